From an optimization exercise on the open Yosys and OpenROAD flow, aimed at small area, a short achievable clock period and few clock cycles per item; shortcuts taken in it are not production practice.
RTL that was checked went through simulation tests only; none was proved equivalent to the original.
Runs are listed by start time; runs that overlapped did not see each other's results, and the first one shown may already differ from the original design.
Not every run is shown, and edits may drop behaviour that the tests do not exercise.
For runs 2, 3, 15 to 19, 24 to 26, 29 and 33, only the layout was checked, not whether the RTL still works.

$ cat config.mk
export PLATFORM = sky130hd
export DESIGN_NAME = led_serial
export DESIGN_NICKNAME = led_serial
export VERILOG_FILES = /design/flow/design.v
export SDC_FILE = /design/flow/constraint.sdc
export NUM_CORES = 4
export LEC_CHECK = 0
export CAP_MARGIN = 20
export CORE_MARGIN = 2
export CORE_UTILIZATION = 40
export PLACE_DENSITY = 0.6
export SLEW_MARGIN = 20
$ cat constraint.sdc
create_clock -name core_clock -period 10.0 [get_ports {clk}]
set_input_delay 2.0000 -clock core_clock [delete_from_list [all_inputs] [get_ports {clk}]]
set_output_delay 2.0000 -clock core_clock [all_outputs]
set_load 0.01 [all_outputs]
$ cat design.v
module led_serial
   (
    clk,
    reset,
    keyi,
    datai,
    dataq,
    start,
    done);
   input          clk;
   input          reset;
   input  [127:0] keyi;
   input  [63:0]  datai;
   output [63:0]  dataq;
   input          start;
   output         done;
   reg  [63:0] state;
   reg  [5:0]  rc;      
   reg  [1:0]  cnt;     
   reg         ksel;    
   reg         busy;
   wire [63:0] k1 = keyi[127:64];
   wire [63:0] k2 = keyi[63:0];
   wire last = (rc == 6'h09);
   function automatic [63:0] addc;
      input [5:0] r;
      begin
         addc = 64'h0;
         addc[63:60] = 4'h8;
         addc[59:56] = {1'b0, r[5:3]};
         addc[47:44] = 4'h9;
         addc[43:40] = {1'b0, r[2:0]};
         addc[31:28] = 4'h2;
         addc[27:24] = {1'b0, r[5:3]};
         addc[15:12] = 4'h3;
         addc[11:8]  = {1'b0, r[2:0]};
      end
   endfunction
   function automatic [3:0] x2;
      input [3:0] d;
      x2 = {d[2], d[1], d[3] ^ d[0], d[3]};
   endfunction
   function automatic [15:0] mcol;
      input [15:0] c;
      reg [3:0] c0, c1, c2, c3, n;
      integer j;
      begin
         c0 = c[15:12]; c1 = c[11:8]; c2 = c[7:4]; c3 = c[3:0];
         for (j = 0; j < 4; j = j + 1) begin
            n = x2(x2(c0)) ^ c1 ^ x2(c2 ^ c3);
            c0 = c1; c1 = c2; c2 = c3; c3 = n;
         end
         mcol = {c0, c1, c2, c3};
      end
   endfunction
   wire [63:0] s;    
   wire [63:0] t;    
   genvar i, r, c;
   generate
      for (i = 0; i < 16; i = i + 1) begin : g_sb
         led_sbox u_sb (.x(state[63-4*i -: 4]), .y(s[63-4*i -: 4]));
      end
      for (r = 0; r < 4; r = r + 1) begin : g_sr_r
         for (c = 0; c < 4; c = c + 1) begin : g_sr_c
            assign t[63-4*(r*4+c) -: 4] = s[63-4*(r*4 + (c+r)%4) -: 4];
         end
      end
   endgenerate
   wire [63:0] mc;
   generate
      for (c = 0; c < 4; c = c + 1) begin : g_mc
         wire [15:0] o = mcol({t[63-4*c -: 4], t[63-4*(4+c) -: 4], t[63-4*(8+c) -: 4], t[63-4*(12+c) -: 4]});
         assign mc[63-4*c -: 4]      = o[15:12];
         assign mc[63-4*(4+c) -: 4]  = o[11:8];
         assign mc[63-4*(8+c) -: 4]  = o[7:4];
         assign mc[63-4*(12+c) -: 4] = o[3:0];
      end
   endgenerate
   wire [5:0] rc_next = {rc[4:0], rc[5] ^ rc[4] ^ 1'b1};
   wire       step_end = (cnt == 2'd3);
   wire [63:0] kmask = step_end ? (ksel ? k2 : k1) : 64'h0;
   wire [63:0] mask  = kmask ^ (last ? 64'h0 : addc(rc));
   always @(posedge clk)
     if (busy) begin
        state <= mc ^ mask;
        rc    <= rc_next;
        cnt   <= cnt + 2'd1;
        if (step_end) ksel <= ~ksel;
     end else if (start) begin
        state <= datai ^ k1 ^ addc(6'h01);
        rc    <= 6'h03;
        cnt   <= 2'd0;
        ksel  <= 1'b1;
     end
   always @(posedge clk, posedge reset)
     if (reset)
       busy <= 1'b0;
     else if (busy)
       busy <= ~last;
     else
       busy <= start;
   assign done  = ~busy;
   assign dataq = state;
endmodule
module led_sbox (x, y);
   input  [3:0] x;
   output [3:0] y;
   localparam [15:0] T0 = 16'h659A, T1 = 16'hA74C, T2 = 16'h3687, T3 = 16'h0ED9;
   assign y = {T3[x], T2[x], T1[x], T0[x]};
endmodule
$ cat run.sh
#!/bin/bash
# synth_recipe.tcl (not shown) runs the flow's synth.tcl, then flattens the netlist and writes it again
# the make line also repeats each setting of config.mk as NAME=value (left out here)
make -C /OpenROAD-flow-scripts/flow DESIGN_CONFIG=/design/flow/config.mk WORK_HOME=/design/flow/orfs CLKGATE_MAP_FILE= SYNTH_SCRIPT=/design/flow/synth_recipe.tcl finish
==> results.txt, run 1 <==
- In this run the biggest area consumer among cell types represents 20.9% of the synthesized area.
- The number of rows in the core area is a little under 60.
- The die covers approximately 27000 µm².
- The longest individual stage delay on the worst path is 0.68 ns.
- The origin of the worst min-delay path is cnt[0].
- The final routed DRC violation total is 0.
- For this run, the top clock speed supported by timing is approximately 0.28 GHz.
- The start of the worst register-to-register path is state[37].
- The die span in x is 166 µm.
- Along the worst hold path, the cell count comes to 1.
- The number of buffers added for setup after CTS is 0.
- The initial core utilization is 40.5%.
- The clock buffer count from CTS is 9.
- Setup repair after global routing left no endpoint under its margin.
- In this run the worst hold path is classified as reg2reg.
- The element type at the critical path end is an output port.
- Buffers placed on the I/O ports in this run total 259.
- After synthesis, the share of flip-flops with an asynchronous set or reset is under 10%.
- The endpoint of the most critical register-to-register path is state[25].
- The run finished with no timing, DRC or antenna violations.
- Hold repair after CTS inserted 0 buffers.
- The sink of the worst hold path is cnt[0].
- The number of warnings issued by yosys is 1.
- Summed over all instances, the cell type with the most area after synthesis is sky130_fd_sc_hd__edfxtp_1.
- At the end of the flow, the number of nets in the layout was 1555.
- The number of resized instances in the post-cts repair step is 0.
- The number of flops mapped to enable cells by yosys is 73.
- The mean instance size in the synthesized netlist is 10.0 µm².
- For met3 alone, demand over resource in global routing was approximately 3.4%.
- The final count of hold timing violations is 0.
- After synthesis, flip-flops and latches occupy 21.2% of the total area.
- The number of nets in the synthesized netlist is roughly 1300.
- The number of max-capacitance violations reported is 0.
- The cell area after placement is 13300 µm².
- The TritonCTS clock tree is yes.
- The number of top-level design ports is 260.
- Once layout is done, the placed cells without fillers occupy around 14000 µm².
- Synthesis produced 1042 cells.
- At the worst endpoint, the required time is 8.00 ns.
- The area of the core is between 20000 and 30000 µm².
- Across every metal layer, demand over resource in global routing totals 21.0%.
- The growth of design area from synthesis to finish is 29.9%.
- The setup slack of the worst register-to-register path is 6.52 ns.
- The count of distinct cell types in the synthesized netlist is 44.
- The post-route clock skew is a little over 0.007 ns.
- The height of the die is ~170 µm.
- The clock latency of the later-clocked register in the worst-skew pair is 0.34 ns.
- In the synthesized netlist, the cells that appear most often are sky130_fd_sc_hd__xnor2_1 (198), sky130_fd_sc_hd__xor2_1 (116), sky130_fd_sc_hd__nand2_1 (107), sky130_fd_sc_hd__ha_1 (86), sky130_fd_sc_hd__edfxtp_1 (73).
- For this block, the initial DRC count from the detailed router was 414.
- Counting flops and latches in the post-synthesis netlist gives 74.
- Sorting the synthesized cells by area gives the leading types as sky130_fd_sc_hd__edfxtp_1 (21%), sky130_fd_sc_hd__xnor2_1 (17%), sky130_fd_sc_hd__ha_1 (10%).
- For this run, the leading register cell type out of synthesis is sky130_fd_sc_hd__edfxtp_1.
- After synthesis the cells add up to 10500 µm².
- The pre-antenna-repair detailed-routing pass consisted of 4 iterations.
- The final worst-path cycle share is between 30% and 40%.
- The maximum buffer depth of the clock tree is 2.
- The cell family contributing the most delay on the critical path is buffers and inverters.
- The worst setup path category is reg2out.
- The number of pins with negative max-slew slack in the final report was 0.
- The met1 layer usage reported by global route is 28.8%.
- STA puts the critical path data arrival time at approximately 1.6 ns.
- The time the final worst path needs with I/O delays and setup is 3.64 ns.
- The placed wire-length estimate is 22800 µm.
- The clock root buffer master is sky130_fd_sc_hd__clkbuf_16.
- The clock transition at the registers of the reported paths is 0.06 ns.
- Measured on the finished design, the core utilization comes to roughly 53%.
- At the end of routability-driven placement, the weighted congestion stood at 0.806.
- The kind of start point of the critical path is a flip-flop.
- The number of levels the H-tree was split into is 3.
- Counting both buffers and inverters, the worst setup path holds a total of 1.
- Setup slack closes at between 6 and 7 ns.
- The sequential cells in the finished layout cover a total of 2220 µm².
- For this block, the routed nets add up to 28800 µm of wire.
- Dividing the detail-routed wire length by the instance count gives 17.8 µm.
- The met2 demand-to-capacity share in global routing is between 30% and 40%.
- OpenSTA, run right after detailed placement, puts the worst setup slack at roughly 6.0 ns.
- The master of the slowest instance on the critical path is sky130_fd_sc_hd__clkdlybuf4s50_1.
- The repair_antennas step left the layout with diodes totalling 0.
- Entering global routing, the biggest net connects 72 pins.
- In this run the worst path has a maximum fanout of 8.
- After routing, the total negative slack on setup checks comes to 0 ns.
- The share of cells above drive strength 1 is 12.1%.
- sky130_fd_sc_hd__xnor2_1 is the most common cell in the netlist.
- The filler cell count in the final layout is 2449.
- The routed layout has 7849 vias.
- Counting cells, the worst reg-to-reg path comes to 8.
- The total overflow left after global routing is 0.
- For this design, the sink count on the clock tree is 74.
- The remaining antenna violation count is 0.
- The most congested layer reported by global routing is met2.
- The first global-routing pass estimated between 40000 and 50000 µm of wire.
- At the pin with the least slew margin, the transition time is 0.827 ns.
- Setup violations remaining at the end of the flow were counted as 0.
- The remaining max-slew budget at the tightest pin is 44.9%.
- After detailed routing, the number of vias per cell comes to just under 5.
- The signal on the critical path passes through clkdlybuf4s50_1.
- Summing all multi-input logic gate instances after layout gives 7810 µm².
- The number of antenna violations at the first check in global routing came to 0.
- The number of global-route vias before repair is 7950.
-- final cells by class --
class                   instances  area share [%]
multi-input cells             861            57.4
well taps                     335            3.08
flip-flops and latches         74            16.3
clock buffers                  11            1.71
clock inverters                 4           0.322
inverters                      62            1.71
repair buffers                266            19.4
-- through the flow --
step,hold slack (ns),cells
6_report,0.569,1613
3_5_place_dp,0.560,1598
3_3_place_gp,0.544,1598
2_1_floorplan,0.529,1042
5_1_grt,0.594,1613
4_1_cts,0.568,1613
-- cell families (layout without fill, tap and decap cells) --
family / after synthesis / in the layout / synth area share [%]
XOR/XNOR: 360 / 360 / 35.2
AO/OA/AOI/OAI: 115 / 115 / 6.23
AND/OR/NAND/NOR: 181 / 181 / 6.84
buffers and inverters: 107 / 343 / 4.26
flip-flops: 74 / 74 / 21.2
multiplexers: 119 / 119 / 16.0
adder cells (fa/ha/maj): 86 / 86 / 10.3
-- cells in the final DEF (no fill, tap or decap), drive strengths merged, types with 2 or more instances in the layout --
master / n
nor2: 59
o21ai: 58
xor2: 122
xor3: 6
ha: 86
mux2: 67
mux2i: 20
o31ai: 3
clkinv: 6
nor2b: 4
a21oi: 39
nand2: 107
clkbuf: 11
xnor3: 19
nor3: 2
xnor2: 213
inv: 59
and2: 5
mux4: 32
clkdlybuf4s50: 259
a211oi: 12
edfxtp: 73
buf: 7
-- sequential cells by signal (all words and copies together), names as in the netlist --
signal / count
busy: 1
rc: 6
ksel: 1
cnt: 2
state: 64
-- worst reg2reg max path, delay by kind of cell, from the launching register on --
family                     cells  cell delay (ns)
buffers and inverters          1             0.18
DFF                            1             0.46
AOI/OAI and AO/OA              1             0.10
muxes                          1             0.55
adders and majority gates      1             0.35
xor gates and xnor gates       4             1.56
-- layer usage --
layer	routed length (µm)	part of all wire, %
met2	13800	48
met4	294	1.0
met5	0	0
met1	13300	46
met3	1370	4.8
-- worst max-delay path by stage --
stage,startpoint,end,slack [ns],cells past startpoint
2_1_floorplan,keyi[10],state[10],6.56,8
3_3_place_gp,keyi[74],state[10],6.01,9
3_5_place_dp,start,state[54],5.99,3
4_1_cts,start,state[6],6.35,3
5_1_grt,keyi[74],state[10],6.26,9
6_report,state[23],dataq[23],6.36,1
Testbench counts, summed over its fixed seeds: cycles 2,352, items 48.
Power of run 1 is not shown: default switching activity piles up to over one toggle a cycle in this logic, so the estimate is an artifact.
==> inputs of run 2 (changes only) <==
--- a/design.v
+++ b/design.v
@@ -21,19 +21,3 @@
    reg         busy;
-   wire [63:0] k1 = keyi[127:64];
-   wire [63:0] k2 = keyi[63:0];
    wire last = (rc == 6'h09);
-   function automatic [63:0] addc;
-      input [5:0] r;
-      begin
-         addc = 64'h0;
-         addc[63:60] = 4'h8;
-         addc[59:56] = {1'b0, r[5:3]};
-         addc[47:44] = 4'h9;
-         addc[43:40] = {1'b0, r[2:0]};
-         addc[31:28] = 4'h2;
-         addc[27:24] = {1'b0, r[5:3]};
-         addc[15:12] = 4'h3;
-         addc[11:8]  = {1'b0, r[2:0]};
-      end
-   endfunction
    function automatic [3:0] x2;
@@ -55,4 +39,4 @@
    endfunction
-   wire [63:0] s;    
-   wire [63:0] t;    
+   wire [63:0] s;
+   wire [63:0] t;
    genvar i, r, c;
@@ -71,3 +55,4 @@
       for (c = 0; c < 4; c = c + 1) begin : g_mc
-         wire [15:0] o = mcol({t[63-4*c -: 4], t[63-4*(4+c) -: 4], t[63-4*(8+c) -: 4], t[63-4*(12+c) -: 4]});
+         wire [15:0] o = mcol({t[63-4*c -: 4], t[63-4*(4+c) -: 4],
+                               t[63-4*(8+c) -: 4], t[63-4*(12+c) -: 4]});
          assign mc[63-4*c -: 4]      = o[15:12];
@@ -78,17 +63,25 @@
    endgenerate
-   wire [5:0] rc_next = {rc[4:0], rc[5] ^ rc[4] ^ 1'b1};
    wire       step_end = (cnt == 2'd3);
-   wire [63:0] kmask = step_end ? (ksel ? k2 : k1) : 64'h0;
-   wire [63:0] mask  = kmask ^ (last ? 64'h0 : addc(rc));
+   wire       use_k1 = ~busy | (step_end & ~ksel);
+   wire       use_k2 = busy & step_end & ksel;
+   wire [5:0] rca = busy ? rc : 6'h01;
+   wire       addc = ~(busy & last);
+   wire [63:0] cmask = addc ? {4'h8, 1'b0, rca[5:3], 8'h0,
+                                4'h9, 1'b0, rca[2:0], 8'h0,
+                                4'h2, 1'b0, rca[5:3], 8'h0,
+                                4'h3, 1'b0, rca[2:0], 8'h0} : 64'h0;
+   wire [63:0] mask = ({64{use_k1}} & keyi[127:64]) | ({64{use_k2}} & keyi[63:0]);
+   wire [63:0] state_next = (busy ? mc : datai) ^ mask ^ cmask;
    always @(posedge clk)
-     if (busy) begin
-        state <= mc ^ mask;
-        rc    <= rc_next;
-        cnt   <= cnt + 2'd1;
+     if (busy | start)
+       state <= state_next;
+   always @(posedge clk)
+     if (start & ~busy) begin
+        rc   <= 6'h03;
+        cnt  <= 2'd0;
+        ksel <= 1'b1;
+     end else begin
+        rc   <= {rc[4:0], rc[5] ^ rc[4] ^ 1'b1};
+        cnt  <= cnt + 2'd1;
         if (step_end) ksel <= ~ksel;
-     end else if (start) begin
-        state <= datai ^ k1 ^ addc(6'h01);
-        rc    <= 6'h03;
-        cnt   <= 2'd0;
-        ksel  <= 1'b1;
      end
@@ -107,4 +100,13 @@
    output [3:0] y;
-   localparam [15:0] T0 = 16'h659A, T1 = 16'hA74C, T2 = 16'h3687, T3 = 16'h0ED9;
-   assign y = {T3[x], T2[x], T1[x], T0[x]};
+   wire a = x[0] & ~x[2];
+   wire b = x[3] & ~a;
+   wire e = x[0] & x[1];
+   wire f = x[2] | ~x[1];
+   wire g = ~((f & ~x[0]) | x[3]) & ~e;
+   wire h = x[3] ^ x[0];
+   wire k = ~((~(x[3] & x[0]) | f) & (x[3] | x[1]));
+   assign y[0] = h ^ (x[2] & ~x[1]);
+   assign y[1] = ~((h & x[2]) | k);
+   assign y[2] = ((b | ~e) & ~(b & ~x[1])) ^ x[2];
+   assign y[3] = ~((f & b) | g);
 endmodule
==> results.txt, run 2 <==
- The number of flops mapped to enable cells by yosys is 64 (-12%).
- The kind of path behind the tightest hold check is reg2reg.
- The number of levels the H-tree was split into is 3 (unchanged).
- The commonest cells after synthesis are sky130_fd_sc_hd__xnor2_1 (150), sky130_fd_sc_hd__xor2_1 (99), sky130_fd_sc_hd__a22oi_1 (64), sky130_fd_sc_hd__edfxtp_1 (64), sky130_fd_sc_hd__a21oi_1 (58).
- The number of resized instances in the post-cts repair step is 0 (unchanged).
- The total negative slack for setup checks is 0 ns (unchanged).
- The global placer's final weighted congestion came to 0.845 (+4.8%).
- The required time of the worst setup path is 8.00 ns (about the same).
- The number of detailed-routing iterations run before antenna repair is 5 (+1).
- The post-route clock skew is 0.0153 ns (+0.00813 ns).
- The height of the die is 156 µm (-6.1%).
- The worst hold-check slack is 0.429 ns (-0.140 ns).
- The length in cells of the worst reg-to-reg path is 10 (+2).
- The transition at the pin with the smallest max-transition slack was 1.05 ns (+0.225 ns).
- The largest net degree at the start of global routing is 66 (-8.3%).
- The clock buffer count from CTS is 9 (unchanged).
- The longest individual stage delay on the worst path is 0.89 ns (+0.21 ns).
- The overall overflow remaining after global route is 0 (unchanged).
- Setup repair after global routing left no endpoint under its margin.
- The number of nets in the synthesized netlist was 1180 (-11%).
- The number of synthesized register bits is 74 (unchanged).
- The share of flip-flops with an asynchronous set or reset was 1.35% (unchanged).
- The share of cells above drive strength 1 came to 4.92% (-7.1 points).
- By area the synthesized netlist is led by sky130_fd_sc_hd__edfxtp_1 (21%), sky130_fd_sc_hd__xnor2_1 (14%), sky130_fd_sc_hd__xor2_1 (9.4%).
- The kind of start point of the critical path is a flip-flop.
- The leading cell type by number of instances after synthesis is sky130_fd_sc_hd__xnor2_1.
- The count of routing violations after the opening detailed-route iteration is 369 (-11%).
- Among all flip-flop cells after synthesis, the most frequent one is sky130_fd_sc_hd__edfxtp_1.
- The worst hold path terminates at cnt[0].
- The clock latency of the later-clocked register in the worst-skew pair came to 0.36 ns (+0.02 ns).
- The mean instance size in the synthesized netlist is 9.51 µm² (-5.3%).
- The number of top-level design ports was 260 (unchanged).
- The setup slack of the worst register-to-register path came to 6.27 ns (-0.25 ns).
- The placed wire-length estimate was 21700 µm (-4.9%).
- The number of warnings issued by yosys was 1 (unchanged).
- More flip-flops sit in one register than any other, and that register is state.
- In this run the critical register-to-register path is launched from state[15].
- The final count of hold timing violations is 0 (unchanged).
- The number of setup violations in the final report came to 0 (unchanged).
- The top cell type's share of synthesized area is 20.9% (-0.049 points).
- The worst setup path category is reg2out.
- The final non-filler cell total is 1465 (-9.2%).
- The maximum buffer depth of the clock tree is 2 (unchanged).
- The cell area after placement was 11900 µm² (-11%).
- The cell area after synthesis was 9200 µm² (-12%).
- The final worst-path cycle share is 42.3% (+5.9 points).
- The wire length of the first global-routing pass was 41600 µm (-8.2%).
- The initial core utilization is 40.7% (+0.24 points).
- The maximum fanout along the worst path is 58 (+50).
- The share of synthesized area occupied by flip-flops and latches is 23.1% (+1.9 points).
- The largest registers in the layout are state: 64 flops, rc: 6 flops, cnt: 2 flops.
- Walking the worst path, the cells encountered are inv_1, clkdlybuf4s50_1.
- The count of distinct cell types in the synthesized netlist is 78 (+77%).
- In this run the most critical hold path is launched from cnt[0].
- The average routed wire per standard cell is 18.9 µm (+5.9%).
- The number of rows in the core area is 55 (-6.8%).
- The master of the slowest instance on the critical path is sky130_fd_sc_hd__dfrtp_4.
- The final instance area came to 12200 µm² (-10%).
- The instance count along the most critical hold path is 1 (unchanged).
- The post-layout net count was 1387 (-11%).
- The final routed DRC violation total came to 0 (unchanged).
- The clock transition at the registers of the reported paths is 0.07 ns (about the same).
- The number of placed instances with taps included was 1448 (-9.4%).
- The total routed wirelength is 27700 µm (-3.8%).
- The count of buffering cells on the critical path with inverters included was 2 (+1).
- The biggest area contributor in the post-synthesis netlist is sky130_fd_sc_hd__edfxtp_1.
- The number of vias after detailed routing was 7724 (-1.6%).
- In the layout the commonest cells are sky130_fd_sc_hd__clkdlybuf4s50_1 (259), sky130_fd_sc_hd__xnor2_1 (150), sky130_fd_sc_hd__xor2_1 (99), sky130_fd_sc_hd__a22oi_1 (64), sky130_fd_sc_hd__edfxtp_1 (64).
- The number of sinks on the clock net came to 74 (unchanged).
- The number of global-route vias before repair was 7275 (-8.5%).
- The hold-fix buffer count after cts is 0 (unchanged).
- The number of antenna violations at the first check in global routing was 1 (+1).
- The number of max-capacitance violations reported is 0 (unchanged).
- The worst register-to-register path ends at state[10].
- The number of pins with negative max-slew slack in the final report is 0 (unchanged).
- The cell count after synthesis is 967 (-7.2%).
- The area of the core came to 22600 µm² (-13%).
- STA classifies the critical path endpoint as an output port.
- In this run the clock root is driven by a sky130_fd_sc_hd__clkbuf_16.
- The multi-input logic area is 6700 µm² (-14%).
- The die span in x is 156 µm (-6.1%).
- The remaining max-slew budget at the tightest pin came to 29.9% (-15 points).
- The number of buffers added for setup after CTS was 0 (unchanged).
- The cell type group with the largest total delay on the critical path is buffers and inverters.
- The filler cell count in the final layout was 2064 (-16%).
- The sequential standard cell area was 2130 µm² (-3.9%).
- Relative to the synthesized area, the layout overhead comes to 32.7%.
- The remaining antenna violation count was 0 (unchanged).
- The global-route usage over all layers is 22.3% (+1.3 points).
- The time the final worst path needs with I/O delays and setup is 4.23 ns (+0.590 ns).
- TritonCTS built the clock tree.
- The library cell used most frequently in the layout, excluding fill and tap cells, is sky130_fd_sc_hd__clkdlybuf4s50_1.
- The flip-flop count of the largest register, all copies and words added came to 64 (unchanged).
- The number of I/O port buffers is 259 (unchanged).
- The number of vias per cell came to 5.27 (+8.3%).
- The run finished with no timing, DRC or antenna violations.
- The data arrival time at the worst-slack endpoint came to 2.23 ns (+0.59 ns).
- The total die area was 24200 µm² (-12%).
- The fmax is 0.237 GHz (-14%).
run 2: changes by cell type after synthesis, moves of 24 or more:
cell,change
sky130_fd_sc_hd__nand2_1,-64
sky130_fd_sc_hd__ha_1,-68
sky130_fd_sc_hd__nor2b_1,+24
sky130_fd_sc_hd__a22oi_1,+64
sky130_fd_sc_hd__mux4_2,-31
sky130_fd_sc_hd__mux2_2,-63
sky130_fd_sc_hd__o21ai_1,-31
sky130_fd_sc_hd__xnor2_1,-48
sky130_fd_sc_hd__inv_1,-40
run 2: cells by family after synthesis:
kind of cell               after synthesis  synth area share [%]
AOI/OAI and AO/OA                      238                  17.4
xor gates and xnor gates               297                  35.1
adders and majority gates               18                  2.45
buffers and inverters                   84                  4.05
DFF                                     74                  23.1
muxes                                   42                  4.76
and+or+nand+nor                        214                  13.1
run 2: worst register-to-register path: cells and delay by family (launching register included):
kind	cells	cell delay, ns
XOR/XNOR	6	1.81
buffers and inverters	1	0.08
flip-flops	1	0.56
adder cells (fa/ha/maj)	1	0.44
AO/OA/AOI/OAI	2	0.58
run 2: layout make-up:
type / count / area share, %
antenna: 1 / 0.0205
inverter: 18 / 0.553
multi-input combinational: 809 / 54.9
clock buffer: 12 / 2.46
timing repair buffer: 262 / 21.4
sequential: 74 / 17.5
tap: 285 / 2.92
clock inverter: 4 / 0.266
run 2: how the worst max path moves through the flow:
stage,start,slack (ns),cells after the start,end
finish,busy,5.77,2,done
global route,busy,5.64,2,done
CTS,busy,5.74,2,done
detailed placement,busy,6.15,2,done
global placement,busy,6.14,2,done
floorplan,state[11],6.75,10,state[5]
run 2: per-stage QoR:
step | setup WS (ns) | utilization (%)
floorplan | 6.75 | -
global placement | 6.14 | 52.6
detailed placement | 6.15 | 52.6
CTS | 5.74 | 54.1
global route | 5.64 | 54.1
finish | 5.77 | 54.1
run 2: layer usage:
metal  part of all wire (%)  up-vias  track usage [%]
li1                       -     3904                -
met1                     46     3587             30.4
met2                     47      212             37.2
met3                    5.4       21             3.94
met4                    1.3        0             4.94
met5                      0        -                0
Power of run 2 is left out for the same reason.
==> inputs of run 3 (changes only) <==
--- a/design.v
+++ b/design.v
@@ -22,19 +22,2 @@
    wire last = (rc == 6'h09);
-   function automatic [3:0] x2;
-      input [3:0] d;
-      x2 = {d[2], d[1], d[3] ^ d[0], d[3]};
-   endfunction
-   function automatic [15:0] mcol;
-      input [15:0] c;
-      reg [3:0] c0, c1, c2, c3, n;
-      integer j;
-      begin
-         c0 = c[15:12]; c1 = c[11:8]; c2 = c[7:4]; c3 = c[3:0];
-         for (j = 0; j < 4; j = j + 1) begin
-            n = x2(x2(c0)) ^ c1 ^ x2(c2 ^ c3);
-            c0 = c1; c1 = c2; c2 = c3; c3 = n;
-         end
-         mcol = {c0, c1, c2, c3};
-      end
-   endfunction
    wire [63:0] s;
@@ -55,4 +38,5 @@
       for (c = 0; c < 4; c = c + 1) begin : g_mc
-         wire [15:0] o = mcol({t[63-4*c -: 4], t[63-4*(4+c) -: 4],
-                               t[63-4*(8+c) -: 4], t[63-4*(12+c) -: 4]});
+         wire [15:0] o;
+         led_mcol u_mc (.i({t[63-4*c -: 4], t[63-4*(4+c) -: 4],
+                            t[63-4*(8+c) -: 4], t[63-4*(12+c) -: 4]}), .o(o));
          assign mc[63-4*c -: 4]      = o[15:12];
@@ -112 +96,78 @@
 endmodule
+module led_mcol (i, o);
+   input  [15:0] i;
+   output [15:0] o;
+   wire x0 = i[15] ^ i[7];
+   wire x1 = i[10] ^ i[5];
+   wire x2 = i[4] ^ i[3];
+   wire x3 = i[9] ^ x0;
+   wire x4 = i[6] ^ i[2];
+   wire x5 = i[11] ^ i[0];
+   wire x6 = i[14] ^ i[8];
+   wire x7 = i[12] ^ i[1];
+   wire x8 = x1 ^ x7;
+   wire x9 = i[13] ^ x4;
+   wire x10 = i[6] ^ x5;
+   wire x11 = i[1] ^ x2;
+   wire x12 = i[7] ^ x6;
+   wire x13 = i[12] ^ i[4];
+   wire x14 = i[14] ^ i[0];
+   wire x15 = x3 ^ x8;
+   wire x16 = i[5] ^ x11;
+   wire x17 = x3 ^ x6;
+   wire x18 = i[11] ^ x9;
+   wire x19 = i[13] ^ i[9];
+   wire x20 = i[9] ^ i[10];
+   wire x21 = i[13] ^ i[6];
+   wire x22 = i[12] ^ i[2];
+   wire x23 = i[8] ^ i[3];
+   wire x24 = i[15] ^ i[8];
+   wire x25 = x4 ^ x14;
+   wire x26 = x1 ^ x23;
+   wire x27 = x2 ^ x5;
+   wire x28 = x4 ^ x13;
+   wire x29 = i[13] ^ x5;
+   wire x30 = x13 ^ x20;
+   wire x31 = x2 ^ x14;
+   wire x32 = x22 ^ x24;
+   wire x33 = i[10] ^ x2;
+   wire x34 = i[0] ^ x1;
+   wire x35 = i[4] ^ x1;
+   wire x36 = x10 ^ x30;
+   wire x37 = x3 ^ x31;
+   wire x38 = x0 ^ x10;
+   wire x39 = i[3] ^ x12;
+   wire x40 = i[5] ^ x28;
+   wire x41 = x12 ^ x34;
+   wire x42 = x27 ^ x32;
+   wire x43 = i[15] ^ x8;
+   wire x44 = x21 ^ x26;
+   wire x45 = x10 ^ x11;
+   wire x46 = x25 ^ x35;
+   wire x47 = x16 ^ x19;
+   wire x48 = x9 ^ x41;
+   wire x49 = x18 ^ x33;
+   wire x50 = x17 ^ x40;
+   wire x51 = x16 ^ x38;
+   wire x52 = i[2] ^ x15;
+   wire x53 = x15 ^ x29;
+   wire x54 = x12 ^ x36;
+   wire x55 = x3 ^ x44;
+   wire x56 = x17 ^ x45;
+   assign o[12] = x39;
+   assign o[13] = x37;
+   assign o[14] = x43;
+   assign o[15] = x18;
+   assign o[8] = x49;
+   assign o[9] = x48;
+   assign o[10] = x56;
+   assign o[11] = x52;
+   assign o[4] = x53;
+   assign o[5] = x50;
+   assign o[6] = x55;
+   assign o[7] = x54;
+   assign o[0] = x51;
+   assign o[1] = x42;
+   assign o[2] = x47;
+   assign o[3] = x46;
+endmodule
==> results.txt, run 3 <==
- The register with the most flip-flops in the final layout is state.
- In the layout the commonest cells are sky130_fd_sc_hd__clkdlybuf4s50_1 (259), sky130_fd_sc_hd__xnor2_1 (201), sky130_fd_sc_hd__xor2_1 (106), sky130_fd_sc_hd__a22oi_1 (65), sky130_fd_sc_hd__edfxtp_1 (64).
- The number of sinks on the clock net came to 74 (unchanged).
- The average routed wire per standard cell is 18.5 µm (-1.9%).
- The total die area is 23300 µm² (-3.8%).
- The filler cell count in the final layout is 2062 (-0.097%).
- The number of buffers added for setup after CTS came to 0 (unchanged).
- The element type at the critical path end is an output port.
- The final count of hold timing violations is 0 (unchanged).
- The top flip-flop cell by instance count after synthesis is sky130_fd_sc_hd__edfxtp_1.
- The flip-flop count of the largest register, all copies and words added was 64 (unchanged).
- The clock transition at the registers of the reported paths is 0.06 ns (about the same).
- The number of setup violations in the final report is 0 (unchanged).
- The number of resized instances in the post-cts repair step came to 0 (unchanged).
- In the post-synthesis netlist, the cell with the most instances is sky130_fd_sc_hd__xnor2_1.
- The met1 layer usage reported by global route is 30.8% (+0.46 points).
- The number of antenna violations at the first check in global routing is 1 (unchanged).
- The length in cells of the worst reg-to-reg path was 8 (-2).
- The library cell with the largest summed area after synthesis is sky130_fd_sc_hd__edfxtp_1.
- The initial core utilization came to 40.6% (-0.13 points).
- The endpoint identified for the worst register-to-register timing path is state[47].
- Ranked by total cell area, the synthesized netlist is headed by sky130_fd_sc_hd__edfxtp_1 (22%), sky130_fd_sc_hd__xnor2_1 (20%), sky130_fd_sc_hd__xor2_1 (11%).
- The number of global-route vias before repair is 7216 (-0.81%).
- The post-layout net count is 1375 (-0.87%).
- The number of flops mapped to enable cells by yosys is 64 (unchanged).
- In this run the worst setup path terminates at done.
- The mean instance size in the synthesized netlist was 9.40 µm² (-1.2%).
- The number of max-capacitance violations reported was 0 (unchanged).
- The setup slack of the worst register-to-register path was 6.81 ns (+0.54 ns).
- The number of I/O port buffers is 259 (unchanged).
- The final non-filler cell total is 1447 (-1.2%).
- The routing usage on met3 came to 3.67% (-0.28 points).
- The final worst-path cycle share is 40.0% (-2.3 points).
- The wire length of the first global-routing pass is 41000 µm (-1.3%).
- The largest net degree at the start of global routing came to 68 (+3.0%).
- The height of the die is 153 µm (-1.9%).
- The number of antenna cells inserted is 0 (-1).
- The share of flip-flops with an asynchronous set or reset is 1.35% (unchanged).
- The start of the worst register-to-register path is state[0].
- The critical path starts at busy.
- The final routed DRC violation total came to 0 (unchanged).
- The number of pins with negative max-slew slack in the final report is 0 (unchanged).
- The flow ran to the end and the layout has no timing, DRC or antenna violations.
- The transition at the pin with the smallest max-transition slack came to 0.974 ns (-0.0773 ns).
- The most common library cell in the layout ignoring fill and taps is sky130_fd_sc_hd__clkdlybuf4s50_1.
- The clock buffer count from CTS was 9 (unchanged).
- The number of vias after detailed routing is 7535 (-2.4%).
- The maximum fanout along the worst path is 34 (-41%).
- Setup repair after global routing left no endpoint under its margin.
- The clock latency of the later-clocked register in the worst-skew pair is 0.35 ns (about the same).
- The placed wire-length estimate is 20900 µm (-3.7%).
- The number of detailed-routing iterations run before antenna repair is 5 (unchanged).
- The kind of start point of the critical path is a flip-flop.
- The number of nets in the synthesized netlist is 1153 (-2.3%).
- The number of warnings issued by yosys was 1 (unchanged).
- The remaining antenna violation count is 0 (unchanged).
- The remaining max-slew budget at the tightest pin is 35.0% (+5.2 points).
- The number of rows in the core area is 54 (-1.8%).
- The most congested layer reported by global routing is met2.
- The maximum buffer depth of the clock tree is 2 (unchanged).
- The count of distinct cell types in the synthesized netlist is 61 (-22%).
- The number of placed instances with taps included came to 1431 (-1.2%).
- The largest registers in the layout are state: 64 flops, rc: 6 flops, cnt: 2 flops.
- The global-route usage over all layers is 22.4% (+0.052 points).
- Compared with the post-synthesis result, the final layout area differs by 34.9%.
- The number of vias per cell was 5.21 (-1.2%).
- TritonCTS built the clock tree.
- The count of routing violations after the opening detailed-route iteration is 420 (+14%).
- The number of levels the H-tree was split into came to 3 (unchanged).
- The share of cells above drive strength 1 is 4.71% (-0.21 points).
- The tree is rooted in a sky130_fd_sc_hd__clkbuf_16.
- The overall overflow remaining after global route came to 0 (unchanged).
- The share of synthesized area occupied by flip-flops and latches is 24.1% (+0.95 points).
- By count the netlist is led by sky130_fd_sc_hd__xnor2_1 (201), sky130_fd_sc_hd__xor2_1 (106), sky130_fd_sc_hd__a22oi_1 (65), sky130_fd_sc_hd__edfxtp_1 (64), sky130_fd_sc_hd__mux2i_1 (45).
- The cell area after synthesis is 8830 µm² (-3.9%).
- The top cell type's share of synthesized area is 21.8% (+0.86 points).
- The total routed wirelength is 26800 µm (-3.1%).
- The number of synthesized register bits was 74 (unchanged).
- The global placer's final weighted congestion is 0.869 (+2.9%).
- The area of the core was 21800 µm² (-3.6%).
- The time the final worst path needs with I/O delays and setup is 4.00 ns (-0.228 ns).
- The data arrival time at the worst-slack endpoint is 2.00 ns (-0.23 ns).
- The fmax is 0.250 GHz (+5.7%).
- The number of top-level design ports came to 260 (unchanged).
- The kind of path behind the tightest hold check is reg2reg.
- The hold-fix buffer count after cts was 0 (unchanged).
- The worst setup path category is reg2out.
- The die span in x is 153 µm (-1.9%).
- The post-route clock skew was 0.0142 ns (-0.00107 ns).
- The met2 demand-to-capacity share in global routing is 37.3% (+0.074 points).
- The total negative slack for setup checks is 0 ns (unchanged).
- The cell count after synthesis is 940 (-2.8%).
- The required time of the worst setup path was 8.00 ns (about the same).
==> run 3: area by class of cell <==
class,instances,area (µm²),area share (%)
multi-input cells,803,6460,54.2
repair buffers,262,2620,21.9
flip-flops and latches,74,2130,17.9
well taps,280,350,2.94
clock buffers,10,250,2.10
clock inverters,6,67.6,0.567
inverters,12,45.0,0.378
==> run 3: worst min path at each step <==
| stage | from | end | depth (start not counted) |
|---|---|---|---|
| 2_1_floorplan | cnt[0] | cnt[0] | 1 |
| 3_3_place_gp | cnt[0] | cnt[0] | 1 |
| 3_5_place_dp | cnt[0] | cnt[0] | 1 |
| 4_1_cts | cnt[0] | cnt[0] | 1 |
| 5_1_grt | cnt[0] | cnt[0] | 1 |
| 6_report | cnt[0] | cnt[0] | 1 |
==> run 3: routing by layer <==
layer	wire length, µm	share of wire [%]
met5	13	0.049
met4	265	0.99
met3	1340	5.0
met2	12600	47
met1	12600	47
==> run 3: kinds of logic after synthesis <==
logic type / after synthesis / synth area share [%]
adders and majority gates: 18 / 2.55
DFF: 74 / 24.1
AOI/OAI and AO/OA: 223 / 17.2
muxes: 52 / 5.99
xor gates and xnor gates: 332 / 36.0
and+or+nand+nor: 178 / 11.3
buffers and inverters: 63 / 2.87
==> run 3: critical path, stage by stage (launching register included) <==
cell                              delay (ns)
sky130_fd_sc_hd__dfrtp_4                0.69
sky130_fd_sc_hd__clkinv_1               0.38
sky130_fd_sc_hd__clkdlybuf4s50_1        0.58
==> run 3: stage by stage <==
step                setup slack (ns)  area, µm²  util, %  hold slack, ns
CTS                             5.97      11900     54.8           0.445
global placement                6.24      11600     53.3           0.430
detailed placement              6.23      11600     53.3           0.433
global route                    5.90      11900     54.8           0.447
finish                          6.00      11900     54.8           0.451
floorplan                       6.77       8830        -           0.395
Power of run 3 is left out for the same reason.
==> inputs of run 4 (changes only) <==
--- a/design.v
+++ b/design.v
@@ -21,2 +21,3 @@
    reg         busy;
+   reg         done_r;  
    wire last = (rc == 6'h09);
@@ -71,10 +72,12 @@
      end
+   wire busy_next = busy ? ~last : start;
    always @(posedge clk, posedge reset)
-     if (reset)
-       busy <= 1'b0;
-     else if (busy)
-       busy <= ~last;
-     else
-       busy <= start;
-   assign done  = ~busy;
+     if (reset) begin
+        busy   <= 1'b0;
+        done_r <= 1'b1;
+     end else begin
+        busy   <= busy_next;
+        done_r <= ~busy_next;
+     end
+   assign done  = done_r;
    assign dataq = state;
==> results.txt, run 4 <==
- The remaining antenna violation count is 0 (unchanged).
- The startpoint identified for the worst register-to-register timing path is state[24].
- The height of the die is 153 µm (+0.28%).
- The number of vias per cell is 5.21 (about the same).
- The flip-flop count of the largest register, all copies and words added came to 64 (unchanged).
- The data arrival time at the worst-slack endpoint is 1.65 ns (-0.35 ns).
- The number of warnings issued by yosys came to 1 (unchanged).
- The count of routing violations after the opening detailed-route iteration is 419 (-0.24%).
- The time the final worst path needs with I/O delays and setup came to 3.65 ns (-0.345 ns).
- The clock buffer count from CTS is 9 (unchanged).
- In this run the most critical hold path is launched from cnt[0].
- The longest individual stage delay on the worst path was 0.67 ns (-0.02 ns).
- The number of flops mapped to enable cells by yosys came to 64 (unchanged).
- The fmax is 0.274 GHz (+9.4%).
- The largest net degree at the start of global routing is 66 (-2.9%).
- The required time of the worst setup path is 8.00 ns (about the same).
- The master of the slowest instance on the critical path is sky130_fd_sc_hd__clkdlybuf4s50_1.
- The kind of start point of the critical path is a flip-flop.
- The cell count after synthesis came to 940 (unchanged).
- The clock root buffer master is sky130_fd_sc_hd__clkbuf_16.
- The number of levels the H-tree was split into came to 3 (unchanged).
- The worst setup path category is reg2out.
- The share of flip-flops with an asynchronous set or reset is 2.67% (+1.3 points).
- The most used flip-flop cell after synthesis is sky130_fd_sc_hd__edfxtp_1.
- The final count of hold timing violations is 0 (unchanged).
- Grouping stages by cell kind, the critical path spends the most delay in buffers and inverters.
- The area of the core is 21800 µm² (+0.31%).
- The initial core utilization is 40.7% (+0.11 points).
- The number of nets in the synthesized netlist is 1153 (unchanged).
- The global placer's final weighted congestion is 0.892 (+2.7%).
- The number of antenna violations at the first check in global routing is 1 (unchanged).
- The number of placed instances with taps included came to 1426 (-0.35%).
- The number of setup violations in the final report is 0 (unchanged).
- The most common library cell in the layout ignoring fill and taps is sky130_fd_sc_hd__clkdlybuf4s50_1.
- The growth of design area from synthesis to finish is 34.0%.
- The total negative slack for setup checks is 0 ns (unchanged).
- The global-route usage over all layers came to 22.7% (+0.30 points).
- The total die area is 23400 µm² (+0.56%).
- The post-route clock skew is 0.00602 ns (-0.00821 ns).
- The length in cells of the worst reg-to-reg path was 8 (unchanged).
- The number of synthesized register bits is 75 (+1.4%).
- The clock transition at the registers of the reported paths is 0.07 ns (about the same).
- STA classifies the critical path endpoint as an output port.
- The cell area after placement came to 11600 µm² (about the same).
- The cell area after synthesis was 8890 µm² (+0.58%).
- The library cells used most frequently in the layout, excluding fill and tap cells, are sky130_fd_sc_hd__clkdlybuf4s50_1 (259), sky130_fd_sc_hd__xnor2_1 (218), sky130_fd_sc_hd__xor2_1 (98), sky130_fd_sc_hd__a22oi_1 (66), sky130_fd_sc_hd__edfxtp_1 (64).
- The number of global-route vias before repair is 7193 (-0.32%).
- The share of cells above drive strength 1 is 4.39% (-0.32 points).
- The total routed wirelength is 27000 µm (+0.69%).
- The top cell type's share of synthesized area is 21.6% (-0.13 points).
- The number of vias after detailed routing was 7515 (-0.27%).
- The final instance area is 11900 µm² (about the same).
- The number of sinks on the clock net is 75 (+1.4%).
- The post-layout net count was 1370 (-0.36%).
- The number of max-capacitance violations reported was 0 (unchanged).
- The number of top-level design ports came to 260 (unchanged).
- The remaining max-slew budget at the tightest pin came to 30.3% (-4.8 points).
- The final non-filler cell total is 1442 (-0.35%).
- In the synthesized netlist, the cells that appear most often are sky130_fd_sc_hd__xnor2_1 (218), sky130_fd_sc_hd__xor2_1 (98), sky130_fd_sc_hd__a22oi_1 (66), sky130_fd_sc_hd__edfxtp_1 (64), sky130_fd_sc_hd__mux2i_1 (46).
- The transition at the pin with the smallest max-transition slack came to 1.05 ns (+0.0717 ns).
- Setup repair after global routing left no endpoint under its margin.
- The number of I/O port buffers is 259 (unchanged).
- The setup slack of the worst register-to-register path is 6.68 ns (-0.13 ns).
- The instance count along the most critical hold path came to 1 (unchanged).
- The endpoint of the most critical register-to-register path is state[16].
- The average routed wire per standard cell is 18.7 µm (+1.0%).
- The count of buffering cells on the critical path with inverters included is 1 (-1).
- The tightest min-delay check is of the reg2reg type.
- The placed wire-length estimate is 20900 µm (+0.18%).
- The number of detailed-routing iterations run before antenna repair is 5 (unchanged).
- The worst hold path terminates at cnt[0].
- The count of distinct cell types in the synthesized netlist is 67 (+9.8%).
- The hold-fix buffer count after cts came to 0 (unchanged).
- The wire length of the first global-routing pass is 41700 µm (+1.6%).
- The number of resized instances in the post-cts repair step is 0 (unchanged).
- The number of pins with negative max-slew slack in the final report came to 0 (unchanged).
- After synthesis, the cell types taking the most area are sky130_fd_sc_hd__edfxtp_1 (22%), sky130_fd_sc_hd__xnor2_1 (21%), sky130_fd_sc_hd__xor2_1 (9.7%).
- The overall overflow remaining after global route is 0 (unchanged).
- The library cell with the largest summed area after synthesis is sky130_fd_sc_hd__edfxtp_1.
- The clock latency of the later-clocked register in the worst-skew pair was 0.35 ns (about the same).
- The number of buffers added for setup after CTS is 0 (unchanged).
- The final worst-path cycle share came to 36.5% (-3.4 points).
- The mean instance size in the synthesized netlist is 9.45 µm² (+0.58%).
- The TritonCTS clock tree is yes.
- The number of antenna cells inserted is 0 (unchanged).
- The run finished with no timing, DRC or antenna violations.
- The maximum fanout along the worst path is 12 (-65%).
- The share of synthesized area occupied by flip-flops and latches came to 24.2% (+0.16 points).
- The number of rows in the core area is 54 (unchanged).
- The final routed DRC violation total is 0 (unchanged).
- The signal on the critical path passes through clkdlybuf4s50_1.
- Among all cell types in the netlist, the one instantiated most often is sky130_fd_sc_hd__xnor2_1.
- The maximum buffer depth of the clock tree was 2 (unchanged).
- In the final layout, the registers with the most flip-flops are state: 64 flops, rc: 6 flops, cnt: 2 flops.
- The die span in x came to 153 µm (+0.28%).
- The register with the most flip-flops is state.
## run 4: changes by cell type after synthesis, sizes merged, moves of 4 or more
cell	change
nor3b	-5
inv	+9
nand2	-5
o211ai	-8
clkbuf	+4
xnor2	+10
a21oi	-6
xor2	-11
## run 4: through the flow
stage	utilization [%]	hold slack [ns]	setup WS (ns)
2_1_floorplan	-	0.398	6.77
3_3_place_gp	53.1	0.416	6.27
3_5_place_dp	53.1	0.417	6.24
4_1_cts	54.6	0.428	6.35
5_1_grt	54.6	0.447	6.28
6_report	54.6	0.425	6.35
## run 4: kinds of logic after synthesis
logic type	after synthesis	synth area share (%)
mux	57	7.00
xor+xnor	332	35.0
simple gates	170	11.0
fa+ha+maj	18	2.53
compound gates	212	16.3
buf+inv	76	3.87
flops	75	24.2
## run 4: final cells by class
| cell class | count | area (µm²) |
|---|---|---|
| Timing Repair Buffer | 262 | 2620 |
| Clock inverter | 5 | 43.8 |
| Sequential cell | 75 | 2160 |
| Inverter | 20 | 75.1 |
| Multi-Input combinational cell | 789 | 6390 |
| Fill cell | 2102 | 9910 |
| Tap cell | 280 | 350 |
| Clock buffer | 11 | 275 |
## run 4: worst max path at each step
stage,start,cells past startpoint,slack [ns],endpoint
after detailed placement,start,2,6.24,state[48]
final,state[25],1,6.35,dataq[25]
after global routing,state[25],1,6.28,dataq[25]
after CTS,state[25],1,6.35,dataq[25]
after floorplan,start,1,6.77,state[0]
after global placement,start,2,6.27,state[48]
## run 4: layer usage
metal | global-route usage (%) | up-vias | share of wire (%)
met5 | 0 | - | 0
met1 | 31.3 | 3510 | 47
met3 | 4.08 | 24 | 5.3
li1 | - | 3779 | -
met4 | 5.56 | 0 | 1.6
met2 | 36.9 | 202 | 46
Testbench counts for the RTL of run 4, summed over its fixed seeds: cycles 2,352, items 48.
Power of run 4 is left out for the same reason.
==> inputs of run 5 (changes only) <==
==> flow/run.sh (new file) <==
#!/bin/bash
# Layout flow: the standard flow, with the ports buffered by the smallest
# buffer instead of the one buffer_ports picks by default.
set -euo pipefail
bash standard.sh synth > synth.log 2>&1
bash standard.sh "BUFFER_PORTS_ARGS=-buffer_cell sky130_fd_sc_hd__buf_1" finish > layout.log 2>&1
==> standard.sh (new file) <==
#!/bin/bash
# synth_recipe.tcl (not shown) runs the flow's synth.tcl, then flattens the netlist and writes it again
# the make line also repeats each setting of config.mk as NAME=value (left out here)
make -C /OpenROAD-flow-scripts/flow DESIGN_CONFIG=/design/flow/config.mk WORK_HOME=/design/flow/orfs CLKGATE_MAP_FILE= SYNTH_SCRIPT=/design/flow/synth_recipe.tcl "${@:-finish}"
removed: run.sh
==> results.txt, run 5 <==
- The number of buffers added for setup after CTS is 0 (unchanged).
- Leaving out fill and tap cells, the most frequent cells in the layout are sky130_fd_sc_hd__buf_1 (259), sky130_fd_sc_hd__xnor2_1 (218), sky130_fd_sc_hd__xor2_1 (98), sky130_fd_sc_hd__a22oi_1 (66), sky130_fd_sc_hd__edfxtp_1 (64).
- The cell count after synthesis came to 940 (unchanged).
- The number of synthesized register bits is 75 (unchanged).
- The fmax is 0.312 GHz (+14%).
- The biggest area contributor in the post-synthesis netlist is sky130_fd_sc_hd__edfxtp_1.
- By instance count, the leading cell after synthesis is sky130_fd_sc_hd__xnor2_1.
- The number of global-route vias before repair is 7092 (-1.4%).
- The TritonCTS clock tree is yes.
- The final count of hold timing violations is 0 (unchanged).
- The number of levels the H-tree was split into came to 3 (unchanged).
- The commonest cells after synthesis are sky130_fd_sc_hd__xnor2_1 (218), sky130_fd_sc_hd__xor2_1 (98), sky130_fd_sc_hd__a22oi_1 (66), sky130_fd_sc_hd__edfxtp_1 (64), sky130_fd_sc_hd__mux2i_1 (46).
- The data arrival time at the worst-slack endpoint was 1.21 ns (-0.44 ns).
- The register with the most flip-flops is state.
- The number of flops mapped to enable cells by yosys is 64 (unchanged).
- The flip-flop count of the largest register, all copies and words added is 64 (unchanged).
- The number of I/O port buffers is 259 (unchanged).
- The total routed wirelength is 25200 µm (-6.6%).
- The top flip-flop cell by instance count after synthesis is sky130_fd_sc_hd__edfxtp_1.
- The clock latency of the later-clocked register in the worst-skew pair is 0.35 ns (about the same).
- The count of buffering cells on the critical path with inverters included is 1 (unchanged).
- The post-layout net count came to 1370 (unchanged).
- The number of antenna violations at the first check in global routing came to 1 (unchanged).
- Yosys attributes the largest share of cell area to sky130_fd_sc_hd__edfxtp_1 (22%), sky130_fd_sc_hd__xnor2_1 (21%), sky130_fd_sc_hd__xor2_1 (9.7%).
- The kind of path behind the tightest hold check is reg2reg.
- The total die area is 23400 µm² (unchanged).
- The share of flip-flops with an asynchronous set or reset came to 2.67% (unchanged).
- From synthesis to final layout, the design area changed by 15.6%.
- The global placer's final weighted congestion was 0.907 (+1.6%).
- The maximum buffer depth of the clock tree is 2 (unchanged).
- The wire length of the first global-routing pass was 38800 µm (-6.8%).
- The count of distinct cell types in the synthesized netlist came to 67 (unchanged).
- The number of detailed-routing iterations run before antenna repair was 5 (unchanged).
- The largest net degree at the start of global routing is 67 (+1.5%).
- The total negative slack for setup checks was 0 ns (unchanged).
- The number of sinks on the clock net is 75 (unchanged).
- The maximum fanout along the worst path is 12 (unchanged).
- The number of vias per cell is 5.20 (-0.27%).
- The number of vias after detailed routing was 7500 (-0.20%).
- The number of top-level design ports came to 260 (unchanged).
- The time the final worst path needs with I/O delays and setup is 3.21 ns (-0.444 ns).
- The height of the die is 153 µm (unchanged).
- The critical path goes through buf_1.
- The number of resized instances in the post-cts repair step came to 0 (unchanged).
- The placed wire-length estimate came to 19800 µm (-5.6%).
- The final worst-path cycle share came to 32.1% (-4.4 points).
- The average routed wire per standard cell is 17.5 µm (-6.7%).
- The share of cells above drive strength 1 is 4.39% (unchanged).
- The global-route usage over all layers came to 21.1% (-1.5 points).
- The run finished with no timing, DRC or antenna violations.
- The clock root buffer master is sky130_fd_sc_hd__clkbuf_16.
- The number of pins with negative max-slew slack in the final report is 0 (unchanged).
- The cell area after synthesis is 8890 µm² (unchanged).
- The hold-fix buffer count after cts came to 0 (unchanged).
- The post-route clock skew was 0.00728 ns (+0.00127 ns).
- The cell type group with the largest total delay on the critical path is flip-flops.
- The die span in x was 153 µm (unchanged).
- The required time of the worst setup path came to 8.00 ns (about the same).
- The number of max-capacitance violations reported came to 0 (unchanged).
- The initial core utilization is 40.7% (unchanged).
- The worst setup path is launched from a flip-flop.
- The worst setup path category is reg2out.
- The element type at the critical path end is an output port.
- The master of the slowest instance on the critical path is sky130_fd_sc_hd__edfxtp_1.
- Setup repair after global routing left no endpoint under its margin.
- The overall overflow remaining after global route came to 0 (unchanged).
- The number of warnings issued by yosys came to 1 (unchanged).
- The mean instance size in the synthesized netlist is 9.45 µm² (unchanged).
- The remaining max-slew budget at the tightest pin is 33.0% (+2.7 points).
- The final routed DRC violation total came to 0 (unchanged).
- The number of setup violations in the final report was 0 (unchanged).
- Leaving out fill and tap cells, the most frequent cell in the layout is sky130_fd_sc_hd__buf_1.
- The area of the core came to 21800 µm² (unchanged).
- The count of routing violations after the opening detailed-route iteration was 567 (+35%).
- The transition at the pin with the smallest max-transition slack is 1.01 ns (-0.0405 ns).
- The share of synthesized area occupied by flip-flops and latches is 24.2% (unchanged).
- The number of nets in the synthesized netlist is 1153 (unchanged).
- The clock buffer count from CTS is 9 (unchanged).
- The number of rows in the core area was 54 (unchanged).
- The clock transition at the registers of the reported paths is 0.07 ns (about the same).
- The remaining antenna violation count came to 0 (unchanged).
- The longest individual stage delay on the worst path was 0.62 ns (-0.05 ns).
- The top cell type's share of synthesized area is 21.6% (unchanged).
- The largest registers in the layout are state: 64 flops, rc: 6 flops, cnt: 2 flops.
run 5: logic make-up (layout without fill, tap and decap cells):
kind of cell | after synthesis | after routing | share of synthesized area [%]
simple gates | 170 | 170 | 11.0
buf+inv | 76 | 298 | 3.87
mux | 57 | 57 | 7.00
other cells | 0 | 1 | 0
fa+ha+maj | 18 | 18 | 2.53
compound gates | 212 | 212 | 16.3
flops | 75 | 75 | 24.2
xor+xnor | 332 | 332 | 35.0
run 5: final timing paths:
kind / startpoint / slack (ns) / to / depth (start not counted)
max: state[25] / 6.79 / dataq[25] / 1
min: cnt[0] / 0.43 / cnt[0] / 1
max reg2reg: state[4] / 6.83 / state[16] / 8
min reg2reg: cnt[0] / 0.43 / cnt[0] / 1
max in group asynchronous: reset / 8.35 / done_r / 2
min in group asynchronous: reset / 1.46 / busy / 2
run 5: area by class of cell:
type                            instances  area, µm²
Clock buffer                           10        250
Timing Repair Buffer                  262        995
Clock inverter                          6       43.8
Inverter                               20       75.1
Sequential cell                        75       2160
Multi-Input combinational cell        789       6390
Antenna cell                            1       2.50
Fill cell                            2185      11600
Tap cell                              280        350
run 5: worst register-to-register path, delay by kind of cell (launching register included):
family	cells	cell delay, ns
AOI/OAI and AO/OA	2	0.56
xor gates and xnor gates	5	1.47
adders and majority gates	1	0.37
DFF	1	0.50
run 5: per-stage QoR:
step / hold slack, ns / cells / setup slack [ns] / cell area [µm²] / utilization [%]
after floorplan: 0.398 / 940 / 6.77 / 8890 / -
after global placement: 0.411 / 1426 / 6.67 / 9970 / 45.7
after detailed placement: 0.414 / 1426 / 6.66 / 9970 / 45.7
after CTS: 0.430 / 1442 / 6.79 / 10300 / 47.0
after global routing: 0.453 / 1442 / 6.65 / 10300 / 47.0
final: 0.429 / 1443 / 6.79 / 10300 / 47.1
run 5: layer usage:
metal / up-vias / global-route usage [%] / routed length (µm)
li1: 3775 / - / -
met1: 3492 / 28.5 / 11600
met2: 202 / 33.9 / 11500
met3: 31 / 4.59 / 1440
met4: 0 / 6.57 / 619
met5: - / 0 / 0
Power of run 5 is left out for the same reason.
==> inputs of run 6 (changes only) <==
==> flow/run.sh (replaced) <==
#!/bin/bash
# Layout flow: the standard flow, with two changes.
#  1. Synthesis maps the logic with the ABC script flow/abc.script in place of
#     ORFS's abc_speed.script (same Yosys script, registers untouched).
#  2. The ports are buffered by the smallest buffer, sky130_fd_sc_hd__buf_1,
#     instead of the one buffer_ports picks by default.
set -euo pipefail
here=$(pwd)
rm -rf "$here/scripts_abc"
cp -r "$FLOW_HOME/scripts" "$here/scripts_abc"
cp "$here/flow/abc.script" "$here/scripts_abc/abc_speed.script"
bash standard.sh "SCRIPTS_DIR=$here/scripts_abc" synth > synth.log 2>&1
bash standard.sh "BUFFER_PORTS_ARGS=-buffer_cell sky130_fd_sc_hd__buf_1" finish > layout.log 2>&1
==> flow/abc.script (new file) <==
&get -n
&st
&syn2
&dch
&nf
&put
==> results.txt, run 6 <==
- The mean instance size in the synthesized netlist came to 9.35 µm² (-1.0%).
- The post-layout net count is 1349 (-1.5%).
- The global placer's final weighted congestion is 0.885 (-2.4%).
- The final non-filler cell total was 1406 (-2.6%).
- The number of resized instances in the post-cts repair step is 0 (unchanged).
- The final worst slack is 6.86 ns (+0.0670 ns).
- The number of pins with negative max-slew slack in the final report was 0 (unchanged).
- The maximum fanout along the worst path is 7 (-5).
- The number of max-capacitance violations reported is 0 (unchanged).
- The placed wire-length estimate came to 17800 µm (-9.9%).
- The share of cells above drive strength 1 came to 2.10% (-2.3 points).
- The area of the core is 19700 µm² (-9.9%).
- The hold-fix buffer count after cts is 0 (unchanged).
- The final routed DRC violation total is 0 (unchanged).
- The pre-CTS setup slack was 6.67 ns (+0.00934 ns).
- The number of placed instances with taps included is 1390 (-2.5%).
- The total routed wirelength is 23000 µm (-8.8%).
- The number of top-level design ports is 260 (unchanged).
- The wire length of the first global-routing pass is 35700 µm (-8.1%).
- Sorting the synthesized cells by area gives the leading types as sky130_fd_sc_hd__xnor2_1 (26%), sky130_fd_sc_hd__edfxtp_1 (24%), sky130_fd_sc_hd__xor2_1 (8.6%).
- The longest individual stage delay on the worst path came to 0.77 ns (+0.15 ns).
- The number of vias after detailed routing is 7178 (-4.3%).
- The number of rows in the core area came to 51 (-5.6%).
- The post-route clock skew came to 0.00511 ns (-0.00217 ns).
- The number of antenna cells inserted is 0 (-1).
- The kind of start point of the critical path is a flip-flop.
- The run finished with no timing, DRC or antenna violations.
- The commonest cells after synthesis are sky130_fd_sc_hd__xnor2_1 (244), sky130_fd_sc_hd__xor2_1 (79), sky130_fd_sc_hd__a21oi_1 (72), sky130_fd_sc_hd__nor2_1 (69).
- The number of nets in the synthesized netlist was 1076 (-6.7%).
- The maximum buffer depth of the clock tree is 2 (unchanged).
- The total negative slack for setup checks is 0 ns (unchanged).
- The worst setup path is captured at a flip-flop.
- The global-route usage over all layers is 21.0% (-0.11 points).
- The kind of path behind the tightest hold check is reg2reg.
- The overall overflow remaining after global route is 0 (unchanged).
- The data arrival time at the worst-slack endpoint was 3.29 ns (+2.08 ns).
- The cell count after synthesis is 863 (-8.2%).
- Yosys instantiated no cell more often than sky130_fd_sc_hd__xnor2_1.
- The largest registers in the layout are state: 64 flops, rc: 6 flops, cnt: 2 flops.
- The number of warnings issued by yosys came to 1 (unchanged).
- The flip-flop count of the largest register, all copies and words added is 64 (unchanged).
- The remaining max-slew budget at the tightest pin was 34.4% (+1.4 points).
- The cell area after synthesis came to 8070 µm² (-9.2%).
- The die span in x was 146 µm (-4.6%).
- The number of buffers added for setup after CTS was 0 (unchanged).
- The share of flip-flops with an asynchronous set or reset is 2.67% (unchanged).
- The count of distinct cell types in the synthesized netlist was 38 (-43%).
- The master of the slowest instance on the critical path is sky130_fd_sc_hd__a211oi_1.
- Setup repair after global routing left no endpoint under its margin.
- TritonCTS built the clock tree.
- The final count of hold timing violations is 0 (unchanged).
- The time the final worst path needs with I/O delays and setup is 3.14 ns (-0.0670 ns).
- The library cells used most frequently in the layout, excluding fill and tap cells, are sky130_fd_sc_hd__buf_1 (259), sky130_fd_sc_hd__xnor2_1 (244), sky130_fd_sc_hd__xor2_1 (79), sky130_fd_sc_hd__a21oi_1 (72), sky130_fd_sc_hd__nor2_1 (69).
- The number of flops mapped to enable cells by yosys came to 64 (unchanged).
- The largest net degree at the start of global routing came to 71 (+6.0%).
- The number of I/O port buffers is 259 (unchanged).
- The height of the die is 146 µm (-4.6%).
- The top flip-flop cell by instance count after synthesis is sky130_fd_sc_hd__edfxtp_1.
- The final worst-path cycle share is 31.4% (-0.67 points).
- The clock latency of the later-clocked register in the worst-skew pair is 0.35 ns (about the same).
- The count of routing violations after the opening detailed-route iteration is 368 (-35%).
- The initial core utilization came to 41.1% (+0.36 points).
- The clock transition at the registers of the reported paths is 0.07 ns (about the same).
- The transition at the pin with the smallest max-transition slack is 0.985 ns (-0.0209 ns).
- Clock tree synthesis selected as its root buffer the cell sky130_fd_sc_hd__clkbuf_16.
- The top cell type's share of synthesized area is 26.5% (+4.8 points).
- The clock buffer count from CTS was 9 (unchanged).
- The share of synthesized area occupied by flip-flops and latches was 26.7% (+2.4 points).
- The register with the most flip-flops in the final layout is state.
- The number of vias per cell is 5.11 (-1.8%).
- The average routed wire per standard cell came to 16.3 µm (-6.4%).
- The remaining antenna violation count is 0 (unchanged).
- The required time of the worst setup path came to 10.15 ns (+2.15 ns).
- The fmax was 0.318 GHz (+2.1%).
- The number of sinks on the clock net is 75 (unchanged).
- The worst setup path category is reg2reg.
- The most common library cell in the layout ignoring fill and taps is sky130_fd_sc_hd__buf_1.
- The core occupancy in the finished layout is 49.4% (+2.3 points).
- Walking the worst path, the cells encountered are ha_1, a211oi_1, xnor2_1, xnor3_1, xnor2_1, mux2i_1, xnor2_1.
- The number of detailed-routing iterations run before antenna repair came to 5 (unchanged).
- The synthesized design spends more area on one cell type than any other, namely sky130_fd_sc_hd__xnor2_1.
- The total die area came to 21300 µm² (-8.9%).
- The number of setup violations in the final report is 0 (unchanged).
- The most common cell type on the critical path is sky130_fd_sc_hd__xnor2_1.
- The number of antenna violations at the first check in global routing is 0 (-1).
- The number of global-route vias before repair is 6713 (-5.3%).
- The number of levels the H-tree was split into is 3 (unchanged).
- The number of synthesized register bits is 75 (unchanged).
- From synthesis to final layout, the design area changed by 20.2%.
[run 6: cell type report]
type,instances,area [µm²]
well taps,265,332
multi-input cells,778,5890
inverters,10,37.5
clock inverters,7,66.3
repair buffers,262,995
fillers,1980,9950
flip-flops and latches,75,2160
clock buffers,9,225
[run 6: worst paths after layout]
kind / cells after the start / start / slack, ns / endpoint
setup / recovery: 7 / state[16] / 6.86 / state[26]
hold / removal: 1 / cnt[0] / 0.43 / cnt[0]
setup reg to reg: 7 / state[16] / 6.86 / state[26]
hold reg to reg: 1 / cnt[0] / 0.43 / cnt[0]
max in group asynchronous: 2 / reset / 8.36 / done_r
min in group asynchronous: 2 / reset / 1.45 / busy
[run 6: per-stage QoR]
stage | hold WS, ns | cell area [µm²]
2_1_floorplan | 0.398 | 8070
3_3_place_gp | 0.419 | 9410
3_5_place_dp | 0.424 | 9410
4_1_cts | 0.436 | 9700
5_1_grt | 0.439 | 9700
6_report | 0.431 | 9700
[run 6: worst max-delay path: cells and delay by family, from the launching register on]
family | cells | cell delay [ns]
AOI/OAI and AO/OA | 1 | 0.77
xor gates and xnor gates | 4 | 1.18
adders and majority gates | 1 | 0.36
DFF | 1 | 0.50
muxes | 1 | 0.12
[run 6: cells by family after synthesis]
kind of cell | after synthesis | synth area share (%)
XOR/XNOR | 337 | 38.9
AND/OR/NAND/NOR | 188 | 12.2
adder cells (fa/ha/maj) | 18 | 2.79
multiplexers | 10 | 1.24
AO/OA/AOI/OAI | 225 | 17.7
flip-flops | 75 | 26.7
buffers and inverters | 10 | 0.465
[run 6: layer usage]
| metal | GRT usage (%) | share of wire (%) |
|---|---|---|
| met3 | 3.22 | 5.0 |
| met2 | 34.8 | 46 |
| met4 | 5.10 | 1.4 |
| met5 | 0 | 0 |
| met1 | 28.9 | 47 |
Power of run 6 is left out for the same reason.
==> inputs of run 7 (changes only) <==
==> flow/abc.script (replaced) <==
strash
&get -n
&fraig -x
&put
scorr
dc2
dretime
strash
&get -n
&dch -f
&nf
&put
==> results.txt, run 7 <==
- The flow ran to the end and the layout has no timing, DRC or antenna violations.
- The worst setup path category is reg2reg.
- The number of pins with negative max-slew slack in the final report came to 0 (unchanged).
- The number of antenna violations at the first check in global routing is 0 (unchanged).
- The element type at the critical path end is a flip-flop.
- STA classifies the critical path startpoint as a flip-flop.
- The multi-input logic area is 5540 µm² (-5.9%).
- The final routed DRC violation total is 0 (unchanged).
- The post-route clock skew came to 0.00847 ns (+0.00336 ns).
- The largest registers in the layout are state: 64 flops, rc: 6 flops, cnt: 2 flops.
- The number of setup violations in the final report was 0 (unchanged).
- Setup repair after global routing left no endpoint under its margin.
- The required time of the worst setup path is 10.10 ns (-0.05 ns).
- The placed wire-length estimate is 17900 µm (+0.33%).
- Leaving out fill and tap cells, the most frequent cells in the layout are sky130_fd_sc_hd__buf_1 (259), sky130_fd_sc_hd__xnor2_1 (246), sky130_fd_sc_hd__a22oi_1 (75), sky130_fd_sc_hd__xor2_1 (69), sky130_fd_sc_hd__nor2_1 (65).
- The clock buffer count from CTS is 9 (unchanged).
- The clock transition at the registers of the reported paths is 0.07 ns (about the same).
- The height of the die is 143 µm (-1.9%).
- The global-route usage over all layers was 21.9% (+0.91 points).
- The total die area was 20500 µm² (-3.8%).
- The library cell with the largest summed area after synthesis is sky130_fd_sc_hd__xnor2_1.
- The number of resized instances in the post-cts repair step is 0 (unchanged).
- The growth of design area from synthesis to finish is 21.1%.
- The maximum fanout along the worst path was 5 (-2).
- The hold-fix buffer count after cts was 0 (unchanged).
- The count of distinct cell types in the synthesized netlist is 34 (-11%).
- The number of rows in the core area is 50 (-2.0%).
- The cell area after placement was 9110 µm² (-3.2%).
- The number of warnings issued by yosys is 1 (unchanged).
- The number of vias after detailed routing is 6788 (-5.4%).
- The cell count after synthesis is 825 (-4.4%).
- Counting instances in the post-synthesis netlist gives the leading cell types as sky130_fd_sc_hd__xnor2_1 (246), sky130_fd_sc_hd__a22oi_1 (75), sky130_fd_sc_hd__xor2_1 (69), sky130_fd_sc_hd__nor2_1 (65), sky130_fd_sc_hd__edfxtp_1 (64).
- The number of flops mapped to enable cells by yosys is 64 (unchanged).
- The number of I/O port buffers came to 259 (unchanged).
- The number of top-level design ports is 260 (unchanged).
- After synthesis, the cell types taking the most area are sky130_fd_sc_hd__xnor2_1 (28%), sky130_fd_sc_hd__edfxtp_1 (25%), sky130_fd_sc_hd__xor2_1 (7.8%).
- The number of levels the H-tree was split into was 3 (unchanged).
- The most common library cell in the layout ignoring fill and taps is sky130_fd_sc_hd__buf_1.
- The post-layout net count is 1311 (-2.8%).
- The number of sinks on the clock net is 75 (unchanged).
- sky130_fd_sc_hd__xnor2_1 is the most common cell in the netlist.
- The share of flip-flops with an asynchronous set or reset came to 2.67% (unchanged).
- The top cell type's share of synthesized area was 27.8% (+1.3 points).
- The final worst-path cycle share is 33.2% (+1.8 points).
- The number of global-route vias before repair is 6220 (-7.3%).
- The top flip-flop cell by instance count after synthesis is sky130_fd_sc_hd__edfxtp_1.
- The largest net degree at the start of global routing is 73 (+2.8%).
- Ranked by flip-flop count, first place goes to state.
- The die span in x is 143 µm (-1.9%).
- The global placer's final weighted congestion is 0.892 (+0.76%).
- The mean instance size in the synthesized netlist is 9.40 µm² (+0.49%).
- The remaining max-slew budget at the tightest pin is 32.9% (-1.4 points).
- The share of synthesized area occupied by flip-flops and latches was 27.8% (+1.1 points).
- The clock latency of the later-clocked register in the worst-skew pair was 0.35 ns (about the same).
- The fmax is 0.301 GHz (-5.3%).
- The number of synthesized register bits is 75 (unchanged).
- The number of detailed-routing iterations run before antenna repair was 5 (unchanged).
- The clock root buffer master is sky130_fd_sc_hd__clkbuf_16.
- The number of max-capacitance violations reported was 0 (unchanged).
- The sequential standard cell area came to 2160 µm² (unchanged).
- The number of nets in the synthesized netlist was 1038 (-3.5%).
- The final instance area is 9390 µm² (-3.2%).
- The total routed wirelength came to 22700 µm (-1.0%).
- The flip-flop count of the largest register, all copies and words added is 64 (unchanged).
- The number of buffers added for setup after CTS is 0 (unchanged).
- In this run the worst hold path is classified as reg2reg.
- The time the final worst path needs with I/O delays and setup is 3.32 ns (+0.175 ns).
- The maximum buffer depth of the clock tree came to 2 (unchanged).
- The area of the core came to 18900 µm² (-3.9%).
- The number of antenna cells inserted is 0 (unchanged).
- The initial core utilization came to 41.0% (about the same).
- The remaining antenna violation count is 0 (unchanged).
- The transition at the pin with the smallest max-transition slack came to 1.01 ns (+0.0212 ns).
- The wire length of the first global-routing pass came to 34100 µm (-4.5%).
- The overall overflow remaining after global route is 0 (unchanged).
- The share of cells above drive strength 1 was 2.27% (+0.16 points).
- The final count of hold timing violations was 0 (unchanged).
- The filler cell count in the final layout is 1886 (-4.7%).
- The count of routing violations after the opening detailed-route iteration is 359 (-2.4%).
- The data arrival time at the worst-slack endpoint is 3.42 ns (+0.13 ns).
- The cell area after synthesis was 7750 µm² (-3.9%).
- The average routed wire per standard cell is 16.7 µm (+2.1%).
- The TritonCTS clock tree is yes.
- The total negative slack for setup checks came to 0 ns (unchanged).
- The number of vias per cell is 4.98 (-2.4%).
run 7: changes by cell type after synthesis, moves of 9 or more:
cell                       change
sky130_fd_sc_hd__o211ai_1     -21
sky130_fd_sc_hd__o22ai_1      +18
sky130_fd_sc_hd__clkinv_1     +15
sky130_fd_sc_hd__nand3b_1     -12
sky130_fd_sc_hd__a21oi_1      -11
sky130_fd_sc_hd__a22oi_1      +11
sky130_fd_sc_hd__or4b_1       -11
sky130_fd_sc_hd__xor2_1       -10
sky130_fd_sc_hd__mux2i_1       +9
run 7: area by class of cell:
type                       count  area share (%)
multi-input combinational    725            59.0
sequential                    75            23.0
timing repair buffer         262            10.6
tap                          260            3.47
clock buffer                   9            2.40
inverter                      25            1.00
clock inverter                 7           0.573
run 7: final timing paths:
path,startpoint,end,slack [ns],cells past startpoint
setup / recovery,state[36],state[41],6.68,8
hold / removal,cnt[0],cnt[0],0.43,1
hold reg to reg,cnt[0],cnt[0],0.43,1
max in group asynchronous,reset,done_r,8.36,2
min in group asynchronous,reset,busy,1.45,2
setup reg to reg,state[36],state[41],6.68,8
run 7: cells by family (layout without fill, tap and decap cells):
family / count (synthesis) / after routing / share of synthesized area (%)
mux: 19 / 19 / 2.45
flops: 75 / 75 / 27.8
fa+ha+maj: 18 / 18 / 2.90
simple gates: 147 / 147 / 8.84
compound gates: 211 / 211 / 16.8
xor+xnor: 330 / 330 / 40.0
buf+inv: 25 / 303 / 1.21
run 7: through the flow:
stage	hold slack (ns)	std cells	util, %	setup slack [ns]
final	0.430	1363	49.7	6.68
after CTS	0.435	1363	49.7	6.71
after global routing	0.437	1363	49.7	6.50
after global placement	0.424	1347	48.2	6.59
after floorplan	0.395	825	-	3.44
after detailed placement	0.425	1347	48.2	6.55
run 7: layer usage:
layer	wire (µm)	track usage (%)	up-vias	part of all wire (%)
met3	1220	3.76	24	5.4
met2	10400	34.7	204	46
li1	-	-	3480	-
met5	0	0	-	0
met4	414	6.91	0	1.8
met1	10700	30.6	3080	47
run 7: critical path: stages, from the launching register on:
cell	delay [ns]
sky130_fd_sc_hd__edfxtp_1	0.49
sky130_fd_sc_hd__ha_1	0.37
sky130_fd_sc_hd__xnor2_1	0.40
sky130_fd_sc_hd__xor3_1	0.46
sky130_fd_sc_hd__xor2_1	0.49
sky130_fd_sc_hd__xnor3_1	0.43
sky130_fd_sc_hd__xor2_1	0.15
sky130_fd_sc_hd__a21oi_1	0.18
sky130_fd_sc_hd__xnor2_1	0.10
Power of run 7 is left out for the same reason.
==> inputs of run 8 (changes only) <==
--- a/flow/run.sh
+++ b/flow/run.sh
@@ -12,2 +12,2 @@
 bash standard.sh "SCRIPTS_DIR=$here/scripts_abc" synth > synth.log 2>&1
-bash standard.sh "BUFFER_PORTS_ARGS=-buffer_cell sky130_fd_sc_hd__buf_1" finish > layout.log 2>&1
+bash standard.sh "BUFFER_PORTS_ARGS=-buffer_cell sky130_fd_sc_hd__buf_1" SETUP_SLACK_MARGIN=7.2 finish > layout.log 2>&1
==> flow/abc.script (replaced) <==
&get -n
&st
&deepsyn -T 60
&dch
&nf
&put
==> results.txt, run 8 <==
- The run finished with no timing, DRC or antenna violations.
- The final worst-path cycle share was 30.2% (-2.9 points).
- The critical path in this run is classified as reg2out.
- The number of warnings issued by yosys is 1 (unchanged).
- The number of rows in the core area was 50 (unchanged).
- The placed wire-length estimate is 17900 µm (+0.17%).
- The pre-CTS setup slack was 6.43 ns (-0.120 ns).
- The initial core utilization is 41.0% (-0.046 points).
- The maximum fanout along the worst path is 5 (unchanged).
- The number of top-level design ports is 260 (unchanged).
- The total routed wirelength came to 28100 µm (+24%).
- The transition at the pin with the smallest max-transition slack is 0.911 ns (-0.0951 ns).
- The number of vias per cell was 5.25 (+5.5%).
- The maximum buffer depth of the clock tree is 2 (unchanged).
- The height of the die is 143 µm (-0.38%).
- The slowest stage of the critical path is the sky130_fd_sc_hd__edfxtp_1 cell.
- By instance count, the leading cell after synthesis is sky130_fd_sc_hd__xnor2_1.
- The number of antenna violations at the first check in global routing is 0 (unchanged).
- The global-route usage over all layers was 24.3% (+2.4 points).
- In this run the clock root is driven by a sky130_fd_sc_hd__clkbuf_16.
- The top cell type's share of synthesized area is 27.4% (-0.35 points).
- The cell count after synthesis is 824 (-0.12%).
- The number of global-route vias before repair is 7185 (+16%).
- The overall overflow remaining after global route was 0 (unchanged).
- STA classifies the critical path startpoint as a flip-flop.
- The clock buffer count from CTS is 9 (unchanged).
- The clock latency of the later-clocked register in the worst-skew pair is 0.35 ns (about the same).
- The number of nets in the synthesized netlist was 1037 (-0.096%).
- The number of detailed-routing iterations run before antenna repair is 5 (unchanged).
- Setup repair after global routing could not meet its margin everywhere.
- The cell type group with the largest total delay on the critical path is flip-flops.
- The number of pins with negative max-slew slack in the final report is 0 (unchanged).
- The fmax was 0.331 GHz (+9.7%).
- The required time of the worst setup path came to 8.00 ns (-2.10 ns).
- The global placer's final weighted congestion is 0.926 (+3.8%).
- The die span in x is 143 µm (-0.38%).
- The hold-fix buffer count after cts is 0 (unchanged).
- By count the netlist is led by sky130_fd_sc_hd__xnor2_1 (241), sky130_fd_sc_hd__xor2_1 (83), sky130_fd_sc_hd__a21oi_1 (75), sky130_fd_sc_hd__a22oi_1 (75), sky130_fd_sc_hd__nor2_1 (70).
- The final count of hold timing violations is 0 (unchanged).
- The total negative slack for setup checks was 0 ns (unchanged).
- The remaining max-slew budget at the tightest pin was 38.6% (+5.7 points).
- The final non-filler cell total was 1511 (+11%).
- The number of levels the H-tree was split into is 3 (unchanged).
- The largest net degree at the start of global routing was 69 (-5.5%).
- The post-layout net count is 1485 (+13%).
- The number of synthesized register bits was 75 (unchanged).
- The number of flops mapped to enable cells by yosys was 64 (unchanged).
- The share of flip-flops with an asynchronous set or reset is 2.67% (unchanged).
- The post-route clock skew was 0.0129 ns (+0.00446 ns).
- The remaining antenna violation count is 0 (unchanged).
- The biggest area contributor in the post-synthesis netlist is sky130_fd_sc_hd__xnor2_1.
- The mean instance size in the synthesized netlist came to 9.34 µm² (-0.65%).
- The wire length of the first global-routing pass was 37800 µm (+11%).
- The number of I/O port buffers is 259 (unchanged).
- The top flip-flop cell by instance count after synthesis is sky130_fd_sc_hd__edfxtp_1.
- The path class of the tightest hold or removal check is reg2reg.
- The number of sinks on the clock net is 75 (unchanged).
- The number of placed instances with taps included came to 1320 (-2.0%).
- The total die area is 20400 µm² (-0.75%).
- The final instance area came to 12000 µm² (+28%).
- The number of antenna cells inserted was 0 (unchanged).
- The count of routing violations after the opening detailed-route iteration came to 387 (+7.8%).
- Leaving out fill and tap cells, the most frequent cell in the layout is sky130_fd_sc_hd__buf_1.
- The cell area after synthesis is 7690 µm² (-0.77%).
- The time the final worst path needs with I/O delays and setup is 3.02 ns (-0.294 ns).
- The final worst slack is 6.98 ns (+0.294 ns).
- The flip-flop count of the largest register, all copies and words added is 64 (unchanged).
- The area of the core came to 18800 µm² (-0.66%).
- The count of buffering cells on the critical path with inverters included is 1 (+1).
- In the post-synthesis netlist, the biggest area contributors are sky130_fd_sc_hd__xnor2_1 (27%), sky130_fd_sc_hd__edfxtp_1 (25%), sky130_fd_sc_hd__xor2_1 (9.4%).
- STA classifies the critical path endpoint as an output port.
- The number of setup violations in the final report is 0 (unchanged).
- TritonCTS built the clock tree.
- The share of synthesized area occupied by flip-flops and latches came to 28.0% (+0.22 points).
- The longest individual stage delay on the worst path is 0.50 ns (about the same).
- The count of distinct cell types in the synthesized netlist is 29 (-15%).
- The top cell types in the final layout, fill and taps aside, are sky130_fd_sc_hd__buf_1 (202), sky130_fd_sc_hd__xnor2_1 (186), sky130_fd_sc_hd__buf_4 (171), sky130_fd_sc_hd__a22oi_1 (70), sky130_fd_sc_hd__nor2_1 (69).
- The growth of design area from synthesis to finish is 56.6%.
- The cell area after placement was 9020 µm² (-1.0%).
- The final routed DRC violation total came to 0 (unchanged).
- The average routed wire per standard cell is 18.6 µm (+12%).
- The number of max-capacitance violations reported came to 0 (unchanged).
- The data arrival time at the worst-slack endpoint is 1.02 ns (-2.40 ns).
- The number of vias after detailed routing was 7940 (+17%).
- In the final layout, the registers with the most flip-flops are state: 64 flops, rc: 6 flops, cnt: 2 flops.
- The critical path goes through buf_1.
- The share of cells above drive strength 1 is 34.0% (+32 points).
- The register with the most flip-flops is state.
- The clock transition at the registers of the reported paths is 0.07 ns (about the same).
[run 8: timing repair]
item                                    CTS  global route
endpoints found under the setup margin  195           117
setup buffers                            89            85
pin swaps                                18            59
gates resized for setup                  96           214
gates cloned                              1             0
[run 8: stage by stage]
| stage | util [%] | hold WS [ns] |
|---|---|---|
| 6_report | 64.2 | 0.432 |
| 5_1_grt | 64.2 | 0.456 |
| 4_1_cts | 55.7 | 0.434 |
| 3_5_place_dp | 48.0 | 0.423 |
| 3_3_place_gp | 48.0 | 0.419 |
| 2_1_floorplan | - | 0.407 |
[run 8: per-layer routing]
metal	vias to the layer above	part of all wire [%]	GRT usage (%)
li1	3795	-	-
met4	0	2.4	6.83
met1	3831	42	31.3
met2	270	50	42.7
met5	-	0	0
met3	44	5.1	3.19
[run 8: cell families after synthesis]
kind of cell,Yosys count,synth area share [%]
compound gates,210,16.5
mux,17,2.24
xor+xnor,335,40.1
flops,75,28.0
buf+inv,16,0.781
simple gates,153,9.40
fa+ha+maj,18,2.93
[run 8: cell type report]
class | count | area (µm²)
fillers | 1586 | 6720
clock inverters | 7 | 61.3
multi-input cells | 734 | 6750
clock buffers | 9 | 225
flip-flops and latches | 75 | 2160
well taps | 234 | 293
inverters | 16 | 61.3
repair buffers | 436 | 2500
[run 8: worst paths after layout]
| path | start | to | cells after the start | slack [ns] |
|---|---|---|---|---|
| max | state[16] | dataq[16] | 1 | 6.98 |
| min reg2reg | cnt[0] | cnt[0] | 1 | 0.43 |
| min in group asynchronous | reset | busy | 2 | 1.45 |
| min | cnt[0] | cnt[0] | 1 | 0.43 |
| max reg2reg | state[53] | state[39] | 13 | 7.09 |
| max in group asynchronous | reset | done_r | 2 | 8.36 |
Power of run 8 is left out for the same reason.
==> inputs of run 9 (changes only) <==
--- a/flow/run.sh
+++ b/flow/run.sh
@@ -12,2 +12,2 @@
 bash standard.sh "SCRIPTS_DIR=$here/scripts_abc" synth > synth.log 2>&1
-bash standard.sh "BUFFER_PORTS_ARGS=-buffer_cell sky130_fd_sc_hd__buf_1" SETUP_SLACK_MARGIN=7.2 finish > layout.log 2>&1
+bash standard.sh "BUFFER_PORTS_ARGS=-buffer_cell sky130_fd_sc_hd__buf_1" SETUP_SLACK_MARGIN=7.0 finish > layout.log 2>&1
==> results.txt, run 9 <==
- The flow ran to the end and the layout has no timing, DRC or antenna violations.
- The number of flops mapped to enable cells by yosys is 64 (unchanged).
- The final count of hold timing violations came to 0 (unchanged).
- The worst setup path is launched from a flip-flop.
- The path class of the tightest hold or removal check is reg2reg.
- The longest individual stage delay on the worst path is 0.50 ns (about the same).
- The required time of the worst setup path is 8.00 ns (about the same).
- The largest total area in the synthesized netlist belongs to sky130_fd_sc_hd__xnor2_1.
- The master of the slowest instance on the critical path is sky130_fd_sc_hd__edfxtp_1.
- The multi-input logic area came to 5950 µm² (-12%).
- The sequential standard cell area is 2160 µm² (unchanged).
- The number of pins with negative max-slew slack in the final report was 0 (unchanged).
- The clock root buffer master is sky130_fd_sc_hd__clkbuf_16.
- The final worst-path cycle share is 30.2% (-0.091 points).
- Setup repair after global routing could not meet its margin everywhere.
- The average routed wire per standard cell is 17.3 µm (-6.9%).
- The element type at the critical path end is an output port.
- The growth of design area from synthesis to finish is 36.9%.
- The number of levels the H-tree was split into came to 3 (unchanged).
- The leading cell type by number of instances after synthesis is sky130_fd_sc_hd__xnor2_1.
- The number of antenna violations at the first check in global routing is 2 (+2).
- state holds more flip-flops than any other register.
- The cell area after placement was 9020 µm² (unchanged).
- The worst setup path is of the reg2out kind.
- The number of vias after detailed routing is 7321 (-7.8%).
- The total negative slack for setup checks is 0 ns (unchanged).
- The cell type group with the largest total delay on the critical path is flip-flops.
- The count of distinct cell types in the synthesized netlist was 29 (unchanged).
- The count of buffering cells on the critical path with inverters included is 1 (unchanged).
- The number of synthesized register bits is 75 (unchanged).
- The area of the core is 18800 µm² (unchanged).
- The flip-flop count of the largest register, all copies and words added is 64 (unchanged).
- The hold-fix buffer count after cts is 0 (unchanged).
- The global placer's final weighted congestion was 0.926 (unchanged).
- The number of top-level design ports is 260 (unchanged).
- The number of max-capacitance violations reported was 0 (unchanged).
- The top flip-flop cell by instance count after synthesis is sky130_fd_sc_hd__edfxtp_1.
- The maximum fanout along the worst path is 5 (unchanged).
- In the layout the commonest cells are sky130_fd_sc_hd__buf_1 (238), sky130_fd_sc_hd__xnor2_1 (209), sky130_fd_sc_hd__buf_4 (93), sky130_fd_sc_hd__a22oi_1 (75), sky130_fd_sc_hd__a21oi_1 (74).
- The share of flip-flops with an asynchronous set or reset is 2.67% (unchanged).
- The number of global-route vias before repair is 6792 (-5.5%).
- The number of vias per cell is 5.11 (-2.7%).
- The remaining antenna violation count is 0 (unchanged).
- The number of setup violations in the final report is 0 (unchanged).
- The clock latency of the later-clocked register in the worst-skew pair came to 0.35 ns (about the same).
- The post-route clock skew is 0.00993 ns (-0.00300 ns).
- The wire length of the first global-routing pass is 36000 µm (-4.7%).
- The data arrival time at the worst-slack endpoint is 1.02 ns (about the same).
- The filler cell count in the final layout is 1799 (+13%).
- The placed wire-length estimate is 17900 µm (unchanged).
- The fmax was 0.332 GHz (+0.30%).
- The final instance area is 10500 µm² (-13%).
- The number of sinks on the clock net is 75 (unchanged).
- The die span in x was 143 µm (unchanged).
- The critical path goes through buf_6.
- The number of detailed-routing iterations run before antenna repair came to 5 (unchanged).
- The total die area was 20400 µm² (unchanged).
- The time the final worst path needs with I/O delays and setup is 3.02 ns (-0.00913 ns).
- The remaining max-slew budget at the tightest pin was 36.5% (-2.1 points).
- The share of cells above drive strength 1 was 17.1% (-17 points).
- TritonCTS built the clock tree.
- The clock buffer count from CTS is 9 (unchanged).
- The cell count after synthesis is 824 (unchanged).
- The number of rows in the core area came to 50 (unchanged).
- The count of routing violations after the opening detailed-route iteration is 333 (-14%).
- By area the synthesized netlist is led by sky130_fd_sc_hd__xnor2_1 (27%), sky130_fd_sc_hd__edfxtp_1 (25%), sky130_fd_sc_hd__xor2_1 (9.4%).
- The most common library cell in the layout ignoring fill and taps is sky130_fd_sc_hd__buf_1.
- The maximum buffer depth of the clock tree is 2 (unchanged).
- The clock transition at the registers of the reported paths was 0.07 ns (about the same).
- The top cell type's share of synthesized area came to 27.4% (unchanged).
- The cell area after synthesis is 7690 µm² (unchanged).
- The largest net degree at the start of global routing is 68 (-1.4%).
- The share of synthesized area occupied by flip-flops and latches is 28.0% (unchanged).
- The largest registers in the layout are state: 64 flops, rc: 6 flops, cnt: 2 flops.
- The height of the die came to 143 µm (unchanged).
- The number of nets in the synthesized netlist is 1037 (unchanged).
- The mean instance size in the synthesized netlist was 9.34 µm² (unchanged).
- The initial core utilization is 41.0% (unchanged).
- The final routed DRC violation total is 0 (unchanged).
- The global-route usage over all layers is 23.0% (-1.3 points).
- The transition at the pin with the smallest max-transition slack came to 0.942 ns (+0.0315 ns).
- The commonest cells after synthesis are sky130_fd_sc_hd__xnor2_1 (241), sky130_fd_sc_hd__xor2_1 (83), sky130_fd_sc_hd__a21oi_1 (75), sky130_fd_sc_hd__a22oi_1 (75), sky130_fd_sc_hd__nor2_1 (70).
- The number of warnings issued by yosys is 1 (unchanged).
- The overall overflow remaining after global route is 0 (unchanged).
- The number of I/O port buffers is 259 (unchanged).
- The post-layout net count was 1404 (-5.5%).
- The total routed wirelength was 24800 µm (-12%).
[run 9: cell types whose count changed in the layout (fill, tap and decap cells not counted), moves of 13 or more]
cell                       previous run  this run
sky130_fd_sc_hd__buf_1              202       238
sky130_fd_sc_hd__buf_4              171        93
sky130_fd_sc_hd__clkbuf_2            46        11
sky130_fd_sc_hd__nor2b_1             21        38
sky130_fd_sc_hd__nor2b_2             16         2
sky130_fd_sc_hd__o21ai_0             18        31
sky130_fd_sc_hd__o21ai_2             19         2
sky130_fd_sc_hd__xnor2_1            186       209
sky130_fd_sc_hd__xnor2_2             44        31
sky130_fd_sc_hd__xor2_1              53        70
[run 9: path summary, 6_finish.rpt]
| path | start | end | slack (ns) | cells after the start |
|---|---|---|---|---|
| setup / recovery | state[23] | dataq[23] | 6.98 | 1 |
| hold / removal | cnt[0] | cnt[0] | 0.43 | 1 |
| setup reg to reg | state[20] | state[14] | 7.02 | 8 |
| hold reg to reg | cnt[0] | cnt[0] | 0.43 | 1 |
| max in group asynchronous | reset | done_r | 8.36 | 2 |
| min in group asynchronous | reset | busy | 1.46 | 2 |
[run 9: cells by family (layout without fill, tap and decap cells)]
family	count (synthesis)	count (layout)	share of synthesized area, %
muxes	17	17	2.24
AOI/OAI and AO/OA	210	210	16.5
buffers and inverters	16	387	0.781
DFF	75	75	28.0
other	0	2	0
and+or+nand+nor	153	154	9.40
xor gates and xnor gates	335	335	40.1
adders and majority gates	18	18	2.93
[run 9: metal layers]
| metal | vias up | GRT usage (%) | share of wire [%] | wire, µm |
|---|---|---|---|---|
| met4 | 0 | 6.57 | 1.8 | 459 |
| met3 | 27 | 3.19 | 5.3 | 1300 |
| met2 | 216 | 38.8 | 49 | 12100 |
| met5 | - | 0 | 0 | 0 |
| met1 | 3442 | 30.9 | 44 | 11000 |
| li1 | 3636 | - | - | - |
[run 9: layout make-up]
type / count / area share, %
clock buffers: 9 / 2.14
clock inverters: 7 / 0.582
multi-input cells: 734 / 56.5
well taps: 234 / 2.78
inverters: 16 / 0.582
repair buffers: 355 / 16.9
diodes: 2 / 0.0475
flip-flops and latches: 75 / 20.5
[run 9: what timing repair did]
item | in CTS | in global routing
endpoints found under the setup margin | 93 | 154
cloned | 0 | 1
buffers inserted | 39 | 54
endpoints found under the hold margin | 0 | 0
resized for setup | 39 | 77
pin swaps | 2 | 11
[run 9: stage by stage]
step / utilization (%) / instances / hold WS, ns / worst slack [ns]
after floorplan: - / 824 / 0.407 / 5.08
after global placement: 48.0 / 1320 / 0.419 / 6.48
after detailed placement: 48.0 / 1320 / 0.423 / 6.43
after CTS: 52.1 / 1375 / 0.434 / 6.97
after global routing: 56.1 / 1431 / 0.456 / 6.89
final: 56.1 / 1432 / 0.432 / 6.98
Power of run 9 is left out for the same reason.
==> inputs of run 10 (changes only) <==
--- a/flow/run.sh
+++ b/flow/run.sh
@@ -12,2 +12,2 @@
 bash standard.sh "SCRIPTS_DIR=$here/scripts_abc" synth > synth.log 2>&1
-bash standard.sh "BUFFER_PORTS_ARGS=-buffer_cell sky130_fd_sc_hd__buf_1" SETUP_SLACK_MARGIN=7.0 finish > layout.log 2>&1
+bash standard.sh "BUFFER_PORTS_ARGS=-buffer_cell sky130_fd_sc_hd__buf_1" SETUP_SLACK_MARGIN=7.0 TNS_END_PERCENT=0 finish > layout.log 2>&1
==> results.txt, run 10 <==
- The top cell type's share of synthesized area is 27.4% (unchanged).
- The number of vias after detailed routing is 6870 (-6.2%).
- The maximum buffer depth of the clock tree is 2 (unchanged).
- The wire length of the first global-routing pass was 33200 µm (-7.7%).
- The startpoint identified for the worst register-to-register timing path is state[43].
- The share of cells above drive strength 1 is 8.19% (-8.9 points).
- The global placer's final weighted congestion is 0.907 (-2.1%).
- The remaining antenna violation count is 0 (unchanged).
- The clock buffer count from CTS is 9 (unchanged).
- The cell type group with the largest total delay on the critical path is flip-flops.
- The maximum fanout along the worst path is 5 (unchanged).
- The global-route usage over all layers is 21.2% (-1.8 points).
- The number of sinks on the clock net came to 75 (unchanged).
- The count of buffering cells on the critical path with inverters included was 1 (unchanged).
- The final routed DRC violation total is 0 (unchanged).
- The number of setup violations in the final report is 0 (unchanged).
- The signal on the critical path passes through buf_1.
- The instance count along the most critical hold path is 1 (unchanged).
- The transition at the pin with the smallest max-transition slack is 0.968 ns (+0.0252 ns).
- The startpoint identified for the worst hold timing path is cnt[0].
- The placed wire-length estimate came to 17500 µm (-2.3%).
- The total routed wirelength is 22600 µm (-8.9%).
- The most common library cell in the layout ignoring fill and taps is sky130_fd_sc_hd__buf_1.
- The number of antenna cells inserted is 0 (-2).
- The share of synthesized area occupied by flip-flops and latches is 28.0% (unchanged).
- The number of vias per cell was 5.06 (-0.97%).
- The final count of hold timing violations was 0 (unchanged).
- The number of I/O port buffers is 259 (unchanged).
- The total die area is 20400 µm² (unchanged).
- The number of nets in the synthesized netlist is 1037 (unchanged).
- The TritonCTS clock tree is yes.
- The number of warnings issued by yosys was 1 (unchanged).
- The mean instance size in the synthesized netlist came to 9.34 µm² (unchanged).
- Among all flip-flop cells after synthesis, the most frequent one is sky130_fd_sc_hd__edfxtp_1.
- The sink of the worst hold path is cnt[0].
- In the final layout, the registers with the most flip-flops are state: 64 flops, rc: 6 flops, cnt: 2 flops.
- The tree is rooted in a sky130_fd_sc_hd__clkbuf_16.
- The number of synthesized register bits is 75 (unchanged).
- The remaining max-slew budget at the tightest pin was 35.5% (-1.0 points).
- The final worst-path cycle share is 30.7% (+0.54 points).
- The endpoint identified for the worst register-to-register timing path is state[45].
- The length in cells of the worst reg-to-reg path came to 8 (unchanged).
- The library cell with the largest summed area after synthesis is sky130_fd_sc_hd__xnor2_1.
- The element type at the critical path end is an output port.
- By instance count, the leading cell after synthesis is sky130_fd_sc_hd__xnor2_1.
- The clock transition at the registers of the reported paths is 0.06 ns (about the same).
- Tracing the worst setup path back leads to its startpoint at state[34].
- The overall overflow remaining after global route is 0 (unchanged).
- Ranked by flip-flop count, first place goes to state.
- The flow ran to the end and the layout has no timing, DRC or antenna violations.
- The worst setup path category is reg2out.
- The number of top-level design ports is 260 (unchanged).
- The required time of the worst setup path is 8.00 ns (about the same).
- The growth of design area from synthesis to finish is 27.4%.
- The die span in x is 143 µm (unchanged).
- The fmax is 0.326 GHz (-1.8%).
- The total negative slack for setup checks is 0 ns (unchanged).
- The number of pins with negative max-slew slack in the final report was 0 (unchanged).
- Sorting the synthesized cells by how often they occur yields sky130_fd_sc_hd__xnor2_1 (241), sky130_fd_sc_hd__xor2_1 (83), sky130_fd_sc_hd__a21oi_1 (75), sky130_fd_sc_hd__a22oi_1 (75), sky130_fd_sc_hd__nor2_1 (70).
- The number of levels the H-tree was split into came to 3 (unchanged).
- The cell count after synthesis is 824 (unchanged).
- The data arrival time at the worst-slack endpoint is 1.07 ns (+0.05 ns).
- The share of flip-flops with an asynchronous set or reset is 2.67% (unchanged).
- The clock latency of the later-clocked register in the worst-skew pair was 0.34 ns (about the same).
- The post-route clock skew was 0.00749 ns (-0.00244 ns).
- The number of detailed-routing iterations run before antenna repair is 5 (unchanged).
- The height of the die is 143 µm (unchanged).
- Setup repair after global routing could not meet its margin everywhere.
- The post-layout net count is 1331 (-5.2%).
- The longest individual stage delay on the worst path is 0.52 ns (+0.02 ns).
- The kind of start point of the critical path is a flip-flop.
- The count of distinct cell types in the synthesized netlist is 29 (unchanged).
- In the post-synthesis netlist, the biggest area contributors are sky130_fd_sc_hd__xnor2_1 (27%), sky130_fd_sc_hd__edfxtp_1 (25%), sky130_fd_sc_hd__xor2_1 (9.4%).
- The setup slack of the worst register-to-register path was 7.02 ns (about the same).
- The count of routing violations after the opening detailed-route iteration was 310 (-6.9%).
- The number of max-capacitance violations reported is 0 (unchanged).
- The area of the core is 18800 µm² (unchanged).
- The largest individual stage delay along the critical path comes from the cell sky130_fd_sc_hd__edfxtp_1.
- The number of antenna violations at the first check in global routing was 0 (-2).
- The number of rows in the core area is 50 (unchanged).
- In the layout the commonest cells are sky130_fd_sc_hd__buf_1 (255), sky130_fd_sc_hd__xnor2_1 (220), sky130_fd_sc_hd__a22oi_1 (75), sky130_fd_sc_hd__a21oi_1 (75), sky130_fd_sc_hd__xor2_1 (74).
- The largest net degree at the start of global routing is 104 (+53%).
- The flip-flop count of the largest register, all copies and words added is 64 (unchanged).
- The kind of path behind the tightest hold check is reg2reg.
- The initial core utilization was 41.0% (unchanged).
- The depth of the critical timing path with buffers and inverters included was 1 (unchanged).
- The number of flops mapped to enable cells by yosys was 64 (unchanged).
- The number of global-route vias before repair is 6213 (-8.5%).
- The cell area after synthesis was 7690 µm² (unchanged).
- The average routed wire per standard cell is 16.7 µm (-3.9%).
- The time the final worst path needs with I/O delays and setup was 3.07 ns (+0.0537 ns).
run 10: cell types whose count changed in the layout (fill, tap and decap cells not counted), moves of 7 or more:
cell                       previous run  this run
sky130_fd_sc_hd__buf_4               93        23
sky130_fd_sc_hd__xnor2_2             31        21
sky130_fd_sc_hd__buf_6                7         0
sky130_fd_sc_hd__xnor2_1            209       220
sky130_fd_sc_hd__o21ai_0             31        39
sky130_fd_sc_hd__clkbuf_2            11         4
sky130_fd_sc_hd__buf_1              238       255
run 10: through the flow:
step           area [µm²]  hold WS [ns]  instances  utilization, %  worst slack [ns]
2_1_floorplan        7710         0.407        824               -              5.01
3_3_place_gp         9020         0.419       1321            48.1              6.68
3_5_place_dp         9020         0.418       1321            48.1              6.65
4_1_cts              9410         0.429       1337            50.1              6.87
5_1_grt              9810         0.440       1357            52.2              6.88
6_report             9810         0.426       1357            52.2              6.93
run 10: logic make-up after synthesis:
kind of cell	share of synthesized area, %
muxes	2.24
xor gates and xnor gates	40.1
DFF	28.0
adders and majority gates	2.93
buffers and inverters	0.781
AOI/OAI and AO/OA	16.5
and+or+nand+nor	9.40
run 10: final cells by class:
type	count	area, µm²
repair buffers	283	1160
well taps	234	293
fillers	1803	8960
flip-flops and latches	75	2160
multi-input cells	733	5790
clock buffers	11	275
inverters	16	61.3
clock inverters	5	62.6
run 10: per-layer routing:
| layer | vias to the layer above | wire [µm] | share of wire, % | GRT usage, % |
|---|---|---|---|---|
| met2 | 211 | 10800 | 48 | 36.2 |
| met4 | 0 | 259 | 1.1 | 4.85 |
| met1 | 3151 | 10300 | 46 | 28.4 |
| met3 | 18 | 1290 | 5.7 | 3.12 |
| li1 | 3490 | - | - | - |
| met5 | - | 0 | 0 | 0 |
run 10: worst max-delay path by stage:
stage,end,slack (ns)
2_1_floorplan,state[40],5.01
3_3_place_gp,done_r,6.68
3_5_place_dp,done_r,6.65
4_1_cts,state[24],6.87
5_1_grt,state[47],6.88
6_report,dataq[34],6.93
run 10: what timing repair did:
item / CTS / global route
resized for setup: 7 / 46
pin swaps: 0 / 2
hold buffers: 0 / 0
buffers inserted: 0 / 20
endpoints found under the setup margin: 81 / 172
Power of run 10 is left out for the same reason.
==> inputs of run 11 (changes only) <==
--- a/flow/run.sh
+++ b/flow/run.sh
@@ -12,2 +12,2 @@
 bash standard.sh "SCRIPTS_DIR=$here/scripts_abc" synth > synth.log 2>&1
-bash standard.sh "BUFFER_PORTS_ARGS=-buffer_cell sky130_fd_sc_hd__buf_1" SETUP_SLACK_MARGIN=7.0 TNS_END_PERCENT=0 finish > layout.log 2>&1
+bash standard.sh "BUFFER_PORTS_ARGS=-buffer_cell sky130_fd_sc_hd__buf_1" SETUP_SLACK_MARGIN=6.8 TNS_END_PERCENT=0 finish > layout.log 2>&1
==> results.txt, run 11 <==
- The met1 layer usage reported by global route was 28.4% (-0.069 points).
- The number of top-level design ports was 260 (unchanged).
- The post-route clock skew was 0.00613 ns (-0.00136 ns).
- The number of levels the H-tree was split into is 3 (unchanged).
- The number of synthesized register bits came to 75 (unchanged).
- The placed wire-length estimate was 17500 µm (unchanged).
- The overall overflow remaining after global route is 0 (unchanged).
- The count of buffering cells on the critical path with inverters included is 0 (-1).
- The flip-flop count of the largest register, all copies and words added is 64 (unchanged).
- The cell area after placement is 9020 µm² (unchanged).
- The remaining max-slew budget at the tightest pin is 34.9% (-0.55 points).
- The post-layout net count is 1311 (-1.5%).
- The final worst-path cycle share was 31.8% (+1.1 points).
- The number of vias per cell came to 5.07 (+0.11%).
- The path with the worst hold slack has its endpoint at cnt[0].
- In the final layout, the registers with the most flip-flops are state: 64 flops, rc: 6 flops, cnt: 2 flops.
- The transition at the pin with the smallest max-transition slack came to 0.976 ns (+0.00826 ns).
- The number of setup violations in the final report is 0 (unchanged).
- The core occupancy in the finished layout is 50.2% (-2.0 points).
- For this run, the leading register cell type out of synthesis is sky130_fd_sc_hd__edfxtp_1.
- The clock latency of the later-clocked register in the worst-skew pair is 0.34 ns (about the same).
- The share of cells above drive strength 1 is 3.35% (-4.8 points).
- The total negative slack for setup checks came to 0 ns (unchanged).
- The kind of start point of the critical path is a flip-flop.
- The top cell type's share of synthesized area is 27.4% (unchanged).
- The number of sinks on the clock net was 75 (unchanged).
- The fmax is 0.315 GHz (-3.4%).
- The master of the slowest instance on the critical path is sky130_fd_sc_hd__xnor3_1.
- The global placer's final weighted congestion was 0.907 (unchanged).
- The setup slack of the worst register-to-register path was 6.82 ns (-0.20 ns).
- The start of the worst register-to-register path is state[22].
- Setup repair after global routing could not meet its margin everywhere.
- The worst setup path category is reg2reg.
- The remaining antenna violation count is 0 (unchanged).
- The number of vias after detailed routing was 6776 (-1.4%).
- The die span in x is 143 µm (unchanged).
- The time the final worst path needs with I/O delays and setup is 3.18 ns (+0.108 ns).
- The number of pins with negative max-slew slack in the final report was 0 (unchanged).
- The length in cells of the worst reg-to-reg path was 8 (unchanged).
- The final count of hold timing violations is 0 (unchanged).
- The met2 demand-to-capacity share in global routing came to 36.1% (-0.10 points).
- The area of the core came to 18800 µm² (unchanged).
- The number of antenna cells inserted is 0 (unchanged).
- The TritonCTS clock tree is yes.
- The flow ran to the end and the layout has no timing, DRC or antenna violations.
- The number of nets in the synthesized netlist is 1037 (unchanged).
- The initial core utilization is 41.0% (unchanged).
- The worst register-to-register path ends at state[45].
- Summed over all instances, the cell type with the most area after synthesis is sky130_fd_sc_hd__xnor2_1.
- The total die area is 20400 µm² (unchanged).
- The number of I/O port buffers is 259 (unchanged).
- The min-delay analysis places its worst path in the category reg2reg.
- The global-route usage over all layers is 21.2% (-0.051 points).
- The total routed wirelength is 22200 µm (-1.9%).
- The number of rows in the core area is 50 (unchanged).
- The maximum buffer depth of the clock tree is 2 (unchanged).
- The number of flops mapped to enable cells by yosys was 64 (unchanged).
- The number of detailed-routing iterations run before antenna repair came to 4 (-1).
- The number of warnings issued by yosys is 1 (unchanged).
- The data arrival time at the worst-slack endpoint is 3.26 ns (+2.19 ns).
- The average routed wire per standard cell is 16.6 µm (-0.47%).
- The count of distinct cell types in the synthesized netlist is 29 (unchanged).
- The mean instance size in the synthesized netlist is 9.34 µm² (unchanged).
- The number of max-capacitance violations reported is 0 (unchanged).
- The number of buffers added for setup after CTS is 0 (unchanged).
- The most common library cell in the layout ignoring fill and taps is sky130_fd_sc_hd__buf_1.
- The most common cell type on the critical path is sky130_fd_sc_hd__xnor2_1.
- The clock root buffer master is sky130_fd_sc_hd__clkbuf_16.
- The element type at the critical path end is a flip-flop.
- The final routed DRC violation total is 0 (unchanged).
- Walking the worst path, the cells encountered are o21ai_0, mux2i_1, xnor2_1, xnor2_1, xor2_1, xnor3_1, a21oi_1, xnor2_1.
- The filler cell count in the final layout is 1834 (+1.7%).
- The final instance area is 9420 µm² (-3.9%).
- The wire length of the first global-routing pass is 33100 µm (-0.29%).
- The worst hold-check slack is 0.426 ns (+0.000134 ns).
- The share of flip-flops with an asynchronous set or reset is 2.67% (unchanged).
- The leading cell type by number of instances after synthesis is sky130_fd_sc_hd__xnor2_1.
- Ranked by total cell area, the synthesized netlist is headed by sky130_fd_sc_hd__xnor2_1 (27%), sky130_fd_sc_hd__edfxtp_1 (25%), sky130_fd_sc_hd__xor2_1 (9.4%).
- The count of routing violations after the opening detailed-route iteration is 354 (+14%).
- The required time of the worst setup path was 10.09 ns (+2.09 ns).
- The cell count after synthesis is 824 (unchanged).
- Broken down by cell family, the worst path's largest delay share belongs to XOR/XNOR gates.
- The cell area after synthesis is 7690 µm² (unchanged).
- The height of the die is 143 µm (unchanged).
- The instance count along the most critical hold path is 1 (unchanged).
- The routing usage on met3 came to 3.12% (unchanged).
- The number of global-route vias before repair is 6196 (-0.27%).
- More flip-flops sit in one register than any other, and that register is state.
- The number of antenna violations at the first check in global routing is 0 (unchanged).
- The clock buffer count from CTS came to 9 (unchanged).
- The multi-input logic area is 5570 µm² (-3.9%).
- The share of synthesized area occupied by flip-flops and latches is 28.0% (unchanged).
- The largest net degree at the start of global routing is 104 (unchanged).
- The top cell types in the final layout, fill and taps aside, are sky130_fd_sc_hd__buf_1 (259), sky130_fd_sc_hd__xnor2_1 (238), sky130_fd_sc_hd__xor2_1 (81), sky130_fd_sc_hd__a22oi_1 (75), sky130_fd_sc_hd__a21oi_1 (75).
- In the synthesized netlist, the cells that appear most often are sky130_fd_sc_hd__xnor2_1 (241), sky130_fd_sc_hd__xor2_1 (83), sky130_fd_sc_hd__a21oi_1 (75), sky130_fd_sc_hd__a22oi_1 (75), sky130_fd_sc_hd__nor2_1 (70).
- The maximum fanout along the worst path is 6 (+1).
- The clock transition at the registers of the reported paths was 0.07 ns (about the same).
- The most congested layer reported by global routing is met2.
- The sequential standard cell area is 2160 µm² (unchanged).
- The longest individual stage delay on the worst path was 0.50 ns (-0.02 ns).
- The origin of the worst min-delay path is cnt[0].
- From synthesis to final layout, the design area changed by 22.5%.
-- run 11: cell counts after synthesis --
No cell type changed its count.
-- run 11: routing by layer --
layer	wire length [µm]	vias up
li1	-	3458
met1	10300	3098
met2	10400	204
met3	1190	16
met4	242	0
met5	0	-
-- run 11: metrics by stage --
stage               setup slack (ns)  instances
floorplan                       5.01        824
global placement                6.68       1321
detailed placement              6.65       1321
CTS                             6.80       1337
global route                    6.63       1337
finish                          6.82       1337
-- run 11: cell type report --
class                   count  share of cell area (%)
repair buffers            263                    10.7
flip-flops and latches     75                    22.9
clock buffers              11                    2.92
multi-input cells         733                    59.1
clock inverters             5                   0.664
inverters                  16                   0.651
well taps                 234                    3.11
-- run 11: worst max-delay path by stage --
stage / startpoint / cells after the start / endpoint
2_1_floorplan: cnt[1] / 6 / state[40]
3_3_place_gp: start / 4 / done_r
3_5_place_dp: start / 4 / done_r
4_1_cts: state[35] / 7 / state[21]
5_1_grt: state[54] / 9 / state[21]
6_report: state[22] / 8 / state[45]
-- run 11: timing repair --
item	CTS	global route
endpoints found under the hold margin	0	0
hold buffers	0	0
endpoints found under the setup margin	10	20
gates resized for setup	3	6
-- run 11: cells by family after synthesis --
family | count (synthesis) | synth area share, %
compound gates | 210 | 16.5
xor+xnor | 335 | 40.1
fa+ha+maj | 18 | 2.93
buf+inv | 16 | 0.781
flops | 75 | 28.0
mux | 17 | 2.24
simple gates | 153 | 9.40
Power of run 11 is left out for the same reason.
==> inputs of run 12 (changes only) <==
--- a/flow/run.sh
+++ b/flow/run.sh
@@ -12,2 +12,2 @@
 bash standard.sh "SCRIPTS_DIR=$here/scripts_abc" synth > synth.log 2>&1
-bash standard.sh "BUFFER_PORTS_ARGS=-buffer_cell sky130_fd_sc_hd__buf_1" SETUP_SLACK_MARGIN=6.8 TNS_END_PERCENT=0 finish > layout.log 2>&1
+bash standard.sh "BUFFER_PORTS_ARGS=-buffer_cell sky130_fd_sc_hd__buf_1" finish > layout.log 2>&1
==> results.txt, run 12 <==
- The run finished with no timing, DRC or antenna violations.
- Summed over all instances, the cell type with the most area after synthesis is sky130_fd_sc_hd__xnor2_1.
- The share of cells above drive strength 1 is 2.27% (-1.1 points).
- The data arrival time at the worst-slack endpoint is 3.29 ns (+0.03 ns).
- The remaining max-slew budget at the tightest pin was 34.0% (-0.96 points).
- The sequential standard cell area is 2160 µm² (-0.12%).
- The wire length of the first global-routing pass is 32500 µm (-1.8%).
- The worst hold path belongs to the class reg2reg.
- The longest individual stage delay on the worst path is 0.63 ns (+0.13 ns).
- The flip-flop count of the largest register, all copies and words added came to 64 (unchanged).
- The filler cell count in the final layout is 1897 (+3.4%).
- In this run the critical register-to-register path is launched from state[35].
- Setup repair after global routing left no endpoint under its margin.
- The cell count after synthesis is 824 (unchanged).
- The origin of the worst min-delay path is cnt[0].
- The top cell type's share of synthesized area is 27.4% (unchanged).
- The number of nets in the synthesized netlist is 1037 (unchanged).
- The number of buffers added for setup after CTS is 0 (unchanged).
- STA classifies the critical path endpoint as a flip-flop.
- The setup path with the least slack is of type reg2reg.
- The number of top-level design ports is 260 (unchanged).
- The clock transition at the registers of the reported paths is 0.07 ns (about the same).
- The total negative slack for setup checks is 0 ns (unchanged).
- The master of the slowest instance on the critical path is sky130_fd_sc_hd__a221oi_1.
- The number of vias after detailed routing came to 6725 (-0.75%).
- The depth of the critical timing path with buffers and inverters included is 7 (-1).
- The fmax is 0.313 GHz (-0.50%).
- The global-route usage over all layers is 20.9% (-0.30 points).
- The post-route clock skew is 0.0124 ns (+0.00622 ns).
- The number of global-route vias before repair is 6151 (-0.73%).
- The register with the most flip-flops in the final layout is state.
- The number of warnings issued by yosys is 1 (unchanged).
- The number of antenna violations at the first check in global routing is 0 (unchanged).
- The mean instance size in the synthesized netlist is 9.34 µm² (unchanged).
- The cell type group with the largest total delay on the critical path is XOR/XNOR gates.
- The placed wire-length estimate came to 17500 µm (+0.24%).
- The initial core utilization is 41.0% (unchanged).
- The multi-input logic area is 5500 µm² (-1.2%).
- The number of sinks on the clock net is 75 (unchanged).
- The largest net degree at the start of global routing is 69 (-34%).
- The overall overflow remaining after global route came to 0 (unchanged).
- The cell area after synthesis is 7690 µm² (unchanged).
- The instance count along the most critical hold path is 1 (unchanged).
- The clock root buffer master is sky130_fd_sc_hd__clkbuf_16.
- The area of the core is 18800 µm² (unchanged).
- Among all cell types in the netlist, the one instantiated most often is sky130_fd_sc_hd__xnor2_1.
- The number of max-capacitance violations reported came to 0 (unchanged).
- The endpoint of the most critical register-to-register path is state[21].
- The setup slack of the worst register-to-register path is 6.81 ns (-0.02 ns).
- The top flip-flop cell by instance count after synthesis is sky130_fd_sc_hd__edfxtp_1.
- The most common library cell in the layout ignoring fill and taps is sky130_fd_sc_hd__buf_1.
- The count of distinct cell types in the synthesized netlist is 29 (unchanged).
- The share of flip-flops with an asynchronous set or reset is 2.67% (unchanged).
- The final worst-path cycle share is 31.9% (+0.16 points).
- The number of I/O port buffers is 259 (unchanged).
- The length in cells of the worst reg-to-reg path was 7 (-1).
- The number of detailed-routing iterations run before antenna repair is 5 (+1).
- The post-layout net count is 1311 (unchanged).
- The global placer's final weighted congestion is 0.881 (-2.9%).
- The kind of start point of the critical path is a flip-flop.
- Sorting the synthesized cells by how often they occur yields sky130_fd_sc_hd__xnor2_1 (241), sky130_fd_sc_hd__xor2_1 (83), sky130_fd_sc_hd__a21oi_1 (75), sky130_fd_sc_hd__a22oi_1 (75), sky130_fd_sc_hd__nor2_1 (70).
- The critical path goes through ha_1, a221oi_1, xor2_1, xor2_1, xnor3_1, a21oi_1, xnor2_1.
- Yosys attributes the largest share of cell area to sky130_fd_sc_hd__xnor2_1 (27%), sky130_fd_sc_hd__edfxtp_1 (25%), sky130_fd_sc_hd__xor2_1 (9.4%).
- The growth of design area from synthesis to finish is 21.4%.
- The number of rows in the core area is 50 (unchanged).
- The transition at the pin with the smallest max-transition slack is 0.990 ns (+0.0144 ns).
- The required time of the worst setup path was 10.10 ns (about the same).
- The final routed DRC violation total is 0 (unchanged).
- The die span in x is 143 µm (unchanged).
- The number of levels the H-tree was split into is 3 (unchanged).
- The TritonCTS clock tree is yes.
- The final count of hold timing violations is 0 (unchanged).
- The average routed wire per standard cell was 16.4 µm (-1.3%).
- The total routed wirelength was 21900 µm (-1.3%).
- The number of flops mapped to enable cells by yosys is 64 (unchanged).
- The clock buffer count from CTS is 9 (unchanged).
- The number of antenna cells inserted is 0 (unchanged).
- The share of synthesized area occupied by flip-flops and latches is 28.0% (unchanged).
- The number of synthesized register bits came to 75 (unchanged).
- The most common cell type on the critical path is sky130_fd_sc_hd__xor2_1.
- The number of setup violations in the final report is 0 (unchanged).
- The total die area is 20400 µm² (unchanged).
- The count of routing violations after the opening detailed-route iteration is 236 (-33%).
- The count of buffering cells on the critical path with inverters included is 0 (unchanged).
- The number of resized instances in the post-cts repair step is 0 (-3).
- The number of vias per cell was 5.03 (-0.75%).
- The sink of the worst hold path is cnt[0].
- The maximum fanout along the worst path was 6 (unchanged).
- The remaining antenna violation count is 0 (unchanged).
- The largest registers in the layout are state: 64 flops, rc: 6 flops, cnt: 2 flops.
- The height of the die is 143 µm (unchanged).
- The hold-fix buffer count after cts is 0 (unchanged).
- The final worst slack is 6.81 ns (-0.0158 ns).
- The number of pins with negative max-slew slack in the final report is 0 (unchanged).
- The maximum buffer depth of the clock tree is 2 (unchanged).
- In the layout the commonest cells are sky130_fd_sc_hd__buf_1 (259), sky130_fd_sc_hd__xnor2_1 (241), sky130_fd_sc_hd__xor2_1 (83), sky130_fd_sc_hd__a22oi_1 (75), sky130_fd_sc_hd__a21oi_1 (75).
- The clock latency of the later-clocked register in the worst-skew pair was 0.34 ns (about the same).
- The time the final worst path needs with I/O delays and setup came to 3.19 ns (+0.0158 ns).
- The pre-CTS setup slack is 6.62 ns (-0.0287 ns).
==> run 12: kinds of logic (layout without fill, tap and decap cells) <==
group	Yosys count	after routing	share of synthesized area [%]
buf+inv	16	295	0.781
simple gates	153	153	9.40
mux	17	17	2.24
flops	75	75	28.0
compound gates	210	210	16.5
xor+xnor	335	335	40.1
fa+ha+maj	18	18	2.93
==> run 12: routing by layer <==
metal,vias up,wire length [µm],part of all wire [%],GRT usage (%)
met5,-,0,0,0
met4,0,206,0.94,3.96
met3,11,1170,5.3,2.98
met2,203,10300,47,34.8
met1,3056,10200,47,29.0
li1,3455,-,-,-
==> run 12: final cells by class <==
type	instances	area share, %
Inverter	16	0.643
Multi-Input combinational cell	733	58.8
Timing Repair Buffer	263	10.7
Clock buffer	13	3.36
Sequential cell	75	23.1
Tap cell	234	3.13
Clock inverter	3	0.241
==> run 12: worst register-to-register path, stage by stage (launching register included) <==
cell	delay, ns
sky130_fd_sc_hd__edfxtp_1	0.49
sky130_fd_sc_hd__ha_1	0.35
sky130_fd_sc_hd__a221oi_1	0.63
sky130_fd_sc_hd__xor2_1	0.49
sky130_fd_sc_hd__xor2_1	0.27
sky130_fd_sc_hd__xnor3_1	0.46
sky130_fd_sc_hd__a21oi_1	0.19
sky130_fd_sc_hd__xnor2_1	0.08
==> run 12: how the worst max path moves through the flow <==
stage              start   endpoint  slack, ns
3_5_place_dp       start     done_r       6.62
2_1_floorplan       busy  state[40]       3.25
4_1_cts        state[54]  state[21]       6.80
5_1_grt        state[54]  state[21]       6.59
3_3_place_gp       start     done_r       6.67
6_report       state[35]  state[21]       6.81
==> run 12: metrics by stage <==
step / instances / utilization, % / cell area, µm² / hold WS (ns)
2_1_floorplan: 824 / - / 7690 / 0.398
3_3_place_gp: 1321 / 48.0 / 9010 / 0.416
3_5_place_dp: 1321 / 48.0 / 9010 / 0.422
4_1_cts: 1337 / 49.8 / 9350 / 0.431
5_1_grt: 1337 / 49.8 / 9350 / 0.459
6_report: 1337 / 49.8 / 9350 / 0.442
Power of run 12 is left out for the same reason.
==> inputs of run 13 (changes only) <==
--- a/config.mk
+++ b/config.mk
@@ -10,2 +10,4 @@
 export CORE_UTILIZATION = 40
+export CTS_CLUSTER_DIAMETER = 500
+export CTS_CLUSTER_SIZE = 100
 export PLACE_DENSITY = 0.6
==> results.txt, run 13 <==
- The flow ran to the end and the layout has no timing, DRC or antenna violations.
- The top layer reached by signal wires is met4.
- The clock root buffer master is sky130_fd_sc_hd__clkbuf_16.
- The clock latency of the later-clocked register in the worst-skew pair was 0.34 ns (about the same).
- The number of warnings issued by yosys was 1 (unchanged).
- The number of top-level design ports came to 260 (unchanged).
- The maximum buffer depth of the clock tree was 2 (unchanged).
- The required time of the worst setup path is 10.10 ns (about the same).
- The number of resized instances in the post-cts repair step is 0 (unchanged).
- The number of pins with negative max-slew slack in the final report is 0 (unchanged).
- The hold-fix buffer count after cts is 0 (unchanged).
- The share of flip-flops with an asynchronous set or reset came to 2.67% (unchanged).
- The number of antenna violations at the first check in global routing is 0 (unchanged).
- The share of cells above drive strength 1 was 2.27% (unchanged).
- After synthesis, the most frequently instantiated cells are sky130_fd_sc_hd__xnor2_1 (241), sky130_fd_sc_hd__xor2_1 (83), sky130_fd_sc_hd__a21oi_1 (75), sky130_fd_sc_hd__a22oi_1 (75), sky130_fd_sc_hd__nor2_1 (70).
- The most used flip-flop cell after synthesis is sky130_fd_sc_hd__edfxtp_1.
- The count of routing violations after the opening detailed-route iteration is 236 (unchanged).
- The detailed-routed wire length on met3 is 1170 µm (unchanged).
- The global placer's final weighted congestion was 0.881 (unchanged).
- The number of nets in the synthesized netlist came to 1037 (unchanged).
- The final count of hold timing violations is 0 (unchanged).
- The final routed DRC violation total is 0 (unchanged).
- Setup repair after global routing left no endpoint under its margin.
- The worst setup path category is reg2reg.
- The leading cell type by number of instances after synthesis is sky130_fd_sc_hd__xnor2_1.
- The global-route usage over all layers is 20.9% (unchanged).
- The number of I/O port buffers is 259 (unchanged).
- The register with the most flip-flops is state.
- The count of distinct cell types in the synthesized netlist was 29 (unchanged).
- The flip-flop count of the largest register, all copies and words added came to 64 (unchanged).
- The library cells used most frequently in the layout, excluding fill and tap cells, are sky130_fd_sc_hd__buf_1 (259), sky130_fd_sc_hd__xnor2_1 (241), sky130_fd_sc_hd__xor2_1 (83), sky130_fd_sc_hd__a22oi_1 (75), sky130_fd_sc_hd__a21oi_1 (75).
- The number of flops mapped to enable cells by yosys is 64 (unchanged).
- The kind of path behind the tightest hold check is reg2reg.
- The share of synthesized area occupied by flip-flops and latches was 28.0% (unchanged).
- The most common library cell in the layout ignoring fill and taps is sky130_fd_sc_hd__buf_1.
- The worst setup path is launched from a flip-flop.
- The area of the core is 18800 µm² (unchanged).
- The number of setup violations in the final report is 0 (unchanged).
- The total routed wirelength is 21900 µm (unchanged).
- The remaining max-slew budget at the tightest pin is 34.0% (unchanged).
- TritonCTS built the clock tree.
- The clock transition at the registers of the reported paths is 0.07 ns (about the same).
- Ranked by total cell area, the synthesized netlist is headed by sky130_fd_sc_hd__xnor2_1 (27%), sky130_fd_sc_hd__edfxtp_1 (25%), sky130_fd_sc_hd__xor2_1 (9.4%).
- The maximum fanout along the worst path is 6 (unchanged).
- The filler cell count in the final layout is 1897 (unchanged).
- The number of buffers added for setup after CTS was 0 (unchanged).
- The number of synthesized register bits is 75 (unchanged).
- The placed wire-length estimate is 17500 µm (unchanged).
- The growth of design area from synthesis to finish is 21.4% (unchanged).
- The top cell type's share of synthesized area was 27.4% (unchanged).
- The clock buffer count from CTS is 9 (unchanged).
- The post-route clock skew is 0.0124 ns (unchanged).
- The total negative slack for setup checks came to 0 ns (unchanged).
- The transition at the pin with the smallest max-transition slack is 0.990 ns (unchanged).
- The largest net degree at the start of global routing is 69 (unchanged).
- The fmax is 0.313 GHz (unchanged).
- The worst setup path is captured at a flip-flop.
- The final worst-path cycle share is 31.9% (unchanged).
- The number of sinks on the clock net is 75 (unchanged).
- The number of vias after detailed routing came to 6725 (unchanged).
- The overall overflow remaining after global route is 0 (unchanged).
- The number of rows in the core area is 50 (unchanged).
- The mean instance size in the synthesized netlist is 9.34 µm² (unchanged).
- The number of max-capacitance violations reported is 0 (unchanged).
- The largest registers in the layout are state: 64 flops, rc: 6 flops, cnt: 2 flops.
- The total die area is 20400 µm² (unchanged).
- The die span in x was 143 µm (unchanged).
- The library cell with the largest summed area after synthesis is sky130_fd_sc_hd__xnor2_1.
- The height of the die was 143 µm (unchanged).
- The average routed wire per standard cell is 16.4 µm (unchanged).
- The total met2 wirelength after detailed routing is 10300 µm (unchanged).
- The data arrival time at the worst-slack endpoint is 3.29 ns (about the same).
- The number of levels the H-tree was split into is 3 (unchanged).
- The number of vias per cell was 5.03 (unchanged).
- The post-layout net count is 1311 (unchanged).
- The time the final worst path needs with I/O delays and setup is 3.19 ns (unchanged).
- The initial core utilization is 41.0% (unchanged).
- The cell area after synthesis is 7690 µm² (unchanged).
- The number of detailed-routing iterations run before antenna repair came to 5 (unchanged).
- The routed metal-1 wire length came to 10200 µm (unchanged).
- The number of antenna cells inserted is 0 (unchanged).
- The cell count after synthesis is 824 (unchanged).
- The number of global-route vias before repair is 6151 (unchanged).
- The remaining antenna violation count is 0 (unchanged).
- The wire length of the first global-routing pass came to 32500 µm (unchanged).
==> run 13: cell counts in the layout (fill, tap and decap cells not counted) <==
No cell type changed its count.
==> run 13: path summary, 6_finish.rpt <==
check,start,endpoint,slack (ns),cells after the start
max reg2reg,state[35],state[21],6.81,7
min reg2reg,cnt[0],cnt[0],0.44,1
max,state[35],state[21],6.81,7
min in group asynchronous,reset,busy,1.47,2
min,cnt[0],cnt[0],0.44,1
max in group asynchronous,reset,done_r,8.34,2
==> run 13: logic make-up after synthesis <==
| group | count (synthesis) | share of synthesized area, % |
|---|---|---|
| fa+ha+maj | 18 | 2.93 |
| compound gates | 210 | 16.5 |
| mux | 17 | 2.24 |
| xor+xnor | 335 | 40.1 |
| simple gates | 153 | 9.40 |
| buf+inv | 16 | 0.781 |
| flops | 75 | 28.0 |
==> run 13: worst max-delay path: stages, from the launching register on <==
cell and delay (ns):
sky130_fd_sc_hd__edfxtp_1 0.49, sky130_fd_sc_hd__ha_1 0.35, sky130_fd_sc_hd__a221oi_1 0.63, sky130_fd_sc_hd__xor2_1 0.49, sky130_fd_sc_hd__xor2_1 0.27, sky130_fd_sc_hd__xnor3_1 0.46, sky130_fd_sc_hd__a21oi_1 0.19, sky130_fd_sc_hd__xnor2_1 0.08
==> run 13: cell type report <==
class	count	area [µm²]	area share, %
multi-input combinational	733	5500	58.8
sequential	75	2160	23.1
timing repair buffer	263	1000	10.7
clock buffer	13	314	3.36
tap	234	293	3.13
inverter	16	60.1	0.643
clock inverter	3	22.5	0.241
==> run 13: layer usage <==
layer	vias up	track usage (%)
li1	3455	-
met1	3056	29.0
met2	203	34.8
met3	11	2.98
met4	0	3.96
met5	-	0
==> run 13: per-stage QoR <==
stage                     setup WS (ns)  cell area [µm²]  hold WS, ns  std cells  utilization (%)
final                              6.81             9350        0.442       1337             49.8
after global routing               6.59             9350        0.459       1337             49.8
after CTS                          6.80             9350        0.431       1337             49.8
after detailed placement           6.62             9010        0.422       1321             48.0
after global placement             6.67             9010        0.416       1321             48.0
after floorplan                    3.25             7690        0.398        824                -
Power of run 13 is left out for the same reason.
==> inputs of run 14 (changes only) <==
--- a/config.mk
+++ b/config.mk
@@ -10,4 +10,3 @@
 export CORE_UTILIZATION = 40
-export CTS_CLUSTER_DIAMETER = 500
-export CTS_CLUSTER_SIZE = 100
+export CTS_BUF_LIST = sky130_fd_sc_hd__clkbuf_8
 export PLACE_DENSITY = 0.6
==> results.txt, run 14 <==
- The global-route usage over all layers was 20.9% (about the same).
- The overall overflow remaining after global route is 0 (unchanged).
- The number of max-capacitance violations reported is 0 (unchanged).
- The cell count after synthesis is 824 (unchanged).
- The number of synthesized register bits was 75 (unchanged).
- The fmax is 0.312 GHz (-0.47%).
- The clock buffer count from CTS came to 9 (unchanged).
- The post-synthesis compound-gate area fraction was 16.5% (unchanged).
- The average routed wire per standard cell came to 16.4 µm (unchanged).
- The number of nets in the synthesized netlist is 1037 (unchanged).
- The count of routing violations after the opening detailed-route iteration is 232 (-1.7%).
- The hold-fix buffer count after cts is 0 (unchanged).
- The leading cell type by number of instances after synthesis is sky130_fd_sc_hd__xnor2_1.
- The number of global-route vias before repair is 6154 (+0.049%).
- The xor-xnor portion of the synthesized cell area is 40.1% (unchanged).
- The number of flops mapped to enable cells by yosys is 64 (unchanged).
- Among all stages on the critical path, the largest delay is contributed by sky130_fd_sc_hd__a221oi_1.
- The cell sitting at the root of the clock tree is a sky130_fd_sc_hd__clkbuf_8.
- The number of rows in the core area is 50 (unchanged).
- The required time of the worst setup path is 10.12 ns (+0.02 ns).
- The longest individual stage delay on the worst path is 0.63 ns (about the same).
- The remaining antenna violation count came to 0 (unchanged).
- The initial core utilization is 41.0% (unchanged).
- The library cell used most frequently in the layout, excluding fill and tap cells, is sky130_fd_sc_hd__buf_1.
- The post-route clock skew is 0.0136 ns (+0.00125 ns).
- sky130_fd_sc_hd__xnor2_1 takes more of the synthesized area than any other cell.
- Setup repair after global routing left no endpoint under its margin.
- The clock latency of the later-clocked register in the worst-skew pair is 0.37 ns (+0.03 ns).
- The number of antenna cells inserted was 0 (unchanged).
- The clock transition at the registers of the reported paths was 0.09 ns (+0.02 ns).
- The number of warnings issued by yosys is 1 (unchanged).
- TritonCTS built the clock tree.
- The top cell type's share of synthesized area came to 27.4% (unchanged).
- The transition at the pin with the smallest max-transition slack is 1.01 ns (+0.0168 ns).
- The dominant combinational cell family by area after synthesis is XOR/XNOR gates.
- The die span in x is 143 µm (unchanged).
- The number of vias after detailed routing came to 6702 (-0.34%).
- The number of I/O port buffers was 259 (unchanged).
- The number of pins with negative max-slew slack in the final report is 0 (unchanged).
- Counting stages on the worst path, the most repeated cell is sky130_fd_sc_hd__xor2_1.
- The count of distinct cell types in the synthesized netlist is 29 (unchanged).
- The maximum fanout along the worst path came to 6 (unchanged).
- The synthesized-area fraction occupied by and/or/nand/nor cells is 9.40% (unchanged).
- The data arrival time at the worst-slack endpoint is 3.33 ns (+0.04 ns).
- On the critical path the largest part of the delay comes from XOR/XNOR gates.
- The height of the die came to 143 µm (unchanged).
- The share of flip-flops with an asynchronous set or reset is 2.67% (unchanged).
- The number of detailed-routing iterations run before antenna repair came to 4 (-1).
- The area of the core is 18800 µm² (unchanged).
- The top flip-flop cell by instance count after synthesis is sky130_fd_sc_hd__edfxtp_1.
- The total routed wirelength was 21900 µm (unchanged).
- The number of sinks on the clock net is 75 (unchanged).
- By startpoint and endpoint, the worst setup path is classified as reg2reg.
- The flow ran to the end and the layout has no timing, DRC or antenna violations.
- The number of top-level design ports was 260 (unchanged).
- The count of buffering cells on the critical path with inverters included came to 0 (unchanged).
- The total die area is 20400 µm² (unchanged).
- The post-layout net count is 1311 (unchanged).
- In the final layout, the registers with the most flip-flops are state: 64 flops, rc: 6 flops, cnt: 2 flops.
- The share of synthesized area occupied by flip-flops and latches is 28.0% (unchanged).
- The final count of hold timing violations is 0 (unchanged).
- The commonest cells after synthesis are sky130_fd_sc_hd__xnor2_1 (241), sky130_fd_sc_hd__xor2_1 (83), sky130_fd_sc_hd__a21oi_1 (75), sky130_fd_sc_hd__a22oi_1 (75), sky130_fd_sc_hd__nor2_1 (70).
- The number of antenna violations at the first check in global routing is 0 (unchanged).
- The path class of the tightest hold or removal check is reg2reg.
- The share of synthesized cell area in full adder, half adder and majority cells was 2.93% (unchanged).
- In the layout the commonest cells are sky130_fd_sc_hd__buf_1 (259), sky130_fd_sc_hd__xnor2_1 (241), sky130_fd_sc_hd__xor2_1 (83), sky130_fd_sc_hd__a22oi_1 (75), sky130_fd_sc_hd__a21oi_1 (75).
- The largest net degree at the start of global routing was 69 (unchanged).
- The total negative slack for setup checks is 0 ns (unchanged).
- The maximum buffer depth of the clock tree is 2 (unchanged).
- The number of levels the H-tree was split into is 3 (unchanged).
- The placed wire-length estimate is 17500 µm (unchanged).
- The cell area after synthesis is 7690 µm² (unchanged).
- The time the final worst path needs with I/O delays and setup came to 3.21 ns (+0.0152 ns).
- The flip-flop count of the largest register, all copies and words added is 64 (unchanged).
- The worst setup path is captured at a flip-flop.
- The final routed DRC violation total is 0 (unchanged).
- The number of setup violations in the final report is 0 (unchanged).
- The number of vias per cell was 5.01 (-0.34%).
- The wire length of the first global-routing pass is 32500 µm (about the same).
- Traced cell by cell, the critical path runs through ha_1, a221oi_1, xor2_1, xor2_1, xnor3_1, a21oi_1, xnor2_1.
- The growth of design area from synthesis to finish is 20.3%.
- The global placer's final weighted congestion is 0.881 (unchanged).
- The portion of netlist area occupied by mux cells is 2.24% (unchanged).
- The number of resized instances in the post-cts repair step is 0 (unchanged).
- The number of buffers added for setup after CTS is 0 (unchanged).
- The filler cell count in the final layout came to 1900 (+0.16%).
- After synthesis, the cell types taking the most area are sky130_fd_sc_hd__xnor2_1 (27%), sky130_fd_sc_hd__edfxtp_1 (25%), sky130_fd_sc_hd__xor2_1 (9.4%).
- The final worst-path cycle share is 32.1% (+0.15 points).
- state holds more flip-flops than any other register.
- The mean instance size in the synthesized netlist was 9.34 µm² (unchanged).
- The worst setup path is launched from a flip-flop.
- The remaining max-slew budget at the tightest pin came to 32.9% (-1.1 points).
- The share of cells above drive strength 1 came to 2.27% (unchanged).
[run 14: kinds of logic (layout without fill, tap and decap cells)]
kind of cell | count (synthesis) | after routing
AOI/OAI and AO/OA | 210 | 210
xor gates and xnor gates | 335 | 335
adders and majority gates | 18 | 18
buffers and inverters | 16 | 295
DFF | 75 | 75
muxes | 17 | 17
and+or+nand+nor | 153 | 153
[run 14: layout make-up]
type                       instances  area, µm²  share of cell area, %
clock inverter                     6        113                   1.22
timing repair buffer             263       1000                   10.8
clock buffer                      10        138                   1.49
tap                              234        293                   3.16
sequential                        75       2160                   23.3
multi-input combinational        733       5500                   59.4
inverter                          16       60.1                  0.649
[run 14: worst reg2reg max path, cell delays in order (launching register included)]
cell and delay (ns):
sky130_fd_sc_hd__edfxtp_1 0.48, sky130_fd_sc_hd__ha_1 0.36, sky130_fd_sc_hd__a221oi_1 0.63, sky130_fd_sc_hd__xor2_1 0.50, sky130_fd_sc_hd__xor2_1 0.28, sky130_fd_sc_hd__xnor3_1 0.46, sky130_fd_sc_hd__a21oi_1 0.18, sky130_fd_sc_hd__xnor2_1 0.08
[run 14: through the flow]
step	setup WS (ns)	instance area, µm²	hold slack, ns	cells	utilization [%]
2_1_floorplan	3.25	7690	0.398	824	-
3_3_place_gp	6.67	9010	0.416	1321	48.0
3_5_place_dp	6.62	9010	0.422	1321	48.0
4_1_cts	6.81	9260	0.435	1337	49.3
5_1_grt	6.59	9260	0.463	1337	49.3
6_report	6.79	9260	0.449	1337	49.3
[run 14: worst paths after layout]
kind | startpoint | endpoint | slack, ns | depth (start not counted)
max in group asynchronous | reset | done_r | 8.37 | 2
min reg2reg | cnt[0] | cnt[0] | 0.45 | 1
max reg2reg | state[32] | state[21] | 6.79 | 7
min | cnt[0] | cnt[0] | 0.45 | 1
max | state[32] | state[21] | 6.79 | 7
min in group asynchronous | reset | busy | 1.45 | 2
[run 14: per-layer routing]
metal | wire length [µm] | global-route usage [%] | up-vias
met5 | 0 | 0 | -
met3 | 1040 | 2.31 | 17
met2 | 10300 | 35.0 | 184
met1 | 10200 | 28.8 | 3050
met4 | 276 | 5.26 | 0
li1 | - | - | 3451
Power of run 14 is left out for the same reason.
==> inputs of run 15 (changes only) <==
--- a/design.v
+++ b/design.v
@@ -49,15 +49,20 @@
    wire       step_end = (cnt == 2'd3);
-   wire       use_k1 = ~busy | (step_end & ~ksel);
+   wire       load = ~busy & start;
+   wire       use_k1 = load | (busy & step_end & ~ksel);
    wire       use_k2 = busy & step_end & ksel;
-   wire [5:0] rca = busy ? rc : 6'h01;
-   wire       addc = ~(busy & last);
-   wire [63:0] cmask = addc ? {4'h8, 1'b0, rca[5:3], 8'h0,
-                                4'h9, 1'b0, rca[2:0], 8'h0,
-                                4'h2, 1'b0, rca[5:3], 8'h0,
-                                4'h3, 1'b0, rca[2:0], 8'h0} : 64'h0;
+   wire       busy_next = busy ? ~last : start;
+   wire [5:0] rca = (busy ? rc : 6'h01) & {6{busy_next}};
+   wire [3:0] c8 = {busy_next, 3'b000};
+   wire [3:0] c9 = {busy_next, 2'b00, busy_next};
+   wire [3:0] c2 = {2'b00, busy_next, 1'b0};
+   wire [3:0] c3 = {2'b00, busy_next, busy_next};
+   wire [63:0] cmask = {c8, 1'b0, rca[5:3], 8'h0,
+                        c9, 1'b0, rca[2:0], 8'h0,
+                        c2, 1'b0, rca[5:3], 8'h0,
+                        c3, 1'b0, rca[2:0], 8'h0};
    wire [63:0] mask = ({64{use_k1}} & keyi[127:64]) | ({64{use_k2}} & keyi[63:0]);
-   wire [63:0] state_next = (busy ? mc : datai) ^ mask ^ cmask;
+   wire [63:0] base = busy ? mc : (start ? datai : state);
+   wire [63:0] state_next = base ^ mask ^ cmask;
    always @(posedge clk)
-     if (busy | start)
-       state <= state_next;
+     state <= state_next;
    always @(posedge clk)
@@ -72,3 +77,2 @@
      end
-   wire busy_next = busy ? ~last : start;
    always @(posedge clk, posedge reset)
--- a/config.mk
+++ b/config.mk
@@ -10,3 +10,2 @@
 export CORE_UTILIZATION = 40
-export CTS_BUF_LIST = sky130_fd_sc_hd__clkbuf_8
 export PLACE_DENSITY = 0.6
==> results.txt, run 15 <==
- The run finished with no timing, DRC or antenna violations.
- The clock buffer count from CTS is 9 (unchanged).
- The number of resized instances in the post-cts repair step is 0 (unchanged).
- The post-layout net count is 1339 (+2.1%).
- Setup repair after global routing left no endpoint under its margin.
- The number of antenna violations at the first check in global routing is 0 (unchanged).
- TritonCTS built the clock tree.
- The required time of the worst setup path came to 10.23 ns (+0.11 ns).
- The number of antenna cells inserted was 0 (unchanged).
- The global-route usage over all layers is 24.2% (+3.3 points).
- The tree is rooted in a sky130_fd_sc_hd__clkbuf_16.
- The total die area is 19500 µm² (-4.4%).
- The maximum buffer depth of the clock tree is 2 (unchanged).
- In the synthesized netlist the dominant register cell turns out to be sky130_fd_sc_hd__dfxtp_1.
- The number of flops mapped to enable cells by yosys is 0 (-100%).
- The placed wire-length estimate is 18300 µm (+4.3%).
- The number of max-capacitance violations reported was 0 (unchanged).
- The largest registers in the layout are state: 64 flops, rc: 6 flops, cnt: 2 flops.
- The number of vias per cell was 5.40 (+7.8%).
- The number of top-level design ports was 260 (unchanged).
- The number of setup violations in the final report came to 0 (unchanged).
- In the synthesized netlist, the cells that appear most often are sky130_fd_sc_hd__xnor2_1 (201), sky130_fd_sc_hd__xor2_1 (103), sky130_fd_sc_hd__dfxtp_1 (73), sky130_fd_sc_hd__a22oi_1 (70), sky130_fd_sc_hd__a21oi_1 (60).
- The count of routing violations after the opening detailed-route iteration is 505 (+120%).
- Compared with the post-synthesis result, the final layout area differs by 21.8%.
- The total routed wirelength came to 24000 µm (+10%).
- The share of flip-flops with an asynchronous set or reset is 2.67% (unchanged).
- The number of pins with negative max-slew slack in the final report is 0 (unchanged).
- The data arrival time at the worst-slack endpoint was 4.40 ns (+1.07 ns).
- The clock latency of the later-clocked register in the worst-skew pair is 0.34 ns (-0.03 ns).
- The number of sinks on the clock net came to 75 (unchanged).
- The number of I/O port buffers is 259 (unchanged).
- The number of vias after detailed routing is 7349 (+9.7%).
- The leading cell type by number of instances after synthesis is sky130_fd_sc_hd__xnor2_1.
- Of all cell types, the one taking the most synthesized area is sky130_fd_sc_hd__xnor2_1.
- Leaving out fill and tap cells, the most frequent cells in the layout are sky130_fd_sc_hd__buf_1 (259), sky130_fd_sc_hd__xnor2_1 (201), sky130_fd_sc_hd__xor2_1 (103), sky130_fd_sc_hd__dfxtp_1 (73), sky130_fd_sc_hd__a22oi_1 (70).
- The worst setup path is launched from an input pin.
- The number of buffers added for setup after CTS was 0 (unchanged).
- The hold-fix buffer count after cts is 0 (unchanged).
- The share of cells above drive strength 1 was 2.39% (+0.12 points).
- Ranked by total cell area, the synthesized netlist is headed by sky130_fd_sc_hd__xnor2_1 (24%), sky130_fd_sc_hd__dfxtp_1 (20%), sky130_fd_sc_hd__xor2_1 (12%).
- The total negative slack for setup checks is 0 ns (unchanged).
- The most common library cell in the layout ignoring fill and taps is sky130_fd_sc_hd__buf_1.
- The number of levels the H-tree was split into is 3 (unchanged).
- The time the final worst path needs with I/O delays and setup is 4.17 ns (+0.960 ns).
- The number of synthesized register bits is 75 (unchanged).
- The height of the die is 140 µm (-2.2%).
- The kind of path behind the tightest hold check is reg2reg.
- The mean instance size in the synthesized netlist was 8.65 µm² (-7.4%).
- The area of the core is 18000 µm² (-4.3%).
- The number of warnings issued by yosys is 1 (unchanged).
- The maximum fanout along the worst path came to 33 (+27).
- The final routed DRC violation total came to 0 (unchanged).
- The remaining max-slew budget at the tightest pin is 42.5% (+9.6 points).
- The final count of hold timing violations is 0 (unchanged).
- The count of distinct cell types in the synthesized netlist was 53 (+83%).
- The critical path is of the in2reg type.
- The fmax was 0.240 GHz (-23%).
- STA classifies the critical path endpoint as a flip-flop.
- The transition at the pin with the smallest max-transition slack is 0.855 ns (-0.152 ns).
- The global placer's final weighted congestion is 0.896 (+1.8%).
- The top cell type's share of synthesized area is 24.0% (-3.5 points).
- The wire length of the first global-routing pass came to 37500 µm (+15%).
- Counting flops per register, the top entry is state.
- The die span in x came to 140 µm (-2.2%).
- The overall overflow remaining after global route came to 0 (unchanged).
- The final worst-path cycle share came to 41.7% (+9.6 points).
- The number of rows in the core area is 49 (-2.0%).
- The number of detailed-routing iterations run before antenna repair is 6 (+2).
- The post-route clock skew is 0.00678 ns (-0.00683 ns).
- The cell area after synthesis is 7340 µm² (-4.6%).
- The clock transition at the registers of the reported paths is 0.06 ns (-0.03 ns).
- The share of synthesized area occupied by flip-flops and latches came to 20.6% (-7.4 points).
- The remaining antenna violation count is 0 (unchanged).
- The number of global-route vias before repair is 6874 (+12%).
- The flip-flop count of the largest register, all copies and words added is 64 (unchanged).
- The number of nets in the synthesized netlist came to 1062 (+2.4%).
- The largest net degree at the start of global routing is 65 (-5.8%).
- The average routed wire per standard cell was 17.7 µm (+8.1%).
- The cell count after synthesis was 849 (+3.0%).
- The initial core utilization was 40.9% (-0.11 points).
[run 15: through the flow]
step           instance area, µm²  instances  util (%)  setup slack, ns  hold slack (ns)
2_1_floorplan                7340        849         -             4.93            0.399
3_3_place_gp                 8670       1344      48.3             5.58            0.411
3_5_place_dp                 8670       1344      48.3             5.48            0.418
4_1_cts                      8940       1360      49.8             5.86            0.427
5_1_grt                      8940       1360      49.8             5.64            0.447
6_report                     8940       1360      49.8             5.83            0.421
[run 15: routing by layer]
layer / up-vias / global-route usage [%] / part of all wire, %
met5: - / 0 / 0
met4: 0 / 6.80 / 1.7
met3: 25 / 3.17 / 6.0
met2: 255 / 38.5 / 45
met1: 3383 / 34.4 / 47
li1: 3686 / - / -
[run 15: path summary, 6_finish.rpt]
path / from / end / slack (ns) / cells after the start
worst max-delay path: start / state[10] / 5.83 / 9
max in group asynchronous: reset / done_r / 8.34 / 2
min in group asynchronous: reset / busy / 1.47 / 2
worst max register to register: state[36] / state[40] / 6.77 / 9
worst min register to register: cnt[0] / cnt[0] / 0.42 / 1
worst min-delay path: cnt[0] / cnt[0] / 0.42 / 1
[run 15: layout make-up]
| cell class | count | area [µm²] |
|---|---|---|
| clock buffers | 14 | 264 |
| flip-flops and latches | 75 | 1510 |
| inverters | 21 | 78.8 |
| clock inverters | 2 | 10.0 |
| well taps | 229 | 287 |
| repair buffers | 266 | 1020 |
| multi-input cells | 753 | 5760 |
| fillers | 1820 | 9020 |
[run 15: logic make-up (layout without fill, tap and decap cells)]
logic type	count (synthesis)	after routing	synth area share, %
adder cells (fa/ha/maj)	18	18	3.07
multiplexers	7	7	0.954
buffers and inverters	21	303	1.07
AND/OR/NAND/NOR	127	127	8.71
flip-flops	75	75	20.6
AO/OA/AOI/OAI	288	288	26.5
XOR/XNOR	313	313	39.1
[run 15: critical path, cell delays in order]
cell	delay (ns)
sky130_fd_sc_hd__buf_1	0.21
sky130_fd_sc_hd__nand2_2	0.10
sky130_fd_sc_hd__nand2_2	0.53
sky130_fd_sc_hd__buf_4	0.48
sky130_fd_sc_hd__a22oi_1	0.18
sky130_fd_sc_hd__xnor2_1	0.32
sky130_fd_sc_hd__xor2_1	0.20
sky130_fd_sc_hd__xnor2_1	0.09
sky130_fd_sc_hd__a221o_1	0.29
Power of run 15 is left out for the same reason.
==> inputs of run 16 (changes only) <==
--- a/config.mk
+++ b/config.mk
@@ -10,2 +10,3 @@
 export CORE_UTILIZATION = 40
+export CTS_BUF_LIST = sky130_fd_sc_hd__clkbuf_8
 export PLACE_DENSITY = 0.6
==> results.txt, run 16 <==
- The flow ran to the end and the layout has no timing, DRC or antenna violations.
- In this run the most critical hold path is launched from cnt[0].
- The count of routing violations after the opening detailed-route iteration was 488 (-3.4%).
- The fmax was 0.242 GHz (+0.92%).
- The total met2 wirelength after detailed routing came to 11600 µm (+6.4%).
- Setup repair after global routing left no endpoint under its margin.
- The routed metal-1 wire length is 11300 µm (about the same).
- The time the final worst path needs with I/O delays and setup was 4.13 ns (-0.0379 ns).
- The worst setup path is captured at a flip-flop.
- The share of cells above drive strength 1 is 2.54% (+0.15 points).
- The top cell types in the final layout, fill and taps aside, are sky130_fd_sc_hd__buf_1 (259), sky130_fd_sc_hd__xnor2_1 (205), sky130_fd_sc_hd__xor2_1 (91), sky130_fd_sc_hd__a22oi_1 (76), sky130_fd_sc_hd__dfxtp_1 (73).
- The required time of the worst setup path is 10.26 ns (+0.03 ns).
- Of all cell types, the one taking the most synthesized area is sky130_fd_sc_hd__xnor2_1.
- The sink of the worst hold path is cnt[0].
- The cell area after synthesis is 7470 µm² (+1.8%).
- The number of levels the H-tree was split into was 3 (unchanged).
- The wire length of the first global-routing pass came to 38800 µm (+3.5%).
- The number of global-route vias before repair is 7179 (+4.4%).
- The post-route clock skew came to 0.0119 ns (+0.00516 ns).
- The number of flops mapped to enable cells by yosys is 0 (unchanged).
- The count of distinct cell types in the synthesized netlist is 45 (-15%).
- The number of sinks on the clock net is 75 (unchanged).
- More flip-flops sit in one register than any other, and that register is state.
- The global placer's final weighted congestion is 0.902 (+0.66%).
- By instance count, the leading cell after synthesis is sky130_fd_sc_hd__xnor2_1.
- The global-route usage over all layers was 25.0% (+0.84 points).
- The clock buffer count from CTS is 9 (unchanged).
- The number of rows in the core area is 49 (unchanged).
- The height of the die is 141 µm (+0.85%).
- The master of the slowest instance on the critical path is sky130_fd_sc_hd__buf_4.
- The share of synthesized area occupied by flip-flops and latches is 20.2% (-0.36 points).
- The number of antenna cells inserted is 0 (unchanged).
- Traced cell by cell, the critical path runs through buf_1, nand2_2, nand2_2, buf_4, a22oi_1, xnor2_1, xor2_1, o21ai_0, a21oi_1, a21oi_1.
- The largest net degree at the start of global routing was 69 (+6.2%).
- The placed wire-length estimate is 19200 µm (+5.1%).
- The top layer reached by signal wires is met4.
- The number of vias per cell was 5.46 (+1.0%).
- The top cell type's share of synthesized area is 24.0% (+0.055 points).
- The post-layout net count is 1349 (+0.75%).
- By count the netlist is led by sky130_fd_sc_hd__xnor2_1 (205), sky130_fd_sc_hd__xor2_1 (91), sky130_fd_sc_hd__a22oi_1 (76), sky130_fd_sc_hd__dfxtp_1 (73), sky130_fd_sc_hd__a21oi_1 (60).
- The number of buffers added for setup after CTS is 0 (unchanged).
- The final worst-path cycle share was 41.3% (-0.38 points).
- The number of synthesized register bits was 75 (unchanged).
- The clock transition at the registers of the reported paths is 0.09 ns (+0.03 ns).
- The clock latency of the later-clocked register in the worst-skew pair was 0.37 ns (+0.03 ns).
- The total die area is 19800 µm² (+1.7%).
- The total negative slack for setup checks was 0 ns (unchanged).
- The critical path is of the in2reg type.
- The number of resized instances in the post-cts repair step is 0 (unchanged).
- Ranked by total cell area, the synthesized netlist is headed by sky130_fd_sc_hd__xnor2_1 (24%), sky130_fd_sc_hd__dfxtp_1 (20%), sky130_fd_sc_hd__xor2_1 (11%).
- The worst setup path is launched from an input pin.
- The maximum fanout along the worst path is 37 (+12%).
- The library cell used most frequently in the layout, excluding fill and tap cells, is sky130_fd_sc_hd__buf_1.
- The cell type group with the largest total delay on the critical path is buffers and inverters.
- The largest registers in the layout are state: 64 flops, rc: 6 flops, cnt: 2 flops.
- The number of detailed-routing iterations run before antenna repair came to 5 (-1).
- The longest individual stage delay on the worst path is 0.51 ns (-0.02 ns).
- The remaining max-slew budget at the tightest pin is 31.7% (-11 points).
- The average routed wire per standard cell is 18.3 µm (+3.5%).
- The area of the core is 18100 µm² (+1.0%).
- The share of flip-flops with an asynchronous set or reset is 2.67% (unchanged).
- The number of antenna violations at the first check in global routing is 0 (unchanged).
- The number of warnings issued by yosys is 1 (unchanged).
- The worst register-to-register path begins at state[63].
- The remaining antenna violation count is 0 (unchanged).
- The data arrival time at the worst-slack endpoint is 4.39 ns (about the same).
- The total routed wirelength was 25100 µm (+4.3%).
- The clock root buffer master is sky130_fd_sc_hd__clkbuf_8.
- The final routed DRC violation total came to 0 (unchanged).
- The number of vias after detailed routing is 7478 (+1.8%).
- The count of buffering cells on the critical path with inverters included is 2 (unchanged).
- The path class of the tightest hold or removal check is reg2reg.
- The instance count along the most critical hold path was 1 (unchanged).
- Tracing the worst setup path back leads to its startpoint at start.
- The die span in x is 141 µm (+0.85%).
- The endpoint of the most critical register-to-register path is state[29].
- The top flip-flop cell by instance count after synthesis is sky130_fd_sc_hd__dfxtp_1.
- The flip-flop count of the largest register, all copies and words added is 64 (unchanged).
- The number of nets in the synthesized netlist came to 1074 (+1.1%).
- The initial core utilization came to 41.2% (+0.30 points).
- The number of top-level design ports is 260 (unchanged).
- The number of max-capacitance violations reported came to 0 (unchanged).
- The hold-fix buffer count after cts is 0 (unchanged).
- The final count of hold timing violations was 0 (unchanged).
- TritonCTS built the clock tree.
- The number of I/O port buffers is 259 (unchanged).
- The transition at the pin with the smallest max-transition slack is 1.02 ns (+0.169 ns).
- The maximum buffer depth of the clock tree is 2 (unchanged).
- The setup slack of the worst register-to-register path is 6.58 ns (-0.19 ns).
- The length in cells of the worst reg-to-reg path is 9 (unchanged).
- The number of pins with negative max-slew slack in the final report is 0 (unchanged).
- The mean instance size in the synthesized netlist is 8.68 µm² (+0.34%).
- Relative to the synthesized area, the layout overhead comes to 20.6%.
- The detailed-routed wire length on met3 is 1800 µm (+25%).
- The cell count after synthesis is 861 (+1.4%).
- The number of setup violations in the final report was 0 (unchanged).
- The overall overflow remaining after global route is 0 (unchanged).
## run 16: kinds of logic (layout without fill, tap and decap cells)
group	after synthesis	count (layout)	share of synthesized area [%]
xor+xnor	310	310	39.0
compound gates	273	273	24.5
simple gates	156	156	10.8
flops	75	75	20.2
fa+ha+maj	18	18	3.01
buf+inv	17	297	0.854
mux	12	12	1.61
## run 16: cell type report
type | count | area (µm²)
clock buffers | 10 | 138
clock inverters | 6 | 86.3
fillers | 1887 | 9140
inverters | 17 | 63.8
multi-input cells | 769 | 5910
flip-flops and latches | 75 | 1510
well taps | 229 | 287
repair buffers | 264 | 1010
## run 16: stage by stage
step | cell area (µm²) | utilization, % | setup slack, ns | hold WS (ns) | std cells
floorplan | 7470 | - | 4.97 | 0.399 | 861
global placement | 8790 | 48.4 | 5.53 | 0.414 | 1354
detailed placement | 8790 | 48.4 | 5.44 | 0.414 | 1354
CTS | 9010 | 49.7 | 5.85 | 0.431 | 1370
global route | 9010 | 49.7 | 5.58 | 0.459 | 1370
finish | 9010 | 49.7 | 5.87 | 0.433 | 1370
## run 16: routing by layer
metal,vias up,track usage [%]
li1,3713,-
met1,3439,34.0
met2,298,41.6
met3,28,3.60
met4,0,6.89
met5,-,0
## run 16: worst max path at each step
stage           endpoint  slack (ns)  cells past startpoint
6_report       state[47]        5.87                     10
5_1_grt        state[47]        5.58                     10
4_1_cts        state[47]        5.85                     10
3_5_place_dp   state[47]        5.44                     10
3_3_place_gp   state[47]        5.53                     10
2_1_floorplan  state[47]        4.97                      8
Power of run 16 is left out for the same reason.
==> inputs of run 17 (changes only) <==
--- a/flow/run.sh
+++ b/flow/run.sh
@@ -12,2 +12,2 @@
 bash standard.sh "SCRIPTS_DIR=$here/scripts_abc" synth > synth.log 2>&1
-bash standard.sh "BUFFER_PORTS_ARGS=-buffer_cell sky130_fd_sc_hd__buf_1" finish > layout.log 2>&1
+bash standard.sh "BUFFER_PORTS_ARGS=-buffer_cell sky130_fd_sc_hd__buf_1" SETUP_SLACK_MARGIN=6.6 TNS_END_PERCENT=0 finish > layout.log 2>&1
--- a/config.mk
+++ b/config.mk
@@ -10,3 +10,2 @@
 export CORE_UTILIZATION = 40
-export CTS_BUF_LIST = sky130_fd_sc_hd__clkbuf_8
 export PLACE_DENSITY = 0.6
==> results.txt, run 17 <==
- The routing usage on met3 is 5.47% (+1.9 points).
- In this run the critical register-to-register path is launched from state[7].
- TritonCTS built the clock tree.
- The number of levels the H-tree was split into is 3 (unchanged).
- The start point of the critical path is start.
- The number of synthesized register bits is 75 (unchanged).
- The worst hold-check slack is 0.420 ns (-0.0122 ns).
- The number of top-level design ports is 260 (unchanged).
- The number of I/O port buffers is 259 (unchanged).
- The largest net degree at the start of global routing is 50 (-28%).
- The time the final worst path needs with I/O delays and setup is 3.39 ns (-0.740 ns).
- The number of pins with negative max-slew slack in the final report is 0 (unchanged).
- The final routed DRC violation total is 0 (unchanged).
- The overall overflow remaining after global route was 0 (unchanged).
- The depth of the critical timing path with buffers and inverters included is 11 (+1).
- The post-layout net count is 1341 (-0.59%).
- The number of sinks on the clock net was 75 (unchanged).
- The signal on the critical path passes through buf_4, nor2_4, buf_12, a21oi_4, buf_12, a22oi_2, xnor2_1, xnor3_1, xor2_1, a22oi_1, xor2_1.
- The most congested layer reported by global routing is met2.
- The number of rows in the core area was 50 (+2.0%).
- The average routed wire per standard cell came to 19.8 µm (+8.0%).
- The wire length of the first global-routing pass is 41000 µm (+5.6%).
- The critical path capture point is state[24].
- The clock transition at the registers of the reported paths came to 0.07 ns (-0.02 ns).
- The number of nets in the synthesized netlist is 1049 (-2.3%).
- The total negative slack for setup checks was 0 ns (unchanged).
- The share of flip-flops with an asynchronous set or reset came to 2.67% (unchanged).
- The run finished with no timing, DRC or antenna violations.
- The clock buffer count from CTS is 9 (unchanged).
- In the synthesized netlist, the cells that appear most often are sky130_fd_sc_hd__xnor2_1 (158), sky130_fd_sc_hd__xor2_1 (99), sky130_fd_sc_hd__dfxtp_1 (73), sky130_fd_sc_hd__a22oi_1 (69), sky130_fd_sc_hd__a21oi_1 (50).
- Broken down by cell family, the worst path's largest delay share belongs to XOR/XNOR gates.
- By area the synthesized netlist is led by sky130_fd_sc_hd__dfxtp_1 (19%), sky130_fd_sc_hd__xnor2_1 (18%), sky130_fd_sc_hd__xor2_1 (11%).
- In the synthesized netlist the dominant register cell turns out to be sky130_fd_sc_hd__dfxtp_1.
- The clock latency of the later-clocked register in the worst-skew pair is 0.36 ns (about the same).
- The hold-fix buffer count after cts is 0 (unchanged).
- The register with the most flip-flops is state.
- The sequential standard cell area is 1510 µm² (unchanged).
- The flip-flop count of the largest register, all copies and words added was 64 (unchanged).
- The remaining antenna violation count came to 0 (unchanged).
- The initial core utilization is 41.2% (about the same).
- The share of cells above drive strength 1 is 4.24% (+1.7 points).
- The mean instance size in the synthesized netlist came to 9.27 µm² (+6.8%).
- The number of antenna cells inserted is 0 (unchanged).
- The cell area after placement is 9130 µm² (+3.9%).
- The met2 demand-to-capacity share in global routing was 43.6% (+2.0 points).
- The longest individual stage delay on the worst path was 0.24 ns (-0.27 ns).
- The data arrival time at the worst-slack endpoint came to 3.67 ns (-0.72 ns).
- The growth of design area from synthesis to finish is 25.1%.
- The number of max-capacitance violations reported is 0 (unchanged).
- In this run the critical register-to-register path is captured at state[34].
- The length in cells of the worst reg-to-reg path is 8 (-1).
- The maximum buffer depth of the clock tree is 2 (unchanged).
- The required time of the worst setup path is 10.28 ns (+0.02 ns).
- The number of vias per cell is 5.51 (+0.94%).
- The count of routing violations after the opening detailed-route iteration is 653 (+34%).
- The number of flops mapped to enable cells by yosys is 0 (unchanged).
- The number of antenna violations at the first check in global routing is 0 (unchanged).
- The transition at the pin with the smallest max-transition slack was 0.826 ns (-0.198 ns).
- The share of synthesized area occupied by flip-flops and latches is 19.5% (-0.72 points).
- The maximum fanout along the worst path came to 12 (-68%).
- On the critical path, the stage with the largest delay is an instance of sky130_fd_sc_hd__xnor3_1.
- The global placer's final weighted congestion is 0.946 (+4.8%).
- The leading cell type by number of instances after synthesis is sky130_fd_sc_hd__xnor2_1.
- STA classifies the critical path endpoint as a flip-flop.
- The post-route clock skew is 0.00979 ns (-0.00214 ns).
- The top cell type's share of synthesized area is 18.9% (-5.2 points).
- The kind of path behind the tightest hold check is reg2reg.
- The library cells used most frequently in the layout, excluding fill and tap cells, are sky130_fd_sc_hd__buf_1 (258), sky130_fd_sc_hd__xnor2_1 (158), sky130_fd_sc_hd__xor2_1 (99), sky130_fd_sc_hd__dfxtp_1 (73), sky130_fd_sc_hd__a22oi_1 (68).
- The number of detailed-routing iterations run before antenna repair came to 6 (+1).
- The number of global-route vias before repair came to 7131 (-0.67%).
- The height of the die is 143 µm (+1.8%).
- The remaining max-slew budget at the tightest pin came to 44.3% (+13 points).
- Setup repair after global routing could not meet its margin everywhere.
- In the final layout, the registers with the most flip-flops are state: 64 flops, rc: 6 flops, cnt: 2 flops.
- The number of setup violations in the final report is 0 (unchanged).
- The final count of hold timing violations is 0 (unchanged).
- The met1 layer usage reported by global route was 35.1% (+1.1 points).
- The count of buffering cells on the critical path with inverters included is 3 (+1).
- The library cell used most frequently in the layout, excluding fill and tap cells, is sky130_fd_sc_hd__buf_1.
- The core occupancy in the finished layout is 51.5% (+1.8 points).
- The kind of start point of the critical path is an input pin.
- The global-route usage over all layers was 26.7% (+1.6 points).
- The final instance area came to 9700 µm² (+7.6%).
- By startpoint and endpoint, the worst setup path is classified as in2reg.
- The area of the core is 18800 µm² (+3.8%).
- The count of distinct cell types in the synthesized netlist is 51 (+13%).
- The fmax is 0.295 GHz (+22%).
- The total routed wirelength is 27500 µm (+9.9%).
- The filler cell count in the final layout was 1879 (-0.42%).
- The setup slack of the worst register-to-register path was 6.72 ns (+0.14 ns).
- The placed wire-length estimate is 19300 µm (+0.30%).
- The total die area was 20500 µm² (+3.6%).
- Of all cell types, the one taking the most synthesized area is sky130_fd_sc_hd__dfxtp_1.
- The number of warnings issued by yosys is 1 (unchanged).
- The clock root buffer master is sky130_fd_sc_hd__clkbuf_16.
- The multi-input logic area is 6240 µm² (+5.6%).
- The die span in x is 143 µm (+1.8%).
- The number of vias after detailed routing was 7675 (+2.6%).
- The cell count after synthesis is 836 (-2.9%).
- The cell area after synthesis was 7750 µm² (+3.7%).
- The final worst-path cycle share was 33.9% (-7.4 points).
run 17: cell count changes in the layout (fill, tap and decap cells not counted), sizes merged, moves of 9 or more:
cell | before | now
nor2b | 33 | 24
xnor3 | 10 | 33
o22ai | 39 | 25
xnor2 | 205 | 158
buf | 264 | 277
a21oi | 60 | 51
a222oi | 18 | 28
run 17: worst min-delay path by stage:
stage | from | to | cells after the start
2_1_floorplan | cnt[0] | cnt[0] | 1
3_3_place_gp | cnt[0] | cnt[0] | 1
3_5_place_dp | cnt[0] | cnt[0] | 1
4_1_cts | cnt[0] | cnt[0] | 1
5_1_grt | cnt[0] | cnt[0] | 1
6_report | cnt[0] | cnt[0] | 1
run 17: area by class of cell:
class / count / share of cell area [%]
Clock buffer: 10 / 2.36
Timing Repair Buffer: 279 / 12.6
Tap cell: 260 / 3.36
Sequential cell: 75 / 15.6
Multi-Input combinational cell: 743 / 64.4
Inverter: 20 / 0.774
Clock inverter: 6 / 0.929
run 17: cells by family (layout without fill, tap and decap cells):
logic type | Yosys count | count (layout) | share of synthesized area [%]
XOR/XNOR | 296 | 296 | 40.5
AO/OA/AOI/OAI | 274 | 275 | 25.1
AND/OR/NAND/NOR | 149 | 150 | 10.5
flip-flops | 75 | 75 | 19.5
buffers and inverters | 20 | 315 | 0.969
adder cells (fa/ha/maj) | 18 | 18 | 2.91
multiplexers | 4 | 4 | 0.517
run 17: what timing repair did:
item,CTS,global route
gates cloned,4,0
resized for setup,13,4
pin swaps,2,1
buffers inserted,8,4
endpoints found under the setup margin,64,20
run 17: routing by layer:
metal | vias up | part of all wire (%)
met3 | 41 | 7.6
met5 | - | 0
met2 | 297 | 47
met4 | 0 | 2.5
met1 | 3588 | 43
li1 | 3749 | -
run 17: worst register-to-register path: cells and delay by family (launching register included):
kind | cells | cell delay, ns
flip-flops | 1 | 0.51
AO/OA/AOI/OAI | 1 | 0.34
XOR/XNOR | 6 | 2.02
adder cells (fa/ha/maj) | 1 | 0.34
run 17: per-stage QoR:
step / instances / setup WS, ns
after floorplan: 836 / 5.77
final: 1393 / 6.61
after global placement: 1361 / 5.01
after global routing: 1393 / 6.53
after detailed placement: 1361 / 4.96
after CTS: 1389 / 6.56
Power of run 17 is left out for the same reason.
==> inputs of run 18 (changes only) <==
--- a/flow/run.sh
+++ b/flow/run.sh
@@ -12,2 +12,2 @@
 bash standard.sh "SCRIPTS_DIR=$here/scripts_abc" synth > synth.log 2>&1
-bash standard.sh "BUFFER_PORTS_ARGS=-buffer_cell sky130_fd_sc_hd__buf_1" SETUP_SLACK_MARGIN=6.6 TNS_END_PERCENT=0 finish > layout.log 2>&1
+bash standard.sh "BUFFER_PORTS_ARGS=-buffer_cell sky130_fd_sc_hd__buf_1" SETUP_SLACK_MARGIN=6.9 TNS_END_PERCENT=0 finish > layout.log 2>&1
==> results.txt, run 18 <==
- The share of cells above drive strength 1 is 4.42% (+0.18 points).
- The filler cell count in the final layout was 1876 (-0.16%).
- The number of detailed-routing iterations run before antenna repair came to 7 (+1).
- Relative to the synthesized area, the layout overhead comes to 25.5%.
- The kind of start point of the critical path is an input pin.
- The area of the core is 18800 µm² (unchanged).
- The final routed DRC violation total is 0 (unchanged).
- The met1 layer usage reported by global route was 34.4% (-0.72 points).
- The global placer's final weighted congestion was 0.946 (unchanged).
- Setup repair after global routing could not meet its margin everywhere.
- The hold-fix buffer count after cts is 0 (unchanged).
- The clock transition at the registers of the reported paths is 0.07 ns (about the same).
- The die span in x is 143 µm (unchanged).
- The clock buffer count from CTS came to 9 (unchanged).
- The largest net degree at the start of global routing was 50 (unchanged).
- By area the synthesized netlist is led by sky130_fd_sc_hd__dfxtp_1 (19%), sky130_fd_sc_hd__xnor2_1 (18%), sky130_fd_sc_hd__xor2_1 (11%).
- The number of global-route vias before repair came to 7175 (+0.62%).
- The maximum buffer depth of the clock tree is 2 (unchanged).
- The total die area is 20500 µm² (unchanged).
- The overall overflow remaining after global route is 0 (unchanged).
- The number of synthesized register bits is 75 (unchanged).
- The share of synthesized area occupied by flip-flops and latches came to 19.5% (unchanged).
- The cell area after synthesis is 7750 µm² (unchanged).
- The number of I/O port buffers is 259 (unchanged).
- The number of vias after detailed routing is 7666 (-0.12%).
- The final worst-path cycle share is 32.8% (-1.1 points).
- The remaining antenna violation count came to 0 (unchanged).
- The number of antenna cells inserted is 0 (unchanged).
- The count of routing violations after the opening detailed-route iteration is 555 (-15%).
- More flip-flops sit in one register than any other, and that register is state.
- Leaving out fill and tap cells, the most frequent cells in the layout are sky130_fd_sc_hd__buf_1 (258), sky130_fd_sc_hd__xnor2_1 (155), sky130_fd_sc_hd__xor2_1 (99), sky130_fd_sc_hd__dfxtp_1 (73), sky130_fd_sc_hd__a22oi_1 (68).
- The start of the worst register-to-register path is state[33].
- The cell count after synthesis is 836 (unchanged).
- The initial core utilization was 41.2% (unchanged).
- The setup slack of the worst register-to-register path was 6.81 ns (+0.09 ns).
- The number of nets in the synthesized netlist is 1049 (unchanged).
- The number of antenna violations at the first check in global routing is 0 (unchanged).
- The post-layout net count is 1340 (-0.075%).
- The path class of the tightest hold or removal check is reg2reg.
- The number of pins with negative max-slew slack in the final report came to 0 (unchanged).
- The mean instance size in the synthesized netlist was 9.27 µm² (unchanged).
- STA classifies the critical path endpoint as a flip-flop.
- The largest registers in the layout are state: 64 flops, rc: 6 flops, cnt: 2 flops.
- The library cell with the largest summed area after synthesis is sky130_fd_sc_hd__dfxtp_1.
- The wire length of the first global-routing pass is 41000 µm (about the same).
- The most congested layer reported by global routing is met2.
- The total routed wirelength is 27600 µm (+0.19%).
- The number of setup violations in the final report is 0 (unchanged).
- The placed wire-length estimate is 19300 µm (unchanged).
- The critical path ends at state[24].
- The required time of the worst setup path is 10.28 ns (about the same).
- The transition at the pin with the smallest max-transition slack is 0.919 ns (+0.0928 ns).
- The top cell type's share of synthesized area was 18.9% (unchanged).
- The longest individual stage delay on the worst path is 0.24 ns (about the same).
- The average routed wire per standard cell is 19.8 µm (+0.26%).
- The slowest stage of the critical path belongs to the cell sky130_fd_sc_hd__xnor3_1.
- The share of flip-flops with an asynchronous set or reset is 2.67% (unchanged).
- The run finished with no timing, DRC or antenna violations.
- The time the final worst path needs with I/O delays and setup is 3.28 ns (-0.109 ns).
- The length in cells of the worst reg-to-reg path is 8 (unchanged).
- The number of warnings issued by yosys is 1 (unchanged).
- The number of levels the H-tree was split into was 3 (unchanged).
- The number of flops mapped to enable cells by yosys was 0 (unchanged).
- The total negative slack for setup checks is 0 ns (unchanged).
- The maximum fanout along the worst path is 7 (-5).
- The fmax is 0.305 GHz (+3.3%).
- The clock latency of the later-clocked register in the worst-skew pair was 0.36 ns (about the same).
- The number of vias per cell is 5.51 (about the same).
- The data arrival time at the worst-slack endpoint is 3.56 ns (-0.11 ns).
- The tree is rooted in a sky130_fd_sc_hd__clkbuf_16.
- The routing usage on met3 is 6.04% (+0.57 points).
- The global-route usage over all layers is 26.6% (about the same).
- The multi-input logic area was 6270 µm² (+0.36%).
- The worst register-to-register path ends at state[38].
- The post-route clock skew came to 0.0110 ns (+0.00118 ns).
- Yosys instantiated no cell more often than sky130_fd_sc_hd__xnor2_1.
- The remaining max-slew budget at the tightest pin is 38.1% (-6.2 points).
- For this run, the leading register cell type out of synthesis is sky130_fd_sc_hd__dfxtp_1.
- The number of max-capacitance violations reported is 0 (unchanged).
- The number of sinks on the clock net is 75 (unchanged).
- TritonCTS built the clock tree.
- The count of distinct cell types in the synthesized netlist is 51 (unchanged).
- The worst setup path category is in2reg.
- The flip-flop count of the largest register, all copies and words added was 64 (unchanged).
- After synthesis, the most frequently instantiated cells are sky130_fd_sc_hd__xnor2_1 (158), sky130_fd_sc_hd__xor2_1 (99), sky130_fd_sc_hd__dfxtp_1 (73), sky130_fd_sc_hd__a22oi_1 (69), sky130_fd_sc_hd__a21oi_1 (50).
- The start point of the critical path is start.
- Counting stages on the worst path, the most repeated cell is sky130_fd_sc_hd__buf_12.
- The most common library cell in the layout ignoring fill and taps is sky130_fd_sc_hd__buf_1.
- The sequential standard cell area is 1510 µm² (unchanged).
- The height of the die came to 143 µm (unchanged).
- The number of top-level design ports was 260 (unchanged).
- Walking the worst path, the cells encountered are buf_12, nor2_4, buf_12, a21oi_4, buf_12, a22oi_2, xnor2_1, xnor3_1, xor2_1, a22oi_1, xor2_1.
- The final count of hold timing violations is 0 (unchanged).
- The number of rows in the core area is 50 (unchanged).
- The met2 demand-to-capacity share in global routing came to 43.9% (+0.28 points).
-- run 18: cell counts after synthesis --
No cell type changed its count.
-- run 18: cell families (layout without fill, tap and decap cells) --
| kind of cell | after synthesis | count (layout) | share of synthesized area, % |
|---|---|---|---|
| buffers and inverters | 20 | 314 | 0.969 |
| multiplexers | 4 | 4 | 0.517 |
| XOR/XNOR | 296 | 296 | 40.5 |
| AO/OA/AOI/OAI | 274 | 275 | 25.1 |
| flip-flops | 75 | 75 | 19.5 |
| adder cells (fa/ha/maj) | 18 | 18 | 2.91 |
| AND/OR/NAND/NOR | 149 | 150 | 10.5 |
-- run 18: worst min-delay path by stage --
stage	slack, ns	from	endpoint	cells after the start
6_report	0.42	cnt[0]	cnt[0]	1
4_1_cts	0.42	cnt[0]	cnt[0]	1
5_1_grt	0.45	cnt[0]	cnt[0]	1
2_1_floorplan	0.40	cnt[0]	cnt[0]	1
3_3_place_gp	0.41	cnt[0]	cnt[0]	1
3_5_place_dp	0.41	cnt[0]	cnt[0]	1
-- run 18: timing repair --
action / 4_1_cts / 5_1_grt
hold endpoints to repair: 0 / 0
gates cloned: 4 / 0
gates resized for setup: 19 / 5
endpoints found under the setup margin: 77 / 60
setup buffers: 11 / 0
pin swaps: 5 / 3
-- run 18: worst max-delay path: cells and delay by family --
family / cells / cell delay, ns
AO/OA/AOI/OAI: 3 / 0.36
XOR/XNOR: 4 / 0.69
AND/OR/NAND/NOR: 1 / 0.11
buffers and inverters: 3 / 0.40
-- run 18: through the flow --
step                setup WS, ns  cells  util [%]  hold slack [ns]  instance area, µm²
floorplan                   5.77    836         -            0.399                7780
global placement            5.01   1361      48.5            0.411                9130
detailed placement          4.96   1361      48.5            0.410                9130
CTS                         6.69   1392      51.5            0.421                9690
global route                6.64   1392      51.7            0.453                9730
finish                      6.72   1392      51.7            0.420                9730
-- run 18: final cells by class --
| class | instances | area share (%) |
|---|---|---|
| inverter | 20 | 0.772 |
| multi-input combinational | 743 | 64.4 |
| sequential | 75 | 15.6 |
| clock inverter | 6 | 0.926 |
| tap | 260 | 3.34 |
| clock buffer | 10 | 2.35 |
| timing repair buffer | 278 | 12.6 |
-- run 18: layer usage --
metal / vias to the layer above / part of all wire (%)
met4: 0 / 2.7
met3: 48 / 7.4
met2: 284 / 47
met5: - / 0
met1: 3588 / 43
li1: 3746 / -
Power of run 18 is left out for the same reason.
==> inputs of run 19 (changes only) <==
--- a/flow/run.sh
+++ b/flow/run.sh
@@ -12,2 +12,2 @@
 bash standard.sh "SCRIPTS_DIR=$here/scripts_abc" synth > synth.log 2>&1
-bash standard.sh "BUFFER_PORTS_ARGS=-buffer_cell sky130_fd_sc_hd__buf_1" SETUP_SLACK_MARGIN=6.9 TNS_END_PERCENT=0 finish > layout.log 2>&1
+bash standard.sh "BUFFER_PORTS_ARGS=-buffer_cell sky130_fd_sc_hd__buf_1" finish > layout.log 2>&1
--- a/config.mk
+++ b/config.mk
@@ -12 +12,2 @@
 export SLEW_MARGIN = 20
+export SYNTH_HIERARCHICAL = 1
==> results.txt, run 19 <==
- The run finished with no timing, DRC or antenna violations.
- The post-route clock skew is 0.00900 ns (-0.00198 ns).
- The count of distinct cell types in the synthesized netlist is 35 (-31%).
- The number of detailed-routing iterations run before antenna repair is 4 (-3).
- The instance count along the most critical hold path is 1 (unchanged).
- The data arrival time at the worst-slack endpoint is 4.01 ns (+0.45 ns).
- The area of the core came to 19500 µm² (+3.7%).
- The register with the most flip-flops is state.
- The library cell used most frequently in the layout, excluding fill and tap cells, is sky130_fd_sc_hd__buf_1.
- The sequential standard cell area is 1510 µm² (unchanged).
- The count of routing violations after the opening detailed-route iteration is 361 (-35%).
- The number of top-level design ports came to 260 (unchanged).
- The worst hold-check slack is 0.422 ns (+0.00229 ns).
- The filler cell count in the final layout is 1976 (+5.3%).
- The number of synthesized register bits is 75 (unchanged).
- The number of warnings issued by yosys is 7 (+6).
- The global placer's final weighted congestion is 0.912 (-3.6%).
- The maximum fanout along the worst path came to 35 (+28).
- The post-layout net count came to 1296 (-3.3%).
- The pre-CTS setup slack is 5.80 ns (+0.839 ns).
- The min-delay analysis places its worst path in the category reg2reg.
- The total negative slack for setup checks is 0 ns (unchanged).
- Setup repair after global routing left no endpoint under its margin.
- The number of rows in the core area is 51 (+2.0%).
- The number of setup violations in the final report came to 0 (unchanged).
- The flip-flop count of the largest register, all copies and words added is 64 (unchanged).
- The final worst slack is 6.22 ns (-0.501 ns).
- The top cell type's share of synthesized area is 18.3% (-0.56 points).
- The longest individual stage delay on the worst path is 0.59 ns (+0.35 ns).
- By count the netlist is led by sky130_fd_sc_hd__xnor2_1 (148), sky130_fd_sc_hd__xor2_1 (121), sky130_fd_sc_hd__a21oi_1 (75), sky130_fd_sc_hd__dfxtp_1 (73), sky130_fd_sc_hd__a22oi_1 (66).
- The number of resized instances in the post-cts repair step is 0 (-19).
- The placed wire-length estimate came to 18800 µm (-2.3%).
- The total die area came to 21100 µm² (+2.9%).
- The clock transition at the registers of the reported paths was 0.06 ns (about the same).
- The required time of the worst setup path is 10.23 ns (-0.05 ns).
- The number of levels the H-tree was split into is 3 (unchanged).
- The number of flops mapped to enable cells by yosys is 0 (unchanged).
- The clock root buffer master is sky130_fd_sc_hd__clkbuf_16.
- The total routed wirelength came to 24900 µm (-9.6%).
- The number of global-route vias before repair came to 6876 (-4.2%).
- The cell count after synthesis is 865 (+3.5%).
- The height of the die is 145 µm (+1.5%).
- The time the final worst path needs with I/O delays and setup was 3.78 ns (+0.501 ns).
- The number of max-capacitance violations reported was 0 (unchanged).
- The final worst-path cycle share was 37.8% (+5.0 points).
- The final count of hold timing violations came to 0 (unchanged).
- The worst setup path category is in2reg.
- The share of flip-flops with an asynchronous set or reset is 2.67% (unchanged).
- The depth of the critical timing path with buffers and inverters included is 7 (-4).
- The element type at the critical path end is a flip-flop.
- STA classifies the critical path startpoint as an input pin.
- The number of antenna cells inserted is 0 (unchanged).
- The number of vias per cell is 5.32 (-3.3%).
- The growth of design area from synthesis to finish is 15.4%.
- The mean instance size in the synthesized netlist is 9.23 µm² (-0.42%).
- The TritonCTS clock tree is yes.
- The number of nets in the synthesized netlist was 1078 (+2.8%).
- In the layout the commonest cells are sky130_fd_sc_hd__buf_1 (259), sky130_fd_sc_hd__xnor2_1 (148), sky130_fd_sc_hd__xor2_1 (121), sky130_fd_sc_hd__a21oi_1 (75), sky130_fd_sc_hd__dfxtp_1 (73).
- The remaining antenna violation count is 0 (unchanged).
- The maximum buffer depth of the clock tree is 2 (unchanged).
- The global-route usage over all layers was 23.2% (-3.4 points).
- The share of synthesized area occupied by flip-flops and latches is 18.9% (-0.57 points).
- The top flip-flop cell by instance count after synthesis is sky130_fd_sc_hd__dfxtp_1.
- The length in cells of the worst reg-to-reg path is 8 (unchanged).
- The overall overflow remaining after global route was 0 (unchanged).
- The critical path goes through buf_1, nor2b_4, a21oi_1, nor2_4, buf_4, a22oi_1, xor2_1.
- The average routed wire per standard cell is 18.4 µm (-7.0%).
- The fmax is 0.264 GHz (-13%).
- The core occupancy in the finished layout came to 47.2% (-4.4 points).
- The die span in x is 145 µm (+1.5%).
- On the critical path, the stage with the largest delay is an instance of sky130_fd_sc_hd__nor2_4.
- The cell area after synthesis is 7990 µm² (+3.0%).
- The number of sinks on the clock net is 75 (unchanged).
- The share of cells above drive strength 1 was 2.85% (-1.6 points).
- The remaining max-slew budget at the tightest pin is 21.3% (-17 points).
- The number of pins with negative max-slew slack in the final report is 0 (unchanged).
- The hold-fix buffer count after cts is 0 (unchanged).
- The final routed DRC violation total is 0 (unchanged).
- The cell type group with the largest total delay on the critical path is simple AND/OR/NAND/NOR gates.
- The leading cell type by number of instances after synthesis is sky130_fd_sc_hd__xnor2_1.
- The count of buffering cells on the critical path with inverters included is 2 (-1).
- Yosys attributes the largest share of cell area to sky130_fd_sc_hd__dfxtp_1 (18%), sky130_fd_sc_hd__xnor2_1 (16%), sky130_fd_sc_hd__xor2_1 (13%).
- The transition at the pin with the smallest max-transition slack is 1.18 ns (+0.261 ns).
- sky130_fd_sc_hd__dfxtp_1 takes more of the synthesized area than any other cell.
- The number of I/O port buffers was 259 (unchanged).
- The largest net degree at the start of global routing is 52 (+4.0%).
- The multi-input logic area was 5990 µm² (-4.4%).
- The number of antenna violations at the first check in global routing is 0 (unchanged).
- The largest registers in the layout are state: 64 flops, rc: 6 flops, cnt: 2 flops.
- The initial core utilization is 40.9% (-0.26 points).
- The number of vias after detailed routing is 7202 (-6.1%).
- The clock latency of the later-clocked register in the worst-skew pair is 0.35 ns (about the same).
- The wire length of the first global-routing pass is 38500 µm (-6.0%).
- The number of buffers added for setup after CTS is 0 (-11).
- The clock buffer count from CTS is 9 (unchanged).
run 19: path summary, 6_finish.rpt:
check | end | from | slack [ns]
worst max-delay path | state[54] | start | 6.22
worst min-delay path | cnt[0] | cnt[0] | 0.42
worst max register to register | state[47] | state[23] | 6.57
worst min register to register | cnt[0] | cnt[0] | 0.42
max in group asynchronous | done_r | reset | 8.36
min in group asynchronous | busy | reset | 1.45
run 19: Yosys stat by module (local to each module, per instance):
module      cells  flops+latches  copies in the design
led_mcol       69              0                     4
led_sbox       13              0                    16
led_serial    381             75                     1
run 19: kinds of logic (layout without fill, tap and decap cells):
family | after synthesis | in the layout | synth area share, %
AO/OA/AOI/OAI | 282 | 282 | 24.5
buffers and inverters | 70 | 293 | 6.30
flip-flops | 75 | 75 | 18.9
adder cells (fa/ha/maj) | 18 | 18 | 2.82
multiplexers | 13 | 13 | 1.66
XOR/XNOR | 301 | 301 | 38.7
AND/OR/NAND/NOR | 106 | 106 | 7.15
run 19: per-layer routing:
metal / vias up / GRT usage (%) / part of all wire [%]
li1: 3561 / - / -
met1: 3353 / 31.5 / 45
met2: 263 / 38.3 / 46
met3: 25 / 3.99 / 6.5
met4: 0 / 5.78 / 1.7
met5: - / 0 / 0
run 19: cell type report:
class                           instances  share of cell area, %
Clock buffer                           14                   2.86
Clock inverter                          2                  0.380
Inverter                                6                  0.244
Multi-Input combinational cell        720                   65.0
Sequential cell                        75                   16.4
Tap cell                              265                   3.60
Timing Repair Buffer                  271                   11.5
run 19: metrics by stage:
stage	cells	cell area [µm²]
2_1_floorplan	865	7990
3_3_place_gp	1335	8910
3_5_place_dp	1335	8910
4_1_cts	1351	9210
5_1_grt	1353	9220
6_report	1353	9220
Power of run 19 is left out for the same reason.
==> inputs of run 20 (changes only) <==
--- a/design.v
+++ b/design.v
@@ -49,20 +49,15 @@
    wire       step_end = (cnt == 2'd3);
-   wire       load = ~busy & start;
-   wire       use_k1 = load | (busy & step_end & ~ksel);
+   wire       use_k1 = ~busy | (step_end & ~ksel);
    wire       use_k2 = busy & step_end & ksel;
-   wire       busy_next = busy ? ~last : start;
-   wire [5:0] rca = (busy ? rc : 6'h01) & {6{busy_next}};
-   wire [3:0] c8 = {busy_next, 3'b000};
-   wire [3:0] c9 = {busy_next, 2'b00, busy_next};
-   wire [3:0] c2 = {2'b00, busy_next, 1'b0};
-   wire [3:0] c3 = {2'b00, busy_next, busy_next};
-   wire [63:0] cmask = {c8, 1'b0, rca[5:3], 8'h0,
-                        c9, 1'b0, rca[2:0], 8'h0,
-                        c2, 1'b0, rca[5:3], 8'h0,
-                        c3, 1'b0, rca[2:0], 8'h0};
+   wire [5:0] rca = busy ? rc : 6'h01;
+   wire       addc = ~(busy & last);
+   wire [63:0] cmask = addc ? {4'h8, 1'b0, rca[5:3], 8'h0,
+                                4'h9, 1'b0, rca[2:0], 8'h0,
+                                4'h2, 1'b0, rca[5:3], 8'h0,
+                                4'h3, 1'b0, rca[2:0], 8'h0} : 64'h0;
    wire [63:0] mask = ({64{use_k1}} & keyi[127:64]) | ({64{use_k2}} & keyi[63:0]);
-   wire [63:0] base = busy ? mc : (start ? datai : state);
-   wire [63:0] state_next = base ^ mask ^ cmask;
+   wire [63:0] state_next = (busy ? mc : datai) ^ mask ^ cmask;
    always @(posedge clk)
-     state <= state_next;
+     if (busy | start)
+       state <= state_next;
    always @(posedge clk)
@@ -77,2 +72,3 @@
      end
+   wire busy_next = busy ? ~last : start;
    always @(posedge clk, posedge reset)
==> flow/abc.script (replaced) <==
&get -n
&st
&deepsyn -T 60
&dch
&nf -p -R 50
&put
--- a/config.mk
+++ b/config.mk
@@ -10,4 +10,4 @@
 export CORE_UTILIZATION = 40
+export CTS_BUF_LIST = sky130_fd_sc_hd__clkbuf_8
 export PLACE_DENSITY = 0.6
 export SLEW_MARGIN = 20
-export SYNTH_HIERARCHICAL = 1
==> results.txt, run 20 <==
- The number of max-capacitance violations reported is 0 (unchanged).
- The final count of hold timing violations was 0 (unchanged).
- The mean instance size in the synthesized netlist is 8.95 µm² (-3.0%).
- The share of cells above drive strength 1 came to 1.79% (-1.1 points).
- The time the final worst path needs with I/O delays and setup is 3.29 ns (-0.488 ns).
- The largest total area in the synthesized netlist belongs to sky130_fd_sc_hd__xnor2_1.
- The number of antenna violations at the first check in global routing is 0 (unchanged).
- sky130_fd_sc_hd__xnor2_1 is the most common cell in the netlist.
- The count of distinct cell types in the synthesized netlist was 27 (-23%).
- Among all flip-flop cells after synthesis, the most frequent one is sky130_fd_sc_hd__edfxtp_1.
- The number of I/O port buffers is 259 (unchanged).
- The post-layout net count is 1327 (+2.4%).
- The number of sinks on the clock net came to 75 (unchanged).
- The worst hold-check slack is 0.431 ns (+0.00871 ns).
- The initial core utilization is 40.5% (-0.42 points).
- The number of vias after detailed routing was 6685 (-7.2%).
- The clock latency of the later-clocked register in the worst-skew pair is 0.38 ns (+0.03 ns).
- The height of the die is 141 µm (-2.9%).
- The largest registers in the layout are state: 64 flops, rc: 6 flops, cnt: 2 flops.
- The overall overflow remaining after global route is 0 (unchanged).
- The placed wire-length estimate is 16600 µm (-12%).
- The area of the core is 18600 µm² (-4.8%).
- The share of flip-flops with an asynchronous set or reset is 2.67% (unchanged).
- The largest net degree at the start of global routing is 106 (+100%).
- The start point of the critical path is state[28].
- The number of setup violations in the final report is 0 (unchanged).
- The remaining max-slew budget at the tightest pin is 29.5% (+8.2 points).
- Leaving out fill and tap cells, the most frequent cell in the layout is sky130_fd_sc_hd__buf_1.
- The cell count after synthesis is 840 (-2.9%).
- The data arrival time at the worst-slack endpoint is 3.47 ns (-0.54 ns).
- The worst setup path is captured at a flip-flop.
- The cell area after synthesis is 7520 µm² (-5.8%).
- The transition at the pin with the smallest max-transition slack is 1.06 ns (-0.123 ns).
- The clock root buffer master is sky130_fd_sc_hd__clkbuf_8.
- The register with the most flip-flops is state.
- The top cell type's share of synthesized area is 29.5% (+11 points).
- The start of the worst register-to-register path is state[28].
- The number of buffers added for setup after CTS came to 0 (unchanged).
- The kind of start point of the critical path is a flip-flop.
- The flip-flop count of the largest register, all copies and words added is 64 (unchanged).
- The hold-fix buffer count after cts was 0 (unchanged).
- The number of vias per cell is 4.94 (-7.2%).
- The wire length of the first global-routing pass is 32700 µm (-15%).
- The number of synthesized register bits was 75 (unchanged).
- The count of routing violations after the opening detailed-route iteration is 262 (-27%).
- The average routed wire per standard cell is 15.8 µm (-14%).
- The number of warnings issued by yosys is 1 (-6).
- The total die area came to 19900 µm² (-5.7%).
- The kind of path behind the tightest hold check is reg2reg.
- The number of rows in the core area is 50 (-2.0%).
- The total negative slack for setup checks is 0 ns (unchanged).
- The final routed DRC violation total came to 0 (unchanged).
- The number of detailed-routing iterations run before antenna repair was 4 (unchanged).
- The clock buffer count from CTS is 9 (unchanged).
- The remaining antenna violation count is 0 (unchanged).
- The sequential standard cell area came to 2160 µm² (+42%).
- The number of nets in the synthesized netlist is 1053 (-2.3%).
- Compared with the post-synthesis result, the final layout area differs by 19.5%.
- The number of levels the H-tree was split into is 3 (unchanged).
- The number of antenna cells inserted is 0 (unchanged).
- Leaving out fill and tap cells, the most frequent cells in the layout are sky130_fd_sc_hd__buf_1 (259), sky130_fd_sc_hd__xnor2_1 (253), sky130_fd_sc_hd__xor2_1 (86), sky130_fd_sc_hd__a21oi_1 (81).
- The number of global-route vias before repair was 6180 (-10%).
- The multi-input logic area came to 5280 µm² (-12%).
- Ranked by instance count, the synthesized netlist is headed by sky130_fd_sc_hd__xnor2_1 (253), sky130_fd_sc_hd__xor2_1 (86), sky130_fd_sc_hd__a21oi_1 (81), sky130_fd_sc_hd__o21ai_0 (79), sky130_fd_sc_hd__a22oi_1 (78).
- By area the synthesized netlist is led by sky130_fd_sc_hd__xnor2_1 (29%), sky130_fd_sc_hd__edfxtp_1 (26%), sky130_fd_sc_hd__xor2_1 (10%).
- The total routed wirelength came to 21300 µm (-14%).
- The global placer's final weighted congestion is 0.886 (-2.8%).
- The filler cell count in the final layout is 1899 (-3.9%).
- The share of synthesized area occupied by flip-flops and latches is 28.6% (+9.7 points).
- The final worst-path cycle share is 32.9% (-4.9 points).
- The maximum buffer depth of the clock tree is 2 (unchanged).
- The clock transition at the registers of the reported paths is 0.08 ns (+0.02 ns).
- The flow ran to the end and the layout has no timing, DRC or antenna violations.
- The number of top-level design ports is 260 (unchanged).
- By startpoint and endpoint, the worst setup path is classified as reg2reg.
- Setup repair after global routing left no endpoint under its margin.
- The post-route clock skew is 0.0149 ns (+0.00587 ns).
- The TritonCTS clock tree is yes.
- The number of flops mapped to enable cells by yosys is 64 (+64).
- The origin of the worst min-delay path is cnt[0].
- The required time of the worst setup path is 10.18 ns (-0.05 ns).
- The fmax was 0.304 GHz (+15%).
- The number of resized instances in the post-cts repair step was 0 (unchanged).
- The number of pins with negative max-slew slack in the final report came to 0 (unchanged).
- The die span in x is 141 µm (-2.9%).
- The global-route usage over all layers is 21.1% (-2.1 points).
- The maximum fanout along the worst path is 6 (-83%).
==> run 20: cell types whose count changed in the layout (fill, tap and decap cells not counted), moves of 17 or more <==
cell / delta
sky130_fd_sc_hd__xor2_1: -35
sky130_fd_sc_hd__o22ai_1: -17
sky130_fd_sc_hd__xnor2_1: +105
sky130_fd_sc_hd__dfxtp_1: -64
sky130_fd_sc_hd__nor2_1: +42
sky130_fd_sc_hd__nand2b_1: -18
sky130_fd_sc_hd__o21ai_0: +69
sky130_fd_sc_hd__clkinv_1: +24
sky130_fd_sc_hd__a211oi_1: -18
sky130_fd_sc_hd__edfxtp_1: +64
sky130_fd_sc_hd__a22o_1: -30
sky130_fd_sc_hd__a221oi_1: -22
sky130_fd_sc_hd__xnor3_1: -24
==> run 20: worst paths after layout <==
check	to	slack [ns]	depth (start not counted)
worst max-delay path	state[20]	6.71	9
worst min-delay path	cnt[0]	0.43	1
worst max register to register	state[20]	6.71	9
worst min register to register	cnt[0]	0.43	1
max in group asynchronous	done_r	8.39	2
min in group asynchronous	busy	1.43	2
==> run 20: cells by family (layout without fill, tap and decap cells) <==
kind of cell | after synthesis | count (layout) | synth area share, %
buffers and inverters | 28 | 307 | 1.40
adder cells (fa/ha/maj) | 18 | 18 | 3.00
XOR/XNOR | 339 | 339 | 39.5
multiplexers | 1 | 1 | 0.133
flip-flops | 75 | 75 | 28.6
AND/OR/NAND/NOR | 137 | 137 | 8.47
AO/OA/AOI/OAI | 242 | 242 | 18.9
==> run 20: stage by stage <==
stage	util, %	instances	setup slack [ns]	cell area (µm²)
CTS	48.4	1353	6.65	8990
detailed placement	47.5	1337	6.70	8830
global route	48.4	1353	6.45	8990
finish	48.4	1353	6.71	8990
floorplan	-	840	3.31	7520
global placement	47.5	1337	6.66	8830
==> run 20: worst max-delay path, cell delays in order, from the launching register on <==
cell                       delay [ns]
sky130_fd_sc_hd__edfxtp_1        0.52
sky130_fd_sc_hd__ha_1            0.37
sky130_fd_sc_hd__a22oi_1         0.16
sky130_fd_sc_hd__o21ai_0         0.32
sky130_fd_sc_hd__xnor2_1         0.57
sky130_fd_sc_hd__xnor2_1         0.23
sky130_fd_sc_hd__xnor2_1         0.33
sky130_fd_sc_hd__xnor2_1         0.16
sky130_fd_sc_hd__a21oi_1         0.09
sky130_fd_sc_hd__xnor2_1         0.32
==> run 20: layout make-up <==
type                            count  area share, %
Tap cell                          234           3.26
Inverter                           28           1.17
Sequential cell                    75           24.0
Timing Repair Buffer              263           11.2
Clock inverter                      7          0.320
Multi-Input combinational cell    737           58.7
Clock buffer                        9           1.38
==> run 20: routing by layer <==
| layer | track usage [%] | wire length [µm] |
|---|---|---|
| met1 | 29.1 | 10200 |
| met2 | 35.1 | 9770 |
| met3 | 2.92 | 1080 |
| met4 | 5.37 | 229 |
| met5 | 0 | 0 |
Testbench counts for the RTL of run 20, summed over its fixed seeds: cycles 2,352, items 48.
Power of run 20 is left out for the same reason.
==> inputs of run 21 (changes only) <==
==> flow/abc.script (replaced) <==
&get -n
&st
&deepsyn -T 60
&dch
&nf -R 35
&put
==> results.txt, run 21 <==
- Traced cell by cell, the critical path runs through ha_1, a22oi_1, o21ai_0, xnor2_1, xnor2_1, xnor2_1, xor2_1, a21oi_1, xnor2_1.
- The share of cells above drive strength 1 is 1.88% (+0.096 points).
- The mean instance size in the synthesized netlist is 8.99 µm² (+0.48%).
- The time the final worst path needs with I/O delays and setup is 3.23 ns (-0.0596 ns).
- The number of max-capacitance violations reported was 0 (unchanged).
- The area of the core is 18600 µm² (unchanged).
- The cell sitting at the root of the clock tree is a sky130_fd_sc_hd__clkbuf_8.
- The number of sinks on the clock net is 75 (unchanged).
- The number of top-level design ports is 260 (unchanged).
- STA classifies the critical path endpoint as a flip-flop.
- The number of rows in the core area is 50 (unchanged).
- The cell area after synthesis came to 7520 µm² (unchanged).
- The final worst slack is 6.77 ns (+0.0596 ns).
- The required time of the worst setup path was 10.12 ns (-0.06 ns).
- The number of resized instances in the post-cts repair step is 0 (unchanged).
- TritonCTS built the clock tree.
- The clock latency of the later-clocked register in the worst-skew pair is 0.38 ns (about the same).
- The number of global-route vias before repair was 6253 (+1.2%).
- The top cell type's share of synthesized area was 29.5% (unchanged).
- The total die area is 19900 µm² (unchanged).
- The number of detailed-routing iterations run before antenna repair is 5 (+1).
- The number of synthesized register bits is 75 (unchanged).
- Among the stages of the critical path, the cell type that occurs most often is sky130_fd_sc_hd__xnor2_1.
- The number of setup violations in the final report was 0 (unchanged).
- The final count of hold timing violations came to 0 (unchanged).
- The remaining antenna violation count is 0 (unchanged).
- The clock buffer count from CTS is 9 (unchanged).
- The height of the die came to 141 µm (unchanged).
- The top layer reached by signal wires is met4.
- The detailed-routed wire length on met3 is 1170 µm (+7.7%).
- The largest registers in the layout are state: 64 flops, rc: 6 flops, cnt: 2 flops.
- The sequential standard cell area was 2160 µm² (unchanged).
- The number of buffers added for setup after CTS came to 0 (unchanged).
- The cell type group with the largest total delay on the critical path is XOR/XNOR gates.
- The overall overflow remaining after global route is 0 (unchanged).
- The hold-fix buffer count after cts was 0 (unchanged).
- The count of routing violations after the opening detailed-route iteration is 321 (+23%).
- The clock transition at the registers of the reported paths is 0.08 ns (about the same).
- The fmax is 0.309 GHz (+1.8%).
- The largest net degree at the start of global routing is 80 (-25%).
- The placed wire-length estimate came to 17200 µm (+3.4%).
- The kind of path behind the tightest hold check is reg2reg.
- The maximum fanout along the worst path is 6 (unchanged).
- The post-route clock skew is 0.0128 ns (-0.00203 ns).
- The count of buffering cells on the critical path with inverters included is 0 (unchanged).
- The wire length of the first global-routing pass is 32700 µm (about the same).
- The longest individual stage delay on the worst path is 0.57 ns (about the same).
- The post-layout net count is 1323 (-0.30%).
- The final worst-path cycle share is 32.3% (-0.60 points).
- The initial core utilization is 40.5% (unchanged).
- The data arrival time at the worst-slack endpoint is 3.36 ns (-0.11 ns).
- The number of antenna cells inserted is 0 (unchanged).
- The number of levels the H-tree was split into is 3 (unchanged).
- The maximum buffer depth of the clock tree was 2 (unchanged).
- From synthesis to final layout, the design area changed by 19.9%.
- The global placer's final weighted congestion came to 0.907 (+2.3%).
- The register with the most flip-flops is state.
- The number of I/O port buffers was 259 (unchanged).
- The kind of start point of the critical path is a flip-flop.
- The flow ran to the end and the layout has no timing, DRC or antenna violations.
- The master of the slowest instance on the critical path is sky130_fd_sc_hd__xnor2_1.
- After synthesis, the most frequently instantiated cells are sky130_fd_sc_hd__xnor2_1 (253), sky130_fd_sc_hd__xor2_1 (86), sky130_fd_sc_hd__a21oi_1 (78), sky130_fd_sc_hd__a22oi_1 (78), sky130_fd_sc_hd__nor2_1 (76).
- The setup path with the least slack is of type reg2reg.
- The multi-input logic area is 5280 µm² (unchanged).
- The remaining max-slew budget at the tightest pin is 34.6% (+5.1 points).
- The average routed wire per standard cell was 16.1 µm (+2.1%).
- The number of vias after detailed routing was 6770 (+1.3%).
- The cell count after synthesis is 836 (-0.48%).
- The transition at the pin with the smallest max-transition slack was 0.980 ns (-0.0771 ns).
- The number of warnings issued by yosys is 1 (unchanged).
- The library cell with the largest summed area after synthesis is sky130_fd_sc_hd__xnor2_1.
- The number of antenna violations at the first check in global routing was 0 (unchanged).
- Leaving out fill and tap cells, the most frequent cells in the layout are sky130_fd_sc_hd__buf_1 (259), sky130_fd_sc_hd__xnor2_1 (253), sky130_fd_sc_hd__xor2_1 (86), sky130_fd_sc_hd__a22oi_1 (78), sky130_fd_sc_hd__a21oi_1 (78).
- The flip-flop count of the largest register, all copies and words added came to 64 (unchanged).
- The number of flops mapped to enable cells by yosys came to 64 (unchanged).
- Ranked by total cell area, the synthesized netlist is headed by sky130_fd_sc_hd__xnor2_1 (29%), sky130_fd_sc_hd__edfxtp_1 (26%), sky130_fd_sc_hd__xor2_1 (10%).
- Setup repair after global routing left no endpoint under its margin.
- The final routed DRC violation total is 0 (unchanged).
- Leaving out fill and tap cells, the most frequent cell in the layout is sky130_fd_sc_hd__buf_1.
- The total met2 wirelength after detailed routing is 10300 µm (+5.9%).
- The top flip-flop cell by instance count after synthesis is sky130_fd_sc_hd__edfxtp_1.
- The share of synthesized area occupied by flip-flops and latches is 28.6% (unchanged).
- The pre-CTS setup slack was 6.67 ns (-0.0308 ns).
- Among all cell types in the netlist, the one instantiated most often is sky130_fd_sc_hd__xnor2_1.
- The count of distinct cell types in the synthesized netlist is 27 (unchanged).
- The number of pins with negative max-slew slack in the final report is 0 (unchanged).
- The die span in x is 141 µm (unchanged).
- The filler cell count in the final layout was 1882 (-0.90%).
- The global-route usage over all layers is 21.3% (+0.18 points).
- The number of nets in the synthesized netlist is 1049 (-0.38%).
- The total negative slack for setup checks is 0 ns (unchanged).
- The number of vias per cell is 5.02 (+1.6%).
- The routed metal-1 wire length was 9980 µm (-2.5%).
- The total routed wirelength is 21700 µm (+1.8%).
- The share of flip-flops with an asynchronous set or reset was 2.67% (unchanged).
-- run 21: cell type report --
cell class                      count  share of cell area [%]
Clock inverter                      7                   0.666
Sequential cell                    75                    23.9
Timing Repair Buffer              263                    11.1
Multi-Input combinational cell    733                    58.5
Inverter                           28                    1.17
Clock buffer                        9                    1.37
Tap cell                          234                    3.25
-- run 21: cell families (layout without fill, tap and decap cells) --
logic type      Yosys count  in the layout  share of synthesized area, %
buf+inv                  28            307                          1.40
simple gates            134            134                          8.15
fa+ha+maj                18             18                          3.00
compound gates          237            237                          18.7
flops                    75             75                          28.6
xor+xnor                339            339                          39.5
mux                       5              5                         0.666
-- run 21: routing by layer --
layer	vias up	GRT usage [%]
met5	-	0
met1	3085	28.3
met3	14	4.25
met4	0	4.63
li1	3482	-
met2	189	36.1
-- run 21: path summary, 6_finish.rpt --
check                           cells past startpoint  slack [ns]         to  startpoint
worst max-delay path                                9        6.77  state[39]   state[28]
worst max register to register                      9        6.77  state[39]   state[28]
min in group asynchronous                           2        1.43       busy       reset
worst min register to register                      1        0.44     cnt[0]      cnt[0]
max in group asynchronous                           2        8.38     done_r       reset
worst min-delay path                                1        0.44     cnt[0]      cnt[0]
-- run 21: per-stage QoR --
stage | cells | utilization [%] | instance area (µm²) | hold slack [ns]
2_1_floorplan | 836 | - | 7520 | 0.398
3_3_place_gp | 1333 | 47.5 | 8830 | 0.419
3_5_place_dp | 1333 | 47.5 | 8830 | 0.423
4_1_cts | 1349 | 48.5 | 9020 | 0.434
5_1_grt | 1349 | 48.5 | 9020 | 0.482
6_report | 1349 | 48.5 | 9020 | 0.442
-- run 21: worst register-to-register path: stages, from the launching register on --
cell and delay (ns):
sky130_fd_sc_hd__edfxtp_1 0.48, sky130_fd_sc_hd__ha_1 0.37, sky130_fd_sc_hd__a22oi_1 0.17, sky130_fd_sc_hd__o21ai_0 0.28, sky130_fd_sc_hd__xnor2_1 0.57, sky130_fd_sc_hd__xnor2_1 0.22
sky130_fd_sc_hd__xnor2_1 0.31, sky130_fd_sc_hd__xor2_1 0.30, sky130_fd_sc_hd__a21oi_1 0.13, sky130_fd_sc_hd__xnor2_1 0.16
Power of run 21 is left out for the same reason.
==> inputs of run 22 (changes only) <==
==> flow/abc.script (replaced) <==
&get -n
&st
&deepsyn -T 60
&dch
&nf -R 20
&put
--- a/config.mk
+++ b/config.mk
@@ -9,5 +9,5 @@
 export CORE_MARGIN = 2
-export CORE_UTILIZATION = 40
+export CORE_UTILIZATION = 60
 export CTS_BUF_LIST = sky130_fd_sc_hd__clkbuf_8
-export PLACE_DENSITY = 0.6
+export PLACE_DENSITY = 0.8
 export SLEW_MARGIN = 20
==> results.txt, run 22 <==
- The number of antenna cells inserted is 0 (unchanged).
- The startpoint identified for the worst register-to-register timing path is state[13].
- The cell count after synthesis is 830 (-0.72%).
- The master of the slowest instance on the critical path is sky130_fd_sc_hd__o21ai_0.
- The count of distinct cell types in the synthesized netlist was 29 (+7.4%).
- The share of cells above drive strength 1 is 2.16% (+0.28 points).
- The average routed wire per standard cell was 15.6 µm (-2.9%).
- The number of vias per cell was 5.40 (+7.6%).
- The initial core utilization is 62.0% (+22 points).
- The length in cells of the worst reg-to-reg path came to 9 (unchanged).
- The count of buffering cells on the critical path with inverters included was 0 (unchanged).
- The overall overflow remaining after global route is 0 (unchanged).
- The total routed wirelength is 19900 µm (-8.1%).
- By area the synthesized netlist is led by sky130_fd_sc_hd__xnor2_1 (29%), sky130_fd_sc_hd__edfxtp_1 (25%), sky130_fd_sc_hd__xor2_1 (9.9%).
- The mean instance size in the synthesized netlist is 9.08 µm² (+0.97%).
- The top cell type's share of synthesized area is 29.4% (-0.073 points).
- The filler cell count in the final layout is 1016 (-46%).
- The post-layout net count is 1317 (-0.45%).
- The cell area after synthesis is 7540 µm² (+0.25%).
- The kind of path behind the tightest hold check is reg2reg.
- The library cell used most frequently in the layout, excluding fill and tap cells, is sky130_fd_sc_hd__buf_1.
- The area of the core came to 12200 µm² (-35%).
- The number of antenna violations at the first check in global routing is 0 (unchanged).
- The worst setup path is captured at a flip-flop.
- The number of synthesized register bits is 75 (unchanged).
- The final non-filler cell total is 1277 (-5.3%).
- The setup slack of the worst register-to-register path is 6.82 ns (+0.06 ns).
- The share of flip-flops with an asynchronous set or reset is 2.67% (unchanged).
- The number of vias after detailed routing is 6898 (+1.9%).
- The clock buffer count from CTS was 9 (unchanged).
- The transition at the pin with the smallest max-transition slack is 0.923 ns (-0.0572 ns).
- The total negative slack for setup checks came to 0 ns (unchanged).
- The number of pins with negative max-slew slack in the final report came to 0 (unchanged).
- The maximum fanout along the worst path is 6 (unchanged).
- The growth of design area from synthesis to finish is 19.2%.
- The number of detailed-routing iterations run before antenna repair is 5 (unchanged).
- The count of routing violations after the opening detailed-route iteration came to 459 (+43%).
- The setup path with the least slack is of type reg2reg.
- The core occupancy in the finished layout was 73.9% (+25 points).
- The number of warnings issued by yosys was 1 (unchanged).
- The clock transition at the registers of the reported paths is 0.08 ns (about the same).
- The number of global-route vias before repair is 6194 (-0.94%).
- The number of sinks on the clock net is 75 (unchanged).
- The number of top-level design ports is 260 (unchanged).
- The global placer's final weighted congestion was 0.917 (+1.1%).
- The final routed DRC violation total came to 0 (unchanged).
- The flip-flop count of the largest register, all copies and words added came to 64 (unchanged).
- The most common cell in the synthesized netlist is sky130_fd_sc_hd__xnor2_1.
- The critical path goes through nor2b_1, o21ai_0, xor2_1, xor2_1, o21ai_0, a21oi_1, a211oi_1, a21oi_1, xnor2_1.
- The number of resized instances in the post-cts repair step was 0 (unchanged).
- The number of setup violations in the final report is 0 (unchanged).
- The height of the die is 116 µm (-18%).
- The clock root buffer master is sky130_fd_sc_hd__clkbuf_8.
- The global-route usage over all layers is 29.1% (+7.8 points).
- The largest net degree at the start of global routing is 81 (+1.3%).
- The clock latency of the later-clocked register in the worst-skew pair is 0.36 ns (-0.02 ns).
- The number of buffers added for setup after CTS is 0 (unchanged).
- The data arrival time at the worst-slack endpoint is 3.29 ns (-0.07 ns).
- Following the worst setup path forward leads to its endpoint at state[10].
- The remaining antenna violation count was 0 (unchanged).
- The kind of start point of the critical path is a flip-flop.
- The final worst-path cycle share was 31.8% (-0.55 points).
- The wire length of the first global-routing pass is 30300 µm (-7.3%).
- The die span in x is 116 µm (-18%).
- The share of synthesized area occupied by flip-flops and latches is 28.6% (-0.071 points).
- The flow ran to the end and the layout has no timing, DRC or antenna violations.
- The number of nets in the synthesized netlist is 1043 (-0.57%).
- The largest registers in the layout are state: 64 flops, rc: 6 flops, cnt: 2 flops.
- The number of rows in the core area is 40 (-20%).
- Broken down by cell family, the worst path's largest delay share belongs to compound AO/OA/AOI/OAI gates.
- Counting instances in the post-synthesis netlist gives the leading cell types as sky130_fd_sc_hd__xnor2_1 (253), sky130_fd_sc_hd__xor2_1 (85), sky130_fd_sc_hd__a22oi_1 (77), sky130_fd_sc_hd__nor2_1 (72), sky130_fd_sc_hd__a21oi_1 (71).
- The final instance area is 8980 µm² (-0.37%).
- The hold-fix buffer count after cts is 0 (unchanged).
- The biggest area contributor in the post-synthesis netlist is sky130_fd_sc_hd__xnor2_1.
- The maximum buffer depth of the clock tree is 2 (unchanged).
- The cell area after placement is 8770 µm² (-0.72%).
- In the layout the commonest cells are sky130_fd_sc_hd__buf_1 (259), sky130_fd_sc_hd__xnor2_1 (253), sky130_fd_sc_hd__xor2_1 (85), sky130_fd_sc_hd__a22oi_1 (77), sky130_fd_sc_hd__nor2_1 (72).
- The time the final worst path needs with I/O delays and setup is 3.18 ns (-0.0552 ns).
- The number of placed instances with taps included is 1261 (-5.4%).
- The total die area is 13500 µm² (-32%).
- The longest individual stage delay on the worst path is 0.60 ns (+0.03 ns).
- The depth of the critical timing path with buffers and inverters included is 9 (unchanged).
- The required time of the worst setup path is 10.11 ns (about the same).
- The number of I/O port buffers is 259 (unchanged).
- The final count of hold timing violations is 0 (unchanged).
- The post-route clock skew is 0.00511 ns (-0.00773 ns).
- The number of flops mapped to enable cells by yosys is 64 (unchanged).
- Setup repair after global routing left no endpoint under its margin.
- The number of levels the H-tree was split into was 3 (unchanged).
- The top flip-flop cell by instance count after synthesis is sky130_fd_sc_hd__edfxtp_1.
- The critical path starts at state[13].
- The number of max-capacitance violations reported was 0 (unchanged).
- TritonCTS built the clock tree.
- The placed wire-length estimate is 15600 µm (-9.0%).
- The remaining max-slew budget at the tightest pin is 38.5% (+3.8 points).
- The endpoint of the most critical register-to-register path is state[10].
- The register with the most flip-flops is state.
- The fmax is 0.315 GHz (+1.7%).
==> run 22: changes by cell type after synthesis, moves of 4 or more <==
cell / before / now
sky130_fd_sc_hd__o21ai_0: 72 / 60
sky130_fd_sc_hd__mux2i_1: 5 / 13
sky130_fd_sc_hd__a21oi_1: 78 / 71
sky130_fd_sc_hd__nand2_1: 10 / 17
sky130_fd_sc_hd__nand3_1: 7 / 2
sky130_fd_sc_hd__o22ai_1: 4 / 9
sky130_fd_sc_hd__nor2_1: 76 / 72
sky130_fd_sc_hd__nor2b_1: 29 / 33
==> run 22: area by class of cell <==
class,count,area (µm²),share of cell area [%]
Tap cell,168,210,2.34
Inverter,26,97.6,1.09
Timing Repair Buffer,263,1000,11.2
Clock inverter,4,48.8,0.543
Multi-Input combinational cell,729,5300,59.0
Clock buffer,12,165,1.84
Sequential cell,75,2160,24.0
==> run 22: worst min path at each step <==
stage                 from     end  slack, ns  depth (start not counted)
floorplan           cnt[0]  cnt[0]       0.40                          1
global placement    cnt[0]  cnt[0]       0.41                          1
detailed placement  cnt[0]  cnt[0]       0.42                          1
CTS                 cnt[0]  cnt[0]       0.44                          1
global route        cnt[0]  cnt[0]       0.45                          1
finish              cnt[0]  cnt[0]       0.44                          1
==> run 22: cells by family after synthesis <==
kind of cell | count (synthesis) | share of synthesized area, %
simple gates | 138 | 8.46
fa+ha+maj | 18 | 2.99
flops | 75 | 28.6
mux | 13 | 1.73
buf+inv | 26 | 1.29
xor+xnor | 338 | 39.3
compound gates | 222 | 17.7
==> run 22: stage by stage <==
stage / hold slack [ns] / worst slack, ns
after detailed placement: 0.420 / 6.72
after CTS: 0.438 / 6.83
after global placement: 0.412 / 6.75
final: 0.439 / 6.82
after global routing: 0.450 / 6.62
after floorplan: 0.398 / 3.26
==> run 22: worst reg2reg max path, cell delays in order, from the launching register on <==
cell	delay, ns
sky130_fd_sc_hd__edfxtp_1	0.51
sky130_fd_sc_hd__nor2b_1	0.22
sky130_fd_sc_hd__o21ai_0	0.60
sky130_fd_sc_hd__xor2_1	0.51
sky130_fd_sc_hd__xor2_1	0.32
sky130_fd_sc_hd__o21ai_0	0.15
sky130_fd_sc_hd__a21oi_1	0.25
sky130_fd_sc_hd__a211oi_1	0.08
sky130_fd_sc_hd__a21oi_1	0.21
sky130_fd_sc_hd__xnor2_1	0.08
==> run 22: metal layers <==
metal	global-route usage (%)	vias to the layer above	wire length [µm]
li1	-	3451	-
met1	37.3	3144	8560
met2	50.5	272	9580
met3	5.29	31	1400
met4	8.65	0	407
met5	0	-	0
Power of run 22 is left out for the same reason.
==> inputs of run 23 (changes only) <==
--- a/config.mk
+++ b/config.mk
@@ -9,5 +9,5 @@
 export CORE_MARGIN = 2
-export CORE_UTILIZATION = 60
+export CORE_UTILIZATION = 40
 export CTS_BUF_LIST = sky130_fd_sc_hd__clkbuf_8
-export PLACE_DENSITY = 0.8
+export PLACE_DENSITY = 0.6
 export SLEW_MARGIN = 20
==> results.txt, run 23 <==
- The mean instance size in the synthesized netlist is 9.08 µm² (unchanged).
- The final instance area is 9050 µm² (+0.71%).
- The final worst-path cycle share is 31.8% (about the same).
- The sequential standard cell area was 2160 µm² (unchanged).
- The maximum buffer depth of the clock tree came to 2 (unchanged).
- For this run, the leading register cell type out of synthesis is sky130_fd_sc_hd__edfxtp_1.
- The met2 demand-to-capacity share in global routing is 35.5% (-15 points).
- The total negative slack for setup checks was 0 ns (unchanged).
- The number of detailed-routing iterations run before antenna repair was 4 (-1).
- The final routed DRC violation total was 0 (unchanged).
- The worst register-to-register path begins at state[31].
- Ranked by flip-flop count, first place goes to state.
- The number of pins with negative max-slew slack in the final report came to 0 (unchanged).
- The number of levels the H-tree was split into was 3 (unchanged).
- The fmax is 0.315 GHz (about the same).
- The most congested layer reported by global routing is met2.
- Setup repair after global routing left no endpoint under its margin.
- The number of top-level design ports was 260 (unchanged).
- The share of cells above drive strength 1 is 2.07% (-0.090 points).
- The overall overflow remaining after global route was 0 (unchanged).
- By count the netlist is led by sky130_fd_sc_hd__xnor2_1 (253), sky130_fd_sc_hd__xor2_1 (85), sky130_fd_sc_hd__a22oi_1 (77), sky130_fd_sc_hd__nor2_1 (72), sky130_fd_sc_hd__a21oi_1 (71).
- The cell area after placement is 8850 µm² (+0.94%).
- The cell area after synthesis is 7540 µm² (unchanged).
- The clock buffer count from CTS is 9 (unchanged).
- The total die area is 20000 µm² (+48%).
- The time the final worst path needs with I/O delays and setup is 3.18 ns (-0.00121 ns).
- The post-route clock skew is 0.0117 ns (+0.00663 ns).
- The share of synthesized cell area in full adder, half adder and majority cells is 2.99% (unchanged).
- The global-route usage over all layers was 21.0% (-8.1 points).
- In the post-synthesis netlist, the cell with the most instances is sky130_fd_sc_hd__xnor2_1.
- The growth of design area from synthesis to finish is 20.0%.
- The kind of start point of the critical path is a flip-flop.
- The core occupancy in the finished layout came to 48.7% (-25 points).
- The required time of the worst setup path is 10.12 ns (about the same).
- The count of routing violations after the opening detailed-route iteration is 343 (-25%).
- The number of rows in the core area is 50 (+25%).
- After synthesis, the largest family of logic cells by area is XOR/XNOR gates.
- The clock root buffer master is sky130_fd_sc_hd__clkbuf_8.
- The remaining antenna violation count is 0 (unchanged).
- The number of buffers added for setup after CTS is 0 (unchanged).
- The transition at the pin with the smallest max-transition slack is 0.993 ns (+0.0695 ns).
- The clock latency of the later-clocked register in the worst-skew pair is 0.36 ns (about the same).
- The placed wire-length estimate is 17000 µm (+8.8%).
- The top cell type's share of synthesized area is 29.4% (unchanged).
- In the layout the commonest cells are sky130_fd_sc_hd__buf_1 (259), sky130_fd_sc_hd__xnor2_1 (253), sky130_fd_sc_hd__xor2_1 (85), sky130_fd_sc_hd__a22oi_1 (77), sky130_fd_sc_hd__nor2_1 (72).
- The library cell with the largest summed area after synthesis is sky130_fd_sc_hd__xnor2_1.
- The number of sinks on the clock net is 75 (unchanged).
- The number of flops mapped to enable cells by yosys is 64 (unchanged).
- The origin of the worst min-delay path is cnt[0].
- The number of vias per cell is 5.00 (-7.4%).
- TritonCTS built the clock tree.
- The remaining max-slew budget at the tightest pin came to 33.8% (-4.6 points).
- The number of warnings issued by yosys is 1 (unchanged).
- The number of max-capacitance violations reported came to 0 (unchanged).
- The start point of the critical path is state[31].
- By startpoint and endpoint, the worst setup path is classified as reg2reg.
- The filler cell count in the final layout is 1908 (+88%).
- The largest registers in the layout are state: 64 flops, rc: 6 flops, cnt: 2 flops.
- The multi-input logic area came to 5300 µm² (unchanged).
- The wire length of the first global-routing pass was 32700 µm (+8.0%).
- The number of antenna cells inserted is 0 (unchanged).
- The height of the die is 141 µm (+22%).
- The routing usage on met3 is 2.80% (-2.5 points).
- The data arrival time at the worst-slack endpoint is 3.29 ns (about the same).
- The synthesized-area fraction occupied by and/or/nand/nor cells is 8.46% (unchanged).
- The worst hold path belongs to the class reg2reg.
- The number of antenna violations at the first check in global routing is 0 (unchanged).
- The post-layout net count is 1317 (unchanged).
- The count of distinct cell types in the synthesized netlist was 29 (unchanged).
- The post-synthesis compound-gate area fraction was 17.7% (unchanged).
- The portion of netlist area occupied by mux cells is 1.73% (unchanged).
- Yosys attributes the largest share of cell area to sky130_fd_sc_hd__xnor2_1 (29%), sky130_fd_sc_hd__edfxtp_1 (25%), sky130_fd_sc_hd__xor2_1 (9.9%).
- The number of resized instances in the post-cts repair step is 0 (unchanged).
- The average routed wire per standard cell is 15.9 µm (+2.1%).
- The number of global-route vias before repair is 6252 (+0.94%).
- The number of I/O port buffers was 259 (unchanged).
- The number of setup violations in the final report is 0 (unchanged).
- The total routed wirelength came to 21400 µm (+7.4%).
- The clock transition at the registers of the reported paths is 0.09 ns (about the same).
- The share of synthesized area occupied by flip-flops and latches was 28.6% (unchanged).
- The number of synthesized register bits is 75 (unchanged).
- The initial core utilization came to 40.6% (-21 points).
- The cell count after synthesis is 830 (unchanged).
- The largest net degree at the start of global routing came to 82 (+1.2%).
- The hold-fix buffer count after cts is 0 (unchanged).
- The area of the core was 18600 µm² (+53%).
- The number of vias after detailed routing is 6720 (-2.6%).
- The xor-xnor portion of the synthesized cell area came to 39.3% (unchanged).
- The die span in x is 141 µm (+22%).
- The flow ran to the end and the layout has no timing, DRC or antenna violations.
- The final count of hold timing violations is 0 (unchanged).
- The worst hold-check slack came to 0.431 ns (-0.00749 ns).
- The maximum fanout along the worst path is 5 (-1).
- The met1 layer usage reported by global route was 28.6% (-8.7 points).
- The number of nets in the synthesized netlist was 1043 (unchanged).
- The flip-flop count of the largest register, all copies and words added is 64 (unchanged).
- The element type at the critical path end is a flip-flop.
- The share of flip-flops with an asynchronous set or reset is 2.67% (unchanged).
- The most common library cell in the layout ignoring fill and taps is sky130_fd_sc_hd__buf_1.
- The global placer's final weighted congestion is 0.919 (+0.26%).
-- run 23: logic make-up after synthesis --
logic type,Yosys count
adders and majority gates,18
AOI/OAI and AO/OA,222
muxes,13
and+or+nand+nor,138
xor gates and xnor gates,338
DFF,75
buffers and inverters,26
-- run 23: worst paths after layout --
check / endpoint / cells after the start / slack, ns
hold / removal: cnt[0] / 1 / 0.43
max in group asynchronous: done_r / 2 / 8.38
setup / recovery: state[20] / 9 / 6.82
min in group asynchronous: busy / 2 / 1.44
hold reg to reg: cnt[0] / 1 / 0.43
setup reg to reg: state[20] / 9 / 6.82
-- run 23: layout make-up --
class / count / share of cell area, %
Inverter: 26 / 1.08
Sequential cell: 75 / 23.8
Timing Repair Buffer: 263 / 11.1
Clock buffer: 10 / 1.52
Tap cell: 234 / 3.24
Clock inverter: 6 / 0.636
Multi-Input combinational cell: 729 / 58.6
-- run 23: worst max-delay path: stages (launching register included) --
cell	delay, ns
sky130_fd_sc_hd__edfxtp_1	0.47
sky130_fd_sc_hd__ha_1	0.34
sky130_fd_sc_hd__a22oi_1	0.16
sky130_fd_sc_hd__o21ai_0	0.35
sky130_fd_sc_hd__xnor2_1	0.61
sky130_fd_sc_hd__xnor2_1	0.21
sky130_fd_sc_hd__xnor2_1	0.33
sky130_fd_sc_hd__xnor2_1	0.18
sky130_fd_sc_hd__a21oi_1	0.11
sky130_fd_sc_hd__xnor2_1	0.16
-- run 23: routing by layer --
layer / part of all wire, % / up-vias
li1: - / 3455
met1: 47 / 3064
met2: 47 / 185
met3: 4.9 / 16
met4: 1.3 / 0
met5: 0 / -
-- run 23: through the flow --
stage	setup slack, ns	cells
after detailed placement	6.67	1327
final	6.82	1343
after global routing	6.61	1343
after floorplan	3.26	830
after CTS	6.84	1343
after global placement	6.68	1327
Power of run 23 is left out for the same reason.
==> inputs of run 24 (changes only) <==
--- a/design.v
+++ b/design.v
@@ -23,41 +23,23 @@
    wire last = (rc == 6'h09);
-   wire [63:0] s;
-   wire [63:0] t;
-   genvar i, r, c;
-   generate
-      for (i = 0; i < 16; i = i + 1) begin : g_sb
-         led_sbox u_sb (.x(state[63-4*i -: 4]), .y(s[63-4*i -: 4]));
-      end
-      for (r = 0; r < 4; r = r + 1) begin : g_sr_r
-         for (c = 0; c < 4; c = c + 1) begin : g_sr_c
-            assign t[63-4*(r*4+c) -: 4] = s[63-4*(r*4 + (c+r)%4) -: 4];
-         end
-      end
-   endgenerate
    wire [63:0] mc;
-   generate
-      for (c = 0; c < 4; c = c + 1) begin : g_mc
-         wire [15:0] o;
-         led_mcol u_mc (.i({t[63-4*c -: 4], t[63-4*(4+c) -: 4],
-                            t[63-4*(8+c) -: 4], t[63-4*(12+c) -: 4]}), .o(o));
-         assign mc[63-4*c -: 4]      = o[15:12];
-         assign mc[63-4*(4+c) -: 4]  = o[11:8];
-         assign mc[63-4*(8+c) -: 4]  = o[7:4];
-         assign mc[63-4*(12+c) -: 4] = o[3:0];
-      end
-   endgenerate
+   led_round u_round (.s(state), .o(mc));
    wire       step_end = (cnt == 2'd3);
-   wire       use_k1 = ~busy | (step_end & ~ksel);
+   wire       load = ~busy & start;
+   wire       use_k1 = load | (busy & step_end & ~ksel);
    wire       use_k2 = busy & step_end & ksel;
-   wire [5:0] rca = busy ? rc : 6'h01;
-   wire       addc = ~(busy & last);
-   wire [63:0] cmask = addc ? {4'h8, 1'b0, rca[5:3], 8'h0,
-                                4'h9, 1'b0, rca[2:0], 8'h0,
-                                4'h2, 1'b0, rca[5:3], 8'h0,
-                                4'h3, 1'b0, rca[2:0], 8'h0} : 64'h0;
+   wire       busy_next = busy ? ~last : start;
+   wire [5:0] rca = (busy ? rc : 6'h01) & {6{busy_next}};
+   wire [3:0] c8 = {busy_next, 3'b000};
+   wire [3:0] c9 = {busy_next, 2'b00, busy_next};
+   wire [3:0] c2 = {2'b00, busy_next, 1'b0};
+   wire [3:0] c3 = {2'b00, busy_next, busy_next};
+   wire [63:0] cmask = {c8, 1'b0, rca[5:3], 8'h0,
+                        c9, 1'b0, rca[2:0], 8'h0,
+                        c2, 1'b0, rca[5:3], 8'h0,
+                        c3, 1'b0, rca[2:0], 8'h0};
    wire [63:0] mask = ({64{use_k1}} & keyi[127:64]) | ({64{use_k2}} & keyi[63:0]);
-   wire [63:0] state_next = (busy ? mc : datai) ^ mask ^ cmask;
+   wire [63:0] base = busy ? mc : (start ? datai : state);
+   wire [63:0] state_next = base ^ mask ^ cmask;
    always @(posedge clk)
-     if (busy | start)
-       state <= state_next;
+     state <= state_next;
    always @(posedge clk)
@@ -72,3 +54,2 @@
      end
-   wire busy_next = busy ? ~last : start;
    always @(posedge clk, posedge reset)
@@ -83,2 +64,28 @@
    assign dataq = state;
+endmodule
+module led_round (s, o);
+   input  [63:0] s;
+   output [63:0] o;
+   wire [63:0] sb;
+   wire [63:0] sr;
+   genvar i, r, c;
+   generate
+      for (i = 0; i < 16; i = i + 1) begin : g_sb
+         led_sbox u_sb (.x(s[63-4*i -: 4]), .y(sb[63-4*i -: 4]));
+      end
+      for (r = 0; r < 4; r = r + 1) begin : g_sr_r
+         for (c = 0; c < 4; c = c + 1) begin : g_sr_c
+            assign sr[63-4*(r*4+c) -: 4] = sb[63-4*(r*4 + (c+r)%4) -: 4];
+         end
+      end
+      for (c = 0; c < 4; c = c + 1) begin : g_mc
+         wire [15:0] m;
+         led_mcol u_mc (.i({sr[63-4*c -: 4], sr[63-4*(4+c) -: 4],
+                            sr[63-4*(8+c) -: 4], sr[63-4*(12+c) -: 4]}), .o(m));
+         assign o[63-4*c -: 4]      = m[15:12];
+         assign o[63-4*(4+c) -: 4]  = m[11:8];
+         assign o[63-4*(8+c) -: 4]  = m[7:4];
+         assign o[63-4*(12+c) -: 4] = m[3:0];
+      end
+   endgenerate
 endmodule
--- a/config.mk
+++ b/config.mk
@@ -13 +13,3 @@
 export SLEW_MARGIN = 20
+export SYNTH_HIERARCHICAL = 1
+export SYNTH_MINIMUM_KEEP_SIZE = 500
==> results.txt, run 24 <==
- The run finished with no timing, DRC or antenna violations.
- The cell count after synthesis was 893 (+7.6%).
- The number of synthesized register bits was 75 (unchanged).
- The largest total area in the synthesized netlist belongs to sky130_fd_sc_hd__dfxtp_1.
- The number of setup violations in the final report was 0 (unchanged).
- The overall overflow remaining after global route came to 0 (unchanged).
- The number of vias after detailed routing is 7045 (+4.8%).
- The worst setup path category is in2reg.
- The number of top-level design ports was 260 (unchanged).
- The hold-fix buffer count after cts is 0 (unchanged).
- The placed wire-length estimate is 18100 µm (+6.6%).
- The post-route clock skew is 0.0130 ns (+0.00125 ns).
- The top cell type's share of synthesized area is 19.2% (-10 points).
- The wire length of the first global-routing pass was 34700 µm (+6.1%).
- The global placer's final weighted congestion is 0.896 (-2.5%).
- By count the netlist is led by sky130_fd_sc_hd__xnor2_1 (158), sky130_fd_sc_hd__xor2_1 (153), sky130_fd_sc_hd__a22oi_1 (76), sky130_fd_sc_hd__dfxtp_1 (73), sky130_fd_sc_hd__o21ai_0 (70).
- The number of pins with negative max-slew slack in the final report is 0 (unchanged).
- TritonCTS built the clock tree.
- The clock buffer count from CTS was 9 (unchanged).
- The number of global-route vias before repair is 6504 (+4.0%).
- The mean instance size in the synthesized netlist is 8.55 µm² (-5.9%).
- The number of max-capacitance violations reported is 0 (unchanged).
- The instance count along the most critical hold path was 1 (unchanged).
- The origin of the worst min-delay path is cnt[0].
- The post-layout net count is 1321 (+0.30%).
- The number of sinks on the clock net is 75 (unchanged).
- The filler cell count in the final layout is 1910 (+0.10%).
- The average routed wire per standard cell came to 17.3 µm (+8.7%).
- The clock transition at the registers of the reported paths is 0.09 ns (about the same).
- The element type at the critical path end is a flip-flop.
- The worst hold path belongs to the class reg2reg.
- The number of antenna violations at the first check in global routing came to 0 (unchanged).
- The share of synthesized area occupied by flip-flops and latches is 19.8% (-8.7 points).
- The share of flip-flops with an asynchronous set or reset came to 2.67% (unchanged).
- The number of buffers added for setup after CTS is 0 (unchanged).
- The count of routing violations after the opening detailed-route iteration is 327 (-4.7%).
- The count of distinct cell types in the synthesized netlist is 29 (unchanged).
- The number of I/O port buffers is 259 (unchanged).
- The number of warnings issued by yosys was 7 (+6).
- The top flip-flop cell by instance count after synthesis is sky130_fd_sc_hd__dfxtp_1.
- The height of the die was 142 µm (+0.59%).
- The maximum fanout along the worst path is 42 (+37).
- The endpoint of the most critical register-to-register path is state[41].
- The area of the core is 18700 µm² (+0.67%).
- The total die area came to 20200 µm² (+1.2%).
- The number of resized instances in the post-cts repair step is 0 (unchanged).
- The register with the most flip-flops in the final layout is state.
- The time the final worst path needs with I/O delays and setup was 4.27 ns (+1.09 ns).
- The data arrival time at the worst-slack endpoint is 4.54 ns (+1.25 ns).
- The leading cell type by number of instances after synthesis is sky130_fd_sc_hd__xnor2_1.
- The sink of the worst hold path is cnt[0].
- Setup repair after global routing left no endpoint under its margin.
- The library cell used most frequently in the layout, excluding fill and tap cells, is sky130_fd_sc_hd__buf_1.
- Yosys attributes the largest share of cell area to sky130_fd_sc_hd__dfxtp_1 (19%), sky130_fd_sc_hd__xnor2_1 (18%), sky130_fd_sc_hd__xor2_1 (18%).
- The largest net degree at the start of global routing was 66 (-20%).
- The met2 demand-to-capacity share in global routing is 37.1% (+1.6 points).
- The share of cells above drive strength 1 is 2.79% (+0.71 points).
- The total negative slack for setup checks came to 0 ns (unchanged).
- The total routed wirelength is 23400 µm (+9.1%).
- The length in cells of the worst reg-to-reg path came to 12 (+3).
- The global-route usage over all layers came to 22.3% (+1.3 points).
- The routing usage on met3 is 3.16% (+0.36 points).
- The clock latency of the later-clocked register in the worst-skew pair was 0.38 ns (+0.02 ns).
- The library cells used most frequently in the layout, excluding fill and tap cells, are sky130_fd_sc_hd__buf_1 (259), sky130_fd_sc_hd__xnor2_1 (158), sky130_fd_sc_hd__xor2_1 (153), sky130_fd_sc_hd__a22oi_1 (76), sky130_fd_sc_hd__dfxtp_1 (73).
- The met1 layer usage reported by global route came to 30.2% (+1.6 points).
- The fmax was 0.234 GHz (-26%).
- The final routed DRC violation total came to 0 (unchanged).
- In the final layout, the registers with the most flip-flops are state: 64 flops, rc: 6 flops, cnt: 2 flops.
- The number of vias per cell is 5.23 (+4.4%).
- The cell area after synthesis is 7630 µm² (+1.2%).
- The maximum buffer depth of the clock tree is 2 (unchanged).
- The flip-flop count of the largest register, all copies and words added is 64 (unchanged).
- The number of nets in the synthesized netlist came to 1106 (+6.0%).
- The transition at the pin with the smallest max-transition slack came to 0.929 ns (-0.0640 ns).
- The remaining antenna violation count is 0 (unchanged).
- The number of rows in the core area came to 50 (unchanged).
- The initial core utilization is 40.8% (+0.22 points).
- The number of flops mapped to enable cells by yosys came to 0 (-100%).
- The remaining max-slew budget at the tightest pin was 37.4% (+3.6 points).
- met2 is the most crowded layer.
- The worst register-to-register path begins at state[56].
- The clock root buffer master is sky130_fd_sc_hd__clkbuf_8.
- The growth of design area from synthesis to finish is 14.3%.
- The final count of hold timing violations came to 0 (unchanged).
- The required time of the worst setup path is 10.27 ns (+0.15 ns).
- STA classifies the critical path startpoint as an input pin.
- The setup slack of the worst register-to-register path was 6.73 ns (-0.09 ns).
- The number of levels the H-tree was split into came to 3 (unchanged).
- The final worst-path cycle share is 42.7% (+11 points).
- The die span in x is 142 µm (+0.59%).
- The number of detailed-routing iterations run before antenna repair is 7 (+3).
-- run 24: critical path, stage by stage --
cell and delay [ns]:
sky130_fd_sc_hd__buf_1 0.21, sky130_fd_sc_hd__nor2b_4 0.18, sky130_fd_sc_hd__buf_4 0.47, sky130_fd_sc_hd__a21oi_1 0.16
sky130_fd_sc_hd__nor2_4 0.64, sky130_fd_sc_hd__buf_4 0.49, sky130_fd_sc_hd__a22oi_1 0.17, sky130_fd_sc_hd__xor2_1 0.19
-- run 24: per-layer routing --
metal / part of all wire, % / wire length [µm] / vias to the layer above
met5: 0 / 0 / -
met4: 1.3 / 299 / 0
met3: 5.4 / 1260 / 19
met2: 46 / 10800 / 229
met1: 47 / 11000 / 3246
li1: - / - / 3551
-- run 24: per-module statistics from Yosys, one instance, submodules excluded --
| module | area (µm²) | copies in the design | flip-flops and latches | cells |
|---|---|---|---|---|
| led_round | 3880 | 1 | 0 | 511 |
| led_serial | 3750 | 1 | 75 | 382 |
-- run 24: stage by stage --
step           std cells  area, µm²  util (%)  hold WS (ns)  setup slack (ns)
2_1_floorplan        893       7630         -         0.399              3.85
3_3_place_gp        1331       8510      45.5         0.410              5.41
3_5_place_dp        1331       8510      45.5         0.413              5.31
4_1_cts             1347       8720      46.6         0.425              5.72
5_1_grt             1347       8720      46.6         0.459              5.49
6_report            1348       8720      46.6         0.422              5.73
-- run 24: worst max path at each step --
stage	start	cells past startpoint	end	slack, ns
after detailed placement	start	8	state[12]	5.31
after global routing	start	8	state[29]	5.49
after floorplan	start	5	state[10]	3.85
final	start	8	state[12]	5.73
after CTS	start	8	state[29]	5.72
after global placement	start	8	state[41]	5.41
-- run 24: cell type report --
type / count / area [µm²] / area share [%]
tap: 234 / 293 / 3.36
antenna: 1 / 2.50 / 0.0287
multi-input combinational: 724 / 5550 / 63.6
clock buffer: 11 / 151 / 1.74
clock inverter: 5 / 60.1 / 0.689
timing repair buffer: 268 / 1040 / 11.9
sequential: 75 / 1510 / 17.4
inverter: 30 / 113 / 1.29
-- run 24: kinds of logic (layout without fill, tap and decap cells) --
group                    Yosys count  count (layout)  share of synthesized area (%)
buffers and inverters             94             314                           7.77
flip-flops                        75              75                           19.8
AO/OA/AOI/OAI                    276             276                           24.1
multiplexers                      21              21                           2.79
XOR/XNOR                         312             312                           36.0
AND/OR/NAND/NOR                   97              97                           6.61
adder cells (fa/ha/maj)           18              18                           2.95
other                              0               1                              0
Power of run 24 is left out for the same reason.
==> inputs of run 25 (changes only) <==
--- a/design.v
+++ b/design.v
@@ -26,20 +26,15 @@
    wire       step_end = (cnt == 2'd3);
-   wire       load = ~busy & start;
-   wire       use_k1 = load | (busy & step_end & ~ksel);
+   wire       use_k1 = ~busy | (step_end & ~ksel);
    wire       use_k2 = busy & step_end & ksel;
-   wire       busy_next = busy ? ~last : start;
-   wire [5:0] rca = (busy ? rc : 6'h01) & {6{busy_next}};
-   wire [3:0] c8 = {busy_next, 3'b000};
-   wire [3:0] c9 = {busy_next, 2'b00, busy_next};
-   wire [3:0] c2 = {2'b00, busy_next, 1'b0};
-   wire [3:0] c3 = {2'b00, busy_next, busy_next};
-   wire [63:0] cmask = {c8, 1'b0, rca[5:3], 8'h0,
-                        c9, 1'b0, rca[2:0], 8'h0,
-                        c2, 1'b0, rca[5:3], 8'h0,
-                        c3, 1'b0, rca[2:0], 8'h0};
+   wire [5:0] rca = busy ? rc : 6'h01;
+   wire       addc = ~(busy & last);
+   wire [63:0] cmask = addc ? {4'h8, 1'b0, rca[5:3], 8'h0,
+                                4'h9, 1'b0, rca[2:0], 8'h0,
+                                4'h2, 1'b0, rca[5:3], 8'h0,
+                                4'h3, 1'b0, rca[2:0], 8'h0} : 64'h0;
    wire [63:0] mask = ({64{use_k1}} & keyi[127:64]) | ({64{use_k2}} & keyi[63:0]);
-   wire [63:0] base = busy ? mc : (start ? datai : state);
-   wire [63:0] state_next = base ^ mask ^ cmask;
+   wire [63:0] state_next = (busy ? mc : datai) ^ mask ^ cmask;
    always @(posedge clk)
-     state <= state_next;
+     if (busy | start)
+       state <= state_next;
    always @(posedge clk)
@@ -54,2 +49,3 @@
      end
+   wire busy_next = busy ? ~last : start;
    always @(posedge clk, posedge reset)
==> results.txt, run 25 <==
- The overall overflow remaining after global route is 0 (unchanged).
- The element type at the critical path end is a flip-flop.
- The final worst slack is 6.76 ns (+1.03 ns).
- The kind of start point of the critical path is a flip-flop.
- The pre-CTS setup slack is 6.66 ns (+1.36 ns).
- In the synthesized netlist the dominant register cell turns out to be sky130_fd_sc_hd__edfxtp_1.
- The clock transition at the registers of the reported paths is 0.09 ns (about the same).
- The origin of the worst min-delay path is cnt[0].
- The average routed wire per standard cell is 16.6 µm (-4.2%).
- The number of detailed-routing iterations run before antenna repair is 4 (-3).
- The growth of design area from synthesis to finish is 13.6%.
- The length in cells of the worst reg-to-reg path is 10 (-2).
- The global-route usage over all layers is 20.1% (-2.2 points).
- The number of vias after detailed routing is 6435 (-8.7%).
- The setup path with the least slack is of type reg2reg.
- The maximum fanout along the worst path is 6 (-86%).
- The share of flip-flops with an asynchronous set or reset is 2.67% (unchanged).
- The endpoint of the most critical register-to-register path is state[24].
- The setup slack of the worst register-to-register path is 6.76 ns (+0.03 ns).
- The maximum buffer depth of the clock tree is 2 (unchanged).
- The global placer's final weighted congestion is 0.849 (-5.3%).
- The worst hold-check slack is 0.432 ns (+0.00967 ns).
- The final worst-path cycle share was 32.4% (-10 points).
- The number of levels the H-tree was split into was 3 (unchanged).
- Counting stages on the worst path, the most repeated cell is sky130_fd_sc_hd__xnor2_1.
- More flip-flops sit in one register than any other, and that register is state.
- The count of routing violations after the opening detailed-route iteration is 238 (-27%).
- The time the final worst path needs with I/O delays and setup is 3.24 ns (-1.03 ns).
- The number of sinks on the clock net was 75 (unchanged).
- The total die area is 21200 µm² (+5.1%).
- The data arrival time at the worst-slack endpoint is 3.36 ns (-1.18 ns).
- The share of cells above drive strength 1 came to 2.20% (-0.58 points).
- The flip-flop count of the largest register, all copies and words added is 64 (unchanged).
- The number of synthesized register bits is 75 (unchanged).
- The number of buffers added for setup after CTS is 0 (unchanged).
- The cell area after synthesis is 8030 µm² (+5.2%).
- The count of distinct cell types in the synthesized netlist was 26 (-10%).
- The number of top-level design ports is 260 (unchanged).
- Among all stages on the critical path, the largest delay is contributed by sky130_fd_sc_hd__xnor2_1.
- The number of antenna violations at the first check in global routing is 0 (unchanged).
- The critical path capture point is state[24].
- The number of flops mapped to enable cells by yosys is 64 (+64).
- The final non-filler cell total is 1309 (-2.9%).
- The die span in x was 146 µm (+2.5%).
- The fmax is 0.309 GHz (+32%).
- The largest net degree at the start of global routing is 66 (unchanged).
- The number of max-capacitance violations reported is 0 (unchanged).
- The longest individual stage delay on the worst path is 0.56 ns (-0.08 ns).
- In this run the clock root is driven by a sky130_fd_sc_hd__clkbuf_8.
- The number of rows in the core area is 51 (+2.0%).
- The leading cell type by number of instances after synthesis is sky130_fd_sc_hd__xnor2_1.
- The remaining antenna violation count is 0 (unchanged).
- The number of I/O port buffers is 259 (unchanged).
- The number of vias per cell is 4.92 (-5.9%).
- The multi-input logic area was 5300 µm² (-4.4%).
- Traced cell by cell, the critical path runs through ha_1, a22oi_1, o21ai_0, xnor2_1, xnor2_1, xor2_1, xnor2_1, mux2i_1, xor2_1, xnor2_1.
- Yosys attributes the largest share of cell area to sky130_fd_sc_hd__edfxtp_1 (24%), sky130_fd_sc_hd__xnor2_1 (21%), sky130_fd_sc_hd__xor2_1 (16%).
- The start point of the critical path is state[16].
- The kind of path behind the tightest hold check is reg2reg.
- The number of pins with negative max-slew slack in the final report was 0 (unchanged).
- TritonCTS built the clock tree.
- The height of the die is 146 µm (+2.5%).
- The sequential standard cell area is 2160 µm² (+42%).
- The number of warnings issued by yosys is 7 (unchanged).
- Setup repair after global routing left no endpoint under its margin.
- The hold-fix buffer count after cts is 0 (unchanged).
- The startpoint identified for the worst register-to-register timing path is state[16].
- The number of nets in the synthesized netlist is 1043 (-5.7%).
- The required time of the worst setup path is 10.12 ns (-0.15 ns).
- The number of resized instances in the post-cts repair step is 0 (unchanged).
- The number of placed instances with taps included is 1293 (-2.9%).
- The post-route clock skew is 0.0124 ns (-0.000632 ns).
- The library cells used most frequently in the layout, excluding fill and tap cells, are sky130_fd_sc_hd__buf_1 (259), sky130_fd_sc_hd__xnor2_1 (189), sky130_fd_sc_hd__xor2_1 (148), sky130_fd_sc_hd__a22oi_1 (74), sky130_fd_sc_hd__mux2i_1 (66).
- The filler cell count in the final layout is 1956 (+2.4%).
- The number of global-route vias before repair is 6203 (-4.6%).
- The clock buffer count from CTS is 9 (unchanged).
- The post-layout net count is 1252 (-5.2%).
- The placed wire-length estimate was 17000 µm (-6.1%).
- The total routed wirelength was 21700 µm (-7.0%).
- The largest registers in the layout are state: 64 flops, rc: 6 flops, cnt: 2 flops.
- The transition at the pin with the smallest max-transition slack is 0.991 ns (+0.0619 ns).
- The most common library cell in the layout ignoring fill and taps is sky130_fd_sc_hd__buf_1.
- The top cell type's share of synthesized area is 23.9% (+4.8 points).
- The remaining max-slew budget at the tightest pin is 34.0% (-3.5 points).
- The final count of hold timing violations is 0 (unchanged).
- The wire length of the first global-routing pass is 33500 µm (-3.7%).
- The cell count after synthesis is 830 (-7.1%).
- The library cell with the largest summed area after synthesis is sky130_fd_sc_hd__edfxtp_1.
- The share of synthesized area occupied by flip-flops and latches was 26.8% (+7.0 points).
- The clock latency of the later-clocked register in the worst-skew pair is 0.37 ns (about the same).
- The total negative slack for setup checks is 0 ns (unchanged).
- The number of antenna cells inserted is 0 (-1).
- The number of setup violations in the final report is 0 (unchanged).
- The run finished with no timing, DRC or antenna violations.
- The initial core utilization is 41.0% (+0.19 points).
- The final routed DRC violation total is 0 (unchanged).
- Counting instances in the post-synthesis netlist gives the leading cell types as sky130_fd_sc_hd__xnor2_1 (189), sky130_fd_sc_hd__xor2_1 (148), sky130_fd_sc_hd__a22oi_1 (74), sky130_fd_sc_hd__mux2i_1 (66).
- The area of the core came to 19600 µm² (+4.7%).
- The mean instance size in the synthesized netlist was 9.67 µm² (+13%).
## run 25: logic make-up after synthesis
logic type               count (synthesis)  share of synthesized area [%]
AO/OA/AOI/OAI                          162                           12.9
XOR/XNOR                               338                           37.0
adder cells (fa/ha/maj)                 18                           2.81
buffers and inverters                   94                           7.39
flip-flops                              75                           26.8
multiplexers                            66                           8.23
AND/OR/NAND/NOR                         77                           4.78
## run 25: critical path: cells and delay by family, from the launching register on
family / cells / cell delay (ns)
adders and majority gates: 1 / 0.36
DFF: 1 / 0.47
AOI/OAI and AO/OA: 2 / 0.48
muxes: 1 / 0.11
xor gates and xnor gates: 6 / 1.56
## run 25: how the worst min path moves through the flow
stage,to,slack (ns),cells past startpoint
final,cnt[0],0.43,1
after global routing,cnt[0],0.44,1
after detailed placement,cnt[0],0.42,1
after CTS,cnt[0],0.43,1
after global placement,cnt[0],0.41,1
after floorplan,cnt[0],0.40,1
## run 25: per-stage QoR
step,utilization [%],cell area (µm²)
after floorplan,-,8030
after global placement,45.4,8900
after detailed placement,45.4,8900
after CTS,46.5,9120
after global routing,46.5,9120
final,46.5,9120
## run 25: per-layer routing
metal / up-vias / track usage [%] / wire, µm
met5: - / 0 / 0
met4: 0 / 2.50 / 102
met3: 6 / 4.20 / 1270
met2: 203 / 34.0 / 10300
met1: 2973 / 27.2 / 10100
li1: 3253 / - / -
## run 25: layout make-up
class | instances | share of cell area [%]
tap | 265 | 3.64
timing repair buffer | 262 | 10.9
multi-input combinational | 661 | 58.2
clock buffer | 10 | 1.51
clock inverter | 6 | 0.878
sequential | 75 | 23.7
inverter | 30 | 1.24
## run 25: per-module statistics from Yosys, one instance, submodules excluded
module | times used | cells | cell area [µm²]
led_round | 1 | 511 | 3880
led_serial | 1 | 319 | 4150
Power of run 25 is left out for the same reason.
==> inputs of run 26 (changes only) <==
--- a/design.v
+++ b/design.v
@@ -26,15 +26,20 @@
    wire       step_end = (cnt == 2'd3);
-   wire       use_k1 = ~busy | (step_end & ~ksel);
+   wire       load = ~busy & start;
+   wire       use_k1 = load | (busy & step_end & ~ksel);
    wire       use_k2 = busy & step_end & ksel;
-   wire [5:0] rca = busy ? rc : 6'h01;
-   wire       addc = ~(busy & last);
-   wire [63:0] cmask = addc ? {4'h8, 1'b0, rca[5:3], 8'h0,
-                                4'h9, 1'b0, rca[2:0], 8'h0,
-                                4'h2, 1'b0, rca[5:3], 8'h0,
-                                4'h3, 1'b0, rca[2:0], 8'h0} : 64'h0;
+   wire       busy_next = busy ? ~last : start;
+   wire [5:0] rca = (busy ? rc : 6'h01) & {6{busy_next}};
+   wire [3:0] c8 = {busy_next, 3'b000};
+   wire [3:0] c9 = {busy_next, 2'b00, busy_next};
+   wire [3:0] c2 = {2'b00, busy_next, 1'b0};
+   wire [3:0] c3 = {2'b00, busy_next, busy_next};
+   wire [63:0] cmask = {c8, 1'b0, rca[5:3], 8'h0,
+                        c9, 1'b0, rca[2:0], 8'h0,
+                        c2, 1'b0, rca[5:3], 8'h0,
+                        c3, 1'b0, rca[2:0], 8'h0};
    wire [63:0] mask = ({64{use_k1}} & keyi[127:64]) | ({64{use_k2}} & keyi[63:0]);
-   wire [63:0] state_next = (busy ? mc : datai) ^ mask ^ cmask;
+   wire [63:0] base = busy ? mc : (start ? datai : state);
+   wire [63:0] state_next = base ^ mask ^ cmask;
    always @(posedge clk)
-     if (busy | start)
-       state <= state_next;
+     state <= state_next;
    always @(posedge clk)
@@ -49,3 +54,2 @@
      end
-   wire busy_next = busy ? ~last : start;
    always @(posedge clk, posedge reset)
--- a/flow/run.sh
+++ b/flow/run.sh
@@ -12,2 +12,3 @@
 bash standard.sh "SCRIPTS_DIR=$here/scripts_abc" synth > synth.log 2>&1
+bash standard.sh SETUP_SLACK_MARGIN=6.8 floorplan > floorplan.log 2>&1
 bash standard.sh "BUFFER_PORTS_ARGS=-buffer_cell sky130_fd_sc_hd__buf_1" finish > layout.log 2>&1
==> results.txt, run 26 <==
- The final count of hold timing violations is 0 (unchanged).
- The number of vias per cell is 5.23 (+6.4%).
- The register with the most flip-flops is state.
- The global placer's final weighted congestion is 0.858 (+1.2%).
- The depth of the critical timing path with buffers and inverters included is 7 (-3).
- The required time of the worst setup path was 10.27 ns (+0.15 ns).
- In the layout the commonest cells are sky130_fd_sc_hd__buf_1 (259), sky130_fd_sc_hd__xnor2_1 (158), sky130_fd_sc_hd__xor2_1 (153), sky130_fd_sc_hd__a22oi_1 (76), sky130_fd_sc_hd__dfxtp_1 (73).
- The largest registers in the layout are state: 64 flops, rc: 6 flops, cnt: 2 flops.
- The transition at the pin with the smallest max-transition slack came to 0.953 ns (-0.0374 ns).
- The length in cells of the worst reg-to-reg path came to 10 (unchanged).
- The growth of design area from synthesis to finish is 14.2%.
- The post-route clock skew is 0.0138 ns (+0.00144 ns).
- By area the synthesized netlist is led by sky130_fd_sc_hd__dfxtp_1 (19%), sky130_fd_sc_hd__xnor2_1 (18%), sky130_fd_sc_hd__xor2_1 (18%).
- The critical path in this run is classified as in2reg.
- The number of sinks on the clock net is 75 (unchanged).
- The final worst-path cycle share is 37.5% (+5.1 points).
- The most critical setup path has its endpoint at state[17].
- The number of nets in the synthesized netlist is 1106 (+6.0%).
- The fmax came to 0.267 GHz (-14%).
- The total negative slack for setup checks is 0 ns (unchanged).
- The global-route usage over all layers is 22.9% (+2.8 points).
- Counting instances in the post-synthesis netlist gives the leading cell types as sky130_fd_sc_hd__xnor2_1 (158), sky130_fd_sc_hd__xor2_1 (153), sky130_fd_sc_hd__a22oi_1 (76), sky130_fd_sc_hd__dfxtp_1 (73), sky130_fd_sc_hd__o21ai_0 (70).
- The largest net degree at the start of global routing was 46 (-30%).
- The time the final worst path needs with I/O delays and setup was 3.75 ns (+0.510 ns).
- The hold-fix buffer count after cts is 0 (unchanged).
- In this run the critical register-to-register path is launched from state[16].
- The mean instance size in the synthesized netlist came to 8.55 µm² (-12%).
- The cell count after synthesis came to 893 (+7.6%).
- The die span in x is 142 µm (-2.4%).
- The cell area after placement came to 8510 µm² (-4.4%).
- The number of buffers added for setup after CTS is 0 (unchanged).
- Setup repair after global routing left no endpoint under its margin.
- The clock transition at the registers of the reported paths is 0.09 ns (about the same).
- The number of levels the H-tree was split into came to 3 (unchanged).
- The total die area is 20200 µm² (-4.8%).
- The number of I/O port buffers came to 259 (unchanged).
- The library cell used most frequently in the layout, excluding fill and tap cells, is sky130_fd_sc_hd__buf_1.
- The worst setup path is launched from an input pin.
- The share of synthesized area occupied by flip-flops and latches was 19.8% (-7.0 points).
- The remaining antenna violation count is 0 (unchanged).
- The share of flip-flops with an asynchronous set or reset is 2.67% (unchanged).
- The clock buffer count from CTS is 9 (unchanged).
- The top cell type's share of synthesized area was 19.2% (-4.8 points).
- The final instance area came to 8710 µm² (-4.4%).
- The placed wire-length estimate is 17900 µm (+5.2%).
- The number of flops mapped to enable cells by yosys is 0 (-100%).
- The number of vias after detailed routing is 7044 (+9.5%).
- The cell area after synthesis came to 7630 µm² (-5.0%).
- The flip-flop count of the largest register, all copies and words added is 64 (unchanged).
- The data arrival time at the worst-slack endpoint is 4.02 ns (+0.66 ns).
- The slowest stage of the critical path is the sky130_fd_sc_hd__buf_4 cell.
- The number of max-capacitance violations reported is 0 (unchanged).
- The share of cells above drive strength 1 is 2.88% (+0.67 points).
- The remaining max-slew budget at the tightest pin is 35.8% (+1.8 points).
- The count of buffering cells on the critical path with inverters included came to 3 (+3).
- The final routed DRC violation total is 0 (unchanged).
- The wire length of the first global-routing pass is 36000 µm (+7.7%).
- In this run the worst setup path begins at start.
- The setup slack of the worst register-to-register path came to 6.66 ns (-0.10 ns).
- The total routed wirelength is 23300 µm (+7.3%).
- The cell type group with the largest total delay on the critical path is buffers and inverters.
- The count of distinct cell types in the synthesized netlist is 29 (+12%).
- In this run the worst hold path is classified as reg2reg.
- The flow ran to the end and the layout has no timing, DRC or antenna violations.
- The TritonCTS clock tree is yes.
- The number of top-level design ports is 260 (unchanged).
- The library cell with the largest summed area after synthesis is sky130_fd_sc_hd__dfxtp_1.
- The number of rows in the core area is 50 (-2.0%).
- The filler cell count in the final layout is 1901 (-2.8%).
- The number of global-route vias before repair is 6740 (+8.7%).
- The height of the die is 142 µm (-2.4%).
- The number of detailed-routing iterations run before antenna repair is 6 (+2).
- The top flip-flop cell by instance count after synthesis is sky130_fd_sc_hd__dfxtp_1.
- The maximum fanout along the worst path is 45 (+39).
- The number of warnings issued by yosys is 7 (unchanged).
- Traced cell by cell, the critical path runs through buf_1, nor2_4, buf_4, nor2_4, buf_4, a22oi_1, xor2_1.
- The number of resized instances in the post-cts repair step is 0 (unchanged).
- The maximum buffer depth of the clock tree came to 2 (unchanged).
- The average routed wire per standard cell is 17.3 µm (+4.3%).
- The element type at the critical path end is a flip-flop.
- The initial core utilization is 40.8% (-0.19 points).
- The number of synthesized register bits came to 75 (unchanged).
- The number of antenna cells inserted came to 0 (unchanged).
- The endpoint of the most critical register-to-register path is state[43].
- The clock latency of the later-clocked register in the worst-skew pair is 0.39 ns (+0.02 ns).
- The longest individual stage delay on the worst path is 0.54 ns (-0.02 ns).
- The clock root buffer master is sky130_fd_sc_hd__clkbuf_8.
- The overall overflow remaining after global route came to 0 (unchanged).
- The count of routing violations after the opening detailed-route iteration is 348 (+46%).
- The area of the core was 18700 µm² (-4.5%).
- The number of pins with negative max-slew slack in the final report is 0 (unchanged).
- The leading cell type by number of instances after synthesis is sky130_fd_sc_hd__xnor2_1.
- The number of setup violations in the final report is 0 (unchanged).
- The post-layout net count is 1321 (+5.5%).
- The number of antenna violations at the first check in global routing is 0 (unchanged).
-- run 26: cell count changes after synthesis, moves of 5 or more --
cell and delta:
sky130_fd_sc_hd__a21oi_1 +39, sky130_fd_sc_hd__a221oi_1 +6, sky130_fd_sc_hd__a22o_1 +30, sky130_fd_sc_hd__dfxtp_1 +64
sky130_fd_sc_hd__edfxtp_1 -64, sky130_fd_sc_hd__mux2i_1 -47, sky130_fd_sc_hd__nand2_1 +5, sky130_fd_sc_hd__nand2b_1 +18
sky130_fd_sc_hd__o21ai_0 +11, sky130_fd_sc_hd__o221ai_1 +22, sky130_fd_sc_hd__xnor2_1 -31, sky130_fd_sc_hd__xor2_1 +5
-- run 26: worst register-to-register path: stages (launching register included) --
cell and delay [ns]:
sky130_fd_sc_hd__dfxtp_1 0.46, sky130_fd_sc_hd__ha_1 0.30, sky130_fd_sc_hd__a22oi_1 0.19, sky130_fd_sc_hd__o21ai_0 0.37, sky130_fd_sc_hd__xnor2_1 0.67, sky130_fd_sc_hd__xnor2_1 0.25, sky130_fd_sc_hd__xor2_1 0.30, sky130_fd_sc_hd__xor2_1 0.29
sky130_fd_sc_hd__a22o_1 0.21, sky130_fd_sc_hd__a21oi_1 0.05, sky130_fd_sc_hd__xor2_1 0.16
-- run 26: cells by family (layout without fill, tap and decap cells) --
kind of cell / count (synthesis) / in the layout / synth area share [%]
simple gates: 97 / 97 / 6.61
compound gates: 276 / 276 / 24.1
fa+ha+maj: 18 / 18 / 2.95
flops: 75 / 75 / 19.8
buf+inv: 94 / 314 / 7.77
xor+xnor: 312 / 312 / 36.0
mux: 21 / 21 / 2.79
-- run 26: layout make-up --
type	count	area (µm²)	area share [%]
clock buffer	9	124	1.42
clock inverter	7	78.8	0.905
inverter	30	113	1.29
multi-input combinational	724	5550	63.7
sequential	75	1510	17.4
tap	234	293	3.36
timing repair buffer	268	1040	11.9
-- run 26: metrics by stage --
| stage | instances | hold WS (ns) | worst slack (ns) | utilization, % |
|---|---|---|---|---|
| after CTS | 1347 | 0.432 | 6.28 | 46.6 |
| after floorplan | 893 | 0.399 | 6.09 | - |
| after global routing | 1347 | 0.457 | 6.08 | 46.6 |
| after global placement | 1331 | 0.411 | 5.87 | 45.5 |
| after detailed placement | 1331 | 0.412 | 5.85 | 45.5 |
| final | 1347 | 0.431 | 6.25 | 46.6 |
-- run 26: how the worst min path moves through the flow --
stage | from | cells after the start | endpoint
after CTS | cnt[0] | 1 | cnt[0]
after floorplan | cnt[0] | 1 | cnt[0]
after global placement | cnt[0] | 1 | cnt[0]
after detailed placement | cnt[0] | 1 | cnt[0]
after global routing | cnt[0] | 1 | cnt[0]
final | cnt[0] | 1 | cnt[0]
-- run 26: modules after synthesis, one instance, submodules excluded --
module	flip-flops and latches	area (µm²)	times used	cells inside
led_serial	75	3750	1	382
led_round	0	3880	1	511
-- run 26: layer usage --
layer	part of all wire, %	up-vias	GRT usage, %
met4	0.95	0	3.84
met3	4.7	15	4.14
met1	47	3282	30.5
li1	-	3554	-
met2	47	193	39.1
met5	0	-	0
Power of run 26 is left out for the same reason.
==> inputs of run 27 (changes only) <==
==> design.v: back to that of run 4 <==
--- a/flow/run.sh
+++ b/flow/run.sh
@@ -12,3 +12,2 @@
 bash standard.sh "SCRIPTS_DIR=$here/scripts_abc" synth > synth.log 2>&1
-bash standard.sh SETUP_SLACK_MARGIN=6.8 floorplan > floorplan.log 2>&1
 bash standard.sh "BUFFER_PORTS_ARGS=-buffer_cell sky130_fd_sc_hd__buf_1" finish > layout.log 2>&1
==> flow/abc.script (replaced) <==
&get -n
&st
&deepsyn -T 60
&dch
&nf -R 10
&put
--- a/config.mk
+++ b/config.mk
@@ -13,3 +13 @@
 export SLEW_MARGIN = 20
-export SYNTH_HIERARCHICAL = 1
-export SYNTH_MINIMUM_KEEP_SIZE = 500
==> results.txt, run 27 <==
- The run finished with no timing, DRC or antenna violations.
- The number of flops mapped to enable cells by yosys is 64 (+64).
- The overall overflow remaining after global route is 0 (unchanged).
- The largest net degree at the start of global routing is 69 (+50%).
- The average routed wire per standard cell is 16.4 µm (-5.5%).
- The die span in x was 143 µm (+0.41%).
- The share of flip-flops with an asynchronous set or reset was 2.67% (unchanged).
- The instance count along the most critical hold path came to 1 (unchanged).
- The number of vias after detailed routing is 6702 (-4.9%).
- The number of nets in the synthesized netlist came to 1037 (-6.2%).
- The clock latency of the later-clocked register in the worst-skew pair was 0.37 ns (-0.02 ns).
- The wire length of the first global-routing pass is 32500 µm (-9.7%).
- The filler cell count in the final layout is 1900 (-0.053%).
- The total routed wirelength is 21900 µm (-6.2%).
- The number of synthesized register bits came to 75 (unchanged).
- The worst setup path category is reg2reg.
- The number of sinks on the clock net is 75 (unchanged).
- The length in cells of the worst reg-to-reg path is 7 (-3).
- The top cell type's share of synthesized area was 27.4% (+8.3 points).
- The tightest min-delay check is of the reg2reg type.
- The area of the core was 18800 µm² (+0.33%).
- The remaining antenna violation count is 0 (unchanged).
- The largest registers in the layout are state: 64 flops, rc: 6 flops, cnt: 2 flops.
- The worst setup path is launched from a flip-flop.
- The setup slack of the worst register-to-register path is 6.79 ns (+0.13 ns).
- The pre-CTS setup slack was 6.62 ns (+0.768 ns).
- The cell sitting at the root of the clock tree is a sky130_fd_sc_hd__clkbuf_8.
- The hold-fix buffer count after cts is 0 (unchanged).
- The number of resized instances in the post-cts repair step was 0 (unchanged).
- The number of warnings issued by yosys is 1 (-6).
- The cell area after synthesis is 7690 µm² (+0.84%).
- The number of antenna violations at the first check in global routing came to 0 (unchanged).
- The share of synthesized area occupied by flip-flops and latches came to 28.0% (+8.2 points).
- The global-route usage over all layers is 20.9% (-2.0 points).
- The TritonCTS clock tree is yes.
- The multi-input logic area is 5500 µm² (-1.0%).
- The global placer's final weighted congestion is 0.881 (+2.6%).
- The final routed DRC violation total is 0 (unchanged).
- The number of global-route vias before repair is 6154 (-8.7%).
- The clock transition at the registers of the reported paths is 0.09 ns (about the same).
- In the layout the commonest cells are sky130_fd_sc_hd__buf_1 (259), sky130_fd_sc_hd__xnor2_1 (241), sky130_fd_sc_hd__xor2_1 (83), sky130_fd_sc_hd__a22oi_1 (75), sky130_fd_sc_hd__a21oi_1 (75).
- The number of setup violations in the final report is 0 (unchanged).
- The total negative slack for setup checks is 0 ns (unchanged).
- The number of top-level design ports was 260 (unchanged).
- The final count of hold timing violations is 0 (unchanged).
- The initial core utilization came to 41.0% (+0.20 points).
- The data arrival time at the worst-slack endpoint is 3.33 ns (-0.69 ns).
- The register with the most flip-flops is state.
- sky130_fd_sc_hd__xnor2_1 takes more of the synthesized area than any other cell.
- The count of routing violations after the opening detailed-route iteration came to 232 (-33%).
- The sequential standard cell area came to 2160 µm² (+42%).
- The number of pins with negative max-slew slack in the final report is 0 (unchanged).
- The number of rows in the core area is 50 (unchanged).
- The maximum buffer depth of the clock tree is 2 (unchanged).
- The flip-flop count of the largest register, all copies and words added was 64 (unchanged).
- The worst setup path is captured at a flip-flop.
- The remaining max-slew budget at the tightest pin is 32.9% (-2.9 points).
- The number of vias per cell came to 5.01 (-4.1%).
- The origin of the worst min-delay path is cnt[0].
- The clock buffer count from CTS is 9 (unchanged).
- The total die area was 20400 µm² (+0.82%).
- The height of the die is 143 µm (+0.41%).
- The required time of the worst setup path came to 10.12 ns (-0.15 ns).
- The endpoint of the most critical register-to-register path is state[21].
- After synthesis, the cell types taking the most area are sky130_fd_sc_hd__xnor2_1 (27%), sky130_fd_sc_hd__edfxtp_1 (25%), sky130_fd_sc_hd__xor2_1 (9.4%).
- The count of distinct cell types in the synthesized netlist came to 29 (unchanged).
- The final worst-path cycle share is 32.1% (-5.4 points).
- The share of cells above drive strength 1 is 2.27% (-0.61 points).
- The number of detailed-routing iterations run before antenna repair was 4 (-2).
- The final worst slack is 6.79 ns (+0.538 ns).
- The number of antenna cells inserted is 0 (unchanged).
- The number of max-capacitance violations reported was 0 (unchanged).
- The transition at the pin with the smallest max-transition slack is 1.01 ns (+0.0539 ns).
- The number of buffers added for setup after CTS came to 0 (unchanged).
- The start of the worst register-to-register path is state[32].
- Leaving out fill and tap cells, the most frequent cell in the layout is sky130_fd_sc_hd__buf_1.
- The mean instance size in the synthesized netlist is 9.34 µm² (+9.3%).
- The sink of the worst hold path is cnt[0].
- sky130_fd_sc_hd__xnor2_1 is the most common cell in the netlist.
- The post-route clock skew is 0.0136 ns (-0.000203 ns).
- The cell count after synthesis was 824 (-7.7%).
- The maximum fanout along the worst path was 6 (-87%).
- The placed wire-length estimate is 17500 µm (-2.2%).
- Setup repair after global routing left no endpoint under its margin.
- The number of I/O port buffers was 259 (unchanged).
- The number of levels the H-tree was split into is 3 (unchanged).
- The post-layout net count is 1311 (-0.76%).
- After synthesis, the most frequently instantiated cells are sky130_fd_sc_hd__xnor2_1 (241), sky130_fd_sc_hd__xor2_1 (83), sky130_fd_sc_hd__a21oi_1 (75), sky130_fd_sc_hd__a22oi_1 (75), sky130_fd_sc_hd__nor2_1 (70).
- The growth of design area from synthesis to finish is 20.3%.
- The fmax is 0.312 GHz (+17%).
- The time the final worst path needs with I/O delays and setup came to 3.21 ns (-0.538 ns).
- The most used flip-flop cell after synthesis is sky130_fd_sc_hd__edfxtp_1.
run 27: final cells by class:
class / instances / area share, %
well taps: 234 / 3.16
clock buffers: 10 / 1.49
inverters: 16 / 0.649
multi-input cells: 733 / 59.4
repair buffers: 263 / 10.8
clock inverters: 6 / 1.22
flip-flops and latches: 75 / 23.3
run 27: worst max-delay path by stage:
stage / startpoint / end / slack, ns / cells past startpoint
detailed placement: start / done_r / 6.62 / 4
global placement: start / done_r / 6.67 / 4
finish: state[32] / state[21] / 6.79 / 7
floorplan: busy / state[40] / 3.25 / 4
CTS: state[54] / state[21] / 6.81 / 9
global route: state[54] / state[21] / 6.59 / 9
run 27: logic make-up after synthesis:
family	share of synthesized area (%)
XOR/XNOR	40.1
multiplexers	2.24
buffers and inverters	0.781
flip-flops	28.0
AND/OR/NAND/NOR	9.40
adder cells (fa/ha/maj)	2.93
AO/OA/AOI/OAI	16.5
run 27: layer usage:
layer / vias up / part of all wire, % / GRT usage (%)
met5: - / 0 / 0
met4: 0 / 1.3 / 5.26
met3: 17 / 4.7 / 2.31
met2: 184 / 47 / 35.0
met1: 3050 / 47 / 28.8
li1: 3451 / - / -
run 27: worst max-delay path, stage by stage, from the launching register on:
cell and delay [ns]:
sky130_fd_sc_hd__edfxtp_1 0.48, sky130_fd_sc_hd__ha_1 0.36, sky130_fd_sc_hd__a221oi_1 0.63, sky130_fd_sc_hd__xor2_1 0.50, sky130_fd_sc_hd__xor2_1 0.27, sky130_fd_sc_hd__xnor3_1 0.46, sky130_fd_sc_hd__a21oi_1 0.18, sky130_fd_sc_hd__xnor2_1 0.08
run 27: through the flow:
step,hold WS [ns],area (µm²),std cells,utilization [%]
finish,0.449,9260,1337,49.3
global route,0.463,9260,1337,49.3
CTS,0.435,9260,1337,49.3
detailed placement,0.422,9010,1321,48.0
global placement,0.416,9010,1321,48.0
floorplan,0.398,7690,824,-
Testbench counts for the RTL of run 27, summed over its fixed seeds: cycles 2,352, items 48.
Power of run 27 is left out for the same reason.
==> inputs of run 28 (changes only) <==
==> flow/abc.script (replaced) <==
&get -n
&st
&deepsyn -T 60
&dch
&nf -R 25
&put
==> results.txt, run 28 <==
- The flow ran to the end and the layout has no timing, DRC or antenna violations.
- The final worst-path cycle share came to 33.9% (+1.8 points).
- The TritonCTS clock tree is yes.
- The post-route clock skew is 0.0114 ns (-0.00224 ns).
- The top cell type's share of synthesized area came to 29.5% (+2.0 points).
- The number of vias per cell was 5.04 (+0.64%).
- In this run the critical register-to-register path is launched from busy.
- The share of synthesized area occupied by flip-flops and latches was 28.6% (+0.65 points).
- The maximum fanout along the worst path is 78 (+72).
- The final routed DRC violation total is 0 (unchanged).
- The number of buffers added for setup after CTS is 0 (unchanged).
- The number of warnings issued by yosys is 1 (unchanged).
- The library cells used most frequently in the layout, excluding fill and tap cells, are sky130_fd_sc_hd__buf_1 (259), sky130_fd_sc_hd__xnor2_1 (253), sky130_fd_sc_hd__xor2_1 (86), sky130_fd_sc_hd__a22oi_1 (78), sky130_fd_sc_hd__nor2_1 (76).
- The number of global-route vias before repair is 6384 (+3.7%).
- The cell area after synthesis is 7520 µm² (-2.3%).
- The growth of design area from synthesis to finish is 20.0%.
- The average routed wire per standard cell is 16.7 µm (+2.2%).
- The hold-fix buffer count after cts is 0 (unchanged).
- The count of distinct cell types in the synthesized netlist is 27 (-6.9%).
- The remaining max-slew budget at the tightest pin is 32.4% (-0.45 points).
- The number of pins with negative max-slew slack in the final report is 0 (unchanged).
- The start point of the critical path is busy.
- The global-route usage over all layers is 22.0% (+1.1 points).
- The endpoint of the most critical register-to-register path is state[58].
- In the final layout, the registers with the most flip-flops are state: 64 flops, rc: 6 flops, cnt: 2 flops.
- The number of I/O port buffers is 259 (unchanged).
- STA classifies the critical path endpoint as a flip-flop.
- The total routed wirelength came to 22500 µm (+2.8%).
- The required time of the worst setup path is 10.12 ns (about the same).
- The most critical setup path has its endpoint at state[58].
- The number of top-level design ports came to 260 (unchanged).
- The wire length of the first global-routing pass was 33900 µm (+4.1%).
- The kind of start point of the critical path is a flip-flop.
- The maximum buffer depth of the clock tree came to 2 (unchanged).
- The number of max-capacitance violations reported was 0 (unchanged).
- The number of antenna cells inserted is 0 (unchanged).
- The number of rows in the core area came to 50 (unchanged).
- The overall overflow remaining after global route is 0 (unchanged).
- The number of resized instances in the post-cts repair step is 0 (unchanged).
- The total die area came to 19900 µm² (-2.2%).
- The clock buffer count from CTS is 9 (unchanged).
- The initial core utilization is 40.5% (-0.53 points).
- The data arrival time at the worst-slack endpoint is 3.51 ns (+0.18 ns).
- The post-layout net count came to 1319 (+0.61%).
- The number of setup violations in the final report is 0 (unchanged).
- The mean instance size in the synthesized netlist is 9.04 µm² (-3.2%).
- The clock root buffer master is sky130_fd_sc_hd__clkbuf_8.
- The setup slack of the worst register-to-register path was 6.61 ns (-0.18 ns).
- The area of the core is 18600 µm² (-1.0%).
- The number of antenna violations at the first check in global routing was 0 (unchanged).
- The number of levels the H-tree was split into is 3 (unchanged).
- The clock latency of the later-clocked register in the worst-skew pair is 0.38 ns (about the same).
- The library cell with the largest summed area after synthesis is sky130_fd_sc_hd__xnor2_1.
- The register with the most flip-flops is state.
- The remaining antenna violation count came to 0 (unchanged).
- The commonest cells after synthesis are sky130_fd_sc_hd__xnor2_1 (253), sky130_fd_sc_hd__xor2_1 (86), sky130_fd_sc_hd__a22oi_1 (78), sky130_fd_sc_hd__nor2_1 (76), sky130_fd_sc_hd__a21oi_1 (74).
- The global placer's final weighted congestion came to 0.899 (+2.1%).
- The total negative slack for setup checks is 0 ns (unchanged).
- The die span in x was 141 µm (-1.1%).
- The cell count after synthesis is 832 (+0.97%).
- The worst setup path category is reg2reg.
- The time the final worst path needs with I/O delays and setup is 3.39 ns (+0.182 ns).
- Ranked by total cell area, the synthesized netlist is headed by sky130_fd_sc_hd__xnor2_1 (29%), sky130_fd_sc_hd__edfxtp_1 (26%), sky130_fd_sc_hd__xor2_1 (10%).
- The fmax is 0.295 GHz (-5.4%).
- The number of synthesized register bits is 75 (unchanged).
- The number of sinks on the clock net came to 75 (unchanged).
- The transition at the pin with the smallest max-transition slack is 1.01 ns (+0.00676 ns).
- The share of flip-flops with an asynchronous set or reset is 2.67% (unchanged).
- The clock transition at the registers of the reported paths is 0.10 ns (about the same).
- The placed wire-length estimate was 17300 µm (-1.3%).
- The share of cells above drive strength 1 was 2.25% (-0.016 points).
- The flip-flop count of the largest register, all copies and words added is 64 (unchanged).
- The top flip-flop cell by instance count after synthesis is sky130_fd_sc_hd__edfxtp_1.
- The count of routing violations after the opening detailed-route iteration was 324 (+40%).
- The kind of path behind the tightest hold check is reg2reg.
- Setup repair after global routing left no endpoint under its margin.
- The number of nets in the synthesized netlist was 1045 (+0.77%).
- The number of detailed-routing iterations run before antenna repair is 5 (+1).
- The number of vias after detailed routing is 6785 (+1.2%).
- The length in cells of the worst reg-to-reg path is 6 (-1).
- The height of the die is 141 µm (-1.1%).
- The leading cell type by number of instances after synthesis is sky130_fd_sc_hd__xnor2_1.
- The largest net degree at the start of global routing is 79 (+14%).
- The number of flops mapped to enable cells by yosys is 64 (unchanged).
- The final count of hold timing violations is 0 (unchanged).
- Leaving out fill and tap cells, the most frequent cell in the layout is sky130_fd_sc_hd__buf_1.
## run 28: changes by cell type in the layout (fill, tap and decap cells not counted), sizes merged, moves of 7 or more
cell,delta
o21ai,+18
xnor2,+12
nor2b,-11
clkinv,+9
nand2,-8
xnor3,-8
inv,+7
nand2b,-7
## run 28: worst min path at each step
stage	start	end	cells after the start
floorplan	cnt[0]	cnt[0]	1
global placement	cnt[0]	cnt[0]	1
detailed placement	cnt[0]	cnt[0]	1
CTS	cnt[0]	cnt[0]	1
global route	cnt[0]	cnt[0]	1
finish	cnt[0]	cnt[0]	1
## run 28: final cells by class
type	count	area, µm²
Clock inverter	7	63.8
Fill cell	1846	9560
Timing Repair Buffer	263	1000
Sequential cell	75	2160
Tap cell	234	293
Clock buffer	9	124
Inverter	28	105
Multi-Input combinational cell	729	5280
## run 28: through the flow
| step | instance area, µm² | worst slack [ns] | hold WS (ns) | std cells | utilization [%] |
|---|---|---|---|---|---|
| after floorplan | 7520 | 3.24 | 0.398 | 832 | - |
| after global placement | 8830 | 6.65 | 0.415 | 1329 | 47.5 |
| after detailed placement | 8830 | 6.65 | 0.422 | 1329 | 47.5 |
| after CTS | 9020 | 6.67 | 0.438 | 1345 | 48.6 |
| after global routing | 9020 | 6.35 | 0.461 | 1345 | 48.6 |
| final | 9020 | 6.61 | 0.434 | 1345 | 48.6 |
## run 28: routing by layer
metal | GRT usage (%) | vias up | wire [µm]
met5 | 0 | - | 0
met4 | 6.89 | 0 | 400
met3 | 3.16 | 20 | 1300
met2 | 35.5 | 228 | 10300
met1 | 30.4 | 3071 | 10500
li1 | - | 3466 | -
## run 28: cell families (layout without fill, tap and decap cells)
logic type	count (synthesis)	after routing	synth area share, %
DFF	75	75	28.6
buffers and inverters	28	307	1.40
AOI/OAI and AO/OA	229	229	18.2
and+or+nand+nor	134	134	8.09
adders and majority gates	18	18	3.00
xor gates and xnor gates	339	339	39.5
muxes	9	9	1.20
## run 28: critical path: stages, from the launching register on
cell	delay, ns
sky130_fd_sc_hd__dfrtp_4	0.84
sky130_fd_sc_hd__buf_4	0.72
sky130_fd_sc_hd__and3_2	0.28
sky130_fd_sc_hd__buf_4	0.62
sky130_fd_sc_hd__a22oi_1	0.21
sky130_fd_sc_hd__xnor2_1	0.26
sky130_fd_sc_hd__xnor2_1	0.10
Power of run 28 is left out for the same reason.
==> inputs of run 29 (changes only) <==
--- a/design.v
+++ b/design.v
@@ -23,41 +23,23 @@
    wire last = (rc == 6'h09);
-   wire [63:0] s;
-   wire [63:0] t;
-   genvar i, r, c;
-   generate
-      for (i = 0; i < 16; i = i + 1) begin : g_sb
-         led_sbox u_sb (.x(state[63-4*i -: 4]), .y(s[63-4*i -: 4]));
-      end
-      for (r = 0; r < 4; r = r + 1) begin : g_sr_r
-         for (c = 0; c < 4; c = c + 1) begin : g_sr_c
-            assign t[63-4*(r*4+c) -: 4] = s[63-4*(r*4 + (c+r)%4) -: 4];
-         end
-      end
-   endgenerate
    wire [63:0] mc;
-   generate
-      for (c = 0; c < 4; c = c + 1) begin : g_mc
-         wire [15:0] o;
-         led_mcol u_mc (.i({t[63-4*c -: 4], t[63-4*(4+c) -: 4],
-                            t[63-4*(8+c) -: 4], t[63-4*(12+c) -: 4]}), .o(o));
-         assign mc[63-4*c -: 4]      = o[15:12];
-         assign mc[63-4*(4+c) -: 4]  = o[11:8];
-         assign mc[63-4*(8+c) -: 4]  = o[7:4];
-         assign mc[63-4*(12+c) -: 4] = o[3:0];
-      end
-   endgenerate
+   led_round u_round (.s(state), .o(mc));
    wire       step_end = (cnt == 2'd3);
-   wire       use_k1 = ~busy | (step_end & ~ksel);
+   wire       use_k1 = busy ? (step_end & ~ksel) : start;
    wire       use_k2 = busy & step_end & ksel;
-   wire [5:0] rca = busy ? rc : 6'h01;
-   wire       addc = ~(busy & last);
-   wire [63:0] cmask = addc ? {4'h8, 1'b0, rca[5:3], 8'h0,
-                                4'h9, 1'b0, rca[2:0], 8'h0,
-                                4'h2, 1'b0, rca[5:3], 8'h0,
-                                4'h3, 1'b0, rca[2:0], 8'h0} : 64'h0;
-   wire [63:0] mask = ({64{use_k1}} & keyi[127:64]) | ({64{use_k2}} & keyi[63:0]);
-   wire [63:0] state_next = (busy ? mc : datai) ^ mask ^ cmask;
+   wire       busy_next = busy ? ~last : start;
+   wire [5:0] rca = (busy ? rc : 6'h01) & {6{busy_next}};
+   wire [3:0] c8 = {busy_next, 3'b000};
+   wire [3:0] c9 = {busy_next, 2'b00, busy_next};
+   wire [3:0] c2 = {2'b00, busy_next, 1'b0};
+   wire [3:0] c3 = {2'b00, busy_next, busy_next};
+   wire [63:0] cmask = {c8, 1'b0, rca[5:3], 8'h0,
+                        c9, 1'b0, rca[2:0], 8'h0,
+                        c2, 1'b0, rca[5:3], 8'h0,
+                        c3, 1'b0, rca[2:0], 8'h0};
+   wire [63:0] state_next;
+   led_mix u_mix (.mc(mc), .d(datai), .q(state), .k1(keyi[127:64]), .k2(keyi[63:0]),
+                  .c(cmask), .busy(busy), .start(start), .u1(use_k1), .u2(use_k2),
+                  .o(state_next));
    always @(posedge clk)
-     if (busy | start)
-       state <= state_next;
+     state <= state_next;
    always @(posedge clk)
@@ -72,3 +54,2 @@
      end
-   wire busy_next = busy ? ~last : start;
    always @(posedge clk, posedge reset)
@@ -83,2 +64,35 @@
    assign dataq = state;
+endmodule
+module led_mix (mc, d, q, k1, k2, c, busy, start, u1, u2, o);
+   input  [63:0] mc, d, q, k1, k2, c;
+   input         busy, start, u1, u2;
+   output [63:0] o;
+   wire [63:0] base = busy ? mc : (start ? d : q);
+   assign o = base ^ (({64{u1}} & k1) | ({64{u2}} & k2)) ^ c;
+endmodule
+module led_round (s, o);
+   input  [63:0] s;
+   output [63:0] o;
+   wire [63:0] sb;
+   wire [63:0] sr;
+   genvar i, r, c;
+   generate
+      for (i = 0; i < 16; i = i + 1) begin : g_sb
+         led_sbox u_sb (.x(s[63-4*i -: 4]), .y(sb[63-4*i -: 4]));
+      end
+      for (r = 0; r < 4; r = r + 1) begin : g_sr_r
+         for (c = 0; c < 4; c = c + 1) begin : g_sr_c
+            assign sr[63-4*(r*4+c) -: 4] = sb[63-4*(r*4 + (c+r)%4) -: 4];
+         end
+      end
+      for (c = 0; c < 4; c = c + 1) begin : g_mc
+         wire [15:0] m;
+         led_mcol u_mc (.i({sr[63-4*c -: 4], sr[63-4*(4+c) -: 4],
+                            sr[63-4*(8+c) -: 4], sr[63-4*(12+c) -: 4]}), .o(m));
+         assign o[63-4*c -: 4]      = m[15:12];
+         assign o[63-4*(4+c) -: 4]  = m[11:8];
+         assign o[63-4*(8+c) -: 4]  = m[7:4];
+         assign o[63-4*(12+c) -: 4] = m[3:0];
+      end
+   endgenerate
 endmodule
==> flow/abc.script (replaced) <==
&get -n
&st
&deepsyn -T 60
&dch
&nf -R 20
&put
--- a/config.mk
+++ b/config.mk
@@ -13 +13,3 @@
 export SLEW_MARGIN = 20
+export SYNTH_HIERARCHICAL = 1
+export SYNTH_MINIMUM_KEEP_SIZE = 500
==> results.txt, run 29 <==
- The number of antenna violations at the first check in global routing is 0 (unchanged).
- The signal on the critical path passes through buf_1, nor2_4, nor2_4, buf_4, a22oi_1, xor2_1.
- The number of vias per cell came to 5.34 (+5.9%).
- Among all stages on the critical path, the largest delay is contributed by sky130_fd_sc_hd__nor2_4.
- Counting instances in the post-synthesis netlist gives the leading cell types as sky130_fd_sc_hd__xnor2_1 (181), sky130_fd_sc_hd__xor2_1 (143), sky130_fd_sc_hd__a22oi_1 (75), sky130_fd_sc_hd__dfxtp_1 (73), sky130_fd_sc_hd__o21ai_0 (69).
- The hold-fix buffer count after cts was 0 (unchanged).
- The final count of hold timing violations came to 0 (unchanged).
- The number of sinks on the clock net is 75 (unchanged).
- The clock latency of the later-clocked register in the worst-skew pair is 0.39 ns (about the same).
- The kind of path behind the tightest hold check is reg2reg.
- The met1 layer usage reported by global route is 31.1% (+0.70 points).
- The post-route clock skew is 0.0166 ns (+0.00528 ns).
- The maximum fanout along the worst path is 37 (-53%).
- The data arrival time at the worst-slack endpoint is 4.16 ns (+0.65 ns).
- The cell count after synthesis is 870 (+4.6%).
- The number of synthesized register bits came to 75 (unchanged).
- The final worst-path cycle share came to 38.5% (+4.6 points).
- The portion of netlist area occupied by mux cells is 1.90% (+0.71 points).
- The TritonCTS clock tree is yes.
- The most common library cell in the layout ignoring fill and taps is sky130_fd_sc_hd__buf_1.
- The routing usage on met3 is 2.96% (-0.20 points).
- The remaining antenna violation count was 0 (unchanged).
- In the post-synthesis netlist, the cell with the most instances is sky130_fd_sc_hd__xnor2_1.
- The cell area after synthesis is 7490 µm² (-0.35%).
- The fmax is 0.260 GHz (-12%).
- The most used flip-flop cell after synthesis is sky130_fd_sc_hd__dfxtp_1.
- The global placer's final weighted congestion was 0.914 (+1.6%).
- The die span in x is 141 µm (-0.17%).
- The endpoint identified for the worst register-to-register timing path is state[28].
- The maximum buffer depth of the clock tree came to 2 (unchanged).
- The number of flops mapped to enable cells by yosys is 0 (-100%).
- The dominant combinational cell family by area after synthesis is XOR/XNOR gates.
- The share of cells above drive strength 1 is 2.48% (+0.23 points).
- The clock buffer count from CTS is 9 (unchanged).
- Yosys attributes the largest share of cell area to sky130_fd_sc_hd__xnor2_1 (21%), sky130_fd_sc_hd__dfxtp_1 (20%), sky130_fd_sc_hd__xor2_1 (17%).
- The global routing stage identified its most utilized layer as met2.
- The largest registers in the layout are state: 64 flops, rc: 6 flops, cnt: 2 flops.
- The required time of the worst setup path is 10.31 ns (+0.19 ns).
- The number of buffers added for setup after CTS was 0 (unchanged).
- The biggest area contributor in the post-synthesis netlist is sky130_fd_sc_hd__xnor2_1.
- The worst register-to-register path begins at state[40].
- The number of antenna cells inserted is 0 (unchanged).
- The synthesized-area fraction occupied by and/or/nand/nor cells came to 5.49% (-2.6 points).
- The worst hold-check slack is 0.428 ns (-0.00587 ns).
- The transition at the pin with the smallest max-transition slack is 1.07 ns (+0.0604 ns).
- The post-layout net count is 1295 (-1.8%).
- The number of max-capacitance violations reported is 0 (unchanged).
- CTS placed an instance of sky130_fd_sc_hd__clkbuf_8 at the clock tree root.
- The share of flip-flops with an asynchronous set or reset is 2.67% (unchanged).
- The critical path in this run is classified as in2reg.
- The number of top-level design ports is 260 (unchanged).
- The total routed wirelength is 23400 µm (+4.1%).
- The top cell type's share of synthesized area is 21.2% (-8.3 points).
- The area growth from synthesis to layout is 14.1%.
- Setup repair after global routing left no endpoint under its margin.
- The number of setup violations in the final report is 0 (unchanged).
- The number of pins with negative max-slew slack in the final report is 0 (unchanged).
- The height of the die is 141 µm (-0.17%).
- The overall overflow remaining after global route is 0 (unchanged).
- The number of levels the H-tree was split into came to 3 (unchanged).
- The share of synthesized cell area in full adder, half adder and majority cells is 3.01% (+0.011 points).
- The number of nets in the synthesized netlist is 1083 (+3.6%).
- The number of rows in the core area came to 50 (unchanged).
- The flow ran to the end and the layout has no timing, DRC or antenna violations.
- The count of distinct cell types in the synthesized netlist is 28 (+3.7%).
- The mean instance size in the synthesized netlist is 8.61 µm² (-4.7%).
- The wire length of the first global-routing pass was 35700 µm (+5.5%).
- The number of detailed-routing iterations run before antenna repair came to 7 (+2).
- The setup slack of the worst register-to-register path is 6.60 ns (about the same).
- The longest individual stage delay on the worst path is 0.85 ns (about the same).
- The average routed wire per standard cell is 17.7 µm (+6.0%).
- The count of routing violations after the opening detailed-route iteration was 510 (+57%).
- The length in cells of the worst reg-to-reg path is 10 (+4).
- The total negative slack for setup checks was 0 ns (unchanged).
- The startpoint identified for the worst hold timing path is cnt[0].
- The met2 demand-to-capacity share in global routing came to 38.6% (+3.2 points).
- The total die area is 19800 µm² (-0.34%).
- The global-route usage over all layers is 23.2% (+1.2 points).
- The placed wire-length estimate is 18200 µm (+5.1%).
- The share of synthesized area occupied by flip-flops and latches was 20.2% (-8.4 points).
- The final routed DRC violation total is 0 (unchanged).
- The number of I/O port buffers came to 259 (unchanged).
- The remaining max-slew budget at the tightest pin is 28.2% (-4.2 points).
- The number of global-route vias before repair is 6591 (+3.2%).
- The instance count along the most critical hold path is 1 (unchanged).
- The initial core utilization is 40.5% (about the same).
- The number of warnings issued by yosys came to 7 (+6).
- The number of resized instances in the post-cts repair step is 0 (unchanged).
- The kind of start point of the critical path is an input pin.
- The largest net degree at the start of global routing is 49 (-38%).
- The post-synthesis compound-gate area fraction is 22.8% (+4.6 points).
- In the layout the commonest cells are sky130_fd_sc_hd__buf_1 (259), sky130_fd_sc_hd__xnor2_1 (181), sky130_fd_sc_hd__xor2_1 (143), sky130_fd_sc_hd__a22oi_1 (75), sky130_fd_sc_hd__dfxtp_1 (73).
- The clock transition at the registers of the reported paths is 0.09 ns (about the same).
- The number of vias after detailed routing is 7055 (+4.0%).
- The register with the most flip-flops in the final layout is state.
- The number of placed instances with taps included is 1305 (-1.8%).
- The final non-filler cell total is 1321 (-1.8%).
- The flip-flop count of the largest register, all copies and words added was 64 (unchanged).
- Among the stages of the critical path, the cell type that occurs most often is sky130_fd_sc_hd__nor2_4.
- STA classifies the critical path endpoint as a flip-flop.
- The time the final worst path needs with I/O delays and setup is 3.85 ns (+0.462 ns).
- The xor-xnor portion of the synthesized cell area was 38.2% (-1.3 points).
- The area of the core was 18500 µm² (-0.34%).
- The sink of the worst hold path is cnt[0].
-- run 29: cell count changes in the layout (fill, tap and decap cells not counted), sizes merged, moves of 35 or more --
cell	delta
xor2	+57
xnor2	-72
edfxtp	-64
nor2	-47
a21oi	-48
a222oi	+35
dfxtp	+64
-- run 29: logic make-up (layout without fill, tap and decap cells) --
logic type	after synthesis	count (layout)
multiplexers	14	14
buffers and inverters	104	321
AO/OA/AOI/OAI	250	250
AND/OR/NAND/NOR	84	84
flip-flops	75	75
XOR/XNOR	325	325
adder cells (fa/ha/maj)	18	18
-- run 29: through the flow --
stage / cell area [µm²] / util [%] / setup WS (ns)
finish: 8550 / 46.2 / 6.15
global route: 8550 / 46.2 / 5.96
CTS: 8550 / 46.2 / 6.18
detailed placement: 8350 / 45.1 / 5.78
global placement: 8350 / 45.1 / 5.87
floorplan: 7490 / - / 3.76
-- run 29: critical path, delay by kind of cell --
kind	cells	cell delay, ns
and+or+nand+nor	2	1.22
xor gates and xnor gates	1	0.17
buffers and inverters	2	0.52
AOI/OAI and AO/OA	1	0.24
-- run 29: layout make-up --
class	instances	area (µm²)
Fill cell	1876	9960
Timing Repair Buffer	265	1020
Clock inverter	5	53.8
Clock buffer	11	151
Sequential cell	75	1510
Inverter	40	150
Tap cell	234	293
Multi-Input combinational cell	691	5370
-- run 29: how the worst max path moves through the flow --
stage                     startpoint         to  slack [ns]
after floorplan                start  state[12]        3.76
after global placement         start   state[2]        5.87
after detailed placement       start  state[24]        5.78
after CTS                      start  state[11]        6.18
after global routing           start  state[11]        5.96
final                          start  state[11]        6.15
-- run 29: modules after synthesis, one instance, submodules excluded --
module,cell area (µm²),flip-flops and latches,cells,times used
led_round,3880,0,511,1
led_serial,3610,75,359,1
-- run 29: metal layers --
metal	vias to the layer above	part of all wire [%]	routed length, µm
met1	3262	45	10500
li1	3493	-	-
met5	-	0	0
met4	0	1.8	414
met3	25	6.6	1530
met2	275	47	10900
Power of run 29 is left out for the same reason.
==> inputs of run 30 (changes only) <==
==> design.v: back to that of run 4 <==
==> flow/abc.script (replaced) <==
&get -n
&st
&deepsyn -T 60
&dch
&nf -R 20
&put
buffer -c
topo
stime -c
upsize -c
dnsize -c
--- a/config.mk
+++ b/config.mk
@@ -13,3 +13 @@
 export SLEW_MARGIN = 20
-export SYNTH_HIERARCHICAL = 1
-export SYNTH_MINIMUM_KEEP_SIZE = 500
==> results.txt, run 30 <==
- Setup repair after global routing left no endpoint under its margin.
- The maximum fanout along the worst path came to 85 (+130%).
- The number of antenna violations at the first check in global routing is 0 (unchanged).
- The element type at the critical path end is a flip-flop.
- The transition at the pin with the smallest max-transition slack is 1.03 ns (-0.0438 ns).
- The cell count after synthesis is 859 (-1.3%).
- The flow ran to the end and the layout has no timing, DRC or antenna violations.
- The number of detailed-routing iterations run before antenna repair came to 5 (-2).
- Tracing the worst setup path back leads to its startpoint at busy.
- The final worst-path cycle share came to 33.7% (-4.8 points).
- The clock latency of the later-clocked register in the worst-skew pair is 0.37 ns (-0.02 ns).
- The number of vias per cell is 5.00 (-6.4%).
- The share of synthesized area occupied by flip-flops and latches was 27.6% (+7.4 points).
- The number of flops mapped to enable cells by yosys was 64 (+64).
- The data arrival time at the worst-slack endpoint was 3.50 ns (-0.66 ns).
- The number of pins with negative max-slew slack in the final report was 0 (unchanged).
- The global routing stage identified its most utilized layer as met2.
- The endpoint of the most critical register-to-register path is state[56].
- By startpoint and endpoint, the worst setup path is classified as reg2reg.
- The clock root buffer master is sky130_fd_sc_hd__clkbuf_8.
- The fmax was 0.296 GHz (+14%).
- The average routed wire per standard cell was 17.1 µm (-3.7%).
- The number of resized instances in the post-cts repair step is 0 (unchanged).
- The post-route clock skew is 0.00524 ns (-0.0114 ns).
- The number of top-level design ports is 260 (unchanged).
- The top cell type's share of synthesized area is 27.5% (+6.3 points).
- The time the final worst path needs with I/O delays and setup is 3.37 ns (-0.476 ns).
- The tightest min-delay check is of the reg2reg type.
- The maximum buffer depth of the clock tree came to 2 (unchanged).
- The remaining max-slew budget at the tightest pin is 31.3% (+3.1 points).
- The count of distinct cell types in the synthesized netlist is 38 (+36%).
- The cell area after synthesis is 7810 µm² (+4.2%).
- The number of global-route vias before repair is 6519 (-1.1%).
- TritonCTS built the clock tree.
- The global-route usage over all layers is 22.4% (-0.76 points).
- From synthesis to final layout, the design area changed by 18.7%.
- The kind of start point of the critical path is a flip-flop.
- The number of nets in the synthesized netlist is 1072 (-1.0%).
- The setup slack of the worst register-to-register path is 6.63 ns (+0.03 ns).
- The clock buffer count from CTS came to 9 (unchanged).
- The share of cells above drive strength 1 came to 4.15% (+1.7 points).
- The number of levels the H-tree was split into was 3 (unchanged).
- The area of the core was 19300 µm² (+4.4%).
- The length in cells of the worst reg-to-reg path is 6 (-4).
- The most common library cell in the layout ignoring fill and taps is sky130_fd_sc_hd__buf_1.
- The total negative slack for setup checks came to 0 ns (unchanged).
- The height of the die is 144 µm (+2.0%).
- The filler cell count in the final layout is 1954 (+4.2%).
- The longest individual stage delay on the worst path was 0.78 ns (-0.07 ns).
- The register with the most flip-flops is state.
- The flip-flop count of the largest register, all copies and words added was 64 (unchanged).
- The commonest cells after synthesis are sky130_fd_sc_hd__xnor2_1 (245), sky130_fd_sc_hd__a22oi_1 (77), sky130_fd_sc_hd__xor2_1 (76), sky130_fd_sc_hd__nor2_1 (72), sky130_fd_sc_hd__a21oi_1 (70).
- The number of setup violations in the final report is 0 (unchanged).
- The met1 layer usage reported by global route is 30.4% (-0.72 points).
- The master of the slowest instance on the critical path is sky130_fd_sc_hd__dfrtp_4.
- The number of synthesized register bits is 75 (unchanged).
- The share of flip-flops with an asynchronous set or reset came to 2.67% (unchanged).
- The wire length of the first global-routing pass is 35300 µm (-1.1%).
- The placed wire-length estimate is 18400 µm (+1.3%).
- The number of warnings issued by yosys is 1 (-6).
- The number of rows in the core area is 51 (+2.0%).
- The met2 demand-to-capacity share in global routing is 36.3% (-2.3 points).
- The final routed DRC violation total came to 0 (unchanged).
- The hold-fix buffer count after cts is 0 (unchanged).
- The overall overflow remaining after global route is 0 (unchanged).
- The core occupancy in the finished layout is 48.0% (+1.8 points).
- The clock transition at the registers of the reported paths is 0.09 ns (about the same).
- The largest registers in the layout are state: 64 flops, rc: 6 flops, cnt: 2 flops.
- Sorting the synthesized cells by area gives the leading types as sky130_fd_sc_hd__xnor2_1 (27%), sky130_fd_sc_hd__edfxtp_1 (25%), sky130_fd_sc_hd__xor2_1 (8.5%).
- The top flip-flop cell by instance count after synthesis is sky130_fd_sc_hd__edfxtp_1.
- In the layout the commonest cells are sky130_fd_sc_hd__buf_1 (259), sky130_fd_sc_hd__xnor2_1 (245), sky130_fd_sc_hd__a22oi_1 (77), sky130_fd_sc_hd__xor2_1 (76), sky130_fd_sc_hd__nor2_1 (72).
- The number of I/O port buffers came to 259 (unchanged).
- The number of sinks on the clock net is 75 (unchanged).
- The number of max-capacitance violations reported is 0 (unchanged).
- The leading cell type by number of instances after synthesis is sky130_fd_sc_hd__xnor2_1.
- The die span in x is 144 µm (+2.0%).
- The final count of hold timing violations was 0 (unchanged).
- The total routed wirelength was 23400 µm (+0.13%).
- The remaining antenna violation count is 0 (unchanged).
- The library cell with the largest summed area after synthesis is sky130_fd_sc_hd__xnor2_1.
- The largest net degree at the start of global routing is 86 (+76%).
- The routing usage on met3 is 3.53% (+0.58 points).
- The required time of the worst setup path came to 10.13 ns (-0.18 ns).
- The count of routing violations after the opening detailed-route iteration is 506 (-0.78%).
- The post-layout net count was 1316 (+1.6%).
- The number of vias after detailed routing was 6866 (-2.7%).
- In this run the worst setup path terminates at state[56].
- The total die area is 20700 µm² (+4.1%).
- The initial core utilization came to 40.4% (-0.073 points).
- The number of buffers added for setup after CTS is 0 (unchanged).
- The global placer's final weighted congestion is 0.893 (-2.3%).
- The mean instance size in the synthesized netlist is 9.09 µm² (+5.6%).
- Walking the worst path, the cells encountered are buf_4, and3_2, buf_4, a22oi_1, xnor2_1, xnor2_1.
- The startpoint identified for the worst register-to-register timing path is busy.
- The number of antenna cells inserted is 0 (unchanged).
## run 30: stage by stage
stage | instances | cell area [µm²] | setup slack (ns) | hold WS (ns)
3_3_place_gp | 1357 | 9050 | 6.66 | 0.417
5_1_grt | 1373 | 9270 | 6.37 | 0.450
4_1_cts | 1373 | 9270 | 6.58 | 0.428
6_report | 1373 | 9270 | 6.63 | 0.436
3_5_place_dp | 1357 | 9050 | 6.60 | 0.412
2_1_floorplan | 859 | 7810 | 6.77 | 0.398
## run 30: cell families after synthesis
kind of cell             share of synthesized area, %
AO/OA/AOI/OAI                                    17.5
AND/OR/NAND/NOR                                  8.23
multiplexers                                     1.67
flip-flops                                       27.6
XOR/XNOR                                         39.5
buffers and inverters                            2.64
adder cells (fa/ha/maj)                          2.88
## run 30: layout make-up
class                           count  area (µm²)  area share (%)
Clock buffer                       10         138            1.48
Clock inverter                      6        88.8           0.958
Inverter                           26        97.6            1.05
Multi-Input combinational cell    729        5470            58.9
Sequential cell                    75        2160            23.3
Tap cell                          265         332            3.58
Timing Repair Buffer              262         995            10.7
## run 30: worst min-delay path by stage
stage | slack (ns) | depth (start not counted) | start | endpoint
after floorplan | 0.40 | 1 | cnt[0] | cnt[0]
after global placement | 0.42 | 1 | cnt[0] | cnt[0]
after detailed placement | 0.41 | 1 | cnt[0] | cnt[0]
after CTS | 0.43 | 1 | cnt[0] | cnt[0]
after global routing | 0.45 | 1 | cnt[0] | cnt[0]
final | 0.44 | 1 | cnt[0] | cnt[0]
## run 30: critical path: cells and delay by family, from the launching register on
family	cells	cell delay [ns]
buffers and inverters	2	1.29
DFF	1	0.78
xor gates and xnor gates	2	0.31
AOI/OAI and AO/OA	1	0.20
and+or+nand+nor	1	0.51
## run 30: layer usage
| layer | up-vias | routed length, µm | part of all wire (%) |
|---|---|---|---|
| li1 | 3447 | - | - |
| met1 | 3182 | 10600 | 45 |
| met2 | 205 | 11000 | 47 |
| met3 | 32 | 1280 | 5.4 |
| met4 | 0 | 572 | 2.4 |
| met5 | - | 0 | 0 |
Testbench counts for the RTL of run 30, summed over its fixed seeds: cycles 2,352, items 48.
Power of run 30 is left out for the same reason.
==> inputs of run 31 (changes only) <==
--- a/flow/run.sh
+++ b/flow/run.sh
@@ -12,2 +12,2 @@
 bash standard.sh "SCRIPTS_DIR=$here/scripts_abc" synth > synth.log 2>&1
-bash standard.sh "BUFFER_PORTS_ARGS=-buffer_cell sky130_fd_sc_hd__buf_1" finish > layout.log 2>&1
+bash standard.sh "BUFFER_PORTS_ARGS=-buffer_cell sky130_fd_sc_hd__buf_1" SETUP_SLACK_MARGIN=7.1 TNS_END_PERCENT=0 SETUP_MOVE_SEQUENCE=sizeup,swap finish > layout.log 2>&1
==> flow/abc.script (replaced) <==
&get -n
&st
&deepsyn -T 60
&dch
&nf -R 20
&put
==> results.txt, run 31 <==
- By area the synthesized netlist is led by sky130_fd_sc_hd__xnor2_1 (29%), sky130_fd_sc_hd__edfxtp_1 (25%), sky130_fd_sc_hd__xor2_1 (9.9%).
- The number of setup violations in the final report is 0 (unchanged).
- The instance count along the most critical hold path is 1 (unchanged).
- The global placer's final weighted congestion came to 0.876 (-1.9%).
- The overall overflow remaining after global route came to 0 (unchanged).
- Ranked by instance count, the synthesized netlist is headed by sky130_fd_sc_hd__xnor2_1 (253), sky130_fd_sc_hd__xor2_1 (85), sky130_fd_sc_hd__a22oi_1 (77), sky130_fd_sc_hd__nor2_1 (72), sky130_fd_sc_hd__a21oi_1 (71).
- The largest registers in the layout are state: 64 flops, rc: 6 flops, cnt: 2 flops.
- The number of global-route vias before repair was 6270 (-3.8%).
- The final count of hold timing violations is 0 (unchanged).
- The core occupancy in the finished layout is 50.0% (+2.1 points).
- The number of flops mapped to enable cells by yosys is 64 (unchanged).
- The number of sinks on the clock net is 75 (unchanged).
- The height of the die was 141 µm (-1.7%).
- The fmax is 0.320 GHz (+8.1%).
- The time the final worst path needs with I/O delays and setup is 3.12 ns (-0.253 ns).
- The worst hold-check slack is 0.426 ns (-0.00992 ns).
- The number of warnings issued by yosys was 1 (unchanged).
- The start of the worst register-to-register path is state[4].
- The maximum fanout along the worst path came to 5 (-94%).
- The library cell with the largest summed area after synthesis is sky130_fd_sc_hd__xnor2_1.
- The required time of the worst setup path came to 8.00 ns (-2.13 ns).
- The worst setup path is of the reg2out kind.
- The largest net degree at the start of global routing was 82 (-4.7%).
- Setup repair after global routing could not meet its margin everywhere.
- The number of antenna violations at the first check in global routing is 0 (unchanged).
- The register with the most flip-flops is state.
- The transition at the pin with the smallest max-transition slack is 0.979 ns (-0.0515 ns).
- The placed wire-length estimate was 17500 µm (-5.3%).
- The number of buffers added for setup after CTS is 0 (unchanged).
- The master of the slowest instance on the critical path is sky130_fd_sc_hd__edfxtp_1.
- The area of the core is 18600 µm² (-3.9%).
- The final worst slack is 6.88 ns (+0.253 ns).
- The wire length of the first global-routing pass is 33500 µm (-5.3%).
- The count of buffering cells on the critical path with inverters included is 1 (-1).
- The count of distinct cell types in the synthesized netlist is 29 (-24%).
- The cell type group with the largest total delay on the critical path is flip-flops.
- The number of levels the H-tree was split into is 3 (unchanged).
- The share of flip-flops with an asynchronous set or reset was 2.67% (unchanged).
- The number of synthesized register bits came to 75 (unchanged).
- The final routed DRC violation total is 0 (unchanged).
- The sink of the worst hold path is cnt[0].
- The endpoint identified for the worst register-to-register timing path is state[19].
- The pre-CTS setup slack is 6.67 ns (+0.0768 ns).
- The worst setup path is captured at an output port.
- The post-route clock skew was 0.0140 ns (+0.00880 ns).
- The number of pins with negative max-slew slack in the final report is 0 (unchanged).
- The number of detailed-routing iterations run before antenna repair came to 5 (unchanged).
- The global-route usage over all layers is 21.7% (-0.74 points).
- The number of antenna cells inserted was 0 (unchanged).
- The final worst-path cycle share was 31.2% (-2.5 points).
- The kind of start point of the critical path is a flip-flop.
- The most common library cell in the layout ignoring fill and taps is sky130_fd_sc_hd__buf_1.
- The run finished with no timing, DRC or antenna violations.
- The longest individual stage delay on the worst path is 0.55 ns (-0.23 ns).
- The number of vias per cell is 5.04 (+0.88%).
- The number of nets in the synthesized netlist came to 1043 (-2.7%).
- The average routed wire per standard cell is 16.8 µm (-1.8%).
- The length in cells of the worst reg-to-reg path was 8 (+2).
- The number of top-level design ports came to 260 (unchanged).
- Leaving out fill and tap cells, the most frequent cells in the layout are sky130_fd_sc_hd__buf_1 (257), sky130_fd_sc_hd__xnor2_1 (241), sky130_fd_sc_hd__a22oi_1 (77), sky130_fd_sc_hd__nor2_1 (72), sky130_fd_sc_hd__a21oi_1 (71).
- The filler cell count in the final layout is 1853 (-5.2%).
- The clock buffer count from CTS was 9 (unchanged).
- The initial core utilization is 40.6% (+0.18 points).
- The post-layout net count is 1317 (+0.076%).
- The origin of the worst min-delay path is cnt[0].
- The clock latency of the later-clocked register in the worst-skew pair is 0.38 ns (about the same).
- The number of max-capacitance violations reported is 0 (unchanged).
- The TritonCTS clock tree is yes.
- The data arrival time at the worst-slack endpoint was 1.12 ns (-2.38 ns).
- The clock transition at the registers of the reported paths is 0.08 ns (about the same).
- The number of I/O port buffers is 259 (unchanged).
- The top cell type's share of synthesized area is 29.4% (+1.9 points).
- The total routed wirelength is 22500 µm (-4.0%).
- The leading cell type by number of instances after synthesis is sky130_fd_sc_hd__xnor2_1.
- The total negative slack for setup checks is 0 ns (unchanged).
- The count of routing violations after the opening detailed-route iteration is 319 (-37%).
- The share of synthesized area occupied by flip-flops and latches is 28.6% (+0.99 points).
- The maximum buffer depth of the clock tree is 2 (unchanged).
- The setup slack of the worst register-to-register path is 7.03 ns (+0.40 ns).
- In the synthesized netlist the dominant register cell turns out to be sky130_fd_sc_hd__edfxtp_1.
- The cell count after synthesis is 830 (-3.4%).
- The clock root buffer master is sky130_fd_sc_hd__clkbuf_8.
- The remaining antenna violation count is 0 (unchanged).
- The critical path goes through buf_1.
- The mean instance size in the synthesized netlist is 9.08 µm² (-0.10%).
- The cell area after synthesis is 7540 µm² (-3.5%).
- The number of vias after detailed routing is 6775 (-1.3%).
- The flip-flop count of the largest register, all copies and words added is 64 (unchanged).
- In this run the worst hold path is classified as reg2reg.
- The share of cells above drive strength 1 was 5.14% (+0.99 points).
- The total die area is 20000 µm² (-3.4%).
- The growth of design area from synthesis to finish is 23.4%.
- The die span in x was 141 µm (-1.7%).
- The remaining max-slew budget at the tightest pin is 34.7% (+3.4 points).
- The number of rows in the core area was 50 (-2.0%).
-- run 31: cell count changes after synthesis, sizes merged --
cell / delta
clkbuf: -28
clkinv: +26
inv: -26
and2b: -4
nor2b: +4
buf: -1
-- run 31: cell type report --
cell class / instances / area, µm² / share of cell area [%]
well taps: 234 / 293 / 3.15
inverters: 26 / 98.8 / 1.06
clock inverters: 5 / 46.3 / 0.498
clock buffers: 11 / 151 / 1.63
repair buffers: 263 / 1010 / 10.8
flip-flops and latches: 75 / 2160 / 23.2
multi-input cells: 729 / 5540 / 59.6
-- run 31: metrics by stage --
step | std cells | area (µm²)
after floorplan | 830 | 7560
after global placement | 1327 | 8870
after detailed placement | 1327 | 8870
after CTS | 1343 | 9080
after global routing | 1343 | 9300
final | 1343 | 9300
-- run 31: cell families (layout without fill, tap and decap cells) --
logic type,Yosys count,count (layout),share of synthesized area (%)
DFF,75,75,28.6
buffers and inverters,26,305,1.29
adders and majority gates,18,18,2.99
muxes,13,13,1.73
xor gates and xnor gates,338,338,39.3
AOI/OAI and AO/OA,222,222,17.7
and+or+nand+nor,138,138,8.46
-- run 31: how the worst max path moves through the flow --
| stage | slack [ns] | start | end | cells after the start |
|---|---|---|---|---|
| floorplan | 5.01 | cnt[1] | state[40] | 6 |
| global placement | 6.68 | start | done_r | 4 |
| detailed placement | 6.67 | start | state[61] | 2 |
| CTS | 6.87 | state[33] | dataq[33] | 1 |
| global route | 6.86 | state[22] | state[28] | 10 |
| finish | 6.88 | state[35] | dataq[35] | 1 |
-- run 31: what timing repair did --
action	4_1_cts	5_1_grt
gates resized for setup	2	41
endpoints found under the hold margin	0	0
cloned	0	0
endpoints found under the setup margin	166	182
pin swaps	0	4
hold buffers	0	0
-- run 31: routing by layer --
layer,routed length [µm],up-vias,part of all wire [%],GRT usage (%)
met5,0,-,0,0
met2,10700,190,48,36.8
met4,246,0,1.1,5.21
met3,1130,18,5.0,2.83
met1,10400,3126,46,29.4
li1,-,3441,-,-
Power of run 31 is left out for the same reason.
==> inputs of run 32 (changes only) <==
--- a/flow/run.sh
+++ b/flow/run.sh
@@ -12,2 +12,2 @@
 bash standard.sh "SCRIPTS_DIR=$here/scripts_abc" synth > synth.log 2>&1
-bash standard.sh "BUFFER_PORTS_ARGS=-buffer_cell sky130_fd_sc_hd__buf_1" SETUP_SLACK_MARGIN=7.1 TNS_END_PERCENT=0 SETUP_MOVE_SEQUENCE=sizeup,swap finish > layout.log 2>&1
+bash standard.sh "BUFFER_PORTS_ARGS=-buffer_cell sky130_fd_sc_hd__buf_1" SETUP_SLACK_MARGIN=6.95 TNS_END_PERCENT=0 SETUP_MOVE_SEQUENCE=sizeup,swap finish > layout.log 2>&1
==> results.txt, run 32 <==
- The flow ran to the end and the layout has no timing, DRC or antenna violations.
- The count of buffering cells on the critical path with inverters included is 1 (unchanged).
- The flip-flop count of the largest register, all copies and words added came to 64 (unchanged).
- The kind of cell with the highest combined delay along the critical path is flip-flops.
- The register with the most flip-flops in the final layout is state.
- The final instance area came to 9150 µm² (-1.6%).
- Summed over all instances, the cell type with the most area after synthesis is sky130_fd_sc_hd__xnor2_1.
- The post-route clock skew is 0.0132 ns (-0.000861 ns).
- The number of vias after detailed routing is 6777 (+0.030%).
- The number of levels the H-tree was split into came to 3 (unchanged).
- The data arrival time at the worst-slack endpoint is 1.12 ns (about the same).
- Setup repair after global routing could not meet its margin everywhere.
- The number of top-level design ports is 260 (unchanged).
- The wire length of the first global-routing pass is 33500 µm (unchanged).
- The cell area after placement was 8870 µm² (unchanged).
- The cell area after synthesis came to 7540 µm² (unchanged).
- By instance count, the leading cell after synthesis is sky130_fd_sc_hd__xnor2_1.
- The average routed wire per standard cell is 16.7 µm (-0.47%).
- The post-layout net count is 1317 (unchanged).
- The worst register-to-register path begins at state[46].
- The final routed DRC violation total is 0 (unchanged).
- The share of synthesized area occupied by flip-flops and latches is 28.6% (unchanged).
- The global-route usage over all layers came to 21.7% (unchanged).
- The height of the die is 141 µm (unchanged).
- The number of synthesized register bits is 75 (unchanged).
- The time the final worst path needs with I/O delays and setup is 3.12 ns (-0.00354 ns).
- The origin of the worst min-delay path is cnt[0].
- The mean instance size in the synthesized netlist is 9.08 µm² (unchanged).
- The number of buffers added for setup after CTS is 0 (unchanged).
- The number of I/O port buffers came to 259 (unchanged).
- The final non-filler cell total is 1343 (unchanged).
- The root buffer cell chosen for the clock tree is sky130_fd_sc_hd__clkbuf_8.
- The transition at the pin with the smallest max-transition slack is 0.975 ns (-0.00358 ns).
- The longest individual stage delay on the worst path came to 0.54 ns (about the same).
- The commonest cells after synthesis are sky130_fd_sc_hd__xnor2_1 (253), sky130_fd_sc_hd__xor2_1 (85), sky130_fd_sc_hd__a22oi_1 (77), sky130_fd_sc_hd__nor2_1 (72), sky130_fd_sc_hd__a21oi_1 (71).
- The instance count along the most critical hold path was 1 (unchanged).
- The share of flip-flops with an asynchronous set or reset is 2.67% (unchanged).
- The maximum buffer depth of the clock tree came to 2 (unchanged).
- The remaining max-slew budget at the tightest pin is 35.0% (+0.24 points).
- The kind of start point of the critical path is a flip-flop.
- The top flip-flop cell by instance count after synthesis is sky130_fd_sc_hd__edfxtp_1.
- The largest registers in the layout are state: 64 flops, rc: 6 flops, cnt: 2 flops.
- The count of routing violations after the opening detailed-route iteration is 371 (+16%).
- The total negative slack for setup checks is 0 ns (unchanged).
- The endpoint of the most critical register-to-register path is state[16].
- The most common library cell in the layout ignoring fill and taps is sky130_fd_sc_hd__buf_1.
- The TritonCTS clock tree is yes.
- The number of antenna cells inserted came to 0 (unchanged).
- The fmax is 0.321 GHz (+0.11%).
- The number of nets in the synthesized netlist was 1043 (unchanged).
- The number of rows in the core area is 50 (unchanged).
- Ranked by total cell area, the synthesized netlist is headed by sky130_fd_sc_hd__xnor2_1 (29%), sky130_fd_sc_hd__edfxtp_1 (25%), sky130_fd_sc_hd__xor2_1 (9.9%).
- The setup slack of the worst register-to-register path is 6.96 ns (-0.07 ns).
- STA classifies the critical path endpoint as an output port.
- The top cell type's share of synthesized area is 29.4% (unchanged).
- The sink of the worst hold path is cnt[0].
- The maximum fanout along the worst path was 5 (unchanged).
- The count of distinct cell types in the synthesized netlist is 29 (unchanged).
- The share of cells above drive strength 1 is 3.34% (-1.8 points).
- Traced cell by cell, the critical path runs through buf_1.
- The tightest min-delay check is of the reg2reg type.
- The remaining antenna violation count came to 0 (unchanged).
- The clock buffer count from CTS is 9 (unchanged).
- The total die area came to 20000 µm² (unchanged).
- The final count of hold timing violations is 0 (unchanged).
- The area of the core came to 18600 µm² (unchanged).
- The worst setup path category is reg2out.
- The growth of design area from synthesis to finish is 21.4%.
- The initial core utilization was 40.6% (unchanged).
- The number of placed instances with taps included came to 1327 (unchanged).
- The number of flops mapped to enable cells by yosys is 64 (unchanged).
- The number of vias per cell is 5.05 (about the same).
- The final worst-path cycle share is 31.2% (-0.035 points).
- The number of detailed-routing iterations run before antenna repair is 5 (unchanged).
- The number of pins with negative max-slew slack in the final report is 0 (unchanged).
- The depth of the critical timing path with buffers and inverters included came to 1 (unchanged).
- The clock latency of the later-clocked register in the worst-skew pair is 0.38 ns (about the same).
- The placed wire-length estimate is 17500 µm (unchanged).
- The clock transition at the registers of the reported paths is 0.08 ns (about the same).
- The number of antenna violations at the first check in global routing is 0 (unchanged).
- The required time of the worst setup path is 8.00 ns (about the same).
- The global placer's final weighted congestion is 0.876 (unchanged).
- The number of setup violations in the final report was 0 (unchanged).
- The die span in x is 141 µm (unchanged).
- The length in cells of the worst reg-to-reg path was 9 (+1).
- The number of max-capacitance violations reported is 0 (unchanged).
- The overall overflow remaining after global route came to 0 (unchanged).
- The number of global-route vias before repair is 6270 (unchanged).
- The number of warnings issued by yosys was 1 (unchanged).
- The largest net degree at the start of global routing is 82 (unchanged).
- The number of sinks on the clock net is 75 (unchanged).
- The cell count after synthesis is 830 (unchanged).
- The total routed wirelength came to 22400 µm (-0.47%).
- In the layout the commonest cells are sky130_fd_sc_hd__buf_1 (259), sky130_fd_sc_hd__xnor2_1 (251), sky130_fd_sc_hd__a22oi_1 (77), sky130_fd_sc_hd__xor2_1 (77), sky130_fd_sc_hd__nor2_1 (72).
- The slowest stage of the critical path belongs to the cell sky130_fd_sc_hd__edfxtp_1.
-- run 32: cell types whose count changed in the layout (fill, tap and decap cells not counted), moves of 2 or more --
| cell | change |
|---|---|
| sky130_fd_sc_hd__xnor2_1 | +10 |
| sky130_fd_sc_hd__clkbuf_2 | -2 |
| sky130_fd_sc_hd__o21ai_0 | +7 |
| sky130_fd_sc_hd__xor2_1 | +7 |
| sky130_fd_sc_hd__xor2_2 | -6 |
| sky130_fd_sc_hd__buf_1 | +2 |
| sky130_fd_sc_hd__o21ai_1 | -7 |
| sky130_fd_sc_hd__xnor2_2 | -10 |
-- run 32: worst max path at each step --
stage                    from   endpoint  slack [ns]
finish              state[33]  dataq[33]        6.88
global route        state[28]  state[36]        6.74
detailed placement      start  state[61]        6.67
global placement        start     done_r        6.68
floorplan              cnt[1]  state[40]        5.01
CTS                 state[33]  dataq[33]        6.87
-- run 32: cell type report --
class                      instances  area, µm²
sequential                        75       2160
fill                            1873       9430
timing repair buffer             263       1010
clock buffer                      11        151
clock inverter                     5       46.3
multi-input combinational        729       5400
tap                              234        293
inverter                          26       98.8
-- run 32: metrics by stage --
stage          hold slack [ns]  setup WS, ns  util, %
3_5_place_dp             0.420          6.67     47.7
2_1_floorplan            0.407          5.01        -
3_3_place_gp             0.414          6.68     47.7
5_1_grt                  0.439          6.74     49.3
4_1_cts                  0.431          6.87     48.9
6_report                 0.426          6.88     49.3
-- run 32: routing by layer --
| layer | part of all wire (%) | GRT usage [%] | up-vias |
|---|---|---|---|
| li1 | - | - | 3446 |
| met1 | 46 | 29.4 | 3120 |
| met2 | 48 | 36.8 | 194 |
| met3 | 5.1 | 2.83 | 17 |
| met4 | 1.1 | 5.21 | 0 |
| met5 | 0 | 0 | - |
-- run 32: timing repair --
action	in CTS	in global routing
gates resized for setup	2	13
hold buffers	0	0
pin swaps	0	1
endpoints found under the setup margin	39	154
-- run 32: cell families (layout without fill, tap and decap cells) --
logic type      after synthesis  count (layout)  share of synthesized area (%)
compound gates              222             222                           17.7
xor+xnor                    338             338                           39.3
flops                        75              75                           28.6
fa+ha+maj                    18              18                           2.99
buf+inv                      26             305                           1.29
mux                          13              13                           1.73
simple gates                138             138                           8.46
Power of run 32 is left out for the same reason.
==> inputs of run 33 (changes only) <==
==> design.v: back to that of run 29 <==
--- a/flow/run.sh
+++ b/flow/run.sh
@@ -12,2 +12,2 @@
 bash standard.sh "SCRIPTS_DIR=$here/scripts_abc" synth > synth.log 2>&1
-bash standard.sh "BUFFER_PORTS_ARGS=-buffer_cell sky130_fd_sc_hd__buf_1" SETUP_SLACK_MARGIN=6.95 TNS_END_PERCENT=0 SETUP_MOVE_SEQUENCE=sizeup,swap finish > layout.log 2>&1
+bash standard.sh "BUFFER_PORTS_ARGS=-buffer_cell sky130_fd_sc_hd__buf_1" SETUP_SLACK_MARGIN=6.95 TNS_END_PERCENT=0 SETUP_MOVE_SEQUENCE=sizeup,swap,buffer finish > layout.log 2>&1
--- a/config.mk
+++ b/config.mk
@@ -13 +13,3 @@
 export SLEW_MARGIN = 20
+export SYNTH_HIERARCHICAL = 1
+export SYNTH_MINIMUM_KEEP_SIZE = 500
==> results.txt, run 33 <==
- The flow ran to the end and the layout has no timing, DRC or antenna violations.
- The remaining max-slew budget at the tightest pin is 43.5% (+8.5 points).
- The time the final worst path needs with I/O delays and setup is 3.55 ns (+0.428 ns).
- The die span in x came to 141 µm (-0.29%).
- The element type at the critical path end is a flip-flop.
- The most common library cell in the layout ignoring fill and taps is sky130_fd_sc_hd__buf_1.
- The kind of path behind the tightest hold check is reg2reg.
- The flip-flop count of the largest register, all copies and words added is 64 (unchanged).
- The maximum buffer depth of the clock tree is 2 (unchanged).
- The number of setup violations in the final report is 0 (unchanged).
- The cell area after synthesis is 7490 µm² (-0.60%).
- The core occupancy in the finished layout is 47.1% (-2.1 points).
- The global-route usage over all layers is 23.1% (+1.4 points).
- The final count of hold timing violations is 0 (unchanged).
- By count the netlist is led by sky130_fd_sc_hd__xnor2_1 (181), sky130_fd_sc_hd__xor2_1 (143), sky130_fd_sc_hd__a22oi_1 (75), sky130_fd_sc_hd__dfxtp_1 (73), sky130_fd_sc_hd__o21ai_0 (69).
- The total routed wirelength is 23500 µm (+4.9%).
- The count of distinct cell types in the synthesized netlist is 28 (-3.4%).
- Walking the worst path, the cells encountered are buf_8, nor2b_4, buf_12, a21oi_4, nor2_4, buf_12, a22oi_2, xor2_1.
- The number of max-capacitance violations reported is 0 (unchanged).
- The wire length of the first global-routing pass is 36100 µm (+8.0%).
- The largest registers in the layout are state: 64 flops, rc: 6 flops, cnt: 2 flops.
- The total die area came to 19800 µm² (-0.58%).
- The hold-fix buffer count after cts is 0 (unchanged).
- sky130_fd_sc_hd__xnor2_1 takes more of the synthesized area than any other cell.
- The clock latency of the later-clocked register in the worst-skew pair is 0.38 ns (about the same).
- The register with the most flip-flops in the final layout is state.
- In the layout the commonest cells are sky130_fd_sc_hd__buf_1 (258), sky130_fd_sc_hd__xnor2_1 (181), sky130_fd_sc_hd__xor2_1 (143), sky130_fd_sc_hd__dfxtp_1 (73), sky130_fd_sc_hd__o21ai_0 (69).
- Setup repair after global routing could not meet its margin everywhere.
- The global placer's final weighted congestion is 0.931 (+6.3%).
- The number of top-level design ports is 260 (unchanged).
- The height of the die is 141 µm (-0.29%).
- The leading cell type by number of instances after synthesis is sky130_fd_sc_hd__xnor2_1.
- The filler cell count in the final layout is 1913 (+2.1%).
- The TritonCTS clock tree is yes.
- The number of antenna violations at the first check in global routing came to 2 (+2).
- The total negative slack for setup checks is 0 ns (unchanged).
- The overall overflow remaining after global route is 0 (unchanged).
- The number of I/O port buffers is 259 (unchanged).
- The number of sinks on the clock net was 75 (unchanged).
- The share of flip-flops with an asynchronous set or reset is 2.67% (unchanged).
- The area of the core is 18500 µm² (-0.34%).
- The post-route clock skew is 0.0125 ns (-0.000712 ns).
- The number of vias after detailed routing came to 7136 (+5.3%).
- The top cell type's share of synthesized area is 21.2% (-8.2 points).
- The count of routing violations after the opening detailed-route iteration is 424 (+14%).
- The count of buffering cells on the critical path with inverters included is 3 (+2).
- The number of nets in the synthesized netlist is 1083 (+3.8%).
- The longest individual stage delay on the worst path is 0.64 ns (+0.10 ns).
- The remaining antenna violation count came to 0 (unchanged).
- The mean instance size in the synthesized netlist is 8.61 µm² (-5.2%).
- The initial core utilization was 40.5% (-0.11 points).
- The most common cell type on the critical path is sky130_fd_sc_hd__buf_12.
- The master of the slowest instance on the critical path is sky130_fd_sc_hd__nor2_4.
- The cell count after synthesis is 870 (+4.8%).
- The data arrival time at the worst-slack endpoint is 3.80 ns (+2.68 ns).
- The growth of design area from synthesis to finish is 16.4%.
- The number of detailed-routing iterations run before antenna repair was 8 (+3).
- The clock buffer count from CTS is 9 (unchanged).
- The multi-input logic area is 5500 µm² (+1.9%).
- The root buffer cell chosen for the clock tree is sky130_fd_sc_hd__clkbuf_8.
- The transition at the pin with the smallest max-transition slack is 0.846 ns (-0.129 ns).
- The critical path is of the in2reg type.
- The maximum fanout along the worst path came to 46 (+41).
- The number of levels the H-tree was split into is 3 (unchanged).
- The post-layout net count is 1297 (-1.5%).
- The clock transition at the registers of the reported paths is 0.08 ns (about the same).
- The final worst-path cycle share is 35.5% (+4.3 points).
- The number of flops mapped to enable cells by yosys was 0 (-100%).
- The final routed DRC violation total is 0 (unchanged).
- The number of global-route vias before repair is 6822 (+8.8%).
- Grouping stages by cell kind, the critical path spends the most delay in simple AND/OR/NAND/NOR gates.
- The number of vias per cell was 5.39 (+6.8%).
- The number of rows in the core area came to 50 (unchanged).
- The placed wire-length estimate came to 18100 µm (+3.8%).
- The share of synthesized area occupied by flip-flops and latches is 20.2% (-8.4 points).
- The top flip-flop cell by instance count after synthesis is sky130_fd_sc_hd__dfxtp_1.
- The fmax came to 0.282 GHz (-12%).
- The share of cells above drive strength 1 is 4.87% (+1.5 points).
- The number of pins with negative max-slew slack in the final report is 0 (unchanged).
- The kind of start point of the critical path is an input pin.
- After synthesis, the cell types taking the most area are sky130_fd_sc_hd__xnor2_1 (21%), sky130_fd_sc_hd__dfxtp_1 (20%), sky130_fd_sc_hd__xor2_1 (17%).
- The sequential standard cell area is 1510 µm² (-30%).
- The number of synthesized register bits is 75 (unchanged).
- The average routed wire per standard cell is 17.7 µm (+6.4%).
- The required time of the worst setup path is 10.26 ns (+2.26 ns).
- The largest net degree at the start of global routing is 67 (-18%).
- The number of warnings issued by yosys was 7 (+6).
run 33: cell count changes after synthesis, moves of 5 or more:
cell	previous run	this run
sky130_fd_sc_hd__xnor2_1	253	181
sky130_fd_sc_hd__a221oi_1	1	6
sky130_fd_sc_hd__o22ai_1	9	28
sky130_fd_sc_hd__nor2b_1	33	28
sky130_fd_sc_hd__nor2_1	72	29
sky130_fd_sc_hd__edfxtp_1	64	0
sky130_fd_sc_hd__o21ai_0	60	69
sky130_fd_sc_hd__dfxtp_1	9	73
sky130_fd_sc_hd__clkinv_1	26	40
sky130_fd_sc_hd__xor2_1	85	143
sky130_fd_sc_hd__a222oi_1	0	35
sky130_fd_sc_hd__a21oi_1	71	26
sky130_fd_sc_hd__buf_4	0	64
run 33: area by class of cell:
class                           count  share of cell area [%]
Tap cell                          234                    3.36
Multi-Input combinational cell    691                    63.1
Clock buffer                       10                    1.58
Timing Repair Buffer              267                    12.2
Antenna cell                        1                  0.0287
Clock inverter                      6                   0.660
Sequential cell                    75                    17.4
Inverter                           40                    1.72
run 33: final timing paths:
| kind | slack, ns | depth (start not counted) | to | from |
|---|---|---|---|---|
| worst max-delay path | 6.45 | 8 | state[38] | start |
| worst min-delay path | 0.43 | 1 | cnt[0] | cnt[0] |
| worst max register to register | 6.65 | 10 | state[28] | state[40] |
| worst min register to register | 0.43 | 1 | cnt[0] | cnt[0] |
| max in group asynchronous | 8.39 | 2 | done_r | reset |
| min in group asynchronous | 1.43 | 2 | busy | reset |
run 33: cell families after synthesis:
family | share of synthesized area (%)
buffers and inverters | 8.42
flip-flops | 20.2
AND/OR/NAND/NOR | 5.49
XOR/XNOR | 38.2
AO/OA/AOI/OAI | 22.8
adder cells (fa/ha/maj) | 3.01
multiplexers | 1.90
run 33: repair_timing:
action,4_1_cts,5_1_grt
gates resized for setup,34,0
pin swaps,2,0
setup buffers,1,0
endpoints found under the setup margin,88,122
run 33: per-stage QoR:
step / worst slack (ns) / hold slack, ns / instance area (µm²) / cells
2_1_floorplan: 4.76 / 0.399 / 7500 / 870
3_5_place_dp: 5.39 / 0.420 / 8360 / 1306
3_3_place_gp: 5.47 / 0.412 / 8360 / 1306
4_1_cts: 6.43 / 0.433 / 8720 / 1323
6_report: 6.45 / 0.429 / 8720 / 1324
5_1_grt: 6.30 / 0.456 / 8720 / 1323
run 33: Yosys stat by module (local to each module, per instance):
module      area (µm²)  cells inside
led_round         3880           511
led_serial        3610           359
run 33: layer usage:
metal | global-route usage [%] | routed length [µm] | up-vias
li1 | - | - | 3494
met1 | 30.7 | 10600 | 3366
met2 | 38.8 | 11000 | 246
met3 | 4.14 | 1500 | 28
met4 | 5.63 | 330 | 2
met5 | 0 | 14 | -
Power of run 33 is left out for the same reason.
==> inputs of run 34 (changes only) <==
==> design.v: back to that of run 4 <==
==> flow/run.sh (replaced) <==
#!/bin/bash
# Layout flow: the standard flow, with three changes.
#  1. Synthesis maps the logic with the ABC script flow/abc.script in place of
#     ORFS's abc_speed.script (same Yosys script, registers untouched).
#  2. The ports are buffered by the smallest buffer, sky130_fd_sc_hd__buf_1,
#     instead of the one buffer_ports picks by default.
#  3. The resizer's setup repair aims at 6.95 ns of slack on the worst path
#     only (TNS_END_PERCENT=0), by upsizing gates and swapping pins (no new
#     buffers). The SDC and the clock period are the standard flow's, unchanged.
# Each step writes its full output to a log file of its own here.
set -euo pipefail
here=$(pwd)
rm -rf "$here/scripts_abc"
cp -r "$FLOW_HOME/scripts" "$here/scripts_abc"
cp "$here/flow/abc.script" "$here/scripts_abc/abc_speed.script"
bash standard.sh "SCRIPTS_DIR=$here/scripts_abc" synth > synth.log 2>&1
bash standard.sh "BUFFER_PORTS_ARGS=-buffer_cell sky130_fd_sc_hd__buf_1" SETUP_SLACK_MARGIN=6.95 TNS_END_PERCENT=0 SETUP_MOVE_SEQUENCE=sizeup,swap finish > layout.log 2>&1
--- a/config.mk
+++ b/config.mk
@@ -13,3 +13 @@
 export SLEW_MARGIN = 20
-export SYNTH_HIERARCHICAL = 1
-export SYNTH_MINIMUM_KEEP_SIZE = 500
==> results.txt, run 34 <==
- The height of the die is 141 µm (+0.29%).
- The largest net degree at the start of global routing is 82 (+22%).
- The number of antenna cells inserted is 0 (-1).
- The number of setup violations in the final report is 0 (unchanged).
- The number of I/O port buffers is 259 (unchanged).
- From synthesis to final layout, the design area changed by 21.4%.
- Walking the worst path, the cells encountered are buf_1.
- The critical path capture point is dataq[33].
- The leading cell type by number of instances after synthesis is sky130_fd_sc_hd__xnor2_1.
- The instance count along the most critical hold path was 1 (unchanged).
- The number of detailed-routing iterations run before antenna repair is 5 (-3).
- The number of global-route vias before repair is 6270 (-8.1%).
- The wire length of the first global-routing pass was 33500 µm (-7.4%).
- Setup repair after global routing could not meet its margin everywhere.
- CTS placed an instance of sky130_fd_sc_hd__clkbuf_8 at the clock tree root.
- The number of warnings issued by yosys was 1 (-6).
- The transition at the pin with the smallest max-transition slack is 0.975 ns (+0.129 ns).
- The global-route usage over all layers is 21.7% (-1.4 points).
- The number of pins with negative max-slew slack in the final report is 0 (unchanged).
- The cell area after placement came to 8870 µm² (+6.1%).
- The post-route clock skew is 0.0132 ns (+0.000712 ns).
- The area of the core is 18600 µm² (+0.34%).
- In the layout the commonest cells are sky130_fd_sc_hd__buf_1 (259), sky130_fd_sc_hd__xnor2_1 (251), sky130_fd_sc_hd__a22oi_1 (77), sky130_fd_sc_hd__xor2_1 (77), sky130_fd_sc_hd__nor2_1 (72).
- The number of placed instances with taps included is 1327 (+1.6%).
- The number of buffers added for setup after CTS came to 0 (-1).
- By count the netlist is led by sky130_fd_sc_hd__xnor2_1 (253), sky130_fd_sc_hd__xor2_1 (85), sky130_fd_sc_hd__a22oi_1 (77), sky130_fd_sc_hd__nor2_1 (72), sky130_fd_sc_hd__a21oi_1 (71).
- The mean instance size in the synthesized netlist is 9.08 µm² (+5.4%).
- The number of nets in the synthesized netlist was 1043 (-3.7%).
- The global placer's final weighted congestion is 0.876 (-5.9%).
- The cell count after synthesis is 830 (-4.6%).
- The maximum fanout along the worst path is 5 (-89%).
- The run finished with no timing, DRC or antenna violations.
- The clock latency of the later-clocked register in the worst-skew pair came to 0.38 ns (about the same).
- The longest individual stage delay on the worst path was 0.54 ns (-0.10 ns).
- The library cell with the largest summed area after synthesis is sky130_fd_sc_hd__xnor2_1.
- The final count of hold timing violations is 0 (unchanged).
- The hold-fix buffer count after cts is 0 (unchanged).
- The largest registers in the layout are state: 64 flops, rc: 6 flops, cnt: 2 flops.
- The number of rows in the core area came to 50 (unchanged).
- The flip-flop count of the largest register, all copies and words added is 64 (unchanged).
- The share of cells above drive strength 1 is 3.34% (-1.5 points).
- The final non-filler cell total came to 1343 (+1.4%).
- The final worst-path cycle share is 31.2% (-4.3 points).
- The total die area is 20000 µm² (+0.58%).
- The time the final worst path needs with I/O delays and setup is 3.12 ns (-0.428 ns).
- The final worst slack is 6.88 ns (+0.428 ns).
- The count of routing violations after the opening detailed-route iteration is 371 (-13%).
- The worst hold path belongs to the class reg2reg.
- The number of synthesized register bits is 75 (unchanged).
- The number of max-capacitance violations reported came to 0 (unchanged).
- The number of levels the H-tree was split into was 3 (unchanged).
- The data arrival time at the worst-slack endpoint was 1.12 ns (-2.68 ns).
- The clock transition at the registers of the reported paths is 0.08 ns (about the same).
- The clock buffer count from CTS is 9 (unchanged).
- STA classifies the critical path endpoint as an output port.
- The TritonCTS clock tree is yes.
- The worst setup path category is reg2out.
- The total negative slack for setup checks is 0 ns (unchanged).
- The number of top-level design ports was 260 (unchanged).
- The remaining antenna violation count was 0 (unchanged).
- The average routed wire per standard cell is 16.7 µm (-6.0%).
- The total routed wirelength is 22400 µm (-4.7%).
- The number of sinks on the clock net is 75 (unchanged).
- The final routed DRC violation total came to 0 (unchanged).
- The pre-CTS setup slack is 6.67 ns (+1.28 ns).
- The post-layout net count is 1317 (+1.5%).
- The initial core utilization is 40.6% (+0.11 points).
- The final instance area is 9150 µm² (+4.9%).
- Broken down by cell family, the worst path's largest delay share belongs to flip-flops.
- The top flip-flop cell by instance count after synthesis is sky130_fd_sc_hd__edfxtp_1.
- The number of vias per cell was 5.05 (-6.4%).
- The placed wire-length estimate is 17500 µm (-3.6%).
- The depth of the critical timing path with buffers and inverters included is 1 (-7).
- The remaining max-slew budget at the tightest pin is 35.0% (-8.5 points).
- The length in cells of the worst reg-to-reg path is 9 (-1).
- The filler cell count in the final layout came to 1873 (-2.1%).
- The endpoint of the most critical register-to-register path is state[16].
- The kind of start point of the critical path is a flip-flop.
- The number of antenna violations at the first check in global routing is 0 (-2).
- The required time of the worst setup path is 8.00 ns (-2.26 ns).
- The overall overflow remaining after global route was 0 (unchanged).
- Leaving out fill and tap cells, the most frequent cell in the layout is sky130_fd_sc_hd__buf_1.
- The start of the worst register-to-register path is state[46].
- The maximum buffer depth of the clock tree is 2 (unchanged).
- The share of synthesized area occupied by flip-flops and latches is 28.6% (+8.4 points).
- The top cell type's share of synthesized area is 29.4% (+8.2 points).
- The die span in x is 141 µm (+0.29%).
- The cell area after synthesis came to 7540 µm² (+0.60%).
- The number of flops mapped to enable cells by yosys is 64 (+64).
- The number of vias after detailed routing came to 6777 (-5.0%).
- The count of distinct cell types in the synthesized netlist is 29 (+3.6%).
- By area the synthesized netlist is led by sky130_fd_sc_hd__xnor2_1 (29%), sky130_fd_sc_hd__edfxtp_1 (25%), sky130_fd_sc_hd__xor2_1 (9.9%).
- For this design, the slowest cell found on the critical path is sky130_fd_sc_hd__edfxtp_1.
- The fmax is 0.321 GHz (+14%).
- The count of buffering cells on the critical path with inverters included came to 1 (-2).
- The setup slack of the worst register-to-register path was 6.96 ns (+0.31 ns).
- The share of flip-flops with an asynchronous set or reset is 2.67% (unchanged).
- Tracing the worst setup path back leads to its startpoint at state[33].
- Ranked by flip-flop count, first place goes to state.
[run 34: changes by cell type after synthesis, moves of 14 or more]
cell                       delta
sky130_fd_sc_hd__xnor2_1     +72
sky130_fd_sc_hd__buf_4       -64
sky130_fd_sc_hd__dfxtp_1     -64
sky130_fd_sc_hd__edfxtp_1    +64
sky130_fd_sc_hd__xor2_1      -58
sky130_fd_sc_hd__a21oi_1     +45
sky130_fd_sc_hd__nor2_1      +43
sky130_fd_sc_hd__a222oi_1    -35
sky130_fd_sc_hd__o22ai_1     -19
sky130_fd_sc_hd__clkinv_1    -14
[run 34: routing by layer]
metal | up-vias | GRT usage [%] | share of wire [%] | wire length, µm
li1 | 3446 | - | - | -
met1 | 3120 | 29.4 | 46 | 10300
met2 | 194 | 36.8 | 48 | 10700
met3 | 17 | 2.83 | 5.1 | 1150
met4 | 0 | 5.21 | 1.1 | 246
met5 | - | 0 | 0 | 0
[run 34: per-stage QoR]
stage               hold slack [ns]  utilization, %
floorplan                     0.407               -
global placement              0.414            47.7
detailed placement            0.420            47.7
CTS                           0.431            48.9
global route                  0.439            49.3
finish                        0.426            49.3
[run 34: worst min-delay path by stage]
stage	startpoint	to	slack [ns]
5_1_grt	cnt[0]	cnt[0]	0.44
6_report	cnt[0]	cnt[0]	0.43
4_1_cts	cnt[0]	cnt[0]	0.43
2_1_floorplan	cnt[0]	cnt[0]	0.41
3_5_place_dp	cnt[0]	cnt[0]	0.42
3_3_place_gp	cnt[0]	cnt[0]	0.41
[run 34: final cells by class]
| cell class | count | area, µm² | area share (%) |
|---|---|---|---|
| sequential | 75 | 2160 | 23.6 |
| clock buffer | 11 | 151 | 1.65 |
| timing repair buffer | 263 | 1010 | 11.0 |
| tap | 234 | 293 | 3.20 |
| clock inverter | 5 | 46.3 | 0.506 |
| multi-input combinational | 729 | 5400 | 59.0 |
| inverter | 26 | 98.8 | 1.08 |
[run 34: repair_timing]
action                                 in CTS  in global routing
endpoints found under the hold margin       0                  0
setup endpoints to repair                  39                154
gates resized for setup                     2                 13
pin swaps                                   0                  1
[run 34: cell families after synthesis]
logic type | count (synthesis) | share of synthesized area [%]
and+or+nand+nor | 138 | 8.46
AOI/OAI and AO/OA | 222 | 17.7
DFF | 75 | 28.6
adders and majority gates | 18 | 2.99
buffers and inverters | 26 | 1.29
muxes | 13 | 1.73
xor gates and xnor gates | 338 | 39.3
Testbench counts for the RTL of run 34, summed over its fixed seeds: cycles 2,352, items 48.
Power of run 34 is left out for the same reason.
==> inputs of run 35 (changes only) <==
--- a/config.mk
+++ b/config.mk
@@ -10,3 +10,2 @@
 export CORE_UTILIZATION = 40
-export CTS_BUF_LIST = sky130_fd_sc_hd__clkbuf_8
 export PLACE_DENSITY = 0.6
==> results.txt, run 35 <==
- The global placer's final weighted congestion was 0.876 (unchanged).
- The placed wire-length estimate is 17500 µm (unchanged).
- The largest registers in the layout are state: 64 flops, rc: 6 flops, cnt: 2 flops.
- After synthesis, the largest family of logic cells by area is XOR/XNOR gates.
- The top cell type's share of synthesized area is 29.4% (unchanged).
- The register with the most flip-flops is state.
- The setup slack of the worst register-to-register path came to 6.95 ns (about the same).
- In the layout the commonest cells are sky130_fd_sc_hd__buf_1 (259), sky130_fd_sc_hd__xnor2_1 (247), sky130_fd_sc_hd__a22oi_1 (77), sky130_fd_sc_hd__nor2_1 (72), sky130_fd_sc_hd__xor2_1 (72).
- The clock latency of the later-clocked register in the worst-skew pair was 0.35 ns (-0.03 ns).
- The library cell with the largest summed area after synthesis is sky130_fd_sc_hd__xnor2_1.
- The data arrival time at the worst-slack endpoint is 1.08 ns (-0.04 ns).
- The mean instance size in the synthesized netlist is 9.08 µm² (unchanged).
- The hold-fix buffer count after cts came to 0 (unchanged).
- The start of the worst register-to-register path is state[28].
- The number of vias after detailed routing was 6802 (+0.37%).
- The post-synthesis compound-gate area fraction is 17.7% (unchanged).
- The clock transition at the registers of the reported paths is 0.06 ns (-0.02 ns).
- The fmax is 0.324 GHz (+1.2%).
- The number of global-route vias before repair is 6311 (+0.65%).
- The worst setup path category is reg2out.
- The master of the slowest instance on the critical path is sky130_fd_sc_hd__edfxtp_1.
- The number of flops mapped to enable cells by yosys is 64 (unchanged).
- The endpoint of the most critical register-to-register path is state[4].
- The post-route clock skew is 0.00951 ns (-0.00366 ns).
- The kind of start point of the critical path is a flip-flop.
- The die span in x was 141 µm (unchanged).
- The transition at the pin with the smallest max-transition slack came to 0.979 ns (+0.00405 ns).
- The critical path goes through buf_1.
- The final routed DRC violation total is 0 (unchanged).
- The instance count along the most critical hold path is 1 (unchanged).
- The total routed wirelength is 22600 µm (+0.74%).
- The length in cells of the worst reg-to-reg path is 8 (-1).
- The number of setup violations in the final report was 0 (unchanged).
- The average routed wire per standard cell is 16.8 µm (+0.74%).
- The xor-xnor portion of the synthesized cell area came to 39.3% (unchanged).
- The number of I/O port buffers is 259 (unchanged).
- The top flip-flop cell by instance count after synthesis is sky130_fd_sc_hd__edfxtp_1.
- The total negative slack for setup checks is 0 ns (unchanged).
- The count of buffering cells on the critical path with inverters included is 1 (unchanged).
- The share of synthesized area occupied by flip-flops and latches came to 28.6% (unchanged).
- By area the synthesized netlist is led by sky130_fd_sc_hd__xnor2_1 (29%), sky130_fd_sc_hd__edfxtp_1 (25%), sky130_fd_sc_hd__xor2_1 (9.9%).
- The number of pins with negative max-slew slack in the final report was 0 (unchanged).
- The pre-CTS setup slack came to 6.67 ns (unchanged).
- The cell area after synthesis is 7540 µm² (unchanged).
- The most common library cell in the layout ignoring fill and taps is sky130_fd_sc_hd__buf_1.
- The number of antenna violations at the first check in global routing is 0 (unchanged).
- The cell count after synthesis is 830 (unchanged).
- The count of distinct cell types in the synthesized netlist came to 29 (unchanged).
- The overall overflow remaining after global route is 0 (unchanged).
- The number of rows in the core area is 50 (unchanged).
- From synthesis to final layout, the design area changed by 23.7%.
- The total die area is 20000 µm² (unchanged).
- The share of cells above drive strength 1 is 4.15% (+0.81 points).
- The longest individual stage delay on the worst path is 0.54 ns (about the same).
- The number of max-capacitance violations reported is 0 (unchanged).
- After synthesis, the most frequently instantiated cells are sky130_fd_sc_hd__xnor2_1 (253), sky130_fd_sc_hd__xor2_1 (85), sky130_fd_sc_hd__a22oi_1 (77), sky130_fd_sc_hd__nor2_1 (72), sky130_fd_sc_hd__a21oi_1 (71).
- The time the final worst path needs with I/O delays and setup is 3.08 ns (-0.0355 ns).
- The clock buffer count from CTS was 9 (unchanged).
- The cell type group with the largest total delay on the critical path is flip-flops.
- The worst hold path belongs to the class reg2reg.
- The run finished with no timing, DRC or antenna violations.
- The maximum buffer depth of the clock tree is 2 (unchanged).
- The global-route usage over all layers is 21.9% (+0.25 points).
- The number of levels the H-tree was split into is 3 (unchanged).
- The synthesized-area fraction occupied by and/or/nand/nor cells came to 8.46% (unchanged).
- The number of placed instances with taps included was 1327 (unchanged).
- The number of vias per cell is 5.06 (+0.37%).
- The number of antenna cells inserted was 0 (unchanged).
- The root buffer cell chosen for the clock tree is sky130_fd_sc_hd__clkbuf_16.
- The wire length of the first global-routing pass is 33800 µm (+1.0%).
- The share of synthesized cell area in full adder, half adder and majority cells is 2.99% (unchanged).
- The startpoint identified for the worst hold timing path is cnt[0].
- The share of flip-flops with an asynchronous set or reset is 2.67% (unchanged).
- The number of warnings issued by yosys came to 1 (unchanged).
- Setup repair after global routing could not meet its margin everywhere.
- The post-layout net count is 1317 (unchanged).
- The remaining max-slew budget at the tightest pin is 34.7% (-0.27 points).
- The remaining antenna violation count is 0 (unchanged).
- The count of routing violations after the opening detailed-route iteration is 343 (-7.5%).
- The number of sinks on the clock net is 75 (unchanged).
- The area of the core is 18600 µm² (unchanged).
- The final count of hold timing violations is 0 (unchanged).
- The final worst slack is 6.92 ns (+0.0355 ns).
- The largest net degree at the start of global routing came to 82 (unchanged).
- The number of nets in the synthesized netlist is 1043 (unchanged).
- The required time of the worst setup path came to 8.00 ns (about the same).
- TritonCTS built the clock tree.
- In the post-synthesis netlist, the cell with the most instances is sky130_fd_sc_hd__xnor2_1.
- The final worst-path cycle share is 30.8% (-0.36 points).
- The flip-flop count of the largest register, all copies and words added is 64 (unchanged).
- The height of the die came to 141 µm (unchanged).
- The element type at the critical path end is an output port.
- The initial core utilization is 40.6% (unchanged).
- The final non-filler cell total is 1343 (unchanged).
- The number of detailed-routing iterations run before antenna repair is 4 (-1).
- The portion of netlist area occupied by mux cells is 1.73% (unchanged).
- The maximum fanout along the worst path is 5 (unchanged).
- The number of top-level design ports was 260 (unchanged).
- The sink of the worst hold path is cnt[0].
- The number of synthesized register bits is 75 (unchanged).
==> run 35: worst max-delay path by stage <==
stage / cells past startpoint / from / slack [ns] / endpoint
final: 1 / state[33] / 6.92 / dataq[33]
after global routing: 10 / state[48] / 6.76 / state[19]
after CTS: 1 / state[33] / 6.91 / dataq[33]
after detailed placement: 2 / start / 6.67 / state[61]
after global placement: 4 / start / 6.68 / done_r
after floorplan: 6 / cnt[1] / 5.01 / state[40]
==> run 35: per-layer routing <==
metal	vias up	track usage, %	share of wire, %
li1	3445	-	-
met1	3141	29.7	46
met2	200	37.1	48
met3	16	3.04	4.9
met4	0	5.42	1.2
met5	-	0	0
==> run 35: what timing repair did <==
item                                    CTS  global route
resized for setup                         4            21
setup buffers                             0             0
pin swaps                                 0             3
endpoints found under the setup margin   15           116
==> run 35: area by class of cell <==
class	count	area (µm²)
clock buffers	15	289
clock inverters	1	5.00
fillers	1851	9250
inverters	26	98.8
multi-input cells	729	5480
flip-flops and latches	75	2160
well taps	234	293
repair buffers	263	1010
==> run 35: metrics by stage <==
| step | util [%] | hold slack, ns | instance area, µm² |
|---|---|---|---|
| final | 50.2 | 0.423 | 9330 |
| after CTS | 49.5 | 0.428 | 9190 |
| after global routing | 50.2 | 0.435 | 9330 |
| after floorplan | - | 0.407 | 7560 |
| after detailed placement | 47.7 | 0.420 | 8870 |
| after global placement | 47.7 | 0.414 | 8870 |
==> run 35: logic make-up after synthesis <==
kind of cell | after synthesis
xor+xnor | 338
compound gates | 222
simple gates | 138
flops | 75
buf+inv | 26
fa+ha+maj | 18
mux | 13
Power of run 35 is left out for the same reason.

[afterwards: timing with drivers on the ports]
Ports are ideal in the flow. The routed layouts listed here were re-timed in OpenROAD. Step 1 sets driving cells, clkbuf_16 on the clock port and buf_2 on the other inputs (assumed; they add their load-dependent delay and slew). Step 2 also shifts input and output timing later by t, the mid clock arrival at the registers, as if the neighbouring blocks saw the same clock. a / b / c = no drivers / after step 1 / after step 2; a / b = the first two.
run | t, ns | setup slack, ns | worst slew at a driven data input, ns
run 1 | 0.387 | 6.364 / 6.317 / 6.026 | 0.05
run 2 | 0.396 | 5.773 / 5.727 / 6.122 | 0.08
run 3 | 0.386 | 6.001 / 5.955 / 6.258 | 0.09
run 4 | 0.390 | 6.346 / 6.302 / 6.260 | 0.07
run 5 | 0.393 | 6.790 / 6.744 / 6.683 | 0.08
run 6 | 0.389 | 6.857 / 6.822 / 6.707 | 0.06
run 7 | 0.393 | 6.682 / 6.682 / 6.579 | 0.07
run 8 | 0.389 | 6.976 / 6.934 / 6.937 | 0.07
run 9 | 0.383 | 6.985 / 6.945 / 6.919 | 0.07
run 10 | 0.383 | 6.931 / 6.889 / 6.704 | 0.04
run 11 | 0.383 | 6.824 / 6.824 / 6.698 | 0.04
run 12 | 0.378 | 6.808 / 6.808 / 6.684 | 0.04
run 13 | 0.378 | 6.808 / 6.808 / 6.684 | 0.04
run 14 | 0.398 | 6.793 / 6.793 / 6.674 | 0.04
run 15 | 0.383 | 5.833 / 5.849 / 5.466 | 0.04
run 16 | 0.407 | 5.871 / 5.885 / 5.478 | 0.06
run 17 | 0.397 | 6.611 / 6.618 / 6.221 | 0.05
run 18 | 0.401 | 6.720 / 6.680 / 6.278 | 0.08
run 19 | 0.391 | 6.219 / 6.232 / 5.841 | 0.06
run 20 | 0.412 | 6.707 / 6.707 / 6.707 | 0.05
run 21 | 0.413 | 6.767 / 6.767 / 6.694 | 0.07
run 22 | 0.392 | 6.822 / 6.822 / 6.751 | 0.05
run 23 | 0.394 | 6.823 / 6.823 / 6.685 | 0.04
run 24 | 0.415 | 5.730 / 5.740 / 5.325 | 0.08
run 25 | 0.403 | 6.765 / 6.765 / 6.699 | 0.06
run 26 | 0.424 | 6.255 / 6.218 / 5.794 | 0.07
run 27 | 0.398 | 6.793 / 6.793 / 6.674 | 0.04
run 28 | 0.413 | 6.611 / 6.611 / 6.611 | 0.06
run 29 | 0.427 | 6.149 / 6.167 / 5.740 | 0.10
run 30 | 0.405 | 6.626 / 6.626 / 6.626 | 0.05
run 31 | 0.406 | 6.879 / 6.844 / 6.692 | 0.07
run 32 | 0.406 | 6.882 / 6.847 / 6.694 | 0.08
run 33 | 0.411 | 6.455 / 6.431 / 6.020 | 0.08
run 34 | 0.406 | 6.882 / 6.847 / 6.694 | 0.08
run 35 | 0.387 | 6.918 / 6.871 / 6.688 | 0.07
After both steps setup and hold are still met in every run listed. The setup slack of run 26, which loses most, moves by -0.037 ns with the drivers and by -0.461 ns with both steps.
